What follows belongs to an exercise in optimizing a design on an open flow for small area, a short achievable clock period and few clock cycles; a production flow would make more cautious choices.
RTL that was checked went through simulation tests only; none was proved equivalent to the original.
Order is by start time. A run may have started before the one above it ended, and the first run may already hold edits.
Some runs may be left out. An edit can pass the tests and still lose a function that they never use.
For runs 1 to 4, 8, 9, 11, 13 to 17, 19, 21, 23 to 25, 28, 36, 37 and 43 to 46, only the layout was checked, not whether the RTL still works.
The clock cells of runs 27 to 32 and 34 to 51 come from the design's own scripts or RTL, not from TritonCTS.
No driver is modelled on the clock port, so clock power and skew are understated where the tree is cut down; a real chip needs a root buffer or a tree.
Power and IR drop assume default switching activity.

==> design/flow/design.v <==
module calc_crc (
    input [7:0] CRC_I,
    input [7:0] DATA_I,
    output [7:0] CRC_O
);
    assign CRC_O[0] = CRC_I[0] ^ CRC_I[6] ^ CRC_I[7] ^ DATA_I[0] ^ DATA_I[6] ^ DATA_I[7];
    assign CRC_O[1] = CRC_I[0] ^ CRC_I[1] ^ CRC_I[6] ^ DATA_I[0] ^ DATA_I[1] ^ DATA_I[6];
    assign CRC_O[2] = CRC_I[0] ^ CRC_I[1] ^ CRC_I[2] ^ CRC_I[6] ^ DATA_I[0] ^ DATA_I[1] ^ DATA_I[2] ^ DATA_I[6];
    assign CRC_O[3] = CRC_I[1] ^ CRC_I[2] ^ CRC_I[3] ^ CRC_I[7] ^ DATA_I[1] ^ DATA_I[2] ^ DATA_I[3] ^ DATA_I[7];
    assign CRC_O[4] = CRC_I[2] ^ CRC_I[3] ^ CRC_I[4] ^ DATA_I[2] ^ DATA_I[3] ^ DATA_I[4];
    assign CRC_O[5] = CRC_I[3] ^ CRC_I[4] ^ CRC_I[5] ^ DATA_I[3] ^ DATA_I[4] ^ DATA_I[5];
    assign CRC_O[6] = CRC_I[4] ^ CRC_I[5] ^ CRC_I[6] ^ DATA_I[4] ^ DATA_I[5] ^ DATA_I[6];
    assign CRC_O[7] = CRC_I[5] ^ CRC_I[6] ^ CRC_I[7] ^ DATA_I[5] ^ DATA_I[6] ^ DATA_I[7];
endmodule
module AxisCrcChecker(
  input        clock,
  input        reset,
  output       io_AxisSlv_ready,
  input        io_AxisSlv_valid,
  input        io_AxisSlv_bits_Tlast,
  input  [7:0] io_AxisSlv_bits_Tdata,
  input        io_AxisMst_ready,
  output       io_AxisMst_valid,
  output       io_AxisMst_bits_Tlast,
  output [7:0] io_AxisMst_bits_Tdata
);
  localparam N  = 1024;           
  localparam LW = 4;              
  localparam LR = 4;              
  localparam KW = N >> LW;        
  localparam KR = N >> LR;        
  localparam RC = (1 << LR) - 1;  
  localparam QD = 8;              
  localparam QL = 3;
  reg       in_rdy;
  reg       i_v;
  reg [7:0] i_d;
  reg       i_l;
  always @(posedge clock) begin
    i_v <= ~reset & io_AxisSlv_valid & in_rdy;
    i_d <= io_AxisSlv_bits_Tdata;
    i_l <= io_AxisSlv_bits_Tlast;
  end
  reg  [7:0] crc;
  wire [7:0] crc_n;
  calc_crc u_calc_crc (.CRC_I(crc), .DATA_I(i_d), .CRC_O(crc_n));
  always @(posedge clock) begin
    if (reset) crc <= 8'hff;
    else if (i_v) crc <= i_l ? 8'hff : crc_n;
  end
  wire i_g = (crc_n == 8'h00);
  reg [9:0] bq [0:3];             
  reg [1:0] b_wp, b_rp;
  reg [2:0] b_cnt;
  wire      b_ne = (b_cnt != 3'd0);
  wire [9:0] b_head = bq[b_rp];
  wire [7:0] w_d = b_head[7:0];
  wire       w_l = b_head[8];
  wire       w_g = b_head[9];
  always @(posedge clock) begin
    if (i_v) bq[b_wp] <= {i_g, i_l, i_d};
  end
  reg  [9:0]  T;                  
  reg  [9:0]  wp;                 
  reg  [10:0] w_id;               
  reg  [10:0] r_id;               
  reg  [10:0] pk_start;           
  reg  [9:0]  rp;                 
  reg         cur_v;              
  reg  [9:0]  cur_end;            
  reg [20:0]   qq [0:QD-1];       
  reg [QL-1:0] q_wp, q_rp;
  reg [QL:0]   q_cnt;
  wire [20:0]  q_head = qq[q_rp];
  wire         q_ne = (q_cnt != 0);
  reg        c_v, c_g;
  reg [10:0] c_end;
  wire full   = (w_id[9:0] == r_id[9:0]) & (w_id[10] != r_id[10]);
  wire w_al   = (wp[LW-1:0] == 0);
  wire q_room = (q_cnt + c_v) < QD;
  wire wr     = b_ne & w_al & ~full & (~w_l | ~w_g | q_room);
  wire [9-LW:0] w_tap = wp[9:LW];
  wire r_al   = (rp[LR-1:0] == RC);
  reg  [2:0] f_used;              
  reg        x_v;
  wire       credit = ({1'b0, f_used} + x_v) < 4'd4;
  wire       rd     = cur_v & r_al & credit;
  wire       lastb  = (r_id[9:0] == cur_end);
  wire       next   = ~cur_v | (rd & lastb);
  wire       load   = next & q_ne;
  reg  [8*N-1:0] ring;
  wire [8*N-1:0] rot = {ring[8*N-9:0], ring[8*N-1:8*N-8]};
  integer k;
  always @(posedge clock) begin
    ring <= rot;
    for (k = 0; k < KW; k = k + 1)
      if (wr && w_tap == k) ring[8*(k<<LW) +: 8] <= w_d;
  end
  wire [8*KR-1:0] taps;
  genvar g;
  generate
    for (g = 0; g < KR; g = g + 1) begin : g_tap
      assign taps[8*g +: 8] = ring[8*((g<<LR)+RC) +: 8];
    end
  endgenerate
  reg [7:0] x_d;
  reg       x_l;
  always @(posedge clock) begin
    x_v <= ~reset & rd;
    x_d <= taps[8*rp[9:LR] +: 8];
    x_l <= lastb;
  end
  reg pop_q;
  always @(posedge clock) begin
    if (reset) begin
      T <= 10'd0;
      wp <= 10'd0;
      w_id <= 11'd1;
      r_id <= 11'd1;
      pk_start <= 11'd1;
      cur_v <= 1'b0;
      cur_end <= 10'd0;
      rp <= 10'd0;
      b_wp <= 2'd0; b_rp <= 2'd0; b_cnt <= 3'd0;
      q_wp <= 0; q_rp <= 0; q_cnt <= 0;
      c_v <= 1'b0; c_g <= 1'b0; c_end <= 11'd0;
      in_rdy <= 1'b0;
      f_used <= 3'd0;
    end else begin
      T <= T + 10'd1;
      if (i_v) b_wp <= b_wp + 2'd1;
      if (wr)  b_rp <= b_rp + 2'd1;
      b_cnt <= b_cnt + i_v - wr;
      in_rdy <= ({1'b0, b_cnt} + i_v + in_rdy - wr) <= 4'd3;
      if (wr) w_id <= w_id + 11'd1;
      else    wp <= wp + 10'd1;
      c_v <= wr & w_l;
      c_g <= w_g;
      c_end <= w_id;
      if (c_v) pk_start <= c_end + 11'd1;
      if (c_v & c_g) begin
        qq[q_wp] <= {pk_start, c_end[9:0]};
        q_wp <= q_wp + 1'b1;
      end
      q_cnt <= q_cnt + (c_v & c_g) - load;
      if (load) q_rp <= q_rp + 1'b1;
      if (load) begin
        cur_v <= 1'b1;
        r_id <= q_head[20:10];
        cur_end <= q_head[9:0];
        rp <= T + 10'd1 - q_head[19:10];
      end else begin
        if (next) cur_v <= 1'b0;
        if (rd) r_id <= r_id + 11'd1;
        else if (~cur_v) r_id <= pk_start;
        if (~rd) rp <= rp + 10'd1;
      end
      f_used <= f_used + x_v - pop_q;
    end
  end
  reg       o_v;
  reg [7:0] o_d;
  reg       o_l;
  reg [8:0] oq [0:2];
  reg [1:0] oq_wp, oq_rp, oq_cnt;
  wire      o_load = ~o_v | io_AxisMst_ready;
  wire      oq_ne  = (oq_cnt != 2'd0);
  wire [8:0] oq_head = oq[oq_rp];
  wire      oq_pop  = o_load & oq_ne;
  wire      oq_push = x_v & ~(o_load & ~oq_ne);
  always @(posedge clock) begin
    if (oq_push) oq[oq_wp] <= {x_l, x_d};
    if (reset) begin
      o_v <= 1'b0;
      oq_wp <= 2'd0; oq_rp <= 2'd0; oq_cnt <= 2'd0;
      pop_q <= 1'b0;
    end else begin
      pop_q <= o_v & io_AxisMst_ready;
      if (o_load) begin
        o_v <= oq_ne | x_v;
        {o_l, o_d} <= oq_ne ? oq_head : {x_l, x_d};
      end
      if (oq_push) oq_wp <= (oq_wp == 2'd2) ? 2'd0 : oq_wp + 2'd1;
      if (oq_pop)  oq_rp <= (oq_rp == 2'd2) ? 2'd0 : oq_rp + 2'd1;
      oq_cnt <= oq_cnt + oq_push - oq_pop;
    end
  end
  assign io_AxisSlv_ready      = in_rdy;
  assign io_AxisMst_valid      = o_v;
  assign io_AxisMst_bits_Tdata = o_d;
  assign io_AxisMst_bits_Tlast = o_l;
endmodule
==> design/flow/run.sh <==
#!/bin/bash
# synth_recipe.tcl (not shown) runs the flow's synth.tcl, then flattens the netlist and writes it again
# the make line also repeats each setting of config.mk as NAME=value (left out here)
make -C /OpenROAD-flow-scripts/flow DESIGN_CONFIG=/design/flow/config.mk WORK_HOME=/design/flow/orfs CLKGATE_MAP_FILE= SYNTH_SCRIPT=/design/flow/synth_recipe.tcl finish
==> design/flow/config.mk <==
export PLATFORM = sky130hd
export DESIGN_NAME = AxisCrcChecker
export DESIGN_NICKNAME = AxisCrcChecker
export VERILOG_FILES = /design/flow/design.v
export SDC_FILE = /design/flow/constraint.sdc
export NUM_CORES = 8
export LEC_CHECK = 0
export CAP_MARGIN = 40
export CORE_MARGIN = 2
export CORE_UTILIZATION = 30
export PLACE_DENSITY = 0.5
export SLEW_MARGIN = 40
export SYNTH_MEMORY_MAX_BITS = 16384
==> design/flow/constraint.sdc <==
create_clock -name core_clock -period 15.0 [get_ports {clock}]
set_input_delay 3.0000 -clock core_clock [delete_from_list [all_inputs] [get_ports {clock}]]
set_output_delay 3.0000 -clock core_clock [all_outputs]
set_load 0.01 [all_outputs]
==> flow_summary.toml, run 1 <==
[critical_path]
cp-start-kind = "flop"
critPathMaxFanout = 1
critPathRequiredTime_ns = 12.00
cpPeakStageDelay_ns = 0.78
cp_slowest_cell = "edfxtp_1"
cp.arrival_ns = 2.56
worst-path-buf-inv = 1
path_cells = "clkdlybuf4s50_1"
worst_setup_path_end_kind = "output port"
cpLargestDelayFamily = "flip-flops"
path_class = "reg2out"

[cts]
h-tree-depth = 6
cts_resized = 0
path_clk_slew_ns = 0.06
cts_root_buf = "clkbuf_16"
cts_tree = "done"
cts_buffers = 744
clk-insertion-delay-late_ns = 1.09
hold_buffers = 0
clk_path_buf_depth = 4
postCtsSetupRepairBufs = 0
clkSinkCount = 8587

[drt]
viasPerCell = 3.62
vias = 73600
ant_nets = 0
route.detailed.drc = 0
first_iter_violations = 3905
wl_mm = 311
first_pass_iters = 5
wl_per_cell_um = 15.3

[floorplanning]
io-pin-count = 24
die_h_um = 801
start_util = 0.301
die_area_sq_um = 642000
core_area_sq_um = 633000
row_count = 292
die_w_um = 801

[grt]
antenna_found_initial = 55
grt_first_pass_wirelength_mm = 457
grt_pass1_vias = 71300
gr-total-overflow = 0
grt_max_degree = 65
grt.total_usage = 0.0942

[finish]
final_common_cell = "dfxtp_1"
syn2layout_area_growth_pct = 18.9
fill_cells = 59300
design_area_sq_um = 227000
multi_input_area_sq_um = 15400
nets = 11400
layout_common_cells = "dfxtp_1 (8333), clkbuf_16 (760), nand2_1 (432)"
final_layout_size_suffix_gt1_frac = 0.143
seq_area_sq_um = 174000

[power]
leakage_nw = 87.5
ir_drop_uv = 117
power_density_nw_per_um2 = 198

[timing]
rsz0062_at_grt = "no"
period_needed_ns = 5.56
drv_slew = 0
fmax_ghz = 0.180
fin_tns_setup_ns = 0
finalClockSkew_ns = 0.0724
setup_viol = 0
tightest_slew_ns = 0.894
slew-limit-headroom = 0.404
hold_violations = 0
final.period_utilization = 0.370

[synthesis]
synth.avg_cell_area_sq_um = 17.7
synth-async-reset-ratio = 0
synthFlopType = "dfxtp_1"
yosys.cell_types.count = 60
synth-edff-count = 244
ys_ff_latch = 8587
yosysWarnings = 1
synth_area_sq_um = 191000
synthCells = 10800
yosysSeqAreaShare = 0.914
syn_nets = 10800

[run]
cap_violations = 0

[placement]
dpl_cell_area_sq_um = 201000
port_buffers = 23
dp_hpwl_mm = 184
gp_congestion = 0.715

[status]
status = "timing/DRC/antenna clean"

[worst_hold_path]
hp-class = "reg2reg"
==> report_power, final <==
part	total [mW]	switching, mW	internal, mW
sequential	23.8	0.359	23.5
clock	19.3	8.07	11.2
combinational	1.83	1.23	0.595
==> worst paths after layout <==
kind / start / to / slack [ns] / cells past startpoint
worst max-delay path: o_d[1] / io_AxisMst_bits_Tdata[1] / 9.44 / 1
worst min-delay path: ring[2911] / ring[2919] / 0.29 / 0
worst max register to register: f_used[1] / q_cnt[2] / 10.67 / 15
worst min register to register: ring[2911] / ring[2919] / 0.29 / 0
==> cell usage after synthesis (all sizes together) (4+ instances only) <==
master | n | area, sq um
a211oi | 38 | 285
a21o | 8 | 60.1
a21oi | 43 | 215
a31oi | 5 | 31.3
and2 | 8 | 50.1
and3 | 6 | 37.5
buf | 79 | 437
clkbuf | 167 | 676
dfxtp | 8343 | 167000
edfxtp | 244 | 7330
fa | 4 | 80.1
ha | 40 | 500
inv | 32 | 123
mux2 | 168 | 1980
mux2i | 39 | 390
mux4 | 209 | 4710
nand2 | 437 | 1640
nand2b | 16 | 100
nand3 | 44 | 238
nand4 | 19 | 119
nor2 | 145 | 773
nor2b | 33 | 206
nor3 | 23 | 115
nor3b | 6 | 45.0
nor4 | 4 | 25.0
o21a | 9 | 67.6
o21ai | 397 | 1990
o22ai | 6 | 37.5
or3 | 55 | 344
xnor2 | 66 | 578
xor2 | 41 | 359
==> logic make-up (layout without fill, tap and decap cells) <==
kind of cell             Yosys count  in the layout  share of synthesized area
flip-flops                      8587           8587                      0.914
AO/OA/AOI/OAI                    521            521                     0.0147
AND/OR/NAND/NOR                  801            801                     0.0196
adder cells (fa/ha/maj)           44             44                    0.00304
multiplexers                     416            416                     0.0371
buffers and inverters            280           1469                    0.00651
XOR/XNOR                         108            108                    0.00504
other                              0             18                          0
==> metal layers <==
layer  routed length (um)  vias to the layer above  GRT usage
met4                 8700                        0     0.0315
met1               160000                    35700      0.141
met2               127000                     1273      0.136
met3                14500                      629     0.0185
met5                    0                        -          0
li1                     -                    36000          -
==> final cells by class <==
cell class	instances	share of cell area
clock inverters	250	0.0150
diodes	18	0.000199
inverters	34	0.000574
repair buffers	81	0.00349
flip-flops and latches	8587	0.769
multi-input cells	1890	0.0679
well taps	8379	0.0462
clock buffers	1104	0.0977
==> sequential cells by signal (all words and copies together) (netlist names), 4 cells and up, named ones only <==
register and count:
T 10, bq 40, c_end 11, crc 8
cur_end 10, i_d 8, o_d 8, oq 27
pk_start 11, q_cnt 4, qq 168, r_id 11
ring 8192, rp 10, w_id 11, wp 10
x_d 8
==> per-stage QoR <==
step | cells | hold WS [ns] | setup slack [ns] | util | total power [mW]
4_1_cts | 20300 | 0.283 | 9.25 | 0.358 | 45.6
3_3_place_gp | 19000 | 0.309 | 9.41 | 0.317 | 26.2
2_1_floorplan | 10800 | 0.310 | 9.10 | - | 25.2
6_report | 20300 | 0.286 | 9.44 | 0.358 | 45.0
5_1_grt | 20300 | 0.296 | 9.33 | 0.358 | 46.6
3_5_place_dp | 19000 | 0.312 | 9.77 | 0.318 | 26.2
==> run 2: changes to the inputs <==
--- a/design/flow/config.mk
+++ b/design/flow/config.mk
@@ -7,7 +7,9 @@
 export LEC_CHECK = 0
 export CAP_MARGIN = 40
 export CORE_MARGIN = 2
-export CORE_UTILIZATION = 30
-export PLACE_DENSITY = 0.5
+export CORE_UTILIZATION = 60
+export CTS_BUF_LIST = sky130_fd_sc_hd__clkbuf_8
+export CTS_CLUSTER_SIZE = 40
+export PLACE_DENSITY = 0.7
 export SLEW_MARGIN = 40
 export SYNTH_MEMORY_MAX_BITS = 16384
==> flow_summary.toml, run 2 <==
[status]
status = "failed layout checks"
violations = "antenna violations"

[drt]
viasPerCell = 4.58
vias = 77300
wl_mm = 324
route.detailed.drc = 0
first_iter_violations = 5100
first_pass_iters = 6
ant_nets = 1
wl_per_cell_um = 19.2

[placement]
preCtsSetupSlack_ns = 9.78
dp_hpwl_mm = 186
port_buffers = 23
gp_congestion = 0.785

[power]
power_mw = 42.9
leakage_nw = 88.6
power_density_nw_per_um2 = 196
ir_drop_uv = 120

[finish]
reg_top3 = "ring (8192), qq (168), bq (40)"
layout_common_cells = "dfxtp_1 (8335), clkbuf_8 (1508), inv_1 (435)"
fin_util = 0.692
multi_input_area_sq_um = 15300
seq_area_sq_um = 174000
largest_register_ffs = 8192
fill_cells = 19000
final_common_cell = "dfxtp_1"
nets = 11900
top_register = "ring"
final_layout_size_suffix_gt1_frac = 0.170
syn2layout_area_growth_pct = 15.1

[timing]
worst_slack_ns = 9.79
slew-limit-headroom = 0.366
setup_viol = 0
timing.hold.ws_ns = 0.263
drv_slew = 0
fmax_ghz = 0.192
hold_violations = 0
period_needed_ns = 5.21
finalClockSkew_ns = 0.0989
tightest_slew_ns = 0.949
final.period_utilization = 0.347
rsz0062_at_grt = "no"
fin_tns_setup_ns = 0

[cts]
cts_resized = 0
cts_buffers = 1234
clkSinkCount = 8587
clk_path_buf_depth = 5
path_clk_slew_ns = 0.07
h-tree-depth = 7
clk-insertion-delay-late_ns = 1.26
cts_tree = "done"
cts_root_buf = "clkbuf_8"
hold_buffers = 0
postCtsSetupRepairBufs = 0

[critical_path]
cp.arrival_ns = 2.21
critPathRequiredTime_ns = 12.00
worst_setup_path_end_kind = "output port"
cp_slowest_cell = "clkdlybuf4s50_1"
worst-path-buf-inv = 1
cpLargestDelayFamily = "buffers and inverters"
startpoint = "in_rdy"
cpPeakStageDelay_ns = 0.57
critPathMaxFanout = 3
path_cells = "clkdlybuf4s50_1"
path_class = "reg2out"
cp-start-kind = "flop"
timing.rr.start = "f_used[1]"

[grt]
grt_first_pass_wirelength_mm = 486
grt_pass1_vias = 82000
gr-total-overflow = 0
grt_max_degree = 99
grt.total_usage = 0.204
antenna_found_initial = 38

[synthesis]
yosysSeqAreaShare = 0.914
synthSimpleGateAreaFrac = 0.0196
ys_ff_latch = 8587
yosysTopAreaCell = "dfxtp_1"
synthMuxAreaShare = 0.0371
synth_top_family_by_area = "multiplexers"
yosysWarnings = 1
yosys.cell_types.count = 60
synthXorXnorAreaFrac = 0.00504
synth_compound_area_frac = 0.0147
synth-edff-count = 244
synth_area_sq_um = 191000
synth_adder_area_share = 0.00304
synth_top_cells_by_area = "dfxtp_1 (88%), edfxtp_1 (3.8%), mux4_2 (2.5%)"
ys_top_cells_by_count = "dfxtp_1 (8343), nand2_1 (437), o21ai_1 (304)"
synthCells = 10800
synth.avg_cell_area_sq_um = 17.7
yosysMostFrequentCell = "dfxtp_1"
synth-async-reset-ratio = 0
synthFlopType = "dfxtp_1"
syn_nets = 10800
synth_top_area_share = 0.876

[floorplanning]
die_h_um = 568
start_util = 0.601
core_area_sq_um = 317000
io-pin-count = 24
die_area_sq_um = 322000
row_count = 207
die_w_um = 568

[worst_hold_path]
hold_start = "ring[833]"
hp-class = "reg2reg"

[run]
cap_violations = 0
## run 2: power breakdown
part	internal, mW	switching, mW	total [mW]
Sequential	23.5	0.347	23.8
Combinational	0.583	1.20	1.79
Clock	9.33	7.99	17.3
## run 2: through the flow
step / area (sq um) / cells
detailed placement: 196000 / 14800
global route: 219000 / 16800
CTS: 219000 / 16800
floorplan: 191000 / 10800
global placement: 196000 / 14800
finish: 219000 / 16900
## run 2: area by class of cell
type	instances	area share
Inverter	34	0.000599
Clock inverter	560	0.0130
Antenna cell	32	0.000365
Sequential cell	8587	0.794
Multi-Input combinational cell	1890	0.0699
Tap cell	4180	0.0238
Timing Repair Buffer	76	0.00319
Clock buffer	1508	0.0946
## run 2: worst paths after layout
| kind | endpoint | slack (ns) | cells after the start |
|---|---|---|---|
| min reg2reg | ring[841] | 0.26 | 0 |
| max reg2reg | q_cnt[2] | 10.53 | 14 |
| max | io_AxisSlv_ready | 9.79 | 1 |
| min | ring[841] | 0.26 | 0 |
## run 2: cells by family after synthesis
family,Yosys count
flip-flops,8587
AND/OR/NAND/NOR,801
AO/OA/AOI/OAI,521
multiplexers,416
buffers and inverters,280
XOR/XNOR,108
adder cells (fa/ha/maj),44
## run 2: per-layer routing
layer  GRT usage  routed length, um
met4      0.0821               7330
met1       0.289             156000
met2       0.299             143000
met3      0.0558              16900
met5           0                135
## run 2: worst reg2reg max path, delay by kind of cell, from the launching register on
kind / cells / cell delay [ns]
flops: 1 / 0.35
compound gates: 3 / 1.04
buf+inv: 3 / 0.64
simple gates: 3 / 0.92
xor+xnor: 1 / 0.18
fa+ha+maj: 4 / 1.18
==> run 3: changes to the inputs <==
--- a/design/flow/config.mk
+++ b/design/flow/config.mk
@@ -8,8 +8,8 @@
 export CAP_MARGIN = 40
 export CORE_MARGIN = 2
 export CORE_UTILIZATION = 60
-export CTS_BUF_LIST = sky130_fd_sc_hd__clkbuf_8
-export CTS_CLUSTER_SIZE = 40
+export CTS_BUF_LIST = sky130_fd_sc_hd__clkbuf_4
+export CTS_CLUSTER_SIZE = 30
 export PLACE_DENSITY = 0.7
 export SLEW_MARGIN = 40
 export SYNTH_MEMORY_MAX_BITS = 16384
==> flow_summary.toml, run 3 <==
[critical_path]
timing.rr.start = "f_used[1]"
worst-path-buf-inv = 1
startpoint = "in_rdy"
ff2ff_setup_slack_ns = 10.57
cpPeakStageDelay_ns = 0.57
cp.arrival_ns = 2.60
rr_worst_depth = 14
path_class = "reg2out"
cp_slowest_cell = "clkdlybuf4s50_1"
worst_setup_path_end_kind = "output port"
path_cells = "clkdlybuf4s50_1"
cpLargestDelayFamily = "buffers and inverters"
cp-start-kind = "flop"
critPathRequiredTime_ns = 12.00
critPathMaxFanout = 3
r2r_end = "q_cnt[2]"

[status]
status = "timing/DRC/antenna clean"

[power]
power_mw = 42.3
ir_drop_uv = 116
power_density_nw_per_um2 = 193
leakage_nw = 88.7

[synthesis]
synthCells = 10800
ys_top_cells_by_count = "dfxtp_1 (8343), nand2_1 (437), o21ai_1 (304)"
synthFlopType = "dfxtp_1"
ys_ff_latch = 8587
yosysSeqAreaShare = 0.914
synth-async-reset-ratio = 0
yosysTopAreaCell = "dfxtp_1"
yosys.cell_types.count = 60
synth_top_area_share = 0.876
yosysMostFrequentCell = "dfxtp_1"
syn_nets = 10800
synth.avg_cell_area_sq_um = 17.7
synth_top_cells_by_area = "dfxtp_1 (88%), edfxtp_1 (3.8%), mux4_2 (2.5%)"
yosysWarnings = 1
synth_area_sq_um = 191000
synth-edff-count = 244

[cts]
h-tree-depth = 7
cts_resized = 0
path_clk_slew_ns = 0.07
cts_root_buf = "clkbuf_4"
cts_tree = "done"
cts_buffers = 1884
clkSinkCount = 8587
hold_buffers = 0
clk_path_buf_depth = 5
postCtsSetupRepairBufs = 0
clk-insertion-delay-late_ns = 1.66

[finish]
largest_register_ffs = 8192
nets = 12500
final_layout_size_suffix_gt1_frac = 0.249
layout_common_cells = "dfxtp_1 (8335), clkbuf_4 (2841), nand2_1 (434)"
fill_cells = 19900
seq_area_sq_um = 174000
reg_top3 = "ring (8192), qq (168), bq (40)"
syn2layout_area_growth_pct = 14.7
multi_input_area_sq_um = 15300
top_register = "ring"
final_common_cell = "dfxtp_1"

[drt]
top_layer = "met5"
met3_length_mm = 17.3
ant_nets = 0
first_pass_iters = 5
route.detailed.drc = 0
first_iter_violations = 4422
wl_met1_mm = 154
wl_mm = 319
wl_per_cell_um = 17.8
wl_met2_mm = 142
viasPerCell = 4.52
vias = 81100

[timing]
period_needed_ns = 5.60
hold_violations = 0
tightest_slew_ns = 0.891
fin_tns_setup_ns = 0
worst_slack_ns = 9.40
setup_viol = 0
rsz0062_at_grt = "no"
slew-limit-headroom = 0.406
final.period_utilization = 0.373
drv_slew = 0
timing.hold.ws_ns = 0.195
fmax_ghz = 0.178
finalClockSkew_ns = 0.163

[grt]
grt_max_degree = 99
antenna_found_initial = 34
grt_first_pass_wirelength_mm = 485
gr-total-overflow = 0
grt.total_usage = 0.203
grt_pass1_vias = 86500

[worst_hold_path]
hp-class = "reg2reg"
hold_start = "ring[5634]"
whs_endpoint = "ring[5642]"
whs_path_depth = 0

[placement]
gp_congestion = 0.785
preCtsSetupSlack_ns = 9.78
port_buffers = 23
dp_hpwl_mm = 186

[floorplanning]
core_area_sq_um = 317000
die_w_um = 568
io-pin-count = 24
die_h_um = 568
die_area_sq_um = 322000
start_util = 0.601
row_count = 207

[run]
cap_violations = 0
## run 3: cell counts after synthesis
No cell type changed its count.
## run 3: where the power goes
part           internal (mW)  switching (mW)
Sequential              23.5           0.342
Combinational          0.582            1.19
Clock                   8.77            7.93
Total                   32.8            9.46
## run 3: worst max path at each step
stage	endpoint	slack (ns)	cells past startpoint
after global routing	io_AxisSlv_ready	9.12	1
after detailed placement	oq_cnt[1]	9.78	10
after CTS	io_AxisSlv_ready	9.14	1
after global placement	oq[1][1]	9.60	5
final	io_AxisSlv_ready	9.40	1
after floorplan	qq[4][0]	9.10	3
## run 3: cell families (layout without fill, tap and decap cells)
kind of cell	Yosys count	in the layout	synth area share
other	0	31	0
buffers and inverters	280	3259	0.00651
xor gates and xnor gates	108	108	0.00504
AOI/OAI and AO/OA	521	521	0.0147
and+or+nand+nor	801	801	0.0196
DFF	8587	8587	0.914
adders and majority gates	44	44	0.00304
muxes	416	416	0.0371
## run 3: final cells by class
cell class / instances / area share
inverter: 34 / 0.000600
clock inverter: 308 / 0.00750
antenna: 31 / 0.000355
timing repair buffer: 76 / 0.00320
multi-input combinational: 1890 / 0.0701
clock buffer: 2841 / 0.0975
tap: 4180 / 0.0239
sequential: 8587 / 0.797
## run 3: through the flow
| stage | instances | util | area, sq um |
|---|---|---|---|
| 5_1_grt | 17900 | 0.690 | 219000 |
| 6_report | 17900 | 0.690 | 219000 |
| 2_1_floorplan | 10800 | - | 191000 |
| 4_1_cts | 17900 | 0.689 | 219000 |
| 3_5_place_dp | 14800 | 0.617 | 196000 |
| 3_3_place_gp | 14800 | 0.617 | 196000 |
## run 3: metal layers
metal  global-route usage  vias up
met3               0.0665      444
met5                    0        -
met2                0.295     1978
li1                     -    39400
met1                0.280    39300
met4               0.0848        4
==> run 4: changes to the inputs <==
--- a/design/flow/config.mk
+++ b/design/flow/config.mk
@@ -8,7 +8,8 @@
 export CAP_MARGIN = 40
 export CORE_MARGIN = 2
 export CORE_UTILIZATION = 60
-export CTS_BUF_LIST = sky130_fd_sc_hd__clkbuf_4
+export CTS_BUF_LIST = sky130_fd_sc_hd__clkbuf_16
+export CTS_CLUSTER_DIAMETER = 100
 export CTS_CLUSTER_SIZE = 30
 export PLACE_DENSITY = 0.7
 export SLEW_MARGIN = 40
==> flow_summary.toml, run 4 <==
[timing]
period_needed_ns = 4.91
setup_viol = 0
hold_violations = 0
fin_tns_setup_ns = 0
timing.hold.ws_ns = 0.297
final.period_utilization = 0.327
drv_slew = 0
finalClockSkew_ns = 0.0539
fmax_ghz = 0.204
rsz0062_at_grt = "no"
worst_slack_ns = 10.09
slew-limit-headroom = 0.401
tightest_slew_ns = 0.896

[cts]
cts_buffers = 325
path_clk_slew_ns = 0.11
clk-insertion-delay-late_ns = 0.95
postCtsSetupRepairBufs = 0
clkSinkCount = 8587
cts_resized = 0
hold_buffers = 0
clk_path_buf_depth = 4
cts_root_buf = "clkbuf_16"
cts_tree = "done"
h-tree-depth = 5

[grt]
grt_pass1_vias = 70500
grt.total_usage = 0.183
grt_first_pass_wirelength_mm = 442
grt_max_degree = 99
antenna_found_initial = 31
gr-total-overflow = 0

[floorplanning]
core_area_sq_um = 317000
die_w_um = 568
row_count = 207
start_util = 0.601
die_h_um = 568
die_area_sq_um = 322000
io-pin-count = 24

[synthesis]
synthMuxAreaShare = 0.0371
yosys.cell_types.count = 60
synthXorXnorAreaFrac = 0.00504
synthFlopType = "dfxtp_1"
synth_top_family_by_area = "multiplexers"
yosysMostFrequentCell = "dfxtp_1"
synth_adder_area_share = 0.00304
synthCells = 10800
synth_compound_area_frac = 0.0147
synth.avg_cell_area_sq_um = 17.7
synthSimpleGateAreaFrac = 0.0196
yosysSeqAreaShare = 0.914
ys_top_cells_by_count = "dfxtp_1 (8343), nand2_1 (437), o21ai_1 (304)"
synth_top_cells_by_area = "dfxtp_1 (88%), edfxtp_1 (3.8%), mux4_2 (2.5%)"
synth-async-reset-ratio = 0
ys_ff_latch = 8587
synth-edff-count = 244
synth_area_sq_um = 191000
yosysTopAreaCell = "dfxtp_1"
synth_top_area_share = 0.876
yosysWarnings = 1
syn_nets = 10800

[critical_path]
timing.rr.start = "f_used[1]"
cp-start-kind = "flop"
path_cells = "clkdlybuf4s50_1"
path_class = "reg2out"
worst_setup_path_end_kind = "output port"
cpPeakStageDelay_ns = 0.58
critPathRequiredTime_ns = 12.00
cpLargestDelayFamily = "buffers and inverters"
ff2ff_setup_slack_ns = 10.47
critical_path_depth = 1
critPathMaxFanout = 3
rr_worst_depth = 14
worst-path-buf-inv = 1
cp.arrival_ns = 1.91
cp_slowest_cell = "clkdlybuf4s50_1"
r2r_end = "q_cnt[2]"

[finish]
nets = 11000
reg_top3 = "ring (8192), qq (168), bq (40)"
final_common_cell = "dfxtp_1"
largest_register_ffs = 8192
stdcell_count = 15200
final_layout_size_suffix_gt1_frac = 0.0778
layout_common_cells = "dfxtp_1 (8335), nand2_1 (434), clkbuf_16 (327)"
top_register = "ring"
syn2layout_area_growth_pct = 7.27

[status]
status = "timing/DRC/antenna clean"

[drt]
ant_nets = 0
first_pass_iters = 5
first_iter_violations = 5078
route.detailed.drc = 0
wl_mm = 299
wl_per_cell_um = 19.7
viasPerCell = 4.66
vias = 70700

[power]
ir_drop_uv = 108
power_density_nw_per_um2 = 175
leakage_nw = 79.3

[worst_hold_path]
whs_endpoint = "ring[3216]"
hold_start = "ring[3208]"
hp-class = "reg2reg"
whs_path_depth = 0

[run]
cap_violations = 0

[placement]
dp.cells = 14800
preCtsSetupSlack_ns = 9.78
gp_congestion = 0.785
dp_hpwl_mm = 186
port_buffers = 23
## run 4: report_power, final
group	internal, mW	switching [mW]	total, mW
combinational	0.582	1.18	1.76
clock	4.03	6.31	10.3
sequential	23.4	0.343	23.8
total	28.1	7.83	35.9
## run 4: metal layers
layer  wire, um  part of all wire  global-route usage
met1     153000              0.51               0.286
met2     128000              0.43               0.273
met3      12500             0.042              0.0268
met4       5880             0.020              0.0409
met5          0                 0                   0
## run 4: stage by stage
stage / power [mW] / util / instance area, sq um
after floorplan: 25.2 / - / 191000
after global placement: 26.0 / 0.617 / 196000
after detailed placement: 26.1 / 0.617 / 196000
after CTS: 36.1 / 0.645 / 205000
after global routing: 37.1 / 0.645 / 205000
final: 35.9 / 0.645 / 205000
## run 4: cell type report
class	count	area [sq um]
inverters	34	131
well taps	4180	5230
repair buffers	76	701
fillers	21000	113000
clock inverters	46	611
flip-flops and latches	8587	174000
multi-input cells	1890	15300
clock buffers	327	8180
diodes	24	60.1
## run 4: logic make-up after synthesis
| kind of cell | after synthesis |
|---|---|
| AOI/OAI and AO/OA | 521 |
| adders and majority gates | 44 |
| buffers and inverters | 280 |
| and+or+nand+nor | 801 |
| muxes | 416 |
| xor gates and xnor gates | 108 |
| DFF | 8587 |
## run 4: worst max-delay path by stage
| stage | to | slack [ns] | start |
|---|---|---|---|
| 3_5_place_dp | oq_cnt[1] | 9.78 | io_AxisMst_ready |
| 4_1_cts | io_AxisSlv_ready | 10.01 | in_rdy |
| 6_report | io_AxisSlv_ready | 10.09 | in_rdy |
| 3_3_place_gp | oq[1][1] | 9.60 | io_AxisMst_ready |
| 2_1_floorplan | qq[4][0] | 9.10 | reset |
| 5_1_grt | io_AxisSlv_ready | 9.99 | in_rdy |
==> run 5: changes to the inputs <==
--- a/design/flow/design.v
+++ b/design/flow/design.v
@@ -25,69 +25,67 @@
   output [7:0] io_AxisMst_bits_Tdata
 );
   localparam N  = 1024;           
-  localparam LW = 4;              
-  localparam LR = 4;              
+  localparam LW = 5;              
+  localparam LR = 5;              
   localparam KW = N >> LW;        
   localparam KR = N >> LR;        
-  localparam RC = (1 << LR) - 1;  
+  localparam [LR-1:0] RC = {LR{1'b1}};  
   localparam QD = 8;              
   localparam QL = 3;
-  reg       in_rdy;
-  reg       i_v;
-  reg [7:0] i_d;
-  reg       i_l;
-  always @(posedge clock) begin
-    i_v <= ~reset & io_AxisSlv_valid & in_rdy;
-    i_d <= io_AxisSlv_bits_Tdata;
-    i_l <= io_AxisSlv_bits_Tlast;
-  end
+  reg        in_rdy;
+  wire       acc = io_AxisSlv_valid & in_rdy;
   reg  [7:0] crc;
   wire [7:0] crc_n;
-  calc_crc u_calc_crc (.CRC_I(crc), .DATA_I(i_d), .CRC_O(crc_n));
+  calc_crc u_calc_crc (.CRC_I(crc), .DATA_I(io_AxisSlv_bits_Tdata), .CRC_O(crc_n));
+  wire       in_g = (crc_n == 8'h00);
   always @(posedge clock) begin
     if (reset) crc <= 8'hff;
-    else if (i_v) crc <= i_l ? 8'hff : crc_n;
-  end
-  wire i_g = (crc_n == 8'h00);
-  reg [9:0] bq [0:3];             
-  reg [1:0] b_wp, b_rp;
-  reg [2:0] b_cnt;
-  wire      b_ne = (b_cnt != 3'd0);
-  wire [9:0] b_head = bq[b_rp];
+    else if (acc) crc <= io_AxisSlv_bits_Tlast ? 8'hff : crc_n;
+  end
+  reg [9:0] bq0, bq1;             
+  reg       b_wp, b_rp;
+  reg [1:0] b_cnt;
+  wire      b_ne = (b_cnt != 2'd0);
+  wire [9:0] b_head = b_rp ? bq1 : bq0;
   wire [7:0] w_d = b_head[7:0];
   wire       w_l = b_head[8];
   wire       w_g = b_head[9];
   always @(posedge clock) begin
-    if (i_v) bq[b_wp] <= {i_g, i_l, i_d};
+    if (acc & ~b_wp) bq0 <= {in_g, io_AxisSlv_bits_Tlast, io_AxisSlv_bits_Tdata};
+    if (acc &  b_wp) bq1 <= {in_g, io_AxisSlv_bits_Tlast, io_AxisSlv_bits_Tdata};
   end
   reg  [9:0]  T;                  
   reg  [9:0]  wp;                 
   reg  [10:0] w_id;               
   reg  [10:0] r_id;               
   reg  [10:0] pk_start;           
+  reg  [9:0]  pk_len;             
   reg  [9:0]  rp;                 
+  reg         r_al;               
   reg         cur_v;              
-  reg  [9:0]  cur_end;            
-  reg [20:0]   qq [0:QD-1];       
+  reg  [9:0]  rem;                
+  reg         lastb;              
+  reg [20:0]   qq [0:QD-1];
   reg [QL-1:0] q_wp, q_rp;
   reg [QL:0]   q_cnt;
   wire [20:0]  q_head = qq[q_rp];
   wire         q_ne = (q_cnt != 0);
   reg        c_v, c_g;
-  reg [10:0] c_end;
+  reg [9:0]  c_len;
   wire full   = (w_id[9:0] == r_id[9:0]) & (w_id[10] != r_id[10]);
   wire w_al   = (wp[LW-1:0] == 0);
   wire q_room = (q_cnt + c_v) < QD;
   wire wr     = b_ne & w_al & ~full & (~w_l | ~w_g | q_room);
+  wire empty  = (w_id == r_id) & ~cur_v & ~q_ne & ~c_v;
+  wire hold   = empty & w_al & ~b_ne;
   wire [9-LW:0] w_tap = wp[9:LW];
-  wire r_al   = (rp[LR-1:0] == RC);
+  reg        credit;
   reg  [2:0] f_used;              
   reg        x_v;
-  wire       credit = ({1'b0, f_used} + x_v) < 4'd4;
-  wire       rd     = cur_v & r_al & credit;
-  wire       lastb  = (r_id[9:0] == cur_end);
-  wire       next   = ~cur_v | (rd & lastb);
-  wire       load   = next & q_ne;
+  wire       rd    = cur_v & r_al & credit;
+  wire       next  = ~cur_v | (rd & lastb);
+  wire       load  = next & q_ne;
+  wire [9:0] rp_ld = T + 10'd1 - q_head[19:10];
   reg  [8*N-1:0] ring;
   wire [8*N-1:0] rot = {ring[8*N-9:0], ring[8*N-1:8*N-8]};
   integer k;
@@ -111,6 +109,7 @@
     x_l <= lastb;
   end
   reg pop_q;
+  wire [2:0] f_next = f_used + x_v - pop_q;
   always @(posedge clock) begin
     if (reset) begin
       T <= 10'd0;
@@ -118,28 +117,34 @@
       w_id <= 11'd1;
       r_id <= 11'd1;
       pk_start <= 11'd1;
+      pk_len <= 10'd0;
       cur_v <= 1'b0;
-      cur_end <= 10'd0;
+      rem <= 10'd0;
+      lastb <= 1'b0;
       rp <= 10'd0;
-      b_wp <= 2'd0; b_rp <= 2'd0; b_cnt <= 3'd0;
+      r_al <= 1'b0;
+      b_wp <= 1'b0; b_rp <= 1'b0; b_cnt <= 2'd0;
       q_wp <= 0; q_rp <= 0; q_cnt <= 0;
-      c_v <= 1'b0; c_g <= 1'b0; c_end <= 11'd0;
-      in_rdy <= 1'b0;
+      c_v <= 1'b0; c_g <= 1'b0; c_len <= 10'd0;
+      in_rdy <= 1'b1;
       f_used <= 3'd0;
+      credit <= 1'b0;
     end else begin
-      T <= T + 10'd1;
-      if (i_v) b_wp <= b_wp + 2'd1;
-      if (wr)  b_rp <= b_rp + 2'd1;
-      b_cnt <= b_cnt + i_v - wr;
-      in_rdy <= ({1'b0, b_cnt} + i_v + in_rdy - wr) <= 4'd3;
-      if (wr) w_id <= w_id + 11'd1;
-      else    wp <= wp + 10'd1;
+      if (~hold) T <= T + 10'd1;
+      if (acc) b_wp <= ~b_wp;
+      if (wr)  b_rp <= ~b_rp;
+      b_cnt <= b_cnt + acc - wr;
+      in_rdy <= ({1'b0, b_cnt} + in_rdy - wr) <= 3'd1;
+      if (wr) begin
+        w_id <= w_id + 11'd1;
+        pk_len <= w_l ? 10'd0 : pk_len + 10'd1;
+      end else if (~hold) wp <= wp + 10'd1;
       c_v <= wr & w_l;
       c_g <= w_g;
-      c_end <= w_id;
-      if (c_v) pk_start <= c_end + 11'd1;
+      c_len <= pk_len;
+      if (c_v) pk_start <= w_id;
       if (c_v & c_g) begin
-        qq[q_wp] <= {pk_start, c_end[9:0]};
+        qq[q_wp] <= {pk_start, c_len};
         q_wp <= q_wp + 1'b1;
       end
       q_cnt <= q_cnt + (c_v & c_g) - load;
@@ -147,15 +152,24 @@
       if (load) begin
         cur_v <= 1'b1;
         r_id <= q_head[20:10];
-        cur_end <= q_head[9:0];
-        rp <= T + 10'd1 - q_head[19:10];
+        rem <= q_head[9:0];
+        lastb <= (q_head[9:0] == 10'd0);
+        rp <= rp_ld;
+        r_al <= (rp_ld[LR-1:0] == RC);
       end else begin
         if (next) cur_v <= 1'b0;
-        if (rd) r_id <= r_id + 11'd1;
-        else if (~cur_v) r_id <= pk_start;
-        if (~rd) rp <= rp + 10'd1;
+        if (rd) begin
+          r_id <= r_id + 11'd1;
+          rem <= rem - 10'd1;
+          lastb <= (rem == 10'd1);
+        end else begin
+          if (~cur_v) r_id <= pk_start;
+          rp <= rp + 10'd1;
+          r_al <= (rp[LR-1:0] == RC - 1'b1);
+        end
       end
-      f_used <= f_used + x_v - pop_q;
+      f_used <= f_next;
+      credit <= ({1'b0, f_next} + rd) <= 4'd3;
     end
   end
   reg       o_v;
==> flow_summary.toml, run 5 <==
[status]
status = "timing/DRC/antenna clean"

[synthesis]
synthFlopType = "dfxtp_1"
synth_adder_area_share = 0.00286
synthSimpleGateAreaFrac = 0.0119
synth_area_sq_um = 185000
synthCells = 9853
yosysTopAreaCell = "dfxtp_1"
synth_top_area_share = 0.900
synth_compound_area_frac = 0.00567
syn_nets = 9906
yosysMostFrequentCell = "dfxtp_1"
ys_ff_latch = 8564
synthMuxAreaShare = 0.0349
synth.avg_cell_area_sq_um = 18.8
synthXorXnorAreaFrac = 0.00477
yosysSeqAreaShare = 0.937
synth-async-reset-ratio = 0
ys_top_cells_by_count = "dfxtp_1 (8340), edfxtp_1 (224), mux2_2 (221)"
synth-edff-count = 224
yosys.cell_types.count = 73
synth_top_family_by_area = "multiplexers"
synth_top_cells_by_area = "dfxtp_1 (90%), edfxtp_1 (3.6%), mux4_2 (1.5%)"
yosysWarnings = 1

[drt]
first_iter_violations = 3917
first_pass_iters = 5
viasPerCell = 4.45
wl_per_cell_um = 17.3
ant_nets = 0
vias = 63600
route.detailed.drc = 0
wl_mm = 247

[run]
cap_violations = 0

[cts]
cts_resized = 0
clk_path_buf_depth = 4
hold_buffers = 0
postCtsSetupRepairBufs = 0
cts_buffers = 327
h-tree-depth = 5
clkSinkCount = 8564
path_clk_slew_ns = 0.10
clk-insertion-delay-late_ns = 0.93
cts_root_buf = "clkbuf_16"
cts_tree = "done"

[placement]
port_buffers = 23
dp_hpwl_mm = 145
gp_congestion = 0.765
preCtsSetupSlack_ns = 9.80
dp.cells = 13900
dpl_cell_area_sq_um = 191000

[timing]
rsz0062_at_grt = "no"
fmax_ghz = 0.205
final.period_utilization = 0.326
drv_slew = 0
slew-limit-headroom = 0.431
finalClockSkew_ns = 0.0535
period_needed_ns = 4.89
worst_slack_ns = 10.11
tightest_slew_ns = 0.854
setup_viol = 0
timing.hold.ws_ns = 0.289
fin_tns_setup_ns = 0
hold_violations = 0

[power]
ir_drop_uv = 116
power_density_nw_per_um2 = 176
leakage_nw = 78.3

[grt]
gr-total-overflow = 0
grt.total_usage = 0.156
grt_pass1_vias = 64700
antenna_found_initial = 25
grt_first_pass_wirelength_mm = 379
grt_max_degree = 90

[critical_path]
worst_setup_path_end_kind = "output port"
critPathRequiredTime_ns = 12.00
critPathMaxFanout = 4
cp.arrival_ns = 1.89
cp_slowest_cell = "clkdlybuf4s50_1"
worst-path-buf-inv = 1
cpPeakStageDelay_ns = 0.58
path_class = "reg2out"
cp-start-kind = "flop"
path_cells = "clkdlybuf4s50_1"
cpLargestDelayFamily = "buffers and inverters"

[floorplanning]
io-pin-count = 24
die_w_um = 560
row_count = 204
die_area_sq_um = 314000
start_util = 0.602
core_area_sq_um = 308000
die_h_um = 560

[finish]
largest_register_ffs = 8192
top_register = "ring"
nets = 10200
final_layout_size_suffix_gt1_frac = 0.0840
design_area_sq_um = 200000
reg_top3 = "ring (8192), qq (168), oq (27)"
layout_common_cells = "dfxtp_1 (8336), clkbuf_16 (332), edfxtp_1 (224)"
stdcell_count = 14300
multi_input_area_sq_um = 11300
final_common_cell = "dfxtp_1"
seq_area_sq_um = 174000
fill_cells = 20400
syn2layout_area_growth_pct = 7.68

[worst_hold_path]
hp-class = "reg2reg"
run 5: changes by cell type after synthesis, moves of 51 or more:
cell	previous run	this run
mux4_2	209	122
nand2_1	437	65
mux2_2	142	221
o21ai_0	93	37
or3_1	55	4
o21ai_1	304	0
run 5: per-stage QoR:
stage / power (mW) / utilization
finish: 35.2 / 0.648
global route: 36.5 / 0.648
CTS: 35.5 / 0.648
detailed placement: 25.5 / 0.619
global placement: 25.4 / 0.619
floorplan: 24.8 / -
run 5: cells by family (layout without fill, tap and decap cells):
kind of cell,after synthesis,after routing
adders and majority gates,40,40
and+or+nand+nor,406,406
DFF,8564,8564
other,0,16
xor gates and xnor gates,101,101
muxes,439,439
AOI/OAI and AO/OA,159,159
buffers and inverters,144,459
run 5: cell type report:
class,count,area share
Timing Repair Buffer,53,0.00249
Inverter,32,0.000608
Clock buffer,332,0.0416
Clock inverter,42,0.00268
Multi-Input combinational cell,1145,0.0566
Sequential cell,8564,0.870
Antenna cell,16,0.000201
Tap cell,4120,0.0258
run 5: path summary, 6_finish.rpt:
check / from / to / slack, ns / cells past startpoint
max reg2reg: q_cnt[1] / ring[768] / 10.89 / 9
min: ring[5446] / ring[5454] / 0.29 / 0
min reg2reg: ring[5446] / ring[5454] / 0.29 / 0
max: in_rdy / io_AxisSlv_ready / 10.11 / 1
run 5: power breakdown:
part           internal, mW  switching, mW
sequential             23.3          0.260
clock                  4.09           6.22
combinational         0.506          0.866
total                  27.9           7.35
run 5: metal layers:
| metal | wire length (um) | track usage | part of all wire |
|---|---|---|---|
| met1 | 125000 | 0.236 | 0.51 |
| met5 | 7 | 0 | 0.000028 |
| met2 | 108000 | 0.240 | 0.44 |
| met3 | 8550 | 0.0230 | 0.035 |
| met4 | 5620 | 0.0385 | 0.023 |
Testbench counts for the RTL of run 5, summed over its fixed seeds: cycles 46,188.
==> run 6: changes to the inputs <==
==> design/flow/flow/run.sh (new file) <==
#!/bin/bash
# Standard layout, with a fast buffer on every port instead of the default choice.
set -euo pipefail
export BUFFER_PORTS_ARGS="-buffer_cell sky130_fd_sc_hd__buf_4"
bash standard.sh > standard.log 2>&1
==> design/flow/standard.sh (new file) <==
#!/bin/bash
# synth_recipe.tcl (not shown) runs the flow's synth.tcl, then flattens the netlist and writes it again
# the make line also repeats each setting of config.mk as NAME=value (left out here)
make -C /OpenROAD-flow-scripts/flow DESIGN_CONFIG=/design/flow/config.mk WORK_HOME=/design/flow/orfs CLKGATE_MAP_FILE= SYNTH_SCRIPT=/design/flow/synth_recipe.tcl "${@:-finish}"
removed: design/flow/run.sh
==> flow_summary.toml, run 6 <==
[status]
status = "timing/DRC/antenna clean"

[timing]
drv_slew = 0
fin_tns_setup_ns = 0
setup_viol = 0
final.period_utilization = 0.301
rsz0062_at_grt = "no"
slew-limit-headroom = 0.464
fmax_ghz = 0.221
hold_violations = 0
period_needed_ns = 4.52
tightest_slew_ns = 0.804
finalClockSkew_ns = 0.0455

[finish]
fin_util = 0.648
largest_register_ffs = 8192
final_layout_size_suffix_gt1_frac = 0.0862
layout_common_cells = "dfxtp_1 (8334), clkbuf_16 (334), edfxtp_1 (224)"
final_common_cell = "dfxtp_1"
top_register = "ring"
nets = 10200
syn2layout_area_growth_pct = 7.65
fill_cells = 20300
reg_top3 = "ring (8192), qq (168), oq (27)"

[floorplanning]
core_area_sq_um = 308000
row_count = 204
io-pin-count = 24
start_util = 0.602
die_area_sq_um = 314000
die_h_um = 560
die_w_um = 560

[cts]
cts_buffers = 327
h-tree-depth = 5
path_clk_slew_ns = 0.11
postCtsSetupRepairBufs = 0
clkSinkCount = 8564
cts_tree = "done"
cts_resized = 0
cts_root_buf = "clkbuf_16"
clk-insertion-delay-late_ns = 0.93
clk_path_buf_depth = 4
hold_buffers = 0

[synthesis]
synth_top_family_by_area = "multiplexers"
synthXorXnorAreaFrac = 0.00477
synth-async-reset-ratio = 0
synthSimpleGateAreaFrac = 0.0119
ys_ff_latch = 8564
synthCells = 9853
yosysSeqAreaShare = 0.937
synthFlopType = "dfxtp_1"
synth_area_sq_um = 185000
synth-edff-count = 224
syn_nets = 9906
synth_top_area_share = 0.900
yosysWarnings = 1
yosysMostFrequentCell = "dfxtp_1"
synth_top_cells_by_area = "dfxtp_1 (90%), edfxtp_1 (3.6%), mux4_2 (1.5%)"
ys_top_cells_by_count = "dfxtp_1 (8340), edfxtp_1 (224), mux2_2 (221)"
synth_compound_area_frac = 0.00567
yosysTopAreaCell = "dfxtp_1"
synthMuxAreaShare = 0.0349
synth.avg_cell_area_sq_um = 18.8
synth_adder_area_share = 0.00286
yosys.cell_types.count = 73

[critical_path]
cpPeakStageDelay_ns = 0.45
worst-path-buf-inv = 1
cp_slowest_cell = "dfxtp_1"
cpLargestDelayFamily = "flip-flops"
cp.arrival_ns = 1.52
path_cells = "buf_4"
worst_setup_path_end_kind = "output port"
path_class = "reg2out"
cp-start-kind = "flop"
critPathMaxFanout = 4
critPathRequiredTime_ns = 12.00

[drt]
first_iter_violations = 3494
wl_met1_mm = 124
top_layer = "met5"
vias = 63700
viasPerCell = 4.45
wl_mm = 250
first_pass_iters = 5
met3_length_mm = 9.20
route.detailed.drc = 0
wl_per_cell_um = 17.5
wl_met2_mm = 109
ant_nets = 0

[grt]
gr-total-overflow = 0
grt.total_usage = 0.158
antenna_found_initial = 34
grt_pass1_vias = 65000
grt_first_pass_wirelength_mm = 381
grt_max_degree = 84

[placement]
dp_hpwl_mm = 146
gp_congestion = 0.771
port_buffers = 23

[power]
power_mw = 35.2
leakage_nw = 78.4
power_density_nw_per_um2 = 176
ir_drop_uv = 118

[worst_hold_path]
hp-class = "reg2reg"

[run]
cap_violations = 0
## run 6: cell type report
| class | count | area [sq um] | area share |
|---|---|---|---|
| antenna | 18 | 45.0 | 0.000226 |
| clock buffer | 334 | 8360 | 0.0419 |
| clock inverter | 39 | 479 | 0.00240 |
| inverter | 32 | 123 | 0.000614 |
| multi-input combinational | 1145 | 11300 | 0.0567 |
| sequential | 8564 | 174000 | 0.870 |
| tap | 4120 | 5150 | 0.0258 |
| timing repair buffer | 55 | 445 | 0.00223 |
## run 6: kinds of logic (layout without fill, tap and decap cells)
logic type      Yosys count  after routing
flops                  8564           8564
mux                     439            439
simple gates            406            406
compound gates          159            159
buf+inv                 144            460
xor+xnor                101            101
fa+ha+maj                40             40
other cells               0             18
## run 6: report_power, final
part           switching (mW)  internal, mW
sequential              0.266          23.3
clock                    6.20          4.12
combinational           0.852         0.503
## run 6: final timing paths
kind	cells past startpoint	from	slack, ns	end
setup / recovery	1	in_rdy	10.48	io_AxisSlv_ready
hold / removal	0	ring[619]	0.30	ring[627]
setup reg to reg	8	c_v	11.31	ring[4867]
hold reg to reg	0	ring[619]	0.30	ring[627]
## run 6: routing by layer
metal	GRT usage	vias up
li1	-	31600
met2	0.244	856
met5	0	-
met4	0.0495	2
met1	0.235	30800
met3	0.0200	430
## run 6: through the flow
step	cells	hold WS (ns)	instance area (sq um)	setup WS (ns)
after global placement	13900	0.310	191000	9.77
after global routing	14300	0.287	200000	10.39
after CTS	14300	0.284	200000	10.37
final	14300	0.298	200000	10.48
after floorplan	9853	0.310	185000	9.53
after detailed placement	13900	0.312	191000	10.04
==> run 7: changes to the inputs <==
==> design/flow/flow/run.sh (replaced) <==
#!/bin/bash
# Standard layout, with a fast buffer on every port and timing repair aimed
# below the 15 ns constraint.
set -euo pipefail
export BUFFER_PORTS_ARGS="-buffer_cell sky130_fd_sc_hd__buf_4"
export SETUP_SLACK_MARGIN=11
bash standard.sh > standard.log 2>&1
==> flow_summary.toml, run 7 <==
[status]
status = "timing/DRC/antenna clean"

[synthesis]
yosysWarnings = 1
synth_top_area_share = 0.900
ys_ff_latch = 8564
syn_nets = 9906
yosys.cell_types.count = 73
synthCells = 9853
synth.avg_cell_area_sq_um = 18.8
synth_area_sq_um = 185000
yosysSeqAreaShare = 0.937
yosysMostFrequentCell = "dfxtp_1"
yosysTopAreaCell = "dfxtp_1"
synth-async-reset-ratio = 0
synth_top_cells_by_area = "dfxtp_1 (90%), edfxtp_1 (3.6%), mux4_2 (1.5%)"
synth-edff-count = 224
ys_top_cells_by_count = "dfxtp_1 (8340), edfxtp_1 (224), mux2_2 (221)"
synthFlopType = "dfxtp_1"

[timing]
finalClockSkew_ns = 0.0691
setup_viol = 0
slew-limit-headroom = 0.435
timing.hold.ws_ns = 0.269
hold_violations = 0
tightest_slew_ns = 0.847
period_needed_ns = 4.45
rsz0062_at_grt = "yes"
final.period_utilization = 0.296
drv_slew = 0
worst_slack_ns = 10.55
fin_tns_setup_ns = 0
fmax_ghz = 0.225

[finish]
syn2layout_area_growth_pct = 7.77
final_common_cell = "dfxtp_1"
final_layout_size_suffix_gt1_frac = 0.0884
top_register = "ring"
layout_common_cells = "dfxtp_1 (8332), clkbuf_16 (333), edfxtp_1 (224)"
largest_register_ffs = 8192
stdcell_count = 14300
fill_cells = 20300
reg_top3 = "ring (8192), qq (168), oq (27)"
design_area_sq_um = 200000
fin_util = 0.649
nets = 10200

[power]
clockPowerShare = 0.293
pwr-share-comb = 0.038
leakage_nw = 78.4
p_int_mw = 27.9
power_mw = 35.2
p_sw_frac = 0.208
ir_drop_uv = 118
power_density_nw_per_um2 = 176
sequentialPowerShare = 0.669
p_switching_mw = 7.33

[floorplanning]
start_util = 0.602
io-pin-count = 24
die_area_sq_um = 314000
die_w_um = 560
row_count = 204
die_h_um = 560
core_area_sq_um = 308000

[cts]
clk-insertion-delay-late_ns = 0.94
clkSinkCount = 8564
cts_tree = "done"
clk_path_buf_depth = 4
path_clk_slew_ns = 0.10
h-tree-depth = 5
cts_buffers = 326
cts_root_buf = "clkbuf_16"

[critical_path]
path_cells = "buf_4"
ff2ff_setup_slack_ns = 11.34
timing.rr.start = "c_v"
cpLargestDelayFamily = "flip-flops"
cp_slowest_cell = "edfxtp_1"
cp.arrival_ns = 1.45
path_class = "reg2out"
critPathRequiredTime_ns = 12.00
worst_setup_path_end_kind = "output port"
r2r_end = "in_rdy"
rr_worst_depth = 11
cp-start-kind = "flop"
critPathMaxFanout = 1
worst-path-buf-inv = 1
cpPeakStageDelay_ns = 0.39

[drt]
route.detailed.drc = 0
viasPerCell = 4.44
wl_per_cell_um = 17.3
first_pass_iters = 5
first_iter_violations = 3720
wl_mm = 248
vias = 63500
ant_nets = 0

[grt]
grt.total_usage = 0.157
antenna_found_initial = 19
grt_pass1_vias = 64900
grt_first_pass_wirelength_mm = 380
gr-total-overflow = 0
grt_max_degree = 86

[worst_hold_path]
hp-class = "reg2reg"
whs_path_depth = 0
whs_endpoint = "ring[465]"
hold_start = "ring[457]"

[placement]
dpl_cell_area_sq_um = 191000
gp_congestion = 0.775
dp.cells = 13900
port_buffers = 23
dp_hpwl_mm = 143
preCtsSetupSlack_ns = 10.16

[run]
cap_violations = 0
## run 7: cell families (layout without fill, tap and decap cells)
logic type / count (synthesis) / in the layout / synth area share
other: 0 / 12 / 0
buffers and inverters: 144 / 454 / 0.00318
DFF: 8564 / 8564 / 0.937
adders and majority gates: 40 / 40 / 0.00286
AOI/OAI and AO/OA: 159 / 159 / 0.00567
and+or+nand+nor: 406 / 406 / 0.0119
xor gates and xnor gates: 101 / 101 / 0.00477
muxes: 439 / 439 / 0.0349
## run 7: layout make-up
class / count / area (sq um) / share of cell area
antenna: 12 / 30.0 / 0.000150
multi-input combinational: 1145 / 11600 / 0.0578
timing repair buffer: 51 / 433 / 0.00217
clock inverter: 38 / 492 / 0.00246
clock buffer: 333 / 8330 / 0.0417
sequential: 8564 / 174000 / 0.869
tap: 4120 / 5150 / 0.0258
inverter: 32 / 128 / 0.000639
## run 7: worst max-delay path by stage
| stage | from | endpoint | slack (ns) | cells after the start |
|---|---|---|---|---|
| global placement | reset | wp[2] | 9.91 | 5 |
| finish | o_d[6] | io_AxisMst_bits_Tdata[6] | 10.55 | 1 |
| CTS | o_d[6] | io_AxisMst_bits_Tdata[6] | 10.44 | 1 |
| global route | o_d[5] | io_AxisMst_bits_Tdata[5] | 10.44 | 1 |
| floorplan | reset | qq[0][0] | 10.48 | 3 |
| detailed placement | reset | wp[2] | 10.16 | 5 |
## run 7: worst reg2reg max path, stage by stage (launching register included)
cell	delay [ns]
dfxtp_2	0.63
and4_1	0.26
o21ai_0	0.14
a221oi_4	0.39
nand2_4	0.20
inv_8	0.29
buf_6	0.53
ha_1	0.35
inv_1	0.08
ha_1	0.16
fa_1	0.41
o21bai_1	0.14
## run 7: power groups by stage
stage	Clock [mW]	Sequential [mW]	Combinational, mW
after floorplan	0	23.9	0.937
after global placement	0	24.1	1.33
after detailed placement	0	24.1	1.35
after CTS	10.6	23.6	1.36
after global routing	11.4	23.6	1.44
final	10.3	23.5	1.34
## run 7: timing repair
action | CTS | global route
setup endpoints to repair | 50 | 12
buffers inserted | 1 | 0
hold buffers | 0 | 0
pin swaps | 0 | 0
gates resized for setup | 8 | 3
## run 7: metal layers
| metal | track usage | share of wire |
|---|---|---|
| met1 | 0.234 | 0.50 |
| met2 | 0.243 | 0.44 |
| met5 | 0 | 0 |
| met3 | 0.0251 | 0.037 |
| met4 | 0.0379 | 0.021 |
--- run 8: outline of the changes from run 7 ---
design/flow/design.v: 206 -> 190 lines; modules unchanged: 1
  AxisCrcChecker: edited, 192 -> 176 lines, shown in part
==> module AxisCrcChecker, changes in run 8, first 47 of 202 lines <==
@@ -16,8 +16,8 @@
   localparam KW = N >> LW;        
   localparam KR = N >> LR;        
   localparam [LR-1:0] RC = {LR{1'b1}};  
-  localparam QD = 8;              
-  localparam QL = 3;
+  localparam QD = 10;             
+  localparam QL = 4;
   reg        in_rdy;
   wire       acc = io_AxisSlv_valid & in_rdy;
   reg  [7:0] crc;
@@ -40,38 +40,34 @@
     if (acc & ~b_wp) bq0 <= {in_g, io_AxisSlv_bits_Tlast, io_AxisSlv_bits_Tdata};
     if (acc &  b_wp) bq1 <= {in_g, io_AxisSlv_bits_Tlast, io_AxisSlv_bits_Tdata};
   end
-  reg  [9:0]  T;                  
-  reg  [9:0]  wp;                 
-  reg  [10:0] w_id;               
-  reg  [10:0] r_id;               
-  reg  [10:0] pk_start;           
+  reg  [9:0]  wp;
+  reg  [10:0] w_id;
+  reg  [10:0] r_id;
+  reg  [9:0]  rp;
+  reg         r_al;               
   reg  [9:0]  pk_len;             
-  reg  [9:0]  rp;                 
-  reg         r_al;               
   reg         cur_v;              
   reg  [9:0]  rem;                
   reg         lastb;              
-  reg [20:0]   qq [0:QD-1];
+  reg [10:0]   qq [0:QD-1];
   reg [QL-1:0] q_wp, q_rp;
   reg [QL:0]   q_cnt;
-  wire [20:0]  q_head = qq[q_rp];
+  wire [10:0]  q_head = qq[q_rp];
   wire         q_ne = (q_cnt != 0);
-  reg        c_v, c_g;
-  reg [9:0]  c_len;
+  wire         q_room = (q_cnt != QD);
   wire full   = (w_id[9:0] == r_id[9:0]) & (w_id[10] != r_id[10]);
   wire w_al   = (wp[LW-1:0] == 0);
-  wire q_room = (q_cnt + c_v) < QD;
-  wire wr     = b_ne & w_al & ~full & (~w_l | ~w_g | q_room);
-  wire empty  = (w_id == r_id) & ~cur_v & ~q_ne & ~c_v;
-  wire hold   = empty & w_al & ~b_ne;
==> flow_summary.toml, run 8 <==
[floorplanning]
row_count = 201
io-pin-count = 24
start_util = 0.603
die_h_um = 553
die_area_sq_um = 306000
die_w_um = 553
core_area_sq_um = 300000

[placement]
gp_congestion = 0.803
port_buffers = 23
dp.cells = 13900
dp_hpwl_mm = 142

[finish]
final_common_cell = "dfxtp_1"
reg_top3 = "ring (8192), qq (110)"
layout_common_cells = "dfxtp_1 (8286), clkbuf_16 (333), nand2_1 (320)"
nets = 10300
stdcell_count = 14200
top_register = "ring"
largest_register_ffs = 8192
final_layout_size_suffix_gt1_frac = 0.0583
fin_util = 0.650
syn2layout_area_growth_pct = 7.84

[cts]
clk_path_buf_depth = 4
h-tree-depth = 5
cts_tree = "done"
cts_buffers = 322
hold_buffers = 0
clkSinkCount = 8453
path_clk_slew_ns = 0.12
cts_root_buf = "clkbuf_16"
clk-insertion-delay-late_ns = 0.94

[critical_path]
critPathRequiredTime_ns = 12.00
cp-start-kind = "flop"
cpPeakStageDelay_ns = 0.42
path_cells = "buf_6"
worst_setup_path_end_kind = "output port"
r2r_end = "r_id[10]"
cp.arrival_ns = 1.51
critical_path_depth = 1
worst-path-buf-inv = 1
rr_worst_depth = 13
ff2ff_setup_slack_ns = 11.14
critPathMaxFanout = 1
path_class = "reg2out"
cp_slowest_cell = "edfxtp_1"
cpLargestDelayFamily = "flip-flops"
endpoint = "io_AxisMst_bits_Tdata[7]"
startpoint = "o_d[7]"

[timing]
fmax_ghz = 0.222
tightest_slew_ns = 0.837
timing.hold.ws_ns = 0.292
rsz0062_at_grt = "yes"
final.period_utilization = 0.300
fin_tns_setup_ns = 0
setup_viol = 0
slew-limit-headroom = 0.440
drv_slew = 0
hold_violations = 0
period_needed_ns = 4.51
finalClockSkew_ns = 0.0627

[synthesis]
ys_top_cells_by_count = "dfxtp_1 (8296), nand2_1 (326), o21ai_0 (285)"
yosysTopAreaCell = "dfxtp_1"
synth-edff-count = 157
yosysMostFrequentCell = "dfxtp_1"
synth_top_area_share = 0.918
synthCells = 9960
synth-async-reset-ratio = 0
syn_nets = 10000
ys_ff_latch = 8453
yosys.cell_types.count = 61
yosysSeqAreaShare = 0.944
yosysWarnings = 1
synth_area_sq_um = 181000
synth.avg_cell_area_sq_um = 18.2
synthFlopType = "dfxtp_1"
synth_top_cells_by_area = "dfxtp_1 (92%), edfxtp_1 (2.6%), mux4_2 (1.2%)"

[grt]
grt_pass1_vias = 63500
gr-total-overflow = 0
grt_max_degree = 62
grt.total_usage = 0.155
antenna_found_initial = 32
grt_first_pass_wirelength_mm = 366

[drt]
wl_mm = 241
wl_per_cell_um = 16.9
ant_nets = 0
first_pass_iters = 7
viasPerCell = 4.46
vias = 63600
route.detailed.drc = 0
first_iter_violations = 4198

[status]
status = "timing/DRC/antenna clean"

[power]
power_density_nw_per_um2 = 178
ir_drop_uv = 124
leakage_nw = 76.5
power_mw = 34.8

[worst_hold_path]
hp-class = "reg2reg"

[run]
cap_violations = 0
==> run 8: cell count changes after synthesis, moves of 44 or more <==
cell | before | now
dfxtp_1 | 8340 | 8296
edfxtp_1 | 224 | 157
mux2_2 | 221 | 13
mux2_4 | 56 | 0
nand2_1 | 65 | 326
o21ai_0 | 37 | 285
==> run 8: what timing repair did <==
action | CTS | global route
pin swaps | 0 | 1
cloned | 1 | 1
setup endpoints to repair | 18 | 52
setup buffers | 1 | 0
gates resized for setup | 17 | 24
==> run 8: area by class of cell <==
| cell class | count | area [sq um] |
|---|---|---|
| clock inverters | 36 | 417 |
| well taps | 3958 | 4950 |
| multi-input cells | 1330 | 9860 |
| inverters | 55 | 210 |
| flip-flops and latches | 8453 | 171000 |
| clock buffers | 332 | 8310 |
| diodes | 16 | 40.0 |
| repair buffers | 60 | 559 |
| fillers | 19700 | 105000 |
==> run 8: worst min path at each step <==
| stage | from | to | slack [ns] | cells after the start |
|---|---|---|---|---|
| after CTS | ring[7776] | ring[7784] | 0.29 | 0 |
| after global routing | ring[7776] | ring[7784] | 0.29 | 0 |
| final | ring[7776] | ring[7784] | 0.29 | 0 |
| after detailed placement | ring[1013] | ring[1021] | 0.31 | 0 |
| after floorplan | ring[992] | ring[1000] | 0.31 | 0 |
| after global placement | ring[2191] | ring[2199] | 0.31 | 0 |
==> run 8: routing by layer <==
metal | global-route usage | part of all wire
met5 | 0 | 0.000054
met4 | 0.0485 | 0.029
met3 | 0.0194 | 0.035
met2 | 0.231 | 0.42
met1 | 0.238 | 0.52
==> run 8: cells by family after synthesis <==
family | after synthesis | synth area share
simple gates | 625 | 0.0152
fa+ha+maj | 65 | 0.00470
mux | 138 | 0.0149
compound gates | 386 | 0.0119
buf+inv | 177 | 0.00402
xor+xnor | 116 | 0.00561
flops | 8453 | 0.944
==> run 8: stage by stage <==
step | cell area [sq um] | worst slack [ns]
6_report | 195000 | 10.49
5_1_grt | 195000 | 10.42
4_1_cts | 195000 | 10.40
3_5_place_dp | 186000 | 10.36
3_3_place_gp | 186000 | 10.36
2_1_floorplan | 181000 | 10.76
==> run 8: where the power goes <==
group	leakage (nW)	internal, mW	switching, mW	total, mW
clock	4.32	4.05	6.11	10.2
combinational	3.81	0.562	0.907	1.47
sequential	68.3	22.9	0.255	23.2
total	76.5	27.6	7.27	34.8
==> run 9: changes to the inputs <==
--- a/design/flow/design.v
+++ b/design/flow/design.v
@@ -170,6 +170,8 @@
     if (oq_push &  oq_wp) oq1 <= {x_l, x_d};
     if (reset) begin
       o_v <= 1'b0;
+      o_d <= 8'd0;
+      o_l <= 1'b0;
       oq_wp <= 1'b0; oq_rp <= 1'b0; oq_cnt <= 2'd0;
       pop_q <= 1'b0;
     end else begin
==> flow_summary.toml, run 9 <==
[status]
status = "timing/DRC/antenna clean"

[power]
p_int_mw = 27.7
pwr-share-comb = 0.048
power_density_nw_per_um2 = 179
sequentialPowerShare = 0.661
comb-power_mw = 1.68
clockPowerShare = 0.291
leakage_nw = 77.5
p_switching_mw = 7.41
ir_drop_uv = 106
clk-power_mw = 10.2
seq_power_mw = 23.2
power.group.top = "registers"
p_sw_frac = 0.211

[floorplanning]
io-pin-count = 24
die_h_um = 555
row_count = 202
die_w_um = 555
die_area_sq_um = 308000
core_area_sq_um = 302000
start_util = 0.602

[synthesis]
ys_ff_latch = 8453
synth_top_family_by_area = "multiplexers"
yosysWarnings = 1
synthMuxAreaShare = 0.0312
yosysSeqAreaShare = 0.938
synth_top_area_share = 0.914
ys_top_cells_by_count = "dfxtp_1 (8305), mux2_2 (278), edfxtp_1 (148)"
synth-async-reset-ratio = 0
synth_adder_area_share = 0.00468
synthXorXnorAreaFrac = 0.00510
synth_top_cells_by_area = "dfxtp_1 (91%), edfxtp_1 (2.4%), mux2_2 (1.7%)"
synth_compound_area_frac = 0.00553
synth.avg_cell_area_sq_um = 18.7
synth_area_sq_um = 182000
yosysTopAreaCell = "dfxtp_1"
yosysMostFrequentCell = "dfxtp_1"
yosys.cell_types.count = 70
synthSimpleGateAreaFrac = 0.0118
synth-edff-count = 148
synthFlopType = "dfxtp_1"
syn_nets = 9811
synthCells = 9733

[timing]
final.period_utilization = 0.300
fin_tns_setup_ns = 0
fmax_ghz = 0.222
drv_slew = 0
period_needed_ns = 4.50
hold_violations = 0
rsz0062_at_grt = "yes"
setup_viol = 0
slew-limit-headroom = 0.420
finalClockSkew_ns = 0.0421
tightest_slew_ns = 0.867

[critical_path]
path_cells = "buf_6"
critPathMaxFanout = 2
cp.arrival_ns = 1.50
path_class = "reg2out"
cp_slowest_cell = "dfxtp_4"
cpPeakStageDelay_ns = 0.44
timing.rr.start = "b_rp"
rr_worst_depth = 6
ff2ff_setup_slack_ns = 11.06
cp-start-kind = "flop"
startpoint = "o_d[7]"
cpLargestDelayFamily = "flip-flops"
worst_setup_path_end_kind = "output port"
critPathRequiredTime_ns = 12.00
worst-path-buf-inv = 1
critical_path_depth = 1

[finish]
final_layout_size_suffix_gt1_frac = 0.0910
fill_cells = 20000
layout_common_cells = "dfxtp_1 (8289), clkbuf_16 (335), mux2_2 (276)"
stdcell_count = 14100
reg_top3 = "ring (8192), qq (110)"
final_common_cell = "dfxtp_1"
syn2layout_area_growth_pct = 7.99
largest_register_ffs = 8192
top_register = "ring"
nets = 10100

[cts]
cts_root_buf = "clkbuf_16"
h-tree-depth = 5
path_clk_slew_ns = 0.10
clk-insertion-delay-late_ns = 0.93
clkSinkCount = 8453
hold_buffers = 0
cts_tree = "done"
clk_path_buf_depth = 4
cts_buffers = 324

[grt]
antenna_found_initial = 29
grt_pass1_vias = 63200
gr-total-overflow = 0
grt.total_usage = 0.155
grt_max_degree = 43
grt_first_pass_wirelength_mm = 367

[drt]
vias = 62500
viasPerCell = 4.44
wl_per_cell_um = 17.0
ant_nets = 0
wl_mm = 240
route.detailed.drc = 0
first_iter_violations = 3767
first_pass_iters = 5

[placement]
dp.cells = 13700
port_buffers = 23
gp_congestion = 0.776
dp_hpwl_mm = 140

[worst_hold_path]
hold_start = "ring[6225]"
hp-class = "reg2reg"
whs_path_depth = 0

[run]
cap_violations = 0
## run 9: cell count changes in the layout (fill, tap and decap cells not counted), moves of 10 or more
cell	previous run	this run
a21oi_1	19	32
o21ai_0	284	23
nand2_1	320	78
nor4_1	8	19
mux2i_1	15	25
nand3_1	48	23
xnor2_1	53	67
nand2_2	6	18
inv_1	63	73
and3_1	17	7
xor2_1	57	32
mux2_2	13	276
nor3_1	12	26
## run 9: stage by stage
stage / setup slack (ns) / util / cell area [sq um] / hold WS (ns) / power (mW)
after CTS: 10.38 / 0.649 / 196000 / 0.310 / 35.4
after floorplan: 10.72 / - / 182000 / 0.310 / 24.7
after global routing: 10.44 / 0.650 / 196000 / 0.313 / 36.3
after detailed placement: 10.30 / 0.620 / 187000 / 0.312 / 25.3
after global placement: 10.14 / 0.619 / 187000 / 0.309 / 25.3
final: 10.50 / 0.650 / 196000 / 0.311 / 35.1
## run 9: repair_timing
| item | in CTS | in global routing |
|---|---|---|
| endpoints found under the setup margin | 24 | 48 |
| cloned | 0 | 1 |
| resized for setup | 42 | 12 |
| pin swaps | 1 | 1 |
| setup buffers | 4 | 2 |
## run 9: kinds of logic (layout without fill, tap and decap cells)
| kind of cell | Yosys count | after routing |
|---|---|---|
| DFF | 8453 | 8453 |
| muxes | 405 | 405 |
| and+or+nand+nor | 397 | 397 |
| buffers and inverters | 156 | 512 |
| AOI/OAI and AO/OA | 151 | 151 |
| xor gates and xnor gates | 106 | 106 |
| adders and majority gates | 65 | 65 |
| other | 0 | 16 |
## run 9: area by class of cell
cell class                      instances  area (sq um)  share of cell area
Antenna cell                           16          40.0            0.000204
Inverter                               64           260             0.00132
Clock buffer                          334          8360              0.0425
Tap cell                             3978          4980              0.0253
Timing Repair Buffer                   71           648             0.00330
Clock inverter                         43           447             0.00227
Sequential cell                      8453        171000               0.869
Multi-Input combinational cell       1124         11000              0.0558
## run 9: worst paths after layout
check,end
worst max register to register,ring[5377]
worst min register to register,ring[6233]
worst max-delay path,io_AxisMst_bits_Tdata[7]
worst min-delay path,ring[6233]
## run 9: routing by layer
metal / GRT usage / vias to the layer above / part of all wire
met1: 0.237 / 30100 / 0.52
li1: - / 31200 / -
met4: 0.0440 / 0 / 0.024
met2: 0.230 / 846 / 0.42
met5: 0 / - / 0
met3: 0.0233 / 357 / 0.040
## run 9: worst reg2reg max path, cell delays in order (launching register included)
cell and delay, ns:
dfxtp_1 0.70, mux2_2 0.51, a21oi_1 0.33, nand2b_4 0.24
nor4b_4 0.83, nand2_1 0.73, mux2_2 0.50
==> run 10: changes to the inputs <==
--- a/design/flow/design.v
+++ b/design/flow/design.v
@@ -32,8 +32,9 @@
   localparam [LR-1:0] RC = {LR{1'b1}};  
   localparam QD = 10;             
   localparam QL = 4;
-  reg        in_rdy;
-  wire       acc = io_AxisSlv_valid & in_rdy;
+  reg        in_rdy;              
+  reg        rdy_i;               
+  wire       acc = io_AxisSlv_valid & rdy_i;
   reg  [7:0] crc;
   wire [7:0] crc_n;
   calc_crc u_calc_crc (.CRC_I(crc), .DATA_I(io_AxisSlv_bits_Tdata), .CRC_O(crc_n));
@@ -116,6 +117,7 @@
       b_wp <= 1'b0; b_rp <= 1'b0; b_cnt <= 2'd0;
       q_wp <= 0; q_rp <= 0; q_cnt <= 0;
       in_rdy <= 1'b1;
+      rdy_i <= 1'b1;
       f_used <= 2'd0;
       credit <= 1'b0;
     end else begin
@@ -123,6 +125,7 @@
       if (wr)  b_rp <= ~b_rp;
       b_cnt <= b_cnt + acc - wr;
       in_rdy <= ({1'b0, b_cnt} + in_rdy - wr) <= 3'd1;
+      rdy_i <= ({1'b0, b_cnt} + rdy_i - wr) <= 3'd1;
       if (wr) begin
         w_id <= w_id + 11'd1;
         pk_len <= w_l ? 10'd0 : pk_len + 10'd1;
@@ -154,35 +157,32 @@
       credit <= (f_next != 2'd3);
     end
   end
+  reg [8:0] oq0, oq1, oq2;
+  reg [1:0] oq_wp, oq_rp, oq_cnt;
   reg       o_v;
   reg [7:0] o_d;
   reg       o_l;
-  reg [8:0] oq0, oq1;
-  reg       oq_wp, oq_rp;
-  reg [1:0] oq_cnt;
-  wire      o_load = ~o_v | io_AxisMst_ready;
-  wire      oq_ne  = (oq_cnt != 2'd0);
-  wire [8:0] oq_head = oq_rp ? oq1 : oq0;
-  wire      oq_pop  = o_load & oq_ne;
-  wire      oq_push = x_v & ~(o_load & ~oq_ne);
+  wire      o_pop  = io_AxisMst_ready & (oq_cnt != 2'd0);
+  wire [1:0] oq_rp1 = (oq_rp == 2'd2) ? 2'd0 : oq_rp + 2'd1;
+  wire [1:0] oq_rpn = o_pop ? oq_rp1 : oq_rp;
+  wire [1:0] oq_cntn = oq_cnt + x_v - o_pop;
+  wire      byp    = (oq_cnt == {1'b0, o_pop});
+  wire [8:0] oq_nh  = byp ? {x_l, x_d} : (oq_rpn == 2'd0) ? oq0 : (oq_rpn == 2'd1) ? oq1 : oq2;
   always @(posedge clock) begin
-    if (oq_push & ~oq_wp) oq0 <= {x_l, x_d};
-    if (oq_push &  oq_wp) oq1 <= {x_l, x_d};
+    if (x_v && oq_wp == 2'd0) oq0 <= {x_l, x_d};
+    if (x_v && oq_wp == 2'd1) oq1 <= {x_l, x_d};
+    if (x_v && oq_wp == 2'd2) oq2 <= {x_l, x_d};
+    {o_l, o_d} <= oq_nh;
     if (reset) begin
       o_v <= 1'b0;
-      o_d <= 8'd0;
-      o_l <= 1'b0;
-      oq_wp <= 1'b0; oq_rp <= 1'b0; oq_cnt <= 2'd0;
+      oq_wp <= 2'd0; oq_rp <= 2'd0; oq_cnt <= 2'd0;
       pop_q <= 1'b0;
     end else begin
-      pop_q <= o_v & io_AxisMst_ready;
-      if (o_load) begin
-        o_v <= oq_ne | x_v;
-        {o_l, o_d} <= oq_ne ? oq_head : {x_l, x_d};
-      end
-      if (oq_push) oq_wp <= ~oq_wp;
-      if (oq_pop)  oq_rp <= ~oq_rp;
-      oq_cnt <= oq_cnt + oq_push - oq_pop;
+      pop_q <= o_pop;
+      o_v <= (oq_cntn != 2'd0);
+      if (x_v) oq_wp <= (oq_wp == 2'd2) ? 2'd0 : oq_wp + 2'd1;
+      oq_rp <= oq_rpn;
+      oq_cnt <= oq_cntn;
     end
   end
   assign io_AxisSlv_ready      = in_rdy;
==> flow_summary.toml, run 10 <==
[status]
status = "timing/DRC/antenna clean"

[finish]
fill_cells = 19900
seq_area_sq_um = 171000
syn2layout_area_growth_pct = 7.89
layout_common_cells = "dfxtp_1 (8290), clkbuf_16 (330), mux2_2 (247)"
reg_top3 = "ring (8192), qq (110)"
largest_register_ffs = 8192
top_register = "ring"
final_layout_size_suffix_gt1_frac = 0.0889
final_common_cell = "dfxtp_1"
nets = 10200
multi_input_area_sq_um = 11100

[synthesis]
synthCells = 9815
yosys.cell_types.count = 73
ys_top_cells_by_count = "dfxtp_1 (8308), mux2_2 (252), nand2_1 (162)"
synth_top_cells_by_area = "dfxtp_1 (91%), edfxtp_1 (2.6%), mux2_2 (1.6%)"
yosysWarnings = 1
syn_nets = 9895
yosysMostFrequentCell = "dfxtp_1"
synth-async-reset-ratio = 0
synth.avg_cell_area_sq_um = 18.6
yosysTopAreaCell = "dfxtp_1"
yosysSeqAreaShare = 0.938
synth_top_area_share = 0.912
ys_ff_latch = 8465
synthFlopType = "dfxtp_1"
synth_area_sq_um = 182000
synth-edff-count = 157

[grt]
grt_max_degree = 44
antenna_found_initial = 33
grt.total_usage = 0.157
grt_pass1_vias = 63900
gr-usage-met2 = 0.234
grtUsageMet3 = 0.0267
gr-total-overflow = 0
top_usage_layer = "met1"
grt_first_pass_wirelength_mm = 371
met1_usage = 0.237

[placement]
gp_congestion = 0.791
port_buffers = 23
dp_hpwl_mm = 140
preCtsSetupSlack_ns = 9.63

[drt]
first_pass_iters = 6
first_iter_violations = 3787
viasPerCell = 4.47
wl_per_cell_um = 17.3
vias = 63200
ant_nets = 0
wl_mm = 244
route.detailed.drc = 0

[timing]
setup_viol = 0
timing.hold.ws_ns = 0.290
worst_slack_ns = 10.54
finalClockSkew_ns = 0.0649
rsz0062_at_grt = "yes"
slew-limit-headroom = 0.422
fin_tns_setup_ns = 0
final.period_utilization = 0.297
hold_violations = 0
drv_slew = 0
fmax_ghz = 0.224
tightest_slew_ns = 0.864
period_needed_ns = 4.46

[floorplanning]
die_area_sq_um = 308000
start_util = 0.602
io-pin-count = 24
row_count = 202
die_h_um = 555
core_area_sq_um = 303000
die_w_um = 555

[critical_path]
r2r_end = "rdy_i"
timing.rr.start = "b_rp"
ff2ff_setup_slack_ns = 11.25
cp_slowest_cell = "dfxtp_4"
worst_setup_path_end_kind = "output port"
cpLargestDelayFamily = "flip-flops"
rr_worst_depth = 13
path_class = "reg2out"
worst-path-buf-inv = 1
cp-start-kind = "flop"
path_cells = "buf_6"
cp.arrival_ns = 1.46
critPathMaxFanout = 1
critPathRequiredTime_ns = 12.00
cpPeakStageDelay_ns = 0.43

[cts]
clk_path_buf_depth = 4
cts_tree = "done"
h-tree-depth = 5
path_clk_slew_ns = 0.10
hold_buffers = 0
clk-insertion-delay-late_ns = 0.94
cts_root_buf = "clkbuf_16"
clkSinkCount = 8465
cts_buffers = 323

[run]
cap_violations = 0

[worst_hold_path]
whs_path_depth = 0
hp-class = "reg2reg"
hold_start = "ring[4069]"
whs_endpoint = "ring[4077]"

[power]
ir_drop_uv = 132
power_density_nw_per_um2 = 179
power_mw = 35.2
leakage_nw = 77.7
## run 10: power breakdown
part           internal [mW]  total, mW  switching [mW]
Sequential              23.0       23.3           0.269
Combinational          0.649       1.72            1.07
Clock                   4.03       10.2            6.16
Total                   27.7       35.2            7.50
## run 10: area by class of cell
class / instances / area share
clock buffer: 328 / 0.0417
inverter: 67 / 0.00130
antenna: 8 / 0.000102
clock inverter: 42 / 0.00272
timing repair buffer: 66 / 0.00307
tap: 3978 / 0.0253
multi-input combinational: 1184 / 0.0565
sequential: 8465 / 0.869
## run 10: cells by family after synthesis
kind of cell,Yosys count,share of synthesized area
AO/OA/AOI/OAI,186,0.00704
adder cells (fa/ha/maj),67,0.00484
multiplexers,381,0.0301
flip-flops,8465,0.938
XOR/XNOR,104,0.00499
AND/OR/NAND/NOR,445,0.0119
buffers and inverters,167,0.00351
## run 10: layer usage
metal  part of all wire  vias to the layer above
li1                   -                    31500
met4              0.025                        0
met3              0.041                      361
met2               0.42                      829
met1               0.51                    30500
met5                  0                        -
## run 10: worst max path at each step
stage,startpoint,endpoint,slack (ns),depth (start not counted)
after floorplan,io_AxisMst_ready,o_v,10.47,11
after global placement,io_AxisMst_ready,o_v,9.70,10
after detailed placement,io_AxisMst_ready,o_d[7],9.63,8
after CTS,o_d[4],io_AxisMst_bits_Tdata[4],10.42,1
after global routing,o_d[4],io_AxisMst_bits_Tdata[4],10.47,1
final,o_d[4],io_AxisMst_bits_Tdata[4],10.54,1
## run 10: stage by stage
stage          area, sq um  cells   util
2_1_floorplan       183000   9815      -
4_1_cts             197000  14100  0.650
3_3_place_gp        188000  13700  0.620
5_1_grt             197000  14100  0.650
3_5_place_dp        188000  13700  0.620
6_report            197000  14100  0.650
## run 10: what timing repair did
action	4_1_cts	5_1_grt
pin swaps	2	1
resized for setup	42	15
gates cloned	1	2
endpoints found under the setup margin	113	47
setup buffers	4	2
Testbench counts for the RTL of run 10, summed over its fixed seeds: cycles 46,150.
==> run 11: changes to the inputs <==
--- a/design/flow/design.v
+++ b/design/flow/design.v
@@ -25,7 +25,7 @@
   output [7:0] io_AxisMst_bits_Tdata
 );
   localparam N  = 1024;           
-  localparam LW = 5;              
+  localparam LW = 6;              
   localparam LR = 5;              
   localparam KW = N >> LW;        
   localparam KR = N >> LR;        
@@ -162,27 +162,31 @@
   reg       o_v;
   reg [7:0] o_d;
   reg       o_l;
-  wire      o_pop  = io_AxisMst_ready & (oq_cnt != 2'd0);
+  wire       oq_ne  = (oq_cnt != 2'd0);
   wire [1:0] oq_rp1 = (oq_rp == 2'd2) ? 2'd0 : oq_rp + 2'd1;
-  wire [1:0] oq_rpn = o_pop ? oq_rp1 : oq_rp;
-  wire [1:0] oq_cntn = oq_cnt + x_v - o_pop;
-  wire      byp    = (oq_cnt == {1'b0, o_pop});
-  wire [8:0] oq_nh  = byp ? {x_l, x_d} : (oq_rpn == 2'd0) ? oq0 : (oq_rpn == 2'd1) ? oq1 : oq2;
+  wire [8:0] x_e    = {x_l, x_d};
+  wire [8:0] e_rp   = (oq_rp  == 2'd0) ? oq0 : (oq_rp  == 2'd1) ? oq1 : oq2;
+  wire [8:0] e_rp1  = (oq_rp1 == 2'd0) ? oq0 : (oq_rp1 == 2'd1) ? oq1 : oq2;
+  wire [1:0] cnt_h  = oq_cnt + x_v;
+  wire [8:0] nh_h   = oq_ne ? e_rp : x_e;
+  wire [1:0] cnt_p  = oq_cnt + x_v - oq_ne;
+  wire [1:0] rp_p   = oq_ne ? oq_rp1 : oq_rp;
+  wire [8:0] nh_p   = oq_cnt[1] ? e_rp1 : x_e;
   always @(posedge clock) begin
-    if (x_v && oq_wp == 2'd0) oq0 <= {x_l, x_d};
-    if (x_v && oq_wp == 2'd1) oq1 <= {x_l, x_d};
-    if (x_v && oq_wp == 2'd2) oq2 <= {x_l, x_d};
-    {o_l, o_d} <= oq_nh;
+    if (x_v && oq_wp == 2'd0) oq0 <= x_e;
+    if (x_v && oq_wp == 2'd1) oq1 <= x_e;
+    if (x_v && oq_wp == 2'd2) oq2 <= x_e;
+    {o_l, o_d} <= io_AxisMst_ready ? nh_p : nh_h;
     if (reset) begin
       o_v <= 1'b0;
       oq_wp <= 2'd0; oq_rp <= 2'd0; oq_cnt <= 2'd0;
       pop_q <= 1'b0;
     end else begin
-      pop_q <= o_pop;
-      o_v <= (oq_cntn != 2'd0);
+      pop_q <= io_AxisMst_ready & oq_ne;
+      o_v <= io_AxisMst_ready ? (cnt_p != 2'd0) : (cnt_h != 2'd0);
       if (x_v) oq_wp <= (oq_wp == 2'd2) ? 2'd0 : oq_wp + 2'd1;
-      oq_rp <= oq_rpn;
-      oq_cnt <= oq_cntn;
+      oq_rp <= io_AxisMst_ready ? rp_p : oq_rp;
+      oq_cnt <= io_AxisMst_ready ? cnt_p : cnt_h;
     end
   end
   assign io_AxisSlv_ready      = in_rdy;
==> design/flow/flow/run.sh (replaced) <==
#!/bin/bash
set -euo pipefail
export BUFFER_PORTS_ARGS="-buffer_cell sky130_fd_sc_hd__buf_4"
export SETUP_SLACK_MARGIN=11
bash standard.sh place > standard_place.log 2>&1
openroad -no_init -exit flow/placeio.tcl > placeio.log 2>&1
bash standard.sh cts > standard_cts.log 2>&1
openroad -no_init -exit flow/unroot.tcl > unroot.log 2>&1
bash standard.sh > standard_finish.log 2>&1
==> design/flow/flow/placeio.tcl (new file) <==
# Move each flip-flop whose output feeds only an output port's buffer next to
# that buffer, then legalize the placement.
set res orfs/results/$::env(FLOW_PLATFORM)/AxisCrcChecker/base
read_db $res/3_place.odb
set block [ord::get_db_block]
proc driver_of {net} {
  foreach it [$net getITerms] { if {[$it isOutputSignal]} { return $it } }
  return ""
}
set moved 0
foreach bt [$block getBTerms] {
  if {[$bt getIoType] ne "OUTPUT"} { continue }
  set net [$bt getNet]
  set bit [driver_of $net]
  if {$bit eq ""} { continue }
  set buf [$bit getInst]
  set inet ""
  foreach it [$buf getITerms] { if {[$it isInputSignal]} { set inet [$it getNet] } }
  if {$inet eq ""} { continue }
  set fit [driver_of $inet]
  if {$fit eq ""} { continue }
  set ff [$fit getInst]
  set m [[$ff getMaster] getName]
  if {![string match "*__df*" $m] && ![string match "*__edf*" $m]} { continue }
  if {[llength [$inet getITerms]] != 2} { continue }
  set loc [$buf getLocation]
  $ff setLocation [lindex $loc 0] [lindex $loc 1]
  $ff setPlacementStatus PLACED
  puts "moved [$ff getName] ($m) next to [$buf getName] for [$bt getName]"
  incr moved
}
puts "moved $moved flip-flops"
detailed_placement
check_placement -verbose
write_db $res/3_place.odb
==> design/flow/flow/unroot.tcl (new file) <==
set res orfs/results/$::env(FLOW_PLATFORM)/AxisCrcChecker/base
read_db $res/4_cts.odb
set block [ord::get_db_block]
set port [$block findBTerm clock]
set cnet [$port getNet]
set its [$cnet getITerms]
puts "clock port net [$cnet getName] feeds [llength $its] pins"
if {[llength $its] == 1} {
  set root [[lindex $its 0] getInst]
  set master [[$root getMaster] getName]
  set onet ""
  foreach it [$root getITerms] {
    if {[$it isOutputSignal]} { set onet [$it getNet] }
  }
  set loads [$onet getITerms]
  set nload 0
  foreach it $loads { if {[$it isInputSignal]} { incr nload } }
  puts "root [$root getName] ($master) drives [$onet getName] with $nload loads"
  if {[string match "*clkbuf*" $master] && $nload <= 4 && [llength [$onet getBTerms]] == 0} {
    foreach it $loads {
      if {[$it isInputSignal]} {
        $it disconnect
        $it connect $cnet
      }
    }
    foreach it [$root getITerms] { $it disconnect }
    odb::dbInst_destroy $root
    odb::dbNet_destroy $onet
    puts "removed root buffer; clock port now feeds [llength [$cnet getITerms]] pins"
  }
}
write_db $res/4_cts.odb
==> flow_summary.toml, run 11 <==
[status]
status = "timing/DRC/antenna clean"

[finish]
syn2layout_area_growth_pct = 8.09
nets = 9995
multi_input_area_sq_um = 9600
final_layout_size_suffix_gt1_frac = 0.0786
seq_area_sq_um = 171000
largest_register_ffs = 8192
top_register = "ring"
layout_common_cells = "dfxtp_1 (8288), clkbuf_16 (335), mux2_2 (157), edfxtp_1 (157), nor2_1 (109)"
fill_cells = 19700
reg_top3 = "ring (8192), qq (110)"
final_common_cell = "dfxtp_1"

[power]
leakage_nw = 77.0
ir_drop_uv = 104
power_density_nw_per_um2 = 179
power_mw = 34.9

[timing]
hold_violations = 0
fmax_ghz = 0.243
tightest_slew_ns = 0.828
final.period_utilization = 0.275
fin_tns_setup_ns = 0
drv_slew = 0
rsz0062_at_grt = "yes"
finalClockSkew_ns = 0.0768
period_needed_ns = 4.12
slew-limit-headroom = 0.448
setup_viol = 0

[drt]
vias = 61200
viasPerCell = 4.39
ant_nets = 0
route.detailed.drc = 0
wl_per_cell_um = 16.4
first_pass_iters = 5
wl_met2_mm = 94.0
wl_mm = 228
wl_met1_mm = 120
top_layer = "met4"
met3_length_mm = 8.47
first_iter_violations = 3647

[critical_path]
critPathRequiredTime_ns = 12.00
cpLargestDelayFamily = "flip-flops"
path_class = "reg2out"
startpoint = "o_d[2]"
worst_setup_path_end_kind = "output port"
cp-start-kind = "flop"
cp_slowest_cell = "dfxtp_2"
worst-path-buf-inv = 1
critPathMaxFanout = 1
path_cells = "buf_6"
cpPeakStageDelay_ns = 0.34
cp.arrival_ns = 1.12

[synthesis]
synthCells = 9605
yosysWarnings = 1
yosysTopAreaCell = "dfxtp_1"
synthFlopType = "dfxtp_1"
yosysSeqAreaShare = 0.946
ys_top_cells_by_count = "dfxtp_1 (8308), mux2_2 (164), edfxtp_1 (157)"
synth_top_area_share = 0.920
ys_ff_latch = 8465
synth_area_sq_um = 181000
synth.avg_cell_area_sq_um = 18.8
yosys.cell_types.count = 69
yosysMostFrequentCell = "dfxtp_1"
syn_nets = 9685
synth-async-reset-ratio = 0
synth_top_cells_by_area = "dfxtp_1 (92%), edfxtp_1 (2.6%), mux4_2 (1.3%)"
synth-edff-count = 157

[floorplanning]
core_area_sq_um = 300000
start_util = 0.603
die_w_um = 553
row_count = 201
die_h_um = 553
die_area_sq_um = 306000
io-pin-count = 24

[cts]
cts_buffers = 324
clk_path_buf_depth = 4
hold_buffers = 0
cts_tree = "done"
h-tree-depth = 5
clk-insertion-delay-late_ns = 0.70
cts_root_buf = "clkbuf_16"
path_clk_slew_ns = 0.11
clkSinkCount = 8465

[grt]
gr-total-overflow = 0
grt_first_pass_wirelength_mm = 351
antenna_found_initial = 29
grt.total_usage = 0.148
grt_pass1_vias = 61200
grt_max_degree = 44

[run]
cap_violations = 0

[placement]
port_buffers = 23
dp_hpwl_mm = 130
gp_congestion = 0.753

[worst_hold_path]
hold_start = "ring[2630]"
hp-class = "reg2reg"
## run 11: layout make-up
class | count | share of cell area
multi-input combinational | 999 | 0.0491
clock inverter | 36 | 0.00259
inverter | 60 | 0.00128
timing repair buffer | 66 | 0.00338
tap | 3958 | 0.0253
clock buffer | 335 | 0.0429
sequential | 8465 | 0.875
antenna | 15 | 0.000192
## run 11: timing repair
| action | CTS | global route |
|---|---|---|
| gates resized for setup | 46 | 24 |
| endpoints found under the setup margin | 177 | 131 |
| pin swaps | 13 | 6 |
| setup buffers | 16 | 4 |
## run 11: kinds of logic after synthesis
family | synth area share
compound gates | 0.00545
xor+xnor | 0.00533
fa+ha+maj | 0.00488
buf+inv | 0.00332
flops | 0.946
mux | 0.0247
simple gates | 0.0105
## run 11: path summary, 6_finish.rpt
path,end,slack [ns],cells past startpoint
min reg2reg,ring[2638],0.29,0
min,ring[2638],0.29,0
max,io_AxisMst_bits_Tdata[2],10.88,1
max reg2reg,r_id[10],11.11,14
## run 11: routing by layer
| metal | up-vias | track usage |
|---|---|---|
| met4 | 0 | 0.0449 |
| met2 | 760 | 0.216 |
| met5 | - | 0 |
| li1 | 30700 | - |
| met3 | 381 | 0.0215 |
| met1 | 29400 | 0.229 |
## run 11: through the flow
stage | instance area [sq um] | worst slack [ns] | utilization | instances | hold slack [ns]
2_1_floorplan | 181000 | 10.78 | - | 9605 | 0.310
3_3_place_gp | 186000 | 9.81 | 0.620 | 13500 | 0.310
3_5_place_dp | 186000 | 9.73 | 0.621 | 13500 | 0.312
4_1_cts | 195000 | 10.53 | 0.651 | 13900 | 0.281
5_1_grt | 195000 | 10.82 | 0.652 | 13900 | 0.287
6_report | 195000 | 10.88 | 0.652 | 13900 | 0.285
## run 11: report_power, final
| part | switching [mW] | leakage [nW] | internal [mW] | total [mW] |
|---|---|---|---|---|
| Clock | 6.06 | 4.40 | 4.10 | 10.2 |
| Sequential | 0.233 | 68.4 | 23.0 | 23.2 |
| Combinational | 0.944 | 4.19 | 0.611 | 1.55 |
| Total | 7.24 | 77.0 | 27.7 | 34.9 |
==> run 12: changes to the inputs <==
--- a/design/flow/design.v
+++ b/design/flow/design.v
@@ -25,7 +25,7 @@
   output [7:0] io_AxisMst_bits_Tdata
 );
   localparam N  = 1024;           
-  localparam LW = 6;              
+  localparam LW = 5;              
   localparam LR = 5;              
   localparam KW = N >> LW;        
   localparam KR = N >> LR;        
@@ -162,31 +162,27 @@
   reg       o_v;
   reg [7:0] o_d;
   reg       o_l;
-  wire       oq_ne  = (oq_cnt != 2'd0);
+  wire      o_pop  = io_AxisMst_ready & (oq_cnt != 2'd0);
   wire [1:0] oq_rp1 = (oq_rp == 2'd2) ? 2'd0 : oq_rp + 2'd1;
-  wire [8:0] x_e    = {x_l, x_d};
-  wire [8:0] e_rp   = (oq_rp  == 2'd0) ? oq0 : (oq_rp  == 2'd1) ? oq1 : oq2;
-  wire [8:0] e_rp1  = (oq_rp1 == 2'd0) ? oq0 : (oq_rp1 == 2'd1) ? oq1 : oq2;
-  wire [1:0] cnt_h  = oq_cnt + x_v;
-  wire [8:0] nh_h   = oq_ne ? e_rp : x_e;
-  wire [1:0] cnt_p  = oq_cnt + x_v - oq_ne;
-  wire [1:0] rp_p   = oq_ne ? oq_rp1 : oq_rp;
-  wire [8:0] nh_p   = oq_cnt[1] ? e_rp1 : x_e;
+  wire [1:0] oq_rpn = o_pop ? oq_rp1 : oq_rp;
+  wire [1:0] oq_cntn = oq_cnt + x_v - o_pop;
+  wire      byp    = (oq_cnt == {1'b0, o_pop});
+  wire [8:0] oq_nh  = byp ? {x_l, x_d} : (oq_rpn == 2'd0) ? oq0 : (oq_rpn == 2'd1) ? oq1 : oq2;
   always @(posedge clock) begin
-    if (x_v && oq_wp == 2'd0) oq0 <= x_e;
-    if (x_v && oq_wp == 2'd1) oq1 <= x_e;
-    if (x_v && oq_wp == 2'd2) oq2 <= x_e;
-    {o_l, o_d} <= io_AxisMst_ready ? nh_p : nh_h;
+    if (x_v && oq_wp == 2'd0) oq0 <= {x_l, x_d};
+    if (x_v && oq_wp == 2'd1) oq1 <= {x_l, x_d};
+    if (x_v && oq_wp == 2'd2) oq2 <= {x_l, x_d};
+    {o_l, o_d} <= oq_nh;
     if (reset) begin
       o_v <= 1'b0;
       oq_wp <= 2'd0; oq_rp <= 2'd0; oq_cnt <= 2'd0;
       pop_q <= 1'b0;
     end else begin
-      pop_q <= io_AxisMst_ready & oq_ne;
-      o_v <= io_AxisMst_ready ? (cnt_p != 2'd0) : (cnt_h != 2'd0);
+      pop_q <= o_pop;
+      o_v <= (oq_cntn != 2'd0);
       if (x_v) oq_wp <= (oq_wp == 2'd2) ? 2'd0 : oq_wp + 2'd1;
-      oq_rp <= io_AxisMst_ready ? rp_p : oq_rp;
-      oq_cnt <= io_AxisMst_ready ? cnt_p : cnt_h;
+      oq_rp <= oq_rpn;
+      oq_cnt <= oq_cntn;
     end
   end
   assign io_AxisSlv_ready      = in_rdy;
==> design/flow/flow/run.sh (replaced) <==
#!/bin/bash
set -euo pipefail
export BUFFER_PORTS_ARGS="-buffer_cell sky130_fd_sc_hd__buf_4"
export SETUP_SLACK_MARGIN=11
bash standard.sh cts > standard_cts.log 2>&1
RES=orfs/results/$FLOW_PLATFORM/AxisCrcChecker/base
openroad -no_init -exit -threads "${NUM_CORES:-8}" flow/unroot.tcl > unroot.log 2>&1
bash standard.sh > standard_finish.log 2>&1
removed: design/flow/flow/placeio.tcl
==> flow_summary.toml, run 12 <==
[floorplanning]
die_area_sq_um = 308000
row_count = 202
die_h_um = 555
core_area_sq_um = 303000
die_w_um = 555
start_util = 0.602
io-pin-count = 24

[critical_path]
rr_worst_depth = 13
timing.rr.start = "b_rp"
startpoint = "o_d[6]"
worst-path-buf-inv = 1
cp-start-kind = "flop"
critPathRequiredTime_ns = 12.00
path_class = "reg2out"
cpLargestDelayFamily = "flip-flops"
worst_setup_path_end_kind = "output port"
path_cells = "buf_6"
r2r_end = "rdy_i"
cp_slowest_cell = "dfxtp_4"
cpPeakStageDelay_ns = 0.44
cp.arrival_ns = 1.23
ff2ff_setup_slack_ns = 11.26
critPathMaxFanout = 1

[worst_hold_path]
hold_start = "ring[4069]"
hp-class = "reg2reg"
whs_endpoint = "ring[4077]"
whs_path_depth = 0

[grt]
grt_first_pass_wirelength_mm = 371
gr-total-overflow = 0
grt_max_degree = 44
grt_pass1_vias = 63900
grt.total_usage = 0.156
antenna_found_initial = 33

[timing]
slew-limit-headroom = 0.433
drv_slew = 0
final.period_utilization = 0.282
fmax_ghz = 0.236
setup_viol = 0
rsz0062_at_grt = "yes"
period_needed_ns = 4.23
hold_violations = 0
tightest_slew_ns = 0.847
fin_tns_setup_ns = 0
finalClockSkew_ns = 0.0572

[drt]
viasPerCell = 4.47
wl_per_cell_um = 17.2
wl_mm = 244
first_pass_iters = 6
ant_nets = 0
first_iter_violations = 3813
route.detailed.drc = 0
vias = 63200

[finish]
final_layout_size_suffix_gt1_frac = 0.0898
seq_area_sq_um = 171000
layout_common_cells = "dfxtp_1 (8290), clkbuf_16 (329), mux2_2 (247)"
largest_register_ffs = 8192
final_common_cell = "dfxtp_1"
multi_input_area_sq_um = 11100
fill_cells = 19900
fin_util = 0.650
reg_top3 = "ring (8192), qq (110)"
nets = 10200
syn2layout_area_growth_pct = 7.95
design_area_sq_um = 197000
top_register = "ring"

[synthesis]
synth-async-reset-ratio = 0
synthFlopType = "dfxtp_1"
synth_top_area_share = 0.912
ys_ff_latch = 8465
synth.avg_cell_area_sq_um = 18.6
synth-edff-count = 157
synth_area_sq_um = 182000
ys_top_cells_by_count = "dfxtp_1 (8308), mux2_2 (252), nand2_1 (162)"
yosysSeqAreaShare = 0.938
yosys.cell_types.count = 73
syn_nets = 9895
yosysWarnings = 1
yosysMostFrequentCell = "dfxtp_1"
yosysTopAreaCell = "dfxtp_1"
synth_top_cells_by_area = "dfxtp_1 (91%), edfxtp_1 (2.6%), mux2_2 (1.6%)"
synthCells = 9815

[cts]
path_clk_slew_ns = 0.10
h-tree-depth = 5
hold_buffers = 0
clk-insertion-delay-late_ns = 0.69
cts_tree = "done"
cts_buffers = 323
clkSinkCount = 8465
cts_root_buf = "clkbuf_16"
clk_path_buf_depth = 4

[power]
pwr-share-comb = 0.050
p_int_mw = 27.7
p_sw_frac = 0.213
ir_drop_uv = 132
power_density_nw_per_um2 = 178
p_switching_mw = 7.48
leakage_nw = 77.8
clockPowerShare = 0.289
sequentialPowerShare = 0.662

[placement]
gp_congestion = 0.791
port_buffers = 23
dp_hpwl_mm = 140
dpl_cell_area_sq_um = 188000

[status]
status = "timing/DRC/antenna clean"

[run]
cap_violations = 0
[run 12: cell families after synthesis]
family / after synthesis / share of synthesized area
AO/OA/AOI/OAI: 186 / 0.00704
XOR/XNOR: 104 / 0.00499
adder cells (fa/ha/maj): 67 / 0.00484
buffers and inverters: 167 / 0.00351
flip-flops: 8465 / 0.938
multiplexers: 381 / 0.0301
AND/OR/NAND/NOR: 445 / 0.0119
[run 12: worst max-delay path by stage]
stage | to | slack (ns) | cells past startpoint
6_report | io_AxisMst_bits_Tdata[6] | 10.77 | 1
5_1_grt | io_AxisMst_bits_Tdata[4] | 10.73 | 1
4_1_cts | io_AxisMst_bits_Tdata[4] | 10.42 | 1
3_5_place_dp | o_d[7] | 9.63 | 8
3_3_place_gp | o_v | 9.70 | 10
2_1_floorplan | o_v | 10.47 | 11
[run 12: per-stage QoR]
| step | total power [mW] | std cells | hold slack, ns | setup WS (ns) |
|---|---|---|---|---|
| 2_1_floorplan | 24.8 | 9815 | 0.310 | 10.47 |
| 5_1_grt | 36.4 | 14100 | 0.301 | 10.73 |
| 3_3_place_gp | 25.4 | 13700 | 0.309 | 9.70 |
| 3_5_place_dp | 25.4 | 13700 | 0.312 | 9.63 |
| 4_1_cts | 35.4 | 14100 | 0.295 | 10.42 |
| 6_report | 35.1 | 14200 | 0.294 | 10.77 |
[run 12: repair_timing]
item	in CTS	in global routing
setup buffers	4	12
pin swaps	2	8
gates resized for setup	42	23
endpoints found under the setup margin	113	77
cloned	1	3
[run 12: per-layer routing]
metal / routed length, um / part of all wire / GRT usage
met2: 103000 / 0.42 / 0.234
met1: 124000 / 0.51 / 0.237
met5: 0 / 0 / 0
met4: 6120 / 0.025 / 0.0430
met3: 10200 / 0.042 / 0.0255
[run 12: cell type report]
| class | instances | area share |
|---|---|---|
| antenna | 15 | 0.000191 |
| clock buffer | 327 | 0.0416 |
| clock inverter | 42 | 0.00272 |
| inverter | 67 | 0.00139 |
| multi-input combinational | 1184 | 0.0565 |
| sequential | 8465 | 0.869 |
| tap | 3978 | 0.0253 |
| timing repair buffer | 76 | 0.00353 |
| timing repair inverter | 1 | 0.0000445 |
[run 12: power by group through the flow]
stage | Combinational, mW | Clock [mW] | Sequential (mW)
after floorplan | 1.17 | 0 | 23.6
after global placement | 1.65 | 0 | 23.7
after detailed placement | 1.68 | 0 | 23.8
after CTS | 1.71 | 10.5 | 23.3
after global routing | 1.91 | 11.2 | 23.3
final | 1.74 | 10.1 | 23.3
Testbench counts for the RTL of run 12, summed over its fixed seeds: cycles 46,150.
==> run 13: changes to the inputs <==
--- a/design/flow/design.v
+++ b/design/flow/design.v
@@ -25,15 +25,16 @@
   output [7:0] io_AxisMst_bits_Tdata
 );
   localparam N  = 1024;           
-  localparam LW = 5;              
+  localparam LW = 6;              
   localparam LR = 5;              
   localparam KW = N >> LW;        
   localparam KR = N >> LR;        
   localparam [LR-1:0] RC = {LR{1'b1}};  
   localparam QD = 10;             
   localparam QL = 4;
-  reg        in_rdy;              
-  reg        rdy_i;               
+  reg        in_rdy;
+  reg  [1:0] b_cnt;
+  wire       rdy_i = ~b_cnt[1];
   wire       acc = io_AxisSlv_valid & rdy_i;
   reg  [7:0] crc;
   wire [7:0] crc_n;
@@ -45,7 +46,6 @@
   end
   reg [9:0] bq0, bq1;             
   reg       b_wp, b_rp;
-  reg [1:0] b_cnt;
   wire      b_ne = (b_cnt != 2'd0);
   wire [9:0] b_head = b_rp ? bq1 : bq0;
   wire [7:0] w_d = b_head[7:0];
@@ -102,6 +102,10 @@
   wire       x_l = lastb;
   wire       x_v = rd;
   reg pop_q;
+  wire [1:0] b_cnt_n = b_cnt + acc - wr;
+  always @(posedge clock) begin
+    if (wr & w_l) qq[q_wp] <= {w_g, pk_len};
+  end
   wire [1:0] f_next = f_used + rd - pop_q;
   always @(posedge clock) begin
     if (reset) begin
@@ -117,23 +121,18 @@
       b_wp <= 1'b0; b_rp <= 1'b0; b_cnt <= 2'd0;
       q_wp <= 0; q_rp <= 0; q_cnt <= 0;
       in_rdy <= 1'b1;
-      rdy_i <= 1'b1;
       f_used <= 2'd0;
       credit <= 1'b0;
     end else begin
       if (acc) b_wp <= ~b_wp;
       if (wr)  b_rp <= ~b_rp;
-      b_cnt <= b_cnt + acc - wr;
-      in_rdy <= ({1'b0, b_cnt} + in_rdy - wr) <= 3'd1;
-      rdy_i <= ({1'b0, b_cnt} + rdy_i - wr) <= 3'd1;
+      b_cnt <= b_cnt_n;
+      in_rdy <= ~b_cnt_n[1];
       if (wr) begin
         w_id <= w_id + 11'd1;
         pk_len <= w_l ? 10'd0 : pk_len + 10'd1;
       end else if (~hold) wp <= wp + 10'd1;
-      if (wr & w_l) begin
-        qq[q_wp] <= {w_g, pk_len};
-        q_wp <= (q_wp == QD - 1) ? 0 : q_wp + 1'b1;
-      end
+      if (wr & w_l) q_wp <= (q_wp == QD - 1) ? 0 : q_wp + 1'b1;
       q_cnt <= q_cnt + (wr & w_l) - load;
       if (load) q_rp <= (q_rp == QD - 1) ? 0 : q_rp + 1'b1;
       if (next) cur_v <= load & q_head[10];
@@ -162,27 +161,31 @@
   reg       o_v;
   reg [7:0] o_d;
   reg       o_l;
-  wire      o_pop  = io_AxisMst_ready & (oq_cnt != 2'd0);
+  wire       oq_ne  = (oq_cnt != 2'd0);
   wire [1:0] oq_rp1 = (oq_rp == 2'd2) ? 2'd0 : oq_rp + 2'd1;
-  wire [1:0] oq_rpn = o_pop ? oq_rp1 : oq_rp;
-  wire [1:0] oq_cntn = oq_cnt + x_v - o_pop;
-  wire      byp    = (oq_cnt == {1'b0, o_pop});
-  wire [8:0] oq_nh  = byp ? {x_l, x_d} : (oq_rpn == 2'd0) ? oq0 : (oq_rpn == 2'd1) ? oq1 : oq2;
+  wire [8:0] x_e    = {x_l, x_d};
+  wire [8:0] e_rp   = (oq_rp  == 2'd0) ? oq0 : (oq_rp  == 2'd1) ? oq1 : oq2;
+  wire [8:0] e_rp1  = (oq_rp1 == 2'd0) ? oq0 : (oq_rp1 == 2'd1) ? oq1 : oq2;
+  wire [1:0] cnt_h  = oq_cnt + x_v;
+  wire [8:0] nh_h   = oq_ne ? e_rp : x_e;
+  wire [1:0] cnt_p  = oq_cnt + x_v - oq_ne;
+  wire [1:0] rp_p   = oq_ne ? oq_rp1 : oq_rp;
+  wire [8:0] nh_p   = oq_cnt[1] ? e_rp1 : x_e;
   always @(posedge clock) begin
-    if (x_v && oq_wp == 2'd0) oq0 <= {x_l, x_d};
-    if (x_v && oq_wp == 2'd1) oq1 <= {x_l, x_d};
-    if (x_v && oq_wp == 2'd2) oq2 <= {x_l, x_d};
-    {o_l, o_d} <= oq_nh;
+    if (x_v && oq_wp == 2'd0) oq0 <= x_e;
+    if (x_v && oq_wp == 2'd1) oq1 <= x_e;
+    if (x_v && oq_wp == 2'd2) oq2 <= x_e;
+    {o_l, o_d} <= io_AxisMst_ready ? nh_p : nh_h;
     if (reset) begin
       o_v <= 1'b0;
       oq_wp <= 2'd0; oq_rp <= 2'd0; oq_cnt <= 2'd0;
       pop_q <= 1'b0;
     end else begin
-      pop_q <= o_pop;
-      o_v <= (oq_cntn != 2'd0);
+      pop_q <= io_AxisMst_ready & oq_ne;
+      o_v <= io_AxisMst_ready ? (cnt_p != 2'd0) : (cnt_h != 2'd0);
       if (x_v) oq_wp <= (oq_wp == 2'd2) ? 2'd0 : oq_wp + 2'd1;
-      oq_rp <= oq_rpn;
-      oq_cnt <= oq_cntn;
+      oq_rp <= io_AxisMst_ready ? rp_p : oq_rp;
+      oq_cnt <= io_AxisMst_ready ? cnt_p : cnt_h;
     end
   end
   assign io_AxisSlv_ready      = in_rdy;
==> design/flow/flow/run.sh (replaced) <==
#!/bin/bash
set -euo pipefail
export BUFFER_PORTS_ARGS="-buffer_cell sky130_fd_sc_hd__buf_4"
export SETUP_SLACK_MARGIN=11
bash standard.sh place > standard_place.log 2>&1
openroad -no_init -exit flow/placeio.tcl > placeio.log 2>&1
bash standard.sh cts > standard_cts.log 2>&1
openroad -no_init -exit flow/unroot.tcl > unroot.log 2>&1
bash standard.sh > standard_finish.log 2>&1
==> design/flow/flow/placeio.tcl (new file) <==
# Move each flip-flop whose output feeds only an output port's buffer next to
# that buffer, then legalize the placement.
set res orfs/results/$::env(FLOW_PLATFORM)/AxisCrcChecker/base
read_db $res/3_place.odb
set block [ord::get_db_block]
proc driver_of {net} {
  foreach it [$net getITerms] { if {[$it isOutputSignal]} { return $it } }
  return ""
}
set moved 0
foreach bt [$block getBTerms] {
  if {[$bt getIoType] ne "OUTPUT"} { continue }
  set net [$bt getNet]
  set bit [driver_of $net]
  if {$bit eq ""} { continue }
  set buf [$bit getInst]
  set inet ""
  foreach it [$buf getITerms] { if {[$it isInputSignal]} { set inet [$it getNet] } }
  if {$inet eq ""} { continue }
  set fit [driver_of $inet]
  if {$fit eq ""} { continue }
  set ff [$fit getInst]
  set m [[$ff getMaster] getName]
  if {![string match "*__df*" $m] && ![string match "*__edf*" $m]} { continue }
  if {[llength [$inet getITerms]] != 2} { continue }
  set loc [$buf getLocation]
  $ff setLocation [lindex $loc 0] [lindex $loc 1]
  $ff setPlacementStatus PLACED
  puts "moved [$ff getName] ($m) next to [$buf getName] for [$bt getName]"
  incr moved
}
puts "moved $moved flip-flops"
detailed_placement
check_placement -verbose
write_db $res/3_place.odb
==> flow_summary.toml, run 13 <==
[synthesis]
synthSimpleGateAreaFrac = 0.0108
ys_ff_latch = 8464
syn_nets = 9670
synth-edff-count = 157
synth-async-reset-ratio = 0
synthMuxAreaShare = 0.0255
synthXorXnorAreaFrac = 0.00489
ys_top_cells_by_count = "dfxtp_1 (8307), mux2_2 (161), edfxtp_1 (157)"
yosysTopAreaCell = "dfxtp_1"
synth_top_family_by_area = "multiplexers"
synth_adder_area_share = 0.00445
synth_area_sq_um = 181000
yosysMostFrequentCell = "dfxtp_1"
synthFlopType = "dfxtp_1"
yosysWarnings = 1
yosysSeqAreaShare = 0.945
yosys.cell_types.count = 72
synth_top_area_share = 0.919
synth.avg_cell_area_sq_um = 18.9
synth_compound_area_frac = 0.00630
synth_top_cells_by_area = "dfxtp_1 (92%), edfxtp_1 (2.6%), mux4_2 (1.3%)"
synthCells = 9595

[finish]
layout_common_cells = "dfxtp_1 (8285), clkbuf_16 (322), mux2_2 (158)"
syn2layout_area_growth_pct = 7.73
top_register = "ring"
design_area_sq_um = 195000
largest_register_ffs = 8192
stdcell_count = 13900
multi_input_area_sq_um = 9680
final_common_cell = "dfxtp_1"
fin_util = 0.650
fill_cells = 19600
seq_area_sq_um = 171000
final_layout_size_suffix_gt1_frac = 0.0779
nets = 9967
reg_top3 = "ring (8192), qq (110)"

[drt]
first_pass_iters = 5
ant_nets = 0
wl_mm = 231
route.detailed.drc = 0
viasPerCell = 4.41
wl_per_cell_um = 16.6
vias = 61300
first_iter_violations = 3371

[critical_path]
cp-start-kind = "flop"
path_class = "reg2out"
critPathMaxFanout = 1
cpLargestDelayFamily = "flip-flops"
path_cells = "buf_6"
cpPeakStageDelay_ns = 0.34
critPathRequiredTime_ns = 12.00
worst_setup_path_end_kind = "output port"
cp.arrival_ns = 1.12
worst-path-buf-inv = 1
cp_slowest_cell = "dfxtp_2"

[cts]
clk_path_buf_depth = 4
path_clk_slew_ns = 0.11
cts_tree = "done"
cts_buffers = 321
h-tree-depth = 5
clkSinkCount = 8464
cts_root_buf = "clkbuf_16"
hold_buffers = 0
clk-insertion-delay-late_ns = 0.69

[grt]
grt_first_pass_wirelength_mm = 356
gr-total-overflow = 0
grt_pass1_vias = 61600
grt.total_usage = 0.150
antenna_found_initial = 25
grt_max_degree = 84

[placement]
dp_hpwl_mm = 133
dpl_cell_area_sq_um = 186000
dp.cells = 13500
gp_congestion = 0.767
port_buffers = 23
preCtsSetupSlack_ns = 10.04

[timing]
setup_viol = 0
hold_violations = 0
finalClockSkew_ns = 0.0441
slew-limit-headroom = 0.432
drv_slew = 0
final.period_utilization = 0.275
fin_tns_setup_ns = 0
fmax_ghz = 0.243
worst_slack_ns = 10.88
period_needed_ns = 4.12
rsz0062_at_grt = "yes"
tightest_slew_ns = 0.852

[floorplanning]
start_util = 0.603
io-pin-count = 24
row_count = 201
die_area_sq_um = 306000
die_h_um = 553
die_w_um = 553
core_area_sq_um = 300000

[status]
status = "timing/DRC/antenna clean"

[run]
cap_violations = 0

[power]
power_density_nw_per_um2 = 179
leakage_nw = 76.6
ir_drop_uv = 110

[worst_hold_path]
hp-class = "reg2reg"
==> run 13: cell types whose count changed after synthesis, sizes merged, moves of 9 or more <==
cell	delta
a21o	+9
a31oi	-9
mux2	-90
o211ai	-12
buf	+16
clkbuf	-32
nor4	+11
mux2i	+15
inv	-15
nand2	-104
==> run 13: metal layers <==
metal / up-vias / global-route usage / part of all wire
li1: 30800 / - / -
met1: 29500 / 0.224 / 0.51
met2: 676 / 0.231 / 0.43
met3: 354 / 0.0237 / 0.034
met4: 2 / 0.0362 / 0.023
met5: - / 0 / 0.000056
==> run 13: per-stage QoR <==
| step | power, mW | hold slack, ns |
|---|---|---|
| global route | 36.1 | 0.309 |
| detailed placement | 25.4 | 0.312 |
| global placement | 25.3 | 0.310 |
| floorplan | 24.8 | 0.310 |
| CTS | 35.2 | 0.300 |
| finish | 34.8 | 0.302 |
==> run 13: area by class of cell <==
| cell class | instances | area share |
|---|---|---|
| multi-input combinational | 993 | 0.0497 |
| clock buffer | 321 | 0.0412 |
| antenna | 10 | 0.000128 |
| sequential | 8464 | 0.877 |
| clock inverter | 44 | 0.00258 |
| timing repair buffer | 59 | 0.00270 |
| inverter | 54 | 0.00108 |
| tap | 3958 | 0.0254 |
==> run 13: worst paths after layout <==
kind | startpoint | to | slack, ns | depth (start not counted)
setup / recovery | o_d[2] | io_AxisMst_bits_Tdata[2] | 10.88 | 1
hold / removal | ring[2251] | ring[2259] | 0.30 | 0
setup reg to reg | flop | r_id[10] | 11.07 | 13
hold reg to reg | ring[2251] | ring[2259] | 0.30 | 0
==> run 13: logic make-up after synthesis <==
family	Yosys count
AO/OA/AOI/OAI	168
XOR/XNOR	101
adder cells (fa/ha/maj)	62
buffers and inverters	138
flip-flops	8464
multiplexers	306
AND/OR/NAND/NOR	356
==> run 13: what timing repair did <==
action / in CTS / in global routing
cloned: 0 / 1
endpoints found under the setup margin: 22 / 31
buffers inserted: 0 / 0
gates resized for setup: 28 / 18
==> run 13: power by group <==
part	switching [mW]	internal, mW	leakage [nW]
Sequential	0.267	23.0	68.3
Combinational	0.947	0.640	4.10
Clock	6.03	3.94	4.23
Total	7.25	27.6	76.6
==> run 14: changes to the inputs <==
--- a/design/flow/config.mk
+++ b/design/flow/config.mk
@@ -11,6 +11,7 @@
 export CTS_BUF_LIST = sky130_fd_sc_hd__clkbuf_16
 export CTS_CLUSTER_DIAMETER = 100
 export CTS_CLUSTER_SIZE = 30
+export GPL_TIMING_DRIVEN = 1
 export PLACE_DENSITY = 0.7
 export SLEW_MARGIN = 40
 export SYNTH_MEMORY_MAX_BITS = 16384
==> flow_summary.toml, run 14 <==
[status]
status = "timing/DRC/antenna clean"

[finish]
fill_cells = 19600
top_register = "ring"
fin_util = 0.650
stdcell_count = 13900
syn2layout_area_growth_pct = 7.73
layout_common_cells = "dfxtp_1 (8285), clkbuf_16 (322), mux2_2 (158)"
final_common_cell = "dfxtp_1"
largest_register_ffs = 8192
reg_top3 = "ring (8192), qq (110)"
nets = 9967
final_layout_size_suffix_gt1_frac = 0.0779

[synthesis]
synth.avg_cell_area_sq_um = 18.9
synthXorXnorAreaFrac = 0.00489
synthFlopType = "dfxtp_1"
yosysWarnings = 1
yosysTopAreaCell = "dfxtp_1"
synth-async-reset-ratio = 0
synthCells = 9595
synthSimpleGateAreaFrac = 0.0108
syn_nets = 9670
synth_top_cells_by_area = "dfxtp_1 (92%), edfxtp_1 (2.6%), mux4_2 (1.3%)"
yosysSeqAreaShare = 0.945
synth_compound_area_frac = 0.00630
synthMuxAreaShare = 0.0255
ys_top_cells_by_count = "dfxtp_1 (8307), mux2_2 (161), edfxtp_1 (157)"
yosys.cell_types.count = 72
synth_top_family_by_area = "multiplexers"
ys_ff_latch = 8464
synth-edff-count = 157
synth_top_area_share = 0.919
synth_adder_area_share = 0.00445
synth_area_sq_um = 181000
yosysMostFrequentCell = "dfxtp_1"

[critical_path]
cp.arrival_ns = 1.12
cpPeakStageDelay_ns = 0.34
worst_setup_path_end_kind = "output port"
cp-start-kind = "flop"
cpLargestDelayFamily = "flip-flops"
path_cells = "buf_6"
critPathRequiredTime_ns = 12.00
path_class = "reg2out"
critPathMaxFanout = 1
worst-path-buf-inv = 1
cp_slowest_cell = "dfxtp_2"

[power]
pwr-share-comb = 0.046
clockPowerShare = 0.286
p_switching_mw = 7.25
sequentialPowerShare = 0.668
power_density_nw_per_um2 = 179
leakage_nw = 76.6
p_sw_frac = 0.208
p_int_mw = 27.6
ir_drop_uv = 110

[timing]
finalClockSkew_ns = 0.0441
worst_slack_ns = 10.88
timing.hold.ws_ns = 0.302
tightest_slew_ns = 0.852
fmax_ghz = 0.243
period_needed_ns = 4.12
final.period_utilization = 0.275
fin_tns_setup_ns = 0
drv_slew = 0
slew-limit-headroom = 0.432
rsz0062_at_grt = "yes"
setup_viol = 0
hold_violations = 0

[drt]
route.detailed.drc = 0
wl_per_cell_um = 16.6
vias = 61300
first_pass_iters = 5
first_iter_violations = 3371
wl_mm = 231
ant_nets = 0
viasPerCell = 4.41

[floorplanning]
io-pin-count = 24
start_util = 0.603
die_h_um = 553
row_count = 201
die_w_um = 553
die_area_sq_um = 306000
core_area_sq_um = 300000

[cts]
cts_buffers = 321
clkSinkCount = 8464
clk-insertion-delay-late_ns = 0.69
clk_path_buf_depth = 4
h-tree-depth = 5
cts_tree = "done"
path_clk_slew_ns = 0.11
hold_buffers = 0
postCtsSetupRepairBufs = 0
cts_root_buf = "clkbuf_16"

[placement]
dp_hpwl_mm = 133
dp.cells = 13500
preCtsSetupSlack_ns = 10.04
gp_congestion = 0.767
port_buffers = 23

[grt]
grt_pass1_vias = 61600
grt_first_pass_wirelength_mm = 356
grt.total_usage = 0.150
grt_max_degree = 84
gr-total-overflow = 0
antenna_found_initial = 25

[worst_hold_path]
hp-class = "reg2reg"

[run]
cap_violations = 0
run 14: cell counts after synthesis:
Identical to the previous run, type by type.
run 14: cells by family (layout without fill, tap and decap cells):
group | after synthesis | after routing
muxes | 306 | 306
DFF | 8464 | 8464
buffers and inverters | 138 | 478
xor gates and xnor gates | 101 | 101
adders and majority gates | 62 | 62
and+or+nand+nor | 356 | 356
AOI/OAI and AO/OA | 168 | 168
other | 0 | 10
run 14: power groups by stage:
stage               combinational, mW  sequential (mW)  clock [mW]
finish                           1.59             23.3        9.97
global placement                 1.55             23.8           0
detailed placement               1.56             23.8           0
global route                     1.75             23.3        11.0
floorplan                        1.13             23.6           0
CTS                              1.59             23.3        10.3
run 14: cell type report:
cell class | instances | area (sq um) | area share
Sequential cell | 8464 | 171000 | 0.877
Multi-Input combinational cell | 993 | 9680 | 0.0497
Clock buffer | 321 | 8030 | 0.0412
Tap cell | 3958 | 4950 | 0.0254
Timing Repair Buffer | 59 | 526 | 0.00270
Clock inverter | 44 | 503 | 0.00258
Inverter | 54 | 211 | 0.00108
Antenna cell | 10 | 25.0 | 0.000128
run 14: per-layer routing:
| metal | GRT usage | vias to the layer above | part of all wire |
|---|---|---|---|
| met5 | 0 | - | 0.000056 |
| met4 | 0.0362 | 2 | 0.023 |
| met3 | 0.0237 | 354 | 0.034 |
| met2 | 0.231 | 676 | 0.43 |
| met1 | 0.224 | 29500 | 0.51 |
| li1 | - | 30800 | - |
run 14: path summary, 6_finish.rpt:
path	cells past startpoint	slack [ns]	start	endpoint
max	1	10.88	o_d[2]	io_AxisMst_bits_Tdata[2]
max reg2reg	13	11.07	flop	r_id[10]
min reg2reg	0	0.30	ring[2251]	ring[2259]
min	0	0.30	ring[2251]	ring[2259]
run 14: repair_timing:
item,in CTS,in global routing
resized for setup,28,18
pin swaps,0,0
setup endpoints to repair,22,31
cloned,0,1
run 14: through the flow:
stage | cell area (sq um) | total power, mW
floorplan | 181000 | 24.8
global placement | 186000 | 25.3
detailed placement | 186000 | 25.4
CTS | 195000 | 35.2
global route | 195000 | 36.1
finish | 195000 | 34.8
==> run 15: changes to the inputs <==
--- a/design/flow/config.mk
+++ b/design/flow/config.mk
@@ -9,9 +9,8 @@
 export CORE_MARGIN = 2
 export CORE_UTILIZATION = 60
 export CTS_BUF_LIST = sky130_fd_sc_hd__clkbuf_16
-export CTS_CLUSTER_DIAMETER = 100
-export CTS_CLUSTER_SIZE = 30
-export GPL_TIMING_DRIVEN = 1
+export CTS_CLUSTER_DIAMETER = 60
+export CTS_CLUSTER_SIZE = 34
 export PLACE_DENSITY = 0.7
 export SLEW_MARGIN = 40
 export SYNTH_MEMORY_MAX_BITS = 16384
==> flow_summary.toml, run 15 <==
[timing]
fmax_ghz = 0.240
slew-limit-headroom = 0.429
timing.hold.ws_ns = 0.275
worst_slack_ns = 10.83
final.period_utilization = 0.278
rsz0062_at_grt = "yes"
drv_slew = 0
setup_viol = 0
fin_tns_setup_ns = 0
period_needed_ns = 4.17
hold_violations = 0
finalClockSkew_ns = 0.0729
tightest_slew_ns = 0.857

[placement]
dp_hpwl_mm = 133
preCtsSetupSlack_ns = 10.04
gp_congestion = 0.767
port_buffers = 23

[critical_path]
path_cells = "buf_6"
cp_slowest_cell = "dfxtp_2"
cpPeakStageDelay_ns = 0.34
worst_setup_path_end_kind = "output port"
cp.arrival_ns = 1.17
worst-path-buf-inv = 1
cpLargestDelayFamily = "flip-flops"
critPathRequiredTime_ns = 12.00
timing.rr.start = "b_rp"
cp-start-kind = "flop"
critPathMaxFanout = 1
ff2ff_setup_slack_ns = 11.14
r2r_end = "q_cnt[4]"
rr_worst_depth = 14
path_class = "reg2out"

[grt]
grt_pass1_vias = 62500
top_usage_layer = "met2"
met1_usage = 0.227
grt.total_usage = 0.152
gr-total-overflow = 0
grtUsageMet3 = 0.0220
antenna_found_initial = 23
grt_max_degree = 84
gr-usage-met2 = 0.234
grt_first_pass_wirelength_mm = 362

[synthesis]
synthSimpleGateAreaFrac = 0.0108
synthFlopType = "dfxtp_1"
synth_top_cells_by_area = "dfxtp_1 (92%), edfxtp_1 (2.6%), mux4_2 (1.3%)"
synth-edff-count = 157
synth-async-reset-ratio = 0
ys_top_cells_by_count = "dfxtp_1 (8307), mux2_2 (161), edfxtp_1 (157)"
yosysWarnings = 1
yosysTopAreaCell = "dfxtp_1"
synth.avg_cell_area_sq_um = 18.9
synth_top_area_share = 0.919
syn_nets = 9670
yosysSeqAreaShare = 0.945
ys_ff_latch = 8464
synth_area_sq_um = 181000
synth_top_family_by_area = "multiplexers"
synthMuxAreaShare = 0.0255
synth_adder_area_share = 0.00445
synth_compound_area_frac = 0.00630
yosys.cell_types.count = 72
synthXorXnorAreaFrac = 0.00489
synthCells = 9595
yosysMostFrequentCell = "dfxtp_1"

[drt]
viasPerCell = 4.38
first_iter_violations = 3415
route.detailed.drc = 0
ant_nets = 1
wl_mm = 235
wl_per_cell_um = 16.6
first_pass_iters = 5
vias = 61900

[worst_hold_path]
whs_endpoint = "ring[7400]"
hp-class = "reg2reg"
whs_path_depth = 0
hold_start = "ring[7392]"

[power]
ir_drop_uv = 118
power_mw = 36.7
power_density_nw_per_um2 = 185
leakage_nw = 78.3

[cts]
cts_tree = "done"
cts_root_buf = "clkbuf_16"
path_clk_slew_ns = 0.12
h-tree-depth = 5
cts_buffers = 352
clk-insertion-delay-late_ns = 0.71
clkSinkCount = 8464
clk_path_buf_depth = 4

[finish]
top_register = "ring"
nets = 10000
syn2layout_area_growth_pct = 9.82
final_layout_size_suffix_gt1_frac = 0.0981
fin_util = 0.663
layout_common_cells = "dfxtp_1 (8286), clkbuf_16 (353), mux2_2 (158)"
fill_cells = 19200
final_common_cell = "dfxtp_1"
reg_top3 = "ring (8192), qq (110)"
largest_register_ffs = 8192

[run]
cap_violations = 0

[floorplanning]
start_util = 0.603
row_count = 201
io-pin-count = 24
die_h_um = 553
die_w_um = 553
die_area_sq_um = 306000
core_area_sq_um = 300000

[status]
violations = "antenna violations"
status = "failed layout checks"
## run 15: cell counts after synthesis
No cell type changed its count.
## run 15: worst max path at each step
stage	start	to	slack [ns]	cells after the start
finish	o_d[2]	io_AxisMst_bits_Tdata[2]	10.83	1
global route	o_d[1]	io_AxisMst_bits_Tdata[1]	10.78	1
CTS	o_d[1]	io_AxisMst_bits_Tdata[1]	10.48	1
detailed placement	reset	q_wp[3]	10.04	5
global placement	reset	rp[9]	9.99	6
floorplan	io_AxisSlv_valid	in_rdy	10.82	9
## run 15: cell families after synthesis
family | after synthesis
flip-flops | 8464
AND/OR/NAND/NOR | 356
multiplexers | 306
AO/OA/AOI/OAI | 168
buffers and inverters | 138
XOR/XNOR | 101
adder cells (fa/ha/maj) | 62
## run 15: area by class of cell
class                           instances  area, sq um  share of cell area
Antenna cell                           15         37.5            0.000189
Clock buffer                          353         8830              0.0444
Multi-Input combinational cell        993         9670              0.0486
Clock inverter                        234         3380              0.0170
Sequential cell                      8464       171000               0.861
Timing Repair Buffer                   71          636             0.00320
Tap cell                             3958         4950              0.0249
Inverter                               54          208             0.00104
## run 15: routing by layer
metal,part of all wire,wire length (um),vias to the layer above
li1,-,-,31100
met1,0.51,120000,29800
met2,0.44,103000,646
met3,0.030,7070,334
met4,0.024,5550,2
met5,0.000055,13,-
## run 15: report_power, final
part	switching, mW	internal [mW]
clock	6.98	4.83
combinational	0.954	0.660
sequential	0.270	23.0
total	8.20	28.5
## run 15: worst register-to-register path, stage by stage (launching register included)
cell     delay [ns]
dfxtp_1        0.69
mux2_2         0.45
a41oi_2        0.30
and2b_1        0.33
nand3_1        0.36
ha_1           0.40
inv_1          0.04
ha_1           0.19
inv_1          0.07
fa_1           0.20
inv_1          0.05
a21oi_1        0.15
nor2_1         0.06
or3_1          0.35
a21oi_1        0.14
## run 15: per-stage QoR
stage	cells	cell area [sq um]
6_report	14100	199000
5_1_grt	14100	199000
3_3_place_gp	13500	186000
3_5_place_dp	13500	186000
4_1_cts	14100	199000
2_1_floorplan	9595	181000
## run 15: repair_timing
action	CTS	global route
endpoints found under the setup margin	22	31
cloned	1	0
setup buffers	0	12
pin swaps	0	1
resized for setup	28	12
hold buffers	0	0
==> run 16: changes to the inputs <==
--- a/design/flow/config.mk
+++ b/design/flow/config.mk
@@ -9,8 +9,8 @@
 export CORE_MARGIN = 2
 export CORE_UTILIZATION = 60
 export CTS_BUF_LIST = sky130_fd_sc_hd__clkbuf_16
-export CTS_CLUSTER_DIAMETER = 60
-export CTS_CLUSTER_SIZE = 34
+export CTS_CLUSTER_DIAMETER = 50
+export CTS_CLUSTER_SIZE = 36
 export PLACE_DENSITY = 0.7
 export SLEW_MARGIN = 40
 export SYNTH_MEMORY_MAX_BITS = 16384
==> flow_summary.toml, run 16 <==
[status]
status = "timing/DRC/antenna clean"

[floorplanning]
core_area_sq_um = 300000
die_area_sq_um = 306000
die_h_um = 553
start_util = 0.603
row_count = 201
io-pin-count = 24
die_w_um = 553

[critical_path]
critPathMaxFanout = 1
r2r_end = "q_cnt[4]"
path_cells = "buf_6"
ff2ff_setup_slack_ns = 11.13
startpoint = "o_d[2]"
rr_worst_depth = 14
cpPeakStageDelay_ns = 0.33
endpoint = "io_AxisMst_bits_Tdata[2]"
cp_slowest_cell = "dfxtp_2"
critPathRequiredTime_ns = 12.00
worst-path-buf-inv = 1
path_class = "reg2out"
cpLargestDelayFamily = "flip-flops"
cp-start-kind = "flop"
cp.arrival_ns = 1.20
worst_setup_path_end_kind = "output port"
timing.rr.start = "b_rp"
critical_path_depth = 1

[drt]
ant_nets = 0
vias = 63200
wl_per_cell_um = 17.0
viasPerCell = 4.37
route.detailed.drc = 0
wl_mm = 245
first_pass_iters = 5
first_iter_violations = 3380

[power]
pwr-share-comb = 0.041
p_int_mw = 30.5
p_switching_mw = 8.88
sequentialPowerShare = 0.590
leakage_nw = 80.7
power_density_nw_per_um2 = 193
ir_drop_uv = 140
p_sw_frac = 0.225
clockPowerShare = 0.369

[grt]
gr-total-overflow = 0
grt_pass1_vias = 65500
top_usage_layer = "met2"
grt_max_degree = 84
grt.total_usage = 0.160
met1_usage = 0.230
grt_first_pass_wirelength_mm = 380
antenna_found_initial = 38
gr-usage-met2 = 0.254
grtUsageMet3 = 0.0261

[finish]
layout_common_cells = "dfxtp_1 (8286), clkbuf_16 (470), mux2_2 (158)"
syn2layout_area_growth_pct = 12.6
fin_util = 0.679
nets = 10100
largest_register_ffs = 8192
top_register = "ring"
fill_cells = 18500
reg_top3 = "ring (8192), qq (110)"
final_layout_size_suffix_gt1_frac = 0.119
final_common_cell = "dfxtp_1"
design_area_sq_um = 204000

[timing]
worst_slack_ns = 10.80
setup_viol = 0
period_needed_ns = 4.20
fin_tns_setup_ns = 0
fmax_ghz = 0.238
finalClockSkew_ns = 0.0964
drv_slew = 0
hold_violations = 0
rsz0062_at_grt = "yes"
final.period_utilization = 0.280
tightest_slew_ns = 0.807
slew-limit-headroom = 0.462

[synthesis]
synth-edff-count = 157
yosysSeqAreaShare = 0.945
yosys.cell_types.count = 72
synth_top_cells_by_area = "dfxtp_1 (92%), edfxtp_1 (2.6%), mux4_2 (1.3%)"
synthFlopType = "dfxtp_1"
synth_area_sq_um = 181000
synthCells = 9595
syn_nets = 9670
ys_ff_latch = 8464
ys_top_cells_by_count = "dfxtp_1 (8307), mux2_2 (161), edfxtp_1 (157)"
yosysWarnings = 1
synth.avg_cell_area_sq_um = 18.9
yosysTopAreaCell = "dfxtp_1"
yosysMostFrequentCell = "dfxtp_1"
synth_top_area_share = 0.919
synth-async-reset-ratio = 0

[cts]
hold_buffers = 0
path_clk_slew_ns = 0.09
clk-insertion-delay-late_ns = 0.75
cts_tree = "done"
cts_buffers = 469
clk_path_buf_depth = 4
h-tree-depth = 5
clkSinkCount = 8464
cts_root_buf = "clkbuf_16"

[placement]
port_buffers = 23
preCtsSetupSlack_ns = 10.04
gp_congestion = 0.767
dp_hpwl_mm = 133
dpl_cell_area_sq_um = 186000

[worst_hold_path]
hp-class = "reg2reg"

[run]
cap_violations = 0
## run 16: cell count changes in the layout (fill, tap and decap cells not counted), sizes merged
cell | before | now
buf | 70 | 66
bufbuf | 1 | 0
bufinv | 6 | 40
clkbuf | 353 | 470
clkinv | 119 | 203
clkinvlp | 9 | 43
diode | 15 | 13
inv | 154 | 189
## run 16: cell families after synthesis
| group | share of synthesized area |
|---|---|
| fa+ha+maj | 0.00445 |
| flops | 0.945 |
| simple gates | 0.0108 |
| compound gates | 0.00630 |
| xor+xnor | 0.00489 |
| buf+inv | 0.00319 |
| mux | 0.0255 |
## run 16: layout make-up
type | count | area, sq um | area share
Tap cell | 3958 | 4950 | 0.0243
Inverter | 54 | 208 | 0.00102
Clock inverter | 421 | 5570 | 0.0274
Timing Repair Buffer | 67 | 586 | 0.00287
Antenna cell | 13 | 32.5 | 0.000160
Clock buffer | 469 | 11700 | 0.0576
Sequential cell | 8464 | 171000 | 0.839
Multi-Input combinational cell | 993 | 9660 | 0.0474
## run 16: power groups by stage
stage               Sequential (mW)  Clock [mW]  Combinational, mW
floorplan                      23.6           0               1.13
global placement               23.8           0               1.55
detailed placement             23.8           0               1.56
CTS                            23.3        14.9               1.59
global route                   23.3        15.7               1.76
finish                         23.3        14.5               1.60
## run 16: how the worst min path moves through the flow
stage                          start          to  slack, ns  depth (start not counted)
after floorplan            ring[992]  ring[1000]       0.31                          0
after global placement    ring[8169]  ring[8177]       0.31                          0
after detailed placement  ring[1109]  ring[1117]       0.31                          0
after CTS                    ring[6]    ring[14]       0.26                          0
after global routing      ring[4983]  ring[4991]       0.26                          0
final                      ring[621]   ring[629]       0.25                          0
## run 16: stage by stage
stage / power, mW / std cells / hold WS [ns]
after floorplan: 24.8 / 9595 / 0.310
after global placement: 25.3 / 13500 / 0.310
after detailed placement: 25.4 / 13500 / 0.312
after CTS: 39.8 / 14400 / 0.255
after global routing: 40.8 / 14400 / 0.259
final: 39.4 / 14400 / 0.251
## run 16: repair_timing
action / 4_1_cts / 5_1_grt
pin swaps: 0 / 1
setup buffers: 0 / 8
endpoints found under the setup margin: 19 / 30
resized for setup: 28 / 11
gates cloned: 0 / 1
## run 16: per-layer routing
layer	share of wire	vias to the layer above
li1	-	31500
met1	0.49	30400
met2	0.45	862
met3	0.035	358
met4	0.022	2
met5	0.000053	-
==> run 17: changes to the inputs <==
--- a/design/flow/config.mk
+++ b/design/flow/config.mk
@@ -9,8 +9,8 @@
 export CORE_MARGIN = 2
 export CORE_UTILIZATION = 60
 export CTS_BUF_LIST = sky130_fd_sc_hd__clkbuf_16
-export CTS_CLUSTER_DIAMETER = 50
-export CTS_CLUSTER_SIZE = 36
+export CTS_CLUSTER_DIAMETER = 45
+export CTS_CLUSTER_SIZE = 40
 export PLACE_DENSITY = 0.7
 export SLEW_MARGIN = 40
 export SYNTH_MEMORY_MAX_BITS = 16384
==> flow_summary.toml, run 17 <==
[finish]
final_layout_size_suffix_gt1_frac = 0.126
seq_area_sq_um = 171000
top_register = "ring"
stdcell_count = 14500
layout_common_cells = "dfxtp_1 (8286), clkbuf_16 (525), mux2_2 (158)"
largest_register_ffs = 8192
reg_top3 = "ring (8192), qq (110)"
fill_cells = 18300
syn2layout_area_growth_pct = 13.3
nets = 10200
final_common_cell = "dfxtp_1"
multi_input_area_sq_um = 9680

[cts]
cts_buffers = 520
cts_tree = "done"
path_clk_slew_ns = 0.10
hold_buffers = 0
h-tree-depth = 6
clk-insertion-delay-late_ns = 0.76
clk_path_buf_depth = 4
clkSinkCount = 8464
cts_root_buf = "clkbuf_16"

[power]
leakage_nw = 81.4
ir_drop_uv = 138
power_density_nw_per_um2 = 196
power_mw = 40.2

[critical_path]
cpLargestDelayFamily = "flip-flops"
critPathMaxFanout = 1
worst-path-buf-inv = 1
critical_path_depth = 1
cp_slowest_cell = "dfxtp_2"
path_class = "reg2out"
cp-start-kind = "flop"
path_cells = "buf_6"
critPathRequiredTime_ns = 12.00
cp.arrival_ns = 1.20
cpPeakStageDelay_ns = 0.33
rr_worst_depth = 14
worst_setup_path_end_kind = "output port"

[synthesis]
yosysTopAreaCell = "dfxtp_1"
yosysWarnings = 1
synth_top_area_share = 0.919
synthFlopType = "dfxtp_1"
yosysSeqAreaShare = 0.945
ys_top_cells_by_count = "dfxtp_1 (8307), mux2_2 (161), edfxtp_1 (157)"
synth_area_sq_um = 181000
ys_ff_latch = 8464
synth-async-reset-ratio = 0
synth-edff-count = 157
yosys.cell_types.count = 72
syn_nets = 9670
yosysMostFrequentCell = "dfxtp_1"
synth.avg_cell_area_sq_um = 18.9
synth_top_cells_by_area = "dfxtp_1 (92%), edfxtp_1 (2.6%), mux4_2 (1.3%)"
synthCells = 9595

[grt]
grt_pass1_vias = 66400
grt.total_usage = 0.163
grt_max_degree = 84
antenna_found_initial = 26
gr-total-overflow = 0
grt_first_pass_wirelength_mm = 386

[floorplanning]
start_util = 0.603
core_area_sq_um = 300000
die_w_um = 553
die_area_sq_um = 306000
io-pin-count = 24
die_h_um = 553
row_count = 201

[drt]
wl_per_cell_um = 17.2
vias = 63600
first_iter_violations = 3317
route.detailed.drc = 0
viasPerCell = 4.39
first_pass_iters = 5
ant_nets = 0
wl_mm = 249

[timing]
final.period_utilization = 0.280
rsz0062_at_grt = "yes"
period_needed_ns = 4.20
fmax_ghz = 0.238
tightest_slew_ns = 0.831
hold_violations = 0
setup_viol = 0
timing.hold.ws_ns = 0.267
fin_tns_setup_ns = 0
finalClockSkew_ns = 0.0890
slew-limit-headroom = 0.446
drv_slew = 0

[worst_hold_path]
hp-class = "reg2reg"
whs_path_depth = 0

[placement]
gp_congestion = 0.767
dp_hpwl_mm = 133
port_buffers = 23
dp.cells = 13500

[status]
status = "timing/DRC/antenna clean"

[run]
cap_violations = 0
[run 17: cell types whose count changed in the layout (fill, tap and decap cells not counted), moves of 2 or more]
cell,change
clkinv_4,-8
clkinv_8,+25
clkinv_16,-24
diode_2,-5
buf_4,+3
clkinvlp_4,-3
inv_6,+30
clkinv_1,-12
clkinv_2,-25
clkbuf_16,+55
inv_8,+28
inv_12,+2
bufinv_16,-8
[run 17: final timing paths]
kind	endpoint	slack, ns	start
setup / recovery	io_AxisMst_bits_Tdata[2]	10.80	o_d[2]
hold / removal	ring[6880]	0.27	ring[6872]
setup reg to reg	q_cnt[4]	11.15	b_rp
hold reg to reg	ring[6880]	0.27	ring[6872]
[run 17: cell families after synthesis]
family | synth area share
compound gates | 0.00630
buf+inv | 0.00319
flops | 0.945
simple gates | 0.0108
mux | 0.0255
xor+xnor | 0.00489
fa+ha+maj | 0.00445
[run 17: power by group]
group	leakage, nW	switching (mW)	internal, mW
Sequential	68.3	0.275	23.0
Combinational	4.16	0.954	0.657
Clock	8.96	7.87	7.47
[run 17: area by class of cell]
class,count,area share
Clock inverter,426,0.0262
Timing Repair Buffer,70,0.00298
Inverter,54,0.00101
Sequential cell,8464,0.834
Antenna cell,8,0.0000976
Tap cell,3958,0.0242
Clock buffer,525,0.0641
Multi-Input combinational cell,993,0.0472
[run 17: what timing repair did]
action	CTS	global route
setup buffers	0	11
resized for setup	28	12
endpoints found under the setup margin	23	30
cloned	1	0
pin swaps	0	1
[run 17: stage by stage]
| stage | util | cell area (sq um) | setup slack (ns) |
|---|---|---|---|
| floorplan | - | 181000 | 10.82 |
| global placement | 0.621 | 186000 | 9.99 |
| detailed placement | 0.621 | 186000 | 10.04 |
| CTS | 0.683 | 205000 | 10.43 |
| global route | 0.683 | 205000 | 10.75 |
| finish | 0.683 | 205000 | 10.80 |
[run 17: metal layers]
metal	up-vias	GRT usage	wire length (um)
li1	31700	-	-
met1	30600	0.233	121000
met2	843	0.259	113000
met3	448	0.0257	8220
met4	0	0.0460	6000
met5	-	0	0
==> run 18: changes to the inputs <==
--- a/design/flow/design.v
+++ b/design/flow/design.v
@@ -56,9 +56,8 @@
     if (acc &  b_wp) bq1 <= {in_g, io_AxisSlv_bits_Tlast, io_AxisSlv_bits_Tdata};
   end
   reg  [9:0]  wp;
-  reg  [10:0] w_id;
-  reg  [10:0] r_id;
   reg  [9:0]  rp;
+  reg         wfull;
   reg         r_al;               
   reg  [9:0]  pk_len;             
   reg         cur_v;              
@@ -70,10 +69,11 @@
   wire [10:0]  q_head = qq[q_rp];
   wire         q_ne = (q_cnt != 0);
   wire         q_room = (q_cnt != QD);
-  wire full   = (w_id[9:0] == r_id[9:0]) & (w_id[10] != r_id[10]);
+  wire eq     = (rp + 10'd1 == wp);
+  wire full   = eq & wfull;
   wire w_al   = (wp[LW-1:0] == 0);
   wire wr     = b_ne & w_al & ~full & (~w_l | q_room);
-  wire empty  = (w_id == r_id);
+  wire empty  = eq & ~wfull;
   wire hold   = empty & w_al & ~wr;
   wire [9-LW:0] w_tap = wp[9:LW];
   reg        credit;
@@ -110,8 +110,7 @@
   always @(posedge clock) begin
     if (reset) begin
       wp <= 10'd0;
-      w_id <= 11'd0;
-      r_id <= 11'd0;
+      wfull <= 1'b0;
       rp <= 10'd1023;
       r_al <= 1'b1;
       pk_len <= 10'd0;
@@ -129,7 +128,6 @@
       b_cnt <= b_cnt_n;
       in_rdy <= ~b_cnt_n[1];
       if (wr) begin
-        w_id <= w_id + 11'd1;
         pk_len <= w_l ? 10'd0 : pk_len + 10'd1;
       end else if (~hold) wp <= wp + 10'd1;
       if (wr & w_l) q_wp <= (q_wp == QD - 1) ? 0 : q_wp + 1'b1;
@@ -143,8 +141,8 @@
         rem <= rem - 10'd1;
         lastb <= (rem == 10'd1);
       end
-      if (skip) r_id <= r_id + {1'b0, q_head[9:0]} + 11'd1 + rd;
-      else if (rd) r_id <= r_id + 11'd1;
+      if (wr) wfull <= 1'b1;
+      else if (rd | skip) wfull <= 1'b0;
       if (skip) begin
         rp <= rp_sk;
         r_al <= (rp_sk[LR-1:0] == RC);
==> design/flow/config.mk (replaced) <==
export PLATFORM = sky130hd
export DESIGN_NAME = AxisCrcChecker
export DESIGN_NICKNAME = AxisCrcChecker
export VERILOG_FILES = /design/flow/design.v
export SDC_FILE = /design/flow/constraint.sdc
export NUM_CORES = 8
export LEC_CHECK = 0
export ABC_AREA = 1
export CAP_MARGIN = 40
export CORE_MARGIN = 2
export CORE_UTILIZATION = 60
export CTS_BUF_LIST = sky130_fd_sc_hd__clkbuf_16
export CTS_CLUSTER_DIAMETER = 100
export CTS_CLUSTER_SIZE = 30
export PLACE_DENSITY = 0.7
export SLEW_MARGIN = 40
export SYNTH_MEMORY_MAX_BITS = 16384
==> flow_summary.toml, run 18 <==
[status]
status = "timing/DRC/antenna clean"

[floorplanning]
die_area_sq_um = 305000
start_util = 0.602
row_count = 201
die_h_um = 552
io-pin-count = 24
die_w_um = 552
core_area_sq_um = 300000

[timing]
setup_viol = 0
drv_slew = 0
tightest_slew_ns = 0.807
finalClockSkew_ns = 0.0325
fin_tns_setup_ns = 0
final.period_utilization = 0.278
fmax_ghz = 0.240
rsz0062_at_grt = "yes"
worst_slack_ns = 10.83
timing.hold.ws_ns = 0.307
hold_violations = 0
period_needed_ns = 4.17
slew-limit-headroom = 0.458

[power]
power_mw = 35.6
power_density_nw_per_um2 = 183
leakage_nw = 76.5
ir_drop_uv = 134

[synthesis]
synth_top_area_share = 0.919
synth_area_sq_um = 180000
synth.avg_cell_area_sq_um = 17.5
yosysMostFrequentCell = "dfxtp_1"
yosys.cell_types.count = 50
synth-async-reset-ratio = 0
synth_top_cells_by_area = "dfxtp_1 (92%), edfxtp_1 (2.6%), o21ai_0 (0.81%)"
yosysTopAreaCell = "dfxtp_1"
ys_top_cells_by_count = "dfxtp_1 (8286), nor2_1 (354), nand2_1 (321)"
synthFlopType = "dfxtp_1"
synthCells = 10300
syn_nets = 10300
synth-edff-count = 157
ys_ff_latch = 8443
yosysWarnings = 1
yosysSeqAreaShare = 0.945

[critical_path]
cpPeakStageDelay_ns = 0.35
path_cells = "buf_8"
worst_setup_path_end_kind = "output port"
path_class = "reg2out"
critPathMaxFanout = 1
cp.arrival_ns = 1.17
critPathRequiredTime_ns = 12.00
cp-start-kind = "flop"
worst-path-buf-inv = 1
cpLargestDelayFamily = "flip-flops"
cp_slowest_cell = "dfxtp_2"

[cts]
cts_tree = "done"
clk_path_buf_depth = 4
h-tree-depth = 5
cts_root_buf = "clkbuf_16"
cts_buffers = 324
clk-insertion-delay-late_ns = 0.67
hold_buffers = 0
path_clk_slew_ns = 0.11
clkSinkCount = 8443

[finish]
fin_util = 0.649
largest_register_ffs = 8192
nets = 10600
layout_common_cells = "dfxtp_1 (8266), nor2_1 (340), clkbuf_16 (333)"
top_register = "ring"
final_common_cell = "dfxtp_1"
final_layout_size_suffix_gt1_frac = 0.0584
syn2layout_area_growth_pct = 7.75
reg_top3 = "ring (8192), qq (110)"
stdcell_count = 14600
design_area_sq_um = 194000

[grt]
grt_pass1_vias = 64700
gr-total-overflow = 0
grt.total_usage = 0.159
grt_first_pass_wirelength_mm = 374
antenna_found_initial = 25
grt_max_degree = 67

[drt]
vias = 64700
wl_per_cell_um = 16.9
wl_mm = 246
route.detailed.drc = 0
first_pass_iters = 5
viasPerCell = 4.44
ant_nets = 0
first_iter_violations = 4262

[placement]
port_buffers = 23
preCtsSetupSlack_ns = 10.22
dpl_cell_area_sq_um = 185000
dp_hpwl_mm = 141
gp_congestion = 0.769
dp.cells = 14200

[run]
cap_violations = 0

[worst_hold_path]
hp-class = "reg2reg"
[run 18: worst paths after layout]
check	start	end	slack, ns	cells after the start
worst max-delay path	in_rdy	io_AxisSlv_ready	10.83	1
worst min-delay path	ring[5324]	ring[5332]	0.31	0
worst max register to register	rp[8]	q_cnt[4]	11.11	19
worst min register to register	ring[5324]	ring[5332]	0.31	0
[run 18: timing repair]
action,4_1_cts,5_1_grt
gates cloned,0,3
setup buffers,1,2
resized for setup,38,17
endpoints found under the setup margin,59,29
[run 18: metal layers]
| metal | GRT usage | part of all wire | wire (um) | up-vias |
|---|---|---|---|---|
| li1 | - | - | - | 32600 |
| met1 | 0.238 | 0.51 | 124000 | 30800 |
| met2 | 0.238 | 0.42 | 104000 | 985 |
| met3 | 0.0281 | 0.047 | 11500 | 342 |
| met4 | 0.0444 | 0.025 | 6130 | 0 |
| met5 | 0 | 0 | 0 | - |
[run 18: layout make-up]
cell class | count | area [sq um]
Timing Repair Buffer | 60 | 642
Clock inverter | 41 | 577
Antenna cell | 6 | 15.0
Sequential cell | 8443 | 171000
Tap cell | 3958 | 4950
Clock buffer | 329 | 8230
Multi-Input combinational cell | 1588 | 8860
Inverter | 139 | 543
Fill cell | 19800 | 105000
[run 18: cells by family (layout without fill, tap and decap cells)]
logic type	Yosys count	count (layout)	synth area share
mux	8	8	0.000444
xor+xnor	66	66	0.00320
fa+ha+maj	39	39	0.00283
compound gates	587	587	0.0200
flops	8443	8443	0.945
simple gates	888	888	0.0215
buf+inv	264	569	0.00670
other cells	0	6	0
[run 18: report_power, final]
group,internal (mW),switching (mW),total [mW]
registers,22.9,0.234,23.2
clock network,4.06,6.08,10.1
logic,0.669,1.59,2.26
total,27.7,7.90,35.6
Testbench counts for the RTL of run 18, summed over its fixed seeds: cycles 46,214.
==> run 19: changes to the inputs <==
--- a/design/flow/design.v
+++ b/design/flow/design.v
@@ -102,7 +102,8 @@
   wire       x_l = lastb;
   wire       x_v = rd;
   reg pop_q;
-  wire [1:0] b_cnt_n = b_cnt + acc - wr;
+  wire [1:0] b_cnt_n = {~wr & (b_cnt[1] | (b_cnt[0] & acc)),
+                        (b_cnt[1] & wr) | (b_cnt[0] & (acc ~^ wr)) | (~b_cnt[1] & ~b_cnt[0] & acc)};
   always @(posedge clock) begin
     if (wr & w_l) qq[q_wp] <= {w_g, pk_len};
   end
@@ -126,7 +127,7 @@
       if (acc) b_wp <= ~b_wp;
       if (wr)  b_rp <= ~b_rp;
       b_cnt <= b_cnt_n;
-      in_rdy <= ~b_cnt_n[1];
+      in_rdy <= wr | ~(b_cnt[1] | (b_cnt[0] & io_AxisSlv_valid));
       if (wr) begin
         pk_len <= w_l ? 10'd0 : pk_len + 10'd1;
       end else if (~hold) wp <= wp + 10'd1;
--- a/design/flow/config.mk
+++ b/design/flow/config.mk
@@ -5,7 +5,6 @@
 export SDC_FILE = /design/flow/constraint.sdc
 export NUM_CORES = 8
 export LEC_CHECK = 0
-export ABC_AREA = 1
 export CAP_MARGIN = 40
 export CORE_MARGIN = 2
 export CORE_UTILIZATION = 60
==> flow_summary.toml, run 19 <==
[drt]
first_pass_iters = 5
first_iter_violations = 3429
vias = 60100
viasPerCell = 4.37
wl_per_cell_um = 16.5
wl_mm = 228
ant_nets = 0
route.detailed.drc = 0

[synthesis]
synth.avg_cell_area_sq_um = 19.0
synthFlopType = "dfxtp_1"
yosysTopAreaCell = "dfxtp_1"
synth_top_area_share = 0.923
ys_top_cells_by_count = "dfxtp_1 (8286), edfxtp_1 (157), mux2_2 (140)"
yosys.cell_types.count = 74
synth_top_cells_by_area = "dfxtp_1 (92%), edfxtp_1 (2.6%), mux4_2 (1.3%)"
synth-edff-count = 157
synthCells = 9466
synth_area_sq_um = 180000
yosysMostFrequentCell = "dfxtp_1"
yosysWarnings = 1
synth-async-reset-ratio = 0
syn_nets = 9516
yosysSeqAreaShare = 0.949
ys_ff_latch = 8443

[grt]
antenna_found_initial = 41
gr-usage-met2 = 0.224
grt_pass1_vias = 60200
top_usage_layer = "met2"
grt_max_degree = 57
gr-total-overflow = 0
grtUsageMet3 = 0.0232
grt.total_usage = 0.148
met1_usage = 0.222
grt_first_pass_wirelength_mm = 346

[cts]
clk-insertion-delay-late_ns = 0.72
cts_buffers = 324
clkSinkCount = 8443
hold_buffers = 0
cts_root_buf = "clkbuf_16"
clk_path_buf_depth = 4
cts_tree = "done"
h-tree-depth = 5
path_clk_slew_ns = 0.11

[timing]
slew-limit-headroom = 0.404
drv_slew = 0
rsz0062_at_grt = "yes"
timing.hold.ws_ns = 0.290
setup_viol = 0
fmax_ghz = 0.241
final.period_utilization = 0.277
finalClockSkew_ns = 0.0861
period_needed_ns = 4.15
hold_violations = 0
tightest_slew_ns = 0.894
fin_tns_setup_ns = 0

[floorplanning]
die_area_sq_um = 304000
io-pin-count = 24
die_h_um = 551
die_w_um = 551
row_count = 200
start_util = 0.604
core_area_sq_um = 298000

[critical_path]
worst_setup_path_end_kind = "output port"
worst-path-buf-inv = 1
path_cells = "buf_6"
cp.arrival_ns = 1.15
cp-start-kind = "flop"
cpLargestDelayFamily = "flip-flops"
critPathRequiredTime_ns = 12.00
cp_slowest_cell = "dfxtp_2"
path_class = "reg2out"
cpPeakStageDelay_ns = 0.34
critPathMaxFanout = 1

[power]
power_density_nw_per_um2 = 177
ir_drop_uv = 140
leakage_nw = 76.4

[finish]
reg_top3 = "ring (8192), qq (110)"
layout_common_cells = "dfxtp_1 (8261), clkbuf_16 (333), edfxtp_1 (157)"
syn2layout_area_growth_pct = 7.93
seq_area_sq_um = 171000
fill_cells = 19400
final_layout_size_suffix_gt1_frac = 0.0792
design_area_sq_um = 194000
nets = 9802
largest_register_ffs = 8192
stdcell_count = 13800
top_register = "ring"
multi_input_area_sq_um = 8820
final_common_cell = "dfxtp_1"
fin_util = 0.652

[status]
status = "timing/DRC/antenna clean"

[placement]
gp_congestion = 0.732
dp.cells = 13400
port_buffers = 23
dp_hpwl_mm = 133
dpl_cell_area_sq_um = 185000

[worst_hold_path]
hp-class = "reg2reg"

[run]
cap_violations = 0
==> run 19: through the flow <==
step,setup WS [ns],power [mW]
after floorplan,10.90,24.2
after global placement,10.11,24.7
after detailed placement,10.26,24.7
after CTS,10.50,34.7
after global routing,10.80,35.6
final,10.85,34.4
==> run 19: worst paths after layout <==
path         slack [ns]                        to  depth (start not counted)      start
min                0.29                 ring[460]                          0  ring[452]
max               10.85  io_AxisMst_bits_Tdata[6]                          1     o_d[6]
min reg2reg        0.29                 ring[460]                          0  ring[452]
max reg2reg       11.05                  q_cnt[4]                         16       b_rp
==> run 19: cells by family after synthesis <==
family	share of synthesized area
flip-flops	0.949
multiplexers	0.0261
AND/OR/NAND/NOR	0.00912
AO/OA/AOI/OAI	0.00630
buffers and inverters	0.00364
XOR/XNOR	0.00338
adder cells (fa/ha/maj)	0.00270
==> run 19: cell type report <==
| class | count | area share |
|---|---|---|
| Multi-Input combinational cell | 880 | 0.0454 |
| Clock buffer | 333 | 0.0429 |
| Sequential cell | 8443 | 0.879 |
| Tap cell | 3939 | 0.0254 |
| Clock inverter | 38 | 0.00293 |
| Inverter | 49 | 0.000961 |
| Antenna cell | 24 | 0.000309 |
| Timing Repair Buffer | 55 | 0.00277 |
==> run 19: routing by layer <==
| metal | routed length (um) | up-vias | share of wire |
|---|---|---|---|
| met3 | 7900 | 423 | 0.035 |
| met4 | 7290 | 6 | 0.032 |
| met2 | 96000 | 670 | 0.42 |
| met1 | 116000 | 28700 | 0.51 |
| li1 | - | 30300 | - |
| met5 | 29 | - | 0.00013 |
==> run 19: power by group <==
group          switching, mW  internal (mW)  total [mW]
clock                   6.07           4.10        10.2
sequential             0.187           22.8        23.0
combinational          0.746          0.517        1.26
total                   7.00           27.4        34.4
==> run 19: repair_timing <==
action	4_1_cts	5_1_grt
endpoints found under the setup margin	171	36
resized for setup	56	13
pin swaps	0	5
cloned	1	0
buffers inserted	2	5
==> run 20: changes to the inputs <==
--- a/design/flow/design.v
+++ b/design/flow/design.v
@@ -102,8 +102,7 @@
   wire       x_l = lastb;
   wire       x_v = rd;
   reg pop_q;
-  wire [1:0] b_cnt_n = {~wr & (b_cnt[1] | (b_cnt[0] & acc)),
-                        (b_cnt[1] & wr) | (b_cnt[0] & (acc ~^ wr)) | (~b_cnt[1] & ~b_cnt[0] & acc)};
+  wire [1:0] b_cnt_n = b_cnt + acc - wr;
   always @(posedge clock) begin
     if (wr & w_l) qq[q_wp] <= {w_g, pk_len};
   end
@@ -127,7 +126,7 @@
       if (acc) b_wp <= ~b_wp;
       if (wr)  b_rp <= ~b_rp;
       b_cnt <= b_cnt_n;
-      in_rdy <= wr | ~(b_cnt[1] | (b_cnt[0] & io_AxisSlv_valid));
+      in_rdy <= ~b_cnt_n[1];
       if (wr) begin
         pk_len <= w_l ? 10'd0 : pk_len + 10'd1;
       end else if (~hold) wp <= wp + 10'd1;
==> flow_summary.toml, run 20 <==
[synthesis]
synth_top_area_share = 0.925
yosysMostFrequentCell = "dfxtp_1"
synth.avg_cell_area_sq_um = 18.7
yosys.cell_types.count = 71
syn_nets = 9646
yosysTopAreaCell = "dfxtp_1"
yosysSeqAreaShare = 0.951
ys_top_cells_by_count = "dfxtp_1 (8286), nand2_1 (172), edfxtp_1 (157)"
ys_ff_latch = 8443
synth_top_cells_by_area = "dfxtp_1 (92%), edfxtp_1 (2.6%), mux4_2 (1.3%)"
synthFlopType = "dfxtp_1"
synthCells = 9594
synth_area_sq_um = 179000
synth-edff-count = 157
yosysWarnings = 1
synth-async-reset-ratio = 0

[critical_path]
critical_path_depth = 1
ff2ff_setup_slack_ns = 11.15
rr_worst_depth = 16
r2r_end = "rp[8]"
critPathMaxFanout = 1
cp-start-kind = "flop"
cp_slowest_cell = "dfxtp_2"
worst-path-buf-inv = 1
cp.arrival_ns = 1.14
path_cells = "buf_6"
critPathRequiredTime_ns = 12.00
startpoint = "o_d[3]"
cpLargestDelayFamily = "flip-flops"
worst_setup_path_end_kind = "output port"
path_class = "reg2out"
endpoint = "io_AxisMst_bits_Tdata[3]"
cpPeakStageDelay_ns = 0.34

[grt]
grt.total_usage = 0.148
top_usage_layer = "met1"
grt_max_degree = 72
antenna_found_initial = 35
met1_usage = 0.230
grt_first_pass_wirelength_mm = 347
grt_pass1_vias = 61300
grtUsageMet3 = 0.0248
gr-usage-met2 = 0.218
gr-total-overflow = 0

[drt]
viasPerCell = 4.40
wl_per_cell_um = 16.3
first_pass_iters = 5
first_iter_violations = 3466
ant_nets = 0
wl_mm = 227
route.detailed.drc = 0
vias = 61200

[floorplanning]
row_count = 200
die_area_sq_um = 303000
start_util = 0.603
core_area_sq_um = 297000
io-pin-count = 24
die_w_um = 551
die_h_um = 551

[timing]
worst_slack_ns = 10.86
period_needed_ns = 4.14
setup_viol = 0
hold_violations = 0
tightest_slew_ns = 0.797
fin_tns_setup_ns = 0
drv_slew = 0
slew-limit-headroom = 0.468
timing.hold.ws_ns = 0.318
final.period_utilization = 0.276
fmax_ghz = 0.242
rsz0062_at_grt = "yes"
finalClockSkew_ns = 0.0442

[cts]
path_clk_slew_ns = 0.10
cts_tree = "done"
clk-insertion-delay-late_ns = 0.70
h-tree-depth = 5
cts_buffers = 322
clkSinkCount = 8443
clk_path_buf_depth = 4
hold_buffers = 0
cts_root_buf = "clkbuf_16"

[placement]
gp_congestion = 0.788
dp_hpwl_mm = 131
port_buffers = 23
preCtsSetupSlack_ns = 10.03

[run]
cap_violations = 0

[finish]
top_register = "ring"
fin_util = 0.653
nets = 9966
layout_common_cells = "dfxtp_1 (8262), clkbuf_16 (331), nand2_1 (171)"
final_layout_size_suffix_gt1_frac = 0.0711
largest_register_ffs = 8192
final_common_cell = "dfxtp_1"
reg_top3 = "ring (8192), qq (110)"
syn2layout_area_growth_pct = 8.18

[power]
leakage_nw = 76.0
power_mw = 34.6
power_density_nw_per_um2 = 178
ir_drop_uv = 119

[worst_hold_path]
hold_start = "ring[5010]"
hp-class = "reg2reg"

[status]
status = "timing/DRC/antenna clean"
run 20: changes by cell type in the layout (fill, tap and decap cells not counted), sizes merged, moves of 5 or more:
| cell | change |
|---|---|
| buf | +44 |
| a21oi | -6 |
| or4b | -5 |
| diode | -16 |
| nor4 | -5 |
| a311oi | -7 |
| nand2 | +122 |
| o21ai | +117 |
| mux2 | -137 |
| o211ai | +13 |
| mux2i | +8 |
| o2111ai | +18 |
| xnor2 | +11 |
| or4 | -6 |
run 20: repair_timing:
action	in CTS	in global routing
pin swaps	0	10
setup buffers	11	19
gates resized for setup	48	26
setup endpoints to repair	68	46
gates cloned	1	2
run 20: worst min path at each step:
stage                     cells after the start         end
after floorplan                               0  ring[1000]
after global placement                        0  ring[6421]
after detailed placement                      0  ring[1020]
after CTS                                     0  ring[6494]
after global routing                          0  ring[5092]
final                                         0  ring[5018]
run 20: area by class of cell:
type	instances	area [sq um]
Tap cell	3939	4930
Inverter	48	185
Antenna cell	8	20.0
Multi-Input combinational cell	999	8580
Clock inverter	40	488
Sequential cell	8443	171000
Fill cell	19500	103000
Timing Repair Buffer	101	1010
Clock buffer	329	8230
run 20: metal layers:
| layer | vias to the layer above | wire, um |
|---|---|---|
| li1 | 30700 | - |
| met1 | 29400 | 120000 |
| met4 | 0 | 4840 |
| met3 | 356 | 8520 |
| met2 | 721 | 93900 |
| met5 | - | 0 |
run 20: power by group:
part / internal, mW / switching (mW)
Clock: 4.03 / 6.02
Sequential: 22.9 / 0.189
Combinational: 0.609 / 0.840
Total: 27.6 / 7.05
run 20: per-stage QoR:
step	cells	instance area, sq um
2_1_floorplan	9594	180000
3_3_place_gp	13500	185000
3_5_place_dp	13500	185000
4_1_cts	13900	194000
5_1_grt	13900	194000
6_report	13900	194000
run 20: cell families (layout without fill, tap and decap cells):
family | after synthesis | count (layout) | share of synthesized area
flops | 8443 | 8443 | 0.951
simple gates | 415 | 415 | 0.0108
compound gates | 289 | 289 | 0.0106
mux | 178 | 178 | 0.0173
buf+inv | 152 | 518 | 0.00367
xor+xnor | 78 | 78 | 0.00389
fa+ha+maj | 39 | 39 | 0.00285
other cells | 0 | 8 | 0
Testbench counts for the RTL of run 20, summed over its fixed seeds: cycles 46,214.
==> run 21: changes to the inputs <==
--- a/design/flow/design.v
+++ b/design/flow/design.v
@@ -36,25 +36,20 @@
   reg  [1:0] b_cnt;
   wire       rdy_i = ~b_cnt[1];
   wire       acc = io_AxisSlv_valid & rdy_i;
+  reg [8:0] bq0, bq1;             
+  reg       b_wp, b_rp;
+  wire      b_ne = (b_cnt != 2'd0);
+  wire [8:0] b_head = b_rp ? bq1 : bq0;
+  wire [7:0] w_d = b_head[7:0];
+  wire       w_l = b_head[8];
+  always @(posedge clock) begin
+    if (acc & ~b_wp) bq0 <= {io_AxisSlv_bits_Tlast, io_AxisSlv_bits_Tdata};
+    if (acc &  b_wp) bq1 <= {io_AxisSlv_bits_Tlast, io_AxisSlv_bits_Tdata};
+  end
   reg  [7:0] crc;
   wire [7:0] crc_n;
-  calc_crc u_calc_crc (.CRC_I(crc), .DATA_I(io_AxisSlv_bits_Tdata), .CRC_O(crc_n));
-  wire       in_g = (crc_n == 8'h00);
-  always @(posedge clock) begin
-    if (reset) crc <= 8'hff;
-    else if (acc) crc <= io_AxisSlv_bits_Tlast ? 8'hff : crc_n;
-  end
-  reg [9:0] bq0, bq1;             
-  reg       b_wp, b_rp;
-  wire      b_ne = (b_cnt != 2'd0);
-  wire [9:0] b_head = b_rp ? bq1 : bq0;
-  wire [7:0] w_d = b_head[7:0];
-  wire       w_l = b_head[8];
-  wire       w_g = b_head[9];
-  always @(posedge clock) begin
-    if (acc & ~b_wp) bq0 <= {in_g, io_AxisSlv_bits_Tlast, io_AxisSlv_bits_Tdata};
-    if (acc &  b_wp) bq1 <= {in_g, io_AxisSlv_bits_Tlast, io_AxisSlv_bits_Tdata};
-  end
+  calc_crc u_calc_crc (.CRC_I(crc), .DATA_I(w_d), .CRC_O(crc_n));
+  wire       w_g = (crc_n == 8'h00);
   reg  [9:0]  wp;
   reg  [9:0]  rp;
   reg         wfull;
@@ -102,7 +97,8 @@
   wire       x_l = lastb;
   wire       x_v = rd;
   reg pop_q;
-  wire [1:0] b_cnt_n = b_cnt + acc - wr;
+  wire [1:0] b_cnt_n = {~wr & (b_cnt[1] | (b_cnt[0] & acc)),
+                        (b_cnt[1] & wr) | (b_cnt[0] & (acc ~^ wr)) | (~b_cnt[1] & ~b_cnt[0] & acc)};
   always @(posedge clock) begin
     if (wr & w_l) qq[q_wp] <= {w_g, pk_len};
   end
@@ -118,6 +114,7 @@
       rem <= 10'd0;
       lastb <= 1'b0;
       b_wp <= 1'b0; b_rp <= 1'b0; b_cnt <= 2'd0;
+      crc <= 8'hff;
       q_wp <= 0; q_rp <= 0; q_cnt <= 0;
       in_rdy <= 1'b1;
       f_used <= 2'd0;
@@ -126,7 +123,8 @@
       if (acc) b_wp <= ~b_wp;
       if (wr)  b_rp <= ~b_rp;
       b_cnt <= b_cnt_n;
-      in_rdy <= ~b_cnt_n[1];
+      in_rdy <= wr | ~(b_cnt[1] | (b_cnt[0] & io_AxisSlv_valid));
+      if (wr) crc <= w_l ? 8'hff : crc_n;
       if (wr) begin
         pk_len <= w_l ? 10'd0 : pk_len + 10'd1;
       end else if (~hold) wp <= wp + 10'd1;
==> flow_summary.toml, run 21 <==
[cts]
cts_tree = "done"
cts_root_buf = "clkbuf_16"
clk-insertion-delay-late_ns = 0.68
h-tree-depth = 5
clk_path_buf_depth = 4
clkSinkCount = 8441
cts_buffers = 323
hold_buffers = 0
path_clk_slew_ns = 0.10

[finish]
top_register = "ring"
layout_common_cells = "dfxtp_1 (8265), clkbuf_16 (326), edfxtp_1 (155)"
syn2layout_area_growth_pct = 8.00
largest_register_ffs = 8192
nets = 9822
multi_input_area_sq_um = 8700
stdcell_count = 13800
fill_cells = 19500
final_common_cell = "dfxtp_1"
seq_area_sq_um = 171000
reg_top3 = "ring (8192), qq (110)"
fin_util = 0.653
final_layout_size_suffix_gt1_frac = 0.0774

[grt]
antenna_found_initial = 32
grt_first_pass_wirelength_mm = 353
grt_max_degree = 54
grt_pass1_vias = 60700
grt.total_usage = 0.152
gr-total-overflow = 0

[synthesis]
synth_top_area_share = 0.924
synth_top_family_by_area = "multiplexers"
ys_ff_latch = 8441
syn_nets = 9514
synth_area_sq_um = 180000
yosysTopAreaCell = "dfxtp_1"
yosysMostFrequentCell = "dfxtp_1"
synth-edff-count = 155
synthXorXnorAreaFrac = 0.00351
synth-async-reset-ratio = 0
synth_top_cells_by_area = "dfxtp_1 (92%), edfxtp_1 (2.6%), mux4_2 (1.3%)"
synthMuxAreaShare = 0.0248
synthSimpleGateAreaFrac = 0.00908
yosysSeqAreaShare = 0.949
synthCells = 9464
ys_top_cells_by_count = "dfxtp_1 (8286), edfxtp_1 (155), mux4_2 (102)"
synth_compound_area_frac = 0.00695
synthFlopType = "dfxtp_1"
synth.avg_cell_area_sq_um = 19.0
synth_adder_area_share = 0.00270
yosysWarnings = 1
yosys.cell_types.count = 76

[timing]
drv_slew = 0
tightest_slew_ns = 0.861
period_needed_ns = 4.16
setup_viol = 0
fin_tns_setup_ns = 0
rsz0062_at_grt = "yes"
slew-limit-headroom = 0.426
fmax_ghz = 0.240
final.period_utilization = 0.277
finalClockSkew_ns = 0.0796
hold_violations = 0

[drt]
viasPerCell = 4.38
wl_per_cell_um = 16.9
first_pass_iters = 5
vias = 60400
ant_nets = 0
wl_mm = 233
first_iter_violations = 3256
route.detailed.drc = 0

[run]
cap_violations = 0

[critical_path]
cp_slowest_cell = "dfxtp_2"
cpPeakStageDelay_ns = 0.36
cp-start-kind = "flop"
critPathMaxFanout = 1
cp.arrival_ns = 1.16
worst-path-buf-inv = 1
worst_setup_path_end_kind = "output port"
critPathRequiredTime_ns = 12.00
path_cells = "buf_8"
ff2ff_setup_slack_ns = 10.99
cpLargestDelayFamily = "flip-flops"
path_class = "reg2out"

[worst_hold_path]
hp-class = "reg2reg"

[placement]
port_buffers = 23
dp_hpwl_mm = 137
dp.cells = 13400
gp_congestion = 0.758

[floorplanning]
die_h_um = 551
row_count = 200
core_area_sq_um = 297000
io-pin-count = 24
die_w_um = 551
die_area_sq_um = 304000
start_util = 0.604

[power]
ir_drop_uv = 130
power_density_nw_per_um2 = 177
leakage_nw = 76.6

[status]
status = "timing/DRC/antenna clean"
==> run 21: changes by cell type in the layout (fill, tap and decap cells not counted), moves of 9 or more <==
cell and change:
o21ai_0 -109, inv_1 +20, mux2_2 +60, a21oi_1 +12, nor2_1 -11, mux2i_1 +15
buf_4 -21, mux2_4 +40, nand2_1 -120, xor2_1 +9, a21o_1 -9
==> run 21: final cells by class <==
| cell class | instances | share of cell area |
|---|---|---|
| clock buffers | 326 | 0.0421 |
| diodes | 13 | 0.000168 |
| inverters | 60 | 0.00118 |
| well taps | 3939 | 0.0254 |
| repair buffers | 73 | 0.00385 |
| multi-input cells | 874 | 0.0448 |
| flip-flops and latches | 8441 | 0.879 |
| clock inverters | 53 | 0.00317 |
==> run 21: per-stage QoR <==
stage                     hold slack (ns)  setup WS, ns  instance area [sq um]  power, mW
after global placement              0.309          9.54                 185000       24.7
after global routing                0.298         10.77                 194000       35.6
after CTS                           0.282         10.49                 194000       34.7
after floorplan                     0.310         11.03                 180000       24.2
final                               0.293         10.84                 194000       34.4
after detailed placement            0.312          9.99                 185000       24.7
==> run 21: timing repair <==
action / CTS / global route
setup buffers: 9 / 8
resized for setup: 53 / 16
pin swaps: 3 / 8
cloned: 1 / 0
endpoints found under the setup margin: 150 / 37
==> run 21: cell families (layout without fill, tap and decap cells) <==
family          Yosys count  in the layout
simple gates            294            294
fa+ha+maj                37             37
compound gates          185            185
flops                  8441           8441
xor+xnor                 72             72
other cells               0             13
mux                     286            286
buf+inv                 149            512
==> run 21: where the power goes <==
group / leakage, nW / total (mW) / internal, mW / switching, mW
clock network: 4.36 / 10.1 / 4.03 / 6.06
logic: 3.99 / 1.36 / 0.544 / 0.814
registers: 68.2 / 22.9 / 22.8 / 0.166
total: 76.6 / 34.4 / 27.3 / 7.04
==> run 21: worst paths after layout <==
path | from | endpoint | cells past startpoint
worst max-delay path | o_d[5] | io_AxisMst_bits_Tdata[5] | 1
worst min-delay path | ring[58] | ring[66] | 0
worst max register to register | rp[1] | q_cnt[4] | 17
worst min register to register | ring[58] | ring[66] | 0
==> run 21: routing by layer <==
layer  part of all wire  GRT usage
met2               0.44      0.238
met4              0.027     0.0435
met5                  0          0
met1               0.50      0.224
met3              0.031     0.0217
==> run 22: changes to the inputs <==
--- a/design/flow/design.v
+++ b/design/flow/design.v
@@ -50,7 +50,7 @@
   wire [7:0] crc_n;
   calc_crc u_calc_crc (.CRC_I(crc), .DATA_I(w_d), .CRC_O(crc_n));
   wire       w_g = (crc_n == 8'h00);
-  reg  [9:0]  wp;
+  reg  [9:0]  wpm;
   reg  [9:0]  rp;
   reg         wfull;
   reg         r_al;               
@@ -64,13 +64,13 @@
   wire [10:0]  q_head = qq[q_rp];
   wire         q_ne = (q_cnt != 0);
   wire         q_room = (q_cnt != QD);
-  wire eq     = (rp + 10'd1 == wp);
+  wire eq     = (rp == wpm);
   wire full   = eq & wfull;
-  wire w_al   = (wp[LW-1:0] == 0);
+  wire w_al   = (wpm[LW-1:0] == {LW{1'b1}});
   wire wr     = b_ne & w_al & ~full & (~w_l | q_room);
   wire empty  = eq & ~wfull;
   wire hold   = empty & w_al & ~wr;
-  wire [9-LW:0] w_tap = wp[9:LW];
+  wire [9-LW:0] w_tap = wpm[9:LW];    
   reg        credit;
   reg  [1:0] f_used;              
   wire       rd    = cur_v & r_al & credit;
@@ -84,7 +84,7 @@
   always @(posedge clock) begin
     ring <= rot;
     for (k = 0; k < KW; k = k + 1)
-      if (wr && w_tap == k) ring[8*(k<<LW) +: 8] <= w_d;
+      if (wr && w_tap == k) ring[8*(((k+1)<<LW) % N) +: 8] <= w_d;
   end
   wire [8*KR-1:0] taps;
   genvar g;
@@ -105,7 +105,7 @@
   wire [1:0] f_next = f_used + rd - pop_q;
   always @(posedge clock) begin
     if (reset) begin
-      wp <= 10'd0;
+      wpm <= 10'd1023;
       wfull <= 1'b0;
       rp <= 10'd1023;
       r_al <= 1'b1;
@@ -127,7 +127,7 @@
       if (wr) crc <= w_l ? 8'hff : crc_n;
       if (wr) begin
         pk_len <= w_l ? 10'd0 : pk_len + 10'd1;
-      end else if (~hold) wp <= wp + 10'd1;
+      end else if (~hold) wpm <= wpm + 10'd1;
       if (wr & w_l) q_wp <= (q_wp == QD - 1) ? 0 : q_wp + 1'b1;
       q_cnt <= q_cnt + (wr & w_l) - load;
       if (load) q_rp <= (q_rp == QD - 1) ? 0 : q_rp + 1'b1;
==> design/flow/flow/placeio.tcl (replaced) <==
# Move each output port's buffer next to its pin, and the flip-flop that
# feeds only that buffer next to the buffer; then legalize the placement.
set res orfs/results/$::env(FLOW_PLATFORM)/AxisCrcChecker/base
read_db $res/3_place.odb
set block [ord::get_db_block]
set core [$block getCoreArea]
set cx0 [$core xMin]; set cy0 [$core yMin]; set cx1 [$core xMax]; set cy1 [$core yMax]
proc driver_of {net} {
  foreach it [$net getITerms] { if {[$it isOutputSignal]} { return $it } }
  return ""
}
proc clamp {v lo hi} { return [expr {$v < $lo ? $lo : ($v > $hi ? $hi : $v)}] }
set moved 0
foreach bt [$block getBTerms] {
  if {[$bt getIoType] ne "OUTPUT"} { continue }
  set net [$bt getNet]
  set bit [driver_of $net]
  if {$bit eq ""} { continue }
  set buf [$bit getInst]
  # pin centre, pulled inside the core
  set bb [[lindex [$bt getBPins] 0] getBBox]
  set px [expr {([$bb xMin] + [$bb xMax]) / 2}]
  set py [expr {([$bb yMin] + [$bb yMax]) / 2}]
  set w [[$buf getMaster] getWidth]
  set h [[$buf getMaster] getHeight]
  set bx [clamp [expr {$px - $w / 2}] $cx0 [expr {$cx1 - $w}]]
  set by [clamp [expr {$py - $h / 2}] $cy0 [expr {$cy1 - $h}]]
  $buf setLocation $bx $by
  $buf setPlacementStatus PLACED
  incr moved
  set inet ""
  foreach it [$buf getITerms] { if {[$it isInputSignal]} { set inet [$it getNet] } }
  if {$inet eq ""} { continue }
  set fit [driver_of $inet]
  if {$fit eq ""} { continue }
  set ff [$fit getInst]
  set m [[$ff getMaster] getName]
  if {![string match "*__df*" $m] && ![string match "*__edf*" $m]} { continue }
  if {[llength [$inet getITerms]] != 2} { continue }
  $ff setLocation $bx $by
  $ff setPlacementStatus PLACED
  puts "moved [$buf getName] and [$ff getName] ($m) to the pin of [$bt getName]"
  incr moved
}
puts "moved $moved cells"
detailed_placement
check_placement -verbose
write_db $res/3_place.odb
==> flow_summary.toml, run 22 <==
[status]
status = "timing/DRC/antenna clean"

[finish]
nets = 9858
layout_common_cells = "dfxtp_1 (8270), clkbuf_16 (323), edfxtp_1 (155)"
syn2layout_area_growth_pct = 7.90
reg_top3 = "ring (8192), qq (110)"
largest_register_ffs = 8192
fin_util = 0.651
final_layout_size_suffix_gt1_frac = 0.0695
design_area_sq_um = 193000
top_register = "ring"
stdcell_count = 13800
final_common_cell = "dfxtp_1"

[placement]
gp_congestion = 0.760
port_buffers = 23
dp_hpwl_mm = 133
dpl_cell_area_sq_um = 184000
dp.cells = 13400
preCtsSetupSlack_ns = 10.03

[synthesis]
synth-edff-count = 155
synth_top_cells_by_area = "dfxtp_1 (93%), edfxtp_1 (2.6%), mux4_2 (1.3%)"
synthFlopType = "dfxtp_1"
synth_area_sq_um = 179000
yosys.cell_types.count = 72
ys_top_cells_by_count = "dfxtp_1 (8286), edfxtp_1 (155), nor2_1 (118)"
syn_nets = 9556
synth.avg_cell_area_sq_um = 18.9
synth_top_area_share = 0.926
yosysSeqAreaShare = 0.952
synth-async-reset-ratio = 0
yosysTopAreaCell = "dfxtp_1"
ys_ff_latch = 8441
yosysWarnings = 1
synthCells = 9507
yosysMostFrequentCell = "dfxtp_1"

[drt]
first_pass_iters = 6
first_iter_violations = 3415
vias = 60700
wl_per_cell_um = 16.7
viasPerCell = 4.39
wl_mm = 231
ant_nets = 0
route.detailed.drc = 0

[critical_path]
worst_setup_path_end_kind = "output port"
path_class = "reg2out"
cpLargestDelayFamily = "flip-flops"
cpPeakStageDelay_ns = 0.34
cp-start-kind = "flop"
critPathMaxFanout = 1
path_cells = "buf_6"
critPathRequiredTime_ns = 12.00
cp.arrival_ns = 1.13
worst-path-buf-inv = 1
cp_slowest_cell = "dfxtp_2"

[cts]
cts_tree = "done"
hold_buffers = 0
cts_root_buf = "clkbuf_16"
cts_buffers = 323
clkSinkCount = 8441
path_clk_slew_ns = 0.10
clk_path_buf_depth = 4
h-tree-depth = 5
clk-insertion-delay-late_ns = 0.69

[power]
ir_drop_uv = 153
leakage_nw = 75.9
power_mw = 34.4
power_density_nw_per_um2 = 178

[floorplanning]
die_h_um = 551
die_area_sq_um = 303000
start_util = 0.603
die_w_um = 551
core_area_sq_um = 297000
io-pin-count = 24
row_count = 200

[grt]
grt.total_usage = 0.151
grt_first_pass_wirelength_mm = 352
antenna_found_initial = 24
grt_max_degree = 53
gr-total-overflow = 0
grt_pass1_vias = 61200

[timing]
hold_violations = 0
slew-limit-headroom = 0.425
finalClockSkew_ns = 0.0671
fmax_ghz = 0.242
final.period_utilization = 0.275
setup_viol = 0
worst_slack_ns = 10.87
tightest_slew_ns = 0.838
fin_tns_setup_ns = 0
drv_slew = 0
timing.hold.ws_ns = 0.306
rsz0062_at_grt = "yes"
period_needed_ns = 4.13

[run]
cap_violations = 0

[worst_hold_path]
hp-class = "reg2reg"
## run 22: cell count changes in the layout (fill, tap and decap cells not counted), sizes merged, moves of 18 or more
cell | previous run | this run
mux2i | 45 | 25
nand2 | 53 | 107
a21oi | 49 | 67
inv | 95 | 72
a211oi | 32 | 14
mux2 | 139 | 103
nor2 | 78 | 124
## run 22: final timing paths
kind	start	to	slack, ns	cells after the start
max	o_d[7]	io_AxisMst_bits_Tdata[7]	10.87	1
min	ring[5657]	ring[5665]	0.31	0
max reg2reg	b_rp	q_cnt[4]	11.23	16
min reg2reg	ring[5657]	ring[5665]	0.31	0
## run 22: routing by layer
metal / up-vias / global-route usage / part of all wire
li1: 30400 / - / -
met5: - / 0 / 0.00016
met1: 29200 / 0.223 / 0.50
met4: 6 / 0.0433 / 0.026
met3: 359 / 0.0230 / 0.039
met2: 752 / 0.234 / 0.44
## run 22: layout make-up
cell class                 count  area (sq um)
timing repair buffer          68           637
inverter                      43           164
sequential                  8441        171000
fill                       19300        104000
multi-input combinational    933          8220
tap                         3939          4930
antenna                       23          57.6
clock inverter                49           719
clock buffer                 323          8080
## run 22: kinds of logic after synthesis
logic type,after synthesis,synth area share
AO/OA/AOI/OAI,204,0.00728
multiplexers,230,0.0208
flip-flops,8441,0.952
AND/OR/NAND/NOR,391,0.0107
buffers and inverters,133,0.00314
XOR/XNOR,72,0.00383
adder cells (fa/ha/maj),36,0.00264
## run 22: power by group
group / switching (mW) / internal, mW
clock: 6.08 / 3.99
combinational: 0.760 / 0.534
sequential: 0.221 / 22.9
## run 22: what timing repair did
item                                   in CTS  in global routing
buffers inserted                            3                  5
gates resized for setup                    22                  5
setup endpoints to repair                  15                 16
endpoints found under the hold margin       0                  0
Testbench counts for the RTL of run 22, summed over its fixed seeds: cycles 46,214.
==> run 23: changes to the inputs <==
--- a/design/flow/design.v
+++ b/design/flow/design.v
@@ -30,7 +30,7 @@
   localparam KW = N >> LW;        
   localparam KR = N >> LR;        
   localparam [LR-1:0] RC = {LR{1'b1}};  
-  localparam QD = 10;             
+  localparam QD = 9;              
   localparam QL = 4;
   reg        in_rdy;
   reg  [1:0] b_cnt;
==> flow_summary.toml, run 23 <==
[status]
status = "timing/DRC/antenna clean"

[cts]
hold_buffers = 0
clkSinkCount = 8430
clk-insertion-delay-late_ns = 0.70
cts_buffers = 320
clk_path_buf_depth = 4
path_clk_slew_ns = 0.10
h-tree-depth = 5
cts_tree = "done"
cts_root_buf = "clkbuf_16"

[timing]
fmax_ghz = 0.242
final.period_utilization = 0.276
setup_viol = 0
tightest_slew_ns = 0.838
drv_slew = 0
period_needed_ns = 4.13
finalClockSkew_ns = 0.0666
rsz0062_at_grt = "yes"
hold_violations = 0
fin_tns_setup_ns = 0
slew-limit-headroom = 0.441

[grt]
grt.total_usage = 0.153
met1_usage = 0.226
gr-usage-met2 = 0.238
gr-total-overflow = 0
antenna_found_initial = 38
top_usage_layer = "met2"
grt_pass1_vias = 60800
grt_first_pass_wirelength_mm = 352
grtUsageMet3 = 0.0219
grt_max_degree = 63

[drt]
first_iter_violations = 3473
wl_mm = 232
wl_per_cell_um = 16.8
vias = 60500
ant_nets = 0
viasPerCell = 4.37
first_pass_iters = 5
route.detailed.drc = 0

[synthesis]
synth_top_cells_by_area = "dfxtp_1 (93%), edfxtp_1 (2.4%), mux4_2 (1.2%)"
synth.avg_cell_area_sq_um = 18.7
ys_top_cells_by_count = "dfxtp_1 (8286), nand2_1 (204), edfxtp_1 (144)"
synth_top_area_share = 0.929
yosysMostFrequentCell = "dfxtp_1"
yosysTopAreaCell = "dfxtp_1"
ys_ff_latch = 8430
yosys.cell_types.count = 64
synthFlopType = "dfxtp_1"
synth-edff-count = 144
synthCells = 9536
synth_area_sq_um = 179000
yosysSeqAreaShare = 0.953
synth-async-reset-ratio = 0
yosysWarnings = 1
syn_nets = 9591

[placement]
dp_hpwl_mm = 136
dpl_cell_area_sq_um = 183000
gp_congestion = 0.755
port_buffers = 23

[critical_path]
worst_setup_path_end_kind = "output port"
cp_slowest_cell = "dfxtp_2"
cp-start-kind = "flop"
cpPeakStageDelay_ns = 0.33
path_cells = "buf_6"
critPathMaxFanout = 1
cp.arrival_ns = 1.13
worst-path-buf-inv = 1
critPathRequiredTime_ns = 12.00
path_class = "reg2out"
cpLargestDelayFamily = "flip-flops"

[finish]
multi_input_area_sq_um = 7790
fin_util = 0.649
reg_top3 = "ring (8192), qq (99)"
syn2layout_area_growth_pct = 7.77
fill_cells = 19500
nets = 9877
layout_common_cells = "dfxtp_1 (8267), clkbuf_16 (324), nand2_1 (199)"
final_layout_size_suffix_gt1_frac = 0.0611
seq_area_sq_um = 170000
final_common_cell = "dfxtp_1"
largest_register_ffs = 8192
top_register = "ring"
design_area_sq_um = 192000

[worst_hold_path]
hp-class = "reg2reg"

[power]
ir_drop_uv = 159
leakage_nw = 75.5
power_density_nw_per_um2 = 178
power_mw = 34.2

[floorplanning]
die_h_um = 549
die_area_sq_um = 302000
core_area_sq_um = 297000
row_count = 200
io-pin-count = 24
start_util = 0.602
die_w_um = 549

[run]
cap_violations = 0
## run 23: cell count changes in the layout (fill, tap and decap cells not counted), moves of 11 or more
cell,previous run,this run
mux2i_1,21,37
o21ai_0,33,133
edfxtp_1,155,144
a21oi_1,67,50
nor2_1,111,90
o21ai_1,19,1
nand2_1,106,199
mux2_2,97,28
## run 23: final timing paths
check                                start               end  slack [ns]  cells after the start
worst max register to register        flop             rp[9]       11.24                     14
worst min-delay path            ring[5321]        ring[5329]        0.29                      0
worst min register to register  ring[5321]        ring[5329]        0.29                      0
worst max-delay path                in_rdy  io_AxisSlv_ready       10.87                      1
## run 23: timing repair
item | 4_1_cts | 5_1_grt
hold endpoints to repair | 0 | 0
buffers inserted | 0 | 1
resized for setup | 26 | 4
cloned | 0 | 1
setup endpoints to repair | 14 | 14
## run 23: through the flow
stage | hold WS [ns] | setup slack [ns] | instances
final | 0.291 | 10.87 | 13800
after global routing | 0.290 | 10.82 | 13800
after global placement | 0.310 | 10.61 | 13400
after CTS | 0.288 | 10.52 | 13800
after detailed placement | 0.312 | 10.54 | 13400
after floorplan | 0.310 | 11.00 | 9536
## run 23: report_power, final
part	total (mW)	switching [mW]	internal, mW
sequential	23.0	0.204	22.8
clock	10.0	6.04	3.98
combinational	1.25	0.729	0.522
## run 23: cell families (layout without fill, tap and decap cells)
group,Yosys count,count (layout),share of synthesized area
other,0,17,0
adders and majority gates,42,42,0.00307
xor gates and xnor gates,82,82,0.00407
muxes,173,173,0.0169
buffers and inverters,136,468,0.00346
AOI/OAI and AO/OA,252,252,0.00825
and+or+nand+nor,421,421,0.0108
DFF,8430,8430,0.953
## run 23: layout make-up
cell class | count | share of cell area
antenna | 17 | 0.000221
clock inverter | 44 | 0.00319
tap | 3939 | 0.0256
multi-input combinational | 970 | 0.0405
clock buffer | 323 | 0.0420
sequential | 8430 | 0.885
inverter | 46 | 0.000911
timing repair buffer | 55 | 0.00265
## run 23: routing by layer
metal  vias to the layer above  share of wire
met2                       776           0.44
li1                      30300              -
met1                     29000           0.50
met5                         -              0
met3                       331          0.040
met4                         0          0.022
==> run 24: changes to the inputs <==
--- a/design/flow/design.v
+++ b/design/flow/design.v
@@ -25,7 +25,7 @@
   output [7:0] io_AxisMst_bits_Tdata
 );
   localparam N  = 1024;           
-  localparam LW = 6;              
+  localparam LW = 7;              
   localparam LR = 5;              
   localparam KW = N >> LW;        
   localparam KR = N >> LR;        
==> flow_summary.toml, run 24 <==
[status]
status = "timing/DRC/antenna clean"

[cts]
cts_buffers = 321
clk_path_buf_depth = 4
cts_tree = "done"
clk-insertion-delay-late_ns = 0.70
cts_root_buf = "clkbuf_16"
path_clk_slew_ns = 0.10
clkSinkCount = 8430
h-tree-depth = 5

[synthesis]
synth-async-reset-ratio = 0
synthCells = 9317
yosysSeqAreaShare = 0.956
yosysTopAreaCell = "dfxtp_1"
ys_ff_latch = 8430
syn_nets = 9372
synth_top_area_share = 0.932
synth_area_sq_um = 178000
yosys.cell_types.count = 72
yosysWarnings = 1
synth_top_cells_by_area = "dfxtp_1 (93%), edfxtp_1 (2.4%), mux4_2 (1.3%)"
synth-edff-count = 144
synthFlopType = "dfxtp_1"
synth.avg_cell_area_sq_um = 19.1
yosysMostFrequentCell = "dfxtp_1"
ys_top_cells_by_count = "dfxtp_1 (8286), edfxtp_1 (144), mux2_2 (100)"

[floorplanning]
die_h_um = 549
core_area_sq_um = 295000
die_w_um = 549
start_util = 0.604
die_area_sq_um = 301000
row_count = 199
io-pin-count = 24

[power]
leakage_nw = 75.6
ir_drop_uv = 165
power_density_nw_per_um2 = 178
power_mw = 34.1

[critical_path]
cpLargestDelayFamily = "flip-flops"
cp-start-kind = "flop"
worst_setup_path_end_kind = "output port"
path_cells = "buf_6"
rr_worst_depth = 6
path_class = "reg2out"
critPathRequiredTime_ns = 12.00
r2r_end = "ring[7173]"
critPathMaxFanout = 1
cpPeakStageDelay_ns = 0.33
cp.arrival_ns = 1.12
cp_slowest_cell = "dfxtp_2"
worst-path-buf-inv = 1
timing.rr.start = "b_rp"
ff2ff_setup_slack_ns = 11.13

[finish]
largest_register_ffs = 8192
layout_common_cells = "dfxtp_1 (8267), clkbuf_16 (324), edfxtp_1 (144)"
final_layout_size_suffix_gt1_frac = 0.0680
design_area_sq_um = 192000
final_common_cell = "dfxtp_1"
nets = 9685
stdcell_count = 13600
top_register = "ring"
reg_top3 = "ring (8192), qq (99)"
syn2layout_area_growth_pct = 7.86
fin_util = 0.652

[timing]
final.period_utilization = 0.275
slew-limit-headroom = 0.409
fmax_ghz = 0.243
finalClockSkew_ns = 0.0571
setup_viol = 0
period_needed_ns = 4.12
fin_tns_setup_ns = 0
drv_slew = 0
timing.hold.ws_ns = 0.293
worst_slack_ns = 10.88
tightest_slew_ns = 0.887
rsz0062_at_grt = "yes"
hold_violations = 0

[grt]
grt_max_degree = 58
grt_first_pass_wirelength_mm = 337
grt.total_usage = 0.145
antenna_found_initial = 56
gr-total-overflow = 0
grt_pass1_vias = 58400

[drt]
vias = 59200
route.detailed.drc = 0
wl_mm = 221
ant_nets = 0
wl_per_cell_um = 16.2
first_iter_violations = 3362
viasPerCell = 4.35
first_pass_iters = 5

[run]
cap_violations = 0

[worst_hold_path]
hold_start = "ring[7617]"
whs_endpoint = "ring[7625]"
whs_path_depth = 0
hp-class = "reg2reg"

[placement]
preCtsSetupSlack_ns = 10.35
port_buffers = 23
gp_congestion = 0.766
dpl_cell_area_sq_um = 183000
dp.cells = 13200
dp_hpwl_mm = 132
==> run 24: final cells by class <==
class / count / area, sq um
Multi-Input combinational cell: 776 / 7400
Clock inverter: 45 / 623
Clock buffer: 323 / 8080
Tap cell: 3919 / 4900
Inverter: 48 / 184
Antenna cell: 21 / 52.6
Timing Repair Buffer: 54 / 488
Fill cell: 19300 / 103000
Sequential cell: 8430 / 170000
==> run 24: timing repair <==
action                     CTS  global route
buffers inserted             0             5
setup endpoints to repair   31            18
cloned                       0             1
pin swaps                    0             2
resized for setup           28            10
hold buffers                 0             0
==> run 24: power by group <==
part | total (mW) | internal, mW | switching (mW)
logic | 1.17 | 0.482 | 0.687
clock network | 10.0 | 3.98 | 6.02
registers | 22.9 | 22.7 | 0.193
==> run 24: kinds of logic (layout without fill, tap and decap cells) <==
family / Yosys count / in the layout / share of synthesized area
AND/OR/NAND/NOR: 299 / 299 / 0.00863
multiplexers: 227 / 227 / 0.0207
AO/OA/AOI/OAI: 139 / 139 / 0.00517
XOR/XNOR: 69 / 69 / 0.00356
other: 0 / 21 / 0
adder cells (fa/ha/maj): 42 / 42 / 0.00308
flip-flops: 8430 / 8430 / 0.956
buffers and inverters: 111 / 470 / 0.00259
==> run 24: how the worst max path moves through the flow <==
stage                     startpoint                to  cells after the start
after floorplan                reset              flop                      4
after global placement          flop             rp[9]                     13
after detailed placement       reset         pk_len[4]                      4
after CTS                     in_rdy  io_AxisSlv_ready                      1
after global routing          in_rdy  io_AxisSlv_ready                      1
final                         in_rdy  io_AxisSlv_ready                      1
==> run 24: per-layer routing <==
metal  part of all wire  routed length, um  GRT usage  vias to the layer above
met5                  0                  0          0                        -
met4              0.019               4240     0.0363                        0
met3              0.041               8990     0.0224                      276
met2               0.40              89100      0.206                      700
met1               0.54             118000      0.234                    28500
li1                   -                  -          -                    29800
==> run 25: changes to the inputs <==
--- a/design/flow/design.v
+++ b/design/flow/design.v
@@ -25,8 +25,8 @@
   output [7:0] io_AxisMst_bits_Tdata
 );
   localparam N  = 1024;           
-  localparam LW = 7;              
-  localparam LR = 5;              
+  localparam LW = 6;              
+  localparam LR = 6;              
   localparam KW = N >> LW;        
   localparam KR = N >> LR;        
   localparam [LR-1:0] RC = {LR{1'b1}};  
==> flow_summary.toml, run 25 <==
[cts]
cts_tree = "done"
path_clk_slew_ns = 0.10
clk_path_buf_depth = 4
h-tree-depth = 5
cts_root_buf = "clkbuf_16"
clkSinkCount = 8430
cts_buffers = 321
clk-insertion-delay-late_ns = 0.71

[timing]
tightest_slew_ns = 0.779
timing.hold.ws_ns = 0.281
rsz0062_at_grt = "yes"
period_needed_ns = 4.13
slew-limit-headroom = 0.480
worst_slack_ns = 10.87
fin_tns_setup_ns = 0
fmax_ghz = 0.242
final.period_utilization = 0.276
finalClockSkew_ns = 0.0618
hold_violations = 0
drv_slew = 0
setup_viol = 0

[synthesis]
synth_area_sq_um = 177000
yosysTopAreaCell = "dfxtp_1"
ys_top_cells_by_count = "dfxtp_1 (8286), nand2_1 (214), o21ai_0 (150)"
yosys.cell_types.count = 57
yosysWarnings = 1
syn_nets = 9531
ys_ff_latch = 8430
synth_top_area_share = 0.936
synth-edff-count = 144
yosysMostFrequentCell = "dfxtp_1"
synth.avg_cell_area_sq_um = 18.7
synthFlopType = "dfxtp_1"
synth_top_cells_by_area = "dfxtp_1 (94%), edfxtp_1 (2.4%), mux4_2 (0.69%)"
synthCells = 9476
yosysSeqAreaShare = 0.960
synth-async-reset-ratio = 0

[critical_path]
cp-start-kind = "flop"
critPathRequiredTime_ns = 12.00
worst_setup_path_end_kind = "output port"
rr_worst_depth = 15
cp.arrival_ns = 1.13
critical_path_depth = 1
cp_slowest_cell = "dfxtp_2"
cpPeakStageDelay_ns = 0.34
path_cells = "buf_6"
critPathMaxFanout = 1
worst-path-buf-inv = 1
cpLargestDelayFamily = "flip-flops"
path_class = "reg2out"

[drt]
ant_nets = 0
wl_per_cell_um = 15.5
first_pass_iters = 5
wl_mm = 214
route.detailed.drc = 0
viasPerCell = 4.28
vias = 58900
first_iter_violations = 3086

[finish]
reg_top3 = "ring (8192), qq (99)"
syn2layout_area_growth_pct = 7.99
layout_common_cells = "dfxtp_1 (8271), clkbuf_16 (323), nand2_1 (214)"
nets = 9839
fill_cells = 19200
design_area_sq_um = 191000
stdcell_count = 13800
top_register = "ring"
final_common_cell = "dfxtp_1"
fin_util = 0.651
largest_register_ffs = 8192
final_layout_size_suffix_gt1_frac = 0.0555

[power]
pwr-share-comb = 0.036
sequentialPowerShare = 0.670
clockPowerShare = 0.294
p_sw_frac = 0.204
ir_drop_uv = 155
power_density_nw_per_um2 = 179
clk-power_mw = 10.1
p_int_mw = 27.3
leakage_nw = 75.1
power_mw = 34.3
power.group.top = "registers"
p_switching_mw = 6.98
seq_power_mw = 23.0
comb-power_mw = 1.24

[placement]
preCtsSetupSlack_ns = 10.39
port_buffers = 23
dp.cells = 13400
dp_hpwl_mm = 121
gp_congestion = 0.780
dpl_cell_area_sq_um = 182000

[grt]
grt_pass1_vias = 59200
gr-total-overflow = 0
grt_max_degree = 46
antenna_found_initial = 27
grt_first_pass_wirelength_mm = 329
grt.total_usage = 0.141

[status]
status = "timing/DRC/antenna clean"

[floorplanning]
die_w_um = 548
die_h_um = 548
die_area_sq_um = 300000
io-pin-count = 24
start_util = 0.603
row_count = 199
core_area_sq_um = 294000

[worst_hold_path]
whs_path_depth = 0
hp-class = "reg2reg"

[run]
cap_violations = 0
-- run 25: cell types whose count changed after synthesis, moves of 12 or more --
| cell | delta |
|---|---|
| nand2_1 | +143 |
| o21ai_0 | +126 |
| mux2_2 | -73 |
| mux4_2 | -45 |
| xnor2_1 | +30 |
| clkbuf_1 | +18 |
| xor2_1 | -12 |
-- run 25: worst register-to-register path: stages (launching register included) --
cell and delay, ns:
dfxtp_1 0.33, buf_4 0.44, xnor2_1 0.20, nand4_1 0.26
nor3_4 0.44, a21oi_4 0.13, and2_1 0.26, inv_4 0.16
ha_1 0.14, inv_1 0.05, ha_1 0.19, fa_1 0.41
a21oi_1 0.18, nor2_1 0.07, or3_1 0.34, a21oi_1 0.14
-- run 25: path summary, 6_finish.rpt --
kind | start | endpoint | slack [ns]
max | in_rdy | io_AxisSlv_ready | 10.87
min | ring[1288] | ring[1296] | 0.28
max reg2reg | rp[7] | q_cnt[4] | 11.23
min reg2reg | ring[1288] | ring[1296] | 0.28
-- run 25: repair_timing --
| item | 4_1_cts | 5_1_grt |
|---|---|---|
| setup endpoints to repair | 107 | 13 |
| buffers inserted | 1 | 7 |
| hold buffers | 0 | 0 |
| pin swaps | 0 | 3 |
| cloned | 1 | 1 |
| gates resized for setup | 23 | 10 |
-- run 25: layer usage --
metal / share of wire / global-route usage / wire, um / vias to the layer above
li1: - / - / - / 30100
met1: 0.52 / 0.214 / 112000 / 27800
met2: 0.41 / 0.209 / 88200 / 641
met3: 0.036 / 0.0243 / 7700 / 358
met4: 0.029 / 0.0407 / 6220 / 8
met5: 0.00022 / 0 / 48 / -
-- run 25: layout make-up --
class | instances | area (sq um) | share of cell area
Antenna cell | 16 | 40.0 | 0.000209
Sequential cell | 8430 | 170000 | 0.889
Clock inverter | 49 | 774 | 0.00405
Multi-Input combinational cell | 928 | 6730 | 0.0351
Tap cell | 3919 | 4900 | 0.0256
Timing Repair Buffer | 58 | 532 | 0.00278
Clock buffer | 322 | 8060 | 0.0421
Inverter | 46 | 175 | 0.000915
-- run 25: cells by family (layout without fill, tap and decap cells) --
family / Yosys count / in the layout / synth area share
simple gates: 426 / 426 / 0.0107
fa+ha+maj: 42 / 42 / 0.00309
compound gates: 260 / 261 / 0.00863
mux: 114 / 114 / 0.0105
flops: 8430 / 8430 / 0.960
buf+inv: 119 / 475 / 0.00275
other cells: 0 / 16 / 0
xor+xnor: 85 / 85 / 0.00420
==> run 26: changes to the inputs <==
--- a/design/flow/design.v
+++ b/design/flow/design.v
@@ -25,7 +25,7 @@
   output [7:0] io_AxisMst_bits_Tdata
 );
   localparam N  = 1024;           
-  localparam LW = 6;              
+  localparam LW = 7;              
   localparam LR = 6;              
   localparam KW = N >> LW;        
   localparam KR = N >> LR;        
==> flow_summary.toml, run 26 <==
[critical_path]
timing.rr.start = "q_cnt[2]"
cpPeakStageDelay_ns = 0.34
worst-path-buf-inv = 1
rr_worst_depth = 13
worst_setup_path_end_kind = "output port"
cp_slowest_cell = "dfxtp_2"
cpLargestDelayFamily = "flip-flops"
critPathRequiredTime_ns = 12.00
path_cells = "buf_6"
critPathMaxFanout = 1
r2r_end = "q_cnt[4]"
cp.arrival_ns = 1.11
cp-start-kind = "flop"
path_class = "reg2out"
ff2ff_setup_slack_ns = 11.25

[grt]
grt_first_pass_wirelength_mm = 318
gr-usage-met2 = 0.200
grt_max_degree = 57
grtUsageMet3 = 0.0248
grt.total_usage = 0.135
met1_usage = 0.206
antenna_found_initial = 25
top_usage_layer = "met1"
gr-total-overflow = 0
grt_pass1_vias = 57500

[power]
sequentialPowerShare = 0.671
p_int_mw = 27.2
leakage_nw = 75.1
pwr-share-comb = 0.033
p_sw_frac = 0.201
clockPowerShare = 0.295
power_density_nw_per_um2 = 178
p_switching_mw = 6.86
ir_drop_uv = 192

[timing]
fmax_ghz = 0.243
slew-limit-headroom = 0.444
finalClockSkew_ns = 0.0713
hold_violations = 0
setup_viol = 0
drv_slew = 0
tightest_slew_ns = 0.825
period_needed_ns = 4.11
fin_tns_setup_ns = 0
rsz0062_at_grt = "yes"
final.period_utilization = 0.274

[drt]
route.detailed.drc = 0
ant_nets = 0
first_iter_violations = 2959
viasPerCell = 4.26
first_pass_iters = 4
wl_per_cell_um = 15.2
vias = 57700
wl_mm = 205

[synthesis]
yosysSeqAreaShare = 0.962
syn_nets = 9321
synth-edff-count = 144
yosysTopAreaCell = "dfxtp_1"
synthCells = 9266
synthFlopType = "dfxtp_1"
ys_top_cells_by_count = "dfxtp_1 (8286), edfxtp_1 (144), mux2_2 (98)"
synth.avg_cell_area_sq_um = 19.1
ys_ff_latch = 8430
synth-async-reset-ratio = 0
yosysWarnings = 1
yosysMostFrequentCell = "dfxtp_1"
synth_top_area_share = 0.937
synth_top_cells_by_area = "dfxtp_1 (94%), edfxtp_1 (2.4%), mux4_2 (0.69%)"
yosys.cell_types.count = 64
synth_area_sq_um = 177000

[finish]
layout_common_cells = "dfxtp_1 (8269), clkbuf_16 (327), edfxtp_1 (144)"
nets = 9628
seq_area_sq_um = 170000
reg_top3 = "ring (8192), qq (99)"
top_register = "ring"
design_area_sq_um = 191000
final_layout_size_suffix_gt1_frac = 0.0624
syn2layout_area_growth_pct = 7.90
largest_register_ffs = 8192
multi_input_area_sq_um = 6400
final_common_cell = "dfxtp_1"
fill_cells = 19300

[cts]
cts_buffers = 322
cts_tree = "done"
path_clk_slew_ns = 0.10
cts_root_buf = "clkbuf_16"
clk_path_buf_depth = 4
clkSinkCount = 8430
clk-insertion-delay-late_ns = 0.70
h-tree-depth = 5
hold_buffers = 0

[placement]
dpl_cell_area_sq_um = 182000
gp_congestion = 0.781
port_buffers = 23
dp_hpwl_mm = 117

[worst_hold_path]
hp-class = "reg2reg"
whs_path_depth = 0
hold_start = "ring[8023]"
whs_endpoint = "ring[8031]"

[run]
cap_violations = 0

[floorplanning]
start_util = 0.603
row_count = 199
core_area_sq_um = 294000
die_w_um = 547
die_h_um = 547
die_area_sq_um = 299000
io-pin-count = 24

[status]
status = "timing/DRC/antenna clean"
==> run 26: final cells by class <==
| type | count | area share |
|---|---|---|
| Clock buffer | 326 | 0.0427 |
| Timing Repair Buffer | 39 | 0.00195 |
| Clock inverter | 44 | 0.00360 |
| Sequential cell | 8430 | 0.892 |
| Multi-Input combinational cell | 736 | 0.0335 |
| Inverter | 45 | 0.000885 |
| Tap cell | 3919 | 0.0257 |
| Antenna cell | 10 | 0.000131 |
==> run 26: routing by layer <==
metal,wire [um],part of all wire
met1,108000,0.52
met2,84800,0.41
met3,7620,0.037
met4,5370,0.026
met5,0,0
==> run 26: cell families after synthesis <==
family / count (synthesis) / share of synthesized area
flops: 8430 / 0.962
simple gates: 294 / 0.00904
mux: 180 / 0.0147
compound gates: 154 / 0.00555
buf+inv: 100 / 0.00238
xor+xnor: 66 / 0.00334
fa+ha+maj: 42 / 0.00310
==> run 26: repair_timing <==
item                                    4_1_cts  5_1_grt
cloned                                        0        1
pin swaps                                     0        1
endpoints found under the setup margin       17       15
buffers inserted                              1        1
resized for setup                            27        5
==> run 26: worst max path at each step <==
stage	from	endpoint	slack [ns]	depth (start not counted)
floorplan	reset	flop	11.00	4
global placement	reset	rp[9]	10.44	5
detailed placement	reset	rp[9]	10.44	5
CTS	o_d[7]	io_AxisMst_bits_Tdata[7]	10.55	1
global route	o_d[2]	io_AxisMst_bits_Tdata[2]	10.83	1
finish	o_d[2]	io_AxisMst_bits_Tdata[2]	10.89	1
==> run 26: through the flow <==
stage               utilization  worst slack, ns  total power [mW]  std cells  hold slack (ns)
floorplan                     -            11.00              24.1       9266            0.310
global placement          0.620            10.44              24.5      13200            0.309
detailed placement        0.620            10.44              24.5      13200            0.312
CTS                       0.650            10.55              34.4      13500            0.286
global route              0.650            10.83              35.3      13500            0.294
finish                    0.650            10.89              34.0      13500            0.290
==> run 26: power by group through the flow <==
stage / sequential (mW) / combinational (mW) / clock, mW
detailed placement: 23.4 / 1.13 / 0
finish: 22.9 / 1.13 / 10.1
global placement: 23.4 / 1.14 / 0
CTS: 22.9 / 1.15 / 10.4
floorplan: 23.3 / 0.790 / 0
global route: 22.9 / 1.27 / 11.1
Testbench counts for the RTL of run 26, summed over its fixed seeds: cycles 46,598.
==> run 27: changes to the inputs <==
==> design/flow/flow/run.sh (replaced) <==
#!/bin/bash
# Standard layout with three changes:
#  - every port gets a fast buffer (buf_4) instead of the default choice, and
#    timing repair aims below the 15 ns constraint;
#  - after placement, each output port's buffer is moved next to its pin and
#    the flip-flop that feeds only that buffer next to the buffer, then the
#    placement is legalized (placeio.tcl);
#  - after clock tree synthesis, the clock tree is rebuilt as a balanced tree
#    of four levels of inverters, the top level's four cells on the clock port
#    (ctree.tcl, ctree_build.tcl).
set -euo pipefail
export BUFFER_PORTS_ARGS="-buffer_cell sky130_fd_sc_hd__buf_4"
export SETUP_SLACK_MARGIN=11
bash standard.sh place > standard_place.log 2>&1
openroad -no_init -exit flow/placeio.tcl > placeio.log 2>&1
bash standard.sh cts > standard_cts.log 2>&1
openroad -no_init -exit flow/ctree.tcl > ctree.log 2>&1
bash standard.sh > standard_finish.log 2>&1
==> design/flow/flow/ctree.tcl (new file) <==
# Replace the clock tree that clock tree synthesis built with a balanced tree
# of inverters (see ctree_build.tcl), then legalize the placement.
set res orfs/results/$::env(FLOW_PLATFORM)/AxisCrcChecker/base
read_db $res/4_cts.odb
source flow/ctree_build.tcl
detailed_placement
check_placement -verbose
write_db $res/4_cts.odb
==> design/flow/flow/ctree_build.tcl (new file) <==
# Replace the clock tree with a balanced tree of inverters built by recursive
# bisection of the clock sinks.  Levels (top to bottom): L1 (on the port, 4
# cells), L2, L3, L4 (leaves, at most F4 sinks each).  An even number of
# inverting levels keeps the clock's polarity.
proc env_or {name def} { if {[info exists ::env($name)]} { return $::env($name) } { return $def } }
set F4 [env_or CT_F4 26]
set F3 [env_or CT_F3 4]
set N2 [env_or CT_N2 4]
set M1 [env_or CT_M1 sky130_fd_sc_hd__clkinv_16]
set M2 [env_or CT_M2 sky130_fd_sc_hd__clkinv_16]
set M3 [env_or CT_M3 sky130_fd_sc_hd__clkinv_8]
set M4 [env_or CT_M4 sky130_fd_sc_hd__clkinv_8]

set block [ord::get_db_block]
set db [ord::get_db]
set port [$block findBTerm clock]
set pnet [$port getNet]

set sinks {}
set dead_insts {}
set dead_nets {}
proc walk {net} {
  global sinks dead_insts dead_nets
  foreach it [$net getITerms] {
    if {![$it isInputSignal]} { continue }
    set inst [$it getInst]
    set m [[$inst getMaster] getName]
    if {[string match "*__clkbuf_*" $m] || [string match "*__clkinv_*" $m] || [string match "*__buf_*" $m] || [string match "*__inv_*" $m]} {
      lappend dead_insts $inst
      foreach o [$inst getITerms] {
        if {[$o isOutputSignal]} { set on [$o getNet]; if {$on ne "NULL"} { lappend dead_nets $on; walk $on } }
      }
    } else {
      lappend sinks $it
    }
  }
}
walk $pnet
puts "ctree: [llength $sinks] sinks, removing [llength $dead_insts] buffers"
set pts {}
foreach it $sinks {
  set xy [$it getAvgXY]
  if {[lindex $xy 0] == 0} {
    set loc [[$it getInst] getLocation]
    set xy [list 1 [lindex $loc 0] [lindex $loc 1]]
  }
  lappend pts [list [lindex $xy 1] [lindex $xy 2] $it]
  $it disconnect
}
foreach inst $dead_insts {
  foreach it [$inst getITerms] { if {[$it getNet] ne "NULL"} { $it disconnect } }
  odb::dbInst_destroy $inst
}
foreach n $dead_nets { odb::dbNet_destroy $n }

proc split_pts {items m} {
  if {$m <= 1 || [llength $items] <= 1} { return [list $items] }
  set m1 [expr {$m / 2}]
  set m2 [expr {$m - $m1}]
  set xs {}; set ys {}
  foreach p $items { lappend xs [lindex $p 0]; lappend ys [lindex $p 1] }
  set xs [lsort -integer $xs]; set ys [lsort -integer $ys]
  set dx [expr {[lindex $xs end] - [lindex $xs 0]}]
  set dy [expr {[lindex $ys end] - [lindex $ys 0]}]
  set idx [expr {$dx >= $dy ? 0 : 1}]
  set s [lsort -integer -index $idx $items]
  set n [llength $s]
  set cut [expr {int(round(double($n) * $m1 / $m))}]
  if {$cut < 1} { set cut 1 }
  if {$cut > $n - 1} { set cut [expr {$n - 1}] }
  return [concat [split_pts [lrange $s 0 [expr {$cut - 1}]] $m1] [split_pts [lrange $s $cut end] $m2]]
}
proc centroid {items} {
  set sx 0.0; set sy 0.0
  foreach p $items { set sx [expr {$sx + [lindex $p 0]}]; set sy [expr {$sy + [lindex $p 1]}] }
  set n [llength $items]
  return [list [expr {int($sx / $n)}] [expr {int($sy / $n)}]]
}
set cnt 0
# make an inverter of master m at (x, y) driving the given iterms; returns {x y inputITerm}
proc make_inv {mname lvl x y loads} {
  global block db cnt
  set master [$db findMaster $mname]
  incr cnt
  set inst [odb::dbInst_create $block $master "ctinv_${lvl}_$cnt"]
  set w [$master getWidth]; set h [$master getHeight]
  $inst setLocation [expr {$x - $w / 2}] [expr {$y - $h / 2}]
  $inst setPlacementStatus PLACED
  set net [odb::dbNet_create $block "ctnet_${lvl}_$cnt"]
  $net setSigType CLOCK
  [$inst findITerm Y] connect $net
  foreach it $loads { $it connect $net }
  return [list $x $y [$inst findITerm A]]
}
set l1items {}
foreach g1 [split_pts $pts 4] {
  set l2items {}
  foreach g2 [split_pts $g1 $N2] {
    set nleaf [expr {int(ceil(double([llength $g2]) / $F4))}]
    set n3 [expr {int(ceil(double($nleaf) / $F3))}]
    set l3items {}
    foreach g3 [split_pts $g2 $n3] {
      set nl [expr {int(ceil(double([llength $g3]) / $F4))}]
      set l4items {}
      foreach g4 [split_pts $g3 $nl] {
        set c [centroid $g4]
        set loads {}
        foreach p $g4 { lappend loads [lindex $p 2] }
        lappend l4items [make_inv $M4 4 [lindex $c 0] [lindex $c 1] $loads]
      }
      set c [centroid $l4items]
      set loads {}
      foreach p $l4items { lappend loads [lindex $p 2] }
      lappend l3items [make_inv $M3 3 [lindex $c 0] [lindex $c 1] $loads]
    }
    set c [centroid $l3items]
    set loads {}
    foreach p $l3items { lappend loads [lindex $p 2] }
    lappend l2items [make_inv $M2 2 [lindex $c 0] [lindex $c 1] $loads]
  }
  set c [centroid $l2items]
  set loads {}
  foreach p $l2items { lappend loads [lindex $p 2] }
  set r [make_inv $M1 1 [lindex $c 0] [lindex $c 1] $loads]
  [lindex $r 2] connect $pnet
}
puts "ctree: built $cnt inverters"
removed: design/flow/flow/unroot.tcl
==> flow_summary.toml, run 27 <==
[placement]
gp_congestion = 0.781
dp_hpwl_mm = 117
preCtsSetupSlack_ns = 10.44
port_buffers = 23

[timing]
tightest_slew_ns = 0.876
drv_slew = 0
fmax_ghz = 0.252
slew-limit-headroom = 0.410
period_needed_ns = 3.97
final.period_utilization = 0.265
hold_violations = 0
worst_slack_ns = 11.03
fin_tns_setup_ns = 0
setup_viol = 0
rsz0062_at_grt = "yes"
finalClockSkew_ns = 0.0536

[drt]
route.detailed.drc = 0
wl_per_cell_um = 15.3
vias = 58300
first_pass_iters = 5
first_iter_violations = 2958
viasPerCell = 4.26
ant_nets = 0
wl_mm = 209

[synthesis]
synth_top_area_share = 0.937
synth-async-reset-ratio = 0
ys_top_cells_by_count = "dfxtp_1 (8286), edfxtp_1 (144), mux2_2 (98)"
synth-edff-count = 144
synth_area_sq_um = 177000
yosysMostFrequentCell = "dfxtp_1"
syn_nets = 9321
synthFlopType = "dfxtp_1"
yosysWarnings = 1
synth.avg_cell_area_sq_um = 19.1
yosys.cell_types.count = 64
yosysTopAreaCell = "dfxtp_1"
synth_top_cells_by_area = "dfxtp_1 (94%), edfxtp_1 (2.4%), mux4_2 (0.69%)"
yosysSeqAreaShare = 0.962
synthCells = 9266
ys_ff_latch = 8430

[critical_path]
cp_slowest_cell = "dfxtp_2"
endpoint = "io_AxisMst_bits_Tdata[3]"
path_class = "reg2out"
cp-start-kind = "flop"
ff2ff_setup_slack_ns = 11.28
worst-path-buf-inv = 1
critical_path_depth = 1
startpoint = "o_d[3]"
r2r_end = "rp[9]"
worst_setup_path_end_kind = "output port"
cpPeakStageDelay_ns = 0.33
critPathMaxFanout = 1
cp.arrival_ns = 0.97
rr_worst_depth = 15
path_cells = "buf_6"
cpLargestDelayFamily = "flip-flops"
critPathRequiredTime_ns = 12.00

[finish]
top_register = "ring"
reg_top3 = "ring (8192), qq (99)"
fin_util = 0.649
layout_common_cells = "dfxtp_1 (8269), clkinv_8 (480), edfxtp_1 (144)"
largest_register_ffs = 8192
final_layout_size_suffix_gt1_frac = 0.0769
nets = 9811
syn2layout_area_growth_pct = 7.71
final_common_cell = "dfxtp_1"

[floorplanning]
die_h_um = 547
row_count = 199
io-pin-count = 24
die_w_um = 547
die_area_sq_um = 299000
core_area_sq_um = 294000
start_util = 0.603

[cts]
hold_buffers = 0
clk-insertion-delay-late_ns = 0.55
clkSinkCount = 8430
path_clk_slew_ns = 0.08

[grt]
grt_max_degree = 57
grt_first_pass_wirelength_mm = 324
grt.total_usage = 0.138
grt_pass1_vias = 58700
antenna_found_initial = 27
gr-total-overflow = 0

[power]
ir_drop_uv = 164
power_mw = 33.1
leakage_nw = 74.3
power_density_nw_per_um2 = 174

[worst_hold_path]
hp-class = "reg2reg"

[status]
status = "timing/DRC/antenna clean"

[run]
cap_violations = 0
run 27: metal layers:
layer	track usage	wire length, um	up-vias
li1	-	-	29900
met1	0.208	109000	27100
met2	0.202	86100	738
met3	0.0256	7210	449
met4	0.0488	6840	0
met5	0	0	-
run 27: worst min path at each step:
stage / slack [ns] / start / to / cells after the start
3_5_place_dp: 0.31 / ring[1036] / ring[1044] / 0
6_report: 0.29 / ring[4069] / ring[4077] / 0
3_3_place_gp: 0.31 / ring[4708] / ring[4716] / 0
2_1_floorplan: 0.31 / ring[992] / ring[1000] / 0
4_1_cts: 0.29 / ring[5431] / ring[5439] / 0
5_1_grt: 0.30 / ring[4071] / ring[4079] / 0
run 27: area by class of cell:
type	instances	area, sq um
repair buffers	43	408
fillers	19200	103000
flip-flops and latches	8430	170000
inverters	545	8580
well taps	3919	4900
clock inverters	1	30.0
diodes	17	42.5
multi-input cells	736	6400
run 27: cells by family after synthesis:
group	after synthesis	synth area share
adders and majority gates	42	0.00310
buffers and inverters	100	0.00238
DFF	8430	0.962
xor gates and xnor gates	66	0.00334
AOI/OAI and AO/OA	154	0.00555
and+or+nand+nor	294	0.00904
muxes	180	0.0147
run 27: report_power, final:
| group | internal, mW | switching [mW] |
|---|---|---|
| clock network | 1.39 | 7.72 |
| logic | 0.468 | 0.677 |
| registers | 22.7 | 0.157 |
| total | 24.6 | 8.55 |
run 27: per-stage QoR:
stage / hold WS [ns] / instances / instance area [sq um]
6_report: 0.292 / 13700 / 191000
3_3_place_gp: 0.309 / 13200 / 182000
2_1_floorplan: 0.310 / 9266 / 177000
3_5_place_dp: 0.312 / 13200 / 182000
4_1_cts: 0.286 / 13500 / 191000
5_1_grt: 0.296 / 13700 / 191000
run 27: timing repair:
| item | 4_1_cts | 5_1_grt |
|---|---|---|
| buffers inserted | 1 | 5 |
| endpoints found under the hold margin | 0 | 0 |
| resized for setup | 27 | 8 |
| gates cloned | 0 | 1 |
| setup endpoints to repair | 17 | 14 |
| pin swaps | 0 | 1 |
==> run 28: changes to the inputs <==
--- a/design/flow/design.v
+++ b/design/flow/design.v
@@ -103,8 +103,13 @@
     if (wr & w_l) qq[q_wp] <= {w_g, pk_len};
   end
   wire [1:0] f_next = f_used + rd - pop_q;
+  reg rst_q;
   always @(posedge clock) begin
-    if (reset) begin
+    rst_q <= reset;
+    in_rdy <= ~reset & (rst_q | wr | ~(b_cnt[1] | (b_cnt[0] & io_AxisSlv_valid)));
+  end
+  always @(posedge clock) begin
+    if (rst_q) begin
       wpm <= 10'd1023;
       wfull <= 1'b0;
       rp <= 10'd1023;
@@ -116,14 +121,12 @@
       b_wp <= 1'b0; b_rp <= 1'b0; b_cnt <= 2'd0;
       crc <= 8'hff;
       q_wp <= 0; q_rp <= 0; q_cnt <= 0;
-      in_rdy <= 1'b1;
       f_used <= 2'd0;
       credit <= 1'b0;
     end else begin
       if (acc) b_wp <= ~b_wp;
       if (wr)  b_rp <= ~b_rp;
       b_cnt <= b_cnt_n;
-      in_rdy <= wr | ~(b_cnt[1] | (b_cnt[0] & io_AxisSlv_valid));
       if (wr) crc <= w_l ? 8'hff : crc_n;
       if (wr) begin
         pk_len <= w_l ? 10'd0 : pk_len + 10'd1;
@@ -172,13 +175,12 @@
     if (x_v && oq_wp == 2'd1) oq1 <= x_e;
     if (x_v && oq_wp == 2'd2) oq2 <= x_e;
     {o_l, o_d} <= io_AxisMst_ready ? nh_p : nh_h;
-    if (reset) begin
-      o_v <= 1'b0;
+    o_v <= ~reset & ~rst_q & (io_AxisMst_ready ? (cnt_p != 2'd0) : (cnt_h != 2'd0));
+    if (rst_q) begin
       oq_wp <= 2'd0; oq_rp <= 2'd0; oq_cnt <= 2'd0;
       pop_q <= 1'b0;
     end else begin
       pop_q <= io_AxisMst_ready & oq_ne;
-      o_v <= io_AxisMst_ready ? (cnt_p != 2'd0) : (cnt_h != 2'd0);
       if (x_v) oq_wp <= (oq_wp == 2'd2) ? 2'd0 : oq_wp + 2'd1;
       oq_rp <= io_AxisMst_ready ? rp_p : oq_rp;
       oq_cnt <= io_AxisMst_ready ? cnt_p : cnt_h;
==> flow_summary.toml, run 28 <==
[power]
power_density_nw_per_um2 = 174
leakage_nw = 74.4
ir_drop_uv = 128

[placement]
dp_hpwl_mm = 121
preCtsSetupSlack_ns = 10.66
gp_congestion = 0.803
dpl_cell_area_sq_um = 182000
port_buffers = 23

[cts]
hold_buffers = 0
clkSinkCount = 8431
clk-insertion-delay-late_ns = 0.58
path_clk_slew_ns = 0.08

[critical_path]
cp_slowest_cell = "dfxtp_4"
critPathRequiredTime_ns = 12.00
worst-path-buf-inv = 1
cpLargestDelayFamily = "flip-flops"
path_class = "reg2out"
cpPeakStageDelay_ns = 0.36
ff2ff_setup_slack_ns = 11.22
rr_worst_depth = 12
critPathMaxFanout = 1
cp-start-kind = "flop"
worst_setup_path_end_kind = "output port"
r2r_end = "rp[8]"
path_cells = "buf_6"
cp.arrival_ns = 1.01

[synthesis]
ys_ff_latch = 8431
yosysSeqAreaShare = 0.962
synthCells = 9341
yosysTopAreaCell = "dfxtp_1"
synth_top_area_share = 0.937
synth_top_cells_by_area = "dfxtp_1 (94%), edfxtp_1 (2.4%), mux4_2 (0.61%)"
yosys.cell_types.count = 73
yosysMostFrequentCell = "dfxtp_1"
ys_top_cells_by_count = "dfxtp_1 (8287), edfxtp_1 (144), nor2_1 (121)"
yosysWarnings = 1
synth-async-reset-ratio = 0
synth.avg_cell_area_sq_um = 18.9
syn_nets = 9396
synth_area_sq_um = 177000
synthFlopType = "dfxtp_1"
synth-edff-count = 144

[drt]
wl_mm = 216
wl_per_cell_um = 15.7
first_pass_iters = 5
route.detailed.drc = 0
ant_nets = 0
viasPerCell = 4.28
vias = 58900
first_iter_violations = 2869

[floorplanning]
row_count = 199
core_area_sq_um = 294000
die_w_um = 547
die_h_um = 547
io-pin-count = 24
start_util = 0.602
die_area_sq_um = 299000

[finish]
reg_top3 = "ring (8192), qq (99)"
largest_register_ffs = 8192
final_common_cell = "dfxtp_1"
final_layout_size_suffix_gt1_frac = 0.0713
layout_common_cells = "dfxtp_1 (8267), clkinv_8 (480), edfxtp_1 (144)"
design_area_sq_um = 191000
top_register = "ring"
syn2layout_area_growth_pct = 7.71
nets = 9880

[grt]
grt.total_usage = 0.144
antenna_found_initial = 22
grt_pass1_vias = 60000
grt_max_degree = 58
grt_first_pass_wirelength_mm = 336
gr-total-overflow = 0

[worst_hold_path]
hold_start = "ring[5211]"
whs_endpoint = "ring[5219]"
whs_path_depth = 0
hp-class = "reg2reg"

[timing]
period_needed_ns = 4.01
drv_slew = 0
worst_slack_ns = 10.99
hold_violations = 0
tightest_slew_ns = 0.847
finalClockSkew_ns = 0.0902
slew-limit-headroom = 0.424
rsz0062_at_grt = "yes"
setup_viol = 0
fin_tns_setup_ns = 0
fmax_ghz = 0.250
final.period_utilization = 0.267

[status]
status = "timing/DRC/antenna clean"

[run]
cap_violations = 0
## run 28: changes by cell type after synthesis, sizes merged, moves of 5 or more
cell / change
nand4: +5
o21ai: +14
xor2: -11
nand2: +25
nand3: -5
xnor2: +16
buf: +15
mux2: -69
a22oi: +7
a211oi: +5
nor2: +50
a21oi: +24
## run 28: what timing repair did
| action | CTS | global route |
|---|---|---|
| buffers inserted | 0 | 1 |
| resized for setup | 28 | 13 |
| setup endpoints to repair | 19 | 20 |
| pin swaps | 0 | 2 |
## run 28: stage by stage
stage	hold slack (ns)	utilization	instances	total power, mW
finish	0.253	0.649	13800	33.3
global route	0.251	0.649	13700	34.6
CTS	0.292	0.650	13600	34.6
detailed placement	0.312	0.619	13200	24.7
global placement	0.309	0.619	13200	24.6
floorplan	0.310	-	9341	24.2
## run 28: layer usage
layer,vias to the layer above,global-route usage,routed length (um)
li1,30100,-,-
met1,27500,0.214,110000
met2,770,0.216,90800
met3,476,0.0254,7530
met4,0,0.0512,7260
met5,-,0,0
## run 28: power by group
group          leakage [nW]  switching, mW  internal [mW]  total [mW]
combinational          2.73          0.709          0.487        1.20
clock                  3.55           7.72           1.39        9.11
sequential             68.1          0.198           22.8        23.0
## run 28: cells by family (layout without fill, tap and decap cells)
group / after synthesis / after routing / synth area share
buf+inv: 113 / 596 / 0.00284
xor+xnor: 71 / 71 / 0.00376
fa+ha+maj: 42 / 42 / 0.00310
other cells: 0 / 12 / 0
compound gates: 210 / 210 / 0.00768
mux: 112 / 112 / 0.0107
flops: 8431 / 8431 / 0.962
simple gates: 362 / 362 / 0.0102
## run 28: cell type report
type	instances	area [sq um]
timing repair buffer	49	435
clock inverter	1	30.0
multi-input combinational	797	6410
tap	3919	4900
inverter	546	8580
sequential	8431	170000
antenna	12	30.0
fill	19300	103000
## run 28: worst max path at each step
stage | end | startpoint | slack [ns] | cells after the start
3_3_place_gp | rp[9] | flop | 10.34 | 13
4_1_cts | io_AxisMst_bits_Tdata[1] | o_d[1] | 10.47 | 1
6_report | io_AxisMst_bits_Tdata[1] | o_d[1] | 10.99 | 1
2_1_floorplan | bq1[0] | io_AxisSlv_valid | 11.12 | 3
5_1_grt | rp[8] | flop | 10.90 | 12
3_5_place_dp | r_al | flop | 10.66 | 14
==> run 29: changes to the inputs <==
--- a/design/flow/design.v
+++ b/design/flow/design.v
@@ -30,8 +30,8 @@
   localparam KW = N >> LW;        
   localparam KR = N >> LR;        
   localparam [LR-1:0] RC = {LR{1'b1}};  
-  localparam QD = 9;              
-  localparam QL = 4;
+  localparam QS = 8;              
+  localparam QL = 3;
   reg        in_rdy;
   reg  [1:0] b_cnt;
   wire       rdy_i = ~b_cnt[1];
@@ -58,12 +58,13 @@
   reg         cur_v;              
   reg  [9:0]  rem;                
   reg         lastb;              
-  reg [10:0]   qq [0:QD-1];
+  reg [10:0]   qq [0:QS-1];
   reg [QL-1:0] q_wp, q_rp;
-  reg [QL:0]   q_cnt;
-  wire [10:0]  q_head = qq[q_rp];
-  wire         q_ne = (q_cnt != 0);
-  wire         q_room = (q_cnt != QD);
+  reg [QL:0]   q_cnt;               
+  reg [10:0]   q_head;
+  reg          q_ne;
+  wire         q_room = ~(q_ne & q_cnt[QL]);
+  wire         qq_ne = (q_cnt != 0);
   wire eq     = (rp == wpm);
   wire full   = eq & wfull;
   wire w_al   = (wpm[LW-1:0] == {LW{1'b1}});
@@ -76,6 +77,8 @@
   wire       rd    = cur_v & r_al & credit;
   wire       next  = ~cur_v | (rd & lastb);
   wire       load  = next & q_ne;
+  wire       q_push    = wr & w_l;
+  wire       q_to_head = q_push & ~qq_ne & (~q_ne | load);
   wire       skip  = load & ~q_head[10];
   wire [9:0] rp_sk = rp - q_head[9:0] - rd;
   reg  [8*N-1:0] ring;
@@ -100,7 +103,9 @@
   wire [1:0] b_cnt_n = {~wr & (b_cnt[1] | (b_cnt[0] & acc)),
                         (b_cnt[1] & wr) | (b_cnt[0] & (acc ~^ wr)) | (~b_cnt[1] & ~b_cnt[0] & acc)};
   always @(posedge clock) begin
-    if (wr & w_l) qq[q_wp] <= {w_g, pk_len};
+    if (q_push & ~q_to_head) qq[q_wp] <= {w_g, pk_len};
+    if (q_to_head) q_head <= {w_g, pk_len};
+    else if (load & qq_ne) q_head <= qq[q_rp];
   end
   wire [1:0] f_next = f_used + rd - pop_q;
   reg rst_q;
@@ -120,7 +125,7 @@
       lastb <= 1'b0;
       b_wp <= 1'b0; b_rp <= 1'b0; b_cnt <= 2'd0;
       crc <= 8'hff;
-      q_wp <= 0; q_rp <= 0; q_cnt <= 0;
+      q_wp <= 0; q_rp <= 0; q_cnt <= 0; q_ne <= 1'b0;
       f_used <= 2'd0;
       credit <= 1'b0;
     end else begin
@@ -131,9 +136,10 @@
       if (wr) begin
         pk_len <= w_l ? 10'd0 : pk_len + 10'd1;
       end else if (~hold) wpm <= wpm + 10'd1;
-      if (wr & w_l) q_wp <= (q_wp == QD - 1) ? 0 : q_wp + 1'b1;
-      q_cnt <= q_cnt + (wr & w_l) - load;
-      if (load) q_rp <= (q_rp == QD - 1) ? 0 : q_rp + 1'b1;
+      if (q_push & ~q_to_head) q_wp <= q_wp + 1'b1;
+      if (load & qq_ne) q_rp <= q_rp + 1'b1;
+      q_cnt <= q_cnt + (q_push & ~q_to_head) - (load & qq_ne);
+      q_ne <= q_push | qq_ne | (q_ne & ~load);
       if (next) cur_v <= load & q_head[10];
       if (load) begin
         rem <= q_head[9:0];
==> flow_summary.toml, run 29 <==
[status]
status = "timing/DRC/antenna clean"

[power]
pwr-share-comb = 0.027
p_int_mw = 24.5
clockPowerShare = 0.275
p_sw_frac = 0.255
leakage_nw = 74.3
power_density_nw_per_um2 = 173
sequentialPowerShare = 0.698
ir_drop_uv = 125
p_switching_mw = 8.37

[critical_path]
cpLargestDelayFamily = "flip-flops"
critPathRequiredTime_ns = 12.00
cp-start-kind = "flop"
r2r_end = "q_cnt[2]"
cp_slowest_cell = "dfxtp_2"
ff2ff_setup_slack_ns = 11.27
cpPeakStageDelay_ns = 0.33
worst_setup_path_end_kind = "output port"
timing.rr.start = "b_rp"
path_class = "reg2out"
path_cells = "buf_6"
worst-path-buf-inv = 1
rr_worst_depth = 11
cp.arrival_ns = 1.01
critPathMaxFanout = 1

[timing]
finalClockSkew_ns = 0.0836
rsz0062_at_grt = "yes"
fin_tns_setup_ns = 0
drv_slew = 0
slew-limit-headroom = 0.282
setup_viol = 0
hold_violations = 0
worst_slack_ns = 10.99
fmax_ghz = 0.249
period_needed_ns = 4.01
tightest_slew_ns = 1.08
final.period_utilization = 0.267

[synthesis]
synth_top_area_share = 0.938
synth.avg_cell_area_sq_um = 19.2
yosysTopAreaCell = "dfxtp_1"
ys_ff_latch = 8428
syn_nets = 9255
yosysMostFrequentCell = "dfxtp_1"
synth_top_cells_by_area = "dfxtp_1 (94%), edfxtp_1 (2.4%), mux4_2 (0.79%)"
yosys.cell_types.count = 67
yosysSeqAreaShare = 0.963
synthCells = 9206
ys_top_cells_by_count = "dfxtp_1 (8284), edfxtp_1 (144), mux2_2 (99)"
synth-edff-count = 144
synth_area_sq_um = 177000
yosysWarnings = 1
synthFlopType = "dfxtp_1"
synth-async-reset-ratio = 0

[finish]
largest_register_ffs = 8192
syn2layout_area_growth_pct = 7.72
top_register = "ring"
reg_top3 = "ring (8192), qq (88), q_head (11)"
final_common_cell = "dfxtp_1"
layout_common_cells = "dfxtp_1 (8262), clkinv_8 (480), edfxtp_1 (144)"
nets = 9738
final_layout_size_suffix_gt1_frac = 0.0778

[drt]
vias = 58200
wl_per_cell_um = 15.0
route.detailed.drc = 0
viasPerCell = 4.27
first_pass_iters = 5
wl_mm = 204
ant_nets = 0
first_iter_violations = 2944

[floorplanning]
die_h_um = 547
start_util = 0.602
core_area_sq_um = 294000
die_w_um = 547
die_area_sq_um = 299000
io-pin-count = 24
row_count = 199

[placement]
preCtsSetupSlack_ns = 10.77
port_buffers = 23
gp_congestion = 0.782
dp_hpwl_mm = 116

[grt]
grt_first_pass_wirelength_mm = 320
gr-total-overflow = 0
grt.total_usage = 0.136
grt_pass1_vias = 58500
grt_max_degree = 62
antenna_found_initial = 21

[cts]
clk-insertion-delay-late_ns = 0.58
path_clk_slew_ns = 0.10
clkSinkCount = 8428
postCtsSetupRepairBufs = 0

[worst_hold_path]
hp-class = "reg2reg"
hold_start = "ring[3548]"
whs_path_depth = 0
whs_endpoint = "ring[3556]"

[run]
cap_violations = 0
## run 29: changes by cell type after synthesis, sizes merged, moves of 9 or more
cell    change
nand2      -33
and2       -12
o21ai      -17
a211oi      -9
nor2       -41
buf        -17
a21oi      -42
mux2       +68
## run 29: worst max-delay path by stage
| stage | from | endpoint | slack [ns] | depth (start not counted) |
|---|---|---|---|---|
| global route | o_d[0] | io_AxisMst_bits_Tdata[0] | 10.93 | 1 |
| finish | o_d[0] | io_AxisMst_bits_Tdata[0] | 10.99 | 1 |
| floorplan | io_AxisSlv_valid | bq0[0] | 11.07 | 2 |
| CTS | o_d[0] | io_AxisMst_bits_Tdata[0] | 10.54 | 1 |
| global placement | io_AxisSlv_valid | bq0[0] | 10.84 | 3 |
| detailed placement | io_AxisSlv_valid | bq0[0] | 10.77 | 3 |
## run 29: logic make-up after synthesis
kind of cell	after synthesis	share of synthesized area
mux	190	0.0159
flops	8428	0.963
simple gates	255	0.00765
compound gates	126	0.00477
xor+xnor	77	0.00394
buf+inv	94	0.00217
fa+ha+maj	36	0.00268
## run 29: power by group through the flow
stage / sequential, mW / clock [mW] / combinational [mW]
CTS: 22.9 / 10.4 / 0.879
floorplan: 23.3 / 0 / 0.675
global placement: 23.5 / 0 / 0.846
detailed placement: 23.5 / 0 / 0.844
finish: 22.9 / 9.04 / 0.875
global route: 23.0 / 10.2 / 0.972
## run 29: through the flow
stage	instances	cell area [sq um]	utilization	hold slack (ns)	power (mW)
after floorplan	9206	177000	-	0.310	24.0
after global placement	13100	182000	0.619	0.310	24.3
after detailed placement	13100	182000	0.619	0.312	24.3
after CTS	13500	191000	0.649	0.311	34.2
after global routing	13600	190000	0.648	0.272	34.2
final	13600	190000	0.648	0.260	32.8
## run 29: cell type report
cell class	count	area (sq um)
Timing Repair Buffer	36	309
Sequential cell	8428	170000
Multi-Input combinational cell	684	6360
Tap cell	3919	4900
Fill cell	19200	103000
Inverter	539	8550
Antenna cell	13	32.5
## run 29: layer usage
layer	vias up	GRT usage	part of all wire	wire length, um
li1	29700	-	-	-
met1	27300	0.208	0.52	107000
met2	780	0.193	0.40	81800
met3	443	0.0289	0.044	9030
met4	4	0.0509	0.034	6880
met5	-	0	0.000083	17
## run 29: repair_timing
action	CTS	global route
hold buffers	0	0
resized for setup	22	12
setup endpoints to repair	14	22
cloned	0	0
Testbench counts for the RTL of run 29, summed over its fixed seeds: cycles 46,604.
==> run 30: changes to the inputs <==
--- a/design/flow/flow/run.sh
+++ b/design/flow/flow/run.sh
@@ -9,7 +9,7 @@
 #    of four levels of inverters, the top level's four cells on the clock port
 #    (ctree.tcl, ctree_build.tcl).
 set -euo pipefail
-export BUFFER_PORTS_ARGS="-buffer_cell sky130_fd_sc_hd__buf_4"
+export BUFFER_PORTS_ARGS="-buffer_cell sky130_fd_sc_hd__buf_8"
 export SETUP_SLACK_MARGIN=11
 bash standard.sh place > standard_place.log 2>&1
 openroad -no_init -exit flow/placeio.tcl > placeio.log 2>&1
==> flow_summary.toml, run 30 <==
[critical_path]
cp.arrival_ns = 4.40
critPathMaxFanout = 24
path_cells = "buf_8, inv_1, a21o_1, nor2_1, a221oi_1"
worst-path-buf-inv = 2
r2r_end = "q_cnt[2]"
cp_slowest_cell = "a221oi_1"
cp-start-kind = "input port"
cpLargestDelayFamily = "compound AO/OA/AOI/OAI gates"
ff2ff_setup_slack_ns = 11.23
rr_worst_depth = 11
path_class = "in2reg"
timing.rr.start = "b_rp"
worst_setup_path_end_kind = "flop"
critPathRequiredTime_ns = 15.37
cpPeakStageDelay_ns = 0.69

[drt]
viasPerCell = 4.27
vias = 58200
first_pass_iters = 5
first_iter_violations = 2903
ant_nets = 0
wl_per_cell_um = 15.0
route.detailed.drc = 0
wl_mm = 204

[timing]
setup_viol = 0
period_needed_ns = 4.02
hold_violations = 0
rsz0062_at_grt = "yes"
fin_tns_setup_ns = 0
drv_slew = 0
timing.hold.ws_ns = 0.278
fmax_ghz = 0.249
worst_slack_ns = 10.98
finalClockSkew_ns = 0.0637
final.period_utilization = 0.268
slew-limit-headroom = 0.418
tightest_slew_ns = 0.872

[placement]
dp_hpwl_mm = 116
dp.cells = 13100
preCtsSetupSlack_ns = 10.80
dpl_cell_area_sq_um = 182000
port_buffers = 23
gp_congestion = 0.777

[power]
p_switching_mw = 8.39
p_int_mw = 24.5
power_mw = 32.9
leakage_nw = 74.3
clockPowerShare = 0.276
pwr-share-comb = 0.027
ir_drop_uv = 121
p_sw_frac = 0.255
sequentialPowerShare = 0.697
power_density_nw_per_um2 = 173

[synthesis]
synth_top_cells_by_area = "dfxtp_1 (94%), edfxtp_1 (2.4%), mux4_2 (0.79%)"
synth_area_sq_um = 177000
synthCells = 9206
yosysWarnings = 1
synth.avg_cell_area_sq_um = 19.2
yosys.cell_types.count = 67
synth_adder_area_share = 0.00268
syn_nets = 9255
synthMuxAreaShare = 0.0159
synthSimpleGateAreaFrac = 0.00765
ys_ff_latch = 8428
yosysSeqAreaShare = 0.963
synthFlopType = "dfxtp_1"
synth-edff-count = 144
ys_top_cells_by_count = "dfxtp_1 (8284), edfxtp_1 (144), mux2_2 (99)"
synth_top_family_by_area = "multiplexers"
synthXorXnorAreaFrac = 0.00394
synth_compound_area_frac = 0.00477
yosysTopAreaCell = "dfxtp_1"
synth_top_area_share = 0.938
synth-async-reset-ratio = 0
yosysMostFrequentCell = "dfxtp_1"

[finish]
final_common_cell = "dfxtp_1"
fin_util = 0.649
largest_register_ffs = 8192
layout_common_cells = "dfxtp_1 (8266), clkinv_8 (480), edfxtp_1 (144)"
multi_input_area_sq_um = 6290
nets = 9743
seq_area_sq_um = 170000
fill_cells = 19200
reg_top3 = "ring (8192), qq (88), q_head (11)"
stdcell_count = 13600
top_register = "ring"
design_area_sq_um = 190000
final_layout_size_suffix_gt1_frac = 0.0776
syn2layout_area_growth_pct = 7.78

[floorplanning]
die_area_sq_um = 299000
io-pin-count = 24
row_count = 199
core_area_sq_um = 294000
die_w_um = 547
die_h_um = 547
start_util = 0.602

[grt]
antenna_found_initial = 40
grt_max_degree = 63
grt_pass1_vias = 58500
gr-total-overflow = 0
grt_first_pass_wirelength_mm = 317
grt.total_usage = 0.135

[cts]
path_clk_slew_ns = 0.09
clk-insertion-delay-late_ns = 0.56
clkSinkCount = 8428
hold_buffers = 0

[worst_hold_path]
whs_endpoint = "ring[2547]"
whs_path_depth = 0
hold_start = "ring[2539]"
hp-class = "reg2reg"

[run]
cap_violations = 0

[status]
status = "timing/DRC/antenna clean"
-- run 30: cell types whose count changed in the layout (fill, tap and decap cells not counted), sizes merged --
cell,change
clkinvlp,+2
diode,-2
buf,+5
-- run 30: logic make-up after synthesis --
family | Yosys count
compound gates | 126
xor+xnor | 77
fa+ha+maj | 36
buf+inv | 94
flops | 8428
mux | 190
simple gates | 255
-- run 30: layout make-up --
| cell class | count | share of cell area |
|---|---|---|
| flip-flops and latches | 8428 | 0.894 |
| inverters | 539 | 0.0449 |
| diodes | 11 | 0.000145 |
| repair buffers | 41 | 0.00254 |
| multi-input cells | 684 | 0.0330 |
| well taps | 3919 | 0.0257 |
| clock inverters | 2 | 0.0000788 |
-- run 30: worst max-delay path by stage --
stage | from | endpoint | slack (ns) | cells past startpoint
4_1_cts | in_rdy | io_AxisSlv_ready | 10.52 | 1
5_1_grt | o_d[0] | io_AxisMst_bits_Tdata[0] | 10.92 | 1
3_5_place_dp | io_AxisSlv_valid | bq0[1] | 10.80 | 3
6_report | io_AxisMst_ready | o_d[0] | 10.98 | 5
2_1_floorplan | io_AxisSlv_valid | bq0[0] | 11.07 | 2
3_3_place_gp | io_AxisSlv_valid | bq0[4] | 10.88 | 3
-- run 30: layer usage --
| layer | up-vias | part of all wire | track usage |
|---|---|---|---|
| met5 | - | 0.00017 | 0 |
| met4 | 6 | 0.035 | 0.0534 |
| met3 | 474 | 0.044 | 0.0276 |
| met2 | 793 | 0.40 | 0.191 |
| met1 | 27200 | 0.52 | 0.205 |
| li1 | 29700 | - | - |
-- run 30: worst reg2reg max path: stages (launching register included) --
cell	delay [ns]
dfxtp_1	0.65
mux2_2	0.44
a31oi_1	0.28
nand2_1	0.30
nor4_4	0.44
inv_1	0.29
ha_1	0.36
inv_1	0.05
ha_1	0.20
fa_1	0.39
xnor2_1	0.17
nor2_1	0.05
-- run 30: power by group through the flow --
| stage | registers (mW) | logic, mW | clock network, mW |
|---|---|---|---|
| 6_report | 22.9 | 0.898 | 9.07 |
| 5_1_grt | 23.0 | 0.995 | 10.2 |
| 4_1_cts | 22.9 | 0.906 | 10.3 |
| 3_5_place_dp | 23.4 | 0.882 | 0 |
| 3_3_place_gp | 23.4 | 0.880 | 0 |
| 2_1_floorplan | 23.3 | 0.675 | 0 |
-- run 30: what timing repair did --
action	4_1_cts	5_1_grt
setup buffers	0	1
cloned	0	0
pin swaps	1	1
setup endpoints to repair	12	16
hold endpoints to repair	0	0
gates resized for setup	11	2
==> run 31: changes to the inputs <==
--- a/design/flow/flow/run.sh
+++ b/design/flow/flow/run.sh
@@ -9,7 +9,7 @@
 #    of four levels of inverters, the top level's four cells on the clock port
 #    (ctree.tcl, ctree_build.tcl).
 set -euo pipefail
-export BUFFER_PORTS_ARGS="-buffer_cell sky130_fd_sc_hd__buf_8"
+export BUFFER_PORTS_ARGS="-buffer_cell sky130_fd_sc_hd__buf_4"
 export SETUP_SLACK_MARGIN=11
 bash standard.sh place > standard_place.log 2>&1
 openroad -no_init -exit flow/placeio.tcl > placeio.log 2>&1
--- a/design/flow/flow/ctree_build.tcl
+++ b/design/flow/flow/ctree_build.tcl
@@ -3,13 +3,14 @@
 # cells), L2, L3, L4 (leaves, at most F4 sinks each).  An even number of
 # inverting levels keeps the clock's polarity.
 proc env_or {name def} { if {[info exists ::env($name)]} { return $::env($name) } { return $def } }
-set F4 [env_or CT_F4 26]
+set F4 [env_or CT_F4 30]
 set F3 [env_or CT_F3 4]
 set N2 [env_or CT_N2 4]
 set M1 [env_or CT_M1 sky130_fd_sc_hd__clkinv_16]
 set M2 [env_or CT_M2 sky130_fd_sc_hd__clkinv_16]
 set M3 [env_or CT_M3 sky130_fd_sc_hd__clkinv_8]
 set M4 [env_or CT_M4 sky130_fd_sc_hd__clkinv_8]
+set H4 [expr {[env_or CT_H4 1e9] * [[ord::get_db_block] getDbUnitsPerMicron]}]
 
 set block [ord::get_db_block]
 set db [ord::get_db]
@@ -70,6 +71,26 @@
   if {$cut > $n - 1} { set cut [expr {$n - 1}] }
   return [concat [split_pts [lrange $s 0 [expr {$cut - 1}]] $m1] [split_pts [lrange $s $cut end] $m2]]
 }
+proc hpwl {items} {
+  set xs {}; set ys {}
+  foreach p $items { lappend xs [lindex $p 0]; lappend ys [lindex $p 1] }
+  set xs [lsort -integer $xs]; set ys [lsort -integer $ys]
+  return [expr {[lindex $xs end] - [lindex $xs 0] + [lindex $ys end] - [lindex $ys 0]}]
+}
+# split a group of sinks into leaves of at most F4 sinks whose spread is at most H4
+proc leaf_groups {items} {
+  global F4 H4
+  set nl [expr {int(ceil(double([llength $items]) / $F4))}]
+  set out {}
+  foreach g [split_pts $items $nl] {
+    if {[llength $g] > 1 && [hpwl $g] > $H4} {
+      set out [concat $out [split_pts $g 2]]
+    } else {
+      lappend out $g
+    }
+  }
+  return $out
+}
 proc centroid {items} {
   set sx 0.0; set sy 0.0
   foreach p $items { set sx [expr {$sx + [lindex $p 0]}]; set sy [expr {$sy + [lindex $p 1]}] }
@@ -100,9 +121,8 @@
     set n3 [expr {int(ceil(double($nleaf) / $F3))}]
     set l3items {}
     foreach g3 [split_pts $g2 $n3] {
-      set nl [expr {int(ceil(double([llength $g3]) / $F4))}]
       set l4items {}
-      foreach g4 [split_pts $g3 $nl] {
+      foreach g4 [leaf_groups $g3] {
         set c [centroid $g4]
         set loads {}
         foreach p $g4 { lappend loads [lindex $p 2] }
==> flow_summary.toml, run 31 <==
[synthesis]
synthMuxAreaShare = 0.0159
synthCells = 9206
synth_adder_area_share = 0.00268
synth_top_area_share = 0.938
synthSimpleGateAreaFrac = 0.00765
yosysMostFrequentCell = "dfxtp_1"
syn_nets = 9255
synth_top_cells_by_area = "dfxtp_1 (94%), edfxtp_1 (2.4%), mux4_2 (0.79%)"
synthXorXnorAreaFrac = 0.00394
yosysTopAreaCell = "dfxtp_1"
ys_ff_latch = 8428
yosysWarnings = 1
yosys.cell_types.count = 67
yosysSeqAreaShare = 0.963
synth.avg_cell_area_sq_um = 19.2
synthFlopType = "dfxtp_1"
synth-async-reset-ratio = 0
synth-edff-count = 144
ys_top_cells_by_count = "dfxtp_1 (8284), edfxtp_1 (144), mux2_2 (99)"
synth_area_sq_um = 177000
synth_top_family_by_area = "multiplexers"
synth_compound_area_frac = 0.00477

[floorplanning]
core_area_sq_um = 294000
die_w_um = 547
die_h_um = 547
row_count = 199
die_area_sq_um = 299000
start_util = 0.602
io-pin-count = 24

[worst_hold_path]
whs_path_depth = 0
hp-class = "reg2reg"

[drt]
vias = 57400
wl_per_cell_um = 15.1
viasPerCell = 4.24
ant_nets = 0
route.detailed.drc = 0
first_pass_iters = 5
wl_mm = 205
first_iter_violations = 3062

[timing]
drv_slew = 0
finalClockSkew_ns = 0.0890
tightest_slew_ns = 1.13
fin_tns_setup_ns = 0
fmax_ghz = 0.249
period_needed_ns = 4.01
final.period_utilization = 0.267
hold_violations = 0
slew-limit-headroom = 0.244
setup_viol = 0
rsz0062_at_grt = "yes"

[finish]
stdcell_count = 13500
largest_register_ffs = 8192
nets = 9658
syn2layout_area_growth_pct = 6.98
reg_top3 = "ring (8192), qq (88), q_head (11)"
top_register = "ring"
final_common_cell = "dfxtp_1"
final_layout_size_suffix_gt1_frac = 0.0702
layout_common_cells = "dfxtp_1 (8262), clkinv_8 (400), edfxtp_1 (144)"

[grt]
gr-total-overflow = 0
grt_first_pass_wirelength_mm = 316
grt_max_degree = 62
grt_pass1_vias = 57200
antenna_found_initial = 19
grt.total_usage = 0.135

[critical_path]
endpoint = "io_AxisSlv_ready"
cp-start-kind = "flop"
worst-path-buf-inv = 1
worst_setup_path_end_kind = "output port"
critPathMaxFanout = 1
path_class = "reg2out"
cpLargestDelayFamily = "flip-flops"
cp_slowest_cell = "dfxtp_2"
timing.rr.start = "rp[6]"
rr_worst_depth = 12
cp.arrival_ns = 1.01
critPathRequiredTime_ns = 12.00
critical_path_depth = 1
cpPeakStageDelay_ns = 0.33
startpoint = "in_rdy"
ff2ff_setup_slack_ns = 11.25
r2r_end = "q_cnt[2]"
path_cells = "buf_6"

[power]
ir_drop_uv = 161
power_density_nw_per_um2 = 171
leakage_nw = 73.7

[placement]
port_buffers = 23
gp_congestion = 0.782
dp.cells = 13100
dp_hpwl_mm = 116

[cts]
clkSinkCount = 8428
clk-insertion-delay-late_ns = 0.59
postCtsSetupRepairBufs = 0
path_clk_slew_ns = 0.12

[run]
cap_violations = 0

[status]
status = "timing/DRC/antenna clean"
==> run 31: cell counts after synthesis <==
Identical to the previous run, type by type.
==> run 31: area by class of cell <==
type,count,area [sq um]
antenna,11,27.5
multi-input combinational,684,6360
tap,3919,4900
fill,19400,105000
sequential,8428,170000
inverter,459,7250
timing repair buffer,36,309
==> run 31: worst register-to-register path, cell delays in order, from the launching register on <==
cell     delay (ns)
dfxtp_2        0.33
buf_4          0.51
xnor2_1        0.20
and4_1         0.23
and4_1         0.31
nor4_4         0.50
inv_1          0.30
ha_1           0.35
inv_1          0.04
ha_1           0.20
fa_1           0.39
xnor2_1        0.18
nor2_1         0.05
==> run 31: worst min path at each step <==
stage | startpoint | to | slack, ns
4_1_cts | ring[6606] | ring[6614] | 0.31
2_1_floorplan | ring[992] | ring[1000] | 0.31
6_report | ring[3548] | ring[3556] | 0.25
3_5_place_dp | ring[992] | ring[1000] | 0.31
5_1_grt | ring[3548] | ring[3556] | 0.26
3_3_place_gp | ring[2124] | ring[2132] | 0.31
==> run 31: metal layers <==
| layer | GRT usage | part of all wire |
|---|---|---|
| met1 | 0.209 | 0.54 |
| met2 | 0.188 | 0.39 |
| met3 | 0.0263 | 0.040 |
| met4 | 0.0493 | 0.033 |
| met5 | 0 | 0.000088 |
==> run 31: through the flow <==
step,hold WS [ns],util,power (mW),setup WS (ns),cell area (sq um)
floorplan,0.310,-,24.0,11.07,177000
global placement,0.310,0.619,24.3,10.84,182000
detailed placement,0.312,0.619,24.3,10.77,182000
CTS,0.311,0.649,34.2,10.54,191000
global route,0.258,0.644,33.5,10.93,189000
finish,0.249,0.644,32.3,10.99,189000
==> run 31: cells by family after synthesis <==
kind of cell	after synthesis
multiplexers	190
AND/OR/NAND/NOR	255
AO/OA/AOI/OAI	126
buffers and inverters	94
XOR/XNOR	77
adder cells (fa/ha/maj)	36
flip-flops	8428
==> run 31: what timing repair did <==
| action | in CTS | in global routing |
|---|---|---|
| hold buffers | 0 | 0 |
| setup endpoints to repair | 14 | 22 |
| gates resized for setup | 22 | 12 |
==> run 31: power breakdown <==
group	internal [mW]	switching [mW]	total, mW
clock network	1.18	7.32	8.50
logic	0.377	0.498	0.875
registers	22.7	0.202	22.9
==> run 32: changes to the inputs <==
--- a/design/flow/flow/ctree_build.tcl
+++ b/design/flow/flow/ctree_build.tcl
@@ -3,14 +3,13 @@
 # cells), L2, L3, L4 (leaves, at most F4 sinks each).  An even number of
 # inverting levels keeps the clock's polarity.
 proc env_or {name def} { if {[info exists ::env($name)]} { return $::env($name) } { return $def } }
-set F4 [env_or CT_F4 30]
+set F4 [env_or CT_F4 26]
 set F3 [env_or CT_F3 4]
 set N2 [env_or CT_N2 4]
 set M1 [env_or CT_M1 sky130_fd_sc_hd__clkinv_16]
 set M2 [env_or CT_M2 sky130_fd_sc_hd__clkinv_16]
 set M3 [env_or CT_M3 sky130_fd_sc_hd__clkinv_8]
 set M4 [env_or CT_M4 sky130_fd_sc_hd__clkinv_8]
-set H4 [expr {[env_or CT_H4 1e9] * [[ord::get_db_block] getDbUnitsPerMicron]}]
 
 set block [ord::get_db_block]
 set db [ord::get_db]
@@ -71,26 +70,6 @@
   if {$cut > $n - 1} { set cut [expr {$n - 1}] }
   return [concat [split_pts [lrange $s 0 [expr {$cut - 1}]] $m1] [split_pts [lrange $s $cut end] $m2]]
 }
-proc hpwl {items} {
-  set xs {}; set ys {}
-  foreach p $items { lappend xs [lindex $p 0]; lappend ys [lindex $p 1] }
-  set xs [lsort -integer $xs]; set ys [lsort -integer $ys]
-  return [expr {[lindex $xs end] - [lindex $xs 0] + [lindex $ys end] - [lindex $ys 0]}]
-}
-# split a group of sinks into leaves of at most F4 sinks whose spread is at most H4
-proc leaf_groups {items} {
-  global F4 H4
-  set nl [expr {int(ceil(double([llength $items]) / $F4))}]
-  set out {}
-  foreach g [split_pts $items $nl] {
-    if {[llength $g] > 1 && [hpwl $g] > $H4} {
-      set out [concat $out [split_pts $g 2]]
-    } else {
-      lappend out $g
-    }
-  }
-  return $out
-}
 proc centroid {items} {
   set sx 0.0; set sy 0.0
   foreach p $items { set sx [expr {$sx + [lindex $p 0]}]; set sy [expr {$sy + [lindex $p 1]}] }
@@ -121,8 +100,9 @@
     set n3 [expr {int(ceil(double($nleaf) / $F3))}]
     set l3items {}
     foreach g3 [split_pts $g2 $n3] {
+      set nl [expr {int(ceil(double([llength $g3]) / $F4))}]
       set l4items {}
-      foreach g4 [leaf_groups $g3] {
+      foreach g4 [split_pts $g3 $nl] {
         set c [centroid $g4]
         set loads {}
         foreach p $g4 { lappend loads [lindex $p 2] }
--- a/design/flow/flow/placeio.tcl
+++ b/design/flow/flow/placeio.tcl
@@ -41,6 +41,20 @@
   $ff setPlacementStatus PLACED
   puts "moved [$buf getName] and [$ff getName] ($m) to the pin of [$bt getName]"
   incr moved
+  # and the gate that drives the flip-flop's D input, when it drives nothing else
+  set dnet [[$ff findITerm D] getNet]
+  if {$dnet ne "NULL" && [llength [$dnet getITerms]] == 2} {
+    set dit [driver_of $dnet]
+    if {$dit ne ""} {
+      set g [$dit getInst]
+      if {![string match "*__df*" [[$g getMaster] getName]]} {
+        $g setLocation $bx $by
+        $g setPlacementStatus PLACED
+        puts "  and its D driver [$g getName] ([[$g getMaster] getName])"
+        incr moved
+      }
+    }
+  }
 }
 puts "moved $moved cells"
 detailed_placement
==> flow_summary.toml, run 32 <==
[status]
status = "timing/DRC/antenna clean"

[critical_path]
path_class = "in2reg"
cp.arrival_ns = 4.53
ff2ff_setup_slack_ns = 11.30
path_cells = "buf_4, inv_1, a21o_1, nor2_1, a221oi_1"
cpPeakStageDelay_ns = 0.69
cp_slowest_cell = "nor2_1"
worst_setup_path_end_kind = "flop"
cp-start-kind = "input port"
critPathMaxFanout = 24
critPathRequiredTime_ns = 15.37
cpLargestDelayFamily = "simple AND/OR/NAND/NOR gates"
worst-path-buf-inv = 2

[finish]
fill_cells = 19300
largest_register_ffs = 8192
final_common_cell = "dfxtp_1"
nets = 9737
reg_top3 = "ring (8192), qq (88), q_head (11)"
layout_common_cells = "dfxtp_1 (8260), clkinv_8 (480), edfxtp_1 (144)"
final_layout_size_suffix_gt1_frac = 0.0775
top_register = "ring"
syn2layout_area_growth_pct = 7.65

[drt]
ant_nets = 0
route.detailed.drc = 0
wl_mm = 209
first_iter_violations = 2978
first_pass_iters = 5
vias = 58300
wl_per_cell_um = 15.3
viasPerCell = 4.28

[synthesis]
synth-edff-count = 144
ys_ff_latch = 8428
yosysSeqAreaShare = 0.963
synth_area_sq_um = 177000
synth_top_cells_by_area = "dfxtp_1 (94%), edfxtp_1 (2.4%), mux4_2 (0.79%)"
synth_top_area_share = 0.938
syn_nets = 9255
yosys.cell_types.count = 67
synthFlopType = "dfxtp_1"
yosysWarnings = 1
ys_top_cells_by_count = "dfxtp_1 (8284), edfxtp_1 (144), mux2_2 (99)"
synth-async-reset-ratio = 0
yosysMostFrequentCell = "dfxtp_1"
yosysTopAreaCell = "dfxtp_1"
synthCells = 9206
synth.avg_cell_area_sq_um = 19.2

[worst_hold_path]
hp-class = "reg2reg"

[cts]
path_clk_slew_ns = 0.09
clk-insertion-delay-late_ns = 0.59
postCtsSetupRepairBufs = 0
hold_buffers = 0
clkSinkCount = 8428

[grt]
antenna_found_initial = 23
grt_first_pass_wirelength_mm = 324
grt_max_degree = 62
grt_pass1_vias = 58500
grt.total_usage = 0.139
gr-total-overflow = 0

[floorplanning]
row_count = 199
die_h_um = 547
die_w_um = 547
die_area_sq_um = 299000
core_area_sq_um = 294000
io-pin-count = 24
start_util = 0.602

[timing]
hold_violations = 0
fin_tns_setup_ns = 0
finalClockSkew_ns = 0.0863
fmax_ghz = 0.241
final.period_utilization = 0.277
slew-limit-headroom = 0.405
drv_slew = 0
rsz0062_at_grt = "yes"
period_needed_ns = 4.16
setup_viol = 0
tightest_slew_ns = 0.889

[power]
power_density_nw_per_um2 = 173
ir_drop_uv = 125
leakage_nw = 74.3
power_mw = 32.9

[run]
cap_violations = 0

[placement]
port_buffers = 23
dp_hpwl_mm = 116
gp_congestion = 0.782
run 32: cell counts after synthesis:
Identical to the previous run, type by type.
run 32: final cells by class:
cell class / count / area [sq um] / area share
Antenna cell: 10 / 25.0 / 0.000132
Inverter: 539 / 8550 / 0.0450
Multi-Input combinational cell: 684 / 6250 / 0.0329
Sequential cell: 8428 / 170000 / 0.895
Tap cell: 3919 / 4900 / 0.0258
Timing Repair Buffer: 35 / 304 / 0.00160
run 32: power by group:
| part | internal (mW) | switching [mW] | total (mW) |
|---|---|---|---|
| clock | 1.37 | 7.67 | 9.04 |
| sequential | 22.7 | 0.203 | 22.9 |
| combinational | 0.371 | 0.509 | 0.880 |
run 32: worst register-to-register path: stages (launching register included):
cell and delay [ns]:
dfxtp_2 0.51, mux2_2 0.43, a31oi_1 0.26, nand2_1 0.29
nor4_4 0.57, inv_1 0.29, ha_1 0.35, inv_1 0.04
ha_1 0.20, fa_1 0.39, xnor2_1 0.18, nor2_1 0.05
run 32: worst paths after layout:
path	endpoint	cells past startpoint	from
min reg2reg	ring[3556]	0	ring[3548]
max reg2reg	q_cnt[2]	11	b_rp
min	ring[3556]	0	ring[3548]
max	o_d[7]	5	io_AxisMst_ready
run 32: logic make-up after synthesis:
family                     count (synthesis)  synth area share
adders and majority gates                 36           0.00268
buffers and inverters                     94           0.00217
and+or+nand+nor                          255           0.00765
muxes                                    190            0.0159
xor gates and xnor gates                  77           0.00394
DFF                                     8428             0.963
AOI/OAI and AO/OA                        126           0.00477
run 32: routing by layer:
metal  GRT usage  part of all wire
met1       0.213              0.52
met2       0.195              0.40
met5           0          0.000081
met3      0.0301             0.045
met4      0.0521             0.034
run 32: what timing repair did:
item                       4_1_cts  5_1_grt
resized for setup               20        6
hold endpoints to repair         0        0
setup endpoints to repair       11       20
run 32: stage by stage:
| step | std cells | setup WS (ns) | util | area, sq um | hold slack, ns |
|---|---|---|---|---|---|
| global route | 13600 | 10.89 | 0.648 | 190000 | 0.272 |
| CTS | 13500 | 10.54 | 0.649 | 191000 | 0.311 |
| finish | 13600 | 10.84 | 0.648 | 190000 | 0.261 |
| global placement | 13100 | 10.84 | 0.619 | 182000 | 0.310 |
| detailed placement | 13100 | 10.77 | 0.619 | 182000 | 0.312 |
| floorplan | 9206 | 11.07 | - | 177000 | 0.310 |
--- run 33: outline of the changes from run 32 ---
changed, not shown: design/flow/flow/run.sh
changed, not shown: design/flow/flow/ctree_build.tcl
new, not shown: design/flow/flow/placeio_early.tcl
==> design/flow/flow/pins.tcl (new file) <==
# Keep each AXI4-Stream port's pins together, in order, so that the logic on
# either side of the design sits next to one group of pins.
set_io_pin_constraint -group -order -pin_names {io_AxisMst_ready io_AxisMst_valid io_AxisMst_bits_Tlast io_AxisMst_bits_Tdata[0] io_AxisMst_bits_Tdata[1] io_AxisMst_bits_Tdata[2] io_AxisMst_bits_Tdata[3] io_AxisMst_bits_Tdata[4] io_AxisMst_bits_Tdata[5] io_AxisMst_bits_Tdata[6] io_AxisMst_bits_Tdata[7]}
set_io_pin_constraint -group -order -pin_names {reset io_AxisSlv_ready io_AxisSlv_valid io_AxisSlv_bits_Tlast io_AxisSlv_bits_Tdata[0] io_AxisSlv_bits_Tdata[1] io_AxisSlv_bits_Tdata[2] io_AxisSlv_bits_Tdata[3] io_AxisSlv_bits_Tdata[4] io_AxisSlv_bits_Tdata[5] io_AxisSlv_bits_Tdata[6] io_AxisSlv_bits_Tdata[7]}
--- a/design/flow/flow/placeio.tcl
+++ b/design/flow/flow/placeio.tcl
@@ -37,24 +37,11 @@
   set m [[$ff getMaster] getName]
   if {![string match "*__df*" $m] && ![string match "*__edf*" $m]} { continue }
   if {[llength [$inet getITerms]] != 2} { continue }
+  if {[$ff getPlacementStatus] eq "FIRM"} { continue }
   $ff setLocation $bx $by
   $ff setPlacementStatus PLACED
   puts "moved [$buf getName] and [$ff getName] ($m) to the pin of [$bt getName]"
   incr moved
-  # and the gate that drives the flip-flop's D input, when it drives nothing else
-  set dnet [[$ff findITerm D] getNet]
-  if {$dnet ne "NULL" && [llength [$dnet getITerms]] == 2} {
-    set dit [driver_of $dnet]
-    if {$dit ne ""} {
-      set g [$dit getInst]
-      if {![string match "*__df*" [[$g getMaster] getName]]} {
-        $g setLocation $bx $by
-        $g setPlacementStatus PLACED
-        puts "  and its D driver [$g getName] ([[$g getMaster] getName])"
-        incr moved
-      }
-    }
-  }
 }
 puts "moved $moved cells"
 detailed_placement
==> flow_summary.toml, run 33 <==
[status]
status = "did not finish"
stop_stage = "3_5_place_dp"
firstError = "[ERROR DPL-0033] detailed placement checks failed during check placement."

[synthesis]
yosysSeqAreaShare = 0.963
synth-edff-count = 144
syn_nets = 9255
synthFlopType = "dfxtp_1"
ys_top_cells_by_count = "dfxtp_1 (8284), edfxtp_1 (144), mux2_2 (99)"
synthCells = 9206
synth_area_sq_um = 177000
yosys.cell_types.count = 67
yosysMostFrequentCell = "dfxtp_1"
yosysTopAreaCell = "dfxtp_1"
synth_top_area_share = 0.938
synth.avg_cell_area_sq_um = 19.2
synth-async-reset-ratio = 0
yosysWarnings = 1
synth_top_cells_by_area = "dfxtp_1 (94%), edfxtp_1 (2.4%), mux4_2 (0.79%)"
ys_ff_latch = 8428

[floorplanning]
die_h_um = 547
start_util = 0.602
io-pin-count = 24
die_w_um = 547
row_count = 199

[placement]
gp_congestion = 0.784
port_buffers = 23
dp_hpwl_mm = 126
run 33: kinds of logic after synthesis:
group / Yosys count / share of synthesized area
xor gates and xnor gates: 77 / 0.00394
and+or+nand+nor: 255 / 0.00765
AOI/OAI and AO/OA: 126 / 0.00477
buffers and inverters: 94 / 0.00217
muxes: 190 / 0.0159
adders and majority gates: 36 / 0.00268
DFF: 8428 / 0.963
run 33: how the worst max path moves through the flow:
stage,start,end,cells past startpoint
after floorplan,io_AxisSlv_valid,bq0[0],2
after global placement,io_AxisSlv_valid,bq0[5],3
run 33: power groups by stage:
stage	Clock, mW	Sequential, mW	Combinational, mW
2_1_floorplan	0	23.3	0.675
3_3_place_gp	0	23.4	0.918
run 33: per-stage QoR:
step	cells	setup WS (ns)	hold WS (ns)	instance area (sq um)	power, mW
2_1_floorplan	9206	11.07	0.310	177000	24.0
3_3_place_gp	13100	10.87	0.310	182000	24.3
==> run 34: changes to the inputs <==
==> design/flow/flow/run.sh (replaced) <==
#!/bin/bash
# Standard layout with these changes:
#  - the pins of each AXI4-Stream port are kept together (pins.tcl), and every
#    port gets a fast buffer (buf_4) instead of the default choice; timing
#    repair aims below the 15 ns constraint;
#  - during global placement, each flip-flop that drives an output port is
#    held next to its pin (placeio_early.tcl, unfix.tcl); after placement each
#    output port's buffer and its flip-flop are moved next to the pin
#    (placeio.tcl);
#  - after clock tree synthesis, the clock tree is rebuilt as a balanced tree
#    of four levels of inverters, the top level's four cells on the clock port
#    (ctree.tcl, ctree_build.tcl).
set -euo pipefail
export BUFFER_PORTS_ARGS="-buffer_cell sky130_fd_sc_hd__buf_4"
export SETUP_SLACK_MARGIN=11
export PRE_IO_PLACEMENT_TCL=$PWD/flow/pins.tcl
RES=orfs/results/$FLOW_PLATFORM/AxisCrcChecker/base
bash standard.sh $PWD/$RES/3_2_place_iop.odb > standard_iop.log 2>&1
openroad -no_init -exit flow/placeio_early.tcl > placeio_early.log 2>&1
bash standard.sh $PWD/$RES/3_3_place_gp.odb > standard_gp.log 2>&1
openroad -no_init -exit flow/unfix.tcl > unfix.log 2>&1
bash standard.sh place > standard_place.log 2>&1
openroad -no_init -exit flow/placeio.tcl > placeio.log 2>&1
bash standard.sh cts > standard_cts.log 2>&1
openroad -no_init -exit flow/ctree.tcl > ctree.log 2>&1
bash standard.sh > standard_finish.log 2>&1
--- a/design/flow/flow/placeio.tcl
+++ b/design/flow/flow/placeio.tcl
@@ -37,7 +37,6 @@
   set m [[$ff getMaster] getName]
   if {![string match "*__df*" $m] && ![string match "*__edf*" $m]} { continue }
   if {[llength [$inet getITerms]] != 2} { continue }
-  if {[$ff getPlacementStatus] eq "FIRM"} { continue }
   $ff setLocation $bx $by
   $ff setPlacementStatus PLACED
   puts "moved [$buf getName] and [$ff getName] ($m) to the pin of [$bt getName]"
==> design/flow/flow/unfix.tcl (new file) <==
# After global placement, release the flip-flops fixed by placeio_early.tcl so
# that detailed placement can legalize them.
set res orfs/results/$::env(FLOW_PLATFORM)/AxisCrcChecker/base
read_db $res/3_3_place_gp.odb
foreach inst [[ord::get_db_block] getInsts] {
  if {[$inst getPlacementStatus] eq "FIRM" && [string match "*__df*" [[$inst getMaster] getName]]} {
    $inst setPlacementStatus PLACED
    puts "released [$inst getName]"
  }
}
write_db $res/3_3_place_gp.odb
==> flow_summary.toml, run 34 <==
[finish]
largest_register_ffs = 8192
design_area_sq_um = 189000
layout_common_cells = "dfxtp_1 (8266), clkinv_8 (400), edfxtp_1 (144)"
fill_cells = 19300
final_layout_size_suffix_gt1_frac = 0.0693
nets = 9661
reg_top3 = "ring (8192), qq (88), q_head (11)"
top_register = "ring"
final_common_cell = "dfxtp_1"
syn2layout_area_growth_pct = 6.92

[timing]
drv_slew = 0
slew-limit-headroom = 0.447
fmax_ghz = 0.251
finalClockSkew_ns = 0.0819
fin_tns_setup_ns = 0
period_needed_ns = 3.99
setup_viol = 0
rsz0062_at_grt = "yes"
tightest_slew_ns = 0.823
final.period_utilization = 0.266
hold_violations = 0

[floorplanning]
io-pin-count = 24
die_w_um = 547
row_count = 199
core_area_sq_um = 294000
start_util = 0.602
die_h_um = 547
die_area_sq_um = 299000

[synthesis]
synthCells = 9206
yosysMostFrequentCell = "dfxtp_1"
ys_top_cells_by_count = "dfxtp_1 (8284), edfxtp_1 (144), mux2_2 (99)"
yosysSeqAreaShare = 0.963
ys_ff_latch = 8428
synth_area_sq_um = 177000
synth_top_area_share = 0.938
syn_nets = 9255
yosysTopAreaCell = "dfxtp_1"
synth_top_cells_by_area = "dfxtp_1 (94%), edfxtp_1 (2.4%), mux4_2 (0.79%)"
synth.avg_cell_area_sq_um = 19.2
synth-edff-count = 144
synthFlopType = "dfxtp_1"
yosysWarnings = 1
yosys.cell_types.count = 67
synth-async-reset-ratio = 0

[power]
ir_drop_uv = 149
pwr-share-comb = 0.028
sequentialPowerShare = 0.709
power_density_nw_per_um2 = 171
p_switching_mw = 8.03
clockPowerShare = 0.263
power_mw = 32.3
p_sw_frac = 0.248
leakage_nw = 73.7
p_int_mw = 24.3

[run]
cap_violations = 0

[cts]
postCtsSetupRepairBufs = 0
path_clk_slew_ns = 0.11
clk-insertion-delay-late_ns = 0.58
clkSinkCount = 8428

[critical_path]
cp_slowest_cell = "dfxtp_2"
worst-path-buf-inv = 1
critical_path_depth = 1
critPathRequiredTime_ns = 12.00
cpPeakStageDelay_ns = 0.33
critPathMaxFanout = 1
cp-start-kind = "flop"
cp.arrival_ns = 0.99
cpLargestDelayFamily = "flip-flops"
rr_worst_depth = 11
worst_setup_path_end_kind = "output port"
path_cells = "buf_6"
path_class = "reg2out"

[worst_hold_path]
hp-class = "reg2reg"
whs_path_depth = 0

[grt]
grt.total_usage = 0.142
antenna_found_initial = 40
grt_pass1_vias = 58500
grt_first_pass_wirelength_mm = 329
gr-total-overflow = 0
grt_max_degree = 56

[placement]
dp_hpwl_mm = 126
dpl_cell_area_sq_um = 182000
port_buffers = 23
gp_congestion = 0.784

[drt]
first_pass_iters = 7
wl_mm = 214
wl_per_cell_um = 15.8
route.detailed.drc = 0
vias = 57800
viasPerCell = 4.27
ant_nets = 0
first_iter_violations = 3007

[status]
status = "timing/DRC/antenna clean"
run 34: cell counts after synthesis:
Identical to the previous run, type by type.
run 34: cell type report:
cell class	count	area, sq um	area share
Antenna cell	5	12.5	0.0000662
Inverter	459	7250	0.0384
Multi-Input combinational cell	684	6250	0.0331
Sequential cell	8428	170000	0.901
Tap cell	3919	4900	0.0260
Timing Repair Buffer	39	338	0.00179
run 34: through the flow:
stage,hold slack (ns),utilization,worst slack (ns),instances
4_1_cts,0.292,0.649,10.53,13500
6_report,0.288,0.644,11.01,13500
2_1_floorplan,0.310,-,11.07,9206
3_3_place_gp,0.310,0.619,10.87,13100
5_1_grt,0.281,0.644,10.95,13500
3_5_place_dp,0.312,0.619,10.76,13100
run 34: power by group through the flow:
stage	logic [mW]	registers (mW)	clock network, mW
floorplan	0.675	23.3	0
global placement	0.918	23.4	0
detailed placement	0.911	23.4	0
CTS	0.923	22.9	10.3
global route	1.01	23.0	9.60
finish	0.903	22.9	8.50
run 34: worst reg2reg max path, cell delays in order (launching register included):
cell	delay, ns
dfxtp_1	0.83
xnor2_1	0.19
and2_1	0.21
and4_1	0.34
nor4_4	0.47
inv_1	0.32
ha_1	0.36
inv_1	0.04
ha_1	0.21
fa_1	0.39
xnor2_1	0.17
nor2_1	0.05
run 34: final timing paths:
check	startpoint	end	slack, ns
max	o_d[2]	io_AxisMst_bits_Tdata[2]	11.01
min	ring[596]	ring[604]	0.29
max reg2reg	rp[9]	q_cnt[2]	11.34
min reg2reg	ring[596]	ring[604]	0.29
run 34: routing by layer:
| layer | share of wire | up-vias | track usage |
|---|---|---|---|
| met4 | 0.028 | 6 | 0.0441 |
| met2 | 0.42 | 751 | 0.211 |
| met1 | 0.51 | 27200 | 0.212 |
| met3 | 0.039 | 409 | 0.0282 |
| li1 | - | 29500 | - |
| met5 | 0.00011 | - | 0 |
run 34: kinds of logic (layout without fill, tap and decap cells):
| logic type | after synthesis | in the layout | synth area share |
|---|---|---|---|
| mux | 190 | 190 | 0.0159 |
| compound gates | 126 | 126 | 0.00477 |
| xor+xnor | 77 | 77 | 0.00394 |
| simple gates | 255 | 255 | 0.00765 |
| buf+inv | 94 | 498 | 0.00217 |
| fa+ha+maj | 36 | 36 | 0.00268 |
| flops | 8428 | 8428 | 0.963 |
| other cells | 0 | 5 | 0 |
run 34: repair_timing:
action,4_1_cts,5_1_grt
pin swaps,0,1
hold buffers,0,0
endpoints found under the setup margin,11,14
gates resized for setup,21,3
==> run 35: changes to the inputs <==
--- a/design/flow/config.mk
+++ b/design/flow/config.mk
@@ -7,10 +7,10 @@
 export LEC_CHECK = 0
 export CAP_MARGIN = 40
 export CORE_MARGIN = 2
-export CORE_UTILIZATION = 60
+export CORE_UTILIZATION = 70
 export CTS_BUF_LIST = sky130_fd_sc_hd__clkbuf_16
 export CTS_CLUSTER_DIAMETER = 100
 export CTS_CLUSTER_SIZE = 30
-export PLACE_DENSITY = 0.7
+export PLACE_DENSITY = 0.8
 export SLEW_MARGIN = 40
 export SYNTH_MEMORY_MAX_BITS = 16384
==> flow_summary.toml, run 35 <==
[timing]
fmax_ghz = 0.250
finalClockSkew_ns = 0.0501
final.period_utilization = 0.266
drv_slew = 0
slew-limit-headroom = 0.420
timing.hold.ws_ns = 0.304
hold_violations = 0
tightest_slew_ns = 0.864
fin_tns_setup_ns = 0
rsz0062_at_grt = "yes"
setup_viol = 0
period_needed_ns = 3.99

[placement]
dp_hpwl_mm = 162
gp_congestion = 0.814
port_buffers = 23
dpl_cell_area_sq_um = 181000
dp.cells = 12500

[critical_path]
cp_slowest_cell = "dfxtp_2"
r2r_end = "q_cnt[2]"
worst_setup_path_end_kind = "output port"
cp-start-kind = "flop"
cp.arrival_ns = 0.99
path_class = "reg2out"
startpoint = "o_d[5]"
cpLargestDelayFamily = "flip-flops"
critPathMaxFanout = 1
worst-path-buf-inv = 1
timing.rr.start = "b_rp"
rr_worst_depth = 11
path_cells = "buf_6"
ff2ff_setup_slack_ns = 11.26
cpPeakStageDelay_ns = 0.34
critPathRequiredTime_ns = 12.00

[synthesis]
synth_adder_area_share = 0.00268
synthXorXnorAreaFrac = 0.00394
synth_compound_area_frac = 0.00477
synth.avg_cell_area_sq_um = 19.2
synth_area_sq_um = 177000
synth_top_area_share = 0.938
synthFlopType = "dfxtp_1"
synth_top_family_by_area = "multiplexers"
syn_nets = 9255
synth-async-reset-ratio = 0
synth_top_cells_by_area = "dfxtp_1 (94%), edfxtp_1 (2.4%), mux4_2 (0.79%)"
ys_top_cells_by_count = "dfxtp_1 (8284), edfxtp_1 (144), mux2_2 (99)"
yosysSeqAreaShare = 0.963
yosys.cell_types.count = 67
synth-edff-count = 144
synthMuxAreaShare = 0.0159
ys_ff_latch = 8428
synthCells = 9206
yosysTopAreaCell = "dfxtp_1"
synthSimpleGateAreaFrac = 0.00765
yosysWarnings = 1
yosysMostFrequentCell = "dfxtp_1"

[cts]
hold_buffers = 0
path_clk_slew_ns = 0.10
clk-insertion-delay-late_ns = 0.55
clkSinkCount = 8428
postCtsSetupRepairBufs = 0

[grt]
gr-total-overflow = 0
grt_pass1_vias = 66900
grt.total_usage = 0.244
antenna_found_initial = 43
grt_max_degree = 62
grt_first_pass_wirelength_mm = 451

[drt]
wl_met2_mm = 172
met3_length_mm = 10.4
vias = 60100
ant_nets = 0
first_pass_iters = 5
wl_met1_mm = 121
wl_mm = 313
viasPerCell = 4.64
first_iter_violations = 3313
top_layer = "met5"
route.detailed.drc = 0
wl_per_cell_um = 24.1

[floorplanning]
die_h_um = 506
die_w_um = 506
die_area_sq_um = 256000
core_area_sq_um = 251000
row_count = 184
start_util = 0.704
io-pin-count = 24

[run]
cap_violations = 0

[finish]
final_common_cell = "dfxtp_1"
top_register = "ring"
nets = 9661
fill_cells = 12400
syn2layout_area_growth_pct = 6.53
design_area_sq_um = 188000
stdcell_count = 13000
final_layout_size_suffix_gt1_frac = 0.0695
layout_common_cells = "dfxtp_1 (8266), clkinv_8 (400), edfxtp_1 (144)"
largest_register_ffs = 8192
reg_top3 = "ring (8192), qq (88), q_head (11)"

[worst_hold_path]
whs_endpoint = "ring[4953]"
hold_start = "ring[4945]"
hp-class = "reg2reg"
whs_path_depth = 0

[power]
p_switching_mw = 8.27
sequentialPowerShare = 0.704
p_int_mw = 24.3
power_density_nw_per_um2 = 173
clockPowerShare = 0.268
ir_drop_uv = 136
leakage_nw = 73.7
power_mw = 32.6
pwr-share-comb = 0.028
p_sw_frac = 0.254

[status]
status = "timing/DRC/antenna clean"
[run 35: how the worst max path moves through the flow]
stage	to	cells past startpoint
2_1_floorplan	bq0[0]	2
3_3_place_gp	bq0[7]	3
3_5_place_dp	bq0[6]	3
4_1_cts	io_AxisMst_bits_Tdata[4]	1
5_1_grt	io_AxisMst_bits_Tdata[5]	1
6_report	io_AxisMst_bits_Tdata[5]	1
[run 35: per-stage QoR]
stage                     worst slack (ns)  utilization
after global placement               10.88        0.721
after floorplan                      11.07            -
after CTS                            10.52        0.755
final                                11.01        0.749
after global routing                 10.96        0.749
after detailed placement             10.77        0.721
[run 35: cell type report]
| class | count | area, sq um | area share |
|---|---|---|---|
| well taps | 3348 | 4190 | 0.0223 |
| multi-input cells | 684 | 6270 | 0.0333 |
| flip-flops and latches | 8428 | 170000 | 0.904 |
| repair buffers | 39 | 338 | 0.00179 |
| clock inverters | 1 | 7.51 | 0.0000399 |
| inverters | 459 | 7250 | 0.0385 |
| diodes | 3 | 7.51 | 0.0000399 |
[run 35: logic make-up (layout without fill, tap and decap cells)]
logic type / after synthesis / count (layout)
compound gates: 126 / 126
xor+xnor: 77 / 77
fa+ha+maj: 36 / 36
buf+inv: 94 / 499
flops: 8428 / 8428
mux: 190 / 190
other cells: 0 / 3
simple gates: 255 / 255
[run 35: power groups by stage]
| stage | registers, mW | logic, mW | clock network (mW) |
|---|---|---|---|
| 2_1_floorplan | 23.3 | 0.675 | 0 |
| 6_report | 23.0 | 0.898 | 8.73 |
| 5_1_grt | 23.0 | 0.991 | 9.57 |
| 3_3_place_gp | 23.4 | 0.901 | 0 |
| 3_5_place_dp | 23.4 | 0.897 | 0 |
| 4_1_cts | 22.9 | 0.910 | 10.6 |
[run 35: routing by layer]
layer  vias up  track usage
li1      29500            -
met1     29200        0.288
met2       946        0.464
met3       460       0.0340
met4        16       0.0662
met5         -            0
[run 35: repair_timing]
item | in CTS | in global routing
gates resized for setup | 23 | 1
pin swaps | 0 | 1
endpoints found under the setup margin | 13 | 13
==> run 36: changes to the inputs <==
--- a/design/flow/design.v
+++ b/design/flow/design.v
@@ -111,7 +111,14 @@
   reg rst_q;
   always @(posedge clock) begin
     rst_q <= reset;
-    in_rdy <= ~reset & (rst_q | wr | ~(b_cnt[1] | (b_cnt[0] & io_AxisSlv_valid)));
+    in_rdy <= reset | wr | ~(b_cnt[1] | (b_cnt[0] & io_AxisSlv_valid));
+    if (reset) begin
+      b_wp <= 1'b0; b_rp <= 1'b0; b_cnt <= 2'd0;
+    end else begin
+      if (acc) b_wp <= ~b_wp;
+      if (wr)  b_rp <= ~b_rp;
+      b_cnt <= b_cnt_n;
+    end
   end
   always @(posedge clock) begin
     if (rst_q) begin
@@ -123,15 +130,11 @@
       cur_v <= 1'b0;
       rem <= 10'd0;
       lastb <= 1'b0;
-      b_wp <= 1'b0; b_rp <= 1'b0; b_cnt <= 2'd0;
       crc <= 8'hff;
       q_wp <= 0; q_rp <= 0; q_cnt <= 0; q_ne <= 1'b0;
       f_used <= 2'd0;
       credit <= 1'b0;
     end else begin
-      if (acc) b_wp <= ~b_wp;
-      if (wr)  b_rp <= ~b_rp;
-      b_cnt <= b_cnt_n;
       if (wr) crc <= w_l ? 8'hff : crc_n;
       if (wr) begin
         pk_len <= w_l ? 10'd0 : pk_len + 10'd1;
--- a/design/flow/config.mk
+++ b/design/flow/config.mk
@@ -7,10 +7,10 @@
 export LEC_CHECK = 0
 export CAP_MARGIN = 40
 export CORE_MARGIN = 2
-export CORE_UTILIZATION = 70
+export CORE_UTILIZATION = 60
 export CTS_BUF_LIST = sky130_fd_sc_hd__clkbuf_16
 export CTS_CLUSTER_DIAMETER = 100
 export CTS_CLUSTER_SIZE = 30
-export PLACE_DENSITY = 0.8
+export PLACE_DENSITY = 0.7
 export SLEW_MARGIN = 40
 export SYNTH_MEMORY_MAX_BITS = 16384
==> flow_summary.toml, run 36 <==
[power]
clockPowerShare = 0.264
leakage_nw = 73.5
ir_drop_uv = 117
sequentialPowerShare = 0.708
p_switching_mw = 8.05
power_density_nw_per_um2 = 171
pwr-share-comb = 0.028
p_sw_frac = 0.249
p_int_mw = 24.3
power_mw = 32.3

[synthesis]
yosysMostFrequentCell = "dfxtp_1"
synthFlopType = "dfxtp_1"
yosysTopAreaCell = "dfxtp_1"
synth_area_sq_um = 177000
synth-async-reset-ratio = 0
synth_top_area_share = 0.938
ys_top_cells_by_count = "dfxtp_1 (8284), edfxtp_1 (144), nor2_1 (82)"
synth-edff-count = 144
yosysSeqAreaShare = 0.962
yosys.cell_types.count = 76
synthCells = 9261
synth_top_cells_by_area = "dfxtp_1 (94%), edfxtp_1 (2.4%), mux4_2 (0.79%)"
ys_ff_latch = 8428
syn_nets = 9310
synth.avg_cell_area_sq_um = 19.1
yosysWarnings = 1

[drt]
first_iter_violations = 3021
ant_nets = 0
viasPerCell = 4.25
wl_mm = 216
wl_per_cell_um = 15.9
first_pass_iters = 5
route.detailed.drc = 0
vias = 57800

[critical_path]
worst-path-buf-inv = 1
path_class = "reg2out"
cpPeakStageDelay_ns = 0.34
ff2ff_setup_slack_ns = 11.42
rr_worst_depth = 11
critPathMaxFanout = 1
cp.arrival_ns = 1.00
critPathRequiredTime_ns = 12.00
r2r_end = "q_cnt[1]"
timing.rr.start = "rp[7]"
cpLargestDelayFamily = "flip-flops"
cp-start-kind = "flop"
path_cells = "buf_6"
cp_slowest_cell = "dfxtp_2"
worst_setup_path_end_kind = "output port"

[worst_hold_path]
whs_endpoint = "ring[3476]"
hp-class = "reg2reg"
hold_start = "ring[3468]"
whs_path_depth = 0

[cts]
clkSinkCount = 8428
clk-insertion-delay-late_ns = 0.58
path_clk_slew_ns = 0.12
hold_buffers = 0

[finish]
layout_common_cells = "dfxtp_1 (8265), clkinv_8 (400), edfxtp_1 (144)"
nets = 9717
top_register = "ring"
final_common_cell = "dfxtp_1"
largest_register_ffs = 8192
final_layout_size_suffix_gt1_frac = 0.0668
reg_top3 = "ring (8192), qq (88), q_head (11)"
syn2layout_area_growth_pct = 6.90

[timing]
slew-limit-headroom = 0.470
tightest_slew_ns = 0.789
fmax_ghz = 0.250
final.period_utilization = 0.267
fin_tns_setup_ns = 0
period_needed_ns = 4.00
drv_slew = 0
rsz0062_at_grt = "yes"
finalClockSkew_ns = 0.0720
setup_viol = 0
hold_violations = 0
worst_slack_ns = 11.00

[floorplanning]
row_count = 199
start_util = 0.602
die_w_um = 547
die_h_um = 547
core_area_sq_um = 294000
io-pin-count = 24
die_area_sq_um = 299000

[placement]
gp_congestion = 0.824
preCtsSetupSlack_ns = 10.79
dp_hpwl_mm = 127
port_buffers = 23

[grt]
grt.total_usage = 0.142
grt_max_degree = 38
antenna_found_initial = 21
grt_first_pass_wirelength_mm = 330
grt_pass1_vias = 57900
gr-total-overflow = 0

[run]
cap_violations = 0

[status]
status = "timing/DRC/antenna clean"
## run 36: final cells by class
cell class,instances,area [sq um]
Antenna cell,13,32.5
Fill cell,19400,105000
Inverter,461,7260
Multi-Input combinational cell,734,6300
Sequential cell,8428,170000
Tap cell,3919,4900
Timing Repair Buffer,43,368
## run 36: cell families after synthesis
family                     synth area share
AOI/OAI and AO/OA                   0.00632
muxes                                0.0139
DFF                                   0.962
xor gates and xnor gates            0.00382
adders and majority gates           0.00267
buffers and inverters               0.00270
and+or+nand+nor                     0.00846
## run 36: worst register-to-register path, stage by stage, from the launching register on
cell and delay [ns]:
dfxtp_2 0.34, buf_6 0.40, xnor2_2 0.20, nand4_2 0.19, or4_4 0.76, nor3b_2 0.30, inv_2 0.20, ha_1 0.26
inv_1 0.06, ha_1 0.18, fa_1 0.41, nor2b_1 0.14
## run 36: worst max path at each step
stage	start	to	slack, ns	cells past startpoint
4_1_cts	o_d[3]	io_AxisMst_bits_Tdata[3]	10.53	1
3_3_place_gp	io_AxisMst_ready	o_l	10.80	5
5_1_grt	o_d[2]	io_AxisMst_bits_Tdata[2]	10.94	1
3_5_place_dp	io_AxisMst_ready	o_l	10.79	5
2_1_floorplan	io_AxisSlv_valid	bq0[0]	11.07	2
6_report	o_d[2]	io_AxisMst_bits_Tdata[2]	11.00	1
## run 36: per-layer routing
metal,share of wire,track usage,vias up
met3,0.031,0.0228,426
met2,0.41,0.211,694
met1,0.52,0.214,27100
met4,0.033,0.0487,0
met5,0,0,-
li1,-,-,29600
## run 36: what timing repair did
action,in CTS,in global routing
setup endpoints to repair,11,13
cloned,0,0
buffers inserted,0,0
resized for setup,21,3
## run 36: metrics by stage
stage,std cells,hold WS (ns),util,instance area (sq um)
final,13600,0.286,0.644,189000
after CTS,13500,0.298,0.649,191000
after global placement,13200,0.309,0.619,182000
after global routing,13600,0.294,0.644,189000
after floorplan,9261,0.310,-,177000
after detailed placement,13200,0.312,0.619,182000
## run 36: power by group through the flow
stage                     logic [mW]  registers (mW)  clock network [mW]
final                          0.911            22.9                8.52
after global routing            1.01            23.0                9.56
after CTS                      0.925            22.9                10.4
after detailed placement       0.911            23.4                   0
after global placement         0.920            23.4                   0
after floorplan                0.696            23.3                   0
==> run 37: changes to the inputs <==
--- a/design/flow/flow/ctree_build.tcl
+++ b/design/flow/flow/ctree_build.tcl
@@ -10,7 +10,7 @@
 set M2 [env_or CT_M2 sky130_fd_sc_hd__clkinv_16]
 set M3 [env_or CT_M3 sky130_fd_sc_hd__clkinv_8]
 set M4 [env_or CT_M4 sky130_fd_sc_hd__clkinv_8]
-set H4 [expr {[env_or CT_H4 1e9] * [[ord::get_db_block] getDbUnitsPerMicron]}]
+set H4 [expr {[env_or CT_H4 120] * [[ord::get_db_block] getDbUnitsPerMicron]}]
 
 set block [ord::get_db_block]
 set db [ord::get_db]
==> flow_summary.toml, run 37 <==
[status]
status = "timing/DRC/antenna clean"

[timing]
setup_viol = 0
tightest_slew_ns = 0.814
timing.hold.ws_ns = 0.265
fmax_ghz = 0.249
rsz0062_at_grt = "yes"
slew-limit-headroom = 0.454
hold_violations = 0
finalClockSkew_ns = 0.0704
fin_tns_setup_ns = 0
period_needed_ns = 4.01
drv_slew = 0
final.period_utilization = 0.267

[synthesis]
synth_compound_area_frac = 0.00632
synthFlopType = "dfxtp_1"
yosysWarnings = 1
synthMuxAreaShare = 0.0139
synthXorXnorAreaFrac = 0.00382
synth_area_sq_um = 177000
synth_top_area_share = 0.938
yosysTopAreaCell = "dfxtp_1"
synth_adder_area_share = 0.00267
syn_nets = 9310
synth_top_cells_by_area = "dfxtp_1 (94%), edfxtp_1 (2.4%), mux4_2 (0.79%)"
synth-edff-count = 144
yosysMostFrequentCell = "dfxtp_1"
synth.avg_cell_area_sq_um = 19.1
ys_ff_latch = 8428
yosysSeqAreaShare = 0.962
synth-async-reset-ratio = 0
synthSimpleGateAreaFrac = 0.00846
yosys.cell_types.count = 76
ys_top_cells_by_count = "dfxtp_1 (8284), edfxtp_1 (144), nor2_1 (82)"
synthCells = 9261
synth_top_family_by_area = "multiplexers"

[floorplanning]
die_w_um = 547
io-pin-count = 24
core_area_sq_um = 294000
row_count = 199
die_h_um = 547
die_area_sq_um = 299000
start_util = 0.602

[finish]
top_register = "ring"
final_layout_size_suffix_gt1_frac = 0.0670
syn2layout_area_growth_pct = 6.91
reg_top3 = "ring (8192), qq (88), q_head (11)"
fill_cells = 19400
final_common_cell = "dfxtp_1"
fin_util = 0.644
design_area_sq_um = 189000
layout_common_cells = "dfxtp_1 (8265), clkinv_8 (402), edfxtp_1 (144)"
largest_register_ffs = 8192
nets = 9719

[drt]
wl_per_cell_um = 15.9
vias = 57800
route.detailed.drc = 0
ant_nets = 0
viasPerCell = 4.25
first_pass_iters = 5
first_iter_violations = 2936
wl_mm = 216

[worst_hold_path]
hp-class = "reg2reg"
whs_path_depth = 0
hold_start = "ring[3461]"
whs_endpoint = "ring[3469]"

[power]
sequentialPowerShare = 0.708
p_sw_frac = 0.249
ir_drop_uv = 117
power_density_nw_per_um2 = 171
pwr-share-comb = 0.028
p_int_mw = 24.3
p_switching_mw = 8.06
leakage_nw = 73.5
clockPowerShare = 0.264

[critical_path]
cpPeakStageDelay_ns = 0.33
cp-start-kind = "flop"
ff2ff_setup_slack_ns = 11.40
critPathRequiredTime_ns = 12.00
cpLargestDelayFamily = "flip-flops"
path_class = "reg2out"
critPathMaxFanout = 1
worst-path-buf-inv = 1
r2r_end = "q_cnt[3]"
path_cells = "buf_6"
worst_setup_path_end_kind = "output port"
cp.arrival_ns = 1.01
cp_slowest_cell = "dfxtp_2"
timing.rr.start = "rp[6]"
rr_worst_depth = 13

[grt]
grt_first_pass_wirelength_mm = 330
grt.total_usage = 0.142
grt_max_degree = 38
gr-total-overflow = 0
grt_pass1_vias = 57900
antenna_found_initial = 22

[run]
cap_violations = 0

[cts]
clkSinkCount = 8428
path_clk_slew_ns = 0.11
hold_buffers = 0
clk-insertion-delay-late_ns = 0.56

[placement]
dp_hpwl_mm = 127
dpl_cell_area_sq_um = 182000
gp_congestion = 0.824
port_buffers = 23
==> run 37: timing repair <==
item	in CTS	in global routing
cloned	0	0
gates resized for setup	21	3
setup endpoints to repair	11	12
pin swaps	0	0
setup buffers	0	0
==> run 37: per-layer routing <==
layer,vias to the layer above,track usage,wire length [um]
met5,-,0,0
met4,0,0.0490,7410
met3,429,0.0229,6720
met2,693,0.210,89200
met1,27100,0.214,113000
li1,29600,-,-
==> run 37: cell families (layout without fill, tap and decap cells) <==
| family | Yosys count | in the layout |
|---|---|---|
| DFF | 8428 | 8428 |
| and+or+nand+nor | 298 | 298 |
| AOI/OAI and AO/OA | 171 | 171 |
| muxes | 156 | 156 |
| buffers and inverters | 99 | 506 |
| xor gates and xnor gates | 73 | 73 |
| adders and majority gates | 36 | 36 |
| other | 0 | 13 |
==> run 37: worst max path at each step <==
stage                     startpoint                        to  depth (start not counted)
finish                           o_v          io_AxisMst_valid                          1
global route                     o_v          io_AxisMst_valid                          1
CTS                           o_d[3]  io_AxisMst_bits_Tdata[3]                          1
detailed placement  io_AxisMst_ready                       o_l                          5
global placement    io_AxisMst_ready                       o_l                          5
floorplan           io_AxisSlv_valid                    bq0[0]                          2
==> run 37: final cells by class <==
class	count	area, sq um	area share
flip-flops and latches	8428	170000	0.900
inverters	463	7290	0.0386
multi-input cells	734	6300	0.0333
well taps	3919	4900	0.0259
repair buffers	43	368	0.00195
diodes	13	32.5	0.000172
==> run 37: per-stage QoR <==
step	power [mW]	worst slack (ns)	instances
2_1_floorplan	24.0	11.07	9261
3_5_place_dp	24.3	10.79	13200
4_1_cts	34.2	10.53	13500
3_3_place_gp	24.3	10.80	13200
6_report	32.4	10.99	13600
5_1_grt	33.6	10.92	13600
==> run 37: power groups by stage <==
stage                     sequential [mW]  clock, mW  combinational [mW]
after floorplan                      23.3          0               0.696
after global placement               23.4          0               0.920
after detailed placement             23.4          0               0.911
after CTS                            22.9       10.4               0.925
after global routing                 23.0       9.58                1.01
final                                22.9       8.54               0.911
==> run 38: changes to the inputs <==
--- a/design/flow/design.v
+++ b/design/flow/design.v
@@ -72,8 +72,7 @@
   wire empty  = eq & ~wfull;
   wire hold   = empty & w_al & ~wr;
   wire [9-LW:0] w_tap = wpm[9:LW];    
-  reg        credit;
-  reg  [1:0] f_used;              
+  reg        credit;              
   wire       rd    = cur_v & r_al & credit;
   wire       next  = ~cur_v | (rd & lastb);
   wire       load  = next & q_ne;
@@ -99,7 +98,6 @@
   wire [7:0] x_d = taps[8*rp[9:LR] +: 8];
   wire       x_l = lastb;
   wire       x_v = rd;
-  reg pop_q;
   wire [1:0] b_cnt_n = {~wr & (b_cnt[1] | (b_cnt[0] & acc)),
                         (b_cnt[1] & wr) | (b_cnt[0] & (acc ~^ wr)) | (~b_cnt[1] & ~b_cnt[0] & acc)};
   always @(posedge clock) begin
@@ -107,7 +105,6 @@
     if (q_to_head) q_head <= {w_g, pk_len};
     else if (load & qq_ne) q_head <= qq[q_rp];
   end
-  wire [1:0] f_next = f_used + rd - pop_q;
   reg rst_q;
   always @(posedge clock) begin
     rst_q <= reset;
@@ -132,8 +129,6 @@
       lastb <= 1'b0;
       crc <= 8'hff;
       q_wp <= 0; q_rp <= 0; q_cnt <= 0; q_ne <= 1'b0;
-      f_used <= 2'd0;
-      credit <= 1'b0;
     end else begin
       if (wr) crc <= w_l ? 8'hff : crc_n;
       if (wr) begin
@@ -160,39 +155,35 @@
         rp <= rp + 10'd1;
         r_al <= (rp[LR-1:0] == RC - 1'b1);
       end
-      f_used <= f_next;
-      credit <= (f_next != 2'd3);
     end
   end
-  reg [8:0] oq0, oq1, oq2;
-  reg [1:0] oq_wp, oq_rp, oq_cnt;
+  reg [8:0] oq0, oq1;
+  reg       oq_wp, oq_rp;
+  reg [1:0] oq_cnt;
   reg       o_v;
   reg [7:0] o_d;
   reg       o_l;
   wire       oq_ne  = (oq_cnt != 2'd0);
-  wire [1:0] oq_rp1 = (oq_rp == 2'd2) ? 2'd0 : oq_rp + 2'd1;
   wire [8:0] x_e    = {x_l, x_d};
-  wire [8:0] e_rp   = (oq_rp  == 2'd0) ? oq0 : (oq_rp  == 2'd1) ? oq1 : oq2;
-  wire [8:0] e_rp1  = (oq_rp1 == 2'd0) ? oq0 : (oq_rp1 == 2'd1) ? oq1 : oq2;
+  wire [8:0] e_rp   = oq_rp ? oq1 : oq0;
+  wire [8:0] e_rp1  = oq_rp ? oq0 : oq1;
   wire [1:0] cnt_h  = oq_cnt + x_v;
   wire [8:0] nh_h   = oq_ne ? e_rp : x_e;
   wire [1:0] cnt_p  = oq_cnt + x_v - oq_ne;
-  wire [1:0] rp_p   = oq_ne ? oq_rp1 : oq_rp;
   wire [8:0] nh_p   = oq_cnt[1] ? e_rp1 : x_e;
   always @(posedge clock) begin
-    if (x_v && oq_wp == 2'd0) oq0 <= x_e;
-    if (x_v && oq_wp == 2'd1) oq1 <= x_e;
-    if (x_v && oq_wp == 2'd2) oq2 <= x_e;
+    if (x_v & ~oq_wp) oq0 <= x_e;
+    if (x_v &  oq_wp) oq1 <= x_e;
     {o_l, o_d} <= io_AxisMst_ready ? nh_p : nh_h;
     o_v <= ~reset & ~rst_q & (io_AxisMst_ready ? (cnt_p != 2'd0) : (cnt_h != 2'd0));
     if (rst_q) begin
-      oq_wp <= 2'd0; oq_rp <= 2'd0; oq_cnt <= 2'd0;
-      pop_q <= 1'b0;
+      oq_wp <= 1'b0; oq_rp <= 1'b0; oq_cnt <= 2'd0;
+      credit <= 1'b0;
     end else begin
-      pop_q <= io_AxisMst_ready & oq_ne;
-      if (x_v) oq_wp <= (oq_wp == 2'd2) ? 2'd0 : oq_wp + 2'd1;
-      oq_rp <= io_AxisMst_ready ? rp_p : oq_rp;
+      if (x_v) oq_wp <= ~oq_wp;
+      if (io_AxisMst_ready & oq_ne) oq_rp <= ~oq_rp;
       oq_cnt <= io_AxisMst_ready ? cnt_p : cnt_h;
+      credit <= io_AxisMst_ready ? ~cnt_p[1] : ~cnt_h[1];
     end
   end
   assign io_AxisSlv_ready      = in_rdy;
==> flow_summary.toml, run 38 <==
[status]
status = "timing/DRC/antenna clean"

[floorplanning]
die_w_um = 545
core_area_sq_um = 291000
die_h_um = 545
io-pin-count = 24
row_count = 198
start_util = 0.604
die_area_sq_um = 297000

[critical_path]
worst_setup_path_end_kind = "output port"
cpPeakStageDelay_ns = 0.36
path_class = "reg2out"
critPathRequiredTime_ns = 12.00
critPathMaxFanout = 1
cp_slowest_cell = "dfxtp_2"
cp.arrival_ns = 1.00
worst-path-buf-inv = 1
cpLargestDelayFamily = "flip-flops"
cp-start-kind = "flop"
path_cells = "buf_6"

[synthesis]
synth-edff-count = 135
ys_ff_latch = 8414
synth_compound_area_frac = 0.00401
synth_area_sq_um = 176000
synthSimpleGateAreaFrac = 0.00703
yosysWarnings = 1
syn_nets = 9162
synthXorXnorAreaFrac = 0.00396
yosysTopAreaCell = "dfxtp_1"
synthFlopType = "dfxtp_1"
synth-async-reset-ratio = 0
synth_top_cells_by_area = "dfxtp_1 (94%), edfxtp_1 (2.3%), mux4_2 (0.79%)"
ys_top_cells_by_count = "dfxtp_1 (8279), edfxtp_1 (135), nor2_1 (67)"
synth.avg_cell_area_sq_um = 19.3
yosysMostFrequentCell = "dfxtp_1"
synthCells = 9115
synthMuxAreaShare = 0.0144
yosysSeqAreaShare = 0.966
synth_top_area_share = 0.943
yosys.cell_types.count = 64
synth_top_family_by_area = "multiplexers"
synth_adder_area_share = 0.00255

[grt]
antenna_found_initial = 20
gr-total-overflow = 0
grt_pass1_vias = 56800
grt.total_usage = 0.140
grt_max_degree = 42
grt_first_pass_wirelength_mm = 320

[power]
leakage_nw = 73.3
ir_drop_uv = 128
power_density_nw_per_um2 = 171

[timing]
timing.hold.ws_ns = 0.292
period_needed_ns = 4.00
final.period_utilization = 0.266
hold_violations = 0
fin_tns_setup_ns = 0
drv_slew = 0
slew-limit-headroom = 0.456
finalClockSkew_ns = 0.0664
rsz0062_at_grt = "yes"
setup_viol = 0
tightest_slew_ns = 0.811
fmax_ghz = 0.250

[drt]
wl_met2_mm = 89.9
wl_mm = 212
wl_per_cell_um = 15.7
viasPerCell = 4.22
route.detailed.drc = 0
vias = 56800
ant_nets = 0
top_layer = "met5"
first_iter_violations = 2946
first_pass_iters = 4
met3_length_mm = 7.62
wl_met1_mm = 107

[cts]
clkSinkCount = 8414
postCtsSetupRepairBufs = 0
clk-insertion-delay-late_ns = 0.56
path_clk_slew_ns = 0.09
cts_resized = 22
hold_buffers = 0

[worst_hold_path]
hp-class = "reg2reg"

[finish]
top_register = "ring"
final_layout_size_suffix_gt1_frac = 0.0663
final_common_cell = "dfxtp_1"
layout_common_cells = "dfxtp_1 (8265), clkinv_8 (402), edfxtp_1 (135)"
fill_cells = 19200
syn2layout_area_growth_pct = 7.00
stdcell_count = 13500
nets = 9582
reg_top3 = "ring (8192), qq (88), q_head (11)"
fin_util = 0.646
largest_register_ffs = 8192

[run]
cap_violations = 0

[placement]
dp.cells = 13000
port_buffers = 23
gp_congestion = 0.786
dp_hpwl_mm = 125
-- run 38: cell count changes after synthesis, sizes merged, moves of 7 or more --
cell	delta
mux2	+12
xnor2	-27
nor2b	-7
nor2	-17
edfxtp	-9
buf	-9
nand4	-12
a21o	-12
o21ai	-38
xor2	+29
nand2	-37
-- run 38: report_power, final --
group	leakage, nW	switching (mW)	internal, mW
clock	3.00	7.33	1.19
combinational	2.48	0.496	0.340
sequential	67.8	0.160	22.7
-- run 38: kinds of logic (layout without fill, tap and decap cells) --
group	count (synthesis)	in the layout
xor gates and xnor gates	76	76
and+or+nand+nor	228	228
adders and majority gates	34	34
buffers and inverters	87	506
other	0	18
AOI/OAI and AO/OA	114	114
muxes	162	162
DFF	8414	8414
-- run 38: final timing paths --
| check | end | startpoint | slack [ns] | cells after the start |
|---|---|---|---|---|
| worst max-delay path | io_AxisMst_bits_Tdata[4] | o_d[4] | 11.00 | 1 |
| worst max register to register | ring[2054] | rp[7] | 11.37 | 7 |
| worst min-delay path | ring[7623] | ring[7615] | 0.29 | 0 |
| worst min register to register | ring[7623] | ring[7615] | 0.29 | 0 |
-- run 38: final cells by class --
cell class                      count  area (sq um)  area share
Antenna cell                       18          45.0    0.000240
Clock inverter                      1          7.51   0.0000399
Inverter                          464          7300      0.0388
Multi-Input combinational cell    614          5670      0.0302
Sequential cell                  8414        170000       0.903
Tap cell                         3900          4880      0.0259
Timing Repair Buffer               41           353     0.00188
-- run 38: per-stage QoR --
stage               instance area (sq um)  total power, mW  worst slack [ns]
finish                             188000             32.2             11.00
global route                       188000             33.4             10.95
CTS                                190000             34.1             10.52
detailed placement                 181000             24.2             10.70
global placement                   181000             24.2             10.70
floorplan                          176000             23.9             11.06
-- run 38: metal layers --
layer	vias to the layer above	track usage
li1	29200	-
met1	26600	0.205
met2	630	0.212
met3	428	0.0229
met4	2	0.0494
met5	-	0
Testbench counts for the RTL of run 38, summed over its fixed seeds: cycles 46,598.
==> run 39: changes to the inputs <==
--- a/design/flow/flow/ctree_build.tcl
+++ b/design/flow/flow/ctree_build.tcl
@@ -10,7 +10,7 @@
 set M2 [env_or CT_M2 sky130_fd_sc_hd__clkinv_16]
 set M3 [env_or CT_M3 sky130_fd_sc_hd__clkinv_8]
 set M4 [env_or CT_M4 sky130_fd_sc_hd__clkinv_8]
-set H4 [expr {[env_or CT_H4 120] * [[ord::get_db_block] getDbUnitsPerMicron]}]
+set H4 [expr {[env_or CT_H4 1e9] * [[ord::get_db_block] getDbUnitsPerMicron]}]
 
 set block [ord::get_db_block]
 set db [ord::get_db]
==> flow_summary.toml, run 39 <==
[placement]
gp_congestion = 0.786
port_buffers = 23
dp_hpwl_mm = 125
dpl_cell_area_sq_um = 181000
preCtsSetupSlack_ns = 10.70

[drt]
ant_nets = 0
vias = 56800
wl_met1_mm = 109
route.detailed.drc = 0
top_layer = "met5"
wl_per_cell_um = 15.8
wl_mm = 212
first_pass_iters = 7
wl_met2_mm = 89.9
viasPerCell = 4.23
first_iter_violations = 3008
met3_length_mm = 6.48

[finish]
reg_top3 = "ring (8192), qq (88), q_head (11)"
largest_register_ffs = 8192
top_register = "ring"
nets = 9580
syn2layout_area_growth_pct = 6.97
fin_util = 0.646
layout_common_cells = "dfxtp_1 (8265), clkinv_8 (400), edfxtp_1 (135)"
final_layout_size_suffix_gt1_frac = 0.0661
design_area_sq_um = 188000
final_common_cell = "dfxtp_1"

[grt]
antenna_found_initial = 20
gr-total-overflow = 0
grt_max_degree = 42
grt_first_pass_wirelength_mm = 320
grt_pass1_vias = 56800
grt.total_usage = 0.140

[timing]
finalClockSkew_ns = 0.0579
tightest_slew_ns = 0.818
drv_slew = 0
hold_violations = 0
fmax_ghz = 0.251
fin_tns_setup_ns = 0
rsz0062_at_grt = "yes"
period_needed_ns = 3.99
slew-limit-headroom = 0.452
final.period_utilization = 0.266
setup_viol = 0
worst_slack_ns = 11.01

[floorplanning]
row_count = 198
start_util = 0.604
io-pin-count = 24
core_area_sq_um = 291000
die_w_um = 545
die_area_sq_um = 297000
die_h_um = 545

[critical_path]
cpLargestDelayFamily = "flip-flops"
worst_setup_path_end_kind = "output port"
cp-start-kind = "flop"
cp.arrival_ns = 0.99
cp_slowest_cell = "dfxtp_2"
path_cells = "buf_6"
cpPeakStageDelay_ns = 0.36
worst-path-buf-inv = 1
ff2ff_setup_slack_ns = 11.39
path_class = "reg2out"
critPathMaxFanout = 1
critPathRequiredTime_ns = 12.00

[synthesis]
syn_nets = 9162
yosysTopAreaCell = "dfxtp_1"
ys_ff_latch = 8414
synth-async-reset-ratio = 0
yosysMostFrequentCell = "dfxtp_1"
synthFlopType = "dfxtp_1"
synth_top_cells_by_area = "dfxtp_1 (94%), edfxtp_1 (2.3%), mux4_2 (0.79%)"
synth-edff-count = 135
synth_area_sq_um = 176000
yosys.cell_types.count = 64
ys_top_cells_by_count = "dfxtp_1 (8279), edfxtp_1 (135), nor2_1 (67)"
synthCells = 9115
yosysWarnings = 1
yosysSeqAreaShare = 0.966
synth.avg_cell_area_sq_um = 19.3
synth_top_area_share = 0.943

[cts]
clkSinkCount = 8414
hold_buffers = 0
clk-insertion-delay-late_ns = 0.55
path_clk_slew_ns = 0.09

[power]
sequentialPowerShare = 0.710
clockPowerShare = 0.264
power_mw = 32.2
leakage_nw = 73.3
pwr-share-comb = 0.026
power_density_nw_per_um2 = 171
p_sw_frac = 0.248
p_switching_mw = 7.97
ir_drop_uv = 128
p_int_mw = 24.2

[worst_hold_path]
hp-class = "reg2reg"

[status]
status = "timing/DRC/antenna clean"

[run]
cap_violations = 0
## run 39: cell counts after synthesis
No cell type changed its count.
## run 39: per-stage QoR
| step | hold WS (ns) | instances |
|---|---|---|
| final | 0.300 | 13400 |
| after global placement | 0.309 | 13000 |
| after floorplan | 0.310 | 9115 |
| after CTS | 0.298 | 13400 |
| after global routing | 0.299 | 13400 |
| after detailed placement | 0.312 | 13000 |
## run 39: logic make-up (layout without fill, tap and decap cells)
kind of cell | count (synthesis) | in the layout | synth area share
xor gates and xnor gates | 76 | 76 | 0.00396
DFF | 8414 | 8414 | 0.966
AOI/OAI and AO/OA | 114 | 114 | 0.00401
and+or+nand+nor | 228 | 228 | 0.00703
buffers and inverters | 87 | 504 | 0.00209
other | 0 | 8 | 0
adders and majority gates | 34 | 34 | 0.00255
muxes | 162 | 162 | 0.0144
## run 39: final timing paths
path / start / to / cells after the start
max: o_d[1] / io_AxisMst_bits_Tdata[1] / 1
min reg2reg: ring[1493] / ring[1501] / 0
max reg2reg: rp[7] / ring[2054] / 7
min: ring[1493] / ring[1501] / 0
## run 39: final cells by class
type | count | area (sq um)
timing repair buffer | 41 | 353
tap | 3900 | 4880
sequential | 8414 | 170000
multi-input combinational | 614 | 5670
clock inverter | 1 | 7.51
fill | 19200 | 103000
inverter | 462 | 7260
antenna | 8 | 20.0
## run 39: timing repair
item / CTS / global route
gates resized for setup: 22 / 1
endpoints found under the hold margin: 0 / 0
setup endpoints to repair: 11 / 13
buffers inserted: 0 / 0
## run 39: power by group through the flow
stage               logic, mW  registers, mW  clock network [mW]
floorplan               0.611           23.3                   0
global placement        0.864           23.3                   0
detailed placement      0.851           23.3                   0
CTS                     0.861           22.8                10.4
global route            0.926           22.9                9.56
finish                  0.835           22.8                8.50
## run 39: layer usage
layer	track usage	up-vias
met4	0.0496	2
met3	0.0228	431
li1	-	29100
met5	0	-
met2	0.212	627
met1	0.205	26700
==> run 40: changes to the inputs <==
--- a/design/flow/flow/run.sh
+++ b/design/flow/flow/run.sh
@@ -14,6 +14,7 @@
 export BUFFER_PORTS_ARGS="-buffer_cell sky130_fd_sc_hd__buf_4"
 export SETUP_SLACK_MARGIN=11
 export PRE_IO_PLACEMENT_TCL=$PWD/flow/pins.tcl
+export PLACE_PINS_ARGS="-min_distance 8"
 RES=orfs/results/$FLOW_PLATFORM/AxisCrcChecker/base
 bash standard.sh $PWD/$RES/3_2_place_iop.odb > standard_iop.log 2>&1
 openroad -no_init -exit flow/placeio_early.tcl > placeio_early.log 2>&1
==> flow_summary.toml, run 40 <==
[status]
status = "timing/DRC/antenna clean"

[synthesis]
synth.avg_cell_area_sq_um = 19.3
synthCells = 9115
ys_top_cells_by_count = "dfxtp_1 (8279), edfxtp_1 (135), nor2_1 (67)"
synth-async-reset-ratio = 0
synth_top_cells_by_area = "dfxtp_1 (94%), edfxtp_1 (2.3%), mux4_2 (0.79%)"
yosysTopAreaCell = "dfxtp_1"
synth-edff-count = 135
yosys.cell_types.count = 64
synth_area_sq_um = 176000
synthFlopType = "dfxtp_1"
yosysSeqAreaShare = 0.966
yosysWarnings = 1
synth_top_area_share = 0.943
yosysMostFrequentCell = "dfxtp_1"
syn_nets = 9162
ys_ff_latch = 8414

[critical_path]
cpLargestDelayFamily = "flip-flops"
path_cells = "buf_6"
path_class = "reg2out"
cp_slowest_cell = "dfxtp_2"
cp-start-kind = "flop"
cpPeakStageDelay_ns = 0.33
worst_setup_path_end_kind = "output port"
worst-path-buf-inv = 1
critPathRequiredTime_ns = 12.00
cp.arrival_ns = 0.97
critPathMaxFanout = 1

[placement]
dp_hpwl_mm = 119
dpl_cell_area_sq_um = 181000
preCtsSetupSlack_ns = 10.63
port_buffers = 23
gp_congestion = 0.774
dp.cells = 13000

[timing]
tightest_slew_ns = 0.823
finalClockSkew_ns = 0.0762
fmax_ghz = 0.252
fin_tns_setup_ns = 0
slew-limit-headroom = 0.451
worst_slack_ns = 11.03
hold_violations = 0
rsz0062_at_grt = "yes"
setup_viol = 0
period_needed_ns = 3.97
drv_slew = 0
final.period_utilization = 0.264

[finish]
multi_input_area_sq_um = 5690
largest_register_ffs = 8192
layout_common_cells = "dfxtp_1 (8264), clkinv_8 (400), edfxtp_1 (135)"
fin_util = 0.646
seq_area_sq_um = 170000
stdcell_count = 13400
top_register = "ring"
fill_cells = 19200
syn2layout_area_growth_pct = 6.98
reg_top3 = "ring (8192), qq (88), q_head (11)"
final_common_cell = "dfxtp_1"
design_area_sq_um = 188000
nets = 9576
final_layout_size_suffix_gt1_frac = 0.0660

[worst_hold_path]
hp-class = "reg2reg"

[power]
leakage_nw = 73.3
ir_drop_uv = 128
power_density_nw_per_um2 = 171

[drt]
ant_nets = 0
wl_mm = 204
first_iter_violations = 2865
route.detailed.drc = 0
vias = 56900
wl_per_cell_um = 15.2
first_pass_iters = 5
viasPerCell = 4.23

[floorplanning]
core_area_sq_um = 291000
start_util = 0.604
io-pin-count = 24
die_w_um = 545
row_count = 198
die_h_um = 545
die_area_sq_um = 297000

[grt]
gr-total-overflow = 0
grt.total_usage = 0.134
antenna_found_initial = 21
grt_first_pass_wirelength_mm = 313
grt_pass1_vias = 56300
grt_max_degree = 47

[cts]
path_clk_slew_ns = 0.09
postCtsSetupRepairBufs = 0
clkSinkCount = 8414
clk-insertion-delay-late_ns = 0.57

[run]
cap_violations = 0
-- run 40: cell types whose count changed in the layout (fill, tap and decap cells not counted), moves of 2 or more --
cell	delta
buf_4	-4
diode_2	+4
nor4b_2	-2
nor4b_4	+2
-- run 40: cell families (layout without fill, tap and decap cells) --
kind of cell / Yosys count / count (layout) / share of synthesized area
buffers and inverters: 87 / 502 / 0.00209
xor gates and xnor gates: 76 / 76 / 0.00396
and+or+nand+nor: 228 / 228 / 0.00703
adders and majority gates: 34 / 34 / 0.00255
muxes: 162 / 162 / 0.0144
other: 0 / 12 / 0
AOI/OAI and AO/OA: 114 / 114 / 0.00401
DFF: 8414 / 8414 / 0.966
-- run 40: through the flow --
step	power (mW)	hold WS (ns)
2_1_floorplan	23.9	0.310
3_3_place_gp	24.1	0.310
3_5_place_dp	24.1	0.312
4_1_cts	33.9	0.290
5_1_grt	33.3	0.273
6_report	32.1	0.283
-- run 40: repair_timing --
item                                    4_1_cts  5_1_grt
resized for setup                            18        6
endpoints found under the setup margin       11       24
hold buffers                                  0        0
-- run 40: where the power goes --
part | internal [mW] | total, mW | switching, mW
logic | 0.333 | 0.798 | 0.465
clock network | 1.19 | 8.51 | 7.32
registers | 22.7 | 22.8 | 0.162
-- run 40: worst paths after layout --
check,startpoint,end,slack (ns),cells past startpoint
hold / removal,ring[7655],ring[7663],0.28,0
setup / recovery,o_d[7],io_AxisMst_bits_Tdata[7],11.03,1
hold reg to reg,ring[7655],ring[7663],0.28,0
setup reg to reg,b_rp,ring[2050],11.26,6
-- run 40: layer usage --
metal  up-vias  GRT usage  part of all wire
met5         -          0                 0
met2       657      0.194              0.40
met4         0     0.0474             0.031
met3       447     0.0205             0.030
li1      29100          -                 -
met1     26600      0.207              0.54
-- run 40: final cells by class --
class | count | area share
diodes | 12 | 0.000160
flip-flops and latches | 8414 | 0.903
repair buffers | 37 | 0.00172
clock inverters | 3 | 0.000173
well taps | 3900 | 0.0260
multi-input cells | 614 | 0.0302
inverters | 462 | 0.0386
==> run 41: changes to the inputs <==
--- a/design/flow/flow/ctree_build.tcl
+++ b/design/flow/flow/ctree_build.tcl
@@ -6,9 +6,9 @@
 set F4 [env_or CT_F4 30]
 set F3 [env_or CT_F3 4]
 set N2 [env_or CT_N2 4]
-set M1 [env_or CT_M1 sky130_fd_sc_hd__clkinv_16]
+set M1 [env_or CT_M1 sky130_fd_sc_hd__inv_16]
 set M2 [env_or CT_M2 sky130_fd_sc_hd__clkinv_16]
-set M3 [env_or CT_M3 sky130_fd_sc_hd__clkinv_8]
+set M3 [env_or CT_M3 sky130_fd_sc_hd__inv_12]
 set M4 [env_or CT_M4 sky130_fd_sc_hd__clkinv_8]
 set H4 [expr {[env_or CT_H4 1e9] * [[ord::get_db_block] getDbUnitsPerMicron]}]
 
==> flow_summary.toml, run 41 <==
[timing]
worst_slack_ns = 11.15
finalClockSkew_ns = 0.0519
final.period_utilization = 0.257
period_needed_ns = 3.85
hold_violations = 0
drv_slew = 0
rsz0062_at_grt = "no"
slew-limit-headroom = 0.443
tightest_slew_ns = 0.834
fmax_ghz = 0.260
fin_tns_setup_ns = 0
setup_viol = 0

[critical_path]
worst_setup_path_end_kind = "flop"
rr_worst_depth = 6
worst-path-buf-inv = 1
critical_path_depth = 3
cp_slowest_cell = "nor2b_2"
critPathRequiredTime_ns = 15.03
timing.rr.start = "b_rp"
path_class = "in2reg"
path_cells = "buf_4, nor2b_1, nor2b_2"
cpPeakStageDelay_ns = 0.50
cpLargestDelayFamily = "simple AND/OR/NAND/NOR gates"
critPathMaxFanout = 9
startpoint = "io_AxisSlv_valid"
cp.arrival_ns = 3.88
cp-start-kind = "input port"

[finish]
largest_register_ffs = 8192
final_common_cell = "dfxtp_1"
reg_top3 = "ring (8192), qq (88), q_head (11)"
layout_common_cells = "dfxtp_1 (8268), clkinv_8 (320), edfxtp_1 (135)"
syn2layout_area_growth_pct = 6.95
top_register = "ring"
final_layout_size_suffix_gt1_frac = 0.0656
nets = 9576

[drt]
first_iter_violations = 2823
wl_per_cell_um = 15.2
vias = 56900
wl_mm = 204
ant_nets = 0
route.detailed.drc = 0
viasPerCell = 4.24
first_pass_iters = 5

[floorplanning]
die_h_um = 545
io-pin-count = 24
die_w_um = 545
die_area_sq_um = 297000
row_count = 198
core_area_sq_um = 291000
start_util = 0.604

[power]
power_mw = 32.3
leakage_nw = 73.3
power_density_nw_per_um2 = 172
ir_drop_uv = 129

[synthesis]
yosysTopAreaCell = "dfxtp_1"
synthFlopType = "dfxtp_1"
synth_top_cells_by_area = "dfxtp_1 (94%), edfxtp_1 (2.3%), mux4_2 (0.79%)"
ys_ff_latch = 8414
yosysSeqAreaShare = 0.966
synth_area_sq_um = 176000
synth_top_area_share = 0.943
synth-async-reset-ratio = 0
synth-edff-count = 135
synthCells = 9115
ys_top_cells_by_count = "dfxtp_1 (8279), edfxtp_1 (135), nor2_1 (67)"
yosys.cell_types.count = 64
syn_nets = 9162
yosysWarnings = 1
yosysMostFrequentCell = "dfxtp_1"
synth.avg_cell_area_sq_um = 19.3

[cts]
hold_buffers = 0
clkSinkCount = 8414
path_clk_slew_ns = 0.11
clk-insertion-delay-late_ns = 0.43

[placement]
port_buffers = 23
gp_congestion = 0.774
preCtsSetupSlack_ns = 10.63
dp_hpwl_mm = 119

[status]
status = "timing/DRC/antenna clean"

[grt]
grt_pass1_vias = 56300
grt.total_usage = 0.135
gr-total-overflow = 0
antenna_found_initial = 20
grt_first_pass_wirelength_mm = 313
grt_max_degree = 47

[worst_hold_path]
whs_path_depth = 0
hp-class = "reg2reg"
hold_start = "ring[2087]"

[run]
cap_violations = 0
-- run 41: kinds of logic after synthesis --
kind of cell / Yosys count / share of synthesized area
AO/OA/AOI/OAI: 114 / 0.00401
XOR/XNOR: 76 / 0.00396
adder cells (fa/ha/maj): 34 / 0.00255
buffers and inverters: 87 / 0.00209
flip-flops: 8414 / 0.966
multiplexers: 162 / 0.0144
AND/OR/NAND/NOR: 228 / 0.00703
-- run 41: metrics by stage --
stage | std cells | cell area, sq um | utilization | hold slack, ns
after floorplan | 9115 | 176000 | - | 0.310
after global placement | 13000 | 181000 | 0.621 | 0.310
after detailed placement | 13000 | 181000 | 0.621 | 0.312
after CTS | 13400 | 189000 | 0.651 | 0.290
after global routing | 13400 | 188000 | 0.646 | 0.288
final | 13400 | 188000 | 0.646 | 0.290
-- run 41: worst paths after layout --
path / end / slack [ns]
hold reg to reg: ring[2095] / 0.29
setup reg to reg: ring[2053] / 11.26
setup / recovery: bq0[3] / 11.15
hold / removal: ring[2095] / 0.29
-- run 41: power by group --
group          internal, mW  switching, mW
registers              22.7          0.162
clock network          1.28           7.42
logic                 0.333          0.465
total                  24.3           8.05
-- run 41: repair_timing --
item | in CTS | in global routing
setup buffers | 0 | 0
setup endpoints to repair | 11 | 14
gates resized for setup | 18 | 2
-- run 41: area by class of cell --
| type | count | area [sq um] |
|---|---|---|
| Sequential cell | 8414 | 170000 |
| Fill cell | 19200 | 103000 |
| Inverter | 462 | 7220 |
| Multi-Input combinational cell | 614 | 5690 |
| Tap cell | 3900 | 4880 |
| Timing Repair Buffer | 37 | 323 |
| Clock inverter | 3 | 32.5 |
| Antenna cell | 10 | 25.0 |
-- run 41: layer usage --
layer  wire length (um)  track usage
met3               6380       0.0226
met4               6010       0.0442
met2              82500        0.194
met1             109000        0.207
met5                  0            0
==> run 42: changes to the inputs <==
--- a/design/flow/design.v
+++ b/design/flow/design.v
@@ -36,16 +36,10 @@
   reg  [1:0] b_cnt;
   wire       rdy_i = ~b_cnt[1];
   wire       acc = io_AxisSlv_valid & rdy_i;
-  reg [8:0] bq0, bq1;             
-  reg       b_wp, b_rp;
+  reg [8:0] bh, bt;               
   wire      b_ne = (b_cnt != 2'd0);
-  wire [8:0] b_head = b_rp ? bq1 : bq0;
-  wire [7:0] w_d = b_head[7:0];
-  wire       w_l = b_head[8];
-  always @(posedge clock) begin
-    if (acc & ~b_wp) bq0 <= {io_AxisSlv_bits_Tlast, io_AxisSlv_bits_Tdata};
-    if (acc &  b_wp) bq1 <= {io_AxisSlv_bits_Tlast, io_AxisSlv_bits_Tdata};
-  end
+  wire [7:0] w_d = bh[7:0];
+  wire       w_l = bh[8];
   reg  [7:0] crc;
   wire [7:0] crc_n;
   calc_crc u_calc_crc (.CRC_I(crc), .DATA_I(w_d), .CRC_O(crc_n));
@@ -98,6 +92,11 @@
   wire [7:0] x_d = taps[8*rp[9:LR] +: 8];
   wire       x_l = lastb;
   wire       x_v = rd;
+  always @(posedge clock) begin
+    if (b_cnt == 2'd0 || (b_cnt == 2'd1 && wr)) bh <= {io_AxisSlv_bits_Tlast, io_AxisSlv_bits_Tdata};
+    else if (b_cnt[1] && wr) bh <= bt;
+    if (b_cnt == 2'd1 && ~wr || b_cnt[1] && wr) bt <= {io_AxisSlv_bits_Tlast, io_AxisSlv_bits_Tdata};
+  end
   wire [1:0] b_cnt_n = {~wr & (b_cnt[1] | (b_cnt[0] & acc)),
                         (b_cnt[1] & wr) | (b_cnt[0] & (acc ~^ wr)) | (~b_cnt[1] & ~b_cnt[0] & acc)};
   always @(posedge clock) begin
@@ -110,10 +109,8 @@
     rst_q <= reset;
     in_rdy <= reset | wr | ~(b_cnt[1] | (b_cnt[0] & io_AxisSlv_valid));
     if (reset) begin
-      b_wp <= 1'b0; b_rp <= 1'b0; b_cnt <= 2'd0;
+      b_cnt <= 2'd0;
     end else begin
-      if (acc) b_wp <= ~b_wp;
-      if (wr)  b_rp <= ~b_rp;
       b_cnt <= b_cnt_n;
     end
   end
==> flow_summary.toml, run 42 <==
[critical_path]
path_class = "reg2out"
cp.arrival_ns = 0.84
worst_setup_path_end_kind = "output port"
critPathRequiredTime_ns = 12.00
cpPeakStageDelay_ns = 0.34
cp_slowest_cell = "dfxtp_1"
critPathMaxFanout = 1
cp-start-kind = "flop"
cpLargestDelayFamily = "flip-flops"
path_cells = "buf_6"
worst-path-buf-inv = 1

[power]
p_sw_frac = 0.250
sequentialPowerShare = 0.705
leakage_nw = 73.4
p_int_mw = 24.4
p_switching_mw = 8.15
power_density_nw_per_um2 = 173
pwr-share-comb = 0.028
clockPowerShare = 0.267
power_mw = 32.5
ir_drop_uv = 138

[synthesis]
syn_nets = 9239
synth_top_cells_by_area = "dfxtp_1 (94%), edfxtp_1 (2.3%), mux4_2 (0.79%)"
synth.avg_cell_area_sq_um = 19.2
yosys.cell_types.count = 73
synth-edff-count = 135
synthCells = 9192
yosysWarnings = 1
synth-async-reset-ratio = 0
synth_top_area_share = 0.940
yosysSeqAreaShare = 0.963
yosysTopAreaCell = "dfxtp_1"
synthFlopType = "dfxtp_1"
ys_top_cells_by_count = "dfxtp_1 (8277), edfxtp_1 (135), mux2_2 (75)"
ys_ff_latch = 8412
yosysMostFrequentCell = "dfxtp_1"
synth_area_sq_um = 176000

[floorplanning]
die_h_um = 546
row_count = 198
io-pin-count = 24
core_area_sq_um = 292000
die_area_sq_um = 298000
die_w_um = 546
start_util = 0.604

[drt]
route.detailed.drc = 0
first_iter_violations = 3156
viasPerCell = 4.27
wl_per_cell_um = 15.1
vias = 57700
first_pass_iters = 4
wl_mm = 204
ant_nets = 0

[finish]
final_common_cell = "dfxtp_1"
syn2layout_area_growth_pct = 6.93
seq_area_sq_um = 170000
nets = 9640
top_register = "ring"
largest_register_ffs = 8192
multi_input_area_sq_um = 6130
reg_top3 = "ring (8192), qq (88), q_head (11)"
final_layout_size_suffix_gt1_frac = 0.0666
fill_cells = 19400
layout_common_cells = "dfxtp_1 (8270), clkinv_8 (320), edfxtp_1 (135)"

[placement]
dp_hpwl_mm = 117
gp_congestion = 0.787
port_buffers = 23

[timing]
fmax_ghz = 0.261
hold_violations = 0
tightest_slew_ns = 0.811
period_needed_ns = 3.84
slew-limit-headroom = 0.458
finalClockSkew_ns = 0.0251
setup_viol = 0
drv_slew = 0
fin_tns_setup_ns = 0
rsz0062_at_grt = "no"
final.period_utilization = 0.256

[grt]
grtUsageMet3 = 0.0259
antenna_found_initial = 34
met1_usage = 0.214
grt_pass1_vias = 57000
grt_first_pass_wirelength_mm = 314
gr-usage-met2 = 0.182
grt_max_degree = 42
grt.total_usage = 0.134
top_usage_layer = "met1"
gr-total-overflow = 0

[cts]
clkSinkCount = 8412
path_clk_slew_ns = 0.10
clk-insertion-delay-late_ns = 0.41

[worst_hold_path]
hp-class = "reg2reg"

[run]
cap_violations = 0

[status]
status = "timing/DRC/antenna clean"
## run 42: cell families (layout without fill, tap and decap cells)
logic type / Yosys count / in the layout / synth area share
other: 0 / 12 / 0
XOR/XNOR: 59 / 59 / 0.00313
AO/OA/AOI/OAI: 143 / 143 / 0.00540
flip-flops: 8412 / 8412 / 0.963
adder cells (fa/ha/maj): 34 / 34 / 0.00254
AND/OR/NAND/NOR: 271 / 271 / 0.00864
buffers and inverters: 105 / 505 / 0.00253
multiplexers: 168 / 168 / 0.0145
## run 42: worst paths after layout
check / start / endpoint / slack, ns / cells past startpoint
worst max-delay path: o_l / io_AxisMst_bits_Tlast / 11.16 / 1
worst min-delay path: ring[6331] / ring[6339] / 0.32 / 0
worst max register to register: credit / rp[8] / 11.45 / 8
worst min register to register: ring[6331] / ring[6339] / 0.32 / 0
## run 42: power by group through the flow
stage                     Combinational, mW  Sequential [mW]  Clock, mW
final                                 0.926             22.9       8.68
after CTS                             0.939             22.9       10.4
after detailed placement              0.931             23.4          0
after global placement                0.926             23.4          0
after floorplan                       0.752             23.3          0
after global routing                   1.04             23.0       9.77
## run 42: metal layers
metal / share of wire / up-vias / wire length, um
li1: - / 29500 / -
met5: 0.00014 / - / 29
met1: 0.55 / 27100 / 112000
met2: 0.38 / 746 / 77900
met3: 0.041 / 426 / 8390
met4: 0.028 / 4 / 5810
## run 42: final cells by class
| cell class | instances | share of cell area |
|---|---|---|
| Inverter | 462 | 0.0383 |
| Antenna cell | 12 | 0.000159 |
| Multi-Input combinational cell | 675 | 0.0325 |
| Clock inverter | 1 | 0.000159 |
| Timing Repair Buffer | 42 | 0.00197 |
| Sequential cell | 8412 | 0.901 |
| Tap cell | 3900 | 0.0259 |
## run 42: repair_timing
action / CTS / global route
buffers inserted: 0 / 0
endpoints found under the setup margin: 11 / 0
endpoints found under the hold margin: 0 / 0
hold buffers: 0 / 0
resized for setup: 12 / 0
## run 42: metrics by stage
stage | hold slack (ns) | worst slack, ns | utilization | area (sq um) | cells
floorplan | 0.310 | 11.06 | - | 176000 | 9192
global placement | 0.310 | 10.67 | 0.621 | 181000 | 13100
detailed placement | 0.312 | 10.67 | 0.622 | 181000 | 13100
CTS | 0.304 | 10.53 | 0.652 | 190000 | 13400
global route | 0.316 | 11.11 | 0.646 | 188000 | 13500
finish | 0.315 | 11.16 | 0.646 | 188000 | 13500
Testbench counts for the RTL of run 42, summed over its fixed seeds: cycles 46,598.
==> run 43: changes to the inputs <==
--- a/design/flow/design.v
+++ b/design/flow/design.v
@@ -69,11 +69,11 @@
   reg        credit;              
   wire       rd    = cur_v & r_al & credit;
   wire       next  = ~cur_v | (rd & lastb);
-  wire       load  = next & q_ne;
+  wire       load  = q_ne & (~cur_v | (rd & lastb & q_head[10]));
   wire       q_push    = wr & w_l;
   wire       q_to_head = q_push & ~qq_ne & (~q_ne | load);
-  wire       skip  = load & ~q_head[10];
-  wire [9:0] rp_sk = rp - q_head[9:0] - rd;
+  wire       skip  = q_ne & ~cur_v & ~q_head[10];
+  wire [9:0] rp_sk = rp - q_head[9:0];
   reg  [8*N-1:0] ring;
   wire [8*N-1:0] rot = {ring[8*N-9:0], ring[8*N-1:8*N-8]};
   integer k;
==> flow_summary.toml, run 43 <==
[floorplanning]
start_util = 0.603
die_area_sq_um = 297000
row_count = 198
core_area_sq_um = 291000
die_h_um = 545
io-pin-count = 24
die_w_um = 545

[timing]
fin_tns_setup_ns = 0
tightest_slew_ns = 0.880
fmax_ghz = 0.261
hold_violations = 0
drv_slew = 0
finalClockSkew_ns = 0.0170
rsz0062_at_grt = "no"
period_needed_ns = 3.83
final.period_utilization = 0.255
slew-limit-headroom = 0.410
timing.hold.ws_ns = 0.318
setup_viol = 0

[placement]
gp_congestion = 0.795
port_buffers = 23
dp_hpwl_mm = 112
dp.cells = 13000

[critical_path]
critical_path_depth = 1
ff2ff_setup_slack_ns = 11.18
cp_slowest_cell = "dfxtp_2"
worst-path-buf-inv = 1
rr_worst_depth = 12
cpLargestDelayFamily = "flip-flops"
path_class = "reg2out"
critPathMaxFanout = 1
cp.arrival_ns = 0.83
critPathRequiredTime_ns = 12.00
path_cells = "buf_6"
worst_setup_path_end_kind = "output port"
cpPeakStageDelay_ns = 0.33
cp-start-kind = "flop"

[drt]
top_layer = "met4"
vias = 57000
wl_met1_mm = 110
first_pass_iters = 4
ant_nets = 0
wl_met2_mm = 74.2
route.detailed.drc = 0
first_iter_violations = 2894
viasPerCell = 4.25
met3_length_mm = 8.37
wl_per_cell_um = 14.7
wl_mm = 197

[synthesis]
synth_top_cells_by_area = "dfxtp_1 (94%), edfxtp_1 (2.3%), mux4_2 (0.80%)"
synthCells = 9110
synth-edff-count = 135
synth.avg_cell_area_sq_um = 19.3
yosysSeqAreaShare = 0.967
ys_top_cells_by_count = "dfxtp_1 (8277), edfxtp_1 (135), nor2_1 (65)"
yosys.cell_types.count = 67
synthFlopType = "dfxtp_1"
synth-async-reset-ratio = 0
yosysMostFrequentCell = "dfxtp_1"
syn_nets = 9149
yosysWarnings = 1
synth_top_area_share = 0.944
synth_area_sq_um = 176000
yosysTopAreaCell = "dfxtp_1"
ys_ff_latch = 8412

[finish]
final_layout_size_suffix_gt1_frac = 0.0662
fin_util = 0.645
final_common_cell = "dfxtp_1"
layout_common_cells = "dfxtp_1 (8264), clkinv_8 (320), edfxtp_1 (135)"
stdcell_count = 13400
largest_register_ffs = 8192
syn2layout_area_growth_pct = 6.96
top_register = "ring"
nets = 9552
reg_top3 = "ring (8192), qq (88), q_head (11)"

[power]
power_mw = 32.4
leakage_nw = 73.3
ir_drop_uv = 137
power_density_nw_per_um2 = 173

[cts]
clk-insertion-delay-late_ns = 0.40
clkSinkCount = 8412
hold_buffers = 0
path_clk_slew_ns = 0.09
postCtsSetupRepairBufs = 0
cts_resized = 22

[grt]
antenna_found_initial = 25
gr-total-overflow = 0
grt.total_usage = 0.131
grt_first_pass_wirelength_mm = 305
grt_max_degree = 49
grt_pass1_vias = 56100

[status]
status = "timing/DRC/antenna clean"

[run]
cap_violations = 0

[worst_hold_path]
hp-class = "reg2reg"
whs_path_depth = 0
==> run 43: cell types whose count changed after synthesis, sizes merged, moves of 10 or more <==
cell / delta
buf: -10
inv: -14
nand2: +15
nand3: -21
nor3: -20
o31ai: -14
or4: -14
xnor2: +16
==> run 43: cell families (layout without fill, tap and decap cells) <==
family	Yosys count	in the layout	synth area share
DFF	8412	8412	0.967
and+or+nand+nor	241	241	0.00717
muxes	162	162	0.0144
AOI/OAI and AO/OA	114	114	0.00413
buffers and inverters	84	487	0.00207
xor gates and xnor gates	71	71	0.00362
adders and majority gates	26	26	0.00194
other	0	10	0
==> run 43: power breakdown <==
group | internal (mW) | switching [mW]
clock network | 1.29 | 7.38
logic | 0.367 | 0.455
registers | 22.7 | 0.227
==> run 43: stage by stage <==
step | area, sq um | worst slack, ns
2_1_floorplan | 176000 | 11.06
3_3_place_gp | 181000 | 10.69
3_5_place_dp | 181000 | 10.72
4_1_cts | 189000 | 10.53
5_1_grt | 188000 | 11.01
6_report | 188000 | 11.17
==> run 43: final cells by class <==
| class | count | area, sq um |
|---|---|---|
| Timing Repair Buffer | 37 | 327 |
| Multi-Input combinational cell | 614 | 5600 |
| Clock inverter | 2 | 47.5 |
| Tap cell | 3900 | 4880 |
| Fill cell | 19200 | 103000 |
| Antenna cell | 10 | 25.0 |
| Inverter | 448 | 7180 |
| Sequential cell | 8412 | 170000 |
==> run 43: metal layers <==
| layer | global-route usage | vias up |
|---|---|---|
| li1 | - | 29100 |
| met1 | 0.213 | 26700 |
| met2 | 0.176 | 801 |
| met3 | 0.0245 | 390 |
| met4 | 0.0427 | 0 |
| met5 | 0 | - |
==> run 43: path summary, 6_finish.rpt <==
check                                   to  startpoint
setup reg to reg                  q_cnt[2]       rp[6]
hold reg to reg                 ring[5751]  ring[5743]
setup / recovery  io_AxisMst_bits_Tdata[1]      o_d[1]
hold / removal                  ring[5751]  ring[5743]
==> run 44: changes to the inputs <==
--- a/design/flow/design.v
+++ b/design/flow/design.v
@@ -154,31 +154,25 @@
       end
     end
   end
-  reg [8:0] oq0, oq1;
-  reg       oq_wp, oq_rp;
+  reg [8:0] o_s;
   reg [1:0] oq_cnt;
   reg       o_v;
   reg [7:0] o_d;
   reg       o_l;
   wire       oq_ne  = (oq_cnt != 2'd0);
   wire [8:0] x_e    = {x_l, x_d};
-  wire [8:0] e_rp   = oq_rp ? oq1 : oq0;
-  wire [8:0] e_rp1  = oq_rp ? oq0 : oq1;
   wire [1:0] cnt_h  = oq_cnt + x_v;
-  wire [8:0] nh_h   = oq_ne ? e_rp : x_e;
+  wire [8:0] nh_h   = oq_ne ? {o_l, o_d} : x_e;
   wire [1:0] cnt_p  = oq_cnt + x_v - oq_ne;
-  wire [8:0] nh_p   = oq_cnt[1] ? e_rp1 : x_e;
+  wire [8:0] nh_p   = oq_cnt[1] ? o_s : x_e;
   always @(posedge clock) begin
-    if (x_v & ~oq_wp) oq0 <= x_e;
-    if (x_v &  oq_wp) oq1 <= x_e;
+    if (~oq_cnt[1]) o_s <= x_e;
     {o_l, o_d} <= io_AxisMst_ready ? nh_p : nh_h;
     o_v <= ~reset & ~rst_q & (io_AxisMst_ready ? (cnt_p != 2'd0) : (cnt_h != 2'd0));
     if (rst_q) begin
-      oq_wp <= 1'b0; oq_rp <= 1'b0; oq_cnt <= 2'd0;
+      oq_cnt <= 2'd0;
       credit <= 1'b0;
     end else begin
-      if (x_v) oq_wp <= ~oq_wp;
-      if (io_AxisMst_ready & oq_ne) oq_rp <= ~oq_rp;
       oq_cnt <= io_AxisMst_ready ? cnt_p : cnt_h;
       credit <= io_AxisMst_ready ? ~cnt_p[1] : ~cnt_h[1];
     end
==> flow_summary.toml, run 44 <==
[placement]
port_buffers = 23
dpl_cell_area_sq_um = 180000
dp.cells = 13000
gp_congestion = 0.791
dp_hpwl_mm = 125

[synthesis]
yosysMostFrequentCell = "dfxtp_1"
synth-edff-count = 126
synth_area_sq_um = 175000
ys_ff_latch = 8401
synth_top_cells_by_area = "dfxtp_1 (94%), edfxtp_1 (2.2%), mux4_2 (0.80%)"
yosys.cell_types.count = 71
synthCells = 9084
synth_top_area_share = 0.944
syn_nets = 9123
synthFlopType = "dfxtp_1"
yosysWarnings = 1
yosysTopAreaCell = "dfxtp_1"
synth.avg_cell_area_sq_um = 19.3
yosysSeqAreaShare = 0.966
ys_top_cells_by_count = "dfxtp_1 (8275), edfxtp_1 (126), mux2_2 (78)"
synth-async-reset-ratio = 0

[grt]
grt_pass1_vias = 56400
grt_max_degree = 47
grt_first_pass_wirelength_mm = 317
gr-total-overflow = 0
grt.total_usage = 0.140
antenna_found_initial = 30

[worst_hold_path]
whs_path_depth = 0
hp-class = "reg2reg"

[power]
ir_drop_uv = 165
power_mw = 32.4
leakage_nw = 73.1
power_density_nw_per_um2 = 173

[timing]
drv_slew = 0
slew-limit-headroom = 0.381
rsz0062_at_grt = "no"
period_needed_ns = 3.95
final.period_utilization = 0.263
timing.hold.ws_ns = 0.306
fin_tns_setup_ns = 0
hold_violations = 0
fmax_ghz = 0.253
tightest_slew_ns = 0.928
finalClockSkew_ns = 0.0550
setup_viol = 0

[finish]
nets = 9529
final_layout_size_suffix_gt1_frac = 0.0693
syn2layout_area_growth_pct = 6.93
reg_top3 = "ring (8192), qq (88), q_head (11)"
design_area_sq_um = 188000
top_register = "ring"
fill_cells = 19400
layout_common_cells = "dfxtp_1 (8268), clkinv_8 (320), edfxtp_1 (126)"
stdcell_count = 13400
final_common_cell = "dfxtp_1"
largest_register_ffs = 8192

[drt]
first_iter_violations = 3018
wl_mm = 210
route.detailed.drc = 0
vias = 57000
viasPerCell = 4.25
first_pass_iters = 5
wl_per_cell_um = 15.7
ant_nets = 0

[critical_path]
rr_worst_depth = 10
cp.arrival_ns = 0.95
worst-path-buf-inv = 1
critPathRequiredTime_ns = 12.00
path_cells = "buf_6"
cp-start-kind = "flop"
critical_path_depth = 1
cp_slowest_cell = "edfxtp_1"
cpPeakStageDelay_ns = 0.42
worst_setup_path_end_kind = "output port"
cpLargestDelayFamily = "flip-flops"
path_class = "reg2out"
critPathMaxFanout = 1

[floorplanning]
die_h_um = 545
start_util = 0.603
die_w_um = 545
io-pin-count = 24
row_count = 198
core_area_sq_um = 291000
die_area_sq_um = 297000

[run]
cap_violations = 0

[cts]
clk-insertion-delay-late_ns = 0.43
clkSinkCount = 8401
hold_buffers = 0
path_clk_slew_ns = 0.09

[status]
status = "timing/DRC/antenna clean"
run 44: power by group:
part	internal (mW)	switching (mW)	leakage, nW
logic	0.358	0.449	2.30
clock network	1.30	7.39	3.04
registers	22.7	0.230	67.8
run 44: final cells by class:
type / instances / area, sq um / area share
timing repair buffer: 34 / 289 / 0.00154
tap: 3900 / 4880 / 0.0260
clock inverter: 3 / 67.6 / 0.000360
multi-input combinational: 608 / 5690 / 0.0303
inverter: 445 / 7160 / 0.0382
antenna: 3 / 7.51 / 0.0000400
sequential: 8401 / 169000 / 0.904
run 44: cell families after synthesis:
kind of cell               after synthesis  share of synthesized area
DFF                                   8401                      0.966
and+or+nand+nor                        245                    0.00765
buffers and inverters                   75                    0.00188
xor gates and xnor gates                73                    0.00377
AOI/OAI and AO/OA                       93                    0.00350
adders and majority gates               26                    0.00194
muxes                                  171                     0.0152
run 44: path summary, 6_finish.rpt:
| path | startpoint | to | slack (ns) |
|---|---|---|---|
| max | o_d[5] | io_AxisMst_bits_Tdata[5] | 11.05 |
| min | ring[5609] | ring[5617] | 0.31 |
| max reg2reg | cur_v | q_cnt[1] | 11.44 |
| min reg2reg | ring[5609] | ring[5617] | 0.31 |
run 44: per-layer routing:
metal  GRT usage  routed length (um)  part of all wire
met1       0.203              106000              0.51
met2       0.215               89300              0.43
met5           0                  40           0.00019
met3      0.0272                8170             0.039
met4      0.0449                6340             0.030
run 44: timing repair:
item                                    in CTS  in global routing
endpoints found under the setup margin      11                  0
gates resized for setup                     11                  0
hold endpoints to repair                     0                  0
setup buffers                                0                  0
run 44: stage by stage:
step | setup slack (ns) | util
2_1_floorplan | 11.02 | -
3_3_place_gp | 10.90 | 0.620
3_5_place_dp | 10.93 | 0.620
4_1_cts | 10.43 | 0.650
5_1_grt | 11.00 | 0.645
6_report | 11.05 | 0.645
==> run 45: changes to the inputs <==
--- a/design/flow/design.v
+++ b/design/flow/design.v
@@ -46,7 +46,7 @@
   wire       w_g = (crc_n == 8'h00);
   reg  [9:0]  wpm;
   reg  [9:0]  rp;
-  reg         wfull;
+  reg  [10:0] occ;
   reg         r_al;               
   reg  [9:0]  pk_len;             
   reg         cur_v;              
@@ -59,11 +59,10 @@
   reg          q_ne;
   wire         q_room = ~(q_ne & q_cnt[QL]);
   wire         qq_ne = (q_cnt != 0);
-  wire eq     = (rp == wpm);
-  wire full   = eq & wfull;
+  wire full   = occ[10];
   wire w_al   = (wpm[LW-1:0] == {LW{1'b1}});
   wire wr     = b_ne & w_al & ~full & (~w_l | q_room);
-  wire empty  = eq & ~wfull;
+  wire empty  = (occ == 11'd0);
   wire hold   = empty & w_al & ~wr;
   wire [9-LW:0] w_tap = wpm[9:LW];    
   reg        credit;              
@@ -117,7 +116,7 @@
   always @(posedge clock) begin
     if (rst_q) begin
       wpm <= 10'd1023;
-      wfull <= 1'b0;
+      occ <= 11'd0;
       rp <= 10'd1023;
       r_al <= 1'b1;
       pk_len <= 10'd0;
@@ -143,8 +142,7 @@
         rem <= rem - 10'd1;
         lastb <= (rem == 10'd1);
       end
-      if (wr) wfull <= 1'b1;
-      else if (rd | skip) wfull <= 1'b0;
+      occ <= occ + wr - rd - (skip ? {1'b0, q_head[9:0]} + 11'd1 : 11'd0);
       if (skip) begin
         rp <= rp_sk;
         r_al <= (rp_sk[LR-1:0] == RC);
@@ -154,25 +152,31 @@
       end
     end
   end
-  reg [8:0] o_s;
+  reg [8:0] oq0, oq1;
+  reg       oq_wp, oq_rp;
   reg [1:0] oq_cnt;
   reg       o_v;
   reg [7:0] o_d;
   reg       o_l;
   wire       oq_ne  = (oq_cnt != 2'd0);
   wire [8:0] x_e    = {x_l, x_d};
+  wire [8:0] e_rp   = oq_rp ? oq1 : oq0;
+  wire [8:0] e_rp1  = oq_rp ? oq0 : oq1;
   wire [1:0] cnt_h  = oq_cnt + x_v;
-  wire [8:0] nh_h   = oq_ne ? {o_l, o_d} : x_e;
+  wire [8:0] nh_h   = oq_ne ? e_rp : x_e;
   wire [1:0] cnt_p  = oq_cnt + x_v - oq_ne;
-  wire [8:0] nh_p   = oq_cnt[1] ? o_s : x_e;
+  wire [8:0] nh_p   = oq_cnt[1] ? e_rp1 : x_e;
   always @(posedge clock) begin
-    if (~oq_cnt[1]) o_s <= x_e;
+    if (x_v & ~oq_wp) oq0 <= x_e;
+    if (x_v &  oq_wp) oq1 <= x_e;
     {o_l, o_d} <= io_AxisMst_ready ? nh_p : nh_h;
     o_v <= ~reset & ~rst_q & (io_AxisMst_ready ? (cnt_p != 2'd0) : (cnt_h != 2'd0));
     if (rst_q) begin
-      oq_cnt <= 2'd0;
+      oq_wp <= 1'b0; oq_rp <= 1'b0; oq_cnt <= 2'd0;
       credit <= 1'b0;
     end else begin
+      if (x_v) oq_wp <= ~oq_wp;
+      if (io_AxisMst_ready & oq_ne) oq_rp <= ~oq_rp;
       oq_cnt <= io_AxisMst_ready ? cnt_p : cnt_h;
       credit <= io_AxisMst_ready ? ~cnt_p[1] : ~cnt_h[1];
     end
==> flow_summary.toml, run 45 <==
[cts]
hold_buffers = 0
clkSinkCount = 8422
clk-insertion-delay-late_ns = 0.42
path_clk_slew_ns = 0.09

[drt]
wl_per_cell_um = 15.4
ant_nets = 0
vias = 57800
route.detailed.drc = 0
viasPerCell = 4.26
first_pass_iters = 5
first_iter_violations = 3099
wl_mm = 208

[critical_path]
ff2ff_setup_slack_ns = 11.29
r2r_end = "occ[9]"
cp_slowest_cell = "dfxtp_2"
cpLargestDelayFamily = "flip-flops"
worst_setup_path_end_kind = "output port"
path_class = "reg2out"
path_cells = "buf_6"
rr_worst_depth = 14
cp-start-kind = "flop"
timing.rr.start = "cur_v"
cp.arrival_ns = 0.85
cpPeakStageDelay_ns = 0.33
critPathRequiredTime_ns = 12.00
critPathMaxFanout = 1
worst-path-buf-inv = 1

[synthesis]
synth_top_area_share = 0.940
ys_top_cells_by_count = "dfxtp_1 (8287), edfxtp_1 (135), nor2_1 (75)"
synth-async-reset-ratio = 0
yosysWarnings = 1
yosysMostFrequentCell = "dfxtp_1"
yosys.cell_types.count = 66
synthFlopType = "dfxtp_1"
synth-edff-count = 135
ys_ff_latch = 8422
synth_top_cells_by_area = "dfxtp_1 (94%), edfxtp_1 (2.3%), mux4_2 (0.79%)"
synth.avg_cell_area_sq_um = 19.1
syn_nets = 9296
synth_area_sq_um = 177000
yosysTopAreaCell = "dfxtp_1"
synthCells = 9227
yosysSeqAreaShare = 0.963

[floorplanning]
die_area_sq_um = 299000
io-pin-count = 24
die_h_um = 546
core_area_sq_um = 293000
die_w_um = 546
row_count = 199
start_util = 0.602

[power]
p_int_mw = 24.5
p_switching_mw = 8.24
pwr-share-comb = 0.032
ir_drop_uv = 152
p_sw_frac = 0.252
sequentialPowerShare = 0.701
clockPowerShare = 0.267
power_density_nw_per_um2 = 173
leakage_nw = 73.7

[timing]
fmax_ghz = 0.260
period_needed_ns = 3.85
setup_viol = 0
final.period_utilization = 0.257
tightest_slew_ns = 0.798
fin_tns_setup_ns = 0
drv_slew = 0
worst_slack_ns = 11.15
finalClockSkew_ns = 0.0520
slew-limit-headroom = 0.464
hold_violations = 0
rsz0062_at_grt = "no"

[worst_hold_path]
whs_endpoint = "ring[2783]"
whs_path_depth = 0
hp-class = "reg2reg"
hold_start = "ring[2775]"

[finish]
reg_top3 = "ring (8192), qq (88)"
top_register = "ring"
final_layout_size_suffix_gt1_frac = 0.0668
largest_register_ffs = 8192
final_common_cell = "dfxtp_1"
layout_common_cells = "dfxtp_1 (8271), clkinv_8 (320), edfxtp_1 (135)"
syn2layout_area_growth_pct = 6.97
fill_cells = 19600
nets = 9703

[placement]
gp_congestion = 0.770
dp_hpwl_mm = 120
port_buffers = 23
preCtsSetupSlack_ns = 10.74

[grt]
grt_first_pass_wirelength_mm = 323
gr-total-overflow = 0
grt_pass1_vias = 57900
grt.total_usage = 0.138
grt_max_degree = 52
antenna_found_initial = 21

[status]
status = "timing/DRC/antenna clean"

[run]
cap_violations = 0
## run 45: changes by cell type in the layout (fill, tap and decap cells not counted), moves of 10 or more
cell	change
inv_1	+34
ha_1	+27
o21ai_0	+17
xor2_1	+17
mux2_4	-16
nand2_1	+15
nor2_1	+14
mux2i_1	+10
## run 45: power groups by stage
stage	sequential (mW)	clock, mW	combinational, mW
2_1_floorplan	23.3	0	0.821
3_3_place_gp	23.4	0	1.02
3_5_place_dp	23.4	0	1.04
4_1_cts	22.9	10.4	1.05
5_1_grt	23.0	9.80	1.19
6_report	22.9	8.72	1.06
## run 45: worst max-delay path by stage
stage / depth (start not counted) / endpoint / startpoint
2_1_floorplan: 4 / o_l / io_AxisMst_ready
3_3_place_gp: 4 / o_d[0] / io_AxisMst_ready
3_5_place_dp: 4 / o_d[7] / io_AxisMst_ready
4_1_cts: 1 / io_AxisMst_bits_Tdata[2] / o_d[2]
5_1_grt: 14 / occ[9] / cur_v
6_report: 1 / io_AxisMst_bits_Tdata[5] / o_d[5]
## run 45: logic make-up after synthesis
family,share of synthesized area
AOI/OAI and AO/OA,0.00466
adders and majority gates,0.00418
DFF,0.963
buffers and inverters,0.00238
and+or+nand+nor,0.00811
muxes,0.0140
xor gates and xnor gates,0.00406
## run 45: stage by stage
| step | utilization | total power [mW] | instances | area, sq um | hold WS, ns |
|---|---|---|---|---|---|
| 2_1_floorplan | - | 24.1 | 9227 | 177000 | 0.310 |
| 3_3_place_gp | 0.619 | 24.4 | 13100 | 182000 | 0.310 |
| 3_5_place_dp | 0.619 | 24.5 | 13100 | 182000 | 0.312 |
| 4_1_cts | 0.650 | 34.4 | 13500 | 191000 | 0.290 |
| 5_1_grt | 0.644 | 33.9 | 13600 | 189000 | 0.320 |
| 6_report | 0.644 | 32.7 | 13600 | 189000 | 0.314 |
## run 45: layer usage
metal  vias to the layer above  routed length, um  global-route usage
met5                         -                  0                   0
met4                         0               6620              0.0463
met3                       437               6920              0.0238
met2                       731              85800               0.202
met1                     27200             109000               0.209
li1                      29500                  -                   -
## run 45: cell type report
type / instances / area [sq um] / area share
clock inverters: 3 / 65.1 / 0.000344
diodes: 9 / 22.5 / 0.000119
flip-flops and latches: 8422 / 170000 / 0.900
repair buffers: 34 / 312 / 0.00165
inverters: 479 / 7300 / 0.0386
well taps: 3919 / 4900 / 0.0260
multi-input cells: 697 / 6300 / 0.0333
## run 45: what timing repair did
item	CTS	global route
buffers inserted	0	0
pin swaps	0	1
setup endpoints to repair	12	3
gates resized for setup	23	4
==> run 46: changes to the inputs <==
--- a/design/flow/design.v
+++ b/design/flow/design.v
@@ -30,8 +30,8 @@
   localparam KW = N >> LW;        
   localparam KR = N >> LR;        
   localparam [LR-1:0] RC = {LR{1'b1}};  
-  localparam QS = 8;              
-  localparam QL = 3;
+  localparam QS = 9;              
+  localparam QL = 4;
   reg        in_rdy;
   reg  [1:0] b_cnt;
   wire       rdy_i = ~b_cnt[1];
@@ -46,7 +46,7 @@
   wire       w_g = (crc_n == 8'h00);
   reg  [9:0]  wpm;
   reg  [9:0]  rp;
-  reg  [10:0] occ;
+  reg         wfull;
   reg         r_al;               
   reg  [9:0]  pk_len;             
   reg         cur_v;              
@@ -57,18 +57,23 @@
   reg [QL:0]   q_cnt;               
   reg [10:0]   q_head;
   reg          q_ne;
-  wire         q_room = ~(q_ne & q_cnt[QL]);
+  wire         q_room = ~(q_ne & (q_cnt == QS));
   wire         qq_ne = (q_cnt != 0);
-  wire full   = occ[10];
+  wire eq     = (rp == wpm);
+  wire full   = eq & wfull;
   wire w_al   = (wpm[LW-1:0] == {LW{1'b1}});
-  wire wr     = b_ne & w_al & ~full & (~w_l | q_room);
-  wire empty  = (occ == 11'd0);
+  wire wr     = b_ne & w_al & (~full | rd | skip) & (~w_l | q_room);
+  wire empty  = eq & ~wfull;
   wire hold   = empty & w_al & ~wr;
   wire [9-LW:0] w_tap = wpm[9:LW];    
   reg        credit;              
-  wire       rd    = cur_v & r_al & credit;
-  wire       next  = ~cur_v | (rd & lastb);
-  wire       load  = q_ne & (~cur_v | (rd & lastb & q_head[10]));
+  wire       head_good = q_ne & q_head[10];
+  wire       h_one = (q_head[9:0] == 10'd0);
+  wire       rd_c  = cur_v & r_al & credit;
+  wire       rd_l  = ~cur_v & head_good & r_al & credit;
+  wire       rd    = rd_c | rd_l;
+  wire       next  = ~cur_v | (rd_c & lastb);
+  wire       load  = q_ne & (~cur_v | (rd_c & lastb & q_head[10]));
   wire       q_push    = wr & w_l;
   wire       q_to_head = q_push & ~qq_ne & (~q_ne | load);
   wire       skip  = q_ne & ~cur_v & ~q_head[10];
@@ -89,7 +94,7 @@
     end
   endgenerate
   wire [7:0] x_d = taps[8*rp[9:LR] +: 8];
-  wire       x_l = lastb;
+  wire       x_l = cur_v ? lastb : h_one;
   wire       x_v = rd;
   always @(posedge clock) begin
     if (b_cnt == 2'd0 || (b_cnt == 2'd1 && wr)) bh <= {io_AxisSlv_bits_Tlast, io_AxisSlv_bits_Tdata};
@@ -116,7 +121,7 @@
   always @(posedge clock) begin
     if (rst_q) begin
       wpm <= 10'd1023;
-      occ <= 11'd0;
+      wfull <= 1'b0;
       rp <= 10'd1023;
       r_al <= 1'b1;
       pk_len <= 10'd0;
@@ -130,19 +135,23 @@
       if (wr) begin
         pk_len <= w_l ? 10'd0 : pk_len + 10'd1;
       end else if (~hold) wpm <= wpm + 10'd1;
-      if (q_push & ~q_to_head) q_wp <= q_wp + 1'b1;
-      if (load & qq_ne) q_rp <= q_rp + 1'b1;
+      if (q_push & ~q_to_head) q_wp <= (q_wp == QS - 1) ? 0 : q_wp + 1'b1;
+      if (load & qq_ne) q_rp <= (q_rp == QS - 1) ? 0 : q_rp + 1'b1;
       q_cnt <= q_cnt + (q_push & ~q_to_head) - (load & qq_ne);
       q_ne <= q_push | qq_ne | (q_ne & ~load);
-      if (next) cur_v <= load & q_head[10];
-      if (load) begin
+      if (next) cur_v <= load & q_head[10] & ~(rd_l & h_one);
+      if (load & rd_l) begin
+        rem <= q_head[9:0] - 10'd1;
+        lastb <= (q_head[9:0] == 10'd1);
+      end else if (load) begin
         rem <= q_head[9:0];
-        lastb <= (q_head[9:0] == 10'd0);
+        lastb <= h_one;
       end else if (rd) begin
         rem <= rem - 10'd1;
         lastb <= (rem == 10'd1);
       end
-      occ <= occ + wr - rd - (skip ? {1'b0, q_head[9:0]} + 11'd1 : 11'd0);
+      if (wr) wfull <= 1'b1;
+      else if (rd | skip) wfull <= 1'b0;
       if (skip) begin
         rp <= rp_sk;
         r_al <= (rp_sk[LR-1:0] == RC);
==> flow_summary.toml, run 46 <==
[synthesis]
synth_top_cells_by_area = "dfxtp_1 (94%), edfxtp_1 (2.5%), mux4_2 (0.79%)"
yosysMostFrequentCell = "dfxtp_1"
syn_nets = 9282
synth.avg_cell_area_sq_um = 19.1
ys_ff_latch = 8427
yosysWarnings = 1
synth-edff-count = 146
synthCells = 9235
yosysSeqAreaShare = 0.963
ys_top_cells_by_count = "dfxtp_1 (8281), edfxtp_1 (146), nor2_1 (78)"
synth_top_area_share = 0.939
yosys.cell_types.count = 73
synth_area_sq_um = 177000
synthFlopType = "dfxtp_1"
synth-async-reset-ratio = 0
yosysTopAreaCell = "dfxtp_1"

[finish]
largest_register_ffs = 8192
reg_top3 = "ring (8192), qq (99), q_head (11)"
syn2layout_area_growth_pct = 6.94
stdcell_count = 13600
fill_cells = 19500
nets = 9685
layout_common_cells = "dfxtp_1 (8265), clkinv_8 (320), edfxtp_1 (146)"
design_area_sq_um = 189000
seq_area_sq_um = 170000
final_layout_size_suffix_gt1_frac = 0.0681
multi_input_area_sq_um = 6160
final_common_cell = "dfxtp_1"
fin_util = 0.644
top_register = "ring"

[floorplanning]
start_util = 0.602
row_count = 199
die_w_um = 547
die_area_sq_um = 299000
die_h_um = 547
io-pin-count = 24
core_area_sq_um = 293000

[grt]
grt_pass1_vias = 58300
grt_first_pass_wirelength_mm = 330
antenna_found_initial = 27
grt_max_degree = 38
gr-total-overflow = 0
grt.total_usage = 0.143

[timing]
timing.hold.ws_ns = 0.286
rsz0062_at_grt = "no"
setup_viol = 0
fin_tns_setup_ns = 0
worst_slack_ns = 11.17
hold_violations = 0
period_needed_ns = 3.83
tightest_slew_ns = 0.814
slew-limit-headroom = 0.457
fmax_ghz = 0.261
drv_slew = 0
final.period_utilization = 0.256
finalClockSkew_ns = 0.0581

[placement]
dp_hpwl_mm = 125
preCtsSetupSlack_ns = 10.75
port_buffers = 23
dpl_cell_area_sq_um = 182000
dp.cells = 13100
gp_congestion = 0.782

[critical_path]
critPathMaxFanout = 1
worst_setup_path_end_kind = "output port"
cp-start-kind = "flop"
cp_slowest_cell = "dfxtp_1"
cpPeakStageDelay_ns = 0.34
cpLargestDelayFamily = "flip-flops"
cp.arrival_ns = 0.83
worst-path-buf-inv = 1
path_cells = "buf_6"
critPathRequiredTime_ns = 12.00
path_class = "reg2out"

[cts]
clk-insertion-delay-late_ns = 0.44
hold_buffers = 0
clkSinkCount = 8427
path_clk_slew_ns = 0.12

[drt]
first_pass_iters = 5
vias = 58000
wl_per_cell_um = 15.9
ant_nets = 0
viasPerCell = 4.28
wl_mm = 216
first_iter_violations = 3111
route.detailed.drc = 0

[power]
power_mw = 32.7
power_density_nw_per_um2 = 173
ir_drop_uv = 146
leakage_nw = 73.6

[run]
cap_violations = 0

[status]
status = "timing/DRC/antenna clean"

[worst_hold_path]
hp-class = "reg2reg"
## run 46: cell types whose count changed after synthesis, sizes merged, moves of 7 or more
cell    before  now
a21oi       21   40
edfxtp     135  146
ha          51   32
inv         59   36
mux2        74   84
nand2       70   77
nor3        22   32
xor2        39   30
## run 46: report_power, final
group | switching (mW) | internal (mW)
clock | 7.42 | 1.30
sequential | 0.252 | 22.8
combinational | 0.580 | 0.411
total | 8.26 | 24.5
## run 46: logic make-up (layout without fill, tap and decap cells)
| logic type | count (synthesis) | after routing | share of synthesized area |
|---|---|---|---|
| adders and majority gates | 34 | 34 | 0.00249 |
| AOI/OAI and AO/OA | 143 | 143 | 0.00506 |
| DFF | 8427 | 8427 | 0.963 |
| buffers and inverters | 96 | 499 | 0.00226 |
| other | 0 | 12 | 0 |
| and+or+nand+nor | 293 | 293 | 0.00836 |
| xor gates and xnor gates | 71 | 71 | 0.00361 |
| muxes | 171 | 171 | 0.0148 |
## run 46: worst reg2reg max path: stages (launching register included)
cell and delay [ns]:
dfxtp_1 0.42, ha_2 0.25, and3_4 0.23, nand4_4 0.13, or2_0 0.25, buf_4 0.22, or4b_4 0.55, ha_1 0.29
inv_1 0.04, ha_1 0.20, fa_1 0.41, a21oi_1 0.15, nor2_1 0.06, or3_1 0.34, a21oi_1 0.14
## run 46: final timing paths
check	end	cells past startpoint	slack [ns]	start
setup / recovery	io_AxisMst_bits_Tdata[0]	1	11.17	o_d[0]
hold reg to reg	ring[1724]	0	0.29	ring[1716]
setup reg to reg	q_cnt[4]	14	11.25	wpm[0]
hold / removal	ring[1724]	0	0.29	ring[1716]
## run 46: routing by layer
| layer | part of all wire | track usage | up-vias |
|---|---|---|---|
| met3 | 0.046 | 0.0282 | 404 |
| li1 | - | - | 29600 |
| met5 | 0.000037 | 0 | - |
| met2 | 0.39 | 0.202 | 801 |
| met1 | 0.53 | 0.225 | 27300 |
| met4 | 0.027 | 0.0413 | 2 |
## run 46: area by class of cell
type,instances,area share
Sequential cell,8427,0.901
Timing Repair Buffer,40,0.00183
Antenna cell,12,0.000159
Multi-Input combinational cell,712,0.0326
Inverter,457,0.0381
Tap cell,3919,0.0260
Clock inverter,2,0.000318
## run 46: what timing repair did
action | CTS | global route
setup endpoints to repair | 12 | 1
setup buffers | 0 | 1
pin swaps | 0 | 1
cloned | 0 | 0
gates resized for setup | 19 | 2
==> run 47: changes to the inputs <==
--- a/design/flow/design.v
+++ b/design/flow/design.v
@@ -30,8 +30,8 @@
   localparam KW = N >> LW;        
   localparam KR = N >> LR;        
   localparam [LR-1:0] RC = {LR{1'b1}};  
-  localparam QS = 9;              
-  localparam QL = 4;
+  localparam QS = 8;              
+  localparam QL = 3;
   reg        in_rdy;
   reg  [1:0] b_cnt;
   wire       rdy_i = ~b_cnt[1];
@@ -57,7 +57,7 @@
   reg [QL:0]   q_cnt;               
   reg [10:0]   q_head;
   reg          q_ne;
-  wire         q_room = ~(q_ne & (q_cnt == QS));
+  wire         q_room = ~(q_ne & q_cnt[QL]);
   wire         qq_ne = (q_cnt != 0);
   wire eq     = (rp == wpm);
   wire full   = eq & wfull;
@@ -135,8 +135,8 @@
       if (wr) begin
         pk_len <= w_l ? 10'd0 : pk_len + 10'd1;
       end else if (~hold) wpm <= wpm + 10'd1;
-      if (q_push & ~q_to_head) q_wp <= (q_wp == QS - 1) ? 0 : q_wp + 1'b1;
-      if (load & qq_ne) q_rp <= (q_rp == QS - 1) ? 0 : q_rp + 1'b1;
+      if (q_push & ~q_to_head) q_wp <= q_wp + 1'b1;
+      if (load & qq_ne) q_rp <= q_rp + 1'b1;
       q_cnt <= q_cnt + (q_push & ~q_to_head) - (load & qq_ne);
       q_ne <= q_push | qq_ne | (q_ne & ~load);
       if (next) cur_v <= load & q_head[10] & ~(rd_l & h_one);
==> flow_summary.toml, run 47 <==
[cts]
postCtsSetupRepairBufs = 0
hold_buffers = 0
cts_resized = 14
path_clk_slew_ns = 0.09
clk-insertion-delay-late_ns = 0.44
clkSinkCount = 8412

[synthesis]
ys_top_cells_by_count = "dfxtp_1 (8277), edfxtp_1 (135), nor2_1 (77)"
syn_nets = 9219
synthCells = 9178
synth.avg_cell_area_sq_um = 19.2
ys_ff_latch = 8412
synth_top_cells_by_area = "dfxtp_1 (94%), edfxtp_1 (2.3%), mux4_2 (0.79%)"
yosysTopAreaCell = "dfxtp_1"
yosysSeqAreaShare = 0.964
synth-edff-count = 135
synth_top_area_share = 0.941
yosysWarnings = 1
yosysMostFrequentCell = "dfxtp_1"
yosys.cell_types.count = 84
synth_area_sq_um = 176000
synth-async-reset-ratio = 0
synthFlopType = "dfxtp_1"

[floorplanning]
die_w_um = 546
core_area_sq_um = 292000
start_util = 0.604
row_count = 198
die_area_sq_um = 298000
io-pin-count = 24
die_h_um = 546

[critical_path]
cp_slowest_cell = "dfxtp_1"
cpPeakStageDelay_ns = 0.34
path_class = "reg2out"
rr_worst_depth = 12
cp-start-kind = "flop"
r2r_end = "q_cnt[2]"
timing.rr.start = "rp[6]"
critPathMaxFanout = 1
critPathRequiredTime_ns = 12.00
cpLargestDelayFamily = "flip-flops"
ff2ff_setup_slack_ns = 11.50
cp.arrival_ns = 0.84
path_cells = "buf_6"
worst_setup_path_end_kind = "output port"
worst-path-buf-inv = 1

[grt]
grt.total_usage = 0.134
grt_first_pass_wirelength_mm = 314
grt_pass1_vias = 57100
antenna_found_initial = 20
gr-total-overflow = 0
grt_max_degree = 50

[timing]
fin_tns_setup_ns = 0
final.period_utilization = 0.256
hold_violations = 0
drv_slew = 0
setup_viol = 0
finalClockSkew_ns = 0.0568
slew-limit-headroom = 0.458
fmax_ghz = 0.260
worst_slack_ns = 11.16
period_needed_ns = 3.84
rsz0062_at_grt = "no"
tightest_slew_ns = 0.814

[finish]
reg_top3 = "ring (8192), qq (88), q_head (11)"
nets = 9620
design_area_sq_um = 188000
top_register = "ring"
multi_input_area_sq_um = 6060
largest_register_ffs = 8192
layout_common_cells = "dfxtp_1 (8269), clkinv_8 (320), edfxtp_1 (135)"
syn2layout_area_growth_pct = 6.90
final_common_cell = "dfxtp_1"
fill_cells = 19400
final_layout_size_suffix_gt1_frac = 0.0653
stdcell_count = 13500
seq_area_sq_um = 170000

[worst_hold_path]
whs_path_depth = 0
hold_start = "ring[2204]"
whs_endpoint = "ring[2212]"
hp-class = "reg2reg"

[placement]
dp.cells = 13100
gp_congestion = 0.796
dpl_cell_area_sq_um = 181000
dp_hpwl_mm = 115
preCtsSetupSlack_ns = 10.88
port_buffers = 23

[drt]
route.detailed.drc = 0
viasPerCell = 4.26
wl_mm = 203
first_pass_iters = 5
first_iter_violations = 3109
ant_nets = 0
wl_per_cell_um = 15.0
vias = 57500

[power]
power_mw = 32.5
ir_drop_uv = 116
power_density_nw_per_um2 = 172
leakage_nw = 73.4

[status]
status = "timing/DRC/antenna clean"

[run]
cap_violations = 0
==> run 47: cell types whose count changed after synthesis, sizes merged, moves of 6 or more <==
cell    before  now
mux2        84   74
o21ai       44   24
nor4        13   22
a21oi       40   32
and3        10    2
edfxtp     146  135
buf         21   31
clkbuf      38   26
o31ai        3   10
nand2       77   57
ha          32   26
==> run 47: worst max path at each step <==
stage,start,end,cells after the start
after CTS,in_rdy,io_AxisSlv_ready,1
after detailed placement,io_AxisMst_ready,o_d[0],4
after global placement,rp[9],qq[2][5],6
after floorplan,io_AxisMst_ready,o_d[7],5
final,o_d[2],io_AxisMst_bits_Tdata[2],1
after global routing,o_d[1],io_AxisMst_bits_Tdata[1],1
==> run 47: routing by layer <==
layer	track usage	vias to the layer above	share of wire	routed length [um]
li1	-	29400	-	-
met1	0.215	26900	0.55	112000
met2	0.183	759	0.38	78000
met3	0.0212	413	0.034	6880
met4	0.0461	0	0.030	6170
met5	0	-	0	0
==> run 47: power by group <==
part           switching (mW)  leakage (nW)  internal (mW)
Clock                    7.41          3.03           1.28
Sequential              0.232          67.9           22.7
Combinational           0.492          2.48          0.365
Total                    8.13          73.4           24.3
==> run 47: area by class of cell <==
cell class / count / area share
antenna: 11 / 0.000146
timing repair buffer: 36 / 0.00165
clock inverter: 3 / 0.000213
tap: 3900 / 0.0259
inverter: 453 / 0.0382
multi-input combinational: 676 / 0.0322
sequential: 8412 / 0.902
==> run 47: through the flow <==
| step | hold WS, ns | utilization |
|---|---|---|
| 6_report | 0.298 | 0.646 |
| 3_5_place_dp | 0.312 | 0.621 |
| 5_1_grt | 0.313 | 0.646 |
| 3_3_place_gp | 0.309 | 0.621 |
| 4_1_cts | 0.309 | 0.652 |
| 2_1_floorplan | 0.310 | - |
==> run 47: cell families after synthesis <==
kind of cell	after synthesis	share of synthesized area
xor gates and xnor gates	71	0.00361
buffers and inverters	90	0.00225
AOI/OAI and AO/OA	125	0.00470
adders and majority gates	28	0.00207
muxes	161	0.0146
DFF	8412	0.964
and+or+nand+nor	291	0.00894
Testbench counts for the RTL of run 47, summed over its fixed seeds: cycles 46,406.
==> run 48: changes to the inputs <==
--- a/design/flow/flow/ctree_build.tcl
+++ b/design/flow/flow/ctree_build.tcl
@@ -5,12 +5,12 @@
 proc env_or {name def} { if {[info exists ::env($name)]} { return $::env($name) } { return $def } }
 set F4 [env_or CT_F4 30]
 set F3 [env_or CT_F3 4]
-set N2 [env_or CT_N2 4]
+set N2 [env_or CT_N2 6]
 set M1 [env_or CT_M1 sky130_fd_sc_hd__inv_16]
 set M2 [env_or CT_M2 sky130_fd_sc_hd__clkinv_16]
 set M3 [env_or CT_M3 sky130_fd_sc_hd__inv_12]
 set M4 [env_or CT_M4 sky130_fd_sc_hd__clkinv_8]
-set H4 [expr {[env_or CT_H4 1e9] * [[ord::get_db_block] getDbUnitsPerMicron]}]
+set H4 [expr {[env_or CT_H4 120] * [[ord::get_db_block] getDbUnitsPerMicron]}]
 
 set block [ord::get_db_block]
 set db [ord::get_db]
==> flow_summary.toml, run 48 <==
[finish]
top_register = "ring"
nets = 9591
final_common_cell = "dfxtp_1"
layout_common_cells = "dfxtp_1 (8269), clkinv_8 (291), edfxtp_1 (135)"
reg_top3 = "ring (8192), qq (88), q_head (11)"
largest_register_ffs = 8192
syn2layout_area_growth_pct = 6.70
fin_util = 0.645
final_layout_size_suffix_gt1_frac = 0.0625
fill_cells = 19400

[grt]
gr-total-overflow = 0
grt.total_usage = 0.133
grt_pass1_vias = 56800
antenna_found_initial = 21
grt_max_degree = 50
grt_first_pass_wirelength_mm = 313

[status]
status = "timing/DRC/antenna clean"

[timing]
tightest_slew_ns = 0.820
fin_tns_setup_ns = 0
fmax_ghz = 0.261
period_needed_ns = 3.83
setup_viol = 0
drv_slew = 0
finalClockSkew_ns = 0.0558
rsz0062_at_grt = "no"
final.period_utilization = 0.255
hold_violations = 0
slew-limit-headroom = 0.454
timing.hold.ws_ns = 0.302

[power]
power_density_nw_per_um2 = 172
ir_drop_uv = 158
leakage_nw = 73.3

[worst_hold_path]
whs_endpoint = "ring[7627]"
whs_path_depth = 0
hold_start = "ring[7619]"
hp-class = "reg2reg"

[synthesis]
yosysTopAreaCell = "dfxtp_1"
syn_nets = 9219
yosysMostFrequentCell = "dfxtp_1"
ys_ff_latch = 8412
synthCells = 9178
yosysSeqAreaShare = 0.964
ys_top_cells_by_count = "dfxtp_1 (8277), edfxtp_1 (135), nor2_1 (77)"
synth_top_cells_by_area = "dfxtp_1 (94%), edfxtp_1 (2.3%), mux4_2 (0.79%)"
synth_top_area_share = 0.941
synthFlopType = "dfxtp_1"
synth-edff-count = 135
yosys.cell_types.count = 84
yosysWarnings = 1
synth_area_sq_um = 176000
synth.avg_cell_area_sq_um = 19.2
synth-async-reset-ratio = 0

[floorplanning]
start_util = 0.604
die_area_sq_um = 298000
io-pin-count = 24
die_h_um = 546
core_area_sq_um = 292000
row_count = 198
die_w_um = 546

[critical_path]
critPathRequiredTime_ns = 12.00
timing.rr.start = "rp[6]"
cp.arrival_ns = 0.83
worst_setup_path_end_kind = "output port"
cpPeakStageDelay_ns = 0.35
worst-path-buf-inv = 1
critPathMaxFanout = 1
cpLargestDelayFamily = "flip-flops"
cp-start-kind = "flop"
startpoint = "o_d[2]"
r2r_end = "q_cnt[2]"
critical_path_depth = 1
rr_worst_depth = 12
ff2ff_setup_slack_ns = 11.50
path_class = "reg2out"
endpoint = "io_AxisMst_bits_Tdata[2]"
cp_slowest_cell = "dfxtp_1"
path_cells = "buf_6"

[cts]
postCtsSetupRepairBufs = 0
clkSinkCount = 8412
clk-insertion-delay-late_ns = 0.42
path_clk_slew_ns = 0.10

[drt]
route.detailed.drc = 0
vias = 57300
ant_nets = 0
wl_mm = 202
wl_per_cell_um = 15.0
first_pass_iters = 5
viasPerCell = 4.25
first_iter_violations = 2964

[placement]
gp_congestion = 0.796
port_buffers = 23
dp_hpwl_mm = 115

[run]
cap_violations = 0
[run 48: cell counts after synthesis]
Identical to the previous run, type by type.
[run 48: final cells by class]
| cell class | count | area, sq um | share of cell area |
|---|---|---|---|
| clock inverter | 3 | 40.0 | 0.000213 |
| sequential | 8412 | 170000 | 0.903 |
| tap | 3900 | 4880 | 0.0260 |
| multi-input combinational | 676 | 6060 | 0.0322 |
| timing repair buffer | 36 | 312 | 0.00166 |
| antenna | 20 | 50.0 | 0.000266 |
| inverter | 424 | 6830 | 0.0363 |
[run 48: report_power, final]
| part | total (mW) | internal, mW | switching (mW) | leakage, nW |
|---|---|---|---|---|
| clock network | 8.51 | 1.23 | 7.28 | 2.86 |
| registers | 22.9 | 22.7 | 0.230 | 67.9 |
| logic | 0.858 | 0.365 | 0.493 | 2.48 |
| total | 32.3 | 24.3 | 8.00 | 73.3 |
[run 48: metrics by stage]
| stage | setup slack (ns) | cell area, sq um | power [mW] | std cells |
|---|---|---|---|---|
| 6_report | 11.17 | 188000 | 32.3 | 13500 |
| 5_1_grt | 11.11 | 188000 | 33.5 | 13500 |
| 4_1_cts | 10.54 | 190000 | 34.2 | 13400 |
| 3_5_place_dp | 10.88 | 181000 | 24.3 | 13100 |
| 3_3_place_gp | 10.81 | 181000 | 24.3 | 13100 |
| 2_1_floorplan | 11.07 | 176000 | 24.0 | 9178 |
[run 48: metal layers]
| layer | vias up | GRT usage | wire, um |
|---|---|---|---|
| met1 | 26900 | 0.215 | 112000 |
| li1 | 29300 | - | - |
| met4 | 0 | 0.0431 | 5600 |
| met2 | 745 | 0.183 | 77700 |
| met3 | 382 | 0.0213 | 7330 |
| met5 | - | 0 | 0 |
[run 48: cell families after synthesis]
family	after synthesis	synth area share
fa+ha+maj	28	0.00207
compound gates	125	0.00470
simple gates	291	0.00894
xor+xnor	71	0.00361
flops	8412	0.964
mux	161	0.0146
buf+inv	90	0.00225
[run 48: what timing repair did]
action | 4_1_cts | 5_1_grt
hold buffers | 0 | 0
gates resized for setup | 14 | 0
setup endpoints to repair | 11 | 0
[run 48: worst reg2reg max path, delay by kind of cell (launching register included)]
family / cells / cell delay [ns]
AND/OR/NAND/NOR: 4 / 1.19
adder cells (fa/ha/maj): 3 / 0.84
XOR/XNOR: 2 / 0.42
flip-flops: 1 / 0.32
buffers and inverters: 3 / 0.65
==> run 49: changes to the inputs <==
--- a/design/flow/design.v
+++ b/design/flow/design.v
@@ -59,13 +59,6 @@
   reg          q_ne;
   wire         q_room = ~(q_ne & q_cnt[QL]);
   wire         qq_ne = (q_cnt != 0);
-  wire eq     = (rp == wpm);
-  wire full   = eq & wfull;
-  wire w_al   = (wpm[LW-1:0] == {LW{1'b1}});
-  wire wr     = b_ne & w_al & (~full | rd | skip) & (~w_l | q_room);
-  wire empty  = eq & ~wfull;
-  wire hold   = empty & w_al & ~wr;
-  wire [9-LW:0] w_tap = wpm[9:LW];    
   reg        credit;              
   wire       head_good = q_ne & q_head[10];
   wire       h_one = (q_head[9:0] == 10'd0);
@@ -74,10 +67,17 @@
   wire       rd    = rd_c | rd_l;
   wire       next  = ~cur_v | (rd_c & lastb);
   wire       load  = q_ne & (~cur_v | (rd_c & lastb & q_head[10]));
+  wire       skip  = q_ne & ~cur_v & ~q_head[10];
+  wire [9:0] rp_sk = rp - q_head[9:0];
+  wire eq     = (rp == wpm);
+  wire full   = eq & wfull;
+  wire w_al   = (wpm[LW-1:0] == {LW{1'b1}});
+  wire wr     = b_ne & w_al & (~full | rd | skip) & (~w_l | q_room);
+  wire empty  = eq & ~wfull;
+  wire hold   = empty & w_al & ~wr;
+  wire [9-LW:0] w_tap = wpm[9:LW];    
   wire       q_push    = wr & w_l;
   wire       q_to_head = q_push & ~qq_ne & (~q_ne | load);
-  wire       skip  = q_ne & ~cur_v & ~q_head[10];
-  wire [9:0] rp_sk = rp - q_head[9:0];
   reg  [8*N-1:0] ring;
   wire [8*N-1:0] rot = {ring[8*N-9:0], ring[8*N-1:8*N-8]};
   integer k;
==> flow_summary.toml, run 49 <==
[power]
leakage_nw = 73.3
power_density_nw_per_um2 = 172
ir_drop_uv = 158

[synthesis]
synth_top_cells_by_area = "dfxtp_1 (94%), edfxtp_1 (2.3%), mux4_2 (0.79%)"
synth_top_area_share = 0.941
synth-async-reset-ratio = 0
yosysWarnings = 1
synthFlopType = "dfxtp_1"
syn_nets = 9219
yosys.cell_types.count = 84
synth-edff-count = 135
ys_ff_latch = 8412
yosysTopAreaCell = "dfxtp_1"
ys_top_cells_by_count = "dfxtp_1 (8277), edfxtp_1 (135), nor2_1 (77)"
synth_area_sq_um = 176000
yosysSeqAreaShare = 0.964
synth.avg_cell_area_sq_um = 19.2
yosysMostFrequentCell = "dfxtp_1"
synthCells = 9178

[critical_path]
cpPeakStageDelay_ns = 0.35
path_cells = "buf_6"
worst_setup_path_end_kind = "output port"
startpoint = "o_d[2]"
path_class = "reg2out"
cp-start-kind = "flop"
timing.rr.start = "rp[6]"
endpoint = "io_AxisMst_bits_Tdata[2]"
critPathRequiredTime_ns = 12.00
rr_worst_depth = 12
cp_slowest_cell = "dfxtp_1"
r2r_end = "q_cnt[2]"
critPathMaxFanout = 1
cpLargestDelayFamily = "flip-flops"
worst-path-buf-inv = 1
ff2ff_setup_slack_ns = 11.50
cp.arrival_ns = 0.83
critical_path_depth = 1

[cts]
clk-insertion-delay-late_ns = 0.42
postCtsSetupRepairBufs = 0
clkSinkCount = 8412
path_clk_slew_ns = 0.10

[placement]
gp_congestion = 0.796
preCtsSetupSlack_ns = 10.88
dp_hpwl_mm = 115
port_buffers = 23
dp.cells = 13100

[timing]
drv_slew = 0
hold_violations = 0
tightest_slew_ns = 0.820
worst_slack_ns = 11.17
slew-limit-headroom = 0.454
finalClockSkew_ns = 0.0558
fmax_ghz = 0.261
fin_tns_setup_ns = 0
period_needed_ns = 3.83
final.period_utilization = 0.255
setup_viol = 0
rsz0062_at_grt = "no"

[grt]
grt_max_degree = 50
grt_pass1_vias = 56800
antenna_found_initial = 21
grt_first_pass_wirelength_mm = 313
gr-total-overflow = 0
grt.total_usage = 0.133

[finish]
top_register = "ring"
fill_cells = 19400
final_layout_size_suffix_gt1_frac = 0.0625
nets = 9591
layout_common_cells = "dfxtp_1 (8269), clkinv_8 (291), edfxtp_1 (135)"
reg_top3 = "ring (8192), qq (88), q_head (11)"
stdcell_count = 13500
largest_register_ffs = 8192
syn2layout_area_growth_pct = 6.70
final_common_cell = "dfxtp_1"

[drt]
first_pass_iters = 5
wl_per_cell_um = 15.0
first_iter_violations = 2964
wl_mm = 202
vias = 57300
route.detailed.drc = 0
viasPerCell = 4.25
ant_nets = 0

[floorplanning]
die_area_sq_um = 298000
row_count = 198
core_area_sq_um = 292000
die_w_um = 546
start_util = 0.604
die_h_um = 546
io-pin-count = 24

[run]
cap_violations = 0

[status]
status = "timing/DRC/antenna clean"

[worst_hold_path]
hp-class = "reg2reg"
[run 49: worst min-delay path by stage]
stage / from / endpoint / cells past startpoint
finish: ring[7619] / ring[7627] / 0
global route: ring[7635] / ring[7643] / 0
CTS: ring[6741] / ring[6749] / 0
detailed placement: ring[1048] / ring[1056] / 0
global placement: ring[6358] / ring[6366] / 0
floorplan: ring[992] / ring[1000] / 0
[run 49: report_power, final]
group          leakage (nW)  internal [mW]  switching (mW)
clock                  2.86           1.23            7.28
combinational          2.48          0.365           0.493
sequential             67.9           22.7           0.230
[run 49: routing by layer]
metal,up-vias,GRT usage,wire (um)
met5,-,0,0
met4,0,0.0431,5600
met3,382,0.0213,7330
met2,745,0.183,77700
met1,26900,0.215,112000
li1,29300,-,-
[run 49: cell families (layout without fill, tap and decap cells)]
logic type               Yosys count  after routing  synth area share
flip-flops                      8412           8412             0.964
AND/OR/NAND/NOR                  291            291           0.00894
multiplexers                     161            161            0.0146
AO/OA/AOI/OAI                    125            125           0.00470
buffers and inverters             90            463           0.00225
XOR/XNOR                          71             71           0.00361
adder cells (fa/ha/maj)           28             28           0.00207
other                              0             20                 0
[run 49: per-stage QoR]
stage               total power, mW  hold WS (ns)  utilization  instance area (sq um)
finish                         32.3         0.302        0.645                 188000
global route                   33.5         0.308        0.644                 188000
CTS                            34.2         0.309        0.652                 190000
detailed placement             24.3         0.312        0.621                 181000
global placement               24.3         0.309        0.621                 181000
floorplan                      24.0         0.310            -                 176000
[run 49: area by class of cell]
type / count / area, sq um / share of cell area
sequential: 8412 / 170000 / 0.903
clock inverter: 3 / 40.0 / 0.000213
antenna: 20 / 50.0 / 0.000266
multi-input combinational: 676 / 6060 / 0.0322
inverter: 424 / 6830 / 0.0363
timing repair buffer: 36 / 312 / 0.00166
tap: 3900 / 4880 / 0.0260
[run 49: timing repair]
action	4_1_cts	5_1_grt
hold buffers	0	0
endpoints found under the setup margin	11	0
gates resized for setup	14	0
Testbench counts for the RTL of run 49, summed over its fixed seeds: cycles 46,406.
==> run 50: changes to the inputs <==
--- a/design/flow/config.mk
+++ b/design/flow/config.mk
@@ -7,10 +7,10 @@
 export LEC_CHECK = 0
 export CAP_MARGIN = 40
 export CORE_MARGIN = 2
-export CORE_UTILIZATION = 60
+export CORE_UTILIZATION = 65
 export CTS_BUF_LIST = sky130_fd_sc_hd__clkbuf_16
 export CTS_CLUSTER_DIAMETER = 100
 export CTS_CLUSTER_SIZE = 30
-export PLACE_DENSITY = 0.7
+export PLACE_DENSITY = 0.75
 export SLEW_MARGIN = 40
 export SYNTH_MEMORY_MAX_BITS = 16384
==> flow_summary.toml, run 50 <==
[status]
status = "timing/DRC/antenna clean"

[synthesis]
yosysSeqAreaShare = 0.964
ys_ff_latch = 8412
synth-edff-count = 135
syn_nets = 9219
synthMuxAreaShare = 0.0146
synth_top_cells_by_area = "dfxtp_1 (94%), edfxtp_1 (2.3%), mux4_2 (0.79%)"
synth_top_area_share = 0.941
synthXorXnorAreaFrac = 0.00361
yosysWarnings = 1
synth-async-reset-ratio = 0
synthSimpleGateAreaFrac = 0.00894
synth_top_family_by_area = "multiplexers"
synthFlopType = "dfxtp_1"
yosys.cell_types.count = 84
ys_top_cells_by_count = "dfxtp_1 (8277), edfxtp_1 (135), nor2_1 (77)"
synth_area_sq_um = 176000
yosysTopAreaCell = "dfxtp_1"
synth.avg_cell_area_sq_um = 19.2
synthCells = 9178
synth_compound_area_frac = 0.00470
synth_adder_area_share = 0.00207
yosysMostFrequentCell = "dfxtp_1"

[critical_path]
cp-start-kind = "flop"
cp_slowest_cell = "dfxtp_2"
critPathRequiredTime_ns = 12.00
worst_setup_path_end_kind = "output port"
path_cells = "buf_6"
worst-path-buf-inv = 1
critPathMaxFanout = 1
cpLargestDelayFamily = "flip-flops"
cp.arrival_ns = 0.83
path_class = "reg2out"
cpPeakStageDelay_ns = 0.34

[run]
cap_violations = 0

[finish]
reg_top3 = "ring (8192), qq (88), q_head (11)"
nets = 9588
layout_common_cells = "dfxtp_1 (8271), clkinv_8 (289), edfxtp_1 (135)"
largest_register_ffs = 8192
final_common_cell = "dfxtp_1"
top_register = "ring"
final_layout_size_suffix_gt1_frac = 0.0622
syn2layout_area_growth_pct = 6.45

[cts]
postCtsSetupRepairBufs = 0
cts_resized = 12
clkSinkCount = 8412
path_clk_slew_ns = 0.10
clk-insertion-delay-late_ns = 0.42
hold_buffers = 0

[power]
clockPowerShare = 0.265
sequentialPowerShare = 0.707
power_density_nw_per_um2 = 173
pwr-share-comb = 0.028
power_mw = 32.4
p_int_mw = 24.3
ir_drop_uv = 168
leakage_nw = 73.2
p_sw_frac = 0.250
p_switching_mw = 8.10

[timing]
slew-limit-headroom = 0.399
final.period_utilization = 0.255
rsz0062_at_grt = "no"
fin_tns_setup_ns = 0
drv_slew = 0
setup_viol = 0
tightest_slew_ns = 0.901
finalClockSkew_ns = 0.0450
fmax_ghz = 0.261
period_needed_ns = 3.83
hold_violations = 0

[floorplanning]
core_area_sq_um = 270000
io-pin-count = 24
die_w_um = 525
die_area_sq_um = 275000
die_h_um = 525
start_util = 0.652
row_count = 191

[drt]
first_iter_violations = 3135
first_pass_iters = 5
wl_per_cell_um = 17.9
viasPerCell = 4.42
route.detailed.drc = 0
wl_mm = 235
ant_nets = 0
vias = 58000

[grt]
gr-total-overflow = 0
antenna_found_initial = 22
grt_pass1_vias = 60700
grt_first_pass_wirelength_mm = 357
grt_max_degree = 50
grt.total_usage = 0.169

[placement]
port_buffers = 23
gp_congestion = 0.789
dp_hpwl_mm = 118

[worst_hold_path]
hp-class = "reg2reg"
-- run 50: cell counts after synthesis --
Identical to the previous run, type by type.
-- run 50: power groups by stage --
stage | Sequential [mW] | Clock [mW] | Combinational, mW
final | 22.9 | 8.59 | 0.900
after global routing | 23.0 | 9.49 | 0.990
after CTS | 22.9 | 10.5 | 0.898
after detailed placement | 23.4 | 0 | 0.884
after global placement | 23.4 | 0 | 0.849
after floorplan | 23.3 | 0 | 0.706
-- run 50: worst paths after layout --
path	depth (start not counted)	end	start	slack, ns
worst max register to register	12	q_cnt[2]	rp[6]	11.58
worst min-delay path	0	ring[4450]	ring[4442]	0.30
worst max-delay path	1	io_AxisSlv_ready	in_rdy	11.17
worst min register to register	0	ring[4450]	ring[4442]	0.30
-- run 50: layer usage --
metal	vias to the layer above	global-route usage	share of wire
li1	29300	-	-
met4	4	0.0417	0.022
met3	397	0.0286	0.040
met5	-	0	0.00011
met1	27500	0.249	0.49
met2	814	0.265	0.45
-- run 50: kinds of logic (layout without fill, tap and decap cells) --
| group | count (synthesis) | count (layout) |
|---|---|---|
| AOI/OAI and AO/OA | 125 | 125 |
| xor gates and xnor gates | 71 | 71 |
| adders and majority gates | 28 | 28 |
| buffers and inverters | 90 | 459 |
| DFF | 8412 | 8412 |
| muxes | 161 | 161 |
| other | 0 | 15 |
| and+or+nand+nor | 291 | 291 |
-- run 50: cell type report --
cell class	instances	area, sq um
sequential	8412	170000
fill	15700	82600
inverter	422	6800
multi-input combinational	676	6080
tap	3570	4470
timing repair buffer	35	309
clock inverter	2	37.5
antenna	15	37.5
-- run 50: worst reg2reg max path: stages, from the launching register on --
cell and delay [ns]:
dfxtp_2 0.32, buf_4 0.51, xor2_1 0.22, nor4_4 0.50, nand4b_4 0.26, nand4_1 0.30, ha_1 0.29, inv_1 0.06
ha_1 0.16, inv_1 0.06, fa_1 0.37, xor2_1 0.17, nor2_1 0.06
-- run 50: metrics by stage --
stage | instance area, sq um | hold slack [ns] | utilization | cells | worst slack [ns]
floorplan | 176000 | 0.310 | - | 9178 | 11.07
global placement | 181000 | 0.309 | 0.669 | 12700 | 10.84
detailed placement | 181000 | 0.312 | 0.669 | 12700 | 10.85
CTS | 189000 | 0.289 | 0.702 | 13100 | 10.54
global route | 187000 | 0.313 | 0.694 | 13100 | 11.12
finish | 187000 | 0.300 | 0.694 | 13100 | 11.17
==> run 51: changes to the inputs <==
--- a/design/flow/config.mk
+++ b/design/flow/config.mk
@@ -7,10 +7,10 @@
 export LEC_CHECK = 0
 export CAP_MARGIN = 40
 export CORE_MARGIN = 2
-export CORE_UTILIZATION = 65
+export CORE_UTILIZATION = 70
 export CTS_BUF_LIST = sky130_fd_sc_hd__clkbuf_16
 export CTS_CLUSTER_DIAMETER = 100
 export CTS_CLUSTER_SIZE = 30
-export PLACE_DENSITY = 0.75
+export PLACE_DENSITY = 0.8
 export SLEW_MARGIN = 40
 export SYNTH_MEMORY_MAX_BITS = 16384
==> flow_summary.toml, run 51 <==
[finish]
syn2layout_area_growth_pct = 6.32
final_layout_size_suffix_gt1_frac = 0.0635
reg_top3 = "ring (8192), qq (88), q_head (11)"
largest_register_ffs = 8192
top_register = "ring"
fin_util = 0.747
final_common_cell = "dfxtp_1"
nets = 9599
fill_cells = 12400
layout_common_cells = "dfxtp_1 (8263), clkinv_8 (290), edfxtp_1 (135)"

[drt]
first_pass_iters = 5
first_iter_violations = 3836
route.detailed.drc = 0
vias = 60500
viasPerCell = 4.69
wl_mm = 318
ant_nets = 0
wl_per_cell_um = 24.7

[critical_path]
critPathRequiredTime_ns = 15.26
critPathMaxFanout = 9
rr_worst_depth = 7
cp.arrival_ns = 4.23
cpLargestDelayFamily = "XOR/XNOR gates"
cp-start-kind = "input port"
cp_slowest_cell = "xor2_4"
cpPeakStageDelay_ns = 0.49
path_cells = "buf_4, xor2_4, mux2i_1, o21ai_0"
worst_setup_path_end_kind = "flop"
critical_path_depth = 4
path_class = "in2reg"
worst-path-buf-inv = 1

[placement]
dp_hpwl_mm = 159
gp_congestion = 0.798
preCtsSetupSlack_ns = 10.68
port_buffers = 23

[floorplanning]
die_w_um = 506
start_util = 0.702
row_count = 184
io-pin-count = 24
die_h_um = 506
core_area_sq_um = 251000
die_area_sq_um = 256000

[grt]
grt_pass1_vias = 66300
grt_first_pass_wirelength_mm = 456
grt.total_usage = 0.249
gr-total-overflow = 0
grt_max_degree = 46
antenna_found_initial = 39

[power]
power_density_nw_per_um2 = 174
sequentialPowerShare = 0.703
pwr-share-comb = 0.030
p_switching_mw = 8.33
power_mw = 32.6
clockPowerShare = 0.267
ir_drop_uv = 155
p_int_mw = 24.3
p_sw_frac = 0.255
leakage_nw = 73.3

[timing]
timing.hold.ws_ns = 0.287
hold_violations = 0
drv_slew = 0
slew-limit-headroom = 0.397
tightest_slew_ns = 0.905
worst_slack_ns = 11.03
final.period_utilization = 0.265
fin_tns_setup_ns = 0
finalClockSkew_ns = 0.0613
setup_viol = 0
rsz0062_at_grt = "no"
period_needed_ns = 3.97
fmax_ghz = 0.252

[synthesis]
synthFlopType = "dfxtp_1"
yosys.cell_types.count = 84
yosysTopAreaCell = "dfxtp_1"
syn_nets = 9219
synth-async-reset-ratio = 0
synthCells = 9178
yosysWarnings = 1
synth_area_sq_um = 176000
ys_top_cells_by_count = "dfxtp_1 (8277), edfxtp_1 (135), nor2_1 (77)"
synth_top_area_share = 0.941
synth_top_cells_by_area = "dfxtp_1 (94%), edfxtp_1 (2.3%), mux4_2 (0.79%)"
ys_ff_latch = 8412
yosysSeqAreaShare = 0.964
synth.avg_cell_area_sq_um = 19.2
synth-edff-count = 135
yosysMostFrequentCell = "dfxtp_1"

[cts]
path_clk_slew_ns = 0.10
hold_buffers = 0
clk-insertion-delay-late_ns = 0.43
postCtsSetupRepairBufs = 0
clkSinkCount = 8412
cts_resized = 21

[status]
status = "timing/DRC/antenna clean"

[worst_hold_path]
hp-class = "reg2reg"
whs_path_depth = 0

[run]
cap_violations = 0
[run 51: cell counts after synthesis]
No cell type changed its count.
[run 51: metrics by stage]
| step | instance area, sq um | std cells |
|---|---|---|
| global route | 187000 | 12900 |
| detailed placement | 180000 | 12500 |
| CTS | 189000 | 12900 |
| finish | 187000 | 12900 |
| floorplan | 176000 | 9178 |
| global placement | 180000 | 12500 |
[run 51: cell families (layout without fill, tap and decap cells)]
| kind of cell | count (synthesis) | in the layout | synth area share |
|---|---|---|---|
| DFF | 8412 | 8412 | 0.964 |
| and+or+nand+nor | 291 | 291 | 0.00894 |
| muxes | 161 | 161 | 0.0146 |
| AOI/OAI and AO/OA | 125 | 125 | 0.00470 |
| buffers and inverters | 90 | 468 | 0.00225 |
| xor gates and xnor gates | 71 | 71 | 0.00361 |
| adders and majority gates | 28 | 28 | 0.00207 |
| other | 0 | 6 | 0 |
[run 51: area by class of cell]
class / count / area, sq um / area share
inverters: 423 / 6810 / 0.0364
flip-flops and latches: 8412 / 170000 / 0.907
well taps: 3348 / 4190 / 0.0224
repair buffers: 45 / 413 / 0.00220
multi-input cells: 676 / 6050 / 0.0323
diodes: 6 / 15.0 / 0.0000802
[run 51: path summary, 6_finish.rpt]
| path | start | endpoint | slack [ns] |
|---|---|---|---|
| min reg2reg | ring[6419] | ring[6427] | 0.29 |
| max reg2reg | wpm[0] | ring[2053] | 11.77 |
| min | ring[6419] | ring[6427] | 0.29 |
| max | io_AxisMst_ready | o_d[2] | 11.03 |
[run 51: power by group through the flow]
stage / combinational [mW] / clock (mW) / sequential [mW]
floorplan: 0.706 / 0 / 23.3
global placement: 0.892 / 0 / 23.4
detailed placement: 0.932 / 0 / 23.4
CTS: 0.956 / 10.7 / 22.9
global route: 1.04 / 9.55 / 23.0
finish: 0.964 / 8.72 / 22.9
[run 51: layer usage]
layer / track usage / wire length [um] / up-vias
met1: 0.305 / 129000 / 29700
met3: 0.0335 / 9950 / 492
met4: 0.0716 / 9850 / 8
met2: 0.459 / 170000 / 1049
li1: - / - / 29300
met5: 0 / 48 / -

==> static timing again, ports no longer ideal <==
The flow's constraints put no driver on any port. The routed layouts listed below were extracted and timed again, unchanged, in two steps. Step 1 assumes that a clkbuf_16 drives the clock port and a buf_2 every other input. Step 2 moves the port delays by t, midway between the first and last clock arrival at a register: inputs arrive t later, outputs are due t later. That takes back most of the time a late clock gives input paths. a / b / c = ideal / step 1 / step 2; a / b = the first two.
run | t (ns) | setup WS [ns] | worst hold slack (ns)
run 1 | 1.174 | 9.443 / 9.320 / 9.821 | 0.286 / 0.286 / 0.286
run 2 | 1.316 | 9.789 / 9.693 / 9.764 | 0.263 / 0.263 / 0.263
run 3 | 1.696 | 9.398 / 9.296 / 9.744 | 0.195 / 0.195 / 0.195
run 4 | 1.019 | 10.092 / 9.995 / 9.785 | 0.297 / 0.297 / 0.297
run 5 | 0.987 | 10.113 / 10.023 / 9.808 | 0.289 / 0.289 / 0.289
run 6 | 0.990 | 10.479 / 10.388 / 10.002 | 0.298 / 0.298 / 0.298
run 7 | 0.982 | 10.553 / 10.458 / 10.134 | 0.269 / 0.269 / 0.269
run 8 | 1.002 | 10.495 / 10.402 / 10.356 | 0.292 / 0.292 / 0.292
run 9 | 1.004 | 10.496 / 10.400 / 10.307 | 0.311 / 0.311 / 0.311
run 10 | 1.004 | 10.539 / 10.447 / 10.080 | 0.290 / 0.290 / 0.290
run 11 | 0.861 | 10.881 / 10.685 / 10.336 | 0.285 / 0.285 / 0.285
run 12 | 0.859 | 10.766 / 10.573 / 10.307 | 0.294 / 0.294 / 0.294
run 13 | 0.857 | 10.878 / 10.683 / 10.303 | 0.302 / 0.301 / 0.301
run 14 | 0.857 | 10.878 / 10.683 / 10.303 | 0.302 / 0.301 / 0.301
run 15 | 0.867 | 10.834 / 10.638 / 10.292 | 0.275 / 0.275 / 0.275
run 16 | 0.902 | 10.803 / 10.603 / 10.295 | 0.251 / 0.251 / 0.251
run 17 | 0.922 | 10.805 / 10.606 / 10.216 | 0.267 / 0.267 / 0.267
run 18 | 0.863 | 10.834 / 10.627 / 10.364 | 0.307 / 0.307 / 0.307
run 19 | 0.872 | 10.847 / 10.645 / 10.438 | 0.290 / 0.290 / 0.290
run 20 | 0.865 | 10.864 / 10.675 / 10.285 | 0.318 / 0.318 / 0.318
run 21 | 0.855 | 10.838 / 10.627 / 10.508 | 0.293 / 0.293 / 0.293
run 22 | 0.863 | 10.874 / 10.669 / 10.378 | 0.306 / 0.306 / 0.306
run 23 | 0.869 | 10.867 / 10.663 / 10.326 | 0.291 / 0.291 / 0.291
run 24 | 0.855 | 10.878 / 10.685 / 10.424 | 0.293 / 0.293 / 0.293
run 25 | 0.875 | 10.867 / 10.662 / 10.282 | 0.281 / 0.281 / 0.281
run 26 | 0.864 | 10.892 / 10.691 / 10.432 | 0.290 / 0.290 / 0.290
run 27 | 0.851 | 11.032 / 10.708 / 10.573 | 0.292 / 0.293 / 0.293
run 28 | 0.861 | 10.994 / 10.672 / 10.505 | 0.253 / 0.254 / 0.254
run 29 | 0.859 | 10.989 / 10.671 / 10.462 | 0.260 / 0.262 / 0.262
run 30 | 0.853 | 10.976 / 10.662 / 10.402 | 0.278 / 0.279 / 0.279
run 31 | 0.853 | 10.992 / 10.677 / 10.469 | 0.249 / 0.251 / 0.251
run 32 | 0.860 | 10.844 / 10.668 / 10.270 | 0.261 / 0.263 / 0.263
run 34 | 0.855 | 11.012 / 10.691 / 10.745 | 0.288 / 0.288 / 0.288
run 35 | 0.843 | 11.006 / 10.681 / 10.777 | 0.304 / 0.305 / 0.305
run 36 | 0.853 | 10.999 / 10.680 / 10.763 | 0.286 / 0.286 / 0.286
run 37 | 0.860 | 10.992 / 10.673 / 10.756 | 0.265 / 0.266 / 0.266
run 38 | 0.845 | 11.005 / 10.680 / 10.728 | 0.292 / 0.292 / 0.292
run 39 | 0.842 | 11.009 / 10.683 / 10.729 | 0.300 / 0.300 / 0.300
run 40 | 0.841 | 11.033 / 10.723 / 10.680 | 0.283 / 0.285 / 0.285
run 41 | 0.685 | 11.152 / 10.889 / 10.688 | 0.290 / 0.290 / 0.290
run 42 | 0.681 | 11.165 / 10.875 / 10.880 | 0.315 / 0.315 / 0.315
run 43 | 0.673 | 11.171 / 10.882 / 10.985 | 0.318 / 0.319 / 0.319
run 44 | 0.688 | 11.051 / 10.764 / 10.868 | 0.306 / 0.305 / 0.305
run 45 | 0.688 | 11.150 / 10.859 / 10.858 | 0.314 / 0.312 / 0.312
run 46 | 0.697 | 11.165 / 10.871 / 10.767 | 0.286 / 0.287 / 0.287
run 47 | 0.696 | 11.155 / 10.866 / 10.893 | 0.298 / 0.297 / 0.297
run 48 | 0.691 | 11.169 / 10.875 / 10.881 | 0.302 / 0.301 / 0.301
run 49 | 0.691 | 11.169 / 10.875 / 10.881 | 0.302 / 0.301 / 0.301
run 50 | 0.694 | 11.169 / 10.867 / 10.844 | 0.300 / 0.300 / 0.300
run 51 | 0.703 | 11.032 / 10.805 / 10.589 | 0.287 / 0.287 / 0.287
For run 17, which loses most, drivers alone change the setup slack by -0.199 ns; drivers and shift together by -0.589 ns.
